Background: an optimization exercise with open tools, aiming at small area and a short achievable clock period. Do not read the settings as production practice. Function was checked by simulation only, so behaviour that the tests miss may differ from the original. Order is by start time. A run may have started before the one above it ended, and the first run may already hold edits. Some runs may be left out. An edit can pass the tests and still lose a function that they never use. Power figures rest on the tool's default switching activity, not on a simulated workload.

==> flow/design.v <==
  typedef enum logic [4:0] {
    ALU_AND                = 5'b00000,
    ALU_OR                 = 5'b00001,
    ALU_XOR                = 5'b00010,
    ALU_ADD                = 5'b00011,
    ALU_SUB                = 5'b00110,
    ALU_SHIFT_LEFT         = 5'b00111,
    ALU_SHIFT_RIGHT        = 5'b01000,
    ALU_SHIFT_RIGHT_AR     = 5'b01001,
    ALU_SHIFT_RIGHT_AR_IMM = 5'b01010,
    ALU_LESS_THAN_UNSIGNED = 5'b01011,
    ALU_LESS_THAN_SIGNED   = 5'b01100,
    ALU_EQUAL              = 5'b01101,
    ALU_MUL                = 5'b01110,
    ALU_MULH               = 5'b01111,
    ALU_DIV                = 5'b10000,
    ALU_DIVU               = 5'b10001,
    ALU_REM                = 5'b10010,
    ALU_REMU               = 5'b10011,
    ALU_F_INT_FLOAT        = 5'b10100,
    ALU_F_FLOAT_INT        = 5'b10101,
    ALU_F_ADD              = 5'b10110,
    ALU_F_SUB              = 5'b10111,
    ALU_F_MUL              = 5'b11000,
    ALU_F_DIV              = 5'b11001,
    ALU_F_SQRT             = 5'b11010,
    ALU_F_EQ               = 5'b11011,
    ALU_F_LT               = 5'b11100,
    ALU_F_LTEQ             = 5'b11101,
    ALU_ADD_0              = 5'b11110
  } alu_op_t;
  typedef struct packed {   
    logic [6:0] block5;
    logic [4:0] block4;
    logic [4:0] block3;
    logic [2:0] block2;
    logic [4:0] block1;
    logic [6:0] opcode;
  } instruction_t;
  typedef enum logic [2:0] {
    R_TYPE,
    I_TYPE,
    S_TYPE,
    B_TYPE,
    U_TYPE,
    J_TYPE,
    HALT_TYPE
  } encoding_t;
  typedef enum logic [2:0] {
    MEM_NO_OP       = 3'b000,
    MEM_FULL_WORD   = 3'b001,
    MEM_HALF_WORD   = 3'b010,
    MEM_BYTE        = 3'b011,
    MEM_HALF_WORD_U = 3'b100,
    MEM_BYTE_U      = 3'b101
  } mem_op_t;
  typedef struct packed {
    alu_op_t alu_op;
    encoding_t encoding;
    logic alu_pc;   
    logic alu_src;   
    logic alu_bypass;
    logic alu_jump;
    logic alu_inv_res;   
    mem_op_t mem_read;   
    mem_op_t mem_write;   
    logic is_branch;   
    logic reg_read_float;
    logic reg_write;   
    logic reg_write_float;
    logic [4:0] write_back_id;
    logic wb_pc;
  } control_t;
module decompressor (
    input logic [31:0] instruction_in,
    output instruction_t instruction_out
);
  always_comb begin : decompressor_main_comb
    instruction_out = '0;
    casez (instruction_in[15:0])
      16'b010???????????00: begin
        instruction_out.opcode = 7'b0000011;
        instruction_out.block1 = {2'b01, instruction_in[4:2]};
        instruction_out.block2 = 3'b010;
        instruction_out.block3 = {2'b01, instruction_in[9:7]};
        instruction_out.block4 = {instruction_in[11:10], instruction_in[6], 2'b00};
        instruction_out.block5 = {{6{instruction_in[5]}}, instruction_in[12]};
      end
      16'b110???????????00: begin
        instruction_out.opcode = 7'b0100011;
        instruction_out.block1 = {instruction_in[11:10], instruction_in[6], 2'b00};
        instruction_out.block2 = 3'b010;
        instruction_out.block3 = {2'b01, instruction_in[9:7]};
        instruction_out.block4 = {2'b01, instruction_in[4:2]};
        instruction_out.block5 = {{6{instruction_in[5]}}, instruction_in[12]};
      end
      16'b000???????????01: begin
        instruction_out.opcode = 7'b0010011;
        instruction_out.block1 = instruction_in[11:7];
        instruction_out.block2 = 3'b000;
        instruction_out.block3 = instruction_in[11:7];
        instruction_out.block4 = instruction_in[6:2];
        instruction_out.block5 = {7{instruction_in[12]}};
      end
      16'b001???????????01: begin
        instruction_out.opcode = 7'b1101111;
        instruction_out.block1 = 5'b00001;   
        instruction_out.block2 = {3{instruction_in[12]}};
        instruction_out.block3 = {5{instruction_in[12]}};
        instruction_out.block4 = {instruction_in[11], instruction_in[5:3], instruction_in[12]};
        instruction_out.block5 = {
          instruction_in[12],
          instruction_in[8],
          instruction_in[10:9],
          instruction_in[6],
          instruction_in[7],
          instruction_in[2]
        };
      end
      16'b010???????????01: begin
        instruction_out.opcode = 7'b0010011;
        instruction_out.block1 = instruction_in[11:7];
        instruction_out.block2 = 3'b000;
        instruction_out.block3 = 5'b00000;
        instruction_out.block4 = instruction_in[6:2];
        instruction_out.block5 = {7{instruction_in[12]}};
      end
      16'b011???????????01: begin
        instruction_out.opcode = 7'b0110111;
        instruction_out.block1 = instruction_in[11:7];
        instruction_out.block2 = instruction_in[4:2];
        instruction_out.block3 = {{3{instruction_in[12]}}, instruction_in[6:5]};
        instruction_out.block4 = {5{instruction_in[12]}};
        instruction_out.block5 = {7{instruction_in[12]}};
      end
      16'b100?00????????01: begin
        instruction_out.opcode = 7'b0010011;
        instruction_out.block1 = {2'b01, instruction_in[9:7]};
        instruction_out.block2 = 3'b101;
        instruction_out.block3 = {2'b01, instruction_in[9:7]};
        instruction_out.block4 = instruction_in[6:2];
        instruction_out.block5 = 7'b0000000;
      end
      16'b100?01????????01: begin
        instruction_out.opcode = 7'b0010011;
        instruction_out.block1 = {2'b01, instruction_in[9:7]};
        instruction_out.block2 = 3'b101;
        instruction_out.block3 = {2'b01, instruction_in[9:7]};
        instruction_out.block4 = instruction_in[6:2];
        instruction_out.block5 = 7'b0100000;
      end
      16'b100?10????????01: begin
        instruction_out.opcode = 7'b0010011;
        instruction_out.block1 = {2'b01, instruction_in[9:7]};
        instruction_out.block2 = 3'b111;
        instruction_out.block3 = {2'b01, instruction_in[9:7]};
        instruction_out.block4 = instruction_in[6:2];
        instruction_out.block5 = {7{instruction_in[12]}};
      end
      16'b100011???00???01: begin
        instruction_out.opcode = 7'b0110011;
        instruction_out.block1 = {2'b01, instruction_in[9:7]};
        instruction_out.block2 = 3'b000;
        instruction_out.block3 = {2'b01, instruction_in[9:7]};
        instruction_out.block4 = {2'b01, instruction_in[4:2]};
        instruction_out.block5 = 7'b0100000;
      end
      16'b100011???01???01: begin
        instruction_out.opcode = 7'b0110011;
        instruction_out.block1 = {2'b01, instruction_in[9:7]};
        instruction_out.block2 = 3'b100;
        instruction_out.block3 = {2'b01, instruction_in[9:7]};
        instruction_out.block4 = {2'b01, instruction_in[4:2]};
        instruction_out.block5 = 7'b0000000;
      end
      16'b100011???10???01: begin
        instruction_out.opcode = 7'b0110011;
        instruction_out.block1 = {2'b01, instruction_in[9:7]};
        instruction_out.block2 = 3'b110;
        instruction_out.block3 = {2'b01, instruction_in[9:7]};
        instruction_out.block4 = {2'b01, instruction_in[4:2]};
        instruction_out.block5 = 7'b0000000;
      end
      16'b100011???11???01: begin
        instruction_out.opcode = 7'b0110011;
        instruction_out.block1 = {2'b01, instruction_in[9:7]};
        instruction_out.block2 = 3'b111;
        instruction_out.block3 = {2'b01, instruction_in[9:7]};
        instruction_out.block4 = {2'b01, instruction_in[4:2]};
        instruction_out.block5 = 7'b0000000;
      end
      16'b101???????????01: begin
        instruction_out.opcode = 7'b1101111;
        instruction_out.block1 = 5'b00000;
        instruction_out.block2 = {3{instruction_in[12]}};
        instruction_out.block3 = {5{instruction_in[12]}};
        instruction_out.block4 = {instruction_in[11], instruction_in[5:3], instruction_in[12]};
        instruction_out.block5 = {
          instruction_in[12],
          instruction_in[8],
          instruction_in[10:9],
          instruction_in[6],
          instruction_in[7],
          instruction_in[2]
        };
      end
      16'b110???????????01: begin
        instruction_out.opcode = 7'b1100011;
        instruction_out.block1 = {instruction_in[11:10], instruction_in[4:3], instruction_in[12]};
        instruction_out.block2 = 3'b000;
        instruction_out.block3 = {2'b01, instruction_in[9:7]};
        instruction_out.block4 = 5'b00000;
        instruction_out.block5 = {{4{instruction_in[12]}}, instruction_in[6:5], instruction_in[2]};
      end
      16'b111???????????01: begin
        instruction_out.opcode = 7'b1100011;
        instruction_out.block1 = {instruction_in[11:10], instruction_in[4:3], instruction_in[12]};
        instruction_out.block2 = 3'b001;
        instruction_out.block3 = {2'b01, instruction_in[9:7]};
        instruction_out.block4 = 5'b00000;
        instruction_out.block5 = {{4{instruction_in[12]}}, instruction_in[6:5], instruction_in[2]};
      end
      16'b000???????????10: begin
        instruction_out.opcode = 7'b0010011;
        instruction_out.block1 = {2'b01, instruction_in[9:7]};
        instruction_out.block2 = 3'b001;
        instruction_out.block3 = {2'b01, instruction_in[9:7]};
        instruction_out.block4 = instruction_in[6:2];
        instruction_out.block5 = 7'b0000000;
      end
      16'b1000??????????10: begin
        if (instruction_in[6:2] == 5'b00000) begin
          instruction_out.opcode = 7'b1100111;
          instruction_out.block1 = 5'b00000;
          instruction_out.block2 = 3'b000;
          instruction_out.block3 = instruction_in[11:7];
          instruction_out.block4 = '0;
          instruction_out.block5 = '0;
        end else begin
          instruction_out.opcode = 7'b0110011;
          instruction_out.block1 = instruction_in[11:7];
          instruction_out.block2 = 3'b000;
          instruction_out.block3 = instruction_in[6:2];
          instruction_out.block4 = '0;
          instruction_out.block5 = 7'b0000000;
        end
      end
      16'b1001??????????10: begin
        if (instruction_in[6:2] == 5'b00000) begin
          instruction_out.opcode = 7'b1100111;
          instruction_out.block1 = 5'b00001;
          instruction_out.block2 = 3'b000;
          instruction_out.block3 = instruction_in[11:7];
          instruction_out.block4 = '0;
          instruction_out.block5 = '0;
        end else begin
          instruction_out.opcode = 7'b0110011;
          instruction_out.block1 = instruction_in[11:7];
          instruction_out.block2 = 3'b000;
          instruction_out.block3 = instruction_in[11:7];
          instruction_out.block4 = instruction_in[6:2];
          instruction_out.block5 = 7'b0000000;
        end
      end
      default: begin
        instruction_out = instruction_in;
      end
    endcase
  end
endmodule
module control (
    input instruction_t instruction,
    output control_t control
);
  always_comb begin
    control = '0;
    control.write_back_id = instruction.block1;
    case (instruction.opcode)
      7'b0110011: begin
        control.encoding = R_TYPE;
      end
      7'b0010011: begin
        control.encoding = I_TYPE;
      end
      7'b1100111: begin   
        control.encoding = I_TYPE;
      end
      7'b0100011: begin
        control.encoding = S_TYPE;
      end
      7'b1100011: begin
        control.encoding = B_TYPE;
      end
      7'b0110111: begin   
        control.encoding = U_TYPE;
      end
      7'b0010111: begin   
        control.encoding = U_TYPE;
      end
      7'b1101111: begin
        control.encoding = J_TYPE;
      end
      7'b0000011: begin
        control.encoding = I_TYPE;   
      end
      7'b1111111: begin
        control.encoding = HALT_TYPE;
      end
      default: begin
        control.encoding = R_TYPE;
      end
    endcase
    casez (instruction)
      32'b???????_?????_?????_???_?????_0110111: begin
        control.alu_src    = 1;
        control.reg_write  = 1;
        control.alu_bypass = 1;
      end
      32'b???????_?????_?????_???_?????_0010111: begin   
        control.alu_src = 1;
        control.alu_pc = 1;
        control.reg_write = 1;
        control.alu_op = ALU_ADD;
      end
      32'b???????_?????_?????_???_?????_1101111: begin   
        control.alu_src = 1;
        control.alu_pc = 1;
        control.reg_write = 1;
        control.alu_jump = 1;
        control.wb_pc = 1;
        control.alu_op = ALU_ADD;
      end
      32'b???????_?????_?????_000_?????_1100111: begin   
        control.alu_src = 1;
        control.reg_write = 1;
        control.alu_jump = 1;
        control.wb_pc = 1;
        control.alu_op = ALU_ADD;
      end
      32'b???????_?????_?????_000_?????_1100011: begin   
        control.is_branch = 1;
        control.alu_op = ALU_EQUAL;
      end
      32'b???????_?????_?????_001_?????_1100011: begin   
        control.is_branch = 1;
        control.alu_op = ALU_EQUAL;
        control.alu_inv_res = 1;
      end
      32'b???????_?????_?????_100_?????_1100011: begin   
        control.is_branch = 1;
        control.alu_op = ALU_LESS_THAN_SIGNED;
      end
      32'b???????_?????_?????_101_?????_1100011: begin   
        control.is_branch = 1;
        control.alu_op = ALU_LESS_THAN_SIGNED;
        control.alu_inv_res = 1;
      end
      32'b???????_?????_?????_110_?????_1100011: begin   
        control.is_branch = 1;
        control.alu_op = ALU_LESS_THAN_UNSIGNED;
      end
      32'b???????_?????_?????_111_?????_1100011: begin   
        control.is_branch = 1;
        control.alu_op = ALU_LESS_THAN_UNSIGNED;
        control.alu_inv_res = 1;
      end
      32'b???????_?????_?????_000_?????_0000011: begin   
        control.alu_op = ALU_ADD;
        control.alu_src = 1;
        control.mem_read = MEM_BYTE;
        control.reg_write = 1;
      end
      32'b???????_?????_?????_001_?????_0000011: begin   
        control.alu_op = ALU_ADD;
        control.alu_src = 1;
        control.mem_read = MEM_HALF_WORD;
        control.reg_write = 1;
      end
      32'b???????_?????_?????_010_?????_0000011: begin
        control.alu_op = ALU_ADD;
        control.alu_src = 1;
        control.mem_read = MEM_FULL_WORD;
        control.reg_write = 1;
      end
      32'b???????_?????_?????_100_?????_0000011: begin   
        control.alu_op = ALU_ADD;
        control.alu_src = 1;
        control.mem_read = MEM_BYTE_U;
        control.reg_write = 1;
      end
      32'b???????_?????_?????_101_?????_0000011: begin   
        control.alu_op = ALU_ADD;
        control.alu_src = 1;
        control.mem_read = MEM_HALF_WORD_U;
        control.reg_write = 1;
      end
      32'b???????_?????_?????_000_?????_0100011: begin   
        control.alu_op = ALU_ADD;
        control.alu_src = 1;
        control.mem_write = MEM_BYTE;
      end
      32'b???????_?????_?????_001_?????_0100011: begin   
        control.alu_op = ALU_ADD;
        control.alu_src = 1;
        control.mem_write = MEM_HALF_WORD;
      end
      32'b???????_?????_?????_010_?????_0100011: begin
        control.alu_op = ALU_ADD;
        control.alu_src = 1;
        control.mem_write = MEM_FULL_WORD;
      end
      32'b???????_?????_?????_000_?????_0010011: begin
        control.alu_op = ALU_ADD;
        control.alu_src = 1;   
        control.reg_write = 1;
      end
      32'b???????_?????_?????_010_?????_0010011: begin
        control.alu_op = ALU_LESS_THAN_SIGNED;
        control.alu_src = 1;
        control.reg_write = 1;
      end
      32'b???????_?????_?????_011_?????_0010011: begin
        control.alu_op = ALU_LESS_THAN_UNSIGNED;
        control.alu_src = 1;
        control.reg_write = 1;
      end
      32'b???????_?????_?????_100_?????_0010011: begin
        control.alu_op = ALU_XOR;
        control.alu_src = 1;   
        control.reg_write = 1;
      end
      32'b???????_?????_?????_110_?????_0010011: begin
        control.alu_op = ALU_OR;
        control.alu_src = 1;   
        control.reg_write = 1;
      end
      32'b???????_?????_?????_111_?????_0010011: begin
        control.alu_op = ALU_AND;
        control.alu_src = 1;   
        control.reg_write = 1;
      end
      32'b0000000_?????_?????_001_?????_0010011: begin
        control.alu_op = ALU_SHIFT_LEFT;
        control.reg_write = 1;
        control.alu_src = 1;
      end
      32'b0000000_?????_?????_101_?????_0010011: begin
        control.alu_op = ALU_SHIFT_RIGHT;
        control.reg_write = 1;
        control.alu_src = 1;
      end
      32'b0100000_?????_?????_101_?????_0010011: begin
        control.alu_op = ALU_SHIFT_RIGHT_AR_IMM;
        control.reg_write = 1;
        control.alu_src = 1;
      end
      32'b0000000_?????_?????_000_?????_0110011: begin
        control.alu_op = ALU_ADD;
        control.reg_write = 1;
      end
      32'b0100000_?????_?????_000_?????_0110011: begin
        control.alu_op = ALU_SUB;
        control.reg_write = 1;
      end
      32'b0000000_?????_?????_001_?????_0110011: begin
        control.alu_op = ALU_SHIFT_LEFT;
        control.reg_write = 1;
      end
      32'b0000000_?????_?????_010_?????_0110011: begin
        control.alu_op = ALU_LESS_THAN_SIGNED;
        control.reg_write = 1;
      end
      32'b0000000_?????_?????_011_?????_0110011: begin
        control.alu_op = ALU_LESS_THAN_UNSIGNED;
        control.reg_write = 1;
      end
      32'b0000000_?????_?????_100_?????_0110011: begin
        control.alu_op = ALU_XOR;
        control.reg_write = 1;
      end
      32'b0000000_?????_?????_101_?????_0110011: begin   
        control.alu_op = ALU_SHIFT_RIGHT;
        control.reg_write = 1;
      end
      32'b0100000_?????_?????_101_?????_0110011: begin
        control.alu_op = ALU_SHIFT_RIGHT_AR;
        control.reg_write = 1;
      end
      32'b0000000_?????_?????_110_?????_0110011: begin
        control.alu_op = ALU_OR;
        control.reg_write = 1;
      end
      32'b0000000_?????_?????_111_?????_0110011: begin
        control.alu_op = ALU_AND;
        control.reg_write = 1;
      end
      32'b0000001_?????_?????_000_?????_0110011: begin   
        control.alu_op = ALU_MUL;
        control.reg_write = 1;
      end
      32'b0000001_?????_?????_001_?????_0110011: begin   
        control.alu_op = ALU_MULH;
        control.reg_write = 1;
      end
      32'b0000001_?????_?????_100_?????_0110011: begin   
        control.alu_op = ALU_DIV;
        control.reg_write = 1;
      end
      32'b0000001_?????_?????_101_?????_0110011: begin   
        control.alu_op = ALU_DIVU;
        control.reg_write = 1;
      end
      32'b0000001_?????_?????_110_?????_0110011: begin   
        control.alu_op = ALU_REM;
        control.reg_write = 1;
      end
      32'b0000001_?????_?????_111_?????_0110011: begin   
        control.alu_op = ALU_REMU;
        control.reg_write = 1;
      end
      32'b1111000_00000_?????_000_?????_1010011: begin   
        control.alu_op = ALU_ADD_0;
        control.reg_write_float = 1;
      end
      32'b1111000_00000_?????_000_?????_1010011: begin   
        control.alu_op = ALU_ADD_0;
        control.reg_write = 1;
        control.reg_read_float = 1;
      end
      32'b1101000_00000_?????_???_?????_1010011: begin   
        control.alu_op = ALU_F_INT_FLOAT;
        control.reg_write_float = 1;
      end
      32'b1100000_00000_?????_???_?????_1010011: begin   
        control.alu_op = ALU_F_FLOAT_INT;
        control.reg_write = 1;
        control.reg_read_float = 1;
      end
      32'b???????_?????_?????_010_?????_0000111: begin   
        control.alu_op = ALU_ADD;
        control.alu_src = 1;
        control.mem_read = MEM_FULL_WORD;
        control.reg_write_float = 1;
      end
      32'b???????_?????_?????_010_?????_0100111: begin   
        control.alu_op = ALU_ADD;
        control.alu_src = 1;
        control.reg_read_float = 1;
        control.mem_write = MEM_FULL_WORD;
      end
      32'b0000000_?????_?????_???_?????_1010011: begin   
        control.alu_op = ALU_F_ADD;
        control.reg_write_float = 1;
        control.reg_read_float = 1;
      end
      32'b0000100_?????_?????_???_?????_1010011: begin   
        control.alu_op = ALU_F_SUB;
        control.reg_write_float = 1;
        control.reg_read_float = 1;
      end
      32'b0001000_?????_?????_???_?????_1010011: begin   
        control.alu_op = ALU_F_MUL;
        control.reg_write_float = 1;
        control.reg_read_float = 1;
      end
      32'b0001100_?????_?????_???_?????_1010011: begin   
        control.alu_op = ALU_F_DIV;
        control.reg_write_float = 1;
        control.reg_read_float = 1;
      end
      32'b0101100_00000_?????_???_?????_1010011: begin   
        control.alu_op = ALU_F_SQRT;
        control.reg_write_float = 1;
        control.reg_read_float = 1;
      end
      32'b1010000_?????_?????_010_?????_1010011: begin   
        control.alu_op = ALU_F_EQ;
        control.reg_write = 1;
        control.reg_read_float = 1;
      end
      32'b1010000_?????_?????_001_?????_1010011: begin   
        control.alu_op = ALU_F_LT;
        control.reg_write = 1;
        control.reg_read_float = 1;
      end
      32'b1010000_?????_?????_000_?????_1010011: begin   
        control.alu_op = ALU_F_LTEQ;
        control.reg_write = 1;
        control.reg_read_float = 1;
      end
      32'b1111111_11111_11111_111_11111_1111111: begin
      end
      default: begin
        control.alu_op  = ALU_AND;
        control.alu_src = 1;   
      end
    endcase
  end
endmodule
module imm_gen (
    input instruction_t instruction,
    input encoding_t control_encoding,
    output logic [31:0] immediate_data
);
  always_comb begin : comb_imm_gen
    case (control_encoding)
      I_TYPE: begin
        immediate_data = {{20{instruction.block5[6]}}, {instruction.block5, instruction.block4}};
      end
      S_TYPE: begin
        immediate_data = {{20{instruction.block5[6]}}, {instruction.block5, instruction.block1}};
      end
      B_TYPE: begin
        immediate_data = {
          {20{instruction.block5[6]}},
          {
            instruction.block5[6],
            instruction.block1[0],
            instruction.block5[5:0],
            instruction.block1[4:1]
          }
        };
      end
      U_TYPE: begin
        immediate_data = {
          {instruction.block5, instruction.block4, instruction.block3, instruction.block2},
          {12'b000000000000}
        };
      end
      J_TYPE: begin
        immediate_data = {
          {12{instruction.block5[6]}},
          {
            instruction.block3,
            instruction.block2,
            instruction.block4[0],
            instruction.block5[5:0],
            instruction.block4[4:1],
            1'b0
          }
        };
      end
      default: begin
        immediate_data = 0;
      end
    endcase
  end
endmodule
module registers (
    input logic clk,
    input logic rst,
    input logic write_en,
    input logic [4:0] write_id,
    input logic [31:0] write_data,
    output logic [1023:0] regs
);
  logic [1023:32] int_register;
  for (genvar k = 1; k < 32; k++) begin : gen_reg
    always_ff @(posedge clk) begin
      if (write_en == 1 && write_id == k) begin
        int_register[32*k+:32] <= write_data;
      end
    end
  end
  assign regs = {int_register, 32'd0};
endmodule
module registers_float (
    input logic clk,
    input logic rst,
    input logic write_en,
    input logic [4:0] write_id,
    input logic [31:0] write_data,
    output logic [1023:0] regs
);
  logic [1023:0] float_register;
  for (genvar k = 0; k < 32; k++) begin : gen_reg
    always_ff @(posedge clk) begin
      if (write_en == 1 && write_id == k) begin
        float_register[32*k+:32] <= write_data;
      end
    end
  end
  assign regs = float_register;
endmodule
module instruction_fetch_stage (
    input  logic                clk,
    input  logic                rst,
    input  logic                branch_taken,
    input  logic         [31:0] pc_branch,
    input  logic                hazard_detected,
    output logic         [31:0] pc,
    output instruction_t        instruction,
    output logic         [31:0] imem_addr,
    input  logic         [31:0] imem_rdata
);
  logic [31:0] instruction_internal;
  always_ff @(posedge clk) begin
    if (rst == 1) begin
      pc <= 0;
    end else begin
      if (branch_taken == 1) begin
        pc <= pc_branch;
      end else if (hazard_detected == 1 || instruction_internal[6:0] == 7'b1111111) begin
        pc <= pc;
      end else begin
        if (instruction_internal[1:0] == 2'b11) begin
          pc <= pc + 4;   
        end else begin
          pc <= pc + 2;   
        end
      end
    end
  end
  assign imem_addr = pc;
  assign instruction_internal = imem_rdata;
  decompressor decompressor_inst (
      .instruction_in (instruction_internal),
      .instruction_out(instruction)
  );
endmodule
module instruction_decode_stage (
    input logic clk,
    input logic rst,
    input instruction_t instruction,
    input logic [31:0] pc,
    input logic reg_write,
    input logic reg_write_float,
    input logic [4:0] write_id,
    input logic [31:0] write_data,
    output logic [31:0] immediate_data,
    output control_t control,
    output logic [31:0] read1_data,
    output logic [31:0] read2_data,
    output logic [4:0] rs1,
    output logic [4:0] rs2
);
  logic [1023:0] int_regs;
  logic [1023:0] float_regs;
  logic [31:0] read1_regs;
  logic [31:0] read2_regs;
  logic        read1_through;
  logic        read2_through;
  assign rs1 = instruction.block3;
  assign rs2 = instruction.block4;
  assign read1_through = write_id == rs1 &&
      ((reg_write == 1 && control.reg_read_float == 0) ||
       (reg_write_float == 1 && control.reg_read_float == 1));
  assign read2_through = write_id == rs2 &&
      ((reg_write == 1 && control.reg_read_float == 0) ||
       (reg_write_float == 1 && control.reg_read_float == 1));
  logic [31:0] sel1;
  logic [31:0] sel2;
  logic [31:0] read1_int;
  logic [31:0] read2_int;
  logic [31:0] read1_float;
  logic [31:0] read2_float;
  always_comb begin
    for (int k = 0; k < 32; k++) begin
      sel1[k] = rs1 == k;
      sel2[k] = rs2 == k;
    end
    read1_int   = 32'd0;
    read2_int   = 32'd0;
    read1_float = 32'd0;
    read2_float = 32'd0;
    for (int k = 1; k < 32; k++) begin
      read1_int = read1_int | ({32{sel1[k]}} & int_regs[32*k+:32]);
      read2_int = read2_int | ({32{sel2[k]}} & int_regs[32*k+:32]);
    end
    for (int k = 0; k < 32; k++) begin
      read1_float = read1_float | ({32{sel1[k]}} & float_regs[32*k+:32]);
      read2_float = read2_float | ({32{sel2[k]}} & float_regs[32*k+:32]);
    end
  end
  assign read1_regs = control.reg_read_float == 1 ? read1_float : read1_int;
  assign read2_regs = control.reg_read_float == 1 ? read2_float : read2_int;
  assign read1_data = read1_through ? write_data : read1_regs;
  assign read2_data = read2_through ? write_data : read2_regs;
  control control_inst (
      .instruction(instruction),
      .control(control)
  );
  registers registers_normal_inst (
      .clk(clk),
      .rst(rst),
      .write_en(reg_write),
      .write_id(write_id),
      .write_data(write_data),
      .regs(int_regs)
  );
  registers_float registers_float_inst (
      .clk(clk),
      .rst(rst),
      .write_en(reg_write_float),
      .write_id(write_id),
      .write_data(write_data),
      .regs(float_regs)
  );
  imm_gen imm_gen_inst (
      .instruction(instruction),
      .control_encoding(control.encoding),
      .immediate_data(immediate_data)
  );
endmodule
module hazard_detection_unit (
    input logic clk,
    input logic rst,
    input logic [4:0] rs1,
    input logic [4:0] rs2,
    input control_t control_ex,
    output logic hazard_detected
);
  always_comb begin
    if (control_ex.mem_read != MEM_NO_OP) begin   
      if (control_ex.write_back_id == rs1 || control_ex.write_back_id == rs2) begin
        hazard_detected = 1;
      end else begin
        hazard_detected = 0;
      end
    end else begin
      hazard_detected = 0;
    end
  end
endmodule
module forwarding_unit (
    input logic clk,
    input logic rst,
    input control_t control_mem_next,   
    input control_t control_wb_next,   
    input logic [4:0] rs_1_next,
    input logic [4:0] rs_2_next,
    input logic reg_read_float_next,
    input logic alu_pc_next,
    input logic alu_src_next,
    output logic [3:0] left_sel,
    output logic [3:0] right_sel,
    output logic [2:0] store_sel
);
  logic wb_1_next;
  logic wb_2_next;
  logic mem_forward;
  logic wb_forward;
  logic mem_1_next;
  logic mem_2_next;
  assign mem_forward = control_mem_next.mem_read == MEM_NO_OP &&
      ((control_mem_next.reg_write && reg_read_float_next == 0) ||
       (control_mem_next.reg_write_float && reg_read_float_next == 1));
  assign wb_forward = (control_wb_next.reg_write && reg_read_float_next == 0) ||
      (control_wb_next.reg_write_float && reg_read_float_next == 1);
  assign mem_1_next = mem_forward && control_mem_next.write_back_id == rs_1_next;
  assign mem_2_next = mem_forward && control_mem_next.write_back_id == rs_2_next;
  assign wb_1_next = !mem_1_next && wb_forward && control_wb_next.write_back_id == rs_1_next;
  assign wb_2_next = !mem_2_next && wb_forward && control_wb_next.write_back_id == rs_2_next;
  always_ff @(posedge clk) begin
    if (rst == 1) begin
      left_sel  <= 4'b0001;
      right_sel <= 4'b0001;
      store_sel <= 3'b001;
    end else begin
      left_sel  <= alu_pc_next ? 4'b1000 : {1'b0, mem_1_next, wb_1_next, !mem_1_next && !wb_1_next};
      right_sel <= alu_src_next ? 4'b1000 : {1'b0, mem_2_next, wb_2_next, !mem_2_next && !wb_2_next};
      store_sel <= {mem_2_next, wb_2_next, !mem_2_next && !wb_2_next};
    end
  end
endmodule
module dsp_mul (
    input logic clk,
    input logic [31:0] left_operand,
    input logic [31:0] right_operand,
    output logic [63:0] mul_res
);
  logic [31:0] left_operand_d;
  logic [15:0] booth_one;
  logic [15:0] booth_two;
  logic [15:0] booth_neg;
  logic [15:0] booth_one_d;
  logic [15:0] booth_two_d;
  logic [15:0] booth_neg_d;
  logic [63:0] mul_s;
  logic [63:0] mul_c;
  logic [63:0] mul_s_d;
  logic [63:0] mul_c_d;
  logic [63:0] mul_res_internal_dd;
  logic [63:0] mul_res_internal_ddd;
  logic [63:0] mul_res_internal_dddd;
  logic [63:0] mul_res_internal_ddddd;
  mul32s_enc mul32s_enc_inst (
      .b  (right_operand),
      .one(booth_one),
      .two(booth_two),
      .neg(booth_neg)
  );
  mul32s mul32s_inst (
      .a  (left_operand_d),
      .one(booth_one_d),
      .two(booth_two_d),
      .neg(booth_neg_d),
      .s  (mul_s),
      .c  (mul_c)
  );
  always_ff @(posedge clk) begin
    left_operand_d         <= left_operand;
    booth_one_d            <= booth_one;
    booth_two_d            <= booth_two;
    booth_neg_d            <= booth_neg;
    mul_s_d                <= mul_s;
    mul_c_d                <= mul_c;
    mul_res_internal_dd    <= mul_s_d + mul_c_d;
    mul_res_internal_ddd   <= mul_res_internal_dd;
    mul_res_internal_dddd  <= mul_res_internal_ddd;
    mul_res_internal_ddddd <= mul_res_internal_dddd;
  end
  assign mul_res = mul_res_internal_ddddd;
endmodule
module mul32s_enc (
    input  logic [31:0] b,
    output logic [15:0] one,
    output logic [15:0] two,
    output logic [15:0] neg
);
  assign one[0] = b[0] ^ 1'b0;
  assign two[0] = (b[1] & ~b[0] & ~1'b0) | (~b[1] & b[0] & 1'b0);
  assign neg[0] = b[1];
  assign one[1] = b[2] ^ b[1];
  assign two[1] = (b[3] & ~b[2] & ~b[1]) | (~b[3] & b[2] & b[1]);
  assign neg[1] = b[3];
  assign one[2] = b[4] ^ b[3];
  assign two[2] = (b[5] & ~b[4] & ~b[3]) | (~b[5] & b[4] & b[3]);
  assign neg[2] = b[5];
  assign one[3] = b[6] ^ b[5];
  assign two[3] = (b[7] & ~b[6] & ~b[5]) | (~b[7] & b[6] & b[5]);
  assign neg[3] = b[7];
  assign one[4] = b[8] ^ b[7];
  assign two[4] = (b[9] & ~b[8] & ~b[7]) | (~b[9] & b[8] & b[7]);
  assign neg[4] = b[9];
  assign one[5] = b[10] ^ b[9];
  assign two[5] = (b[11] & ~b[10] & ~b[9]) | (~b[11] & b[10] & b[9]);
  assign neg[5] = b[11];
  assign one[6] = b[12] ^ b[11];
  assign two[6] = (b[13] & ~b[12] & ~b[11]) | (~b[13] & b[12] & b[11]);
  assign neg[6] = b[13];
  assign one[7] = b[14] ^ b[13];
  assign two[7] = (b[15] & ~b[14] & ~b[13]) | (~b[15] & b[14] & b[13]);
  assign neg[7] = b[15];
  assign one[8] = b[16] ^ b[15];
  assign two[8] = (b[17] & ~b[16] & ~b[15]) | (~b[17] & b[16] & b[15]);
  assign neg[8] = b[17];
  assign one[9] = b[18] ^ b[17];
  assign two[9] = (b[19] & ~b[18] & ~b[17]) | (~b[19] & b[18] & b[17]);
  assign neg[9] = b[19];
  assign one[10] = b[20] ^ b[19];
  assign two[10] = (b[21] & ~b[20] & ~b[19]) | (~b[21] & b[20] & b[19]);
  assign neg[10] = b[21];
  assign one[11] = b[22] ^ b[21];
  assign two[11] = (b[23] & ~b[22] & ~b[21]) | (~b[23] & b[22] & b[21]);
  assign neg[11] = b[23];
  assign one[12] = b[24] ^ b[23];
  assign two[12] = (b[25] & ~b[24] & ~b[23]) | (~b[25] & b[24] & b[23]);
  assign neg[12] = b[25];
  assign one[13] = b[26] ^ b[25];
  assign two[13] = (b[27] & ~b[26] & ~b[25]) | (~b[27] & b[26] & b[25]);
  assign neg[13] = b[27];
  assign one[14] = b[28] ^ b[27];
  assign two[14] = (b[29] & ~b[28] & ~b[27]) | (~b[29] & b[28] & b[27]);
  assign neg[14] = b[29];
  assign one[15] = b[30] ^ b[29];
  assign two[15] = (b[31] & ~b[30] & ~b[29]) | (~b[31] & b[30] & b[29]);
  assign neg[15] = b[31];
endmodule
module mul32s (
    input  logic [31:0] a,
    input  logic [15:0] one,
    input  logic [15:0] two,
    input  logic [15:0] neg,
    output logic [63:0] s,
    output logic [63:0] c
);
  logic one0, two0, neg0;
  assign one0 = one[0];
  assign two0 = two[0];
  assign neg0 = neg[0];
  logic [32:0] pp0;
  assign pp0[0] = ((one0 & a[0]) | (two0 & 1'b0)) ^ neg0;
  assign pp0[1] = ((one0 & a[1]) | (two0 & a[0])) ^ neg0;
  assign pp0[2] = ((one0 & a[2]) | (two0 & a[1])) ^ neg0;
  assign pp0[3] = ((one0 & a[3]) | (two0 & a[2])) ^ neg0;
  assign pp0[4] = ((one0 & a[4]) | (two0 & a[3])) ^ neg0;
  assign pp0[5] = ((one0 & a[5]) | (two0 & a[4])) ^ neg0;
  assign pp0[6] = ((one0 & a[6]) | (two0 & a[5])) ^ neg0;
  assign pp0[7] = ((one0 & a[7]) | (two0 & a[6])) ^ neg0;
  assign pp0[8] = ((one0 & a[8]) | (two0 & a[7])) ^ neg0;
  assign pp0[9] = ((one0 & a[9]) | (two0 & a[8])) ^ neg0;
  assign pp0[10] = ((one0 & a[10]) | (two0 & a[9])) ^ neg0;
  assign pp0[11] = ((one0 & a[11]) | (two0 & a[10])) ^ neg0;
  assign pp0[12] = ((one0 & a[12]) | (two0 & a[11])) ^ neg0;
  assign pp0[13] = ((one0 & a[13]) | (two0 & a[12])) ^ neg0;
  assign pp0[14] = ((one0 & a[14]) | (two0 & a[13])) ^ neg0;
  assign pp0[15] = ((one0 & a[15]) | (two0 & a[14])) ^ neg0;
  assign pp0[16] = ((one0 & a[16]) | (two0 & a[15])) ^ neg0;
  assign pp0[17] = ((one0 & a[17]) | (two0 & a[16])) ^ neg0;
  assign pp0[18] = ((one0 & a[18]) | (two0 & a[17])) ^ neg0;
  assign pp0[19] = ((one0 & a[19]) | (two0 & a[18])) ^ neg0;
  assign pp0[20] = ((one0 & a[20]) | (two0 & a[19])) ^ neg0;
  assign pp0[21] = ((one0 & a[21]) | (two0 & a[20])) ^ neg0;
  assign pp0[22] = ((one0 & a[22]) | (two0 & a[21])) ^ neg0;
  assign pp0[23] = ((one0 & a[23]) | (two0 & a[22])) ^ neg0;
  assign pp0[24] = ((one0 & a[24]) | (two0 & a[23])) ^ neg0;
  assign pp0[25] = ((one0 & a[25]) | (two0 & a[24])) ^ neg0;
  assign pp0[26] = ((one0 & a[26]) | (two0 & a[25])) ^ neg0;
  assign pp0[27] = ((one0 & a[27]) | (two0 & a[26])) ^ neg0;
  assign pp0[28] = ((one0 & a[28]) | (two0 & a[27])) ^ neg0;
  assign pp0[29] = ((one0 & a[29]) | (two0 & a[28])) ^ neg0;
  assign pp0[30] = ((one0 & a[30]) | (two0 & a[29])) ^ neg0;
  assign pp0[31] = ((one0 & a[31]) | (two0 & a[30])) ^ neg0;
  assign pp0[32] = ((one0 & a[31]) | (two0 & a[31])) ^ neg0;
  logic one1, two1, neg1;
  assign one1 = one[1];
  assign two1 = two[1];
  assign neg1 = neg[1];
  logic [32:0] pp1;
  assign pp1[0] = ((one1 & a[0]) | (two1 & 1'b0)) ^ neg1;
  assign pp1[1] = ((one1 & a[1]) | (two1 & a[0])) ^ neg1;
  assign pp1[2] = ((one1 & a[2]) | (two1 & a[1])) ^ neg1;
  assign pp1[3] = ((one1 & a[3]) | (two1 & a[2])) ^ neg1;
  assign pp1[4] = ((one1 & a[4]) | (two1 & a[3])) ^ neg1;
  assign pp1[5] = ((one1 & a[5]) | (two1 & a[4])) ^ neg1;
  assign pp1[6] = ((one1 & a[6]) | (two1 & a[5])) ^ neg1;
  assign pp1[7] = ((one1 & a[7]) | (two1 & a[6])) ^ neg1;
  assign pp1[8] = ((one1 & a[8]) | (two1 & a[7])) ^ neg1;
  assign pp1[9] = ((one1 & a[9]) | (two1 & a[8])) ^ neg1;
  assign pp1[10] = ((one1 & a[10]) | (two1 & a[9])) ^ neg1;
  assign pp1[11] = ((one1 & a[11]) | (two1 & a[10])) ^ neg1;
  assign pp1[12] = ((one1 & a[12]) | (two1 & a[11])) ^ neg1;
  assign pp1[13] = ((one1 & a[13]) | (two1 & a[12])) ^ neg1;
  assign pp1[14] = ((one1 & a[14]) | (two1 & a[13])) ^ neg1;
  assign pp1[15] = ((one1 & a[15]) | (two1 & a[14])) ^ neg1;
  assign pp1[16] = ((one1 & a[16]) | (two1 & a[15])) ^ neg1;
  assign pp1[17] = ((one1 & a[17]) | (two1 & a[16])) ^ neg1;
  assign pp1[18] = ((one1 & a[18]) | (two1 & a[17])) ^ neg1;
  assign pp1[19] = ((one1 & a[19]) | (two1 & a[18])) ^ neg1;
  assign pp1[20] = ((one1 & a[20]) | (two1 & a[19])) ^ neg1;
  assign pp1[21] = ((one1 & a[21]) | (two1 & a[20])) ^ neg1;
  assign pp1[22] = ((one1 & a[22]) | (two1 & a[21])) ^ neg1;
  assign pp1[23] = ((one1 & a[23]) | (two1 & a[22])) ^ neg1;
  assign pp1[24] = ((one1 & a[24]) | (two1 & a[23])) ^ neg1;
  assign pp1[25] = ((one1 & a[25]) | (two1 & a[24])) ^ neg1;
  assign pp1[26] = ((one1 & a[26]) | (two1 & a[25])) ^ neg1;
  assign pp1[27] = ((one1 & a[27]) | (two1 & a[26])) ^ neg1;
  assign pp1[28] = ((one1 & a[28]) | (two1 & a[27])) ^ neg1;
  assign pp1[29] = ((one1 & a[29]) | (two1 & a[28])) ^ neg1;
  assign pp1[30] = ((one1 & a[30]) | (two1 & a[29])) ^ neg1;
  assign pp1[31] = ((one1 & a[31]) | (two1 & a[30])) ^ neg1;
  assign pp1[32] = ((one1 & a[31]) | (two1 & a[31])) ^ neg1;
  logic one2, two2, neg2;
  assign one2 = one[2];
  assign two2 = two[2];
  assign neg2 = neg[2];
  logic [32:0] pp2;
  assign pp2[0] = ((one2 & a[0]) | (two2 & 1'b0)) ^ neg2;
  assign pp2[1] = ((one2 & a[1]) | (two2 & a[0])) ^ neg2;
  assign pp2[2] = ((one2 & a[2]) | (two2 & a[1])) ^ neg2;
  assign pp2[3] = ((one2 & a[3]) | (two2 & a[2])) ^ neg2;
  assign pp2[4] = ((one2 & a[4]) | (two2 & a[3])) ^ neg2;
  assign pp2[5] = ((one2 & a[5]) | (two2 & a[4])) ^ neg2;
  assign pp2[6] = ((one2 & a[6]) | (two2 & a[5])) ^ neg2;
  assign pp2[7] = ((one2 & a[7]) | (two2 & a[6])) ^ neg2;
  assign pp2[8] = ((one2 & a[8]) | (two2 & a[7])) ^ neg2;
  assign pp2[9] = ((one2 & a[9]) | (two2 & a[8])) ^ neg2;
  assign pp2[10] = ((one2 & a[10]) | (two2 & a[9])) ^ neg2;
  assign pp2[11] = ((one2 & a[11]) | (two2 & a[10])) ^ neg2;
  assign pp2[12] = ((one2 & a[12]) | (two2 & a[11])) ^ neg2;
  assign pp2[13] = ((one2 & a[13]) | (two2 & a[12])) ^ neg2;
  assign pp2[14] = ((one2 & a[14]) | (two2 & a[13])) ^ neg2;
  assign pp2[15] = ((one2 & a[15]) | (two2 & a[14])) ^ neg2;
  assign pp2[16] = ((one2 & a[16]) | (two2 & a[15])) ^ neg2;
  assign pp2[17] = ((one2 & a[17]) | (two2 & a[16])) ^ neg2;
  assign pp2[18] = ((one2 & a[18]) | (two2 & a[17])) ^ neg2;
  assign pp2[19] = ((one2 & a[19]) | (two2 & a[18])) ^ neg2;
  assign pp2[20] = ((one2 & a[20]) | (two2 & a[19])) ^ neg2;
  assign pp2[21] = ((one2 & a[21]) | (two2 & a[20])) ^ neg2;
  assign pp2[22] = ((one2 & a[22]) | (two2 & a[21])) ^ neg2;
  assign pp2[23] = ((one2 & a[23]) | (two2 & a[22])) ^ neg2;
  assign pp2[24] = ((one2 & a[24]) | (two2 & a[23])) ^ neg2;
  assign pp2[25] = ((one2 & a[25]) | (two2 & a[24])) ^ neg2;
  assign pp2[26] = ((one2 & a[26]) | (two2 & a[25])) ^ neg2;
  assign pp2[27] = ((one2 & a[27]) | (two2 & a[26])) ^ neg2;
  assign pp2[28] = ((one2 & a[28]) | (two2 & a[27])) ^ neg2;
  assign pp2[29] = ((one2 & a[29]) | (two2 & a[28])) ^ neg2;
  assign pp2[30] = ((one2 & a[30]) | (two2 & a[29])) ^ neg2;
  assign pp2[31] = ((one2 & a[31]) | (two2 & a[30])) ^ neg2;
  assign pp2[32] = ((one2 & a[31]) | (two2 & a[31])) ^ neg2;
  logic one3, two3, neg3;
  assign one3 = one[3];
  assign two3 = two[3];
  assign neg3 = neg[3];
  logic [32:0] pp3;
  assign pp3[0] = ((one3 & a[0]) | (two3 & 1'b0)) ^ neg3;
  assign pp3[1] = ((one3 & a[1]) | (two3 & a[0])) ^ neg3;
  assign pp3[2] = ((one3 & a[2]) | (two3 & a[1])) ^ neg3;
  assign pp3[3] = ((one3 & a[3]) | (two3 & a[2])) ^ neg3;
  assign pp3[4] = ((one3 & a[4]) | (two3 & a[3])) ^ neg3;
  assign pp3[5] = ((one3 & a[5]) | (two3 & a[4])) ^ neg3;
  assign pp3[6] = ((one3 & a[6]) | (two3 & a[5])) ^ neg3;
  assign pp3[7] = ((one3 & a[7]) | (two3 & a[6])) ^ neg3;
  assign pp3[8] = ((one3 & a[8]) | (two3 & a[7])) ^ neg3;
  assign pp3[9] = ((one3 & a[9]) | (two3 & a[8])) ^ neg3;
  assign pp3[10] = ((one3 & a[10]) | (two3 & a[9])) ^ neg3;
  assign pp3[11] = ((one3 & a[11]) | (two3 & a[10])) ^ neg3;
  assign pp3[12] = ((one3 & a[12]) | (two3 & a[11])) ^ neg3;
  assign pp3[13] = ((one3 & a[13]) | (two3 & a[12])) ^ neg3;
  assign pp3[14] = ((one3 & a[14]) | (two3 & a[13])) ^ neg3;
  assign pp3[15] = ((one3 & a[15]) | (two3 & a[14])) ^ neg3;
  assign pp3[16] = ((one3 & a[16]) | (two3 & a[15])) ^ neg3;
  assign pp3[17] = ((one3 & a[17]) | (two3 & a[16])) ^ neg3;
  assign pp3[18] = ((one3 & a[18]) | (two3 & a[17])) ^ neg3;
  assign pp3[19] = ((one3 & a[19]) | (two3 & a[18])) ^ neg3;
  assign pp3[20] = ((one3 & a[20]) | (two3 & a[19])) ^ neg3;
  assign pp3[21] = ((one3 & a[21]) | (two3 & a[20])) ^ neg3;
  assign pp3[22] = ((one3 & a[22]) | (two3 & a[21])) ^ neg3;
  assign pp3[23] = ((one3 & a[23]) | (two3 & a[22])) ^ neg3;
  assign pp3[24] = ((one3 & a[24]) | (two3 & a[23])) ^ neg3;
  assign pp3[25] = ((one3 & a[25]) | (two3 & a[24])) ^ neg3;
  assign pp3[26] = ((one3 & a[26]) | (two3 & a[25])) ^ neg3;
  assign pp3[27] = ((one3 & a[27]) | (two3 & a[26])) ^ neg3;
  assign pp3[28] = ((one3 & a[28]) | (two3 & a[27])) ^ neg3;
  assign pp3[29] = ((one3 & a[29]) | (two3 & a[28])) ^ neg3;
  assign pp3[30] = ((one3 & a[30]) | (two3 & a[29])) ^ neg3;
  assign pp3[31] = ((one3 & a[31]) | (two3 & a[30])) ^ neg3;
  assign pp3[32] = ((one3 & a[31]) | (two3 & a[31])) ^ neg3;
  logic one4, two4, neg4;
  assign one4 = one[4];
  assign two4 = two[4];
  assign neg4 = neg[4];
  logic [32:0] pp4;
  assign pp4[0] = ((one4 & a[0]) | (two4 & 1'b0)) ^ neg4;
  assign pp4[1] = ((one4 & a[1]) | (two4 & a[0])) ^ neg4;
  assign pp4[2] = ((one4 & a[2]) | (two4 & a[1])) ^ neg4;
  assign pp4[3] = ((one4 & a[3]) | (two4 & a[2])) ^ neg4;
  assign pp4[4] = ((one4 & a[4]) | (two4 & a[3])) ^ neg4;
  assign pp4[5] = ((one4 & a[5]) | (two4 & a[4])) ^ neg4;
  assign pp4[6] = ((one4 & a[6]) | (two4 & a[5])) ^ neg4;
  assign pp4[7] = ((one4 & a[7]) | (two4 & a[6])) ^ neg4;
  assign pp4[8] = ((one4 & a[8]) | (two4 & a[7])) ^ neg4;
  assign pp4[9] = ((one4 & a[9]) | (two4 & a[8])) ^ neg4;
  assign pp4[10] = ((one4 & a[10]) | (two4 & a[9])) ^ neg4;
  assign pp4[11] = ((one4 & a[11]) | (two4 & a[10])) ^ neg4;
  assign pp4[12] = ((one4 & a[12]) | (two4 & a[11])) ^ neg4;
  assign pp4[13] = ((one4 & a[13]) | (two4 & a[12])) ^ neg4;
  assign pp4[14] = ((one4 & a[14]) | (two4 & a[13])) ^ neg4;
  assign pp4[15] = ((one4 & a[15]) | (two4 & a[14])) ^ neg4;
  assign pp4[16] = ((one4 & a[16]) | (two4 & a[15])) ^ neg4;
  assign pp4[17] = ((one4 & a[17]) | (two4 & a[16])) ^ neg4;
  assign pp4[18] = ((one4 & a[18]) | (two4 & a[17])) ^ neg4;
  assign pp4[19] = ((one4 & a[19]) | (two4 & a[18])) ^ neg4;
  assign pp4[20] = ((one4 & a[20]) | (two4 & a[19])) ^ neg4;
  assign pp4[21] = ((one4 & a[21]) | (two4 & a[20])) ^ neg4;
  assign pp4[22] = ((one4 & a[22]) | (two4 & a[21])) ^ neg4;
  assign pp4[23] = ((one4 & a[23]) | (two4 & a[22])) ^ neg4;
  assign pp4[24] = ((one4 & a[24]) | (two4 & a[23])) ^ neg4;
  assign pp4[25] = ((one4 & a[25]) | (two4 & a[24])) ^ neg4;
  assign pp4[26] = ((one4 & a[26]) | (two4 & a[25])) ^ neg4;
  assign pp4[27] = ((one4 & a[27]) | (two4 & a[26])) ^ neg4;
  assign pp4[28] = ((one4 & a[28]) | (two4 & a[27])) ^ neg4;
  assign pp4[29] = ((one4 & a[29]) | (two4 & a[28])) ^ neg4;
  assign pp4[30] = ((one4 & a[30]) | (two4 & a[29])) ^ neg4;
  assign pp4[31] = ((one4 & a[31]) | (two4 & a[30])) ^ neg4;
  assign pp4[32] = ((one4 & a[31]) | (two4 & a[31])) ^ neg4;
  logic one5, two5, neg5;
  assign one5 = one[5];
  assign two5 = two[5];
  assign neg5 = neg[5];
  logic [32:0] pp5;
  assign pp5[0] = ((one5 & a[0]) | (two5 & 1'b0)) ^ neg5;
  assign pp5[1] = ((one5 & a[1]) | (two5 & a[0])) ^ neg5;
  assign pp5[2] = ((one5 & a[2]) | (two5 & a[1])) ^ neg5;
  assign pp5[3] = ((one5 & a[3]) | (two5 & a[2])) ^ neg5;
  assign pp5[4] = ((one5 & a[4]) | (two5 & a[3])) ^ neg5;
  assign pp5[5] = ((one5 & a[5]) | (two5 & a[4])) ^ neg5;
  assign pp5[6] = ((one5 & a[6]) | (two5 & a[5])) ^ neg5;
  assign pp5[7] = ((one5 & a[7]) | (two5 & a[6])) ^ neg5;
  assign pp5[8] = ((one5 & a[8]) | (two5 & a[7])) ^ neg5;
  assign pp5[9] = ((one5 & a[9]) | (two5 & a[8])) ^ neg5;
  assign pp5[10] = ((one5 & a[10]) | (two5 & a[9])) ^ neg5;
  assign pp5[11] = ((one5 & a[11]) | (two5 & a[10])) ^ neg5;
  assign pp5[12] = ((one5 & a[12]) | (two5 & a[11])) ^ neg5;
  assign pp5[13] = ((one5 & a[13]) | (two5 & a[12])) ^ neg5;
  assign pp5[14] = ((one5 & a[14]) | (two5 & a[13])) ^ neg5;
  assign pp5[15] = ((one5 & a[15]) | (two5 & a[14])) ^ neg5;
  assign pp5[16] = ((one5 & a[16]) | (two5 & a[15])) ^ neg5;
  assign pp5[17] = ((one5 & a[17]) | (two5 & a[16])) ^ neg5;
  assign pp5[18] = ((one5 & a[18]) | (two5 & a[17])) ^ neg5;
  assign pp5[19] = ((one5 & a[19]) | (two5 & a[18])) ^ neg5;
  assign pp5[20] = ((one5 & a[20]) | (two5 & a[19])) ^ neg5;
  assign pp5[21] = ((one5 & a[21]) | (two5 & a[20])) ^ neg5;
  assign pp5[22] = ((one5 & a[22]) | (two5 & a[21])) ^ neg5;
  assign pp5[23] = ((one5 & a[23]) | (two5 & a[22])) ^ neg5;
  assign pp5[24] = ((one5 & a[24]) | (two5 & a[23])) ^ neg5;
  assign pp5[25] = ((one5 & a[25]) | (two5 & a[24])) ^ neg5;
  assign pp5[26] = ((one5 & a[26]) | (two5 & a[25])) ^ neg5;
  assign pp5[27] = ((one5 & a[27]) | (two5 & a[26])) ^ neg5;
  assign pp5[28] = ((one5 & a[28]) | (two5 & a[27])) ^ neg5;
  assign pp5[29] = ((one5 & a[29]) | (two5 & a[28])) ^ neg5;
  assign pp5[30] = ((one5 & a[30]) | (two5 & a[29])) ^ neg5;
  assign pp5[31] = ((one5 & a[31]) | (two5 & a[30])) ^ neg5;
  assign pp5[32] = ((one5 & a[31]) | (two5 & a[31])) ^ neg5;
  logic one6, two6, neg6;
  assign one6 = one[6];
  assign two6 = two[6];
  assign neg6 = neg[6];
  logic [32:0] pp6;
  assign pp6[0] = ((one6 & a[0]) | (two6 & 1'b0)) ^ neg6;
  assign pp6[1] = ((one6 & a[1]) | (two6 & a[0])) ^ neg6;
  assign pp6[2] = ((one6 & a[2]) | (two6 & a[1])) ^ neg6;
  assign pp6[3] = ((one6 & a[3]) | (two6 & a[2])) ^ neg6;
  assign pp6[4] = ((one6 & a[4]) | (two6 & a[3])) ^ neg6;
  assign pp6[5] = ((one6 & a[5]) | (two6 & a[4])) ^ neg6;
  assign pp6[6] = ((one6 & a[6]) | (two6 & a[5])) ^ neg6;
  assign pp6[7] = ((one6 & a[7]) | (two6 & a[6])) ^ neg6;
  assign pp6[8] = ((one6 & a[8]) | (two6 & a[7])) ^ neg6;
  assign pp6[9] = ((one6 & a[9]) | (two6 & a[8])) ^ neg6;
  assign pp6[10] = ((one6 & a[10]) | (two6 & a[9])) ^ neg6;
  assign pp6[11] = ((one6 & a[11]) | (two6 & a[10])) ^ neg6;
  assign pp6[12] = ((one6 & a[12]) | (two6 & a[11])) ^ neg6;
  assign pp6[13] = ((one6 & a[13]) | (two6 & a[12])) ^ neg6;
  assign pp6[14] = ((one6 & a[14]) | (two6 & a[13])) ^ neg6;
  assign pp6[15] = ((one6 & a[15]) | (two6 & a[14])) ^ neg6;
  assign pp6[16] = ((one6 & a[16]) | (two6 & a[15])) ^ neg6;
  assign pp6[17] = ((one6 & a[17]) | (two6 & a[16])) ^ neg6;
  assign pp6[18] = ((one6 & a[18]) | (two6 & a[17])) ^ neg6;
  assign pp6[19] = ((one6 & a[19]) | (two6 & a[18])) ^ neg6;
  assign pp6[20] = ((one6 & a[20]) | (two6 & a[19])) ^ neg6;
  assign pp6[21] = ((one6 & a[21]) | (two6 & a[20])) ^ neg6;
  assign pp6[22] = ((one6 & a[22]) | (two6 & a[21])) ^ neg6;
  assign pp6[23] = ((one6 & a[23]) | (two6 & a[22])) ^ neg6;
  assign pp6[24] = ((one6 & a[24]) | (two6 & a[23])) ^ neg6;
  assign pp6[25] = ((one6 & a[25]) | (two6 & a[24])) ^ neg6;
  assign pp6[26] = ((one6 & a[26]) | (two6 & a[25])) ^ neg6;
  assign pp6[27] = ((one6 & a[27]) | (two6 & a[26])) ^ neg6;
  assign pp6[28] = ((one6 & a[28]) | (two6 & a[27])) ^ neg6;
  assign pp6[29] = ((one6 & a[29]) | (two6 & a[28])) ^ neg6;
  assign pp6[30] = ((one6 & a[30]) | (two6 & a[29])) ^ neg6;
  assign pp6[31] = ((one6 & a[31]) | (two6 & a[30])) ^ neg6;
  assign pp6[32] = ((one6 & a[31]) | (two6 & a[31])) ^ neg6;
  logic one7, two7, neg7;
  assign one7 = one[7];
  assign two7 = two[7];
  assign neg7 = neg[7];
  logic [32:0] pp7;
  assign pp7[0] = ((one7 & a[0]) | (two7 & 1'b0)) ^ neg7;
  assign pp7[1] = ((one7 & a[1]) | (two7 & a[0])) ^ neg7;
  assign pp7[2] = ((one7 & a[2]) | (two7 & a[1])) ^ neg7;
  assign pp7[3] = ((one7 & a[3]) | (two7 & a[2])) ^ neg7;
  assign pp7[4] = ((one7 & a[4]) | (two7 & a[3])) ^ neg7;
  assign pp7[5] = ((one7 & a[5]) | (two7 & a[4])) ^ neg7;
  assign pp7[6] = ((one7 & a[6]) | (two7 & a[5])) ^ neg7;
  assign pp7[7] = ((one7 & a[7]) | (two7 & a[6])) ^ neg7;
  assign pp7[8] = ((one7 & a[8]) | (two7 & a[7])) ^ neg7;
  assign pp7[9] = ((one7 & a[9]) | (two7 & a[8])) ^ neg7;
  assign pp7[10] = ((one7 & a[10]) | (two7 & a[9])) ^ neg7;
  assign pp7[11] = ((one7 & a[11]) | (two7 & a[10])) ^ neg7;
  assign pp7[12] = ((one7 & a[12]) | (two7 & a[11])) ^ neg7;
  assign pp7[13] = ((one7 & a[13]) | (two7 & a[12])) ^ neg7;
  assign pp7[14] = ((one7 & a[14]) | (two7 & a[13])) ^ neg7;
  assign pp7[15] = ((one7 & a[15]) | (two7 & a[14])) ^ neg7;
  assign pp7[16] = ((one7 & a[16]) | (two7 & a[15])) ^ neg7;
  assign pp7[17] = ((one7 & a[17]) | (two7 & a[16])) ^ neg7;
  assign pp7[18] = ((one7 & a[18]) | (two7 & a[17])) ^ neg7;
  assign pp7[19] = ((one7 & a[19]) | (two7 & a[18])) ^ neg7;
  assign pp7[20] = ((one7 & a[20]) | (two7 & a[19])) ^ neg7;
  assign pp7[21] = ((one7 & a[21]) | (two7 & a[20])) ^ neg7;
  assign pp7[22] = ((one7 & a[22]) | (two7 & a[21])) ^ neg7;
  assign pp7[23] = ((one7 & a[23]) | (two7 & a[22])) ^ neg7;
  assign pp7[24] = ((one7 & a[24]) | (two7 & a[23])) ^ neg7;
  assign pp7[25] = ((one7 & a[25]) | (two7 & a[24])) ^ neg7;
  assign pp7[26] = ((one7 & a[26]) | (two7 & a[25])) ^ neg7;
  assign pp7[27] = ((one7 & a[27]) | (two7 & a[26])) ^ neg7;
  assign pp7[28] = ((one7 & a[28]) | (two7 & a[27])) ^ neg7;
  assign pp7[29] = ((one7 & a[29]) | (two7 & a[28])) ^ neg7;
  assign pp7[30] = ((one7 & a[30]) | (two7 & a[29])) ^ neg7;
  assign pp7[31] = ((one7 & a[31]) | (two7 & a[30])) ^ neg7;
  assign pp7[32] = ((one7 & a[31]) | (two7 & a[31])) ^ neg7;
  logic one8, two8, neg8;
  assign one8 = one[8];
  assign two8 = two[8];
  assign neg8 = neg[8];
  logic [32:0] pp8;
  assign pp8[0] = ((one8 & a[0]) | (two8 & 1'b0)) ^ neg8;
  assign pp8[1] = ((one8 & a[1]) | (two8 & a[0])) ^ neg8;
  assign pp8[2] = ((one8 & a[2]) | (two8 & a[1])) ^ neg8;
  assign pp8[3] = ((one8 & a[3]) | (two8 & a[2])) ^ neg8;
  assign pp8[4] = ((one8 & a[4]) | (two8 & a[3])) ^ neg8;
  assign pp8[5] = ((one8 & a[5]) | (two8 & a[4])) ^ neg8;
  assign pp8[6] = ((one8 & a[6]) | (two8 & a[5])) ^ neg8;
  assign pp8[7] = ((one8 & a[7]) | (two8 & a[6])) ^ neg8;
  assign pp8[8] = ((one8 & a[8]) | (two8 & a[7])) ^ neg8;
  assign pp8[9] = ((one8 & a[9]) | (two8 & a[8])) ^ neg8;
  assign pp8[10] = ((one8 & a[10]) | (two8 & a[9])) ^ neg8;
  assign pp8[11] = ((one8 & a[11]) | (two8 & a[10])) ^ neg8;
  assign pp8[12] = ((one8 & a[12]) | (two8 & a[11])) ^ neg8;
  assign pp8[13] = ((one8 & a[13]) | (two8 & a[12])) ^ neg8;
  assign pp8[14] = ((one8 & a[14]) | (two8 & a[13])) ^ neg8;
  assign pp8[15] = ((one8 & a[15]) | (two8 & a[14])) ^ neg8;
  assign pp8[16] = ((one8 & a[16]) | (two8 & a[15])) ^ neg8;
  assign pp8[17] = ((one8 & a[17]) | (two8 & a[16])) ^ neg8;
  assign pp8[18] = ((one8 & a[18]) | (two8 & a[17])) ^ neg8;
  assign pp8[19] = ((one8 & a[19]) | (two8 & a[18])) ^ neg8;
  assign pp8[20] = ((one8 & a[20]) | (two8 & a[19])) ^ neg8;
  assign pp8[21] = ((one8 & a[21]) | (two8 & a[20])) ^ neg8;
  assign pp8[22] = ((one8 & a[22]) | (two8 & a[21])) ^ neg8;
  assign pp8[23] = ((one8 & a[23]) | (two8 & a[22])) ^ neg8;
  assign pp8[24] = ((one8 & a[24]) | (two8 & a[23])) ^ neg8;
  assign pp8[25] = ((one8 & a[25]) | (two8 & a[24])) ^ neg8;
  assign pp8[26] = ((one8 & a[26]) | (two8 & a[25])) ^ neg8;
  assign pp8[27] = ((one8 & a[27]) | (two8 & a[26])) ^ neg8;
  assign pp8[28] = ((one8 & a[28]) | (two8 & a[27])) ^ neg8;
  assign pp8[29] = ((one8 & a[29]) | (two8 & a[28])) ^ neg8;
  assign pp8[30] = ((one8 & a[30]) | (two8 & a[29])) ^ neg8;
  assign pp8[31] = ((one8 & a[31]) | (two8 & a[30])) ^ neg8;
  assign pp8[32] = ((one8 & a[31]) | (two8 & a[31])) ^ neg8;
  logic one9, two9, neg9;
  assign one9 = one[9];
  assign two9 = two[9];
  assign neg9 = neg[9];
  logic [32:0] pp9;
  assign pp9[0] = ((one9 & a[0]) | (two9 & 1'b0)) ^ neg9;
  assign pp9[1] = ((one9 & a[1]) | (two9 & a[0])) ^ neg9;
  assign pp9[2] = ((one9 & a[2]) | (two9 & a[1])) ^ neg9;
  assign pp9[3] = ((one9 & a[3]) | (two9 & a[2])) ^ neg9;
  assign pp9[4] = ((one9 & a[4]) | (two9 & a[3])) ^ neg9;
  assign pp9[5] = ((one9 & a[5]) | (two9 & a[4])) ^ neg9;
  assign pp9[6] = ((one9 & a[6]) | (two9 & a[5])) ^ neg9;
  assign pp9[7] = ((one9 & a[7]) | (two9 & a[6])) ^ neg9;
  assign pp9[8] = ((one9 & a[8]) | (two9 & a[7])) ^ neg9;
  assign pp9[9] = ((one9 & a[9]) | (two9 & a[8])) ^ neg9;
  assign pp9[10] = ((one9 & a[10]) | (two9 & a[9])) ^ neg9;
  assign pp9[11] = ((one9 & a[11]) | (two9 & a[10])) ^ neg9;
  assign pp9[12] = ((one9 & a[12]) | (two9 & a[11])) ^ neg9;
  assign pp9[13] = ((one9 & a[13]) | (two9 & a[12])) ^ neg9;
  assign pp9[14] = ((one9 & a[14]) | (two9 & a[13])) ^ neg9;
  assign pp9[15] = ((one9 & a[15]) | (two9 & a[14])) ^ neg9;
  assign pp9[16] = ((one9 & a[16]) | (two9 & a[15])) ^ neg9;
  assign pp9[17] = ((one9 & a[17]) | (two9 & a[16])) ^ neg9;
  assign pp9[18] = ((one9 & a[18]) | (two9 & a[17])) ^ neg9;
  assign pp9[19] = ((one9 & a[19]) | (two9 & a[18])) ^ neg9;
  assign pp9[20] = ((one9 & a[20]) | (two9 & a[19])) ^ neg9;
  assign pp9[21] = ((one9 & a[21]) | (two9 & a[20])) ^ neg9;
  assign pp9[22] = ((one9 & a[22]) | (two9 & a[21])) ^ neg9;
  assign pp9[23] = ((one9 & a[23]) | (two9 & a[22])) ^ neg9;
  assign pp9[24] = ((one9 & a[24]) | (two9 & a[23])) ^ neg9;
  assign pp9[25] = ((one9 & a[25]) | (two9 & a[24])) ^ neg9;
  assign pp9[26] = ((one9 & a[26]) | (two9 & a[25])) ^ neg9;
  assign pp9[27] = ((one9 & a[27]) | (two9 & a[26])) ^ neg9;
  assign pp9[28] = ((one9 & a[28]) | (two9 & a[27])) ^ neg9;
  assign pp9[29] = ((one9 & a[29]) | (two9 & a[28])) ^ neg9;
  assign pp9[30] = ((one9 & a[30]) | (two9 & a[29])) ^ neg9;
  assign pp9[31] = ((one9 & a[31]) | (two9 & a[30])) ^ neg9;
  assign pp9[32] = ((one9 & a[31]) | (two9 & a[31])) ^ neg9;
  logic one10, two10, neg10;
  assign one10 = one[10];
  assign two10 = two[10];
  assign neg10 = neg[10];
  logic [32:0] pp10;
  assign pp10[0] = ((one10 & a[0]) | (two10 & 1'b0)) ^ neg10;
  assign pp10[1] = ((one10 & a[1]) | (two10 & a[0])) ^ neg10;
  assign pp10[2] = ((one10 & a[2]) | (two10 & a[1])) ^ neg10;
  assign pp10[3] = ((one10 & a[3]) | (two10 & a[2])) ^ neg10;
  assign pp10[4] = ((one10 & a[4]) | (two10 & a[3])) ^ neg10;
  assign pp10[5] = ((one10 & a[5]) | (two10 & a[4])) ^ neg10;
  assign pp10[6] = ((one10 & a[6]) | (two10 & a[5])) ^ neg10;
  assign pp10[7] = ((one10 & a[7]) | (two10 & a[6])) ^ neg10;
  assign pp10[8] = ((one10 & a[8]) | (two10 & a[7])) ^ neg10;
  assign pp10[9] = ((one10 & a[9]) | (two10 & a[8])) ^ neg10;
  assign pp10[10] = ((one10 & a[10]) | (two10 & a[9])) ^ neg10;
  assign pp10[11] = ((one10 & a[11]) | (two10 & a[10])) ^ neg10;
  assign pp10[12] = ((one10 & a[12]) | (two10 & a[11])) ^ neg10;
  assign pp10[13] = ((one10 & a[13]) | (two10 & a[12])) ^ neg10;
  assign pp10[14] = ((one10 & a[14]) | (two10 & a[13])) ^ neg10;
  assign pp10[15] = ((one10 & a[15]) | (two10 & a[14])) ^ neg10;
  assign pp10[16] = ((one10 & a[16]) | (two10 & a[15])) ^ neg10;
  assign pp10[17] = ((one10 & a[17]) | (two10 & a[16])) ^ neg10;
  assign pp10[18] = ((one10 & a[18]) | (two10 & a[17])) ^ neg10;
  assign pp10[19] = ((one10 & a[19]) | (two10 & a[18])) ^ neg10;
  assign pp10[20] = ((one10 & a[20]) | (two10 & a[19])) ^ neg10;
  assign pp10[21] = ((one10 & a[21]) | (two10 & a[20])) ^ neg10;
  assign pp10[22] = ((one10 & a[22]) | (two10 & a[21])) ^ neg10;
  assign pp10[23] = ((one10 & a[23]) | (two10 & a[22])) ^ neg10;
  assign pp10[24] = ((one10 & a[24]) | (two10 & a[23])) ^ neg10;
  assign pp10[25] = ((one10 & a[25]) | (two10 & a[24])) ^ neg10;
  assign pp10[26] = ((one10 & a[26]) | (two10 & a[25])) ^ neg10;
  assign pp10[27] = ((one10 & a[27]) | (two10 & a[26])) ^ neg10;
  assign pp10[28] = ((one10 & a[28]) | (two10 & a[27])) ^ neg10;
  assign pp10[29] = ((one10 & a[29]) | (two10 & a[28])) ^ neg10;
  assign pp10[30] = ((one10 & a[30]) | (two10 & a[29])) ^ neg10;
  assign pp10[31] = ((one10 & a[31]) | (two10 & a[30])) ^ neg10;
  assign pp10[32] = ((one10 & a[31]) | (two10 & a[31])) ^ neg10;
  logic one11, two11, neg11;
  assign one11 = one[11];
  assign two11 = two[11];
  assign neg11 = neg[11];
  logic [32:0] pp11;
  assign pp11[0] = ((one11 & a[0]) | (two11 & 1'b0)) ^ neg11;
  assign pp11[1] = ((one11 & a[1]) | (two11 & a[0])) ^ neg11;
  assign pp11[2] = ((one11 & a[2]) | (two11 & a[1])) ^ neg11;
  assign pp11[3] = ((one11 & a[3]) | (two11 & a[2])) ^ neg11;
  assign pp11[4] = ((one11 & a[4]) | (two11 & a[3])) ^ neg11;
  assign pp11[5] = ((one11 & a[5]) | (two11 & a[4])) ^ neg11;
  assign pp11[6] = ((one11 & a[6]) | (two11 & a[5])) ^ neg11;
  assign pp11[7] = ((one11 & a[7]) | (two11 & a[6])) ^ neg11;
  assign pp11[8] = ((one11 & a[8]) | (two11 & a[7])) ^ neg11;
  assign pp11[9] = ((one11 & a[9]) | (two11 & a[8])) ^ neg11;
  assign pp11[10] = ((one11 & a[10]) | (two11 & a[9])) ^ neg11;
  assign pp11[11] = ((one11 & a[11]) | (two11 & a[10])) ^ neg11;
  assign pp11[12] = ((one11 & a[12]) | (two11 & a[11])) ^ neg11;
  assign pp11[13] = ((one11 & a[13]) | (two11 & a[12])) ^ neg11;
  assign pp11[14] = ((one11 & a[14]) | (two11 & a[13])) ^ neg11;
  assign pp11[15] = ((one11 & a[15]) | (two11 & a[14])) ^ neg11;
  assign pp11[16] = ((one11 & a[16]) | (two11 & a[15])) ^ neg11;
  assign pp11[17] = ((one11 & a[17]) | (two11 & a[16])) ^ neg11;
  assign pp11[18] = ((one11 & a[18]) | (two11 & a[17])) ^ neg11;
  assign pp11[19] = ((one11 & a[19]) | (two11 & a[18])) ^ neg11;
  assign pp11[20] = ((one11 & a[20]) | (two11 & a[19])) ^ neg11;
  assign pp11[21] = ((one11 & a[21]) | (two11 & a[20])) ^ neg11;
  assign pp11[22] = ((one11 & a[22]) | (two11 & a[21])) ^ neg11;
  assign pp11[23] = ((one11 & a[23]) | (two11 & a[22])) ^ neg11;
  assign pp11[24] = ((one11 & a[24]) | (two11 & a[23])) ^ neg11;
  assign pp11[25] = ((one11 & a[25]) | (two11 & a[24])) ^ neg11;
  assign pp11[26] = ((one11 & a[26]) | (two11 & a[25])) ^ neg11;
  assign pp11[27] = ((one11 & a[27]) | (two11 & a[26])) ^ neg11;
  assign pp11[28] = ((one11 & a[28]) | (two11 & a[27])) ^ neg11;
  assign pp11[29] = ((one11 & a[29]) | (two11 & a[28])) ^ neg11;
  assign pp11[30] = ((one11 & a[30]) | (two11 & a[29])) ^ neg11;
  assign pp11[31] = ((one11 & a[31]) | (two11 & a[30])) ^ neg11;
  assign pp11[32] = ((one11 & a[31]) | (two11 & a[31])) ^ neg11;
  logic one12, two12, neg12;
  assign one12 = one[12];
  assign two12 = two[12];
  assign neg12 = neg[12];
  logic [32:0] pp12;
  assign pp12[0] = ((one12 & a[0]) | (two12 & 1'b0)) ^ neg12;
  assign pp12[1] = ((one12 & a[1]) | (two12 & a[0])) ^ neg12;
  assign pp12[2] = ((one12 & a[2]) | (two12 & a[1])) ^ neg12;
  assign pp12[3] = ((one12 & a[3]) | (two12 & a[2])) ^ neg12;
  assign pp12[4] = ((one12 & a[4]) | (two12 & a[3])) ^ neg12;
  assign pp12[5] = ((one12 & a[5]) | (two12 & a[4])) ^ neg12;
  assign pp12[6] = ((one12 & a[6]) | (two12 & a[5])) ^ neg12;
  assign pp12[7] = ((one12 & a[7]) | (two12 & a[6])) ^ neg12;
  assign pp12[8] = ((one12 & a[8]) | (two12 & a[7])) ^ neg12;
  assign pp12[9] = ((one12 & a[9]) | (two12 & a[8])) ^ neg12;
  assign pp12[10] = ((one12 & a[10]) | (two12 & a[9])) ^ neg12;
  assign pp12[11] = ((one12 & a[11]) | (two12 & a[10])) ^ neg12;
  assign pp12[12] = ((one12 & a[12]) | (two12 & a[11])) ^ neg12;
  assign pp12[13] = ((one12 & a[13]) | (two12 & a[12])) ^ neg12;
  assign pp12[14] = ((one12 & a[14]) | (two12 & a[13])) ^ neg12;
  assign pp12[15] = ((one12 & a[15]) | (two12 & a[14])) ^ neg12;
  assign pp12[16] = ((one12 & a[16]) | (two12 & a[15])) ^ neg12;
  assign pp12[17] = ((one12 & a[17]) | (two12 & a[16])) ^ neg12;
  assign pp12[18] = ((one12 & a[18]) | (two12 & a[17])) ^ neg12;
  assign pp12[19] = ((one12 & a[19]) | (two12 & a[18])) ^ neg12;
  assign pp12[20] = ((one12 & a[20]) | (two12 & a[19])) ^ neg12;
  assign pp12[21] = ((one12 & a[21]) | (two12 & a[20])) ^ neg12;
  assign pp12[22] = ((one12 & a[22]) | (two12 & a[21])) ^ neg12;
  assign pp12[23] = ((one12 & a[23]) | (two12 & a[22])) ^ neg12;
  assign pp12[24] = ((one12 & a[24]) | (two12 & a[23])) ^ neg12;
  assign pp12[25] = ((one12 & a[25]) | (two12 & a[24])) ^ neg12;
  assign pp12[26] = ((one12 & a[26]) | (two12 & a[25])) ^ neg12;
  assign pp12[27] = ((one12 & a[27]) | (two12 & a[26])) ^ neg12;
  assign pp12[28] = ((one12 & a[28]) | (two12 & a[27])) ^ neg12;
  assign pp12[29] = ((one12 & a[29]) | (two12 & a[28])) ^ neg12;
  assign pp12[30] = ((one12 & a[30]) | (two12 & a[29])) ^ neg12;
  assign pp12[31] = ((one12 & a[31]) | (two12 & a[30])) ^ neg12;
  assign pp12[32] = ((one12 & a[31]) | (two12 & a[31])) ^ neg12;
  logic one13, two13, neg13;
  assign one13 = one[13];
  assign two13 = two[13];
  assign neg13 = neg[13];
  logic [32:0] pp13;
  assign pp13[0] = ((one13 & a[0]) | (two13 & 1'b0)) ^ neg13;
  assign pp13[1] = ((one13 & a[1]) | (two13 & a[0])) ^ neg13;
  assign pp13[2] = ((one13 & a[2]) | (two13 & a[1])) ^ neg13;
  assign pp13[3] = ((one13 & a[3]) | (two13 & a[2])) ^ neg13;
  assign pp13[4] = ((one13 & a[4]) | (two13 & a[3])) ^ neg13;
  assign pp13[5] = ((one13 & a[5]) | (two13 & a[4])) ^ neg13;
  assign pp13[6] = ((one13 & a[6]) | (two13 & a[5])) ^ neg13;
  assign pp13[7] = ((one13 & a[7]) | (two13 & a[6])) ^ neg13;
  assign pp13[8] = ((one13 & a[8]) | (two13 & a[7])) ^ neg13;
  assign pp13[9] = ((one13 & a[9]) | (two13 & a[8])) ^ neg13;
  assign pp13[10] = ((one13 & a[10]) | (two13 & a[9])) ^ neg13;
  assign pp13[11] = ((one13 & a[11]) | (two13 & a[10])) ^ neg13;
  assign pp13[12] = ((one13 & a[12]) | (two13 & a[11])) ^ neg13;
  assign pp13[13] = ((one13 & a[13]) | (two13 & a[12])) ^ neg13;
  assign pp13[14] = ((one13 & a[14]) | (two13 & a[13])) ^ neg13;
  assign pp13[15] = ((one13 & a[15]) | (two13 & a[14])) ^ neg13;
  assign pp13[16] = ((one13 & a[16]) | (two13 & a[15])) ^ neg13;
  assign pp13[17] = ((one13 & a[17]) | (two13 & a[16])) ^ neg13;
  assign pp13[18] = ((one13 & a[18]) | (two13 & a[17])) ^ neg13;
  assign pp13[19] = ((one13 & a[19]) | (two13 & a[18])) ^ neg13;
  assign pp13[20] = ((one13 & a[20]) | (two13 & a[19])) ^ neg13;
  assign pp13[21] = ((one13 & a[21]) | (two13 & a[20])) ^ neg13;
  assign pp13[22] = ((one13 & a[22]) | (two13 & a[21])) ^ neg13;
  assign pp13[23] = ((one13 & a[23]) | (two13 & a[22])) ^ neg13;
  assign pp13[24] = ((one13 & a[24]) | (two13 & a[23])) ^ neg13;
  assign pp13[25] = ((one13 & a[25]) | (two13 & a[24])) ^ neg13;
  assign pp13[26] = ((one13 & a[26]) | (two13 & a[25])) ^ neg13;
  assign pp13[27] = ((one13 & a[27]) | (two13 & a[26])) ^ neg13;
  assign pp13[28] = ((one13 & a[28]) | (two13 & a[27])) ^ neg13;
  assign pp13[29] = ((one13 & a[29]) | (two13 & a[28])) ^ neg13;
  assign pp13[30] = ((one13 & a[30]) | (two13 & a[29])) ^ neg13;
  assign pp13[31] = ((one13 & a[31]) | (two13 & a[30])) ^ neg13;
  assign pp13[32] = ((one13 & a[31]) | (two13 & a[31])) ^ neg13;
  logic one14, two14, neg14;
  assign one14 = one[14];
  assign two14 = two[14];
  assign neg14 = neg[14];
  logic [32:0] pp14;
  assign pp14[0] = ((one14 & a[0]) | (two14 & 1'b0)) ^ neg14;
  assign pp14[1] = ((one14 & a[1]) | (two14 & a[0])) ^ neg14;
  assign pp14[2] = ((one14 & a[2]) | (two14 & a[1])) ^ neg14;
  assign pp14[3] = ((one14 & a[3]) | (two14 & a[2])) ^ neg14;
  assign pp14[4] = ((one14 & a[4]) | (two14 & a[3])) ^ neg14;
  assign pp14[5] = ((one14 & a[5]) | (two14 & a[4])) ^ neg14;
  assign pp14[6] = ((one14 & a[6]) | (two14 & a[5])) ^ neg14;
  assign pp14[7] = ((one14 & a[7]) | (two14 & a[6])) ^ neg14;
  assign pp14[8] = ((one14 & a[8]) | (two14 & a[7])) ^ neg14;
  assign pp14[9] = ((one14 & a[9]) | (two14 & a[8])) ^ neg14;
  assign pp14[10] = ((one14 & a[10]) | (two14 & a[9])) ^ neg14;
  assign pp14[11] = ((one14 & a[11]) | (two14 & a[10])) ^ neg14;
  assign pp14[12] = ((one14 & a[12]) | (two14 & a[11])) ^ neg14;
  assign pp14[13] = ((one14 & a[13]) | (two14 & a[12])) ^ neg14;
  assign pp14[14] = ((one14 & a[14]) | (two14 & a[13])) ^ neg14;
  assign pp14[15] = ((one14 & a[15]) | (two14 & a[14])) ^ neg14;
  assign pp14[16] = ((one14 & a[16]) | (two14 & a[15])) ^ neg14;
  assign pp14[17] = ((one14 & a[17]) | (two14 & a[16])) ^ neg14;
  assign pp14[18] = ((one14 & a[18]) | (two14 & a[17])) ^ neg14;
  assign pp14[19] = ((one14 & a[19]) | (two14 & a[18])) ^ neg14;
  assign pp14[20] = ((one14 & a[20]) | (two14 & a[19])) ^ neg14;
  assign pp14[21] = ((one14 & a[21]) | (two14 & a[20])) ^ neg14;
  assign pp14[22] = ((one14 & a[22]) | (two14 & a[21])) ^ neg14;
  assign pp14[23] = ((one14 & a[23]) | (two14 & a[22])) ^ neg14;
  assign pp14[24] = ((one14 & a[24]) | (two14 & a[23])) ^ neg14;
  assign pp14[25] = ((one14 & a[25]) | (two14 & a[24])) ^ neg14;
  assign pp14[26] = ((one14 & a[26]) | (two14 & a[25])) ^ neg14;
  assign pp14[27] = ((one14 & a[27]) | (two14 & a[26])) ^ neg14;
  assign pp14[28] = ((one14 & a[28]) | (two14 & a[27])) ^ neg14;
  assign pp14[29] = ((one14 & a[29]) | (two14 & a[28])) ^ neg14;
  assign pp14[30] = ((one14 & a[30]) | (two14 & a[29])) ^ neg14;
  assign pp14[31] = ((one14 & a[31]) | (two14 & a[30])) ^ neg14;
  assign pp14[32] = ((one14 & a[31]) | (two14 & a[31])) ^ neg14;
  logic one15, two15, neg15;
  assign one15 = one[15];
  assign two15 = two[15];
  assign neg15 = neg[15];
  logic [32:0] pp15;
  assign pp15[0] = ((one15 & a[0]) | (two15 & 1'b0)) ^ neg15;
  assign pp15[1] = ((one15 & a[1]) | (two15 & a[0])) ^ neg15;
  assign pp15[2] = ((one15 & a[2]) | (two15 & a[1])) ^ neg15;
  assign pp15[3] = ((one15 & a[3]) | (two15 & a[2])) ^ neg15;
  assign pp15[4] = ((one15 & a[4]) | (two15 & a[3])) ^ neg15;
  assign pp15[5] = ((one15 & a[5]) | (two15 & a[4])) ^ neg15;
  assign pp15[6] = ((one15 & a[6]) | (two15 & a[5])) ^ neg15;
  assign pp15[7] = ((one15 & a[7]) | (two15 & a[6])) ^ neg15;
  assign pp15[8] = ((one15 & a[8]) | (two15 & a[7])) ^ neg15;
  assign pp15[9] = ((one15 & a[9]) | (two15 & a[8])) ^ neg15;
  assign pp15[10] = ((one15 & a[10]) | (two15 & a[9])) ^ neg15;
  assign pp15[11] = ((one15 & a[11]) | (two15 & a[10])) ^ neg15;
  assign pp15[12] = ((one15 & a[12]) | (two15 & a[11])) ^ neg15;
  assign pp15[13] = ((one15 & a[13]) | (two15 & a[12])) ^ neg15;
  assign pp15[14] = ((one15 & a[14]) | (two15 & a[13])) ^ neg15;
  assign pp15[15] = ((one15 & a[15]) | (two15 & a[14])) ^ neg15;
  assign pp15[16] = ((one15 & a[16]) | (two15 & a[15])) ^ neg15;
  assign pp15[17] = ((one15 & a[17]) | (two15 & a[16])) ^ neg15;
  assign pp15[18] = ((one15 & a[18]) | (two15 & a[17])) ^ neg15;
  assign pp15[19] = ((one15 & a[19]) | (two15 & a[18])) ^ neg15;
  assign pp15[20] = ((one15 & a[20]) | (two15 & a[19])) ^ neg15;
  assign pp15[21] = ((one15 & a[21]) | (two15 & a[20])) ^ neg15;
  assign pp15[22] = ((one15 & a[22]) | (two15 & a[21])) ^ neg15;
  assign pp15[23] = ((one15 & a[23]) | (two15 & a[22])) ^ neg15;
  assign pp15[24] = ((one15 & a[24]) | (two15 & a[23])) ^ neg15;
  assign pp15[25] = ((one15 & a[25]) | (two15 & a[24])) ^ neg15;
  assign pp15[26] = ((one15 & a[26]) | (two15 & a[25])) ^ neg15;
  assign pp15[27] = ((one15 & a[27]) | (two15 & a[26])) ^ neg15;
  assign pp15[28] = ((one15 & a[28]) | (two15 & a[27])) ^ neg15;
  assign pp15[29] = ((one15 & a[29]) | (two15 & a[28])) ^ neg15;
  assign pp15[30] = ((one15 & a[30]) | (two15 & a[29])) ^ neg15;
  assign pp15[31] = ((one15 & a[31]) | (two15 & a[30])) ^ neg15;
  assign pp15[32] = ((one15 & a[31]) | (two15 & a[31])) ^ neg15;
  logic hs1;
  logic hc2;
  assign hs1 = pp0[24] ^ pp1[22];
  assign hc2 = pp0[24] & pp1[22];
  logic hs3;
  logic hc4;
  assign hs3 = pp0[25] ^ pp1[23];
  assign hc4 = pp0[25] & pp1[23];
  logic fs5;
  logic fc6;
  assign fs5 = pp0[26] ^ pp1[24] ^ pp2[22];
  assign fc6 = (pp0[26] & pp1[24]) | (pp0[26] & pp2[22]) | (pp1[24] & pp2[22]);
  logic hs7;
  logic hc8;
  assign hs7 = pp3[20] ^ pp4[18];
  assign hc8 = pp3[20] & pp4[18];
  logic fs9;
  logic fc10;
  assign fs9 = pp0[27] ^ pp1[25] ^ pp2[23];
  assign fc10 = (pp0[27] & pp1[25]) | (pp0[27] & pp2[23]) | (pp1[25] & pp2[23]);
  logic hs11;
  logic hc12;
  assign hs11 = pp3[21] ^ pp4[19];
  assign hc12 = pp3[21] & pp4[19];
  logic fs13;
  logic fc14;
  assign fs13 = pp0[28] ^ pp1[26] ^ pp2[24];
  assign fc14 = (pp0[28] & pp1[26]) | (pp0[28] & pp2[24]) | (pp1[26] & pp2[24]);
  logic fs15;
  logic fc16;
  assign fs15 = pp3[22] ^ pp4[20] ^ pp5[18];
  assign fc16 = (pp3[22] & pp4[20]) | (pp3[22] & pp5[18]) | (pp4[20] & pp5[18]);
  logic hs17;
  logic hc18;
  assign hs17 = pp6[16] ^ pp7[14];
  assign hc18 = pp6[16] & pp7[14];
  logic fs19;
  logic fc20;
  assign fs19 = pp0[29] ^ pp1[27] ^ pp2[25];
  assign fc20 = (pp0[29] & pp1[27]) | (pp0[29] & pp2[25]) | (pp1[27] & pp2[25]);
  logic fs21;
  logic fc22;
  assign fs21 = pp3[23] ^ pp4[21] ^ pp5[19];
  assign fc22 = (pp3[23] & pp4[21]) | (pp3[23] & pp5[19]) | (pp4[21] & pp5[19]);
  logic hs23;
  logic hc24;
  assign hs23 = pp6[17] ^ pp7[15];
  assign hc24 = pp6[17] & pp7[15];
  logic fs25;
  logic fc26;
  assign fs25 = pp0[30] ^ pp1[28] ^ pp2[26];
  assign fc26 = (pp0[30] & pp1[28]) | (pp0[30] & pp2[26]) | (pp1[28] & pp2[26]);
  logic fs27;
  logic fc28;
  assign fs27 = pp3[24] ^ pp4[22] ^ pp5[20];
  assign fc28 = (pp3[24] & pp4[22]) | (pp3[24] & pp5[20]) | (pp4[22] & pp5[20]);
  logic fs29;
  logic fc30;
  assign fs29 = pp6[18] ^ pp7[16] ^ pp8[14];
  assign fc30 = (pp6[18] & pp7[16]) | (pp6[18] & pp8[14]) | (pp7[16] & pp8[14]);
  logic hs31;
  logic hc32;
  assign hs31 = pp9[12] ^ pp10[10];
  assign hc32 = pp9[12] & pp10[10];
  logic fs33;
  logic fc34;
  assign fs33 = pp0[31] ^ pp1[29] ^ pp2[27];
  assign fc34 = (pp0[31] & pp1[29]) | (pp0[31] & pp2[27]) | (pp1[29] & pp2[27]);
  logic fs35;
  logic fc36;
  assign fs35 = pp3[25] ^ pp4[23] ^ pp5[21];
  assign fc36 = (pp3[25] & pp4[23]) | (pp3[25] & pp5[21]) | (pp4[23] & pp5[21]);
  logic fs37;
  logic fc38;
  assign fs37 = pp6[19] ^ pp7[17] ^ pp8[15];
  assign fc38 = (pp6[19] & pp7[17]) | (pp6[19] & pp8[15]) | (pp7[17] & pp8[15]);
  logic hs39;
  logic hc40;
  assign hs39 = pp9[13] ^ pp10[11];
  assign hc40 = pp9[13] & pp10[11];
  logic fs41;
  logic fc42;
  assign fs41 = ~pp0[32] ^ pp1[30] ^ pp2[28];
  assign fc42 = (~pp0[32] & pp1[30]) | (~pp0[32] & pp2[28]) | (pp1[30] & pp2[28]);
  logic fs43;
  logic fc44;
  assign fs43 = pp3[26] ^ pp4[24] ^ pp5[22];
  assign fc44 = (pp3[26] & pp4[24]) | (pp3[26] & pp5[22]) | (pp4[24] & pp5[22]);
  logic fs45;
  logic fc46;
  assign fs45 = pp6[20] ^ pp7[18] ^ pp8[16];
  assign fc46 = (pp6[20] & pp7[18]) | (pp6[20] & pp8[16]) | (pp7[18] & pp8[16]);
  logic fs47;
  logic fc48;
  assign fs47 = pp9[14] ^ pp10[12] ^ pp11[10];
  assign fc48 = (pp9[14] & pp10[12]) | (pp9[14] & pp11[10]) | (pp10[12] & pp11[10]);
  logic fs49;
  logic fc50;
  assign fs49 = pp1[31] ^ pp2[29] ^ pp3[27];
  assign fc50 = (pp1[31] & pp2[29]) | (pp1[31] & pp3[27]) | (pp2[29] & pp3[27]);
  logic fs51;
  logic fc52;
  assign fs51 = pp4[25] ^ pp5[23] ^ pp6[21];
  assign fc52 = (pp4[25] & pp5[23]) | (pp4[25] & pp6[21]) | (pp5[23] & pp6[21]);
  logic fs53;
  logic fc54;
  assign fs53 = pp7[19] ^ pp8[17] ^ pp9[15];
  assign fc54 = (pp7[19] & pp8[17]) | (pp7[19] & pp9[15]) | (pp8[17] & pp9[15]);
  logic hs55;
  logic hc56;
  assign hs55 = pp10[13] ^ pp11[11];
  assign hc56 = pp10[13] & pp11[11];
  logic fs57;
  logic fc58;
  assign fs57 = ~pp1[32] ^ pp2[30] ^ pp3[28];
  assign fc58 = (~pp1[32] & pp2[30]) | (~pp1[32] & pp3[28]) | (pp2[30] & pp3[28]);
  logic fs59;
  logic fc60;
  assign fs59 = pp4[26] ^ pp5[24] ^ pp6[22];
  assign fc60 = (pp4[26] & pp5[24]) | (pp4[26] & pp6[22]) | (pp5[24] & pp6[22]);
  logic fs61;
  logic fc62;
  assign fs61 = pp7[20] ^ pp8[18] ^ pp9[16];
  assign fc62 = (pp7[20] & pp8[18]) | (pp7[20] & pp9[16]) | (pp8[18] & pp9[16]);
  logic fs63;
  logic fc64;
  assign fs63 = pp2[31] ^ pp3[29] ^ pp4[27];
  assign fc64 = (pp2[31] & pp3[29]) | (pp2[31] & pp4[27]) | (pp3[29] & pp4[27]);
  logic fs65;
  logic fc66;
  assign fs65 = pp5[25] ^ pp6[23] ^ pp7[21];
  assign fc66 = (pp5[25] & pp6[23]) | (pp5[25] & pp7[21]) | (pp6[23] & pp7[21]);
  logic hs67;
  logic hc68;
  assign hs67 = pp8[19] ^ pp9[17];
  assign hc68 = pp8[19] & pp9[17];
  logic fs69;
  logic fc70;
  assign fs69 = ~pp2[32] ^ pp3[30] ^ pp4[28];
  assign fc70 = (~pp2[32] & pp3[30]) | (~pp2[32] & pp4[28]) | (pp3[30] & pp4[28]);
  logic fs71;
  logic fc72;
  assign fs71 = pp5[26] ^ pp6[24] ^ pp7[22];
  assign fc72 = (pp5[26] & pp6[24]) | (pp5[26] & pp7[22]) | (pp6[24] & pp7[22]);
  logic fs73;
  logic fc74;
  assign fs73 = pp3[31] ^ pp4[29] ^ pp5[27];
  assign fc74 = (pp3[31] & pp4[29]) | (pp3[31] & pp5[27]) | (pp4[29] & pp5[27]);
  logic hs75;
  logic hc76;
  assign hs75 = pp6[25] ^ pp7[23];
  assign hc76 = pp6[25] & pp7[23];
  logic fs77;
  logic fc78;
  assign fs77 = ~pp3[32] ^ pp4[30] ^ pp5[28];
  assign fc78 = (~pp3[32] & pp4[30]) | (~pp3[32] & pp5[28]) | (pp4[30] & pp5[28]);
  logic hs79;
  logic hc80;
  assign hs79 = pp4[31] ^ pp5[29];
  assign hc80 = pp4[31] & pp5[29];
  logic hs81;
  logic hc82;
  assign hs81 = pp0[16] ^ pp1[14];
  assign hc82 = pp0[16] & pp1[14];
  logic hs83;
  logic hc84;
  assign hs83 = pp0[17] ^ pp1[15];
  assign hc84 = pp0[17] & pp1[15];
  logic fs85;
  logic fc86;
  assign fs85 = pp0[18] ^ pp1[16] ^ pp2[14];
  assign fc86 = (pp0[18] & pp1[16]) | (pp0[18] & pp2[14]) | (pp1[16] & pp2[14]);
  logic hs87;
  logic hc88;
  assign hs87 = pp3[12] ^ pp4[10];
  assign hc88 = pp3[12] & pp4[10];
  logic fs89;
  logic fc90;
  assign fs89 = pp0[19] ^ pp1[17] ^ pp2[15];
  assign fc90 = (pp0[19] & pp1[17]) | (pp0[19] & pp2[15]) | (pp1[17] & pp2[15]);
  logic hs91;
  logic hc92;
  assign hs91 = pp3[13] ^ pp4[11];
  assign hc92 = pp3[13] & pp4[11];
  logic fs93;
  logic fc94;
  assign fs93 = pp0[20] ^ pp1[18] ^ pp2[16];
  assign fc94 = (pp0[20] & pp1[18]) | (pp0[20] & pp2[16]) | (pp1[18] & pp2[16]);
  logic fs95;
  logic fc96;
  assign fs95 = pp3[14] ^ pp4[12] ^ pp5[10];
  assign fc96 = (pp3[14] & pp4[12]) | (pp3[14] & pp5[10]) | (pp4[12] & pp5[10]);
  logic hs97;
  logic hc98;
  assign hs97 = pp6[8] ^ pp7[6];
  assign hc98 = pp6[8] & pp7[6];
  logic fs99;
  logic fc100;
  assign fs99 = pp0[21] ^ pp1[19] ^ pp2[17];
  assign fc100 = (pp0[21] & pp1[19]) | (pp0[21] & pp2[17]) | (pp1[19] & pp2[17]);
  logic fs101;
  logic fc102;
  assign fs101 = pp3[15] ^ pp4[13] ^ pp5[11];
  assign fc102 = (pp3[15] & pp4[13]) | (pp3[15] & pp5[11]) | (pp4[13] & pp5[11]);
  logic hs103;
  logic hc104;
  assign hs103 = pp6[9] ^ pp7[7];
  assign hc104 = pp6[9] & pp7[7];
  logic fs105;
  logic fc106;
  assign fs105 = pp0[22] ^ pp1[20] ^ pp2[18];
  assign fc106 = (pp0[22] & pp1[20]) | (pp0[22] & pp2[18]) | (pp1[20] & pp2[18]);
  logic fs107;
  logic fc108;
  assign fs107 = pp3[16] ^ pp4[14] ^ pp5[12];
  assign fc108 = (pp3[16] & pp4[14]) | (pp3[16] & pp5[12]) | (pp4[14] & pp5[12]);
  logic fs109;
  logic fc110;
  assign fs109 = pp6[10] ^ pp7[8] ^ pp8[6];
  assign fc110 = (pp6[10] & pp7[8]) | (pp6[10] & pp8[6]) | (pp7[8] & pp8[6]);
  logic hs111;
  logic hc112;
  assign hs111 = pp9[4] ^ pp10[2];
  assign hc112 = pp9[4] & pp10[2];
  logic fs113;
  logic fc114;
  assign fs113 = pp0[23] ^ pp1[21] ^ pp2[19];
  assign fc114 = (pp0[23] & pp1[21]) | (pp0[23] & pp2[19]) | (pp1[21] & pp2[19]);
  logic fs115;
  logic fc116;
  assign fs115 = pp3[17] ^ pp4[15] ^ pp5[13];
  assign fc116 = (pp3[17] & pp4[15]) | (pp3[17] & pp5[13]) | (pp4[15] & pp5[13]);
  logic fs117;
  logic fc118;
  assign fs117 = pp6[11] ^ pp7[9] ^ pp8[7];
  assign fc118 = (pp6[11] & pp7[9]) | (pp6[11] & pp8[7]) | (pp7[9] & pp8[7]);
  logic hs119;
  logic hc120;
  assign hs119 = pp9[5] ^ pp10[3];
  assign hc120 = pp9[5] & pp10[3];
  logic fs121;
  logic fc122;
  assign fs121 = hs1 ^ pp2[20] ^ pp3[18];
  assign fc122 = (hs1 & pp2[20]) | (hs1 & pp3[18]) | (pp2[20] & pp3[18]);
  logic fs123;
  logic fc124;
  assign fs123 = pp4[16] ^ pp5[14] ^ pp6[12];
  assign fc124 = (pp4[16] & pp5[14]) | (pp4[16] & pp6[12]) | (pp5[14] & pp6[12]);
  logic fs125;
  logic fc126;
  assign fs125 = pp7[10] ^ pp8[8] ^ pp9[6];
  assign fc126 = (pp7[10] & pp8[8]) | (pp7[10] & pp9[6]) | (pp8[8] & pp9[6]);
  logic fs127;
  logic fc128;
  assign fs127 = pp10[4] ^ pp11[2] ^ pp12[0];
  assign fc128 = (pp10[4] & pp11[2]) | (pp10[4] & pp12[0]) | (pp11[2] & pp12[0]);
  logic fs129;
  logic fc130;
  assign fs129 = hs3 ^ pp2[21] ^ pp3[19];
  assign fc130 = (hs3 & pp2[21]) | (hs3 & pp3[19]) | (pp2[21] & pp3[19]);
  logic fs131;
  logic fc132;
  assign fs131 = pp4[17] ^ pp5[15] ^ pp6[13];
  assign fc132 = (pp4[17] & pp5[15]) | (pp4[17] & pp6[13]) | (pp5[15] & pp6[13]);
  logic fs133;
  logic fc134;
  assign fs133 = pp7[11] ^ pp8[9] ^ pp9[7];
  assign fc134 = (pp7[11] & pp8[9]) | (pp7[11] & pp9[7]) | (pp8[9] & pp9[7]);
  logic fs135;
  logic fc136;
  assign fs135 = pp10[5] ^ pp11[3] ^ pp12[1];
  assign fc136 = (pp10[5] & pp11[3]) | (pp10[5] & pp12[1]) | (pp11[3] & pp12[1]);
  logic fs137;
  logic fc138;
  assign fs137 = fs5 ^ hs7 ^ pp5[16];
  assign fc138 = (fs5 & hs7) | (fs5 & pp5[16]) | (hs7 & pp5[16]);
  logic fs139;
  logic fc140;
  assign fs139 = pp6[14] ^ pp7[12] ^ pp8[10];
  assign fc140 = (pp6[14] & pp7[12]) | (pp6[14] & pp8[10]) | (pp7[12] & pp8[10]);
  logic fs141;
  logic fc142;
  assign fs141 = pp9[8] ^ pp10[6] ^ pp11[4];
  assign fc142 = (pp9[8] & pp10[6]) | (pp9[8] & pp11[4]) | (pp10[6] & pp11[4]);
  logic fs143;
  logic fc144;
  assign fs143 = pp12[2] ^ pp13[0] ^ neg13;
  assign fc144 = (pp12[2] & pp13[0]) | (pp12[2] & neg13) | (pp13[0] & neg13);
  logic fs145;
  logic fc146;
  assign fs145 = fs9 ^ hs11 ^ pp5[17];
  assign fc146 = (fs9 & hs11) | (fs9 & pp5[17]) | (hs11 & pp5[17]);
  logic fs147;
  logic fc148;
  assign fs147 = pp6[15] ^ pp7[13] ^ pp8[11];
  assign fc148 = (pp6[15] & pp7[13]) | (pp6[15] & pp8[11]) | (pp7[13] & pp8[11]);
  logic fs149;
  logic fc150;
  assign fs149 = pp9[9] ^ pp10[7] ^ pp11[5];
  assign fc150 = (pp9[9] & pp10[7]) | (pp9[9] & pp11[5]) | (pp10[7] & pp11[5]);
  logic fs151;
  logic fc152;
  assign fs151 = pp12[3] ^ pp13[1] ^ fc6;
  assign fc152 = (pp12[3] & pp13[1]) | (pp12[3] & fc6) | (pp13[1] & fc6);
  logic fs153;
  logic fc154;
  assign fs153 = fs13 ^ fs15 ^ hs17;
  assign fc154 = (fs13 & fs15) | (fs13 & hs17) | (fs15 & hs17);
  logic fs155;
  logic fc156;
  assign fs155 = pp8[12] ^ pp9[10] ^ pp10[8];
  assign fc156 = (pp8[12] & pp9[10]) | (pp8[12] & pp10[8]) | (pp9[10] & pp10[8]);
  logic fs157;
  logic fc158;
  assign fs157 = pp11[6] ^ pp12[4] ^ pp13[2];
  assign fc158 = (pp11[6] & pp12[4]) | (pp11[6] & pp13[2]) | (pp12[4] & pp13[2]);
  logic fs159;
  logic fc160;
  assign fs159 = pp14[0] ^ neg14 ^ fc10;
  assign fc160 = (pp14[0] & neg14) | (pp14[0] & fc10) | (neg14 & fc10);
  logic fs161;
  logic fc162;
  assign fs161 = fs19 ^ fs21 ^ hs23;
  assign fc162 = (fs19 & fs21) | (fs19 & hs23) | (fs21 & hs23);
  logic fs163;
  logic fc164;
  assign fs163 = pp8[13] ^ pp9[11] ^ pp10[9];
  assign fc164 = (pp8[13] & pp9[11]) | (pp8[13] & pp10[9]) | (pp9[11] & pp10[9]);
  logic fs165;
  logic fc166;
  assign fs165 = pp11[7] ^ pp12[5] ^ pp13[3];
  assign fc166 = (pp11[7] & pp12[5]) | (pp11[7] & pp13[3]) | (pp12[5] & pp13[3]);
  logic fs167;
  logic fc168;
  assign fs167 = pp14[1] ^ fc14 ^ fc16;
  assign fc168 = (pp14[1] & fc14) | (pp14[1] & fc16) | (fc14 & fc16);
  logic fs169;
  logic fc170;
  assign fs169 = fs25 ^ fs27 ^ fs29;
  assign fc170 = (fs25 & fs27) | (fs25 & fs29) | (fs27 & fs29);
  logic fs171;
  logic fc172;
  assign fs171 = hs31 ^ pp11[8] ^ pp12[6];
  assign fc172 = (hs31 & pp11[8]) | (hs31 & pp12[6]) | (pp11[8] & pp12[6]);
  logic fs173;
  logic fc174;
  assign fs173 = pp13[4] ^ pp14[2] ^ pp15[0];
  assign fc174 = (pp13[4] & pp14[2]) | (pp13[4] & pp15[0]) | (pp14[2] & pp15[0]);
  logic fs175;
  logic fc176;
  assign fs175 = neg15 ^ fc20 ^ fc22;
  assign fc176 = (neg15 & fc20) | (neg15 & fc22) | (fc20 & fc22);
  logic fs177;
  logic fc178;
  assign fs177 = fs33 ^ fs35 ^ fs37;
  assign fc178 = (fs33 & fs35) | (fs33 & fs37) | (fs35 & fs37);
  logic fs179;
  logic fc180;
  assign fs179 = hs39 ^ pp11[9] ^ pp12[7];
  assign fc180 = (hs39 & pp11[9]) | (hs39 & pp12[7]) | (pp11[9] & pp12[7]);
  logic fs181;
  logic fc182;
  assign fs181 = pp13[5] ^ pp14[3] ^ pp15[1];
  assign fc182 = (pp13[5] & pp14[3]) | (pp13[5] & pp15[1]) | (pp14[3] & pp15[1]);
  logic fs183;
  logic fc184;
  assign fs183 = fc26 ^ fc28 ^ fc30;
  assign fc184 = (fc26 & fc28) | (fc26 & fc30) | (fc28 & fc30);
  logic fs185;
  logic fc186;
  assign fs185 = fs41 ^ fs43 ^ fs45;
  assign fc186 = (fs41 & fs43) | (fs41 & fs45) | (fs43 & fs45);
  logic fs187;
  logic fc188;
  assign fs187 = fs47 ^ pp12[8] ^ pp13[6];
  assign fc188 = (fs47 & pp12[8]) | (fs47 & pp13[6]) | (pp12[8] & pp13[6]);
  logic fs189;
  logic fc190;
  assign fs189 = pp14[4] ^ pp15[2] ^ 1'b1;
  assign fc190 = (pp14[4] & pp15[2]) | (pp14[4] & 1'b1) | (pp15[2] & 1'b1);
  logic fs191;
  logic fc192;
  assign fs191 = fc34 ^ fc36 ^ fc38;
  assign fc192 = (fc34 & fc36) | (fc34 & fc38) | (fc36 & fc38);
  logic fs193;
  logic fc194;
  assign fs193 = fs49 ^ fs51 ^ fs53;
  assign fc194 = (fs49 & fs51) | (fs49 & fs53) | (fs51 & fs53);
  logic fs195;
  logic fc196;
  assign fs195 = hs55 ^ pp12[9] ^ pp13[7];
  assign fc196 = (hs55 & pp12[9]) | (hs55 & pp13[7]) | (pp12[9] & pp13[7]);
  logic fs197;
  logic fc198;
  assign fs197 = pp14[5] ^ pp15[3] ^ 1'b1;
  assign fc198 = (pp14[5] & pp15[3]) | (pp14[5] & 1'b1) | (pp15[3] & 1'b1);
  logic fs199;
  logic fc200;
  assign fs199 = fc42 ^ fc44 ^ fc46;
  assign fc200 = (fc42 & fc44) | (fc42 & fc46) | (fc44 & fc46);
  logic fs201;
  logic fc202;
  assign fs201 = fs57 ^ fs59 ^ fs61;
  assign fc202 = (fs57 & fs59) | (fs57 & fs61) | (fs59 & fs61);
  logic fs203;
  logic fc204;
  assign fs203 = pp10[14] ^ pp11[12] ^ pp12[10];
  assign fc204 = (pp10[14] & pp11[12]) | (pp10[14] & pp12[10]) | (pp11[12] & pp12[10]);
  logic fs205;
  logic fc206;
  assign fs205 = pp13[8] ^ pp14[6] ^ pp15[4];
  assign fc206 = (pp13[8] & pp14[6]) | (pp13[8] & pp15[4]) | (pp14[6] & pp15[4]);
  logic fs207;
  logic fc208;
  assign fs207 = fc50 ^ fc52 ^ fc54;
  assign fc208 = (fc50 & fc52) | (fc50 & fc54) | (fc52 & fc54);
  logic fs209;
  logic fc210;
  assign fs209 = fs63 ^ fs65 ^ hs67;
  assign fc210 = (fs63 & fs65) | (fs63 & hs67) | (fs65 & hs67);
  logic fs211;
  logic fc212;
  assign fs211 = pp10[15] ^ pp11[13] ^ pp12[11];
  assign fc212 = (pp10[15] & pp11[13]) | (pp10[15] & pp12[11]) | (pp11[13] & pp12[11]);
  logic fs213;
  logic fc214;
  assign fs213 = pp13[9] ^ pp14[7] ^ pp15[5];
  assign fc214 = (pp13[9] & pp14[7]) | (pp13[9] & pp15[5]) | (pp14[7] & pp15[5]);
  logic fs215;
  logic fc216;
  assign fs215 = 1'b1 ^ fc58 ^ fc60;
  assign fc216 = (1'b1 & fc58) | (1'b1 & fc60) | (fc58 & fc60);
  logic fs217;
  logic fc218;
  assign fs217 = fs69 ^ fs71 ^ pp8[20];
  assign fc218 = (fs69 & fs71) | (fs69 & pp8[20]) | (fs71 & pp8[20]);
  logic fs219;
  logic fc220;
  assign fs219 = pp9[18] ^ pp10[16] ^ pp11[14];
  assign fc220 = (pp9[18] & pp10[16]) | (pp9[18] & pp11[14]) | (pp10[16] & pp11[14]);
  logic fs221;
  logic fc222;
  assign fs221 = pp12[12] ^ pp13[10] ^ pp14[8];
  assign fc222 = (pp12[12] & pp13[10]) | (pp12[12] & pp14[8]) | (pp13[10] & pp14[8]);
  logic fs223;
  logic fc224;
  assign fs223 = pp15[6] ^ fc64 ^ fc66;
  assign fc224 = (pp15[6] & fc64) | (pp15[6] & fc66) | (fc64 & fc66);
  logic fs225;
  logic fc226;
  assign fs225 = fs73 ^ hs75 ^ pp8[21];
  assign fc226 = (fs73 & hs75) | (fs73 & pp8[21]) | (hs75 & pp8[21]);
  logic fs227;
  logic fc228;
  assign fs227 = pp9[19] ^ pp10[17] ^ pp11[15];
  assign fc228 = (pp9[19] & pp10[17]) | (pp9[19] & pp11[15]) | (pp10[17] & pp11[15]);
  logic fs229;
  logic fc230;
  assign fs229 = pp12[13] ^ pp13[11] ^ pp14[9];
  assign fc230 = (pp12[13] & pp13[11]) | (pp12[13] & pp14[9]) | (pp13[11] & pp14[9]);
  logic fs231;
  logic fc232;
  assign fs231 = pp15[7] ^ 1'b1 ^ fc70;
  assign fc232 = (pp15[7] & 1'b1) | (pp15[7] & fc70) | (1'b1 & fc70);
  logic fs233;
  logic fc234;
  assign fs233 = fs77 ^ pp6[26] ^ pp7[24];
  assign fc234 = (fs77 & pp6[26]) | (fs77 & pp7[24]) | (pp6[26] & pp7[24]);
  logic fs235;
  logic fc236;
  assign fs235 = pp8[22] ^ pp9[20] ^ pp10[18];
  assign fc236 = (pp8[22] & pp9[20]) | (pp8[22] & pp10[18]) | (pp9[20] & pp10[18]);
  logic fs237;
  logic fc238;
  assign fs237 = pp11[16] ^ pp12[14] ^ pp13[12];
  assign fc238 = (pp11[16] & pp12[14]) | (pp11[16] & pp13[12]) | (pp12[14] & pp13[12]);
  logic fs239;
  logic fc240;
  assign fs239 = pp14[10] ^ pp15[8] ^ fc74;
  assign fc240 = (pp14[10] & pp15[8]) | (pp14[10] & fc74) | (pp15[8] & fc74);
  logic fs241;
  logic fc242;
  assign fs241 = hs79 ^ pp6[27] ^ pp7[25];
  assign fc242 = (hs79 & pp6[27]) | (hs79 & pp7[25]) | (pp6[27] & pp7[25]);
  logic fs243;
  logic fc244;
  assign fs243 = pp8[23] ^ pp9[21] ^ pp10[19];
  assign fc244 = (pp8[23] & pp9[21]) | (pp8[23] & pp10[19]) | (pp9[21] & pp10[19]);
  logic fs245;
  logic fc246;
  assign fs245 = pp11[17] ^ pp12[15] ^ pp13[13];
  assign fc246 = (pp11[17] & pp12[15]) | (pp11[17] & pp13[13]) | (pp12[15] & pp13[13]);
  logic fs247;
  logic fc248;
  assign fs247 = pp14[11] ^ pp15[9] ^ 1'b1;
  assign fc248 = (pp14[11] & pp15[9]) | (pp14[11] & 1'b1) | (pp15[9] & 1'b1);
  logic fs249;
  logic fc250;
  assign fs249 = ~pp4[32] ^ pp5[30] ^ pp6[28];
  assign fc250 = (~pp4[32] & pp5[30]) | (~pp4[32] & pp6[28]) | (pp5[30] & pp6[28]);
  logic fs251;
  logic fc252;
  assign fs251 = pp7[26] ^ pp8[24] ^ pp9[22];
  assign fc252 = (pp7[26] & pp8[24]) | (pp7[26] & pp9[22]) | (pp8[24] & pp9[22]);
  logic fs253;
  logic fc254;
  assign fs253 = pp10[20] ^ pp11[18] ^ pp12[16];
  assign fc254 = (pp10[20] & pp11[18]) | (pp10[20] & pp12[16]) | (pp11[18] & pp12[16]);
  logic fs255;
  logic fc256;
  assign fs255 = pp13[14] ^ pp14[12] ^ pp15[10];
  assign fc256 = (pp13[14] & pp14[12]) | (pp13[14] & pp15[10]) | (pp14[12] & pp15[10]);
  logic fs257;
  logic fc258;
  assign fs257 = pp5[31] ^ pp6[29] ^ pp7[27];
  assign fc258 = (pp5[31] & pp6[29]) | (pp5[31] & pp7[27]) | (pp6[29] & pp7[27]);
  logic fs259;
  logic fc260;
  assign fs259 = pp8[25] ^ pp9[23] ^ pp10[21];
  assign fc260 = (pp8[25] & pp9[23]) | (pp8[25] & pp10[21]) | (pp9[23] & pp10[21]);
  logic fs261;
  logic fc262;
  assign fs261 = pp11[19] ^ pp12[17] ^ pp13[15];
  assign fc262 = (pp11[19] & pp12[17]) | (pp11[19] & pp13[15]) | (pp12[17] & pp13[15]);
  logic hs263;
  logic hc264;
  assign hs263 = pp14[13] ^ pp15[11];
  assign hc264 = pp14[13] & pp15[11];
  logic fs265;
  logic fc266;
  assign fs265 = ~pp5[32] ^ pp6[30] ^ pp7[28];
  assign fc266 = (~pp5[32] & pp6[30]) | (~pp5[32] & pp7[28]) | (pp6[30] & pp7[28]);
  logic fs267;
  logic fc268;
  assign fs267 = pp8[26] ^ pp9[24] ^ pp10[22];
  assign fc268 = (pp8[26] & pp9[24]) | (pp8[26] & pp10[22]) | (pp9[24] & pp10[22]);
  logic fs269;
  logic fc270;
  assign fs269 = pp11[20] ^ pp12[18] ^ pp13[16];
  assign fc270 = (pp11[20] & pp12[18]) | (pp11[20] & pp13[16]) | (pp12[18] & pp13[16]);
  logic fs271;
  logic fc272;
  assign fs271 = pp6[31] ^ pp7[29] ^ pp8[27];
  assign fc272 = (pp6[31] & pp7[29]) | (pp6[31] & pp8[27]) | (pp7[29] & pp8[27]);
  logic fs273;
  logic fc274;
  assign fs273 = pp9[25] ^ pp10[23] ^ pp11[21];
  assign fc274 = (pp9[25] & pp10[23]) | (pp9[25] & pp11[21]) | (pp10[23] & pp11[21]);
  logic hs275;
  logic hc276;
  assign hs275 = pp12[19] ^ pp13[17];
  assign hc276 = pp12[19] & pp13[17];
  logic fs277;
  logic fc278;
  assign fs277 = ~pp6[32] ^ pp7[30] ^ pp8[28];
  assign fc278 = (~pp6[32] & pp7[30]) | (~pp6[32] & pp8[28]) | (pp7[30] & pp8[28]);
  logic fs279;
  logic fc280;
  assign fs279 = pp9[26] ^ pp10[24] ^ pp11[22];
  assign fc280 = (pp9[26] & pp10[24]) | (pp9[26] & pp11[22]) | (pp10[24] & pp11[22]);
  logic fs281;
  logic fc282;
  assign fs281 = pp7[31] ^ pp8[29] ^ pp9[27];
  assign fc282 = (pp7[31] & pp8[29]) | (pp7[31] & pp9[27]) | (pp8[29] & pp9[27]);
  logic hs283;
  logic hc284;
  assign hs283 = pp10[25] ^ pp11[23];
  assign hc284 = pp10[25] & pp11[23];
  logic fs285;
  logic fc286;
  assign fs285 = ~pp7[32] ^ pp8[30] ^ pp9[28];
  assign fc286 = (~pp7[32] & pp8[30]) | (~pp7[32] & pp9[28]) | (pp8[30] & pp9[28]);
  logic hs287;
  logic hc288;
  assign hs287 = pp8[31] ^ pp9[29];
  assign hc288 = pp8[31] & pp9[29];
  logic hs289;
  logic hc290;
  assign hs289 = pp0[10] ^ pp1[8];
  assign hc290 = pp0[10] & pp1[8];
  logic hs291;
  logic hc292;
  assign hs291 = pp0[11] ^ pp1[9];
  assign hc292 = pp0[11] & pp1[9];
  logic fs293;
  logic fc294;
  assign fs293 = pp0[12] ^ pp1[10] ^ pp2[8];
  assign fc294 = (pp0[12] & pp1[10]) | (pp0[12] & pp2[8]) | (pp1[10] & pp2[8]);
  logic hs295;
  logic hc296;
  assign hs295 = pp3[6] ^ pp4[4];
  assign hc296 = pp3[6] & pp4[4];
  logic fs297;
  logic fc298;
  assign fs297 = pp0[13] ^ pp1[11] ^ pp2[9];
  assign fc298 = (pp0[13] & pp1[11]) | (pp0[13] & pp2[9]) | (pp1[11] & pp2[9]);
  logic hs299;
  logic hc300;
  assign hs299 = pp3[7] ^ pp4[5];
  assign hc300 = pp3[7] & pp4[5];
  logic fs301;
  logic fc302;
  assign fs301 = pp0[14] ^ pp1[12] ^ pp2[10];
  assign fc302 = (pp0[14] & pp1[12]) | (pp0[14] & pp2[10]) | (pp1[12] & pp2[10]);
  logic fs303;
  logic fc304;
  assign fs303 = pp3[8] ^ pp4[6] ^ pp5[4];
  assign fc304 = (pp3[8] & pp4[6]) | (pp3[8] & pp5[4]) | (pp4[6] & pp5[4]);
  logic hs305;
  logic hc306;
  assign hs305 = pp6[2] ^ pp7[0];
  assign hc306 = pp6[2] & pp7[0];
  logic fs307;
  logic fc308;
  assign fs307 = pp0[15] ^ pp1[13] ^ pp2[11];
  assign fc308 = (pp0[15] & pp1[13]) | (pp0[15] & pp2[11]) | (pp1[13] & pp2[11]);
  logic fs309;
  logic fc310;
  assign fs309 = pp3[9] ^ pp4[7] ^ pp5[5];
  assign fc310 = (pp3[9] & pp4[7]) | (pp3[9] & pp5[5]) | (pp4[7] & pp5[5]);
  logic hs311;
  logic hc312;
  assign hs311 = pp6[3] ^ pp7[1];
  assign hc312 = pp6[3] & pp7[1];
  logic fs313;
  logic fc314;
  assign fs313 = hs81 ^ pp2[12] ^ pp3[10];
  assign fc314 = (hs81 & pp2[12]) | (hs81 & pp3[10]) | (pp2[12] & pp3[10]);
  logic fs315;
  logic fc316;
  assign fs315 = pp4[8] ^ pp5[6] ^ pp6[4];
  assign fc316 = (pp4[8] & pp5[6]) | (pp4[8] & pp6[4]) | (pp5[6] & pp6[4]);
  logic fs317;
  logic fc318;
  assign fs317 = pp7[2] ^ pp8[0] ^ neg8;
  assign fc318 = (pp7[2] & pp8[0]) | (pp7[2] & neg8) | (pp8[0] & neg8);
  logic fs319;
  logic fc320;
  assign fs319 = hs83 ^ pp2[13] ^ pp3[11];
  assign fc320 = (hs83 & pp2[13]) | (hs83 & pp3[11]) | (pp2[13] & pp3[11]);
  logic fs321;
  logic fc322;
  assign fs321 = pp4[9] ^ pp5[7] ^ pp6[5];
  assign fc322 = (pp4[9] & pp5[7]) | (pp4[9] & pp6[5]) | (pp5[7] & pp6[5]);
  logic fs323;
  logic fc324;
  assign fs323 = pp7[3] ^ pp8[1] ^ hc82;
  assign fc324 = (pp7[3] & pp8[1]) | (pp7[3] & hc82) | (pp8[1] & hc82);
  logic fs325;
  logic fc326;
  assign fs325 = fs85 ^ hs87 ^ pp5[8];
  assign fc326 = (fs85 & hs87) | (fs85 & pp5[8]) | (hs87 & pp5[8]);
  logic fs327;
  logic fc328;
  assign fs327 = pp6[6] ^ pp7[4] ^ pp8[2];
  assign fc328 = (pp6[6] & pp7[4]) | (pp6[6] & pp8[2]) | (pp7[4] & pp8[2]);
  logic fs329;
  logic fc330;
  assign fs329 = pp9[0] ^ neg9 ^ hc84;
  assign fc330 = (pp9[0] & neg9) | (pp9[0] & hc84) | (neg9 & hc84);
  logic fs331;
  logic fc332;
  assign fs331 = fs89 ^ hs91 ^ pp5[9];
  assign fc332 = (fs89 & hs91) | (fs89 & pp5[9]) | (hs91 & pp5[9]);
  logic fs333;
  logic fc334;
  assign fs333 = pp6[7] ^ pp7[5] ^ pp8[3];
  assign fc334 = (pp6[7] & pp7[5]) | (pp6[7] & pp8[3]) | (pp7[5] & pp8[3]);
  logic fs335;
  logic fc336;
  assign fs335 = pp9[1] ^ fc86 ^ hc88;
  assign fc336 = (pp9[1] & fc86) | (pp9[1] & hc88) | (fc86 & hc88);
  logic fs337;
  logic fc338;
  assign fs337 = fs93 ^ fs95 ^ hs97;
  assign fc338 = (fs93 & fs95) | (fs93 & hs97) | (fs95 & hs97);
  logic fs339;
  logic fc340;
  assign fs339 = pp8[4] ^ pp9[2] ^ pp10[0];
  assign fc340 = (pp8[4] & pp9[2]) | (pp8[4] & pp10[0]) | (pp9[2] & pp10[0]);
  logic fs341;
  logic fc342;
  assign fs341 = neg10 ^ fc90 ^ hc92;
  assign fc342 = (neg10 & fc90) | (neg10 & hc92) | (fc90 & hc92);
  logic fs343;
  logic fc344;
  assign fs343 = fs99 ^ fs101 ^ hs103;
  assign fc344 = (fs99 & fs101) | (fs99 & hs103) | (fs101 & hs103);
  logic fs345;
  logic fc346;
  assign fs345 = pp8[5] ^ pp9[3] ^ pp10[1];
  assign fc346 = (pp8[5] & pp9[3]) | (pp8[5] & pp10[1]) | (pp9[3] & pp10[1]);
  logic fs347;
  logic fc348;
  assign fs347 = fc94 ^ fc96 ^ hc98;
  assign fc348 = (fc94 & fc96) | (fc94 & hc98) | (fc96 & hc98);
  logic fs349;
  logic fc350;
  assign fs349 = fs105 ^ fs107 ^ fs109;
  assign fc350 = (fs105 & fs107) | (fs105 & fs109) | (fs107 & fs109);
  logic fs351;
  logic fc352;
  assign fs351 = hs111 ^ pp11[0] ^ neg11;
  assign fc352 = (hs111 & pp11[0]) | (hs111 & neg11) | (pp11[0] & neg11);
  logic fs353;
  logic fc354;
  assign fs353 = fc100 ^ fc102 ^ hc104;
  assign fc354 = (fc100 & fc102) | (fc100 & hc104) | (fc102 & hc104);
  logic fs355;
  logic fc356;
  assign fs355 = fs113 ^ fs115 ^ fs117;
  assign fc356 = (fs113 & fs115) | (fs113 & fs117) | (fs115 & fs117);
  logic fs357;
  logic fc358;
  assign fs357 = hs119 ^ pp11[1] ^ fc106;
  assign fc358 = (hs119 & pp11[1]) | (hs119 & fc106) | (pp11[1] & fc106);
  logic fs359;
  logic fc360;
  assign fs359 = fc108 ^ fc110 ^ hc112;
  assign fc360 = (fc108 & fc110) | (fc108 & hc112) | (fc110 & hc112);
  logic fs361;
  logic fc362;
  assign fs361 = fs121 ^ fs123 ^ fs125;
  assign fc362 = (fs121 & fs123) | (fs121 & fs125) | (fs123 & fs125);
  logic fs363;
  logic fc364;
  assign fs363 = fs127 ^ neg12 ^ fc114;
  assign fc364 = (fs127 & neg12) | (fs127 & fc114) | (neg12 & fc114);
  logic fs365;
  logic fc366;
  assign fs365 = fc116 ^ fc118 ^ hc120;
  assign fc366 = (fc116 & fc118) | (fc116 & hc120) | (fc118 & hc120);
  logic fs367;
  logic fc368;
  assign fs367 = fs129 ^ fs131 ^ fs133;
  assign fc368 = (fs129 & fs131) | (fs129 & fs133) | (fs131 & fs133);
  logic fs369;
  logic fc370;
  assign fs369 = fs135 ^ hc2 ^ fc122;
  assign fc370 = (fs135 & hc2) | (fs135 & fc122) | (hc2 & fc122);
  logic fs371;
  logic fc372;
  assign fs371 = fc124 ^ fc126 ^ fc128;
  assign fc372 = (fc124 & fc126) | (fc124 & fc128) | (fc126 & fc128);
  logic fs373;
  logic fc374;
  assign fs373 = fs137 ^ fs139 ^ fs141;
  assign fc374 = (fs137 & fs139) | (fs137 & fs141) | (fs139 & fs141);
  logic fs375;
  logic fc376;
  assign fs375 = fs143 ^ hc4 ^ fc130;
  assign fc376 = (fs143 & hc4) | (fs143 & fc130) | (hc4 & fc130);
  logic fs377;
  logic fc378;
  assign fs377 = fc132 ^ fc134 ^ fc136;
  assign fc378 = (fc132 & fc134) | (fc132 & fc136) | (fc134 & fc136);
  logic fs379;
  logic fc380;
  assign fs379 = fs145 ^ fs147 ^ fs149;
  assign fc380 = (fs145 & fs147) | (fs145 & fs149) | (fs147 & fs149);
  logic fs381;
  logic fc382;
  assign fs381 = fs151 ^ hc8 ^ fc138;
  assign fc382 = (fs151 & hc8) | (fs151 & fc138) | (hc8 & fc138);
  logic fs383;
  logic fc384;
  assign fs383 = fc140 ^ fc142 ^ fc144;
  assign fc384 = (fc140 & fc142) | (fc140 & fc144) | (fc142 & fc144);
  logic fs385;
  logic fc386;
  assign fs385 = fs153 ^ fs155 ^ fs157;
  assign fc386 = (fs153 & fs155) | (fs153 & fs157) | (fs155 & fs157);
  logic fs387;
  logic fc388;
  assign fs387 = fs159 ^ hc12 ^ fc146;
  assign fc388 = (fs159 & hc12) | (fs159 & fc146) | (hc12 & fc146);
  logic fs389;
  logic fc390;
  assign fs389 = fc148 ^ fc150 ^ fc152;
  assign fc390 = (fc148 & fc150) | (fc148 & fc152) | (fc150 & fc152);
  logic fs391;
  logic fc392;
  assign fs391 = fs161 ^ fs163 ^ fs165;
  assign fc392 = (fs161 & fs163) | (fs161 & fs165) | (fs163 & fs165);
  logic fs393;
  logic fc394;
  assign fs393 = fs167 ^ hc18 ^ fc154;
  assign fc394 = (fs167 & hc18) | (fs167 & fc154) | (hc18 & fc154);
  logic fs395;
  logic fc396;
  assign fs395 = fc156 ^ fc158 ^ fc160;
  assign fc396 = (fc156 & fc158) | (fc156 & fc160) | (fc158 & fc160);
  logic fs397;
  logic fc398;
  assign fs397 = fs169 ^ fs171 ^ fs173;
  assign fc398 = (fs169 & fs171) | (fs169 & fs173) | (fs171 & fs173);
  logic fs399;
  logic fc400;
  assign fs399 = fs175 ^ hc24 ^ fc162;
  assign fc400 = (fs175 & hc24) | (fs175 & fc162) | (hc24 & fc162);
  logic fs401;
  logic fc402;
  assign fs401 = fc164 ^ fc166 ^ fc168;
  assign fc402 = (fc164 & fc166) | (fc164 & fc168) | (fc166 & fc168);
  logic fs403;
  logic fc404;
  assign fs403 = fs177 ^ fs179 ^ fs181;
  assign fc404 = (fs177 & fs179) | (fs177 & fs181) | (fs179 & fs181);
  logic fs405;
  logic fc406;
  assign fs405 = fs183 ^ hc32 ^ fc170;
  assign fc406 = (fs183 & hc32) | (fs183 & fc170) | (hc32 & fc170);
  logic fs407;
  logic fc408;
  assign fs407 = fc172 ^ fc174 ^ fc176;
  assign fc408 = (fc172 & fc174) | (fc172 & fc176) | (fc174 & fc176);
  logic fs409;
  logic fc410;
  assign fs409 = fs185 ^ fs187 ^ fs189;
  assign fc410 = (fs185 & fs187) | (fs185 & fs189) | (fs187 & fs189);
  logic fs411;
  logic fc412;
  assign fs411 = fs191 ^ hc40 ^ fc178;
  assign fc412 = (fs191 & hc40) | (fs191 & fc178) | (hc40 & fc178);
  logic fs413;
  logic fc414;
  assign fs413 = fc180 ^ fc182 ^ fc184;
  assign fc414 = (fc180 & fc182) | (fc180 & fc184) | (fc182 & fc184);
  logic fs415;
  logic fc416;
  assign fs415 = fs193 ^ fs195 ^ fs197;
  assign fc416 = (fs193 & fs195) | (fs193 & fs197) | (fs195 & fs197);
  logic fs417;
  logic fc418;
  assign fs417 = fs199 ^ fc48 ^ fc186;
  assign fc418 = (fs199 & fc48) | (fs199 & fc186) | (fc48 & fc186);
  logic fs419;
  logic fc420;
  assign fs419 = fc188 ^ fc190 ^ fc192;
  assign fc420 = (fc188 & fc190) | (fc188 & fc192) | (fc190 & fc192);
  logic fs421;
  logic fc422;
  assign fs421 = fs201 ^ fs203 ^ fs205;
  assign fc422 = (fs201 & fs203) | (fs201 & fs205) | (fs203 & fs205);
  logic fs423;
  logic fc424;
  assign fs423 = fs207 ^ hc56 ^ fc194;
  assign fc424 = (fs207 & hc56) | (fs207 & fc194) | (hc56 & fc194);
  logic fs425;
  logic fc426;
  assign fs425 = fc196 ^ fc198 ^ fc200;
  assign fc426 = (fc196 & fc198) | (fc196 & fc200) | (fc198 & fc200);
  logic fs427;
  logic fc428;
  assign fs427 = fs209 ^ fs211 ^ fs213;
  assign fc428 = (fs209 & fs211) | (fs209 & fs213) | (fs211 & fs213);
  logic fs429;
  logic fc430;
  assign fs429 = fs215 ^ fc62 ^ fc202;
  assign fc430 = (fs215 & fc62) | (fs215 & fc202) | (fc62 & fc202);
  logic fs431;
  logic fc432;
  assign fs431 = fc204 ^ fc206 ^ fc208;
  assign fc432 = (fc204 & fc206) | (fc204 & fc208) | (fc206 & fc208);
  logic fs433;
  logic fc434;
  assign fs433 = fs217 ^ fs219 ^ fs221;
  assign fc434 = (fs217 & fs219) | (fs217 & fs221) | (fs219 & fs221);
  logic fs435;
  logic fc436;
  assign fs435 = fs223 ^ hc68 ^ fc210;
  assign fc436 = (fs223 & hc68) | (fs223 & fc210) | (hc68 & fc210);
  logic fs437;
  logic fc438;
  assign fs437 = fc212 ^ fc214 ^ fc216;
  assign fc438 = (fc212 & fc214) | (fc212 & fc216) | (fc214 & fc216);
  logic fs439;
  logic fc440;
  assign fs439 = fs225 ^ fs227 ^ fs229;
  assign fc440 = (fs225 & fs227) | (fs225 & fs229) | (fs227 & fs229);
  logic fs441;
  logic fc442;
  assign fs441 = fs231 ^ fc72 ^ fc218;
  assign fc442 = (fs231 & fc72) | (fs231 & fc218) | (fc72 & fc218);
  logic fs443;
  logic fc444;
  assign fs443 = fc220 ^ fc222 ^ fc224;
  assign fc444 = (fc220 & fc222) | (fc220 & fc224) | (fc222 & fc224);
  logic fs445;
  logic fc446;
  assign fs445 = fs233 ^ fs235 ^ fs237;
  assign fc446 = (fs233 & fs235) | (fs233 & fs237) | (fs235 & fs237);
  logic fs447;
  logic fc448;
  assign fs447 = fs239 ^ hc76 ^ fc226;
  assign fc448 = (fs239 & hc76) | (fs239 & fc226) | (hc76 & fc226);
  logic fs449;
  logic fc450;
  assign fs449 = fc228 ^ fc230 ^ fc232;
  assign fc450 = (fc228 & fc230) | (fc228 & fc232) | (fc230 & fc232);
  logic fs451;
  logic fc452;
  assign fs451 = fs241 ^ fs243 ^ fs245;
  assign fc452 = (fs241 & fs243) | (fs241 & fs245) | (fs243 & fs245);
  logic fs453;
  logic fc454;
  assign fs453 = fs247 ^ fc78 ^ fc234;
  assign fc454 = (fs247 & fc78) | (fs247 & fc234) | (fc78 & fc234);
  logic fs455;
  logic fc456;
  assign fs455 = fc236 ^ fc238 ^ fc240;
  assign fc456 = (fc236 & fc238) | (fc236 & fc240) | (fc238 & fc240);
  logic fs457;
  logic fc458;
  assign fs457 = fs249 ^ fs251 ^ fs253;
  assign fc458 = (fs249 & fs251) | (fs249 & fs253) | (fs251 & fs253);
  logic fs459;
  logic fc460;
  assign fs459 = fs255 ^ hc80 ^ fc242;
  assign fc460 = (fs255 & hc80) | (fs255 & fc242) | (hc80 & fc242);
  logic fs461;
  logic fc462;
  assign fs461 = fc244 ^ fc246 ^ fc248;
  assign fc462 = (fc244 & fc246) | (fc244 & fc248) | (fc246 & fc248);
  logic fs463;
  logic fc464;
  assign fs463 = fs257 ^ fs259 ^ fs261;
  assign fc464 = (fs257 & fs259) | (fs257 & fs261) | (fs259 & fs261);
  logic fs465;
  logic fc466;
  assign fs465 = hs263 ^ 1'b1 ^ fc250;
  assign fc466 = (hs263 & 1'b1) | (hs263 & fc250) | (1'b1 & fc250);
  logic fs467;
  logic fc468;
  assign fs467 = fc252 ^ fc254 ^ fc256;
  assign fc468 = (fc252 & fc254) | (fc252 & fc256) | (fc254 & fc256);
  logic fs469;
  logic fc470;
  assign fs469 = fs265 ^ fs267 ^ fs269;
  assign fc470 = (fs265 & fs267) | (fs265 & fs269) | (fs267 & fs269);
  logic fs471;
  logic fc472;
  assign fs471 = pp14[14] ^ pp15[12] ^ fc258;
  assign fc472 = (pp14[14] & pp15[12]) | (pp14[14] & fc258) | (pp15[12] & fc258);
  logic fs473;
  logic fc474;
  assign fs473 = fc260 ^ fc262 ^ hc264;
  assign fc474 = (fc260 & fc262) | (fc260 & hc264) | (fc262 & hc264);
  logic fs475;
  logic fc476;
  assign fs475 = fs271 ^ fs273 ^ hs275;
  assign fc476 = (fs271 & fs273) | (fs271 & hs275) | (fs273 & hs275);
  logic fs477;
  logic fc478;
  assign fs477 = pp14[15] ^ pp15[13] ^ 1'b1;
  assign fc478 = (pp14[15] & pp15[13]) | (pp14[15] & 1'b1) | (pp15[13] & 1'b1);
  logic fs479;
  logic fc480;
  assign fs479 = fc266 ^ fc268 ^ fc270;
  assign fc480 = (fc266 & fc268) | (fc266 & fc270) | (fc268 & fc270);
  logic fs481;
  logic fc482;
  assign fs481 = fs277 ^ fs279 ^ pp12[20];
  assign fc482 = (fs277 & fs279) | (fs277 & pp12[20]) | (fs279 & pp12[20]);
  logic fs483;
  logic fc484;
  assign fs483 = pp13[18] ^ pp14[16] ^ pp15[14];
  assign fc484 = (pp13[18] & pp14[16]) | (pp13[18] & pp15[14]) | (pp14[16] & pp15[14]);
  logic fs485;
  logic fc486;
  assign fs485 = fc272 ^ fc274 ^ hc276;
  assign fc486 = (fc272 & fc274) | (fc272 & hc276) | (fc274 & hc276);
  logic fs487;
  logic fc488;
  assign fs487 = fs281 ^ hs283 ^ pp12[21];
  assign fc488 = (fs281 & hs283) | (fs281 & pp12[21]) | (hs283 & pp12[21]);
  logic fs489;
  logic fc490;
  assign fs489 = pp13[19] ^ pp14[17] ^ pp15[15];
  assign fc490 = (pp13[19] & pp14[17]) | (pp13[19] & pp15[15]) | (pp14[17] & pp15[15]);
  logic fs491;
  logic fc492;
  assign fs491 = 1'b1 ^ fc278 ^ fc280;
  assign fc492 = (1'b1 & fc278) | (1'b1 & fc280) | (fc278 & fc280);
  logic fs493;
  logic fc494;
  assign fs493 = fs285 ^ pp10[26] ^ pp11[24];
  assign fc494 = (fs285 & pp10[26]) | (fs285 & pp11[24]) | (pp10[26] & pp11[24]);
  logic fs495;
  logic fc496;
  assign fs495 = pp12[22] ^ pp13[20] ^ pp14[18];
  assign fc496 = (pp12[22] & pp13[20]) | (pp12[22] & pp14[18]) | (pp13[20] & pp14[18]);
  logic fs497;
  logic fc498;
  assign fs497 = pp15[16] ^ fc282 ^ hc284;
  assign fc498 = (pp15[16] & fc282) | (pp15[16] & hc284) | (fc282 & hc284);
  logic fs499;
  logic fc500;
  assign fs499 = hs287 ^ pp10[27] ^ pp11[25];
  assign fc500 = (hs287 & pp10[27]) | (hs287 & pp11[25]) | (pp10[27] & pp11[25]);
  logic fs501;
  logic fc502;
  assign fs501 = pp12[23] ^ pp13[21] ^ pp14[19];
  assign fc502 = (pp12[23] & pp13[21]) | (pp12[23] & pp14[19]) | (pp13[21] & pp14[19]);
  logic fs503;
  logic fc504;
  assign fs503 = pp15[17] ^ 1'b1 ^ fc286;
  assign fc504 = (pp15[17] & 1'b1) | (pp15[17] & fc286) | (1'b1 & fc286);
  logic fs505;
  logic fc506;
  assign fs505 = ~pp8[32] ^ pp9[30] ^ pp10[28];
  assign fc506 = (~pp8[32] & pp9[30]) | (~pp8[32] & pp10[28]) | (pp9[30] & pp10[28]);
  logic fs507;
  logic fc508;
  assign fs507 = pp11[26] ^ pp12[24] ^ pp13[22];
  assign fc508 = (pp11[26] & pp12[24]) | (pp11[26] & pp13[22]) | (pp12[24] & pp13[22]);
  logic fs509;
  logic fc510;
  assign fs509 = pp14[20] ^ pp15[18] ^ hc288;
  assign fc510 = (pp14[20] & pp15[18]) | (pp14[20] & hc288) | (pp15[18] & hc288);
  logic fs511;
  logic fc512;
  assign fs511 = pp9[31] ^ pp10[29] ^ pp11[27];
  assign fc512 = (pp9[31] & pp10[29]) | (pp9[31] & pp11[27]) | (pp10[29] & pp11[27]);
  logic fs513;
  logic fc514;
  assign fs513 = pp12[25] ^ pp13[23] ^ pp14[21];
  assign fc514 = (pp12[25] & pp13[23]) | (pp12[25] & pp14[21]) | (pp13[23] & pp14[21]);
  logic hs515;
  logic hc516;
  assign hs515 = pp15[19] ^ 1'b1;
  assign hc516 = pp15[19] & 1'b1;
  logic fs517;
  logic fc518;
  assign fs517 = ~pp9[32] ^ pp10[30] ^ pp11[28];
  assign fc518 = (~pp9[32] & pp10[30]) | (~pp9[32] & pp11[28]) | (pp10[30] & pp11[28]);
  logic fs519;
  logic fc520;
  assign fs519 = pp12[26] ^ pp13[24] ^ pp14[22];
  assign fc520 = (pp12[26] & pp13[24]) | (pp12[26] & pp14[22]) | (pp13[24] & pp14[22]);
  logic fs521;
  logic fc522;
  assign fs521 = pp10[31] ^ pp11[29] ^ pp12[27];
  assign fc522 = (pp10[31] & pp11[29]) | (pp10[31] & pp12[27]) | (pp11[29] & pp12[27]);
  logic hs523;
  logic hc524;
  assign hs523 = pp13[25] ^ pp14[23];
  assign hc524 = pp13[25] & pp14[23];
  logic fs525;
  logic fc526;
  assign fs525 = ~pp10[32] ^ pp11[30] ^ pp12[28];
  assign fc526 = (~pp10[32] & pp11[30]) | (~pp10[32] & pp12[28]) | (pp11[30] & pp12[28]);
  logic hs527;
  logic hc528;
  assign hs527 = pp11[31] ^ pp12[29];
  assign hc528 = pp11[31] & pp12[29];
  logic hs529;
  logic hc530;
  assign hs529 = pp0[6] ^ pp1[4];
  assign hc530 = pp0[6] & pp1[4];
  logic hs531;
  logic hc532;
  assign hs531 = pp0[7] ^ pp1[5];
  assign hc532 = pp0[7] & pp1[5];
  logic fs533;
  logic fc534;
  assign fs533 = pp0[8] ^ pp1[6] ^ pp2[4];
  assign fc534 = (pp0[8] & pp1[6]) | (pp0[8] & pp2[4]) | (pp1[6] & pp2[4]);
  logic hs535;
  logic hc536;
  assign hs535 = pp3[2] ^ pp4[0];
  assign hc536 = pp3[2] & pp4[0];
  logic fs537;
  logic fc538;
  assign fs537 = pp0[9] ^ pp1[7] ^ pp2[5];
  assign fc538 = (pp0[9] & pp1[7]) | (pp0[9] & pp2[5]) | (pp1[7] & pp2[5]);
  logic hs539;
  logic hc540;
  assign hs539 = pp3[3] ^ pp4[1];
  assign hc540 = pp3[3] & pp4[1];
  logic fs541;
  logic fc542;
  assign fs541 = hs289 ^ pp2[6] ^ pp3[4];
  assign fc542 = (hs289 & pp2[6]) | (hs289 & pp3[4]) | (pp2[6] & pp3[4]);
  logic fs543;
  logic fc544;
  assign fs543 = pp4[2] ^ pp5[0] ^ neg5;
  assign fc544 = (pp4[2] & pp5[0]) | (pp4[2] & neg5) | (pp5[0] & neg5);
  logic fs545;
  logic fc546;
  assign fs545 = hs291 ^ pp2[7] ^ pp3[5];
  assign fc546 = (hs291 & pp2[7]) | (hs291 & pp3[5]) | (pp2[7] & pp3[5]);
  logic fs547;
  logic fc548;
  assign fs547 = pp4[3] ^ pp5[1] ^ hc290;
  assign fc548 = (pp4[3] & pp5[1]) | (pp4[3] & hc290) | (pp5[1] & hc290);
  logic fs549;
  logic fc550;
  assign fs549 = fs293 ^ hs295 ^ pp5[2];
  assign fc550 = (fs293 & hs295) | (fs293 & pp5[2]) | (hs295 & pp5[2]);
  logic fs551;
  logic fc552;
  assign fs551 = pp6[0] ^ neg6 ^ hc292;
  assign fc552 = (pp6[0] & neg6) | (pp6[0] & hc292) | (neg6 & hc292);
  logic fs553;
  logic fc554;
  assign fs553 = fs297 ^ hs299 ^ pp5[3];
  assign fc554 = (fs297 & hs299) | (fs297 & pp5[3]) | (hs299 & pp5[3]);
  logic fs555;
  logic fc556;
  assign fs555 = pp6[1] ^ fc294 ^ hc296;
  assign fc556 = (pp6[1] & fc294) | (pp6[1] & hc296) | (fc294 & hc296);
  logic fs557;
  logic fc558;
  assign fs557 = fs301 ^ fs303 ^ hs305;
  assign fc558 = (fs301 & fs303) | (fs301 & hs305) | (fs303 & hs305);
  logic fs559;
  logic fc560;
  assign fs559 = neg7 ^ fc298 ^ hc300;
  assign fc560 = (neg7 & fc298) | (neg7 & hc300) | (fc298 & hc300);
  logic fs561;
  logic fc562;
  assign fs561 = fs307 ^ fs309 ^ hs311;
  assign fc562 = (fs307 & fs309) | (fs307 & hs311) | (fs309 & hs311);
  logic fs563;
  logic fc564;
  assign fs563 = fc302 ^ fc304 ^ hc306;
  assign fc564 = (fc302 & fc304) | (fc302 & hc306) | (fc304 & hc306);
  logic fs565;
  logic fc566;
  assign fs565 = fs313 ^ fs315 ^ fs317;
  assign fc566 = (fs313 & fs315) | (fs313 & fs317) | (fs315 & fs317);
  logic fs567;
  logic fc568;
  assign fs567 = fc308 ^ fc310 ^ hc312;
  assign fc568 = (fc308 & fc310) | (fc308 & hc312) | (fc310 & hc312);
  logic fs569;
  logic fc570;
  assign fs569 = fs319 ^ fs321 ^ fs323;
  assign fc570 = (fs319 & fs321) | (fs319 & fs323) | (fs321 & fs323);
  logic fs571;
  logic fc572;
  assign fs571 = fc314 ^ fc316 ^ fc318;
  assign fc572 = (fc314 & fc316) | (fc314 & fc318) | (fc316 & fc318);
  logic fs573;
  logic fc574;
  assign fs573 = fs325 ^ fs327 ^ fs329;
  assign fc574 = (fs325 & fs327) | (fs325 & fs329) | (fs327 & fs329);
  logic fs575;
  logic fc576;
  assign fs575 = fc320 ^ fc322 ^ fc324;
  assign fc576 = (fc320 & fc322) | (fc320 & fc324) | (fc322 & fc324);
  logic fs577;
  logic fc578;
  assign fs577 = fs331 ^ fs333 ^ fs335;
  assign fc578 = (fs331 & fs333) | (fs331 & fs335) | (fs333 & fs335);
  logic fs579;
  logic fc580;
  assign fs579 = fc326 ^ fc328 ^ fc330;
  assign fc580 = (fc326 & fc328) | (fc326 & fc330) | (fc328 & fc330);
  logic fs581;
  logic fc582;
  assign fs581 = fs337 ^ fs339 ^ fs341;
  assign fc582 = (fs337 & fs339) | (fs337 & fs341) | (fs339 & fs341);
  logic fs583;
  logic fc584;
  assign fs583 = fc332 ^ fc334 ^ fc336;
  assign fc584 = (fc332 & fc334) | (fc332 & fc336) | (fc334 & fc336);
  logic fs585;
  logic fc586;
  assign fs585 = fs343 ^ fs345 ^ fs347;
  assign fc586 = (fs343 & fs345) | (fs343 & fs347) | (fs345 & fs347);
  logic fs587;
  logic fc588;
  assign fs587 = fc338 ^ fc340 ^ fc342;
  assign fc588 = (fc338 & fc340) | (fc338 & fc342) | (fc340 & fc342);
  logic fs589;
  logic fc590;
  assign fs589 = fs349 ^ fs351 ^ fs353;
  assign fc590 = (fs349 & fs351) | (fs349 & fs353) | (fs351 & fs353);
  logic fs591;
  logic fc592;
  assign fs591 = fc344 ^ fc346 ^ fc348;
  assign fc592 = (fc344 & fc346) | (fc344 & fc348) | (fc346 & fc348);
  logic fs593;
  logic fc594;
  assign fs593 = fs355 ^ fs357 ^ fs359;
  assign fc594 = (fs355 & fs357) | (fs355 & fs359) | (fs357 & fs359);
  logic fs595;
  logic fc596;
  assign fs595 = fc350 ^ fc352 ^ fc354;
  assign fc596 = (fc350 & fc352) | (fc350 & fc354) | (fc352 & fc354);
  logic fs597;
  logic fc598;
  assign fs597 = fs361 ^ fs363 ^ fs365;
  assign fc598 = (fs361 & fs363) | (fs361 & fs365) | (fs363 & fs365);
  logic fs599;
  logic fc600;
  assign fs599 = fc356 ^ fc358 ^ fc360;
  assign fc600 = (fc356 & fc358) | (fc356 & fc360) | (fc358 & fc360);
  logic fs601;
  logic fc602;
  assign fs601 = fs367 ^ fs369 ^ fs371;
  assign fc602 = (fs367 & fs369) | (fs367 & fs371) | (fs369 & fs371);
  logic fs603;
  logic fc604;
  assign fs603 = fc362 ^ fc364 ^ fc366;
  assign fc604 = (fc362 & fc364) | (fc362 & fc366) | (fc364 & fc366);
  logic fs605;
  logic fc606;
  assign fs605 = fs373 ^ fs375 ^ fs377;
  assign fc606 = (fs373 & fs375) | (fs373 & fs377) | (fs375 & fs377);
  logic fs607;
  logic fc608;
  assign fs607 = fc368 ^ fc370 ^ fc372;
  assign fc608 = (fc368 & fc370) | (fc368 & fc372) | (fc370 & fc372);
  logic fs609;
  logic fc610;
  assign fs609 = fs379 ^ fs381 ^ fs383;
  assign fc610 = (fs379 & fs381) | (fs379 & fs383) | (fs381 & fs383);
  logic fs611;
  logic fc612;
  assign fs611 = fc374 ^ fc376 ^ fc378;
  assign fc612 = (fc374 & fc376) | (fc374 & fc378) | (fc376 & fc378);
  logic fs613;
  logic fc614;
  assign fs613 = fs385 ^ fs387 ^ fs389;
  assign fc614 = (fs385 & fs387) | (fs385 & fs389) | (fs387 & fs389);
  logic fs615;
  logic fc616;
  assign fs615 = fc380 ^ fc382 ^ fc384;
  assign fc616 = (fc380 & fc382) | (fc380 & fc384) | (fc382 & fc384);
  logic fs617;
  logic fc618;
  assign fs617 = fs391 ^ fs393 ^ fs395;
  assign fc618 = (fs391 & fs393) | (fs391 & fs395) | (fs393 & fs395);
  logic fs619;
  logic fc620;
  assign fs619 = fc386 ^ fc388 ^ fc390;
  assign fc620 = (fc386 & fc388) | (fc386 & fc390) | (fc388 & fc390);
  logic fs621;
  logic fc622;
  assign fs621 = fs397 ^ fs399 ^ fs401;
  assign fc622 = (fs397 & fs399) | (fs397 & fs401) | (fs399 & fs401);
  logic fs623;
  logic fc624;
  assign fs623 = fc392 ^ fc394 ^ fc396;
  assign fc624 = (fc392 & fc394) | (fc392 & fc396) | (fc394 & fc396);
  logic fs625;
  logic fc626;
  assign fs625 = fs403 ^ fs405 ^ fs407;
  assign fc626 = (fs403 & fs405) | (fs403 & fs407) | (fs405 & fs407);
  logic fs627;
  logic fc628;
  assign fs627 = fc398 ^ fc400 ^ fc402;
  assign fc628 = (fc398 & fc400) | (fc398 & fc402) | (fc400 & fc402);
  logic fs629;
  logic fc630;
  assign fs629 = fs409 ^ fs411 ^ fs413;
  assign fc630 = (fs409 & fs411) | (fs409 & fs413) | (fs411 & fs413);
  logic fs631;
  logic fc632;
  assign fs631 = fc404 ^ fc406 ^ fc408;
  assign fc632 = (fc404 & fc406) | (fc404 & fc408) | (fc406 & fc408);
  logic fs633;
  logic fc634;
  assign fs633 = fs415 ^ fs417 ^ fs419;
  assign fc634 = (fs415 & fs417) | (fs415 & fs419) | (fs417 & fs419);
  logic fs635;
  logic fc636;
  assign fs635 = fc410 ^ fc412 ^ fc414;
  assign fc636 = (fc410 & fc412) | (fc410 & fc414) | (fc412 & fc414);
  logic fs637;
  logic fc638;
  assign fs637 = fs421 ^ fs423 ^ fs425;
  assign fc638 = (fs421 & fs423) | (fs421 & fs425) | (fs423 & fs425);
  logic fs639;
  logic fc640;
  assign fs639 = fc416 ^ fc418 ^ fc420;
  assign fc640 = (fc416 & fc418) | (fc416 & fc420) | (fc418 & fc420);
  logic fs641;
  logic fc642;
  assign fs641 = fs427 ^ fs429 ^ fs431;
  assign fc642 = (fs427 & fs429) | (fs427 & fs431) | (fs429 & fs431);
  logic fs643;
  logic fc644;
  assign fs643 = fc422 ^ fc424 ^ fc426;
  assign fc644 = (fc422 & fc424) | (fc422 & fc426) | (fc424 & fc426);
  logic fs645;
  logic fc646;
  assign fs645 = fs433 ^ fs435 ^ fs437;
  assign fc646 = (fs433 & fs435) | (fs433 & fs437) | (fs435 & fs437);
  logic fs647;
  logic fc648;
  assign fs647 = fc428 ^ fc430 ^ fc432;
  assign fc648 = (fc428 & fc430) | (fc428 & fc432) | (fc430 & fc432);
  logic fs649;
  logic fc650;
  assign fs649 = fs439 ^ fs441 ^ fs443;
  assign fc650 = (fs439 & fs441) | (fs439 & fs443) | (fs441 & fs443);
  logic fs651;
  logic fc652;
  assign fs651 = fc434 ^ fc436 ^ fc438;
  assign fc652 = (fc434 & fc436) | (fc434 & fc438) | (fc436 & fc438);
  logic fs653;
  logic fc654;
  assign fs653 = fs445 ^ fs447 ^ fs449;
  assign fc654 = (fs445 & fs447) | (fs445 & fs449) | (fs447 & fs449);
  logic fs655;
  logic fc656;
  assign fs655 = fc440 ^ fc442 ^ fc444;
  assign fc656 = (fc440 & fc442) | (fc440 & fc444) | (fc442 & fc444);
  logic fs657;
  logic fc658;
  assign fs657 = fs451 ^ fs453 ^ fs455;
  assign fc658 = (fs451 & fs453) | (fs451 & fs455) | (fs453 & fs455);
  logic fs659;
  logic fc660;
  assign fs659 = fc446 ^ fc448 ^ fc450;
  assign fc660 = (fc446 & fc448) | (fc446 & fc450) | (fc448 & fc450);
  logic fs661;
  logic fc662;
  assign fs661 = fs457 ^ fs459 ^ fs461;
  assign fc662 = (fs457 & fs459) | (fs457 & fs461) | (fs459 & fs461);
  logic fs663;
  logic fc664;
  assign fs663 = fc452 ^ fc454 ^ fc456;
  assign fc664 = (fc452 & fc454) | (fc452 & fc456) | (fc454 & fc456);
  logic fs665;
  logic fc666;
  assign fs665 = fs463 ^ fs465 ^ fs467;
  assign fc666 = (fs463 & fs465) | (fs463 & fs467) | (fs465 & fs467);
  logic fs667;
  logic fc668;
  assign fs667 = fc458 ^ fc460 ^ fc462;
  assign fc668 = (fc458 & fc460) | (fc458 & fc462) | (fc460 & fc462);
  logic fs669;
  logic fc670;
  assign fs669 = fs469 ^ fs471 ^ fs473;
  assign fc670 = (fs469 & fs471) | (fs469 & fs473) | (fs471 & fs473);
  logic fs671;
  logic fc672;
  assign fs671 = fc464 ^ fc466 ^ fc468;
  assign fc672 = (fc464 & fc466) | (fc464 & fc468) | (fc466 & fc468);
  logic fs673;
  logic fc674;
  assign fs673 = fs475 ^ fs477 ^ fs479;
  assign fc674 = (fs475 & fs477) | (fs475 & fs479) | (fs477 & fs479);
  logic fs675;
  logic fc676;
  assign fs675 = fc470 ^ fc472 ^ fc474;
  assign fc676 = (fc470 & fc472) | (fc470 & fc474) | (fc472 & fc474);
  logic fs677;
  logic fc678;
  assign fs677 = fs481 ^ fs483 ^ fs485;
  assign fc678 = (fs481 & fs483) | (fs481 & fs485) | (fs483 & fs485);
  logic fs679;
  logic fc680;
  assign fs679 = fc476 ^ fc478 ^ fc480;
  assign fc680 = (fc476 & fc478) | (fc476 & fc480) | (fc478 & fc480);
  logic fs681;
  logic fc682;
  assign fs681 = fs487 ^ fs489 ^ fs491;
  assign fc682 = (fs487 & fs489) | (fs487 & fs491) | (fs489 & fs491);
  logic fs683;
  logic fc684;
  assign fs683 = fc482 ^ fc484 ^ fc486;
  assign fc684 = (fc482 & fc484) | (fc482 & fc486) | (fc484 & fc486);
  logic fs685;
  logic fc686;
  assign fs685 = fs493 ^ fs495 ^ fs497;
  assign fc686 = (fs493 & fs495) | (fs493 & fs497) | (fs495 & fs497);
  logic fs687;
  logic fc688;
  assign fs687 = fc488 ^ fc490 ^ fc492;
  assign fc688 = (fc488 & fc490) | (fc488 & fc492) | (fc490 & fc492);
  logic fs689;
  logic fc690;
  assign fs689 = fs499 ^ fs501 ^ fs503;
  assign fc690 = (fs499 & fs501) | (fs499 & fs503) | (fs501 & fs503);
  logic fs691;
  logic fc692;
  assign fs691 = fc494 ^ fc496 ^ fc498;
  assign fc692 = (fc494 & fc496) | (fc494 & fc498) | (fc496 & fc498);
  logic fs693;
  logic fc694;
  assign fs693 = fs505 ^ fs507 ^ fs509;
  assign fc694 = (fs505 & fs507) | (fs505 & fs509) | (fs507 & fs509);
  logic fs695;
  logic fc696;
  assign fs695 = fc500 ^ fc502 ^ fc504;
  assign fc696 = (fc500 & fc502) | (fc500 & fc504) | (fc502 & fc504);
  logic fs697;
  logic fc698;
  assign fs697 = fs511 ^ fs513 ^ hs515;
  assign fc698 = (fs511 & fs513) | (fs511 & hs515) | (fs513 & hs515);
  logic fs699;
  logic fc700;
  assign fs699 = fc506 ^ fc508 ^ fc510;
  assign fc700 = (fc506 & fc508) | (fc506 & fc510) | (fc508 & fc510);
  logic fs701;
  logic fc702;
  assign fs701 = fs517 ^ fs519 ^ pp15[20];
  assign fc702 = (fs517 & fs519) | (fs517 & pp15[20]) | (fs519 & pp15[20]);
  logic fs703;
  logic fc704;
  assign fs703 = fc512 ^ fc514 ^ hc516;
  assign fc704 = (fc512 & fc514) | (fc512 & hc516) | (fc514 & hc516);
  logic fs705;
  logic fc706;
  assign fs705 = fs521 ^ hs523 ^ pp15[21];
  assign fc706 = (fs521 & hs523) | (fs521 & pp15[21]) | (hs523 & pp15[21]);
  logic fs707;
  logic fc708;
  assign fs707 = 1'b1 ^ fc518 ^ fc520;
  assign fc708 = (1'b1 & fc518) | (1'b1 & fc520) | (fc518 & fc520);
  logic fs709;
  logic fc710;
  assign fs709 = fs525 ^ pp13[26] ^ pp14[24];
  assign fc710 = (fs525 & pp13[26]) | (fs525 & pp14[24]) | (pp13[26] & pp14[24]);
  logic fs711;
  logic fc712;
  assign fs711 = pp15[22] ^ fc522 ^ hc524;
  assign fc712 = (pp15[22] & fc522) | (pp15[22] & hc524) | (fc522 & hc524);
  logic fs713;
  logic fc714;
  assign fs713 = hs527 ^ pp13[27] ^ pp14[25];
  assign fc714 = (hs527 & pp13[27]) | (hs527 & pp14[25]) | (pp13[27] & pp14[25]);
  logic fs715;
  logic fc716;
  assign fs715 = pp15[23] ^ 1'b1 ^ fc526;
  assign fc716 = (pp15[23] & 1'b1) | (pp15[23] & fc526) | (1'b1 & fc526);
  logic fs717;
  logic fc718;
  assign fs717 = ~pp11[32] ^ pp12[30] ^ pp13[28];
  assign fc718 = (~pp11[32] & pp12[30]) | (~pp11[32] & pp13[28]) | (pp12[30] & pp13[28]);
  logic fs719;
  logic fc720;
  assign fs719 = pp14[26] ^ pp15[24] ^ hc528;
  assign fc720 = (pp14[26] & pp15[24]) | (pp14[26] & hc528) | (pp15[24] & hc528);
  logic fs721;
  logic fc722;
  assign fs721 = pp12[31] ^ pp13[29] ^ pp14[27];
  assign fc722 = (pp12[31] & pp13[29]) | (pp12[31] & pp14[27]) | (pp13[29] & pp14[27]);
  logic hs723;
  logic hc724;
  assign hs723 = pp15[25] ^ 1'b1;
  assign hc724 = pp15[25] & 1'b1;
  logic fs725;
  logic fc726;
  assign fs725 = ~pp12[32] ^ pp13[30] ^ pp14[28];
  assign fc726 = (~pp12[32] & pp13[30]) | (~pp12[32] & pp14[28]) | (pp13[30] & pp14[28]);
  logic hs727;
  logic hc728;
  assign hs727 = pp13[31] ^ pp14[29];
  assign hc728 = pp13[31] & pp14[29];
  logic hs729;
  logic hc730;
  assign hs729 = pp0[4] ^ pp1[2];
  assign hc730 = pp0[4] & pp1[2];
  logic hs731;
  logic hc732;
  assign hs731 = pp0[5] ^ pp1[3];
  assign hc732 = pp0[5] & pp1[3];
  logic fs733;
  logic fc734;
  assign fs733 = hs529 ^ pp2[2] ^ pp3[0];
  assign fc734 = (hs529 & pp2[2]) | (hs529 & pp3[0]) | (pp2[2] & pp3[0]);
  logic fs735;
  logic fc736;
  assign fs735 = hs531 ^ pp2[3] ^ pp3[1];
  assign fc736 = (hs531 & pp2[3]) | (hs531 & pp3[1]) | (pp2[3] & pp3[1]);
  logic fs737;
  logic fc738;
  assign fs737 = fs533 ^ hs535 ^ neg4;
  assign fc738 = (fs533 & hs535) | (fs533 & neg4) | (hs535 & neg4);
  logic fs739;
  logic fc740;
  assign fs739 = fs537 ^ hs539 ^ fc534;
  assign fc740 = (fs537 & hs539) | (fs537 & fc534) | (hs539 & fc534);
  logic fs741;
  logic fc742;
  assign fs741 = fs541 ^ fs543 ^ fc538;
  assign fc742 = (fs541 & fs543) | (fs541 & fc538) | (fs543 & fc538);
  logic fs743;
  logic fc744;
  assign fs743 = fs545 ^ fs547 ^ fc542;
  assign fc744 = (fs545 & fs547) | (fs545 & fc542) | (fs547 & fc542);
  logic fs745;
  logic fc746;
  assign fs745 = fs549 ^ fs551 ^ fc546;
  assign fc746 = (fs549 & fs551) | (fs549 & fc546) | (fs551 & fc546);
  logic fs747;
  logic fc748;
  assign fs747 = fs553 ^ fs555 ^ fc550;
  assign fc748 = (fs553 & fs555) | (fs553 & fc550) | (fs555 & fc550);
  logic fs749;
  logic fc750;
  assign fs749 = fs557 ^ fs559 ^ fc554;
  assign fc750 = (fs557 & fs559) | (fs557 & fc554) | (fs559 & fc554);
  logic fs751;
  logic fc752;
  assign fs751 = fs561 ^ fs563 ^ fc558;
  assign fc752 = (fs561 & fs563) | (fs561 & fc558) | (fs563 & fc558);
  logic fs753;
  logic fc754;
  assign fs753 = fs565 ^ fs567 ^ fc562;
  assign fc754 = (fs565 & fs567) | (fs565 & fc562) | (fs567 & fc562);
  logic fs755;
  logic fc756;
  assign fs755 = fs569 ^ fs571 ^ fc566;
  assign fc756 = (fs569 & fs571) | (fs569 & fc566) | (fs571 & fc566);
  logic fs757;
  logic fc758;
  assign fs757 = fs573 ^ fs575 ^ fc570;
  assign fc758 = (fs573 & fs575) | (fs573 & fc570) | (fs575 & fc570);
  logic fs759;
  logic fc760;
  assign fs759 = fs577 ^ fs579 ^ fc574;
  assign fc760 = (fs577 & fs579) | (fs577 & fc574) | (fs579 & fc574);
  logic fs761;
  logic fc762;
  assign fs761 = fs581 ^ fs583 ^ fc578;
  assign fc762 = (fs581 & fs583) | (fs581 & fc578) | (fs583 & fc578);
  logic fs763;
  logic fc764;
  assign fs763 = fs585 ^ fs587 ^ fc582;
  assign fc764 = (fs585 & fs587) | (fs585 & fc582) | (fs587 & fc582);
  logic fs765;
  logic fc766;
  assign fs765 = fs589 ^ fs591 ^ fc586;
  assign fc766 = (fs589 & fs591) | (fs589 & fc586) | (fs591 & fc586);
  logic fs767;
  logic fc768;
  assign fs767 = fs593 ^ fs595 ^ fc590;
  assign fc768 = (fs593 & fs595) | (fs593 & fc590) | (fs595 & fc590);
  logic fs769;
  logic fc770;
  assign fs769 = fs597 ^ fs599 ^ fc594;
  assign fc770 = (fs597 & fs599) | (fs597 & fc594) | (fs599 & fc594);
  logic fs771;
  logic fc772;
  assign fs771 = fs601 ^ fs603 ^ fc598;
  assign fc772 = (fs601 & fs603) | (fs601 & fc598) | (fs603 & fc598);
  logic fs773;
  logic fc774;
  assign fs773 = fs605 ^ fs607 ^ fc602;
  assign fc774 = (fs605 & fs607) | (fs605 & fc602) | (fs607 & fc602);
  logic fs775;
  logic fc776;
  assign fs775 = fs609 ^ fs611 ^ fc606;
  assign fc776 = (fs609 & fs611) | (fs609 & fc606) | (fs611 & fc606);
  logic fs777;
  logic fc778;
  assign fs777 = fs613 ^ fs615 ^ fc610;
  assign fc778 = (fs613 & fs615) | (fs613 & fc610) | (fs615 & fc610);
  logic fs779;
  logic fc780;
  assign fs779 = fs617 ^ fs619 ^ fc614;
  assign fc780 = (fs617 & fs619) | (fs617 & fc614) | (fs619 & fc614);
  logic fs781;
  logic fc782;
  assign fs781 = fs621 ^ fs623 ^ fc618;
  assign fc782 = (fs621 & fs623) | (fs621 & fc618) | (fs623 & fc618);
  logic fs783;
  logic fc784;
  assign fs783 = fs625 ^ fs627 ^ fc622;
  assign fc784 = (fs625 & fs627) | (fs625 & fc622) | (fs627 & fc622);
  logic fs785;
  logic fc786;
  assign fs785 = fs629 ^ fs631 ^ fc626;
  assign fc786 = (fs629 & fs631) | (fs629 & fc626) | (fs631 & fc626);
  logic fs787;
  logic fc788;
  assign fs787 = fs633 ^ fs635 ^ fc630;
  assign fc788 = (fs633 & fs635) | (fs633 & fc630) | (fs635 & fc630);
  logic fs789;
  logic fc790;
  assign fs789 = fs637 ^ fs639 ^ fc634;
  assign fc790 = (fs637 & fs639) | (fs637 & fc634) | (fs639 & fc634);
  logic fs791;
  logic fc792;
  assign fs791 = fs641 ^ fs643 ^ fc638;
  assign fc792 = (fs641 & fs643) | (fs641 & fc638) | (fs643 & fc638);
  logic fs793;
  logic fc794;
  assign fs793 = fs645 ^ fs647 ^ fc642;
  assign fc794 = (fs645 & fs647) | (fs645 & fc642) | (fs647 & fc642);
  logic fs795;
  logic fc796;
  assign fs795 = fs649 ^ fs651 ^ fc646;
  assign fc796 = (fs649 & fs651) | (fs649 & fc646) | (fs651 & fc646);
  logic fs797;
  logic fc798;
  assign fs797 = fs653 ^ fs655 ^ fc650;
  assign fc798 = (fs653 & fs655) | (fs653 & fc650) | (fs655 & fc650);
  logic fs799;
  logic fc800;
  assign fs799 = fs657 ^ fs659 ^ fc654;
  assign fc800 = (fs657 & fs659) | (fs657 & fc654) | (fs659 & fc654);
  logic fs801;
  logic fc802;
  assign fs801 = fs661 ^ fs663 ^ fc658;
  assign fc802 = (fs661 & fs663) | (fs661 & fc658) | (fs663 & fc658);
  logic fs803;
  logic fc804;
  assign fs803 = fs665 ^ fs667 ^ fc662;
  assign fc804 = (fs665 & fs667) | (fs665 & fc662) | (fs667 & fc662);
  logic fs805;
  logic fc806;
  assign fs805 = fs669 ^ fs671 ^ fc666;
  assign fc806 = (fs669 & fs671) | (fs669 & fc666) | (fs671 & fc666);
  logic fs807;
  logic fc808;
  assign fs807 = fs673 ^ fs675 ^ fc670;
  assign fc808 = (fs673 & fs675) | (fs673 & fc670) | (fs675 & fc670);
  logic fs809;
  logic fc810;
  assign fs809 = fs677 ^ fs679 ^ fc674;
  assign fc810 = (fs677 & fs679) | (fs677 & fc674) | (fs679 & fc674);
  logic fs811;
  logic fc812;
  assign fs811 = fs681 ^ fs683 ^ fc678;
  assign fc812 = (fs681 & fs683) | (fs681 & fc678) | (fs683 & fc678);
  logic fs813;
  logic fc814;
  assign fs813 = fs685 ^ fs687 ^ fc682;
  assign fc814 = (fs685 & fs687) | (fs685 & fc682) | (fs687 & fc682);
  logic fs815;
  logic fc816;
  assign fs815 = fs689 ^ fs691 ^ fc686;
  assign fc816 = (fs689 & fs691) | (fs689 & fc686) | (fs691 & fc686);
  logic fs817;
  logic fc818;
  assign fs817 = fs693 ^ fs695 ^ fc690;
  assign fc818 = (fs693 & fs695) | (fs693 & fc690) | (fs695 & fc690);
  logic fs819;
  logic fc820;
  assign fs819 = fs697 ^ fs699 ^ fc694;
  assign fc820 = (fs697 & fs699) | (fs697 & fc694) | (fs699 & fc694);
  logic fs821;
  logic fc822;
  assign fs821 = fs701 ^ fs703 ^ fc698;
  assign fc822 = (fs701 & fs703) | (fs701 & fc698) | (fs703 & fc698);
  logic fs823;
  logic fc824;
  assign fs823 = fs705 ^ fs707 ^ fc702;
  assign fc824 = (fs705 & fs707) | (fs705 & fc702) | (fs707 & fc702);
  logic fs825;
  logic fc826;
  assign fs825 = fs709 ^ fs711 ^ fc706;
  assign fc826 = (fs709 & fs711) | (fs709 & fc706) | (fs711 & fc706);
  logic fs827;
  logic fc828;
  assign fs827 = fs713 ^ fs715 ^ fc710;
  assign fc828 = (fs713 & fs715) | (fs713 & fc710) | (fs715 & fc710);
  logic fs829;
  logic fc830;
  assign fs829 = fs717 ^ fs719 ^ fc714;
  assign fc830 = (fs717 & fs719) | (fs717 & fc714) | (fs719 & fc714);
  logic fs831;
  logic fc832;
  assign fs831 = fs721 ^ hs723 ^ fc718;
  assign fc832 = (fs721 & hs723) | (fs721 & fc718) | (hs723 & fc718);
  logic fs833;
  logic fc834;
  assign fs833 = fs725 ^ pp15[26] ^ fc722;
  assign fc834 = (fs725 & pp15[26]) | (fs725 & fc722) | (pp15[26] & fc722);
  logic fs835;
  logic fc836;
  assign fs835 = hs727 ^ pp15[27] ^ 1'b1;
  assign fc836 = (hs727 & pp15[27]) | (hs727 & 1'b1) | (pp15[27] & 1'b1);
  logic fs837;
  logic fc838;
  assign fs837 = ~pp13[32] ^ pp14[30] ^ pp15[28];
  assign fc838 = (~pp13[32] & pp14[30]) | (~pp13[32] & pp15[28]) | (pp14[30] & pp15[28]);
  logic hs839;
  logic hc840;
  assign hs839 = pp14[31] ^ pp15[29];
  assign hc840 = pp14[31] & pp15[29];
  logic hs841;
  logic hc842;
  assign hs841 = pp0[2] ^ pp1[0];
  assign hc842 = pp0[2] & pp1[0];
  logic hs843;
  logic hc844;
  assign hs843 = pp0[3] ^ pp1[1];
  assign hc844 = pp0[3] & pp1[1];
  logic fs845;
  logic fc846;
  assign fs845 = hs729 ^ pp2[0] ^ neg2;
  assign fc846 = (hs729 & pp2[0]) | (hs729 & neg2) | (pp2[0] & neg2);
  logic fs847;
  logic fc848;
  assign fs847 = hs731 ^ pp2[1] ^ hc730;
  assign fc848 = (hs731 & pp2[1]) | (hs731 & hc730) | (pp2[1] & hc730);
  logic fs849;
  logic fc850;
  assign fs849 = fs733 ^ neg3 ^ hc732;
  assign fc850 = (fs733 & neg3) | (fs733 & hc732) | (neg3 & hc732);
  logic fs851;
  logic fc852;
  assign fs851 = fs735 ^ hc530 ^ fc734;
  assign fc852 = (fs735 & hc530) | (fs735 & fc734) | (hc530 & fc734);
  logic fs853;
  logic fc854;
  assign fs853 = fs737 ^ hc532 ^ fc736;
  assign fc854 = (fs737 & hc532) | (fs737 & fc736) | (hc532 & fc736);
  logic fs855;
  logic fc856;
  assign fs855 = fs739 ^ hc536 ^ fc738;
  assign fc856 = (fs739 & hc536) | (fs739 & fc738) | (hc536 & fc738);
  logic fs857;
  logic fc858;
  assign fs857 = fs741 ^ hc540 ^ fc740;
  assign fc858 = (fs741 & hc540) | (fs741 & fc740) | (hc540 & fc740);
  logic fs859;
  logic fc860;
  assign fs859 = fs743 ^ fc544 ^ fc742;
  assign fc860 = (fs743 & fc544) | (fs743 & fc742) | (fc544 & fc742);
  logic fs861;
  logic fc862;
  assign fs861 = fs745 ^ fc548 ^ fc744;
  assign fc862 = (fs745 & fc548) | (fs745 & fc744) | (fc548 & fc744);
  logic fs863;
  logic fc864;
  assign fs863 = fs747 ^ fc552 ^ fc746;
  assign fc864 = (fs747 & fc552) | (fs747 & fc746) | (fc552 & fc746);
  logic fs865;
  logic fc866;
  assign fs865 = fs749 ^ fc556 ^ fc748;
  assign fc866 = (fs749 & fc556) | (fs749 & fc748) | (fc556 & fc748);
  logic fs867;
  logic fc868;
  assign fs867 = fs751 ^ fc560 ^ fc750;
  assign fc868 = (fs751 & fc560) | (fs751 & fc750) | (fc560 & fc750);
  logic fs869;
  logic fc870;
  assign fs869 = fs753 ^ fc564 ^ fc752;
  assign fc870 = (fs753 & fc564) | (fs753 & fc752) | (fc564 & fc752);
  logic fs871;
  logic fc872;
  assign fs871 = fs755 ^ fc568 ^ fc754;
  assign fc872 = (fs755 & fc568) | (fs755 & fc754) | (fc568 & fc754);
  logic fs873;
  logic fc874;
  assign fs873 = fs757 ^ fc572 ^ fc756;
  assign fc874 = (fs757 & fc572) | (fs757 & fc756) | (fc572 & fc756);
  logic fs875;
  logic fc876;
  assign fs875 = fs759 ^ fc576 ^ fc758;
  assign fc876 = (fs759 & fc576) | (fs759 & fc758) | (fc576 & fc758);
  logic fs877;
  logic fc878;
  assign fs877 = fs761 ^ fc580 ^ fc760;
  assign fc878 = (fs761 & fc580) | (fs761 & fc760) | (fc580 & fc760);
  logic fs879;
  logic fc880;
  assign fs879 = fs763 ^ fc584 ^ fc762;
  assign fc880 = (fs763 & fc584) | (fs763 & fc762) | (fc584 & fc762);
  logic fs881;
  logic fc882;
  assign fs881 = fs765 ^ fc588 ^ fc764;
  assign fc882 = (fs765 & fc588) | (fs765 & fc764) | (fc588 & fc764);
  logic fs883;
  logic fc884;
  assign fs883 = fs767 ^ fc592 ^ fc766;
  assign fc884 = (fs767 & fc592) | (fs767 & fc766) | (fc592 & fc766);
  logic fs885;
  logic fc886;
  assign fs885 = fs769 ^ fc596 ^ fc768;
  assign fc886 = (fs769 & fc596) | (fs769 & fc768) | (fc596 & fc768);
  logic fs887;
  logic fc888;
  assign fs887 = fs771 ^ fc600 ^ fc770;
  assign fc888 = (fs771 & fc600) | (fs771 & fc770) | (fc600 & fc770);
  logic fs889;
  logic fc890;
  assign fs889 = fs773 ^ fc604 ^ fc772;
  assign fc890 = (fs773 & fc604) | (fs773 & fc772) | (fc604 & fc772);
  logic fs891;
  logic fc892;
  assign fs891 = fs775 ^ fc608 ^ fc774;
  assign fc892 = (fs775 & fc608) | (fs775 & fc774) | (fc608 & fc774);
  logic fs893;
  logic fc894;
  assign fs893 = fs777 ^ fc612 ^ fc776;
  assign fc894 = (fs777 & fc612) | (fs777 & fc776) | (fc612 & fc776);
  logic fs895;
  logic fc896;
  assign fs895 = fs779 ^ fc616 ^ fc778;
  assign fc896 = (fs779 & fc616) | (fs779 & fc778) | (fc616 & fc778);
  logic fs897;
  logic fc898;
  assign fs897 = fs781 ^ fc620 ^ fc780;
  assign fc898 = (fs781 & fc620) | (fs781 & fc780) | (fc620 & fc780);
  logic fs899;
  logic fc900;
  assign fs899 = fs783 ^ fc624 ^ fc782;
  assign fc900 = (fs783 & fc624) | (fs783 & fc782) | (fc624 & fc782);
  logic fs901;
  logic fc902;
  assign fs901 = fs785 ^ fc628 ^ fc784;
  assign fc902 = (fs785 & fc628) | (fs785 & fc784) | (fc628 & fc784);
  logic fs903;
  logic fc904;
  assign fs903 = fs787 ^ fc632 ^ fc786;
  assign fc904 = (fs787 & fc632) | (fs787 & fc786) | (fc632 & fc786);
  logic fs905;
  logic fc906;
  assign fs905 = fs789 ^ fc636 ^ fc788;
  assign fc906 = (fs789 & fc636) | (fs789 & fc788) | (fc636 & fc788);
  logic fs907;
  logic fc908;
  assign fs907 = fs791 ^ fc640 ^ fc790;
  assign fc908 = (fs791 & fc640) | (fs791 & fc790) | (fc640 & fc790);
  logic fs909;
  logic fc910;
  assign fs909 = fs793 ^ fc644 ^ fc792;
  assign fc910 = (fs793 & fc644) | (fs793 & fc792) | (fc644 & fc792);
  logic fs911;
  logic fc912;
  assign fs911 = fs795 ^ fc648 ^ fc794;
  assign fc912 = (fs795 & fc648) | (fs795 & fc794) | (fc648 & fc794);
  logic fs913;
  logic fc914;
  assign fs913 = fs797 ^ fc652 ^ fc796;
  assign fc914 = (fs797 & fc652) | (fs797 & fc796) | (fc652 & fc796);
  logic fs915;
  logic fc916;
  assign fs915 = fs799 ^ fc656 ^ fc798;
  assign fc916 = (fs799 & fc656) | (fs799 & fc798) | (fc656 & fc798);
  logic fs917;
  logic fc918;
  assign fs917 = fs801 ^ fc660 ^ fc800;
  assign fc918 = (fs801 & fc660) | (fs801 & fc800) | (fc660 & fc800);
  logic fs919;
  logic fc920;
  assign fs919 = fs803 ^ fc664 ^ fc802;
  assign fc920 = (fs803 & fc664) | (fs803 & fc802) | (fc664 & fc802);
  logic fs921;
  logic fc922;
  assign fs921 = fs805 ^ fc668 ^ fc804;
  assign fc922 = (fs805 & fc668) | (fs805 & fc804) | (fc668 & fc804);
  logic fs923;
  logic fc924;
  assign fs923 = fs807 ^ fc672 ^ fc806;
  assign fc924 = (fs807 & fc672) | (fs807 & fc806) | (fc672 & fc806);
  logic fs925;
  logic fc926;
  assign fs925 = fs809 ^ fc676 ^ fc808;
  assign fc926 = (fs809 & fc676) | (fs809 & fc808) | (fc676 & fc808);
  logic fs927;
  logic fc928;
  assign fs927 = fs811 ^ fc680 ^ fc810;
  assign fc928 = (fs811 & fc680) | (fs811 & fc810) | (fc680 & fc810);
  logic fs929;
  logic fc930;
  assign fs929 = fs813 ^ fc684 ^ fc812;
  assign fc930 = (fs813 & fc684) | (fs813 & fc812) | (fc684 & fc812);
  logic fs931;
  logic fc932;
  assign fs931 = fs815 ^ fc688 ^ fc814;
  assign fc932 = (fs815 & fc688) | (fs815 & fc814) | (fc688 & fc814);
  logic fs933;
  logic fc934;
  assign fs933 = fs817 ^ fc692 ^ fc816;
  assign fc934 = (fs817 & fc692) | (fs817 & fc816) | (fc692 & fc816);
  logic fs935;
  logic fc936;
  assign fs935 = fs819 ^ fc696 ^ fc818;
  assign fc936 = (fs819 & fc696) | (fs819 & fc818) | (fc696 & fc818);
  logic fs937;
  logic fc938;
  assign fs937 = fs821 ^ fc700 ^ fc820;
  assign fc938 = (fs821 & fc700) | (fs821 & fc820) | (fc700 & fc820);
  logic fs939;
  logic fc940;
  assign fs939 = fs823 ^ fc704 ^ fc822;
  assign fc940 = (fs823 & fc704) | (fs823 & fc822) | (fc704 & fc822);
  logic fs941;
  logic fc942;
  assign fs941 = fs825 ^ fc708 ^ fc824;
  assign fc942 = (fs825 & fc708) | (fs825 & fc824) | (fc708 & fc824);
  logic fs943;
  logic fc944;
  assign fs943 = fs827 ^ fc712 ^ fc826;
  assign fc944 = (fs827 & fc712) | (fs827 & fc826) | (fc712 & fc826);
  logic fs945;
  logic fc946;
  assign fs945 = fs829 ^ fc716 ^ fc828;
  assign fc946 = (fs829 & fc716) | (fs829 & fc828) | (fc716 & fc828);
  logic fs947;
  logic fc948;
  assign fs947 = fs831 ^ fc720 ^ fc830;
  assign fc948 = (fs831 & fc720) | (fs831 & fc830) | (fc720 & fc830);
  logic fs949;
  logic fc950;
  assign fs949 = fs833 ^ hc724 ^ fc832;
  assign fc950 = (fs833 & hc724) | (fs833 & fc832) | (hc724 & fc832);
  logic fs951;
  logic fc952;
  assign fs951 = fs835 ^ fc726 ^ fc834;
  assign fc952 = (fs835 & fc726) | (fs835 & fc834) | (fc726 & fc834);
  logic fs953;
  logic fc954;
  assign fs953 = fs837 ^ hc728 ^ fc836;
  assign fc954 = (fs837 & hc728) | (fs837 & fc836) | (hc728 & fc836);
  logic fs955;
  logic fc956;
  assign fs955 = hs839 ^ 1'b1 ^ fc838;
  assign fc956 = (hs839 & 1'b1) | (hs839 & fc838) | (1'b1 & fc838);
  logic fs957;
  logic fc958;
  assign fs957 = ~pp14[32] ^ pp15[30] ^ hc840;
  assign fc958 = (~pp14[32] & pp15[30]) | (~pp14[32] & hc840) | (pp15[30] & hc840);
  logic hs959;
  logic hc960;
  assign hs959 = pp15[31] ^ 1'b1;
  assign hc960 = pp15[31] & 1'b1;
  assign s[0] = pp0[0];
  assign c[0] = neg0;
  assign s[1] = pp0[1];
  assign c[1] = 1'b0;
  assign s[2] = hs841;
  assign c[2] = neg1;
  assign s[3] = hs843;
  assign c[3] = hc842;
  assign s[4] = fs845;
  assign c[4] = hc844;
  assign s[5] = fs847;
  assign c[5] = fc846;
  assign s[6] = fs849;
  assign c[6] = fc848;
  assign s[7] = fs851;
  assign c[7] = fc850;
  assign s[8] = fs853;
  assign c[8] = fc852;
  assign s[9] = fs855;
  assign c[9] = fc854;
  assign s[10] = fs857;
  assign c[10] = fc856;
  assign s[11] = fs859;
  assign c[11] = fc858;
  assign s[12] = fs861;
  assign c[12] = fc860;
  assign s[13] = fs863;
  assign c[13] = fc862;
  assign s[14] = fs865;
  assign c[14] = fc864;
  assign s[15] = fs867;
  assign c[15] = fc866;
  assign s[16] = fs869;
  assign c[16] = fc868;
  assign s[17] = fs871;
  assign c[17] = fc870;
  assign s[18] = fs873;
  assign c[18] = fc872;
  assign s[19] = fs875;
  assign c[19] = fc874;
  assign s[20] = fs877;
  assign c[20] = fc876;
  assign s[21] = fs879;
  assign c[21] = fc878;
  assign s[22] = fs881;
  assign c[22] = fc880;
  assign s[23] = fs883;
  assign c[23] = fc882;
  assign s[24] = fs885;
  assign c[24] = fc884;
  assign s[25] = fs887;
  assign c[25] = fc886;
  assign s[26] = fs889;
  assign c[26] = fc888;
  assign s[27] = fs891;
  assign c[27] = fc890;
  assign s[28] = fs893;
  assign c[28] = fc892;
  assign s[29] = fs895;
  assign c[29] = fc894;
  assign s[30] = fs897;
  assign c[30] = fc896;
  assign s[31] = fs899;
  assign c[31] = fc898;
  assign s[32] = fs901;
  assign c[32] = fc900;
  assign s[33] = fs903;
  assign c[33] = fc902;
  assign s[34] = fs905;
  assign c[34] = fc904;
  assign s[35] = fs907;
  assign c[35] = fc906;
  assign s[36] = fs909;
  assign c[36] = fc908;
  assign s[37] = fs911;
  assign c[37] = fc910;
  assign s[38] = fs913;
  assign c[38] = fc912;
  assign s[39] = fs915;
  assign c[39] = fc914;
  assign s[40] = fs917;
  assign c[40] = fc916;
  assign s[41] = fs919;
  assign c[41] = fc918;
  assign s[42] = fs921;
  assign c[42] = fc920;
  assign s[43] = fs923;
  assign c[43] = fc922;
  assign s[44] = fs925;
  assign c[44] = fc924;
  assign s[45] = fs927;
  assign c[45] = fc926;
  assign s[46] = fs929;
  assign c[46] = fc928;
  assign s[47] = fs931;
  assign c[47] = fc930;
  assign s[48] = fs933;
  assign c[48] = fc932;
  assign s[49] = fs935;
  assign c[49] = fc934;
  assign s[50] = fs937;
  assign c[50] = fc936;
  assign s[51] = fs939;
  assign c[51] = fc938;
  assign s[52] = fs941;
  assign c[52] = fc940;
  assign s[53] = fs943;
  assign c[53] = fc942;
  assign s[54] = fs945;
  assign c[54] = fc944;
  assign s[55] = fs947;
  assign c[55] = fc946;
  assign s[56] = fs949;
  assign c[56] = fc948;
  assign s[57] = fs951;
  assign c[57] = fc950;
  assign s[58] = fs953;
  assign c[58] = fc952;
  assign s[59] = fs955;
  assign c[59] = fc954;
  assign s[60] = fs957;
  assign c[60] = fc956;
  assign s[61] = hs959;
  assign c[61] = fc958;
  assign s[62] = ~pp15[32];
  assign c[62] = hc960;
  assign s[63] = 1'b1;
  assign c[63] = 1'b0;
endmodule
module mul24u_enc (
    input  logic [23:0] b,
    output logic [12:0] one,
    output logic [12:0] two,
    output logic [12:0] neg
);
  assign one[0] = b[0] ^ 1'b0;
  assign two[0] = (b[1] & ~b[0] & ~1'b0) | (~b[1] & b[0] & 1'b0);
  assign neg[0] = b[1];
  assign one[1] = b[2] ^ b[1];
  assign two[1] = (b[3] & ~b[2] & ~b[1]) | (~b[3] & b[2] & b[1]);
  assign neg[1] = b[3];
  assign one[2] = b[4] ^ b[3];
  assign two[2] = (b[5] & ~b[4] & ~b[3]) | (~b[5] & b[4] & b[3]);
  assign neg[2] = b[5];
  assign one[3] = b[6] ^ b[5];
  assign two[3] = (b[7] & ~b[6] & ~b[5]) | (~b[7] & b[6] & b[5]);
  assign neg[3] = b[7];
  assign one[4] = b[8] ^ b[7];
  assign two[4] = (b[9] & ~b[8] & ~b[7]) | (~b[9] & b[8] & b[7]);
  assign neg[4] = b[9];
  assign one[5] = b[10] ^ b[9];
  assign two[5] = (b[11] & ~b[10] & ~b[9]) | (~b[11] & b[10] & b[9]);
  assign neg[5] = b[11];
  assign one[6] = b[12] ^ b[11];
  assign two[6] = (b[13] & ~b[12] & ~b[11]) | (~b[13] & b[12] & b[11]);
  assign neg[6] = b[13];
  assign one[7] = b[14] ^ b[13];
  assign two[7] = (b[15] & ~b[14] & ~b[13]) | (~b[15] & b[14] & b[13]);
  assign neg[7] = b[15];
  assign one[8] = b[16] ^ b[15];
  assign two[8] = (b[17] & ~b[16] & ~b[15]) | (~b[17] & b[16] & b[15]);
  assign neg[8] = b[17];
  assign one[9] = b[18] ^ b[17];
  assign two[9] = (b[19] & ~b[18] & ~b[17]) | (~b[19] & b[18] & b[17]);
  assign neg[9] = b[19];
  assign one[10] = b[20] ^ b[19];
  assign two[10] = (b[21] & ~b[20] & ~b[19]) | (~b[21] & b[20] & b[19]);
  assign neg[10] = b[21];
  assign one[11] = b[22] ^ b[21];
  assign two[11] = (b[23] & ~b[22] & ~b[21]) | (~b[23] & b[22] & b[21]);
  assign neg[11] = b[23];
  assign one[12] = 1'b0 ^ b[23];
  assign two[12] = (1'b0 & ~1'b0 & ~b[23]) | (~1'b0 & 1'b0 & b[23]);
  assign neg[12] = 1'b0;
endmodule
module mul24u (
    input  logic [23:0] a,
    input  logic [12:0] one,
    input  logic [12:0] two,
    input  logic [12:0] neg,
    output logic [47:0] s,
    output logic [47:0] c
);
  logic one0, two0, neg0;
  assign one0 = one[0];
  assign two0 = two[0];
  assign neg0 = neg[0];
  logic [25:0] pp0;
  assign pp0[0] = ((one0 & a[0]) | (two0 & 1'b0)) ^ neg0;
  assign pp0[1] = ((one0 & a[1]) | (two0 & a[0])) ^ neg0;
  assign pp0[2] = ((one0 & a[2]) | (two0 & a[1])) ^ neg0;
  assign pp0[3] = ((one0 & a[3]) | (two0 & a[2])) ^ neg0;
  assign pp0[4] = ((one0 & a[4]) | (two0 & a[3])) ^ neg0;
  assign pp0[5] = ((one0 & a[5]) | (two0 & a[4])) ^ neg0;
  assign pp0[6] = ((one0 & a[6]) | (two0 & a[5])) ^ neg0;
  assign pp0[7] = ((one0 & a[7]) | (two0 & a[6])) ^ neg0;
  assign pp0[8] = ((one0 & a[8]) | (two0 & a[7])) ^ neg0;
  assign pp0[9] = ((one0 & a[9]) | (two0 & a[8])) ^ neg0;
  assign pp0[10] = ((one0 & a[10]) | (two0 & a[9])) ^ neg0;
  assign pp0[11] = ((one0 & a[11]) | (two0 & a[10])) ^ neg0;
  assign pp0[12] = ((one0 & a[12]) | (two0 & a[11])) ^ neg0;
  assign pp0[13] = ((one0 & a[13]) | (two0 & a[12])) ^ neg0;
  assign pp0[14] = ((one0 & a[14]) | (two0 & a[13])) ^ neg0;
  assign pp0[15] = ((one0 & a[15]) | (two0 & a[14])) ^ neg0;
  assign pp0[16] = ((one0 & a[16]) | (two0 & a[15])) ^ neg0;
  assign pp0[17] = ((one0 & a[17]) | (two0 & a[16])) ^ neg0;
  assign pp0[18] = ((one0 & a[18]) | (two0 & a[17])) ^ neg0;
  assign pp0[19] = ((one0 & a[19]) | (two0 & a[18])) ^ neg0;
  assign pp0[20] = ((one0 & a[20]) | (two0 & a[19])) ^ neg0;
  assign pp0[21] = ((one0 & a[21]) | (two0 & a[20])) ^ neg0;
  assign pp0[22] = ((one0 & a[22]) | (two0 & a[21])) ^ neg0;
  assign pp0[23] = ((one0 & a[23]) | (two0 & a[22])) ^ neg0;
  assign pp0[24] = ((one0 & 1'b0) | (two0 & a[23])) ^ neg0;
  assign pp0[25] = ((one0 & 1'b0) | (two0 & 1'b0)) ^ neg0;
  logic one1, two1, neg1;
  assign one1 = one[1];
  assign two1 = two[1];
  assign neg1 = neg[1];
  logic [25:0] pp1;
  assign pp1[0] = ((one1 & a[0]) | (two1 & 1'b0)) ^ neg1;
  assign pp1[1] = ((one1 & a[1]) | (two1 & a[0])) ^ neg1;
  assign pp1[2] = ((one1 & a[2]) | (two1 & a[1])) ^ neg1;
  assign pp1[3] = ((one1 & a[3]) | (two1 & a[2])) ^ neg1;
  assign pp1[4] = ((one1 & a[4]) | (two1 & a[3])) ^ neg1;
  assign pp1[5] = ((one1 & a[5]) | (two1 & a[4])) ^ neg1;
  assign pp1[6] = ((one1 & a[6]) | (two1 & a[5])) ^ neg1;
  assign pp1[7] = ((one1 & a[7]) | (two1 & a[6])) ^ neg1;
  assign pp1[8] = ((one1 & a[8]) | (two1 & a[7])) ^ neg1;
  assign pp1[9] = ((one1 & a[9]) | (two1 & a[8])) ^ neg1;
  assign pp1[10] = ((one1 & a[10]) | (two1 & a[9])) ^ neg1;
  assign pp1[11] = ((one1 & a[11]) | (two1 & a[10])) ^ neg1;
  assign pp1[12] = ((one1 & a[12]) | (two1 & a[11])) ^ neg1;
  assign pp1[13] = ((one1 & a[13]) | (two1 & a[12])) ^ neg1;
  assign pp1[14] = ((one1 & a[14]) | (two1 & a[13])) ^ neg1;
  assign pp1[15] = ((one1 & a[15]) | (two1 & a[14])) ^ neg1;
  assign pp1[16] = ((one1 & a[16]) | (two1 & a[15])) ^ neg1;
  assign pp1[17] = ((one1 & a[17]) | (two1 & a[16])) ^ neg1;
  assign pp1[18] = ((one1 & a[18]) | (two1 & a[17])) ^ neg1;
  assign pp1[19] = ((one1 & a[19]) | (two1 & a[18])) ^ neg1;
  assign pp1[20] = ((one1 & a[20]) | (two1 & a[19])) ^ neg1;
  assign pp1[21] = ((one1 & a[21]) | (two1 & a[20])) ^ neg1;
  assign pp1[22] = ((one1 & a[22]) | (two1 & a[21])) ^ neg1;
  assign pp1[23] = ((one1 & a[23]) | (two1 & a[22])) ^ neg1;
  assign pp1[24] = ((one1 & 1'b0) | (two1 & a[23])) ^ neg1;
  assign pp1[25] = ((one1 & 1'b0) | (two1 & 1'b0)) ^ neg1;
  logic one2, two2, neg2;
  assign one2 = one[2];
  assign two2 = two[2];
  assign neg2 = neg[2];
  logic [25:0] pp2;
  assign pp2[0] = ((one2 & a[0]) | (two2 & 1'b0)) ^ neg2;
  assign pp2[1] = ((one2 & a[1]) | (two2 & a[0])) ^ neg2;
  assign pp2[2] = ((one2 & a[2]) | (two2 & a[1])) ^ neg2;
  assign pp2[3] = ((one2 & a[3]) | (two2 & a[2])) ^ neg2;
  assign pp2[4] = ((one2 & a[4]) | (two2 & a[3])) ^ neg2;
  assign pp2[5] = ((one2 & a[5]) | (two2 & a[4])) ^ neg2;
  assign pp2[6] = ((one2 & a[6]) | (two2 & a[5])) ^ neg2;
  assign pp2[7] = ((one2 & a[7]) | (two2 & a[6])) ^ neg2;
  assign pp2[8] = ((one2 & a[8]) | (two2 & a[7])) ^ neg2;
  assign pp2[9] = ((one2 & a[9]) | (two2 & a[8])) ^ neg2;
  assign pp2[10] = ((one2 & a[10]) | (two2 & a[9])) ^ neg2;
  assign pp2[11] = ((one2 & a[11]) | (two2 & a[10])) ^ neg2;
  assign pp2[12] = ((one2 & a[12]) | (two2 & a[11])) ^ neg2;
  assign pp2[13] = ((one2 & a[13]) | (two2 & a[12])) ^ neg2;
  assign pp2[14] = ((one2 & a[14]) | (two2 & a[13])) ^ neg2;
  assign pp2[15] = ((one2 & a[15]) | (two2 & a[14])) ^ neg2;
  assign pp2[16] = ((one2 & a[16]) | (two2 & a[15])) ^ neg2;
  assign pp2[17] = ((one2 & a[17]) | (two2 & a[16])) ^ neg2;
  assign pp2[18] = ((one2 & a[18]) | (two2 & a[17])) ^ neg2;
  assign pp2[19] = ((one2 & a[19]) | (two2 & a[18])) ^ neg2;
  assign pp2[20] = ((one2 & a[20]) | (two2 & a[19])) ^ neg2;
  assign pp2[21] = ((one2 & a[21]) | (two2 & a[20])) ^ neg2;
  assign pp2[22] = ((one2 & a[22]) | (two2 & a[21])) ^ neg2;
  assign pp2[23] = ((one2 & a[23]) | (two2 & a[22])) ^ neg2;
  assign pp2[24] = ((one2 & 1'b0) | (two2 & a[23])) ^ neg2;
  assign pp2[25] = ((one2 & 1'b0) | (two2 & 1'b0)) ^ neg2;
  logic one3, two3, neg3;
  assign one3 = one[3];
  assign two3 = two[3];
  assign neg3 = neg[3];
  logic [25:0] pp3;
  assign pp3[0] = ((one3 & a[0]) | (two3 & 1'b0)) ^ neg3;
  assign pp3[1] = ((one3 & a[1]) | (two3 & a[0])) ^ neg3;
  assign pp3[2] = ((one3 & a[2]) | (two3 & a[1])) ^ neg3;
  assign pp3[3] = ((one3 & a[3]) | (two3 & a[2])) ^ neg3;
  assign pp3[4] = ((one3 & a[4]) | (two3 & a[3])) ^ neg3;
  assign pp3[5] = ((one3 & a[5]) | (two3 & a[4])) ^ neg3;
  assign pp3[6] = ((one3 & a[6]) | (two3 & a[5])) ^ neg3;
  assign pp3[7] = ((one3 & a[7]) | (two3 & a[6])) ^ neg3;
  assign pp3[8] = ((one3 & a[8]) | (two3 & a[7])) ^ neg3;
  assign pp3[9] = ((one3 & a[9]) | (two3 & a[8])) ^ neg3;
  assign pp3[10] = ((one3 & a[10]) | (two3 & a[9])) ^ neg3;
  assign pp3[11] = ((one3 & a[11]) | (two3 & a[10])) ^ neg3;
  assign pp3[12] = ((one3 & a[12]) | (two3 & a[11])) ^ neg3;
  assign pp3[13] = ((one3 & a[13]) | (two3 & a[12])) ^ neg3;
  assign pp3[14] = ((one3 & a[14]) | (two3 & a[13])) ^ neg3;
  assign pp3[15] = ((one3 & a[15]) | (two3 & a[14])) ^ neg3;
  assign pp3[16] = ((one3 & a[16]) | (two3 & a[15])) ^ neg3;
  assign pp3[17] = ((one3 & a[17]) | (two3 & a[16])) ^ neg3;
  assign pp3[18] = ((one3 & a[18]) | (two3 & a[17])) ^ neg3;
  assign pp3[19] = ((one3 & a[19]) | (two3 & a[18])) ^ neg3;
  assign pp3[20] = ((one3 & a[20]) | (two3 & a[19])) ^ neg3;
  assign pp3[21] = ((one3 & a[21]) | (two3 & a[20])) ^ neg3;
  assign pp3[22] = ((one3 & a[22]) | (two3 & a[21])) ^ neg3;
  assign pp3[23] = ((one3 & a[23]) | (two3 & a[22])) ^ neg3;
  assign pp3[24] = ((one3 & 1'b0) | (two3 & a[23])) ^ neg3;
  assign pp3[25] = ((one3 & 1'b0) | (two3 & 1'b0)) ^ neg3;
  logic one4, two4, neg4;
  assign one4 = one[4];
  assign two4 = two[4];
  assign neg4 = neg[4];
  logic [25:0] pp4;
  assign pp4[0] = ((one4 & a[0]) | (two4 & 1'b0)) ^ neg4;
  assign pp4[1] = ((one4 & a[1]) | (two4 & a[0])) ^ neg4;
  assign pp4[2] = ((one4 & a[2]) | (two4 & a[1])) ^ neg4;
  assign pp4[3] = ((one4 & a[3]) | (two4 & a[2])) ^ neg4;
  assign pp4[4] = ((one4 & a[4]) | (two4 & a[3])) ^ neg4;
  assign pp4[5] = ((one4 & a[5]) | (two4 & a[4])) ^ neg4;
  assign pp4[6] = ((one4 & a[6]) | (two4 & a[5])) ^ neg4;
  assign pp4[7] = ((one4 & a[7]) | (two4 & a[6])) ^ neg4;
  assign pp4[8] = ((one4 & a[8]) | (two4 & a[7])) ^ neg4;
  assign pp4[9] = ((one4 & a[9]) | (two4 & a[8])) ^ neg4;
  assign pp4[10] = ((one4 & a[10]) | (two4 & a[9])) ^ neg4;
  assign pp4[11] = ((one4 & a[11]) | (two4 & a[10])) ^ neg4;
  assign pp4[12] = ((one4 & a[12]) | (two4 & a[11])) ^ neg4;
  assign pp4[13] = ((one4 & a[13]) | (two4 & a[12])) ^ neg4;
  assign pp4[14] = ((one4 & a[14]) | (two4 & a[13])) ^ neg4;
  assign pp4[15] = ((one4 & a[15]) | (two4 & a[14])) ^ neg4;
  assign pp4[16] = ((one4 & a[16]) | (two4 & a[15])) ^ neg4;
  assign pp4[17] = ((one4 & a[17]) | (two4 & a[16])) ^ neg4;
  assign pp4[18] = ((one4 & a[18]) | (two4 & a[17])) ^ neg4;
  assign pp4[19] = ((one4 & a[19]) | (two4 & a[18])) ^ neg4;
  assign pp4[20] = ((one4 & a[20]) | (two4 & a[19])) ^ neg4;
  assign pp4[21] = ((one4 & a[21]) | (two4 & a[20])) ^ neg4;
  assign pp4[22] = ((one4 & a[22]) | (two4 & a[21])) ^ neg4;
  assign pp4[23] = ((one4 & a[23]) | (two4 & a[22])) ^ neg4;
  assign pp4[24] = ((one4 & 1'b0) | (two4 & a[23])) ^ neg4;
  assign pp4[25] = ((one4 & 1'b0) | (two4 & 1'b0)) ^ neg4;
  logic one5, two5, neg5;
  assign one5 = one[5];
  assign two5 = two[5];
  assign neg5 = neg[5];
  logic [25:0] pp5;
  assign pp5[0] = ((one5 & a[0]) | (two5 & 1'b0)) ^ neg5;
  assign pp5[1] = ((one5 & a[1]) | (two5 & a[0])) ^ neg5;
  assign pp5[2] = ((one5 & a[2]) | (two5 & a[1])) ^ neg5;
  assign pp5[3] = ((one5 & a[3]) | (two5 & a[2])) ^ neg5;
  assign pp5[4] = ((one5 & a[4]) | (two5 & a[3])) ^ neg5;
  assign pp5[5] = ((one5 & a[5]) | (two5 & a[4])) ^ neg5;
  assign pp5[6] = ((one5 & a[6]) | (two5 & a[5])) ^ neg5;
  assign pp5[7] = ((one5 & a[7]) | (two5 & a[6])) ^ neg5;
  assign pp5[8] = ((one5 & a[8]) | (two5 & a[7])) ^ neg5;
  assign pp5[9] = ((one5 & a[9]) | (two5 & a[8])) ^ neg5;
  assign pp5[10] = ((one5 & a[10]) | (two5 & a[9])) ^ neg5;
  assign pp5[11] = ((one5 & a[11]) | (two5 & a[10])) ^ neg5;
  assign pp5[12] = ((one5 & a[12]) | (two5 & a[11])) ^ neg5;
  assign pp5[13] = ((one5 & a[13]) | (two5 & a[12])) ^ neg5;
  assign pp5[14] = ((one5 & a[14]) | (two5 & a[13])) ^ neg5;
  assign pp5[15] = ((one5 & a[15]) | (two5 & a[14])) ^ neg5;
  assign pp5[16] = ((one5 & a[16]) | (two5 & a[15])) ^ neg5;
  assign pp5[17] = ((one5 & a[17]) | (two5 & a[16])) ^ neg5;
  assign pp5[18] = ((one5 & a[18]) | (two5 & a[17])) ^ neg5;
  assign pp5[19] = ((one5 & a[19]) | (two5 & a[18])) ^ neg5;
  assign pp5[20] = ((one5 & a[20]) | (two5 & a[19])) ^ neg5;
  assign pp5[21] = ((one5 & a[21]) | (two5 & a[20])) ^ neg5;
  assign pp5[22] = ((one5 & a[22]) | (two5 & a[21])) ^ neg5;
  assign pp5[23] = ((one5 & a[23]) | (two5 & a[22])) ^ neg5;
  assign pp5[24] = ((one5 & 1'b0) | (two5 & a[23])) ^ neg5;
  assign pp5[25] = ((one5 & 1'b0) | (two5 & 1'b0)) ^ neg5;
  logic one6, two6, neg6;
  assign one6 = one[6];
  assign two6 = two[6];
  assign neg6 = neg[6];
  logic [25:0] pp6;
  assign pp6[0] = ((one6 & a[0]) | (two6 & 1'b0)) ^ neg6;
  assign pp6[1] = ((one6 & a[1]) | (two6 & a[0])) ^ neg6;
  assign pp6[2] = ((one6 & a[2]) | (two6 & a[1])) ^ neg6;
  assign pp6[3] = ((one6 & a[3]) | (two6 & a[2])) ^ neg6;
  assign pp6[4] = ((one6 & a[4]) | (two6 & a[3])) ^ neg6;
  assign pp6[5] = ((one6 & a[5]) | (two6 & a[4])) ^ neg6;
  assign pp6[6] = ((one6 & a[6]) | (two6 & a[5])) ^ neg6;
  assign pp6[7] = ((one6 & a[7]) | (two6 & a[6])) ^ neg6;
  assign pp6[8] = ((one6 & a[8]) | (two6 & a[7])) ^ neg6;
  assign pp6[9] = ((one6 & a[9]) | (two6 & a[8])) ^ neg6;
  assign pp6[10] = ((one6 & a[10]) | (two6 & a[9])) ^ neg6;
  assign pp6[11] = ((one6 & a[11]) | (two6 & a[10])) ^ neg6;
  assign pp6[12] = ((one6 & a[12]) | (two6 & a[11])) ^ neg6;
  assign pp6[13] = ((one6 & a[13]) | (two6 & a[12])) ^ neg6;
  assign pp6[14] = ((one6 & a[14]) | (two6 & a[13])) ^ neg6;
  assign pp6[15] = ((one6 & a[15]) | (two6 & a[14])) ^ neg6;
  assign pp6[16] = ((one6 & a[16]) | (two6 & a[15])) ^ neg6;
  assign pp6[17] = ((one6 & a[17]) | (two6 & a[16])) ^ neg6;
  assign pp6[18] = ((one6 & a[18]) | (two6 & a[17])) ^ neg6;
  assign pp6[19] = ((one6 & a[19]) | (two6 & a[18])) ^ neg6;
  assign pp6[20] = ((one6 & a[20]) | (two6 & a[19])) ^ neg6;
  assign pp6[21] = ((one6 & a[21]) | (two6 & a[20])) ^ neg6;
  assign pp6[22] = ((one6 & a[22]) | (two6 & a[21])) ^ neg6;
  assign pp6[23] = ((one6 & a[23]) | (two6 & a[22])) ^ neg6;
  assign pp6[24] = ((one6 & 1'b0) | (two6 & a[23])) ^ neg6;
  assign pp6[25] = ((one6 & 1'b0) | (two6 & 1'b0)) ^ neg6;
  logic one7, two7, neg7;
  assign one7 = one[7];
  assign two7 = two[7];
  assign neg7 = neg[7];
  logic [25:0] pp7;
  assign pp7[0] = ((one7 & a[0]) | (two7 & 1'b0)) ^ neg7;
  assign pp7[1] = ((one7 & a[1]) | (two7 & a[0])) ^ neg7;
  assign pp7[2] = ((one7 & a[2]) | (two7 & a[1])) ^ neg7;
  assign pp7[3] = ((one7 & a[3]) | (two7 & a[2])) ^ neg7;
  assign pp7[4] = ((one7 & a[4]) | (two7 & a[3])) ^ neg7;
  assign pp7[5] = ((one7 & a[5]) | (two7 & a[4])) ^ neg7;
  assign pp7[6] = ((one7 & a[6]) | (two7 & a[5])) ^ neg7;
  assign pp7[7] = ((one7 & a[7]) | (two7 & a[6])) ^ neg7;
  assign pp7[8] = ((one7 & a[8]) | (two7 & a[7])) ^ neg7;
  assign pp7[9] = ((one7 & a[9]) | (two7 & a[8])) ^ neg7;
  assign pp7[10] = ((one7 & a[10]) | (two7 & a[9])) ^ neg7;
  assign pp7[11] = ((one7 & a[11]) | (two7 & a[10])) ^ neg7;
  assign pp7[12] = ((one7 & a[12]) | (two7 & a[11])) ^ neg7;
  assign pp7[13] = ((one7 & a[13]) | (two7 & a[12])) ^ neg7;
  assign pp7[14] = ((one7 & a[14]) | (two7 & a[13])) ^ neg7;
  assign pp7[15] = ((one7 & a[15]) | (two7 & a[14])) ^ neg7;
  assign pp7[16] = ((one7 & a[16]) | (two7 & a[15])) ^ neg7;
  assign pp7[17] = ((one7 & a[17]) | (two7 & a[16])) ^ neg7;
  assign pp7[18] = ((one7 & a[18]) | (two7 & a[17])) ^ neg7;
  assign pp7[19] = ((one7 & a[19]) | (two7 & a[18])) ^ neg7;
  assign pp7[20] = ((one7 & a[20]) | (two7 & a[19])) ^ neg7;
  assign pp7[21] = ((one7 & a[21]) | (two7 & a[20])) ^ neg7;
  assign pp7[22] = ((one7 & a[22]) | (two7 & a[21])) ^ neg7;
  assign pp7[23] = ((one7 & a[23]) | (two7 & a[22])) ^ neg7;
  assign pp7[24] = ((one7 & 1'b0) | (two7 & a[23])) ^ neg7;
  assign pp7[25] = ((one7 & 1'b0) | (two7 & 1'b0)) ^ neg7;
  logic one8, two8, neg8;
  assign one8 = one[8];
  assign two8 = two[8];
  assign neg8 = neg[8];
  logic [25:0] pp8;
  assign pp8[0] = ((one8 & a[0]) | (two8 & 1'b0)) ^ neg8;
  assign pp8[1] = ((one8 & a[1]) | (two8 & a[0])) ^ neg8;
  assign pp8[2] = ((one8 & a[2]) | (two8 & a[1])) ^ neg8;
  assign pp8[3] = ((one8 & a[3]) | (two8 & a[2])) ^ neg8;
  assign pp8[4] = ((one8 & a[4]) | (two8 & a[3])) ^ neg8;
  assign pp8[5] = ((one8 & a[5]) | (two8 & a[4])) ^ neg8;
  assign pp8[6] = ((one8 & a[6]) | (two8 & a[5])) ^ neg8;
  assign pp8[7] = ((one8 & a[7]) | (two8 & a[6])) ^ neg8;
  assign pp8[8] = ((one8 & a[8]) | (two8 & a[7])) ^ neg8;
  assign pp8[9] = ((one8 & a[9]) | (two8 & a[8])) ^ neg8;
  assign pp8[10] = ((one8 & a[10]) | (two8 & a[9])) ^ neg8;
  assign pp8[11] = ((one8 & a[11]) | (two8 & a[10])) ^ neg8;
  assign pp8[12] = ((one8 & a[12]) | (two8 & a[11])) ^ neg8;
  assign pp8[13] = ((one8 & a[13]) | (two8 & a[12])) ^ neg8;
  assign pp8[14] = ((one8 & a[14]) | (two8 & a[13])) ^ neg8;
  assign pp8[15] = ((one8 & a[15]) | (two8 & a[14])) ^ neg8;
  assign pp8[16] = ((one8 & a[16]) | (two8 & a[15])) ^ neg8;
  assign pp8[17] = ((one8 & a[17]) | (two8 & a[16])) ^ neg8;
  assign pp8[18] = ((one8 & a[18]) | (two8 & a[17])) ^ neg8;
  assign pp8[19] = ((one8 & a[19]) | (two8 & a[18])) ^ neg8;
  assign pp8[20] = ((one8 & a[20]) | (two8 & a[19])) ^ neg8;
  assign pp8[21] = ((one8 & a[21]) | (two8 & a[20])) ^ neg8;
  assign pp8[22] = ((one8 & a[22]) | (two8 & a[21])) ^ neg8;
  assign pp8[23] = ((one8 & a[23]) | (two8 & a[22])) ^ neg8;
  assign pp8[24] = ((one8 & 1'b0) | (two8 & a[23])) ^ neg8;
  assign pp8[25] = ((one8 & 1'b0) | (two8 & 1'b0)) ^ neg8;
  logic one9, two9, neg9;
  assign one9 = one[9];
  assign two9 = two[9];
  assign neg9 = neg[9];
  logic [25:0] pp9;
  assign pp9[0] = ((one9 & a[0]) | (two9 & 1'b0)) ^ neg9;
  assign pp9[1] = ((one9 & a[1]) | (two9 & a[0])) ^ neg9;
  assign pp9[2] = ((one9 & a[2]) | (two9 & a[1])) ^ neg9;
  assign pp9[3] = ((one9 & a[3]) | (two9 & a[2])) ^ neg9;
  assign pp9[4] = ((one9 & a[4]) | (two9 & a[3])) ^ neg9;
  assign pp9[5] = ((one9 & a[5]) | (two9 & a[4])) ^ neg9;
  assign pp9[6] = ((one9 & a[6]) | (two9 & a[5])) ^ neg9;
  assign pp9[7] = ((one9 & a[7]) | (two9 & a[6])) ^ neg9;
  assign pp9[8] = ((one9 & a[8]) | (two9 & a[7])) ^ neg9;
  assign pp9[9] = ((one9 & a[9]) | (two9 & a[8])) ^ neg9;
  assign pp9[10] = ((one9 & a[10]) | (two9 & a[9])) ^ neg9;
  assign pp9[11] = ((one9 & a[11]) | (two9 & a[10])) ^ neg9;
  assign pp9[12] = ((one9 & a[12]) | (two9 & a[11])) ^ neg9;
  assign pp9[13] = ((one9 & a[13]) | (two9 & a[12])) ^ neg9;
  assign pp9[14] = ((one9 & a[14]) | (two9 & a[13])) ^ neg9;
  assign pp9[15] = ((one9 & a[15]) | (two9 & a[14])) ^ neg9;
  assign pp9[16] = ((one9 & a[16]) | (two9 & a[15])) ^ neg9;
  assign pp9[17] = ((one9 & a[17]) | (two9 & a[16])) ^ neg9;
  assign pp9[18] = ((one9 & a[18]) | (two9 & a[17])) ^ neg9;
  assign pp9[19] = ((one9 & a[19]) | (two9 & a[18])) ^ neg9;
  assign pp9[20] = ((one9 & a[20]) | (two9 & a[19])) ^ neg9;
  assign pp9[21] = ((one9 & a[21]) | (two9 & a[20])) ^ neg9;
  assign pp9[22] = ((one9 & a[22]) | (two9 & a[21])) ^ neg9;
  assign pp9[23] = ((one9 & a[23]) | (two9 & a[22])) ^ neg9;
  assign pp9[24] = ((one9 & 1'b0) | (two9 & a[23])) ^ neg9;
  assign pp9[25] = ((one9 & 1'b0) | (two9 & 1'b0)) ^ neg9;
  logic one10, two10, neg10;
  assign one10 = one[10];
  assign two10 = two[10];
  assign neg10 = neg[10];
  logic [25:0] pp10;
  assign pp10[0] = ((one10 & a[0]) | (two10 & 1'b0)) ^ neg10;
  assign pp10[1] = ((one10 & a[1]) | (two10 & a[0])) ^ neg10;
  assign pp10[2] = ((one10 & a[2]) | (two10 & a[1])) ^ neg10;
  assign pp10[3] = ((one10 & a[3]) | (two10 & a[2])) ^ neg10;
  assign pp10[4] = ((one10 & a[4]) | (two10 & a[3])) ^ neg10;
  assign pp10[5] = ((one10 & a[5]) | (two10 & a[4])) ^ neg10;
  assign pp10[6] = ((one10 & a[6]) | (two10 & a[5])) ^ neg10;
  assign pp10[7] = ((one10 & a[7]) | (two10 & a[6])) ^ neg10;
  assign pp10[8] = ((one10 & a[8]) | (two10 & a[7])) ^ neg10;
  assign pp10[9] = ((one10 & a[9]) | (two10 & a[8])) ^ neg10;
  assign pp10[10] = ((one10 & a[10]) | (two10 & a[9])) ^ neg10;
  assign pp10[11] = ((one10 & a[11]) | (two10 & a[10])) ^ neg10;
  assign pp10[12] = ((one10 & a[12]) | (two10 & a[11])) ^ neg10;
  assign pp10[13] = ((one10 & a[13]) | (two10 & a[12])) ^ neg10;
  assign pp10[14] = ((one10 & a[14]) | (two10 & a[13])) ^ neg10;
  assign pp10[15] = ((one10 & a[15]) | (two10 & a[14])) ^ neg10;
  assign pp10[16] = ((one10 & a[16]) | (two10 & a[15])) ^ neg10;
  assign pp10[17] = ((one10 & a[17]) | (two10 & a[16])) ^ neg10;
  assign pp10[18] = ((one10 & a[18]) | (two10 & a[17])) ^ neg10;
  assign pp10[19] = ((one10 & a[19]) | (two10 & a[18])) ^ neg10;
  assign pp10[20] = ((one10 & a[20]) | (two10 & a[19])) ^ neg10;
  assign pp10[21] = ((one10 & a[21]) | (two10 & a[20])) ^ neg10;
  assign pp10[22] = ((one10 & a[22]) | (two10 & a[21])) ^ neg10;
  assign pp10[23] = ((one10 & a[23]) | (two10 & a[22])) ^ neg10;
  assign pp10[24] = ((one10 & 1'b0) | (two10 & a[23])) ^ neg10;
  assign pp10[25] = ((one10 & 1'b0) | (two10 & 1'b0)) ^ neg10;
  logic one11, two11, neg11;
  assign one11 = one[11];
  assign two11 = two[11];
  assign neg11 = neg[11];
  logic [25:0] pp11;
  assign pp11[0] = ((one11 & a[0]) | (two11 & 1'b0)) ^ neg11;
  assign pp11[1] = ((one11 & a[1]) | (two11 & a[0])) ^ neg11;
  assign pp11[2] = ((one11 & a[2]) | (two11 & a[1])) ^ neg11;
  assign pp11[3] = ((one11 & a[3]) | (two11 & a[2])) ^ neg11;
  assign pp11[4] = ((one11 & a[4]) | (two11 & a[3])) ^ neg11;
  assign pp11[5] = ((one11 & a[5]) | (two11 & a[4])) ^ neg11;
  assign pp11[6] = ((one11 & a[6]) | (two11 & a[5])) ^ neg11;
  assign pp11[7] = ((one11 & a[7]) | (two11 & a[6])) ^ neg11;
  assign pp11[8] = ((one11 & a[8]) | (two11 & a[7])) ^ neg11;
  assign pp11[9] = ((one11 & a[9]) | (two11 & a[8])) ^ neg11;
  assign pp11[10] = ((one11 & a[10]) | (two11 & a[9])) ^ neg11;
  assign pp11[11] = ((one11 & a[11]) | (two11 & a[10])) ^ neg11;
  assign pp11[12] = ((one11 & a[12]) | (two11 & a[11])) ^ neg11;
  assign pp11[13] = ((one11 & a[13]) | (two11 & a[12])) ^ neg11;
  assign pp11[14] = ((one11 & a[14]) | (two11 & a[13])) ^ neg11;
  assign pp11[15] = ((one11 & a[15]) | (two11 & a[14])) ^ neg11;
  assign pp11[16] = ((one11 & a[16]) | (two11 & a[15])) ^ neg11;
  assign pp11[17] = ((one11 & a[17]) | (two11 & a[16])) ^ neg11;
  assign pp11[18] = ((one11 & a[18]) | (two11 & a[17])) ^ neg11;
  assign pp11[19] = ((one11 & a[19]) | (two11 & a[18])) ^ neg11;
  assign pp11[20] = ((one11 & a[20]) | (two11 & a[19])) ^ neg11;
  assign pp11[21] = ((one11 & a[21]) | (two11 & a[20])) ^ neg11;
  assign pp11[22] = ((one11 & a[22]) | (two11 & a[21])) ^ neg11;
  assign pp11[23] = ((one11 & a[23]) | (two11 & a[22])) ^ neg11;
  assign pp11[24] = ((one11 & 1'b0) | (two11 & a[23])) ^ neg11;
  assign pp11[25] = ((one11 & 1'b0) | (two11 & 1'b0)) ^ neg11;
  logic one12, two12, neg12;
  assign one12 = one[12];
  assign two12 = two[12];
  assign neg12 = neg[12];
  logic [25:0] pp12;
  assign pp12[0] = ((one12 & a[0]) | (two12 & 1'b0)) ^ neg12;
  assign pp12[1] = ((one12 & a[1]) | (two12 & a[0])) ^ neg12;
  assign pp12[2] = ((one12 & a[2]) | (two12 & a[1])) ^ neg12;
  assign pp12[3] = ((one12 & a[3]) | (two12 & a[2])) ^ neg12;
  assign pp12[4] = ((one12 & a[4]) | (two12 & a[3])) ^ neg12;
  assign pp12[5] = ((one12 & a[5]) | (two12 & a[4])) ^ neg12;
  assign pp12[6] = ((one12 & a[6]) | (two12 & a[5])) ^ neg12;
  assign pp12[7] = ((one12 & a[7]) | (two12 & a[6])) ^ neg12;
  assign pp12[8] = ((one12 & a[8]) | (two12 & a[7])) ^ neg12;
  assign pp12[9] = ((one12 & a[9]) | (two12 & a[8])) ^ neg12;
  assign pp12[10] = ((one12 & a[10]) | (two12 & a[9])) ^ neg12;
  assign pp12[11] = ((one12 & a[11]) | (two12 & a[10])) ^ neg12;
  assign pp12[12] = ((one12 & a[12]) | (two12 & a[11])) ^ neg12;
  assign pp12[13] = ((one12 & a[13]) | (two12 & a[12])) ^ neg12;
  assign pp12[14] = ((one12 & a[14]) | (two12 & a[13])) ^ neg12;
  assign pp12[15] = ((one12 & a[15]) | (two12 & a[14])) ^ neg12;
  assign pp12[16] = ((one12 & a[16]) | (two12 & a[15])) ^ neg12;
  assign pp12[17] = ((one12 & a[17]) | (two12 & a[16])) ^ neg12;
  assign pp12[18] = ((one12 & a[18]) | (two12 & a[17])) ^ neg12;
  assign pp12[19] = ((one12 & a[19]) | (two12 & a[18])) ^ neg12;
  assign pp12[20] = ((one12 & a[20]) | (two12 & a[19])) ^ neg12;
  assign pp12[21] = ((one12 & a[21]) | (two12 & a[20])) ^ neg12;
  assign pp12[22] = ((one12 & a[22]) | (two12 & a[21])) ^ neg12;
  assign pp12[23] = ((one12 & a[23]) | (two12 & a[22])) ^ neg12;
  assign pp12[24] = ((one12 & 1'b0) | (two12 & a[23])) ^ neg12;
  assign pp12[25] = ((one12 & 1'b0) | (two12 & 1'b0)) ^ neg12;
  logic hs1;
  logic hc2;
  assign hs1 = pp0[24] ^ pp1[22];
  assign hc2 = pp0[24] & pp1[22];
  logic fs3;
  logic fc4;
  assign fs3 = ~pp0[25] ^ pp1[23] ^ pp2[21];
  assign fc4 = (~pp0[25] & pp1[23]) | (~pp0[25] & pp2[21]) | (pp1[23] & pp2[21]);
  logic hs5;
  logic hc6;
  assign hs5 = pp1[24] ^ pp2[22];
  assign hc6 = pp1[24] & pp2[22];
  logic hs7;
  logic hc8;
  assign hs7 = pp0[16] ^ pp1[14];
  assign hc8 = pp0[16] & pp1[14];
  logic hs9;
  logic hc10;
  assign hs9 = pp0[17] ^ pp1[15];
  assign hc10 = pp0[17] & pp1[15];
  logic fs11;
  logic fc12;
  assign fs11 = pp0[18] ^ pp1[16] ^ pp2[14];
  assign fc12 = (pp0[18] & pp1[16]) | (pp0[18] & pp2[14]) | (pp1[16] & pp2[14]);
  logic hs13;
  logic hc14;
  assign hs13 = pp3[12] ^ pp4[10];
  assign hc14 = pp3[12] & pp4[10];
  logic fs15;
  logic fc16;
  assign fs15 = pp0[19] ^ pp1[17] ^ pp2[15];
  assign fc16 = (pp0[19] & pp1[17]) | (pp0[19] & pp2[15]) | (pp1[17] & pp2[15]);
  logic hs17;
  logic hc18;
  assign hs17 = pp3[13] ^ pp4[11];
  assign hc18 = pp3[13] & pp4[11];
  logic fs19;
  logic fc20;
  assign fs19 = pp0[20] ^ pp1[18] ^ pp2[16];
  assign fc20 = (pp0[20] & pp1[18]) | (pp0[20] & pp2[16]) | (pp1[18] & pp2[16]);
  logic fs21;
  logic fc22;
  assign fs21 = pp3[14] ^ pp4[12] ^ pp5[10];
  assign fc22 = (pp3[14] & pp4[12]) | (pp3[14] & pp5[10]) | (pp4[12] & pp5[10]);
  logic hs23;
  logic hc24;
  assign hs23 = pp6[8] ^ pp7[6];
  assign hc24 = pp6[8] & pp7[6];
  logic fs25;
  logic fc26;
  assign fs25 = pp0[21] ^ pp1[19] ^ pp2[17];
  assign fc26 = (pp0[21] & pp1[19]) | (pp0[21] & pp2[17]) | (pp1[19] & pp2[17]);
  logic fs27;
  logic fc28;
  assign fs27 = pp3[15] ^ pp4[13] ^ pp5[11];
  assign fc28 = (pp3[15] & pp4[13]) | (pp3[15] & pp5[11]) | (pp4[13] & pp5[11]);
  logic hs29;
  logic hc30;
  assign hs29 = pp6[9] ^ pp7[7];
  assign hc30 = pp6[9] & pp7[7];
  logic fs31;
  logic fc32;
  assign fs31 = pp0[22] ^ pp1[20] ^ pp2[18];
  assign fc32 = (pp0[22] & pp1[20]) | (pp0[22] & pp2[18]) | (pp1[20] & pp2[18]);
  logic fs33;
  logic fc34;
  assign fs33 = pp3[16] ^ pp4[14] ^ pp5[12];
  assign fc34 = (pp3[16] & pp4[14]) | (pp3[16] & pp5[12]) | (pp4[14] & pp5[12]);
  logic fs35;
  logic fc36;
  assign fs35 = pp6[10] ^ pp7[8] ^ pp8[6];
  assign fc36 = (pp6[10] & pp7[8]) | (pp6[10] & pp8[6]) | (pp7[8] & pp8[6]);
  logic hs37;
  logic hc38;
  assign hs37 = pp9[4] ^ pp10[2];
  assign hc38 = pp9[4] & pp10[2];
  logic fs39;
  logic fc40;
  assign fs39 = pp0[23] ^ pp1[21] ^ pp2[19];
  assign fc40 = (pp0[23] & pp1[21]) | (pp0[23] & pp2[19]) | (pp1[21] & pp2[19]);
  logic fs41;
  logic fc42;
  assign fs41 = pp3[17] ^ pp4[15] ^ pp5[13];
  assign fc42 = (pp3[17] & pp4[15]) | (pp3[17] & pp5[13]) | (pp4[15] & pp5[13]);
  logic fs43;
  logic fc44;
  assign fs43 = pp6[11] ^ pp7[9] ^ pp8[7];
  assign fc44 = (pp6[11] & pp7[9]) | (pp6[11] & pp8[7]) | (pp7[9] & pp8[7]);
  logic hs45;
  logic hc46;
  assign hs45 = pp9[5] ^ pp10[3];
  assign hc46 = pp9[5] & pp10[3];
  logic fs47;
  logic fc48;
  assign fs47 = hs1 ^ pp2[20] ^ pp3[18];
  assign fc48 = (hs1 & pp2[20]) | (hs1 & pp3[18]) | (pp2[20] & pp3[18]);
  logic fs49;
  logic fc50;
  assign fs49 = pp4[16] ^ pp5[14] ^ pp6[12];
  assign fc50 = (pp4[16] & pp5[14]) | (pp4[16] & pp6[12]) | (pp5[14] & pp6[12]);
  logic fs51;
  logic fc52;
  assign fs51 = pp7[10] ^ pp8[8] ^ pp9[6];
  assign fc52 = (pp7[10] & pp8[8]) | (pp7[10] & pp9[6]) | (pp8[8] & pp9[6]);
  logic fs53;
  logic fc54;
  assign fs53 = pp10[4] ^ pp11[2] ^ pp12[0];
  assign fc54 = (pp10[4] & pp11[2]) | (pp10[4] & pp12[0]) | (pp11[2] & pp12[0]);
  logic fs55;
  logic fc56;
  assign fs55 = fs3 ^ pp3[19] ^ pp4[17];
  assign fc56 = (fs3 & pp3[19]) | (fs3 & pp4[17]) | (pp3[19] & pp4[17]);
  logic fs57;
  logic fc58;
  assign fs57 = pp5[15] ^ pp6[13] ^ pp7[11];
  assign fc58 = (pp5[15] & pp6[13]) | (pp5[15] & pp7[11]) | (pp6[13] & pp7[11]);
  logic fs59;
  logic fc60;
  assign fs59 = pp8[9] ^ pp9[7] ^ pp10[5];
  assign fc60 = (pp8[9] & pp9[7]) | (pp8[9] & pp10[5]) | (pp9[7] & pp10[5]);
  logic fs61;
  logic fc62;
  assign fs61 = pp11[3] ^ pp12[1] ^ 1'b1;
  assign fc62 = (pp11[3] & pp12[1]) | (pp11[3] & 1'b1) | (pp12[1] & 1'b1);
  logic fs63;
  logic fc64;
  assign fs63 = hs5 ^ pp3[20] ^ pp4[18];
  assign fc64 = (hs5 & pp3[20]) | (hs5 & pp4[18]) | (pp3[20] & pp4[18]);
  logic fs65;
  logic fc66;
  assign fs65 = pp5[16] ^ pp6[14] ^ pp7[12];
  assign fc66 = (pp5[16] & pp6[14]) | (pp5[16] & pp7[12]) | (pp6[14] & pp7[12]);
  logic fs67;
  logic fc68;
  assign fs67 = pp8[10] ^ pp9[8] ^ pp10[6];
  assign fc68 = (pp8[10] & pp9[8]) | (pp8[10] & pp10[6]) | (pp9[8] & pp10[6]);
  logic fs69;
  logic fc70;
  assign fs69 = pp11[4] ^ pp12[2] ^ 1'b1;
  assign fc70 = (pp11[4] & pp12[2]) | (pp11[4] & 1'b1) | (pp12[2] & 1'b1);
  logic fs71;
  logic fc72;
  assign fs71 = ~pp1[25] ^ pp2[23] ^ pp3[21];
  assign fc72 = (~pp1[25] & pp2[23]) | (~pp1[25] & pp3[21]) | (pp2[23] & pp3[21]);
  logic fs73;
  logic fc74;
  assign fs73 = pp4[19] ^ pp5[17] ^ pp6[15];
  assign fc74 = (pp4[19] & pp5[17]) | (pp4[19] & pp6[15]) | (pp5[17] & pp6[15]);
  logic fs75;
  logic fc76;
  assign fs75 = pp7[13] ^ pp8[11] ^ pp9[9];
  assign fc76 = (pp7[13] & pp8[11]) | (pp7[13] & pp9[9]) | (pp8[11] & pp9[9]);
  logic fs77;
  logic fc78;
  assign fs77 = pp10[7] ^ pp11[5] ^ pp12[3];
  assign fc78 = (pp10[7] & pp11[5]) | (pp10[7] & pp12[3]) | (pp11[5] & pp12[3]);
  logic fs79;
  logic fc80;
  assign fs79 = pp2[24] ^ pp3[22] ^ pp4[20];
  assign fc80 = (pp2[24] & pp3[22]) | (pp2[24] & pp4[20]) | (pp3[22] & pp4[20]);
  logic fs81;
  logic fc82;
  assign fs81 = pp5[18] ^ pp6[16] ^ pp7[14];
  assign fc82 = (pp5[18] & pp6[16]) | (pp5[18] & pp7[14]) | (pp6[16] & pp7[14]);
  logic fs83;
  logic fc84;
  assign fs83 = pp8[12] ^ pp9[10] ^ pp10[8];
  assign fc84 = (pp8[12] & pp9[10]) | (pp8[12] & pp10[8]) | (pp9[10] & pp10[8]);
  logic hs85;
  logic hc86;
  assign hs85 = pp11[6] ^ pp12[4];
  assign hc86 = pp11[6] & pp12[4];
  logic fs87;
  logic fc88;
  assign fs87 = ~pp2[25] ^ pp3[23] ^ pp4[21];
  assign fc88 = (~pp2[25] & pp3[23]) | (~pp2[25] & pp4[21]) | (pp3[23] & pp4[21]);
  logic fs89;
  logic fc90;
  assign fs89 = pp5[19] ^ pp6[17] ^ pp7[15];
  assign fc90 = (pp5[19] & pp6[17]) | (pp5[19] & pp7[15]) | (pp6[17] & pp7[15]);
  logic fs91;
  logic fc92;
  assign fs91 = pp8[13] ^ pp9[11] ^ pp10[9];
  assign fc92 = (pp8[13] & pp9[11]) | (pp8[13] & pp10[9]) | (pp9[11] & pp10[9]);
  logic fs93;
  logic fc94;
  assign fs93 = pp3[24] ^ pp4[22] ^ pp5[20];
  assign fc94 = (pp3[24] & pp4[22]) | (pp3[24] & pp5[20]) | (pp4[22] & pp5[20]);
  logic fs95;
  logic fc96;
  assign fs95 = pp6[18] ^ pp7[16] ^ pp8[14];
  assign fc96 = (pp6[18] & pp7[16]) | (pp6[18] & pp8[14]) | (pp7[16] & pp8[14]);
  logic hs97;
  logic hc98;
  assign hs97 = pp9[12] ^ pp10[10];
  assign hc98 = pp9[12] & pp10[10];
  logic fs99;
  logic fc100;
  assign fs99 = ~pp3[25] ^ pp4[23] ^ pp5[21];
  assign fc100 = (~pp3[25] & pp4[23]) | (~pp3[25] & pp5[21]) | (pp4[23] & pp5[21]);
  logic fs101;
  logic fc102;
  assign fs101 = pp6[19] ^ pp7[17] ^ pp8[15];
  assign fc102 = (pp6[19] & pp7[17]) | (pp6[19] & pp8[15]) | (pp7[17] & pp8[15]);
  logic fs103;
  logic fc104;
  assign fs103 = pp4[24] ^ pp5[22] ^ pp6[20];
  assign fc104 = (pp4[24] & pp5[22]) | (pp4[24] & pp6[20]) | (pp5[22] & pp6[20]);
  logic hs105;
  logic hc106;
  assign hs105 = pp7[18] ^ pp8[16];
  assign hc106 = pp7[18] & pp8[16];
  logic fs107;
  logic fc108;
  assign fs107 = ~pp4[25] ^ pp5[23] ^ pp6[21];
  assign fc108 = (~pp4[25] & pp5[23]) | (~pp4[25] & pp6[21]) | (pp5[23] & pp6[21]);
  logic hs109;
  logic hc110;
  assign hs109 = pp5[24] ^ pp6[22];
  assign hc110 = pp5[24] & pp6[22];
  logic hs111;
  logic hc112;
  assign hs111 = pp0[10] ^ pp1[8];
  assign hc112 = pp0[10] & pp1[8];
  logic hs113;
  logic hc114;
  assign hs113 = pp0[11] ^ pp1[9];
  assign hc114 = pp0[11] & pp1[9];
  logic fs115;
  logic fc116;
  assign fs115 = pp0[12] ^ pp1[10] ^ pp2[8];
  assign fc116 = (pp0[12] & pp1[10]) | (pp0[12] & pp2[8]) | (pp1[10] & pp2[8]);
  logic hs117;
  logic hc118;
  assign hs117 = pp3[6] ^ pp4[4];
  assign hc118 = pp3[6] & pp4[4];
  logic fs119;
  logic fc120;
  assign fs119 = pp0[13] ^ pp1[11] ^ pp2[9];
  assign fc120 = (pp0[13] & pp1[11]) | (pp0[13] & pp2[9]) | (pp1[11] & pp2[9]);
  logic hs121;
  logic hc122;
  assign hs121 = pp3[7] ^ pp4[5];
  assign hc122 = pp3[7] & pp4[5];
  logic fs123;
  logic fc124;
  assign fs123 = pp0[14] ^ pp1[12] ^ pp2[10];
  assign fc124 = (pp0[14] & pp1[12]) | (pp0[14] & pp2[10]) | (pp1[12] & pp2[10]);
  logic fs125;
  logic fc126;
  assign fs125 = pp3[8] ^ pp4[6] ^ pp5[4];
  assign fc126 = (pp3[8] & pp4[6]) | (pp3[8] & pp5[4]) | (pp4[6] & pp5[4]);
  logic hs127;
  logic hc128;
  assign hs127 = pp6[2] ^ pp7[0];
  assign hc128 = pp6[2] & pp7[0];
  logic fs129;
  logic fc130;
  assign fs129 = pp0[15] ^ pp1[13] ^ pp2[11];
  assign fc130 = (pp0[15] & pp1[13]) | (pp0[15] & pp2[11]) | (pp1[13] & pp2[11]);
  logic fs131;
  logic fc132;
  assign fs131 = pp3[9] ^ pp4[7] ^ pp5[5];
  assign fc132 = (pp3[9] & pp4[7]) | (pp3[9] & pp5[5]) | (pp4[7] & pp5[5]);
  logic hs133;
  logic hc134;
  assign hs133 = pp6[3] ^ pp7[1];
  assign hc134 = pp6[3] & pp7[1];
  logic fs135;
  logic fc136;
  assign fs135 = hs7 ^ pp2[12] ^ pp3[10];
  assign fc136 = (hs7 & pp2[12]) | (hs7 & pp3[10]) | (pp2[12] & pp3[10]);
  logic fs137;
  logic fc138;
  assign fs137 = pp4[8] ^ pp5[6] ^ pp6[4];
  assign fc138 = (pp4[8] & pp5[6]) | (pp4[8] & pp6[4]) | (pp5[6] & pp6[4]);
  logic fs139;
  logic fc140;
  assign fs139 = pp7[2] ^ pp8[0] ^ neg8;
  assign fc140 = (pp7[2] & pp8[0]) | (pp7[2] & neg8) | (pp8[0] & neg8);
  logic fs141;
  logic fc142;
  assign fs141 = hs9 ^ pp2[13] ^ pp3[11];
  assign fc142 = (hs9 & pp2[13]) | (hs9 & pp3[11]) | (pp2[13] & pp3[11]);
  logic fs143;
  logic fc144;
  assign fs143 = pp4[9] ^ pp5[7] ^ pp6[5];
  assign fc144 = (pp4[9] & pp5[7]) | (pp4[9] & pp6[5]) | (pp5[7] & pp6[5]);
  logic fs145;
  logic fc146;
  assign fs145 = pp7[3] ^ pp8[1] ^ hc8;
  assign fc146 = (pp7[3] & pp8[1]) | (pp7[3] & hc8) | (pp8[1] & hc8);
  logic fs147;
  logic fc148;
  assign fs147 = fs11 ^ hs13 ^ pp5[8];
  assign fc148 = (fs11 & hs13) | (fs11 & pp5[8]) | (hs13 & pp5[8]);
  logic fs149;
  logic fc150;
  assign fs149 = pp6[6] ^ pp7[4] ^ pp8[2];
  assign fc150 = (pp6[6] & pp7[4]) | (pp6[6] & pp8[2]) | (pp7[4] & pp8[2]);
  logic fs151;
  logic fc152;
  assign fs151 = pp9[0] ^ neg9 ^ hc10;
  assign fc152 = (pp9[0] & neg9) | (pp9[0] & hc10) | (neg9 & hc10);
  logic fs153;
  logic fc154;
  assign fs153 = fs15 ^ hs17 ^ pp5[9];
  assign fc154 = (fs15 & hs17) | (fs15 & pp5[9]) | (hs17 & pp5[9]);
  logic fs155;
  logic fc156;
  assign fs155 = pp6[7] ^ pp7[5] ^ pp8[3];
  assign fc156 = (pp6[7] & pp7[5]) | (pp6[7] & pp8[3]) | (pp7[5] & pp8[3]);
  logic fs157;
  logic fc158;
  assign fs157 = pp9[1] ^ fc12 ^ hc14;
  assign fc158 = (pp9[1] & fc12) | (pp9[1] & hc14) | (fc12 & hc14);
  logic fs159;
  logic fc160;
  assign fs159 = fs19 ^ fs21 ^ hs23;
  assign fc160 = (fs19 & fs21) | (fs19 & hs23) | (fs21 & hs23);
  logic fs161;
  logic fc162;
  assign fs161 = pp8[4] ^ pp9[2] ^ pp10[0];
  assign fc162 = (pp8[4] & pp9[2]) | (pp8[4] & pp10[0]) | (pp9[2] & pp10[0]);
  logic fs163;
  logic fc164;
  assign fs163 = neg10 ^ fc16 ^ hc18;
  assign fc164 = (neg10 & fc16) | (neg10 & hc18) | (fc16 & hc18);
  logic fs165;
  logic fc166;
  assign fs165 = fs25 ^ fs27 ^ hs29;
  assign fc166 = (fs25 & fs27) | (fs25 & hs29) | (fs27 & hs29);
  logic fs167;
  logic fc168;
  assign fs167 = pp8[5] ^ pp9[3] ^ pp10[1];
  assign fc168 = (pp8[5] & pp9[3]) | (pp8[5] & pp10[1]) | (pp9[3] & pp10[1]);
  logic fs169;
  logic fc170;
  assign fs169 = fc20 ^ fc22 ^ hc24;
  assign fc170 = (fc20 & fc22) | (fc20 & hc24) | (fc22 & hc24);
  logic fs171;
  logic fc172;
  assign fs171 = fs31 ^ fs33 ^ fs35;
  assign fc172 = (fs31 & fs33) | (fs31 & fs35) | (fs33 & fs35);
  logic fs173;
  logic fc174;
  assign fs173 = hs37 ^ pp11[0] ^ neg11;
  assign fc174 = (hs37 & pp11[0]) | (hs37 & neg11) | (pp11[0] & neg11);
  logic fs175;
  logic fc176;
  assign fs175 = fc26 ^ fc28 ^ hc30;
  assign fc176 = (fc26 & fc28) | (fc26 & hc30) | (fc28 & hc30);
  logic fs177;
  logic fc178;
  assign fs177 = fs39 ^ fs41 ^ fs43;
  assign fc178 = (fs39 & fs41) | (fs39 & fs43) | (fs41 & fs43);
  logic fs179;
  logic fc180;
  assign fs179 = hs45 ^ pp11[1] ^ fc32;
  assign fc180 = (hs45 & pp11[1]) | (hs45 & fc32) | (pp11[1] & fc32);
  logic fs181;
  logic fc182;
  assign fs181 = fc34 ^ fc36 ^ hc38;
  assign fc182 = (fc34 & fc36) | (fc34 & hc38) | (fc36 & hc38);
  logic fs183;
  logic fc184;
  assign fs183 = fs47 ^ fs49 ^ fs51;
  assign fc184 = (fs47 & fs49) | (fs47 & fs51) | (fs49 & fs51);
  logic fs185;
  logic fc186;
  assign fs185 = fs53 ^ neg12 ^ fc40;
  assign fc186 = (fs53 & neg12) | (fs53 & fc40) | (neg12 & fc40);
  logic fs187;
  logic fc188;
  assign fs187 = fc42 ^ fc44 ^ hc46;
  assign fc188 = (fc42 & fc44) | (fc42 & hc46) | (fc44 & hc46);
  logic fs189;
  logic fc190;
  assign fs189 = fs55 ^ fs57 ^ fs59;
  assign fc190 = (fs55 & fs57) | (fs55 & fs59) | (fs57 & fs59);
  logic fs191;
  logic fc192;
  assign fs191 = fs61 ^ hc2 ^ fc48;
  assign fc192 = (fs61 & hc2) | (fs61 & fc48) | (hc2 & fc48);
  logic fs193;
  logic fc194;
  assign fs193 = fc50 ^ fc52 ^ fc54;
  assign fc194 = (fc50 & fc52) | (fc50 & fc54) | (fc52 & fc54);
  logic fs195;
  logic fc196;
  assign fs195 = fs63 ^ fs65 ^ fs67;
  assign fc196 = (fs63 & fs65) | (fs63 & fs67) | (fs65 & fs67);
  logic fs197;
  logic fc198;
  assign fs197 = fs69 ^ fc4 ^ fc56;
  assign fc198 = (fs69 & fc4) | (fs69 & fc56) | (fc4 & fc56);
  logic fs199;
  logic fc200;
  assign fs199 = fc58 ^ fc60 ^ fc62;
  assign fc200 = (fc58 & fc60) | (fc58 & fc62) | (fc60 & fc62);
  logic fs201;
  logic fc202;
  assign fs201 = fs71 ^ fs73 ^ fs75;
  assign fc202 = (fs71 & fs73) | (fs71 & fs75) | (fs73 & fs75);
  logic fs203;
  logic fc204;
  assign fs203 = fs77 ^ hc6 ^ fc64;
  assign fc204 = (fs77 & hc6) | (fs77 & fc64) | (hc6 & fc64);
  logic fs205;
  logic fc206;
  assign fs205 = fc66 ^ fc68 ^ fc70;
  assign fc206 = (fc66 & fc68) | (fc66 & fc70) | (fc68 & fc70);
  logic fs207;
  logic fc208;
  assign fs207 = fs79 ^ fs81 ^ fs83;
  assign fc208 = (fs79 & fs81) | (fs79 & fs83) | (fs81 & fs83);
  logic fs209;
  logic fc210;
  assign fs209 = hs85 ^ 1'b1 ^ fc72;
  assign fc210 = (hs85 & 1'b1) | (hs85 & fc72) | (1'b1 & fc72);
  logic fs211;
  logic fc212;
  assign fs211 = fc74 ^ fc76 ^ fc78;
  assign fc212 = (fc74 & fc76) | (fc74 & fc78) | (fc76 & fc78);
  logic fs213;
  logic fc214;
  assign fs213 = fs87 ^ fs89 ^ fs91;
  assign fc214 = (fs87 & fs89) | (fs87 & fs91) | (fs89 & fs91);
  logic fs215;
  logic fc216;
  assign fs215 = pp11[7] ^ pp12[5] ^ fc80;
  assign fc216 = (pp11[7] & pp12[5]) | (pp11[7] & fc80) | (pp12[5] & fc80);
  logic fs217;
  logic fc218;
  assign fs217 = fc82 ^ fc84 ^ hc86;
  assign fc218 = (fc82 & fc84) | (fc82 & hc86) | (fc84 & hc86);
  logic fs219;
  logic fc220;
  assign fs219 = fs93 ^ fs95 ^ hs97;
  assign fc220 = (fs93 & fs95) | (fs93 & hs97) | (fs95 & hs97);
  logic fs221;
  logic fc222;
  assign fs221 = pp11[8] ^ pp12[6] ^ 1'b1;
  assign fc222 = (pp11[8] & pp12[6]) | (pp11[8] & 1'b1) | (pp12[6] & 1'b1);
  logic fs223;
  logic fc224;
  assign fs223 = fc88 ^ fc90 ^ fc92;
  assign fc224 = (fc88 & fc90) | (fc88 & fc92) | (fc90 & fc92);
  logic fs225;
  logic fc226;
  assign fs225 = fs99 ^ fs101 ^ pp9[13];
  assign fc226 = (fs99 & fs101) | (fs99 & pp9[13]) | (fs101 & pp9[13]);
  logic fs227;
  logic fc228;
  assign fs227 = pp10[11] ^ pp11[9] ^ pp12[7];
  assign fc228 = (pp10[11] & pp11[9]) | (pp10[11] & pp12[7]) | (pp11[9] & pp12[7]);
  logic fs229;
  logic fc230;
  assign fs229 = fc94 ^ fc96 ^ hc98;
  assign fc230 = (fc94 & fc96) | (fc94 & hc98) | (fc96 & hc98);
  logic fs231;
  logic fc232;
  assign fs231 = fs103 ^ hs105 ^ pp9[14];
  assign fc232 = (fs103 & hs105) | (fs103 & pp9[14]) | (hs105 & pp9[14]);
  logic fs233;
  logic fc234;
  assign fs233 = pp10[12] ^ pp11[10] ^ pp12[8];
  assign fc234 = (pp10[12] & pp11[10]) | (pp10[12] & pp12[8]) | (pp11[10] & pp12[8]);
  logic fs235;
  logic fc236;
  assign fs235 = 1'b1 ^ fc100 ^ fc102;
  assign fc236 = (1'b1 & fc100) | (1'b1 & fc102) | (fc100 & fc102);
  logic fs237;
  logic fc238;
  assign fs237 = fs107 ^ pp7[19] ^ pp8[17];
  assign fc238 = (fs107 & pp7[19]) | (fs107 & pp8[17]) | (pp7[19] & pp8[17]);
  logic fs239;
  logic fc240;
  assign fs239 = pp9[15] ^ pp10[13] ^ pp11[11];
  assign fc240 = (pp9[15] & pp10[13]) | (pp9[15] & pp11[11]) | (pp10[13] & pp11[11]);
  logic fs241;
  logic fc242;
  assign fs241 = pp12[9] ^ fc104 ^ hc106;
  assign fc242 = (pp12[9] & fc104) | (pp12[9] & hc106) | (fc104 & hc106);
  logic fs243;
  logic fc244;
  assign fs243 = hs109 ^ pp7[20] ^ pp8[18];
  assign fc244 = (hs109 & pp7[20]) | (hs109 & pp8[18]) | (pp7[20] & pp8[18]);
  logic fs245;
  logic fc246;
  assign fs245 = pp9[16] ^ pp10[14] ^ pp11[12];
  assign fc246 = (pp9[16] & pp10[14]) | (pp9[16] & pp11[12]) | (pp10[14] & pp11[12]);
  logic fs247;
  logic fc248;
  assign fs247 = pp12[10] ^ 1'b1 ^ fc108;
  assign fc248 = (pp12[10] & 1'b1) | (pp12[10] & fc108) | (1'b1 & fc108);
  logic fs249;
  logic fc250;
  assign fs249 = ~pp5[25] ^ pp6[23] ^ pp7[21];
  assign fc250 = (~pp5[25] & pp6[23]) | (~pp5[25] & pp7[21]) | (pp6[23] & pp7[21]);
  logic fs251;
  logic fc252;
  assign fs251 = pp8[19] ^ pp9[17] ^ pp10[15];
  assign fc252 = (pp8[19] & pp9[17]) | (pp8[19] & pp10[15]) | (pp9[17] & pp10[15]);
  logic fs253;
  logic fc254;
  assign fs253 = pp11[13] ^ pp12[11] ^ hc110;
  assign fc254 = (pp11[13] & pp12[11]) | (pp11[13] & hc110) | (pp12[11] & hc110);
  logic fs255;
  logic fc256;
  assign fs255 = pp6[24] ^ pp7[22] ^ pp8[20];
  assign fc256 = (pp6[24] & pp7[22]) | (pp6[24] & pp8[20]) | (pp7[22] & pp8[20]);
  logic fs257;
  logic fc258;
  assign fs257 = pp9[18] ^ pp10[16] ^ pp11[14];
  assign fc258 = (pp9[18] & pp10[16]) | (pp9[18] & pp11[14]) | (pp10[16] & pp11[14]);
  logic hs259;
  logic hc260;
  assign hs259 = pp12[12] ^ 1'b1;
  assign hc260 = pp12[12] & 1'b1;
  logic fs261;
  logic fc262;
  assign fs261 = ~pp6[25] ^ pp7[23] ^ pp8[21];
  assign fc262 = (~pp6[25] & pp7[23]) | (~pp6[25] & pp8[21]) | (pp7[23] & pp8[21]);
  logic fs263;
  logic fc264;
  assign fs263 = pp9[19] ^ pp10[17] ^ pp11[15];
  assign fc264 = (pp9[19] & pp10[17]) | (pp9[19] & pp11[15]) | (pp10[17] & pp11[15]);
  logic fs265;
  logic fc266;
  assign fs265 = pp7[24] ^ pp8[22] ^ pp9[20];
  assign fc266 = (pp7[24] & pp8[22]) | (pp7[24] & pp9[20]) | (pp8[22] & pp9[20]);
  logic hs267;
  logic hc268;
  assign hs267 = pp10[18] ^ pp11[16];
  assign hc268 = pp10[18] & pp11[16];
  logic fs269;
  logic fc270;
  assign fs269 = ~pp7[25] ^ pp8[23] ^ pp9[21];
  assign fc270 = (~pp7[25] & pp8[23]) | (~pp7[25] & pp9[21]) | (pp8[23] & pp9[21]);
  logic hs271;
  logic hc272;
  assign hs271 = pp8[24] ^ pp9[22];
  assign hc272 = pp8[24] & pp9[22];
  logic hs273;
  logic hc274;
  assign hs273 = pp0[6] ^ pp1[4];
  assign hc274 = pp0[6] & pp1[4];
  logic hs275;
  logic hc276;
  assign hs275 = pp0[7] ^ pp1[5];
  assign hc276 = pp0[7] & pp1[5];
  logic fs277;
  logic fc278;
  assign fs277 = pp0[8] ^ pp1[6] ^ pp2[4];
  assign fc278 = (pp0[8] & pp1[6]) | (pp0[8] & pp2[4]) | (pp1[6] & pp2[4]);
  logic hs279;
  logic hc280;
  assign hs279 = pp3[2] ^ pp4[0];
  assign hc280 = pp3[2] & pp4[0];
  logic fs281;
  logic fc282;
  assign fs281 = pp0[9] ^ pp1[7] ^ pp2[5];
  assign fc282 = (pp0[9] & pp1[7]) | (pp0[9] & pp2[5]) | (pp1[7] & pp2[5]);
  logic hs283;
  logic hc284;
  assign hs283 = pp3[3] ^ pp4[1];
  assign hc284 = pp3[3] & pp4[1];
  logic fs285;
  logic fc286;
  assign fs285 = hs111 ^ pp2[6] ^ pp3[4];
  assign fc286 = (hs111 & pp2[6]) | (hs111 & pp3[4]) | (pp2[6] & pp3[4]);
  logic fs287;
  logic fc288;
  assign fs287 = pp4[2] ^ pp5[0] ^ neg5;
  assign fc288 = (pp4[2] & pp5[0]) | (pp4[2] & neg5) | (pp5[0] & neg5);
  logic fs289;
  logic fc290;
  assign fs289 = hs113 ^ pp2[7] ^ pp3[5];
  assign fc290 = (hs113 & pp2[7]) | (hs113 & pp3[5]) | (pp2[7] & pp3[5]);
  logic fs291;
  logic fc292;
  assign fs291 = pp4[3] ^ pp5[1] ^ hc112;
  assign fc292 = (pp4[3] & pp5[1]) | (pp4[3] & hc112) | (pp5[1] & hc112);
  logic fs293;
  logic fc294;
  assign fs293 = fs115 ^ hs117 ^ pp5[2];
  assign fc294 = (fs115 & hs117) | (fs115 & pp5[2]) | (hs117 & pp5[2]);
  logic fs295;
  logic fc296;
  assign fs295 = pp6[0] ^ neg6 ^ hc114;
  assign fc296 = (pp6[0] & neg6) | (pp6[0] & hc114) | (neg6 & hc114);
  logic fs297;
  logic fc298;
  assign fs297 = fs119 ^ hs121 ^ pp5[3];
  assign fc298 = (fs119 & hs121) | (fs119 & pp5[3]) | (hs121 & pp5[3]);
  logic fs299;
  logic fc300;
  assign fs299 = pp6[1] ^ fc116 ^ hc118;
  assign fc300 = (pp6[1] & fc116) | (pp6[1] & hc118) | (fc116 & hc118);
  logic fs301;
  logic fc302;
  assign fs301 = fs123 ^ fs125 ^ hs127;
  assign fc302 = (fs123 & fs125) | (fs123 & hs127) | (fs125 & hs127);
  logic fs303;
  logic fc304;
  assign fs303 = neg7 ^ fc120 ^ hc122;
  assign fc304 = (neg7 & fc120) | (neg7 & hc122) | (fc120 & hc122);
  logic fs305;
  logic fc306;
  assign fs305 = fs129 ^ fs131 ^ hs133;
  assign fc306 = (fs129 & fs131) | (fs129 & hs133) | (fs131 & hs133);
  logic fs307;
  logic fc308;
  assign fs307 = fc124 ^ fc126 ^ hc128;
  assign fc308 = (fc124 & fc126) | (fc124 & hc128) | (fc126 & hc128);
  logic fs309;
  logic fc310;
  assign fs309 = fs135 ^ fs137 ^ fs139;
  assign fc310 = (fs135 & fs137) | (fs135 & fs139) | (fs137 & fs139);
  logic fs311;
  logic fc312;
  assign fs311 = fc130 ^ fc132 ^ hc134;
  assign fc312 = (fc130 & fc132) | (fc130 & hc134) | (fc132 & hc134);
  logic fs313;
  logic fc314;
  assign fs313 = fs141 ^ fs143 ^ fs145;
  assign fc314 = (fs141 & fs143) | (fs141 & fs145) | (fs143 & fs145);
  logic fs315;
  logic fc316;
  assign fs315 = fc136 ^ fc138 ^ fc140;
  assign fc316 = (fc136 & fc138) | (fc136 & fc140) | (fc138 & fc140);
  logic fs317;
  logic fc318;
  assign fs317 = fs147 ^ fs149 ^ fs151;
  assign fc318 = (fs147 & fs149) | (fs147 & fs151) | (fs149 & fs151);
  logic fs319;
  logic fc320;
  assign fs319 = fc142 ^ fc144 ^ fc146;
  assign fc320 = (fc142 & fc144) | (fc142 & fc146) | (fc144 & fc146);
  logic fs321;
  logic fc322;
  assign fs321 = fs153 ^ fs155 ^ fs157;
  assign fc322 = (fs153 & fs155) | (fs153 & fs157) | (fs155 & fs157);
  logic fs323;
  logic fc324;
  assign fs323 = fc148 ^ fc150 ^ fc152;
  assign fc324 = (fc148 & fc150) | (fc148 & fc152) | (fc150 & fc152);
  logic fs325;
  logic fc326;
  assign fs325 = fs159 ^ fs161 ^ fs163;
  assign fc326 = (fs159 & fs161) | (fs159 & fs163) | (fs161 & fs163);
  logic fs327;
  logic fc328;
  assign fs327 = fc154 ^ fc156 ^ fc158;
  assign fc328 = (fc154 & fc156) | (fc154 & fc158) | (fc156 & fc158);
  logic fs329;
  logic fc330;
  assign fs329 = fs165 ^ fs167 ^ fs169;
  assign fc330 = (fs165 & fs167) | (fs165 & fs169) | (fs167 & fs169);
  logic fs331;
  logic fc332;
  assign fs331 = fc160 ^ fc162 ^ fc164;
  assign fc332 = (fc160 & fc162) | (fc160 & fc164) | (fc162 & fc164);
  logic fs333;
  logic fc334;
  assign fs333 = fs171 ^ fs173 ^ fs175;
  assign fc334 = (fs171 & fs173) | (fs171 & fs175) | (fs173 & fs175);
  logic fs335;
  logic fc336;
  assign fs335 = fc166 ^ fc168 ^ fc170;
  assign fc336 = (fc166 & fc168) | (fc166 & fc170) | (fc168 & fc170);
  logic fs337;
  logic fc338;
  assign fs337 = fs177 ^ fs179 ^ fs181;
  assign fc338 = (fs177 & fs179) | (fs177 & fs181) | (fs179 & fs181);
  logic fs339;
  logic fc340;
  assign fs339 = fc172 ^ fc174 ^ fc176;
  assign fc340 = (fc172 & fc174) | (fc172 & fc176) | (fc174 & fc176);
  logic fs341;
  logic fc342;
  assign fs341 = fs183 ^ fs185 ^ fs187;
  assign fc342 = (fs183 & fs185) | (fs183 & fs187) | (fs185 & fs187);
  logic fs343;
  logic fc344;
  assign fs343 = fc178 ^ fc180 ^ fc182;
  assign fc344 = (fc178 & fc180) | (fc178 & fc182) | (fc180 & fc182);
  logic fs345;
  logic fc346;
  assign fs345 = fs189 ^ fs191 ^ fs193;
  assign fc346 = (fs189 & fs191) | (fs189 & fs193) | (fs191 & fs193);
  logic fs347;
  logic fc348;
  assign fs347 = fc184 ^ fc186 ^ fc188;
  assign fc348 = (fc184 & fc186) | (fc184 & fc188) | (fc186 & fc188);
  logic fs349;
  logic fc350;
  assign fs349 = fs195 ^ fs197 ^ fs199;
  assign fc350 = (fs195 & fs197) | (fs195 & fs199) | (fs197 & fs199);
  logic fs351;
  logic fc352;
  assign fs351 = fc190 ^ fc192 ^ fc194;
  assign fc352 = (fc190 & fc192) | (fc190 & fc194) | (fc192 & fc194);
  logic fs353;
  logic fc354;
  assign fs353 = fs201 ^ fs203 ^ fs205;
  assign fc354 = (fs201 & fs203) | (fs201 & fs205) | (fs203 & fs205);
  logic fs355;
  logic fc356;
  assign fs355 = fc196 ^ fc198 ^ fc200;
  assign fc356 = (fc196 & fc198) | (fc196 & fc200) | (fc198 & fc200);
  logic fs357;
  logic fc358;
  assign fs357 = fs207 ^ fs209 ^ fs211;
  assign fc358 = (fs207 & fs209) | (fs207 & fs211) | (fs209 & fs211);
  logic fs359;
  logic fc360;
  assign fs359 = fc202 ^ fc204 ^ fc206;
  assign fc360 = (fc202 & fc204) | (fc202 & fc206) | (fc204 & fc206);
  logic fs361;
  logic fc362;
  assign fs361 = fs213 ^ fs215 ^ fs217;
  assign fc362 = (fs213 & fs215) | (fs213 & fs217) | (fs215 & fs217);
  logic fs363;
  logic fc364;
  assign fs363 = fc208 ^ fc210 ^ fc212;
  assign fc364 = (fc208 & fc210) | (fc208 & fc212) | (fc210 & fc212);
  logic fs365;
  logic fc366;
  assign fs365 = fs219 ^ fs221 ^ fs223;
  assign fc366 = (fs219 & fs221) | (fs219 & fs223) | (fs221 & fs223);
  logic fs367;
  logic fc368;
  assign fs367 = fc214 ^ fc216 ^ fc218;
  assign fc368 = (fc214 & fc216) | (fc214 & fc218) | (fc216 & fc218);
  logic fs369;
  logic fc370;
  assign fs369 = fs225 ^ fs227 ^ fs229;
  assign fc370 = (fs225 & fs227) | (fs225 & fs229) | (fs227 & fs229);
  logic fs371;
  logic fc372;
  assign fs371 = fc220 ^ fc222 ^ fc224;
  assign fc372 = (fc220 & fc222) | (fc220 & fc224) | (fc222 & fc224);
  logic fs373;
  logic fc374;
  assign fs373 = fs231 ^ fs233 ^ fs235;
  assign fc374 = (fs231 & fs233) | (fs231 & fs235) | (fs233 & fs235);
  logic fs375;
  logic fc376;
  assign fs375 = fc226 ^ fc228 ^ fc230;
  assign fc376 = (fc226 & fc228) | (fc226 & fc230) | (fc228 & fc230);
  logic fs377;
  logic fc378;
  assign fs377 = fs237 ^ fs239 ^ fs241;
  assign fc378 = (fs237 & fs239) | (fs237 & fs241) | (fs239 & fs241);
  logic fs379;
  logic fc380;
  assign fs379 = fc232 ^ fc234 ^ fc236;
  assign fc380 = (fc232 & fc234) | (fc232 & fc236) | (fc234 & fc236);
  logic fs381;
  logic fc382;
  assign fs381 = fs243 ^ fs245 ^ fs247;
  assign fc382 = (fs243 & fs245) | (fs243 & fs247) | (fs245 & fs247);
  logic fs383;
  logic fc384;
  assign fs383 = fc238 ^ fc240 ^ fc242;
  assign fc384 = (fc238 & fc240) | (fc238 & fc242) | (fc240 & fc242);
  logic fs385;
  logic fc386;
  assign fs385 = fs249 ^ fs251 ^ fs253;
  assign fc386 = (fs249 & fs251) | (fs249 & fs253) | (fs251 & fs253);
  logic fs387;
  logic fc388;
  assign fs387 = fc244 ^ fc246 ^ fc248;
  assign fc388 = (fc244 & fc246) | (fc244 & fc248) | (fc246 & fc248);
  logic fs389;
  logic fc390;
  assign fs389 = fs255 ^ fs257 ^ hs259;
  assign fc390 = (fs255 & fs257) | (fs255 & hs259) | (fs257 & hs259);
  logic fs391;
  logic fc392;
  assign fs391 = fc250 ^ fc252 ^ fc254;
  assign fc392 = (fc250 & fc252) | (fc250 & fc254) | (fc252 & fc254);
  logic fs393;
  logic fc394;
  assign fs393 = fs261 ^ fs263 ^ pp12[13];
  assign fc394 = (fs261 & fs263) | (fs261 & pp12[13]) | (fs263 & pp12[13]);
  logic fs395;
  logic fc396;
  assign fs395 = fc256 ^ fc258 ^ hc260;
  assign fc396 = (fc256 & fc258) | (fc256 & hc260) | (fc258 & hc260);
  logic fs397;
  logic fc398;
  assign fs397 = fs265 ^ hs267 ^ pp12[14];
  assign fc398 = (fs265 & hs267) | (fs265 & pp12[14]) | (hs267 & pp12[14]);
  logic fs399;
  logic fc400;
  assign fs399 = 1'b1 ^ fc262 ^ fc264;
  assign fc400 = (1'b1 & fc262) | (1'b1 & fc264) | (fc262 & fc264);
  logic fs401;
  logic fc402;
  assign fs401 = fs269 ^ pp10[19] ^ pp11[17];
  assign fc402 = (fs269 & pp10[19]) | (fs269 & pp11[17]) | (pp10[19] & pp11[17]);
  logic fs403;
  logic fc404;
  assign fs403 = pp12[15] ^ fc266 ^ hc268;
  assign fc404 = (pp12[15] & fc266) | (pp12[15] & hc268) | (fc266 & hc268);
  logic fs405;
  logic fc406;
  assign fs405 = hs271 ^ pp10[20] ^ pp11[18];
  assign fc406 = (hs271 & pp10[20]) | (hs271 & pp11[18]) | (pp10[20] & pp11[18]);
  logic fs407;
  logic fc408;
  assign fs407 = pp12[16] ^ 1'b1 ^ fc270;
  assign fc408 = (pp12[16] & 1'b1) | (pp12[16] & fc270) | (1'b1 & fc270);
  logic fs409;
  logic fc410;
  assign fs409 = ~pp8[25] ^ pp9[23] ^ pp10[21];
  assign fc410 = (~pp8[25] & pp9[23]) | (~pp8[25] & pp10[21]) | (pp9[23] & pp10[21]);
  logic fs411;
  logic fc412;
  assign fs411 = pp11[19] ^ pp12[17] ^ hc272;
  assign fc412 = (pp11[19] & pp12[17]) | (pp11[19] & hc272) | (pp12[17] & hc272);
  logic fs413;
  logic fc414;
  assign fs413 = pp9[24] ^ pp10[22] ^ pp11[20];
  assign fc414 = (pp9[24] & pp10[22]) | (pp9[24] & pp11[20]) | (pp10[22] & pp11[20]);
  logic hs415;
  logic hc416;
  assign hs415 = pp12[18] ^ 1'b1;
  assign hc416 = pp12[18] & 1'b1;
  logic fs417;
  logic fc418;
  assign fs417 = ~pp9[25] ^ pp10[23] ^ pp11[21];
  assign fc418 = (~pp9[25] & pp10[23]) | (~pp9[25] & pp11[21]) | (pp10[23] & pp11[21]);
  logic hs419;
  logic hc420;
  assign hs419 = pp10[24] ^ pp11[22];
  assign hc420 = pp10[24] & pp11[22];
  logic hs421;
  logic hc422;
  assign hs421 = pp0[4] ^ pp1[2];
  assign hc422 = pp0[4] & pp1[2];
  logic hs423;
  logic hc424;
  assign hs423 = pp0[5] ^ pp1[3];
  assign hc424 = pp0[5] & pp1[3];
  logic fs425;
  logic fc426;
  assign fs425 = hs273 ^ pp2[2] ^ pp3[0];
  assign fc426 = (hs273 & pp2[2]) | (hs273 & pp3[0]) | (pp2[2] & pp3[0]);
  logic fs427;
  logic fc428;
  assign fs427 = hs275 ^ pp2[3] ^ pp3[1];
  assign fc428 = (hs275 & pp2[3]) | (hs275 & pp3[1]) | (pp2[3] & pp3[1]);
  logic fs429;
  logic fc430;
  assign fs429 = fs277 ^ hs279 ^ neg4;
  assign fc430 = (fs277 & hs279) | (fs277 & neg4) | (hs279 & neg4);
  logic fs431;
  logic fc432;
  assign fs431 = fs281 ^ hs283 ^ fc278;
  assign fc432 = (fs281 & hs283) | (fs281 & fc278) | (hs283 & fc278);
  logic fs433;
  logic fc434;
  assign fs433 = fs285 ^ fs287 ^ fc282;
  assign fc434 = (fs285 & fs287) | (fs285 & fc282) | (fs287 & fc282);
  logic fs435;
  logic fc436;
  assign fs435 = fs289 ^ fs291 ^ fc286;
  assign fc436 = (fs289 & fs291) | (fs289 & fc286) | (fs291 & fc286);
  logic fs437;
  logic fc438;
  assign fs437 = fs293 ^ fs295 ^ fc290;
  assign fc438 = (fs293 & fs295) | (fs293 & fc290) | (fs295 & fc290);
  logic fs439;
  logic fc440;
  assign fs439 = fs297 ^ fs299 ^ fc294;
  assign fc440 = (fs297 & fs299) | (fs297 & fc294) | (fs299 & fc294);
  logic fs441;
  logic fc442;
  assign fs441 = fs301 ^ fs303 ^ fc298;
  assign fc442 = (fs301 & fs303) | (fs301 & fc298) | (fs303 & fc298);
  logic fs443;
  logic fc444;
  assign fs443 = fs305 ^ fs307 ^ fc302;
  assign fc444 = (fs305 & fs307) | (fs305 & fc302) | (fs307 & fc302);
  logic fs445;
  logic fc446;
  assign fs445 = fs309 ^ fs311 ^ fc306;
  assign fc446 = (fs309 & fs311) | (fs309 & fc306) | (fs311 & fc306);
  logic fs447;
  logic fc448;
  assign fs447 = fs313 ^ fs315 ^ fc310;
  assign fc448 = (fs313 & fs315) | (fs313 & fc310) | (fs315 & fc310);
  logic fs449;
  logic fc450;
  assign fs449 = fs317 ^ fs319 ^ fc314;
  assign fc450 = (fs317 & fs319) | (fs317 & fc314) | (fs319 & fc314);
  logic fs451;
  logic fc452;
  assign fs451 = fs321 ^ fs323 ^ fc318;
  assign fc452 = (fs321 & fs323) | (fs321 & fc318) | (fs323 & fc318);
  logic fs453;
  logic fc454;
  assign fs453 = fs325 ^ fs327 ^ fc322;
  assign fc454 = (fs325 & fs327) | (fs325 & fc322) | (fs327 & fc322);
  logic fs455;
  logic fc456;
  assign fs455 = fs329 ^ fs331 ^ fc326;
  assign fc456 = (fs329 & fs331) | (fs329 & fc326) | (fs331 & fc326);
  logic fs457;
  logic fc458;
  assign fs457 = fs333 ^ fs335 ^ fc330;
  assign fc458 = (fs333 & fs335) | (fs333 & fc330) | (fs335 & fc330);
  logic fs459;
  logic fc460;
  assign fs459 = fs337 ^ fs339 ^ fc334;
  assign fc460 = (fs337 & fs339) | (fs337 & fc334) | (fs339 & fc334);
  logic fs461;
  logic fc462;
  assign fs461 = fs341 ^ fs343 ^ fc338;
  assign fc462 = (fs341 & fs343) | (fs341 & fc338) | (fs343 & fc338);
  logic fs463;
  logic fc464;
  assign fs463 = fs345 ^ fs347 ^ fc342;
  assign fc464 = (fs345 & fs347) | (fs345 & fc342) | (fs347 & fc342);
  logic fs465;
  logic fc466;
  assign fs465 = fs349 ^ fs351 ^ fc346;
  assign fc466 = (fs349 & fs351) | (fs349 & fc346) | (fs351 & fc346);
  logic fs467;
  logic fc468;
  assign fs467 = fs353 ^ fs355 ^ fc350;
  assign fc468 = (fs353 & fs355) | (fs353 & fc350) | (fs355 & fc350);
  logic fs469;
  logic fc470;
  assign fs469 = fs357 ^ fs359 ^ fc354;
  assign fc470 = (fs357 & fs359) | (fs357 & fc354) | (fs359 & fc354);
  logic fs471;
  logic fc472;
  assign fs471 = fs361 ^ fs363 ^ fc358;
  assign fc472 = (fs361 & fs363) | (fs361 & fc358) | (fs363 & fc358);
  logic fs473;
  logic fc474;
  assign fs473 = fs365 ^ fs367 ^ fc362;
  assign fc474 = (fs365 & fs367) | (fs365 & fc362) | (fs367 & fc362);
  logic fs475;
  logic fc476;
  assign fs475 = fs369 ^ fs371 ^ fc366;
  assign fc476 = (fs369 & fs371) | (fs369 & fc366) | (fs371 & fc366);
  logic fs477;
  logic fc478;
  assign fs477 = fs373 ^ fs375 ^ fc370;
  assign fc478 = (fs373 & fs375) | (fs373 & fc370) | (fs375 & fc370);
  logic fs479;
  logic fc480;
  assign fs479 = fs377 ^ fs379 ^ fc374;
  assign fc480 = (fs377 & fs379) | (fs377 & fc374) | (fs379 & fc374);
  logic fs481;
  logic fc482;
  assign fs481 = fs381 ^ fs383 ^ fc378;
  assign fc482 = (fs381 & fs383) | (fs381 & fc378) | (fs383 & fc378);
  logic fs483;
  logic fc484;
  assign fs483 = fs385 ^ fs387 ^ fc382;
  assign fc484 = (fs385 & fs387) | (fs385 & fc382) | (fs387 & fc382);
  logic fs485;
  logic fc486;
  assign fs485 = fs389 ^ fs391 ^ fc386;
  assign fc486 = (fs389 & fs391) | (fs389 & fc386) | (fs391 & fc386);
  logic fs487;
  logic fc488;
  assign fs487 = fs393 ^ fs395 ^ fc390;
  assign fc488 = (fs393 & fs395) | (fs393 & fc390) | (fs395 & fc390);
  logic fs489;
  logic fc490;
  assign fs489 = fs397 ^ fs399 ^ fc394;
  assign fc490 = (fs397 & fs399) | (fs397 & fc394) | (fs399 & fc394);
  logic fs491;
  logic fc492;
  assign fs491 = fs401 ^ fs403 ^ fc398;
  assign fc492 = (fs401 & fs403) | (fs401 & fc398) | (fs403 & fc398);
  logic fs493;
  logic fc494;
  assign fs493 = fs405 ^ fs407 ^ fc402;
  assign fc494 = (fs405 & fs407) | (fs405 & fc402) | (fs407 & fc402);
  logic fs495;
  logic fc496;
  assign fs495 = fs409 ^ fs411 ^ fc406;
  assign fc496 = (fs409 & fs411) | (fs409 & fc406) | (fs411 & fc406);
  logic fs497;
  logic fc498;
  assign fs497 = fs413 ^ hs415 ^ fc410;
  assign fc498 = (fs413 & hs415) | (fs413 & fc410) | (hs415 & fc410);
  logic fs499;
  logic fc500;
  assign fs499 = fs417 ^ pp12[19] ^ fc414;
  assign fc500 = (fs417 & pp12[19]) | (fs417 & fc414) | (pp12[19] & fc414);
  logic fs501;
  logic fc502;
  assign fs501 = hs419 ^ pp12[20] ^ 1'b1;
  assign fc502 = (hs419 & pp12[20]) | (hs419 & 1'b1) | (pp12[20] & 1'b1);
  logic fs503;
  logic fc504;
  assign fs503 = ~pp10[25] ^ pp11[23] ^ pp12[21];
  assign fc504 = (~pp10[25] & pp11[23]) | (~pp10[25] & pp12[21]) | (pp11[23] & pp12[21]);
  logic hs505;
  logic hc506;
  assign hs505 = pp11[24] ^ pp12[22];
  assign hc506 = pp11[24] & pp12[22];
  logic hs507;
  logic hc508;
  assign hs507 = pp0[2] ^ pp1[0];
  assign hc508 = pp0[2] & pp1[0];
  logic hs509;
  logic hc510;
  assign hs509 = pp0[3] ^ pp1[1];
  assign hc510 = pp0[3] & pp1[1];
  logic fs511;
  logic fc512;
  assign fs511 = hs421 ^ pp2[0] ^ neg2;
  assign fc512 = (hs421 & pp2[0]) | (hs421 & neg2) | (pp2[0] & neg2);
  logic fs513;
  logic fc514;
  assign fs513 = hs423 ^ pp2[1] ^ hc422;
  assign fc514 = (hs423 & pp2[1]) | (hs423 & hc422) | (pp2[1] & hc422);
  logic fs515;
  logic fc516;
  assign fs515 = fs425 ^ neg3 ^ hc424;
  assign fc516 = (fs425 & neg3) | (fs425 & hc424) | (neg3 & hc424);
  logic fs517;
  logic fc518;
  assign fs517 = fs427 ^ hc274 ^ fc426;
  assign fc518 = (fs427 & hc274) | (fs427 & fc426) | (hc274 & fc426);
  logic fs519;
  logic fc520;
  assign fs519 = fs429 ^ hc276 ^ fc428;
  assign fc520 = (fs429 & hc276) | (fs429 & fc428) | (hc276 & fc428);
  logic fs521;
  logic fc522;
  assign fs521 = fs431 ^ hc280 ^ fc430;
  assign fc522 = (fs431 & hc280) | (fs431 & fc430) | (hc280 & fc430);
  logic fs523;
  logic fc524;
  assign fs523 = fs433 ^ hc284 ^ fc432;
  assign fc524 = (fs433 & hc284) | (fs433 & fc432) | (hc284 & fc432);
  logic fs525;
  logic fc526;
  assign fs525 = fs435 ^ fc288 ^ fc434;
  assign fc526 = (fs435 & fc288) | (fs435 & fc434) | (fc288 & fc434);
  logic fs527;
  logic fc528;
  assign fs527 = fs437 ^ fc292 ^ fc436;
  assign fc528 = (fs437 & fc292) | (fs437 & fc436) | (fc292 & fc436);
  logic fs529;
  logic fc530;
  assign fs529 = fs439 ^ fc296 ^ fc438;
  assign fc530 = (fs439 & fc296) | (fs439 & fc438) | (fc296 & fc438);
  logic fs531;
  logic fc532;
  assign fs531 = fs441 ^ fc300 ^ fc440;
  assign fc532 = (fs441 & fc300) | (fs441 & fc440) | (fc300 & fc440);
  logic fs533;
  logic fc534;
  assign fs533 = fs443 ^ fc304 ^ fc442;
  assign fc534 = (fs443 & fc304) | (fs443 & fc442) | (fc304 & fc442);
  logic fs535;
  logic fc536;
  assign fs535 = fs445 ^ fc308 ^ fc444;
  assign fc536 = (fs445 & fc308) | (fs445 & fc444) | (fc308 & fc444);
  logic fs537;
  logic fc538;
  assign fs537 = fs447 ^ fc312 ^ fc446;
  assign fc538 = (fs447 & fc312) | (fs447 & fc446) | (fc312 & fc446);
  logic fs539;
  logic fc540;
  assign fs539 = fs449 ^ fc316 ^ fc448;
  assign fc540 = (fs449 & fc316) | (fs449 & fc448) | (fc316 & fc448);
  logic fs541;
  logic fc542;
  assign fs541 = fs451 ^ fc320 ^ fc450;
  assign fc542 = (fs451 & fc320) | (fs451 & fc450) | (fc320 & fc450);
  logic fs543;
  logic fc544;
  assign fs543 = fs453 ^ fc324 ^ fc452;
  assign fc544 = (fs453 & fc324) | (fs453 & fc452) | (fc324 & fc452);
  logic fs545;
  logic fc546;
  assign fs545 = fs455 ^ fc328 ^ fc454;
  assign fc546 = (fs455 & fc328) | (fs455 & fc454) | (fc328 & fc454);
  logic fs547;
  logic fc548;
  assign fs547 = fs457 ^ fc332 ^ fc456;
  assign fc548 = (fs457 & fc332) | (fs457 & fc456) | (fc332 & fc456);
  logic fs549;
  logic fc550;
  assign fs549 = fs459 ^ fc336 ^ fc458;
  assign fc550 = (fs459 & fc336) | (fs459 & fc458) | (fc336 & fc458);
  logic fs551;
  logic fc552;
  assign fs551 = fs461 ^ fc340 ^ fc460;
  assign fc552 = (fs461 & fc340) | (fs461 & fc460) | (fc340 & fc460);
  logic fs553;
  logic fc554;
  assign fs553 = fs463 ^ fc344 ^ fc462;
  assign fc554 = (fs463 & fc344) | (fs463 & fc462) | (fc344 & fc462);
  logic fs555;
  logic fc556;
  assign fs555 = fs465 ^ fc348 ^ fc464;
  assign fc556 = (fs465 & fc348) | (fs465 & fc464) | (fc348 & fc464);
  logic fs557;
  logic fc558;
  assign fs557 = fs467 ^ fc352 ^ fc466;
  assign fc558 = (fs467 & fc352) | (fs467 & fc466) | (fc352 & fc466);
  logic fs559;
  logic fc560;
  assign fs559 = fs469 ^ fc356 ^ fc468;
  assign fc560 = (fs469 & fc356) | (fs469 & fc468) | (fc356 & fc468);
  logic fs561;
  logic fc562;
  assign fs561 = fs471 ^ fc360 ^ fc470;
  assign fc562 = (fs471 & fc360) | (fs471 & fc470) | (fc360 & fc470);
  logic fs563;
  logic fc564;
  assign fs563 = fs473 ^ fc364 ^ fc472;
  assign fc564 = (fs473 & fc364) | (fs473 & fc472) | (fc364 & fc472);
  logic fs565;
  logic fc566;
  assign fs565 = fs475 ^ fc368 ^ fc474;
  assign fc566 = (fs475 & fc368) | (fs475 & fc474) | (fc368 & fc474);
  logic fs567;
  logic fc568;
  assign fs567 = fs477 ^ fc372 ^ fc476;
  assign fc568 = (fs477 & fc372) | (fs477 & fc476) | (fc372 & fc476);
  logic fs569;
  logic fc570;
  assign fs569 = fs479 ^ fc376 ^ fc478;
  assign fc570 = (fs479 & fc376) | (fs479 & fc478) | (fc376 & fc478);
  logic fs571;
  logic fc572;
  assign fs571 = fs481 ^ fc380 ^ fc480;
  assign fc572 = (fs481 & fc380) | (fs481 & fc480) | (fc380 & fc480);
  logic fs573;
  logic fc574;
  assign fs573 = fs483 ^ fc384 ^ fc482;
  assign fc574 = (fs483 & fc384) | (fs483 & fc482) | (fc384 & fc482);
  logic fs575;
  logic fc576;
  assign fs575 = fs485 ^ fc388 ^ fc484;
  assign fc576 = (fs485 & fc388) | (fs485 & fc484) | (fc388 & fc484);
  logic fs577;
  logic fc578;
  assign fs577 = fs487 ^ fc392 ^ fc486;
  assign fc578 = (fs487 & fc392) | (fs487 & fc486) | (fc392 & fc486);
  logic fs579;
  logic fc580;
  assign fs579 = fs489 ^ fc396 ^ fc488;
  assign fc580 = (fs489 & fc396) | (fs489 & fc488) | (fc396 & fc488);
  logic fs581;
  logic fc582;
  assign fs581 = fs491 ^ fc400 ^ fc490;
  assign fc582 = (fs491 & fc400) | (fs491 & fc490) | (fc400 & fc490);
  logic fs583;
  logic fc584;
  assign fs583 = fs493 ^ fc404 ^ fc492;
  assign fc584 = (fs493 & fc404) | (fs493 & fc492) | (fc404 & fc492);
  logic fs585;
  logic fc586;
  assign fs585 = fs495 ^ fc408 ^ fc494;
  assign fc586 = (fs495 & fc408) | (fs495 & fc494) | (fc408 & fc494);
  logic fs587;
  logic fc588;
  assign fs587 = fs497 ^ fc412 ^ fc496;
  assign fc588 = (fs497 & fc412) | (fs497 & fc496) | (fc412 & fc496);
  logic fs589;
  logic fc590;
  assign fs589 = fs499 ^ hc416 ^ fc498;
  assign fc590 = (fs499 & hc416) | (fs499 & fc498) | (hc416 & fc498);
  logic fs591;
  logic fc592;
  assign fs591 = fs501 ^ fc418 ^ fc500;
  assign fc592 = (fs501 & fc418) | (fs501 & fc500) | (fc418 & fc500);
  logic fs593;
  logic fc594;
  assign fs593 = fs503 ^ hc420 ^ fc502;
  assign fc594 = (fs503 & hc420) | (fs503 & fc502) | (hc420 & fc502);
  logic fs595;
  logic fc596;
  assign fs595 = hs505 ^ 1'b1 ^ fc504;
  assign fc596 = (hs505 & 1'b1) | (hs505 & fc504) | (1'b1 & fc504);
  logic fs597;
  logic fc598;
  assign fs597 = ~pp11[25] ^ pp12[23] ^ hc506;
  assign fc598 = (~pp11[25] & pp12[23]) | (~pp11[25] & hc506) | (pp12[23] & hc506);
  assign s[0] = pp0[0];
  assign c[0] = neg0;
  assign s[1] = pp0[1];
  assign c[1] = 1'b0;
  assign s[2] = hs507;
  assign c[2] = neg1;
  assign s[3] = hs509;
  assign c[3] = hc508;
  assign s[4] = fs511;
  assign c[4] = hc510;
  assign s[5] = fs513;
  assign c[5] = fc512;
  assign s[6] = fs515;
  assign c[6] = fc514;
  assign s[7] = fs517;
  assign c[7] = fc516;
  assign s[8] = fs519;
  assign c[8] = fc518;
  assign s[9] = fs521;
  assign c[9] = fc520;
  assign s[10] = fs523;
  assign c[10] = fc522;
  assign s[11] = fs525;
  assign c[11] = fc524;
  assign s[12] = fs527;
  assign c[12] = fc526;
  assign s[13] = fs529;
  assign c[13] = fc528;
  assign s[14] = fs531;
  assign c[14] = fc530;
  assign s[15] = fs533;
  assign c[15] = fc532;
  assign s[16] = fs535;
  assign c[16] = fc534;
  assign s[17] = fs537;
  assign c[17] = fc536;
  assign s[18] = fs539;
  assign c[18] = fc538;
  assign s[19] = fs541;
  assign c[19] = fc540;
  assign s[20] = fs543;
  assign c[20] = fc542;
  assign s[21] = fs545;
  assign c[21] = fc544;
  assign s[22] = fs547;
  assign c[22] = fc546;
  assign s[23] = fs549;
  assign c[23] = fc548;
  assign s[24] = fs551;
  assign c[24] = fc550;
  assign s[25] = fs553;
  assign c[25] = fc552;
  assign s[26] = fs555;
  assign c[26] = fc554;
  assign s[27] = fs557;
  assign c[27] = fc556;
  assign s[28] = fs559;
  assign c[28] = fc558;
  assign s[29] = fs561;
  assign c[29] = fc560;
  assign s[30] = fs563;
  assign c[30] = fc562;
  assign s[31] = fs565;
  assign c[31] = fc564;
  assign s[32] = fs567;
  assign c[32] = fc566;
  assign s[33] = fs569;
  assign c[33] = fc568;
  assign s[34] = fs571;
  assign c[34] = fc570;
  assign s[35] = fs573;
  assign c[35] = fc572;
  assign s[36] = fs575;
  assign c[36] = fc574;
  assign s[37] = fs577;
  assign c[37] = fc576;
  assign s[38] = fs579;
  assign c[38] = fc578;
  assign s[39] = fs581;
  assign c[39] = fc580;
  assign s[40] = fs583;
  assign c[40] = fc582;
  assign s[41] = fs585;
  assign c[41] = fc584;
  assign s[42] = fs587;
  assign c[42] = fc586;
  assign s[43] = fs589;
  assign c[43] = fc588;
  assign s[44] = fs591;
  assign c[44] = fc590;
  assign s[45] = fs593;
  assign c[45] = fc592;
  assign s[46] = fs595;
  assign c[46] = fc594;
  assign s[47] = fs597;
  assign c[47] = fc596;
endmodule
module dsp_div (
    input logic clk,
    input logic rst,
    input alu_op_t alu_op,
    input logic signed [31:0] left_operand,
    input logic signed [31:0] right_operand,
    output logic [31:0] div_res_unsigned,
    output logic [31:0] rem_res_unsigned,
    output logic [31:0] div_res_signed,
    output logic [31:0] rem_res_signed
);
  logic [31:0] right_operand_d;
  logic        left_sign_d;
  logic        right_sign_d;
  logic [32:0] acc_n;   
  logic [31:0] quo_n;   
  logic [32:0] acc_nn;
  logic [31:0] quo_nn;
  logic [ 7:0] i;
  logic        run;
  logic        start_u;
  logic        start_s;
  logic [31:0] left_operand_unsigned;
  logic [31:0] right_operand_unsigned;
  logic [31:0] x;   
  logic [31:0] y;   
  logic        y_is_0;
  logic        y_is_1;
  logic [32:0] acc_start;
  logic [31:0] quo_start;
  function automatic logic [31:0] negate(input logic [31:0] x);
    logic [31:0] p;   
    p = x;
    for (int l = 0; l < 5; l++) begin
      for (int k = 0; k < 32; k++) begin
        if (((k >> l) & 1) == 1) p[k] = p[k] | p[((k>>l)<<l)-1];
      end
    end
    negate = x ^ {p[30:0], 1'b0};
  endfunction
  always_comb begin
    left_operand_unsigned  = negate(left_operand);
    right_operand_unsigned = negate(right_operand);
  end
  assign start_u = (alu_op == ALU_DIVU || alu_op == ALU_REMU) && run == 0;
  assign start_s = (alu_op == ALU_DIV || alu_op == ALU_REM) && run == 0;
  logic [33:0] acc_diff;
  assign acc_diff = {1'b0, acc_n} - {2'b0, right_operand_d};
  always_comb begin
    if (acc_diff[33] == 0) begin
      acc_nn = {acc_diff[31:0], quo_n[31]};
      quo_nn = {quo_n[30:0], 1'b1};
    end else begin
      acc_nn = {acc_n[31:0], quo_n[31]};
      quo_nn = {quo_n[30:0], 1'b0};
    end
  end
  always_comb begin
    if (start_s == 1 && left_operand[31] == 1) begin
      x = left_operand_unsigned;
    end else begin
      x = left_operand;
    end
    if (start_s == 1 && right_operand[31] == 1) begin
      y = right_operand_unsigned;
    end else begin
      y = right_operand;
    end
    y_is_0 = right_operand == 32'd0;
    y_is_1 = (right_operand == 32'd1) || (start_s == 1 && right_operand == 32'hffffffff);
    if (y_is_0 || (y_is_1 && x[31] == 1)) begin
      acc_start = {31'b0, x[31] & ~y_is_1, x[30]};
      quo_start = {x[29:0], 2'b01};
    end else begin
      acc_start = {31'b0, x[31], x[30]};
      quo_start = {x[29:0], 2'b00};
    end
  end
  always_ff @(posedge clk) begin
    if (rst == 1) begin
      run <= 0;
      i   <= 0;
      right_operand_d <= 0;
      left_sign_d <= 0;
      right_sign_d <= 0;
      acc_n <= 0;
      quo_n <= 32'd1;
    end else begin
      if (start_u == 1 || start_s == 1) begin
        run <= 1;
        i <= 0;
        right_operand_d <= y;
        acc_n <= acc_start;
        quo_n <= quo_start;
        if (start_s == 1) begin
          left_sign_d  <= left_operand[31];
          right_sign_d <= right_operand[31];
        end
      end else begin
        if (i == 32 - 1) begin   
          run <= 0;
          i   <= 0;
        end else begin   
          i     <= i + 1;
          acc_n <= acc_nn;
          quo_n <= quo_nn;
        end
      end
    end
  end
  assign div_res_unsigned = quo_n;
  assign rem_res_unsigned = acc_n[32:1];   
  always_comb begin
    if (left_sign_d == 0 && right_sign_d == 0) begin   
      div_res_signed = quo_n;
      rem_res_signed = acc_n[32:1];
    end else if (left_sign_d == 1 && right_sign_d == 0) begin 
      div_res_signed = ~(quo_n) + 1;
      rem_res_signed = ~(acc_n[32:1]) + 1;
    end else if (left_sign_d == 0 && right_sign_d == 1) begin 
      div_res_signed = -quo_n;
      rem_res_signed = acc_n[32:1];
    end else begin   
      div_res_signed = quo_n;
      rem_res_signed = -acc_n[32:1];
    end
  end
endmodule
module dsp_float (
    input  logic           clk,
    input  logic           rst,
    input  alu_op_t        alu_op,
    input  logic    [31:0] left_operand,
    input  logic    [31:0] right_operand,
    output logic    [31:0] int_float_res,
    output logic    [31:0] float_int_res,
    output logic    [31:0] float_add_res,
    output logic    [31:0] float_sub_res,
    output logic           float_eq_res,
    output logic           float_lt_res,
    output logic           float_lte_res,
    output logic    [31:0] float_mul_res,
    output logic    [31:0] float_div_res,
    output logic    [31:0] float_sqrt_res
);
  logic [31:0] left_operand_d;
  logic [31:0] right_operand_d;
  always_ff @(posedge clk) begin
    left_operand_d  <= left_operand;
    right_operand_d <= right_operand;
  end
  fp_int_to_float fp_int_to_float_inst (
      .clk(clk), .rst(rst), .alu_op(alu_op),
      .left_operand(left_operand), .right_operand(right_operand),
      .left_operand_d(left_operand_d), .right_operand_d(right_operand_d),
      .int_float_res(int_float_res)
  );
  fp_float_to_int fp_float_to_int_inst (
      .clk(clk), .rst(rst), .alu_op(alu_op),
      .left_operand(left_operand), .right_operand(right_operand),
      .left_operand_d(left_operand_d), .right_operand_d(right_operand_d),
      .float_int_res(float_int_res)
  );
  fp_compare fp_compare_inst (
      .clk(clk), .rst(rst), .alu_op(alu_op),
      .left_operand(left_operand), .right_operand(right_operand),
      .left_operand_d(left_operand_d), .right_operand_d(right_operand_d),
      .float_eq_res(float_eq_res), .float_lt_res(float_lt_res), .float_lte_res(float_lte_res)
  );
  fp_add_sub fp_add_sub_inst (
      .clk(clk), .rst(rst), .alu_op(alu_op),
      .left_operand(left_operand), .right_operand(right_operand),
      .left_operand_d(left_operand_d), .right_operand_d(right_operand_d),
      .float_add_res(float_add_res), .float_sub_res(float_sub_res)
  );
  fp_mul fp_mul_inst (
      .clk(clk), .rst(rst), .alu_op(alu_op),
      .left_operand(left_operand), .right_operand(right_operand),
      .left_operand_d(left_operand_d), .right_operand_d(right_operand_d),
      .float_mul_res(float_mul_res)
  );
  fp_div fp_div_inst (
      .clk(clk), .rst(rst), .alu_op(alu_op),
      .left_operand(left_operand), .right_operand(right_operand),
      .left_operand_d(left_operand_d), .right_operand_d(right_operand_d),
      .float_div_res(float_div_res)
  );
  fp_sqrt fp_sqrt_inst (
      .clk(clk), .rst(rst), .alu_op(alu_op),
      .left_operand(left_operand), .right_operand(right_operand),
      .left_operand_d(left_operand_d), .right_operand_d(right_operand_d),
      .float_sqrt_res(float_sqrt_res)
  );
endmodule
module fp_int_to_float (
    input  logic           clk,
    input  logic           rst,
    input  alu_op_t        alu_op,
    input  logic    [31:0] left_operand,
    input  logic    [31:0] right_operand,
    input  logic    [31:0] left_operand_d,
    input  logic    [31:0] right_operand_d,
    output logic [31:0] int_float_res
);
  logic        int_float_run;
  logic [ 7:0] int_float_i;   
  logic        sign;
  logic [31:0] left_operand_unsigned_d;
  logic [ 7:0] shift_point;
  logic [ 7:0] shift_point_biased;
  logic [31:0] left_operand_unsigned;
  logic [54:0] mantissa_long;
  logic [54:0] mantissa_long_shifted;
  logic [22:0] mantissa;
  function automatic logic [31:0] negate(input logic [31:0] x);
    logic [31:0] p;   
    p = x;
    for (int l = 0; l < 5; l++) begin
      for (int k = 0; k < 32; k++) begin
        if (((k >> l) & 1) == 1) p[k] = p[k] | p[((k>>l)<<l)-1];
      end
    end
    negate = x ^ {p[30:0], 1'b0};
  endfunction
  assign left_operand_unsigned = negate(left_operand);
  assign shift_point_biased = shift_point + 127;   
  assign mantissa_long = {left_operand_unsigned_d, 23'b00000000_00000000_0000000};
  assign mantissa_long_shifted = mantissa_long >> shift_point[4:0];
  assign mantissa = mantissa_long_shifted[22:0];
  always_comb begin
    if (left_operand_unsigned_d == 0) begin
      int_float_res = 32'h00_00_00_00;
    end else begin
      int_float_res = {sign, shift_point_biased[7:0], mantissa};
    end
  end
  always_ff @(posedge clk) begin
    if (rst == 1) begin
      int_float_run  <= 0;
      int_float_i    <= 0;
      sign <= 0;
      shift_point <= 0;
      left_operand_unsigned_d <= 0;
    end else begin
      if ((alu_op == ALU_F_INT_FLOAT) && int_float_run == 0) begin
        int_float_run <= 1;
        int_float_i   <= 0;
        shift_point   <= 0;
        if (left_operand[31] == 1) begin
          sign <= 1;
          left_operand_unsigned_d <= left_operand_unsigned;
        end else begin
          sign <= 0;
          left_operand_unsigned_d <= left_operand;
        end
      end else begin
        if (int_float_i == 32 - 1) begin   
          int_float_run <= 0;
          int_float_i   <= 0;
        end else begin   
          int_float_i <= int_float_i + 1;
          if (int_float_run == 1 && left_operand_unsigned_d[int_float_i[4:0]] == 1) begin
            shift_point <= int_float_i;
          end
        end
      end
    end
  end
endmodule
module fp_float_to_int (
    input  logic           clk,
    input  logic           rst,
    input  alu_op_t        alu_op,
    input  logic    [31:0] left_operand,
    input  logic    [31:0] right_operand,
    input  logic    [31:0] left_operand_d,
    input  logic    [31:0] right_operand_d,
    output logic [31:0] float_int_res
);
  logic [ 7:0] float_int_exponent;
  logic [ 7:0] float_int_shift;
  logic [23:0] float_int_martisa;
  logic [23:0] float_int_martisa_shifted;
  logic [23:0] float_int_martisa_shifted_unsigned;
  logic        float_int_sign_dd;
  logic [23:0] float_int_value_dd;
  assign float_int_exponent = left_operand_d[30:23];
  assign float_int_shift = float_int_exponent - 127;
  assign float_int_martisa = {1'b1, left_operand_d[22:0]};
  assign float_int_martisa_shifted = float_int_martisa >> (23 - float_int_shift);
  assign float_int_martisa_shifted_unsigned = ~float_int_martisa_shifted + 1;
  always_ff @(posedge clk) begin
    float_int_sign_dd <= left_operand_d[31];
    if (left_operand_d[31] == 1) begin
      float_int_value_dd <= float_int_martisa_shifted_unsigned;
    end else begin
      float_int_value_dd <= float_int_martisa_shifted;
    end
  end
  assign float_int_res = {{8{float_int_sign_dd}}, float_int_value_dd};
endmodule
module fp_compare (
    input  logic           clk,
    input  logic           rst,
    input  alu_op_t        alu_op,
    input  logic    [31:0] left_operand,
    input  logic    [31:0] right_operand,
    input  logic    [31:0] left_operand_d,
    input  logic    [31:0] right_operand_d,
    output logic float_eq_res,
    output logic float_lt_res,
    output logic float_lte_res
);
  always_comb begin
    if (left_operand[31] == 0 && right_operand[31] == 0) begin
      float_lt_res  = left_operand[30:0] < right_operand[30:0];
      float_lte_res = left_operand[30:0] <= right_operand[30:0];
      float_eq_res  = left_operand[30:0] == right_operand[30:0];
    end else if (left_operand[31] == 1 && right_operand[31] == 0) begin
      if (left_operand[30:0] == 0 && right_operand[31] == 0) begin
        float_lt_res = 0;   
        float_eq_res = 1;
      end else begin
        float_lt_res = 1;
        float_eq_res = 0;
      end
      float_lte_res = 1;
    end else if (left_operand[31] == 0 && right_operand[31] == 1) begin
      if (left_operand[30:0] == 0 && right_operand[31] == 0) begin
        float_lte_res = 1;   
        float_eq_res  = 1;
      end else begin
        float_lte_res = 0;
        float_eq_res  = 0;
      end
      float_lt_res = 0;
    end else begin
      float_lt_res  = right_operand[30:0] < left_operand[30:0];
      float_lte_res = right_operand[30:0] <= left_operand[30:0];
      float_eq_res  = left_operand[30:0] == right_operand[30:0];
    end
  end
endmodule
module fp_add_sub (
    input  logic           clk,
    input  logic           rst,
    input  alu_op_t        alu_op,
    input  logic    [31:0] left_operand,
    input  logic    [31:0] right_operand,
    input  logic    [31:0] left_operand_d,
    input  logic    [31:0] right_operand_d,
    output logic [31:0] float_add_res,
    output logic [31:0] float_sub_res
);
  logic [31:0] add_left_right;
  logic [30:0] sub_left_right;
  logic [30:0] sub_right_left;
  logic [23:0] right_matrissa_shifted;
  logic [23:0] left_matrissa_shifted;
  logic [ 7:0] exponent_shifted;
  logic [23:0] right_matrissa_shifted_dd;
  logic [23:0] left_matrissa_shifted_dd;
  logic [ 7:0] exponent_shifted_dd;
  logic        left_sign_dd;
  logic        right_sign_dd;
  logic        left_greater_dd;
  logic [24:0] add_martisa_unshifted;
  logic [22:0] add_martisa;
  logic [ 7:0] add_exponent;
  logic [23:0] sub_left_right_martisa_unshifted;
  logic [22:0] sub_left_right_martisa;
  logic [ 7:0] sub_left_right_exponent;
  logic [24:0] sub_right_left_martisa_unshifted;
  logic [22:0] sub_right_left_martisa;
  logic [ 7:0] sub_right_left_exponent;
  always_comb begin
    if (left_operand_d[30:23] > right_operand_d[30:23]) begin
      right_matrissa_shifted = {1'b1,right_operand_d[22:0]} >> (left_operand_d[30:23] - right_operand_d[30:23]);  
      exponent_shifted = left_operand_d[30:23];
      left_matrissa_shifted = {1'b1, left_operand_d[22:0]};
    end else begin
      left_matrissa_shifted = {1'b1,left_operand_d[22:0]} >> (right_operand_d[30:23] - left_operand_d[30:23]);  
      exponent_shifted = right_operand_d[30:23];
      right_matrissa_shifted = {1'b1, right_operand_d[22:0]};
    end
  end
  always_ff @(posedge clk) begin
    right_matrissa_shifted_dd <= right_matrissa_shifted;
    left_matrissa_shifted_dd  <= left_matrissa_shifted;
    exponent_shifted_dd       <= exponent_shifted;
    left_sign_dd              <= left_operand_d[31];
    right_sign_dd             <= right_operand_d[31];
    left_greater_dd           <= left_operand_d[30:0] > right_operand_d[30:0];
  end
  assign add_martisa_unshifted = left_matrissa_shifted_dd + right_matrissa_shifted_dd;
  always_comb begin
    if (add_martisa_unshifted[24] == 1) begin
      add_martisa  = add_martisa_unshifted[23:1];
      add_exponent = exponent_shifted_dd + 1;
    end else begin
      add_martisa  = add_martisa_unshifted[22:0];
      add_exponent = exponent_shifted_dd;
    end
  end
  assign add_left_right = {(left_sign_dd & right_sign_dd), add_exponent, add_martisa};
  assign sub_left_right_martisa_unshifted = left_matrissa_shifted_dd - right_matrissa_shifted_dd;
  always_comb begin
    if (sub_left_right_martisa_unshifted[23] == 0) begin
      sub_left_right_martisa  = {sub_left_right_martisa_unshifted[21:0], 1'b0};   
      sub_left_right_exponent = exponent_shifted_dd - 1;
    end else begin
      sub_left_right_martisa  = sub_left_right_martisa_unshifted[22:0];
      sub_left_right_exponent = exponent_shifted_dd;
    end
  end
  assign sub_left_right = {sub_left_right_exponent, sub_left_right_martisa};
  assign sub_right_left_martisa_unshifted = right_matrissa_shifted_dd - left_matrissa_shifted_dd;
  always_comb begin
    if (sub_right_left_martisa_unshifted[23] == 0) begin
      sub_right_left_martisa  = {sub_right_left_martisa_unshifted[21:0], 1'b0};
      sub_right_left_exponent = exponent_shifted_dd - 1;
    end else begin
      sub_right_left_martisa  = sub_right_left_martisa_unshifted[22:0];
      sub_right_left_exponent = exponent_shifted_dd;
    end
  end
  assign sub_right_left = {sub_right_left_exponent, sub_right_left_martisa};
  always_comb begin
    if (left_sign_dd == 0 && right_sign_dd == 0) begin
      float_add_res = add_left_right;   
      if (left_greater_dd) begin
        float_sub_res = {1'b0, sub_left_right};
      end else begin
        float_sub_res = {1'b1, sub_right_left};
      end
    end else if (left_sign_dd == 1 && right_sign_dd == 0) begin
      if (left_greater_dd) begin
        float_add_res = {1'b1, sub_left_right};
      end else begin
        float_add_res = {1'b0, sub_right_left};
      end
      float_sub_res = add_left_right;   
    end else if (left_sign_dd == 0 && right_sign_dd == 1) begin
      if (left_greater_dd) begin
        float_add_res = {1'b0, sub_left_right};
      end else begin
        float_add_res = {1'b1, sub_right_left};
      end
      float_sub_res = add_left_right;   
    end else begin
      float_add_res = add_left_right;   
      if (left_greater_dd) begin
        float_sub_res = {1'b1, sub_left_right};   
      end else begin
        float_sub_res = {1'b0, sub_right_left};   
      end
    end
  end
endmodule
module fp_mul (
    input  logic           clk,
    input  logic           rst,
    input  alu_op_t        alu_op,
    input  logic    [31:0] left_operand,
    input  logic    [31:0] right_operand,
    input  logic    [31:0] left_operand_d,
    input  logic    [31:0] right_operand_d,
    output logic [31:0] float_mul_res
);
  logic [47:0] fmul_s;
  logic [47:0] fmul_c;
  logic [47:0] fmul_s_dd;
  logic [47:0] fmul_c_dd;
  logic        fmul_sign_dd;
  logic [ 7:0] fmul_exp_dd;
  logic [47:0] fmul_sum;
  logic [24:0] fmul_m_ddd;
  logic        fmul_sign_ddd;
  logic [ 7:0] fmul_exp_ddd;
  logic [31:0] fmul_res_dddd;
  logic [31:0] fmul_res_ddddd;
  logic [12:0] fmul_one;
  logic [12:0] fmul_two;
  logic [12:0] fmul_neg;
  logic [12:0] fmul_one_d;
  logic [12:0] fmul_two_d;
  logic [12:0] fmul_neg_d;
  mul24u_enc mul24u_enc_inst (
      .b  ({1'b1, right_operand[22:0]}),
      .one(fmul_one),
      .two(fmul_two),
      .neg(fmul_neg)
  );
  always_ff @(posedge clk) begin
    fmul_one_d <= fmul_one;
    fmul_two_d <= fmul_two;
    fmul_neg_d <= fmul_neg;
  end
  mul24u mul24u_inst (
      .a  ({1'b1, left_operand_d[22:0]}),
      .one(fmul_one_d),
      .two(fmul_two_d),
      .neg(fmul_neg_d),
      .s  (fmul_s),
      .c  (fmul_c)
  );
  assign fmul_sum = fmul_s_dd + fmul_c_dd;
  always_ff @(posedge clk) begin
    fmul_s_dd     <= fmul_s;
    fmul_c_dd     <= fmul_c;
    fmul_sign_dd  <= left_operand_d[31] ^ right_operand_d[31];
    fmul_exp_dd   <= left_operand_d[30:23] + right_operand_d[30:23] - 127;
    fmul_m_ddd    <= fmul_sum[47:23];
    fmul_sign_ddd <= fmul_sign_dd;
    fmul_exp_ddd  <= fmul_exp_dd;
    if (fmul_m_ddd[24] == 1) begin
      fmul_res_dddd <= {fmul_sign_ddd, fmul_exp_ddd + 8'd1, fmul_m_ddd[23:1]};
    end else begin
      fmul_res_dddd <= {fmul_sign_ddd, fmul_exp_ddd, fmul_m_ddd[22:0]};
    end
    fmul_res_ddddd <= fmul_res_dddd;
  end
  assign float_mul_res = fmul_res_ddddd;
endmodule
module fp_div (
    input  logic           clk,
    input  logic           rst,
    input  alu_op_t        alu_op,
    input  logic    [31:0] left_operand,
    input  logic    [31:0] right_operand,
    input  logic    [31:0] left_operand_d,
    input  logic    [31:0] right_operand_d,
    output logic    [31:0] float_div_res
);
  logic [ 7:0] div_i;   
  logic        div_run;
  logic [23:0] div_right_mantissa_unshifted;
  logic [23:0] div_left_mantissa_unshifted;
  logic [23:0] div_right_mantissa_shifted;   
  logic [23:0] div_left_mantissa_shifted;
  logic        div_sign;
  logic [ 7:0] div_exponent_unshifted;
  logic [ 7:0] div_exponent;
  logic [ 4:0] div_right_shift_point;
  logic [ 4:0] div_left_shift_point;
  logic [23:0] quo;
  logic [23:0] quo_next;   
  logic [24:0] acc;
  logic [24:0] acc_next;   
  logic [23:0] div_mantissa_unshifted;
  logic [ 7:0] div_mantissa_shift_point;
  logic [22:0] div_mantissa;
  logic [ 3:0] div_mantissa_group;
  function automatic logic [4:0] lowest_set_bit(input logic [23:0] m);
    lowest_set_bit = 5'd0;
    for (int k = 23; k >= 0; k--) begin
      if (m[k] == 1) lowest_set_bit = 5'(k);
    end
  endfunction
  assign div_right_shift_point = lowest_set_bit(div_right_mantissa_unshifted);
  assign div_left_shift_point  = lowest_set_bit(div_left_mantissa_unshifted);
  assign div_left_mantissa_shifted = div_left_mantissa_unshifted >> div_left_shift_point;
  always_comb begin
    case (div_i)
      8'd30:   div_mantissa_group = div_mantissa_unshifted[3:0];
      8'd31:   div_mantissa_group = div_mantissa_unshifted[7:4];
      8'd32:   div_mantissa_group = div_mantissa_unshifted[11:8];
      8'd33:   div_mantissa_group = div_mantissa_unshifted[15:12];
      default: div_mantissa_group = div_mantissa_unshifted[19:16];
    endcase
  end
  always_ff @(posedge clk) begin
    if (rst == 1) begin
      div_right_mantissa_shifted <= 0;
    end else begin
      div_right_mantissa_shifted <= div_right_mantissa_unshifted >> div_right_shift_point;
    end
  end
  always_ff @(posedge clk) begin
    if (rst == 1) begin
      div_run <= 0;
      div_i   <= 0;
      div_mantissa_shift_point <= 0;
      div_right_mantissa_unshifted <= 0;
      div_left_mantissa_unshifted <= 0;
      div_sign <= 0;
      div_exponent_unshifted <= 0;
      acc <= 0;
      quo <= 0;
    end else begin
      if ((alu_op == ALU_F_DIV) && div_run == 0) begin
        div_run <= 1;
        div_i <= 0;
        div_mantissa_shift_point <= 0;
        div_right_mantissa_unshifted <= {1'b1, right_operand[22:0]};
        div_left_mantissa_unshifted <= {1'b1, left_operand[22:0]};
        div_sign <= left_operand[31] ^ right_operand[31];
        div_exponent_unshifted <= left_operand[30:23] - right_operand[30:23] + 127;
      end else begin
        if (div_i == 36 - 1) begin   
          div_run <= 0;
          div_i   <= 0;
        end else begin   
          div_i <= div_i + 1;
          if (div_i < 6) begin
          end else if (div_i == 6) begin
            acc <= {{24{1'b0}}, div_left_mantissa_shifted[23]};
            quo <= {div_left_mantissa_shifted[22:0], 1'b0};
          end else if (div_i < 30) begin
            acc <= acc_next;
            quo <= quo_next;
          end else begin
            if (div_mantissa_group[3] == 1) begin
              div_mantissa_shift_point <= 24 - ((div_i - 30) * 4 + 3);
            end else if (div_mantissa_group[2] == 1) begin
              div_mantissa_shift_point <= 24 - ((div_i - 30) * 4 + 2);
            end else if (div_mantissa_group[1] == 1) begin
              div_mantissa_shift_point <= 24 - ((div_i - 30) * 4 + 1);
            end else if (div_mantissa_group[0] == 1) begin
              div_mantissa_shift_point <= 24 - ((div_i - 30) * 4 + 0);
            end
          end
        end
      end
    end
  end
  always_comb begin
    if (acc >= {1'b0, div_right_mantissa_shifted}) begin
      acc_next = (acc - div_right_mantissa_shifted) << 1;
      acc_next[0] = quo[22];
      quo_next = quo << 1;
      quo_next[0] = 1'b1;
    end else begin
      acc_next = acc << 1;
      acc_next[0] = quo[22];
      quo_next = quo << 1;
    end
  end
  assign div_mantissa_unshifted = quo_next[23:0];
  assign div_mantissa = quo[22:0] << div_mantissa_shift_point[4:0];
  always_comb begin
    if (div_right_mantissa_unshifted > div_left_mantissa_unshifted) begin
      div_exponent = div_exponent_unshifted - 1;
    end else begin
      div_exponent = div_exponent_unshifted;
    end
  end
  assign float_div_res = {div_sign, div_exponent, div_mantissa};
endmodule
module fp_sqrt (
    input  logic           clk,
    input  logic           rst,
    input  alu_op_t        alu_op,
    input  logic    [31:0] left_operand,
    input  logic    [31:0] right_operand,
    input  logic    [31:0] left_operand_d,
    input  logic    [31:0] right_operand_d,
    output logic [31:0] float_sqrt_res
);
  logic [24 : 0] root_x;
  logic [24 : 0] root_x_next;
  logic [24 : 0] root_q;
  logic [24 : 0] root_q_next;
  logic [26 : 0] root_acc;
  logic [26 : 0] root_acc_next;   
  logic [26 : 0] root_sign_test_reg;   
  logic [7 : 0] root_i;
  logic root_run;
  logic [7:0] root_exponent;
  logic [30:0] float_sqrt_res_q;
  logic [24:0] root_mantissa_operand_unshifted;
  logic [24:0] root_mantissa_operand_shifted;
  assign root_mantissa_operand_unshifted = {2'b01, left_operand[22:0]};
  assign root_mantissa_operand_shifted   = {2'b01, left_operand[22:0]} << 1;
  always_comb begin
    root_sign_test_reg = root_acc - {root_q, 2'b01};
    if (root_sign_test_reg[25+1] == 0) begin
      {root_acc_next, root_x_next} = {root_sign_test_reg[25-1 : 0], root_x, 2'b0};
      root_q_next = {root_q[25-2 : 0], 1'b1};
    end else begin
      {root_acc_next, root_x_next} = {root_acc[25-1 : 0], root_x, 2'b0};
      root_q_next = root_q << 1;
    end
  end
  always_ff @(posedge clk) begin
    if (rst == 1) begin
      root_run <= 0;
      root_i   <= 0;
      root_exponent <= 0;
      root_q <= 0;
      root_acc <= 0;
      root_x <= 0;
      float_sqrt_res_q <= 0;
    end else begin
      if ((alu_op == ALU_F_SQRT) && root_run == 0) begin
        root_run      <= 1;
        root_i        <= 0;
        root_exponent <= ((left_operand[30:23] - 127) >> 1) + 127;
        if (left_operand[23] == 0) begin
          root_q   <= 0;
          root_acc <= {{25{1'b0}}, root_mantissa_operand_shifted[24:23]};
          root_x   <= {root_mantissa_operand_shifted[22:0], 2'b0};
        end else begin
          root_q   <= 0;
          root_acc <= {{25{1'b0}}, root_mantissa_operand_unshifted[24:23]};
          root_x   <= {root_mantissa_operand_unshifted[22:0], 2'b0};
        end
      end else begin
        if (root_i == 32 - 1) begin
          root_run <= 0;
        end else begin
          root_i <= root_i + 1;
          if (root_i < 23) begin
            root_x   <= root_x_next;
            root_q   <= root_q_next;
            root_acc <= root_acc_next;
          end
        end
      end
      if (root_run == 1 && root_i == 30) begin
        float_sqrt_res_q <= {root_exponent, root_q_next[22:0]};
      end
    end
  end
  assign float_sqrt_res = {1'b0, float_sqrt_res_q};
endmodule
module alu (
    input logic clk,
    input logic rst,
    input logic [31:0] left_operand,
    input logic [31:0] right_operand,
    input alu_op_t alu_op,
    input logic [31:0] alu_sel,   
    output logic [31:0] alu_res,
    output logic insert_bubble
);
  logic [63:0] mul_res;
  logic [31:0] div_res_unsigned;
  logic [31:0] rem_res_unsigned;
  logic [31:0] div_res_signed;
  logic [31:0] rem_res_signed;
  logic [31:0] int_float_res;
  logic [31:0] float_int_res;
  logic [31:0] float_add_res;
  logic [31:0] float_sub_res;
  logic        float_eq_res;
  logic        float_lt_res;
  logic        float_lte_res;
  logic [31:0] float_mul_res;
  logic [31:0] float_div_res;
  logic [31:0] float_sqrt_res;
  logic        shift_fill;
  logic        shift_big;
  logic [31:0] shift_right_res;
  logic [31:0] shift_left_res;
  assign shift_fill = (alu_sel[ALU_SHIFT_RIGHT_AR] | alu_sel[ALU_SHIFT_RIGHT_AR_IMM]) & left_operand[31];
  assign shift_big = !alu_sel[ALU_SHIFT_RIGHT_AR_IMM] && right_operand[31:5] != 0;
  always_comb begin
    if (shift_big) begin
      shift_right_res = {32{shift_fill}};
    end else begin
      shift_right_res = 32'($signed({shift_fill, left_operand}) >>> right_operand[4:0]);
    end
    if (right_operand[31:5] != 0) begin
      shift_left_res = 32'd0;
    end else begin
      shift_left_res = left_operand << right_operand[4:0];
    end
  end
  always_comb begin
    alu_res = ({32{alu_sel[ALU_AND]}} & (left_operand & right_operand))
        | ({32{alu_sel[ALU_OR]}} & (left_operand | right_operand))
        | ({32{alu_sel[ALU_XOR]}} & (left_operand ^ right_operand))
        | ({32{alu_sel[ALU_ADD]}} & (left_operand + right_operand))
        | ({32{alu_sel[ALU_SUB]}} & (left_operand - right_operand))
        | ({32{alu_sel[ALU_SHIFT_LEFT]}} & shift_left_res)
        | ({32{alu_sel[ALU_SHIFT_RIGHT] | alu_sel[ALU_SHIFT_RIGHT_AR] | alu_sel[ALU_SHIFT_RIGHT_AR_IMM]}} & shift_right_res)
        | {31'b0, alu_sel[ALU_LESS_THAN_UNSIGNED] & (left_operand < right_operand)}
        | {31'b0, alu_sel[ALU_LESS_THAN_SIGNED] & ($signed(left_operand) < $signed(right_operand))}
        | {31'b0, alu_sel[ALU_EQUAL] & (left_operand == right_operand)}
        | ({32{alu_sel[ALU_MUL]}} & mul_res[31:0])
        | ({32{alu_sel[ALU_MULH]}} & mul_res[63:32])
        | ({32{alu_sel[ALU_DIV]}} & div_res_signed)
        | ({32{alu_sel[ALU_DIVU]}} & div_res_unsigned)
        | ({32{alu_sel[ALU_REM]}} & rem_res_signed)
        | ({32{alu_sel[ALU_REMU]}} & rem_res_unsigned)
        | ({32{alu_sel[ALU_F_INT_FLOAT]}} & int_float_res)
        | ({32{alu_sel[ALU_F_FLOAT_INT]}} & float_int_res)
        | ({32{alu_sel[ALU_F_ADD]}} & float_add_res)
        | ({32{alu_sel[ALU_F_SUB]}} & float_sub_res)
        | {31'b0, alu_sel[ALU_F_EQ] & float_eq_res}
        | {31'b0, alu_sel[ALU_F_LT] & float_lt_res}
        | {31'b0, alu_sel[ALU_F_LTEQ] & float_lte_res}
        | ({32{alu_sel[ALU_F_MUL]}} & float_mul_res)
        | ({32{alu_sel[ALU_F_DIV]}} & float_div_res)
        | ({32{alu_sel[ALU_F_SQRT]}} & float_sqrt_res)
        | ({32{alu_sel[ALU_ADD_0]}} & left_operand);   
  end
  dsp_mul dsp_mul_inst (   
      .clk(clk),
      .left_operand(left_operand),
      .right_operand(right_operand),
      .mul_res(mul_res)
  );   
  dsp_div dsp_div_inst (   
      .clk(clk),
      .rst(rst),
      .alu_op(alu_op),
      .left_operand(left_operand),
      .right_operand(right_operand),
      .div_res_unsigned(div_res_unsigned),
      .rem_res_unsigned(rem_res_unsigned),
      .div_res_signed(div_res_signed),
      .rem_res_signed(rem_res_signed)
  );   
  dsp_float dsp_float_inst (   
      .clk(clk),
      .rst(rst),
      .alu_op(alu_op),
      .left_operand(left_operand),
      .right_operand(right_operand),
      .int_float_res(int_float_res),
      .float_int_res(float_int_res),
      .float_add_res(float_add_res),
      .float_sub_res(float_sub_res),
      .float_eq_res(float_eq_res),
      .float_lt_res(float_lt_res),
      .float_lte_res(float_lte_res),
      .float_mul_res(float_mul_res),
      .float_div_res(float_div_res),
      .float_sqrt_res(float_sqrt_res)
  );   
  logic start_2, start_6, start_32, start_36;
  logic idle_2, idle_6, idle_32, idle_36;
  logic mid_2, mid_6, mid_32, mid_36;
  assign start_2  = alu_sel[ALU_F_ADD] | alu_sel[ALU_F_SUB] | alu_sel[ALU_F_FLOAT_INT];
  assign start_6  = alu_sel[ALU_MUL] | alu_sel[ALU_MULH] | alu_sel[ALU_F_MUL];
  assign start_32 = alu_sel[ALU_DIV] | alu_sel[ALU_DIVU] | alu_sel[ALU_REM] | alu_sel[ALU_REMU]
      | alu_sel[ALU_F_INT_FLOAT] | alu_sel[ALU_F_SQRT];
  assign start_36 = alu_sel[ALU_F_DIV];
  bubble_counter #(.N(2)) bubble_2_inst (.clk(clk), .rst(rst), .start(start_2), .idle(idle_2), .mid(mid_2));
  bubble_counter #(.N(6)) bubble_6_inst (.clk(clk), .rst(rst), .start(start_6), .idle(idle_6), .mid(mid_6));
  bubble_counter #(.N(32)) bubble_32_inst (.clk(clk), .rst(rst), .start(start_32), .idle(idle_32), .mid(mid_32));
  bubble_counter #(.N(36)) bubble_36_inst (.clk(clk), .rst(rst), .start(start_36), .idle(idle_36), .mid(mid_36));
  assign insert_bubble = (start_2 & idle_2) | mid_2 | (start_6 & idle_6) | mid_6
      | (start_32 & idle_32) | mid_32 | (start_36 & idle_36) | mid_36;
endmodule
module bubble_counter #(
    parameter int N = 2
) (
    input logic clk,
    input logic rst,
    input logic start,
    output logic idle,
    output logic mid
);
  logic [5:0] count;
  logic [5:0] count_next;
  always_comb begin
    if (count == N) begin
      count_next = 0;
    end else if (count != 0) begin
      count_next = count + 1;
    end else if (start == 1) begin
      count_next = 1;
    end else begin
      count_next = 0;
    end
  end
  always_ff @(posedge clk) begin
    if (rst == 1) begin
      count <= 0;
      idle  <= 1;
      mid   <= 0;
    end else begin
      count <= count_next;
      idle  <= count_next == 0;
      mid   <= count_next != 0 && count_next != N;
    end
  end
endmodule
module execute_stage (
    input logic clk,
    input logic rst,
    input logic [31:0] pc_execute,
    input logic [31:0] data1,
    input logic [31:0] data2,
    input logic [31:0] immediate_data,
    input control_t control,
    input logic [31:0] alu_sel,   
    input logic [3:0] left_sel,   
    input logic [3:0] right_sel,   
    input logic [2:0] store_sel,   
    input logic [31:0] alu_res_mem,
    input logic [31:0] wb_fwd,
    output logic [31:0] alu_res,   
    output logic [31:0] mem_addr,   
    output logic branch_taken,
    output logic [3:0] store_be,
    output logic [31:0] store_wdata,
    output logic insert_bubble
);
  logic [31:0] left_operand;
  logic [31:0] right_operand;
  logic [31:0] mem_data;
  logic [31:0] alu_res_internal;
  logic        compare_res;
  assign left_operand = ({32{left_sel[3]}} & pc_execute) | ({32{left_sel[2]}} & alu_res_mem)
      | ({32{left_sel[1]}} & wb_fwd) | ({32{left_sel[0]}} & data1);
  assign right_operand = ({32{right_sel[3]}} & immediate_data) | ({32{right_sel[2]}} & alu_res_mem)
      | ({32{right_sel[1]}} & wb_fwd) | ({32{right_sel[0]}} & data2);
  assign mem_data = ({32{store_sel[2]}} & alu_res_mem) | ({32{store_sel[1]}} & wb_fwd)
      | ({32{store_sel[0]}} & data2);
  always_comb begin
    if (control.alu_bypass == 1) begin
      mem_addr = immediate_data;
    end else if (control.alu_inv_res == 1) begin
      mem_addr = ~alu_res_internal;
    end else begin
      mem_addr = alu_res_internal;
    end
  end
  always_comb begin : alu_mux_out
    if (control.is_branch == 1) begin
      alu_res = {immediate_data[30:0], 1'b0} + pc_execute;
    end else if (control.alu_bypass == 1) begin   
      alu_res = immediate_data;
    end else begin
      if (control.alu_inv_res == 1) begin
        alu_res = ~alu_res_internal;
      end else begin
        alu_res = alu_res_internal;
      end
    end
  end
  always_comb begin
    if (alu_sel[ALU_EQUAL] == 1) begin
      compare_res = left_operand == right_operand;
    end else if (alu_sel[ALU_LESS_THAN_SIGNED] == 1) begin
      compare_res = $signed(left_operand) < $signed(right_operand);
    end else begin
      compare_res = left_operand < right_operand;
    end
  end
  assign branch_taken = ((compare_res ^ control.alu_inv_res) & control.is_branch) | control.alu_jump;
  store_lanes store_lanes_inst (
      .mem_write(control.mem_write),
      .byte_offset(left_operand[1:0] + right_operand[1:0]),
      .mem_data_in(mem_data),
      .be(store_be),
      .wdata(store_wdata)
  );
  alu alu_inst (
      .clk(clk),
      .rst(rst),
      .left_operand(left_operand),
      .right_operand(right_operand),
      .alu_op(control.alu_op),
      .alu_sel(alu_sel),
      .alu_res(alu_res_internal),
      .insert_bubble(insert_bubble)
  );
endmodule
module memory_stage (
    input logic clk,
    input logic rst,
    input logic [31:0] alu_res_in,
    input control_t control,
    output logic [31:0] mem_data_out,
    input logic [31:0] dmem_rdata
);
  logic [31:0] mem_data_internal_out;
  logic [1:0] byte_offset;
  assign byte_offset = alu_res_in[1:0];
  always_comb begin : READ
    case (byte_offset)
      2'b00:   mem_data_internal_out = dmem_rdata;
      2'b01:   mem_data_internal_out = {dmem_rdata[7:0], dmem_rdata[31:8]};
      2'b10:   mem_data_internal_out = {dmem_rdata[15:0], dmem_rdata[31:16]};
      default: mem_data_internal_out = {dmem_rdata[23:0], dmem_rdata[31:24]};
    endcase
  end
  always_comb begin : OUT_MUX
    case (control.mem_read)
      MEM_HALF_WORD: mem_data_out = {{16{mem_data_internal_out[15]}}, mem_data_internal_out[15:0]};
      MEM_BYTE: mem_data_out = {{24{mem_data_internal_out[7]}}, mem_data_internal_out[7:0]};
      MEM_HALF_WORD_U: mem_data_out = {16'b00000000_00000000, mem_data_internal_out[15:0]};
      MEM_BYTE_U: mem_data_out = {24'b00000000_00000000_00000000, mem_data_internal_out[7:0]};
      default: mem_data_out = mem_data_internal_out;
    endcase
  end
endmodule
module store_lanes (
    input mem_op_t mem_write,
    input logic [1:0] byte_offset,
    input logic [31:0] mem_data_in,
    output logic [3:0] be,
    output logic [31:0] wdata
);
  logic [31:0] mem_data_internal_in;
  always_comb begin : IN_MUX
    if (mem_write == MEM_HALF_WORD) begin
      mem_data_internal_in = {16'b00000000_00000000, mem_data_in[15:0]};
    end else if (mem_write == MEM_BYTE) begin
      mem_data_internal_in = {24'b00000000_00000000_00000000, mem_data_in[7:0]};
    end else begin
      mem_data_internal_in = mem_data_in;
    end
  end
  assign wdata = mem_data_internal_in << byte_offset * 8;
  always_comb begin : BYTE_ENABLE
    if (mem_write == MEM_BYTE) begin
      case (byte_offset)
        2'b00:   be = 4'b0001;
        2'b01:   be = 4'b0010;
        2'b10:   be = 4'b0100;
        default: be = 4'b1000;
      endcase
    end else if (mem_write == MEM_HALF_WORD) begin
      case (byte_offset)
        2'b00:   be = 4'b0011;
        2'b01:   be = 4'b0110;
        2'b10:   be = 4'b1100;
        default: be = 4'b1000;   
      endcase
    end else begin
      be = 4'b1111;
    end
  end
endmodule
module writeback_stage (
    input logic clk,
    input logic rst,
    input control_t control,   
    input logic [31:0] pc4,
    input logic [31:0] alu_res,
    input logic [31:0] mem_data,
    output logic [31:0] wb_data,
    output logic [31:0] wb_fwd
);
  always_ff @(posedge clk) begin
    if (rst == 1) begin
      wb_data <= 0;
      wb_fwd  <= 0;
    end else begin
      if (control.mem_read != MEM_NO_OP) begin
        wb_data <= mem_data;
        wb_fwd  <= mem_data;
      end else if (control.wb_pc == 1) begin
        wb_data <= pc4;
        wb_fwd  <= alu_res;
      end else begin
        wb_data <= alu_res;
        wb_fwd  <= alu_res;
      end
    end
  end
endmodule
module quinta_core (
    input  logic        clk,
    input  logic        rst,
    output logic [31:0] imem_addr,
    input  logic [31:0] imem_rdata,
    output logic [31:0] dmem_addr,
    output logic        dmem_we,
    output logic [ 3:0] dmem_be,
    output logic [31:0] dmem_wdata,
    output logic        dmem_re,
    input  logic [31:0] dmem_rdata
);
  logic         sys_clk;
  assign sys_clk = clk;
  instruction_t        instruction_fetch;
  logic         [31:0] pc_fetch;
  logic                pc_pause_fetch;
  instruction_t        instruction_decode;
  logic         [31:0] pc_decode;
  control_t            control_decode;
  logic         [31:0] read1_data_decode;
  logic         [31:0] read2_data_decode;
  logic         [31:0] immediate_data_decode;
  logic         [ 4:0] rs1_decode;
  logic         [ 4:0] rs2_decode;
  logic                hazard_detected_decode;
  control_t            control_execute;
  logic         [31:0] alu_sel_execute;   
  logic         [31:0] data1_execute;
  logic         [31:0] data2_execute;
  logic         [31:0] immediate_data_execute;
  logic         [31:0] alu_res_execute;
  logic         [31:0] pc_execute;
  logic                branch_taken_execute;
  logic         [ 4:0] rs1_execute;
  logic         [ 4:0] rs2_execute;
  logic                insert_bubble_execute;
  logic         [ 3:0] store_be_execute;
  logic         [31:0] store_wdata_execute;
  logic                hold_execute;
  logic         [ 4:0] rs1_execute_next;
  logic         [ 4:0] rs2_execute_next;
  logic                reg_read_float_execute_next;
  control_t            control_mem_next;
  logic         [ 3:0] left_sel;
  logic         [ 3:0] right_sel;
  logic         [ 2:0] store_sel;
  logic                alu_pc_execute_next;
  logic                alu_src_execute_next;
  logic         [31:0] mem_addr_execute;
  control_t            control_mem;
  logic         [31:0] alu_res_in_mem;   
  logic         [31:0] mem_data_out_mem;
  logic                branch_taken_mem;
  logic         [31:0] pc4_mem;
  logic         [31:0] dmem_addr_mem;   
  logic         [ 3:0] dmem_be_mem;
  logic         [31:0] dmem_wdata_mem;
  logic                dmem_we_mem;
  logic                dmem_re_mem;
  control_t            control_wb;
  logic         [31:0] wb_data_wb;   
  logic         [31:0] wb_fwd_wb;   
  assign hold_execute = insert_bubble_execute == 1 && hazard_detected_decode == 0 && branch_taken_mem == 0;
  always_comb begin
    control_mem_next = control_execute;
    if (branch_taken_mem == 1) begin
      control_mem_next.reg_write = 0;   
      control_mem_next.mem_write = MEM_NO_OP;   
      control_mem_next.is_branch = 0;   
    end
  end
  assign rs1_execute_next = hold_execute ? rs1_execute : rs1_decode;
  assign rs2_execute_next = hold_execute ? rs2_execute : rs2_decode;
  assign alu_pc_execute_next = hold_execute ? control_execute.alu_pc : control_decode.alu_pc;
  assign alu_src_execute_next = hold_execute ? control_execute.alu_src : control_decode.alu_src;
  assign reg_read_float_execute_next = hold_execute ? control_execute.reg_read_float : control_decode.reg_read_float;
  always_ff @(posedge sys_clk) begin
    if (rst == 1) begin
      instruction_decode <= 'b0;
      pc_decode <= 0;
      pc_execute <= 0;
      data1_execute <= 0;
      data2_execute <= 0;
      immediate_data_execute <= 0;
      rs1_execute <= 0;
      rs2_execute <= 0;
      control_execute <= 'b0;
      alu_sel_execute <= 32'd1;
      alu_res_in_mem <= 0;
      branch_taken_mem <= 0;
      control_mem <= 'b0;
      pc4_mem <= 32'd4;
      dmem_addr_mem <= 0;
      dmem_be_mem <= 0;
      dmem_wdata_mem <= 0;
      dmem_we_mem <= 0;
      dmem_re_mem <= 0;
      control_wb <= 'b0;
    end else begin
      if (hazard_detected_decode == 1) begin
        instruction_decode <= instruction_decode;
        pc_decode          <= pc_decode;
      end else if (insert_bubble_execute == 1) begin
        instruction_decode <= instruction_decode;
        pc_decode          <= pc_decode;
      end else begin
        pc_decode <= pc_fetch;
        instruction_decode <= instruction_fetch;
        if (branch_taken_mem == 1) begin
          instruction_decode <= 'b0;   
        end
      end
      if (hold_execute == 0) begin
        pc_execute <= pc_decode;
        data1_execute <= read1_data_decode;
        data2_execute <= read2_data_decode;
        immediate_data_execute <= immediate_data_decode;
        rs1_execute <= rs1_decode;
        rs2_execute <= rs2_decode;
        control_execute <= control_decode;
        alu_sel_execute <= 32'd1 << control_decode.alu_op;
        if (hazard_detected_decode == 1 || branch_taken_mem == 1) begin
          control_execute.reg_write <= 0;   
          control_execute.mem_write <= MEM_NO_OP;   
          control_execute.is_branch <= 0;   
        end
      end
      alu_res_in_mem <= alu_res_execute;
      branch_taken_mem <= branch_taken_execute;
      control_mem <= control_mem_next;
      pc4_mem <= pc_execute + 4;
      dmem_addr_mem <= mem_addr_execute;
      dmem_be_mem <= store_be_execute;
      dmem_wdata_mem <= store_wdata_execute;
      dmem_we_mem <= control_mem_next.mem_write != MEM_NO_OP;
      dmem_re_mem <= control_mem_next.mem_read != MEM_NO_OP;
      control_wb <= control_mem;
    end
  end
  assign dmem_addr  = dmem_addr_mem;
  assign dmem_we    = dmem_we_mem;
  assign dmem_re    = dmem_re_mem;
  assign dmem_be    = dmem_be_mem;
  assign dmem_wdata = dmem_wdata_mem;
  assign pc_pause_fetch = hazard_detected_decode | insert_bubble_execute;
  instruction_fetch_stage instruction_fetch_stage_inst (
      .clk(sys_clk),
      .rst(rst),
      .branch_taken(branch_taken_mem),
      .pc_branch(alu_res_in_mem),
      .hazard_detected(pc_pause_fetch),
      .pc(pc_fetch),
      .instruction(instruction_fetch),
      .imem_addr(imem_addr),
      .imem_rdata(imem_rdata)
  );
  instruction_decode_stage instruction_decode_stage_inst (
      .clk(sys_clk),
      .rst(rst),
      .instruction(instruction_decode),
      .pc(pc_decode),
      .reg_write(control_wb.reg_write),
      .reg_write_float(control_wb.reg_write_float),
      .write_id(control_wb.write_back_id),
      .write_data(wb_data_wb),
      .immediate_data(immediate_data_decode),
      .control(control_decode),
      .read1_data(read1_data_decode),
      .read2_data(read2_data_decode),
      .rs1(rs1_decode),
      .rs2(rs2_decode)
  );
  hazard_detection_unit hazard_detection_unit_inst (
      .clk(sys_clk),
      .rst(rst),
      .rs1(rs1_decode),
      .rs2(rs2_decode),
      .control_ex(control_execute),
      .hazard_detected(hazard_detected_decode)
  );
  forwarding_unit forwarding_unit_inst (
      .clk(sys_clk),
      .rst(rst),
      .control_mem_next(control_mem_next),
      .control_wb_next(control_mem),
      .rs_1_next(rs1_execute_next),
      .rs_2_next(rs2_execute_next),
      .reg_read_float_next(reg_read_float_execute_next),
      .alu_pc_next(alu_pc_execute_next),
      .alu_src_next(alu_src_execute_next),
      .left_sel(left_sel),
      .right_sel(right_sel),
      .store_sel(store_sel)
  );
  execute_stage execute_stage_inst (
      .clk(sys_clk),
      .rst(rst),
      .pc_execute(pc_execute),
      .data1(data1_execute),
      .data2(data2_execute),
      .immediate_data(immediate_data_execute),
      .control(control_execute),
      .alu_sel(alu_sel_execute),
      .left_sel(left_sel),
      .right_sel(right_sel),
      .store_sel(store_sel),
      .alu_res_mem(alu_res_in_mem),
      .wb_fwd(wb_fwd_wb),
      .alu_res(alu_res_execute),
      .mem_addr(mem_addr_execute),
      .branch_taken(branch_taken_execute),
      .store_be(store_be_execute),
      .store_wdata(store_wdata_execute),
      .insert_bubble(insert_bubble_execute)
  );
  memory_stage memory_stage_inst (
      .clk(sys_clk),
      .rst(rst),
      .alu_res_in(alu_res_in_mem),
      .control(control_mem),
      .mem_data_out(mem_data_out_mem),
      .dmem_rdata(dmem_rdata)
  );
  writeback_stage writeback_stage_inst (
      .clk(sys_clk),
      .rst(rst),
      .control(control_mem),
      .pc4(pc4_mem),
      .alu_res(alu_res_in_mem),
      .mem_data(mem_data_out_mem),
      .wb_data(wb_data_wb),
      .wb_fwd(wb_fwd_wb)
  );
endmodule
==> flow/flow/run.sh <==
#!/bin/bash
# The standard layout (standard.sh), with timing repair aiming for
# SETUP_SLACK_MARGIN ns of slack beyond the clock constraint. make's full
# output goes to flow.log here; each ORFS step also keeps its own log under
# orfs/logs/.
set -euo pipefail
bash standard.sh SETUP_SLACK_MARGIN=7.0 finish > flow.log 2>&1
==> flow/standard.sh <==
#!/bin/bash
# synth_recipe.tcl (not shown) runs the flow's synth.tcl, then flattens the netlist and writes it again
# the make line also repeats each setting of config.mk as NAME=value (left out here)
make -C /OpenROAD-flow-scripts/flow DESIGN_CONFIG=/design/flow/config.mk WORK_HOME=/design/flow/orfs CLKGATE_MAP_FILE= SYNTH_SCRIPT=/design/flow/synth_recipe.tcl "${@:-finish}"
==> flow/config.mk <==
export PLATFORM = sky130hd
export DESIGN_NAME = quinta_core
export DESIGN_NICKNAME = quinta_core
export VERILOG_FILES = /design/flow/design.v
export SDC_FILE = /design/flow/constraint.sdc
export NUM_CORES = 8
export LEC_CHECK = 0
export ABC_AREA = 1
export CAP_MARGIN = 20
export CORE_MARGIN = 2
export CORE_UTILIZATION = 30
export SLEW_MARGIN = 20
==> flow/constraint.sdc <==
create_clock -name core_clock -period 11.5 [get_ports {clk}]
set_input_delay 2.3000 -clock core_clock [delete_from_list [all_inputs] [get_ports {clk}]]
set_output_delay 2.3000 -clock core_clock [all_outputs]
set_load 0.01 [all_outputs]
==> run summary, run 1 <==
Run status
The flow ran to the end, but the layout failed its checks. The layout checks failed on max-capacitance violations, max-slew violations.

Synth
By area the synthesized netlist is led by edfxtp_1, dfxtp_1, nand2_1. Counting every net in the synthesized netlist gives 25700. The post-synthesis cell count is 24400. By instance count, the leading cell after synthesis is nand2_1.

The share of flip-flops with an asynchronous set or reset after synthesis is 0. The number of unique standard cell types used by synthesis is 88. In this run, synthesis produced a sequential element count of 3704. The yosys synthesis warning count is 29. The number of flops mapped to enable cells by yosys is 2016. The post-synthesis cell area is ~210000 sq um. The dominant cell type by area after synthesis is edfxtp_1. The average cell area after synthesis is roughly 8.6 sq um. The share of synthesized area occupied by flip-flops and latches is 0.447.

The dominant synthesized flop cell is edfxtp_1. In the synthesized netlist, the cells that appear most often are nand2_1, inv_1, edfxtp_1. The top-area cell type share of the netlist area is 0.287.

Critical path
The cell class contributing the biggest share of worst-path delay is buffers and inverters. The number of buffers and inverters on the critical path is 6. The highest fanout seen on the critical path is 24.

Walking the worst path, the cells encountered are inv_1 > nor2_1 > inv_1 > nor2_1 > inv_1 > nor2_4 > buf_4 > buf_6 > a22o_1 > a221oi_1 > nand3_1 > nor4_1 > nand4_1 > nand2_1 > a31oi_2 > o21bai_1 > inv_1. The signal arrival time at the worst endpoint is just under 6 ns. STA puts the critical path data required time at around 13 ns.

For this run, the slowest stage of the critical path takes approximately 0.61 ns. The element type at the critical path end is a register. STA classifies the critical path startpoint as a register. Among all stages on the critical path, the largest delay is contributed by a31oi_2. The cell type with the highest occurrence count on the critical path is inv_1. The category of the most critical setup path is reg -> reg.

Timing
The post-route setup TNS is 0 ns. The worst slew margin relative to its limit is -0.0696. The maximum frequency from static timing analysis is between 0.2 and 0.25 GHz.

The actual slew at the worst max-slew pin is between 1.5 and 2 ns. The final number of hold-violating endpoints is 0. The final worst slack is roughly 6.6 ns. The number of slew-limit violations in the final report came to 18. Setup repair after global routing could not meet its margin everywhere. Clock skew on the completed layout was measured at 0.201 ns. Setup violations remaining at the end of the flow were counted as 0.

The worst path needs approximately 4.9 ns of the cycle, external delays included. The post-route fraction of the period consumed by the critical path is 0.423.

Routing
The final antenna-violating net count is 0. The DRC violations left is 0. The overall routed net length is 1310000 um. The mean routed wirelength per cell is 37.6 um. The first-pass detailed-route iteration total is 12. The via-per-instance ratio is 6.22. The iteration-0 DRC count of the detailed router is 38700. The final route contains 217000 vias.

Power and ir drop
The share of total power dissipated in combinational logic is 0.629. The switching share of total power is 0.509. The share of total power dissipated in sequential elements is 0.210.

The peak supply drop is 510 uV. The power dissipated by switching net loads is 45800 uW. The power share of the clock group is 0.161. The static power due to leakage is 0.100 uW.

The internal portion of the total power is 44200 uW. The design draws between 90000 and 100000 uW. The power per cell area is 354 nW/um^2.

Placed design
The routability congestion estimate is 1.11. Port buffering added 167 buffers. Counting tap cells, the placed design contains a total of 33300 instances.

The placed wire-length estimate is 892000 um. OpenSTA, run right after detailed placement, puts the worst setup slack at between 4 and 5 ns.

Clocking
The count of clock tree sinks is around 3700. The clock tree from TritonCTS is built. At the later pin of the worst-skew pair, clock insertion delay measures roughly 1.2 ns. TritonCTS created 419 clock buffers. The cell at the root of the clock tree is clkbuf_16. The number of hold buffers added after CTS was 0. The depth of the CTS H-tree is 5. The maximum root-to-sink buffer count is 4. The clock edge transition at the registers on the reported setup and hold paths is 0.06 ns.

Die
The floorplan has 308 rows. The core region is 702000 sq um. The vertical die dimension is 843 um. During I/O placement, the number of pins put on the boundary was ~170. For this configuration, the core starts out at a cell density of 0.301.

The horizontal die dimension is 843 um. The floorplan step defined a die boundary enclosing 710000 sq um.

Layout
At the end of the flow, the number of nets in the layout was 26200. Of the cells placed in the final design, the portion with a size suffix greater than 1 is 0.135. The number of non-filler instances in the completed layout is 34800. Compared with the post-synthesis result, the final layout area differs by 20.5%. The count of fill cells added during filler insertion is 71300.

Global routing
Entering global routing, the biggest net connects approximately 140 pins. The total grt overflow is 0. The wire length of the first global-routing pass is 1710000 um. The via count of the first global-routing pass came to between 150k and 200k. In the global route stage, overall resource usage came out at 0.348. The initial antenna violation count was between 150 and 200.

Run
Max-cap violations in this run came to 1.

Min path
The type of the worst min-delay path is reg -> reg.
metal layers:
layer,global-route usage,wire length (um),vias to the layer above
li1,-,-,86000
met1,0.420,462000,105000
met2,0.479,506000,20200
met3,0.157,204000,5602
met4,0.271,135000,108
met5,0.0153,2580,-
cell type report:
| class | instances | area, sq um | share of cell area |
|---|---|---|---|
| Antenna cell | 284 | 711 | 0.00279 |
| Clock buffer | 539 | 11400 | 0.0448 |
| Tap cell | 9300 | 11600 | 0.0457 |
| Clock inverter | 235 | 3070 | 0.0121 |
| Sequential cell | 3704 | 94800 | 0.372 |
| Timing Repair inverter | 10 | 92.6 | 0.000364 |
| Multi-Input combinational cell | 16100 | 106000 | 0.416 |
| Inverter | 3215 | 12800 | 0.0504 |
| Timing Repair Buffer | 1407 | 14200 | 0.0558 |
cells by family after synthesis:
| logic type | count (synthesis) | share of synthesized area |
|---|---|---|
| XOR/XNOR | 968 | 0.0403 |
| buffers and inverters | 4570 | 0.0821 |
| flip-flops | 3704 | 0.447 |
| AND/OR/NAND/NOR | 7562 | 0.150 |
| adder cells (fa/ha/maj) | 1197 | 0.0915 |
| AO/OA/AOI/OAI | 6365 | 0.188 |
| multiplexers | 38 | 0.00182 |
layout by cell type (no fill, tap or decap), types with 95 or more instances in the layout:
| cell type | n |
|---|---|
| o21ai_0 | 1451 |
| clkinv_2 | 95 |
| a211oi_1 | 104 |
| nor2_4 | 152 |
| nor4_1 | 97 |
| clkbuf_16 | 433 |
| o221ai_1 | 129 |
| nor2_1 | 1267 |
| inv_1 | 2923 |
| buf_4 | 928 |
| nand2_1 | 4291 |
| a21oi_1 | 1440 |
| buf_12 | 127 |
| fa_1 | 544 |
| diode_2 | 284 |
| inv_2 | 114 |
| o211ai_1 | 258 |
| xnor2_1 | 114 |
| nand3_1 | 788 |
| ha_1 | 562 |
| xor2_1 | 793 |
| edfxtp_1 | 2016 |
| buf_6 | 107 |
| nor3_1 | 155 |
| nand4_1 | 382 |
| a221oi_1 | 535 |
| clkdlybuf4s50_1 | 113 |
| dfxtp_1 | 1514 |
| clkinvlp_4 | 96 |
| o2111ai_1 | 157 |
| a31oi_1 | 143 |
| o22ai_1 | 1115 |
| o21ai_1 | 148 |
final timing paths:
check	start	to	slack, ns	cells past startpoint
worst max register to register	instruction_decode[23]	data2_execute[6]	6.63	17
worst min-delay path	register	register	0.27	0
worst min register to register	register	register	0.27	0
worst max-delay path	instruction_decode[23]	data2_execute[6]	6.63	17
timing repair:
item	4_1_cts	5_1_grt
setup endpoints to repair	716	352
pin swaps	188	220
gates resized for setup	1415	703
buffers inserted	298	138
gates cloned	41	9
per-stage QoR:
stage | utilization | area, sq um | hold slack (ns)
global route | 0.362 | 254000 | 0.290
global placement | 0.322 | 226000 | 0.311
finish | 0.362 | 254000 | 0.267
CTS | 0.355 | 249000 | 0.281
floorplan | - | 211000 | 0.310
detailed placement | 0.322 | 226000 | 0.312
power by group through the flow:
stage	combinational [uW]	clock [uW]	sequential, uW
6_report	56700	14500	18900
4_1_cts	52600	14500	18800
5_1_grt	60500	15000	18900
3_5_place_dp	49500	0	19000
2_1_floorplan	30000	0	17900
3_3_place_gp	49400	0	19000
==> run 2: too many edits to list; what changed since run 1 <==
flow/design.v: 6677 -> 6731 lines; modules unchanged: 19
  instruction_decode_stage: edited, 84 -> 80 lines
  dsp_mul: edited, 49 -> 71 lines
  mul32s_lo: new, 1337 lines, not shown
  mul32s_hi: new, 1337 lines, shown in part
  mul24u_lo: new, 922 lines, not shown
  mul24u_hi: new, 787 lines, not shown
  fp_add_sub: edited, 116 -> 97 lines
  fp_mul: edited, 65 -> 89 lines
  fp_div: edited, 125 -> 134 lines
  alu: edited, 121 -> 127 lines
  execute_stage: edited, 82 -> 65 lines
  writeback_stage: edited, 28 -> 23 lines
  quinta_core: edited, 235 -> 259 lines
  removed: mul32s, mul24u
==> module instruction_decode_stage as of run 2 <==
module instruction_decode_stage (
    input logic clk,
    input logic rst,
    input instruction_t instruction,
    input control_t control_in,   
    input logic [31:0] rs1_sel,   
    input logic [31:0] rs2_sel,   
    input logic [31:0] pc,
    input logic reg_write,
    input logic reg_write_float,
    input logic [4:0] write_id,
    input logic [31:0] write_data,
    output logic [31:0] immediate_data,
    output control_t control,
    output logic [31:0] read1_data,
    output logic [31:0] read2_data,
    output logic [4:0] rs1,
    output logic [4:0] rs2
);
  logic [1023:0] int_regs;
  logic [1023:0] float_regs;
  logic [31:0] read1_regs;
  logic [31:0] read2_regs;
  logic        read1_through;
  logic        read2_through;
  assign rs1 = instruction.block3;
  assign rs2 = instruction.block4;
  assign read1_through = write_id == rs1 &&
      ((reg_write == 1 && control.reg_read_float == 0) ||
       (reg_write_float == 1 && control.reg_read_float == 1));
  assign read2_through = write_id == rs2 &&
      ((reg_write == 1 && control.reg_read_float == 0) ||
       (reg_write_float == 1 && control.reg_read_float == 1));
  logic [31:0] sel1;
  logic [31:0] sel2;
  logic [31:0] read1_int;
  logic [31:0] read2_int;
  logic [31:0] read1_float;
  logic [31:0] read2_float;
  assign sel1 = rs1_sel;
  assign sel2 = rs2_sel;
  for (genvar b = 0; b < 32; b++) begin : gen_read_bit
    logic [31:0] int_column;
    logic [31:0] float_column;
    for (genvar k = 0; k < 32; k++) begin : gen_column
      assign int_column[k]   = int_regs[32*k+b];
      assign float_column[k] = float_regs[32*k+b];
    end
    assign read1_int[b]   = |(sel1[31:1] & int_column[31:1]);
    assign read2_int[b]   = |(sel2[31:1] & int_column[31:1]);
    assign read1_float[b] = |(sel1 & float_column);
    assign read2_float[b] = |(sel2 & float_column);
  end
  assign read1_regs = control.reg_read_float == 1 ? read1_float : read1_int;
  assign read2_regs = control.reg_read_float == 1 ? read2_float : read2_int;
  assign read1_data = read1_through ? write_data : read1_regs;
  assign read2_data = read2_through ? write_data : read2_regs;
  assign control = control_in;
  registers registers_normal_inst (
      .clk(clk),
      .rst(rst),
      .write_en(reg_write),
      .write_id(write_id),
      .write_data(write_data),
      .regs(int_regs)
  );
  registers_float registers_float_inst (
      .clk(clk),
      .rst(rst),
      .write_en(reg_write_float),
      .write_id(write_id),
      .write_data(write_data),
      .regs(float_regs)
  );
  imm_gen imm_gen_inst (
      .instruction(instruction),
      .control_encoding(control.encoding),
      .immediate_data(immediate_data)
  );
endmodule
==> module dsp_mul as of run 2 <==
module dsp_mul (
    input logic clk,
    input logic [31:0] left_operand,
    input logic [31:0] right_operand,
    output logic [63:0] mul_res
);
  logic [31:0] left_operand_d;
  logic [15:0] booth_one;
  logic [15:0] booth_two;
  logic [15:0] booth_neg;
  logic [15:0] booth_one_d;
  logic [15:0] booth_two_d;
  logic [15:0] booth_neg_d;
  logic [63:0] lo_s;
  logic [63:0] lo_c;
  logic [63:0] hi_s;
  logic [63:0] hi_c;
  logic [63:0] lo_s_d;
  logic [63:0] lo_c_d;
  logic [63:0] hi_s_d;
  logic [63:0] hi_c_d;
  logic [63:0] csa1_s;
  logic [63:0] csa1_c;
  logic [63:0] csa2_s;
  logic [63:0] csa2_c;
  logic [63:0] mul_res_internal_dd;
  logic [63:0] mul_res_internal_ddd;
  logic [63:0] mul_res_internal_dddd;
  logic [63:0] mul_res_internal_ddddd;
  mul32s_enc mul32s_enc_inst (
      .b  (right_operand),
      .one(booth_one),
      .two(booth_two),
      .neg(booth_neg)
  );
  mul32s_lo mul32s_lo_inst (
      .a  (left_operand_d),
      .one(booth_one_d),
      .two(booth_two_d),
      .neg(booth_neg_d),
      .s  (lo_s),
      .c  (lo_c)
  );
  mul32s_hi mul32s_hi_inst (
      .a  (left_operand_d),
      .one(booth_one_d),
      .two(booth_two_d),
      .neg(booth_neg_d),
      .s  (hi_s),
      .c  (hi_c)
  );
  assign csa1_s = lo_s_d ^ lo_c_d ^ hi_s_d;
  assign csa1_c = {(lo_s_d[62:0] & lo_c_d[62:0]) | (lo_s_d[62:0] & hi_s_d[62:0]) | (lo_c_d[62:0] & hi_s_d[62:0]), 1'b0};
  assign csa2_s = csa1_s ^ csa1_c ^ hi_c_d;
  assign csa2_c = {(csa1_s[62:0] & csa1_c[62:0]) | (csa1_s[62:0] & hi_c_d[62:0]) | (csa1_c[62:0] & hi_c_d[62:0]), 1'b0};
  always_ff @(posedge clk) begin
    left_operand_d         <= left_operand;
    booth_one_d            <= booth_one;
    booth_two_d            <= booth_two;
    booth_neg_d            <= booth_neg;
    lo_s_d                 <= lo_s;
    lo_c_d                 <= lo_c;
    hi_s_d                 <= hi_s;
    hi_c_d                 <= hi_c;
    mul_res_internal_dd    <= csa2_s + csa2_c;
    mul_res_internal_ddd   <= mul_res_internal_dd;
    mul_res_internal_dddd  <= mul_res_internal_ddd;
    mul_res_internal_ddddd <= mul_res_internal_dddd;
  end
  assign mul_res = mul_res_internal_ddddd;
endmodule
==> module mul32s_hi as of run 2, first 37 of 1337 lines <==
module mul32s_hi (
    input  logic [31:0] a,
    input  logic [15:0] one,
    input  logic [15:0] two,
    input  logic [15:0] neg,
    output logic [63:0] s,
    output logic [63:0] c
);
  logic one8, two8, neg8;
  assign one8 = one[8];
  assign two8 = two[8];
  assign neg8 = neg[8];
  logic [32:0] pp8;
  assign pp8[0] = ((one8 & a[0]) | (two8 & 1'b0)) ^ neg8;
  assign pp8[1] = ((one8 & a[1]) | (two8 & a[0])) ^ neg8;
  assign pp8[2] = ((one8 & a[2]) | (two8 & a[1])) ^ neg8;
  assign pp8[3] = ((one8 & a[3]) | (two8 & a[2])) ^ neg8;
  assign pp8[4] = ((one8 & a[4]) | (two8 & a[3])) ^ neg8;
  assign pp8[5] = ((one8 & a[5]) | (two8 & a[4])) ^ neg8;
  assign pp8[6] = ((one8 & a[6]) | (two8 & a[5])) ^ neg8;
  assign pp8[7] = ((one8 & a[7]) | (two8 & a[6])) ^ neg8;
  assign pp8[8] = ((one8 & a[8]) | (two8 & a[7])) ^ neg8;
  assign pp8[9] = ((one8 & a[9]) | (two8 & a[8])) ^ neg8;
  assign pp8[10] = ((one8 & a[10]) | (two8 & a[9])) ^ neg8;
  assign pp8[11] = ((one8 & a[11]) | (two8 & a[10])) ^ neg8;
  assign pp8[12] = ((one8 & a[12]) | (two8 & a[11])) ^ neg8;
  assign pp8[13] = ((one8 & a[13]) | (two8 & a[12])) ^ neg8;
  assign pp8[14] = ((one8 & a[14]) | (two8 & a[13])) ^ neg8;
  assign pp8[15] = ((one8 & a[15]) | (two8 & a[14])) ^ neg8;
  assign pp8[16] = ((one8 & a[16]) | (two8 & a[15])) ^ neg8;
  assign pp8[17] = ((one8 & a[17]) | (two8 & a[16])) ^ neg8;
  assign pp8[18] = ((one8 & a[18]) | (two8 & a[17])) ^ neg8;
  assign pp8[19] = ((one8 & a[19]) | (two8 & a[18])) ^ neg8;
  assign pp8[20] = ((one8 & a[20]) | (two8 & a[19])) ^ neg8;
  assign pp8[21] = ((one8 & a[21]) | (two8 & a[20])) ^ neg8;
  assign pp8[22] = ((one8 & a[22]) | (two8 & a[21])) ^ neg8;
  assign pp8[23] = ((one8 & a[23]) | (two8 & a[22])) ^ neg8;
==> module fp_add_sub as of run 2 <==
module fp_add_sub (
    input  logic           clk,
    input  logic           rst,
    input  alu_op_t        alu_op,
    input  logic    [31:0] left_operand,
    input  logic    [31:0] right_operand,
    input  logic    [31:0] left_operand_d,
    input  logic    [31:0] right_operand_d,
    output logic [31:0] float_add_res,
    output logic [31:0] float_sub_res
);
  logic        swap;   
  logic [23:0] big_mantissa;
  logic [23:0] small_mantissa;
  logic [ 7:0] exponent_difference;
  logic [ 7:0] exponent_shifted;
  logic [23:0] big_mantissa_dd;
  logic [23:0] small_mantissa_shifted_dd;
  logic [ 7:0] exponent_shifted_dd;
  logic        swap_dd;
  logic        left_sign_dd;
  logic        right_sign_dd;
  logic        left_greater_dd;
  always_comb begin
    swap = !(left_operand_d[30:23] > right_operand_d[30:23]);
    if (swap) begin
      big_mantissa        = {1'b1, right_operand_d[22:0]};
      small_mantissa      = {1'b1, left_operand_d[22:0]};
      exponent_difference = right_operand_d[30:23] - left_operand_d[30:23];
      exponent_shifted    = right_operand_d[30:23];
    end else begin
      big_mantissa        = {1'b1, left_operand_d[22:0]};
      small_mantissa      = {1'b1, right_operand_d[22:0]};
      exponent_difference = left_operand_d[30:23] - right_operand_d[30:23];
      exponent_shifted    = left_operand_d[30:23];
    end
  end
  always_ff @(posedge clk) begin
    big_mantissa_dd           <= big_mantissa;
    small_mantissa_shifted_dd <= small_mantissa >> exponent_difference;
    exponent_shifted_dd       <= exponent_shifted;
    swap_dd                   <= swap;
    left_sign_dd              <= left_operand_d[31];
    right_sign_dd             <= right_operand_d[31];
    left_greater_dd           <= left_operand_d[30:0] > right_operand_d[30:0];
  end
  logic [24:0] add_martisa_unshifted;
  logic [22:0] add_martisa;
  logic [ 7:0] add_exponent;
  logic [31:0] add_left_right;
  assign add_martisa_unshifted = big_mantissa_dd + small_mantissa_shifted_dd;
  always_comb begin
    if (add_martisa_unshifted[24] == 1) begin
      add_martisa  = add_martisa_unshifted[23:1];
      add_exponent = exponent_shifted_dd + 1;
    end else begin
      add_martisa  = add_martisa_unshifted[22:0];
      add_exponent = exponent_shifted_dd;
    end
  end
  assign add_left_right = {(left_sign_dd & right_sign_dd), add_exponent, add_martisa};
  logic [23:0] sub_minuend;
  logic [23:0] sub_subtrahend;
  logic [23:0] sub_martisa_unshifted;
  logic [22:0] sub_martisa;
  logic [ 7:0] sub_exponent;
  logic [30:0] sub_res;
  always_comb begin
    if (left_greater_dd != swap_dd) begin
      sub_minuend    = big_mantissa_dd;
      sub_subtrahend = small_mantissa_shifted_dd;
    end else begin
      sub_minuend    = small_mantissa_shifted_dd;
      sub_subtrahend = big_mantissa_dd;
    end
  end
  assign sub_martisa_unshifted = sub_minuend - sub_subtrahend;
  always_comb begin
    if (sub_martisa_unshifted[23] == 0) begin
      sub_martisa  = {sub_martisa_unshifted[21:0], 1'b0};   
      sub_exponent = exponent_shifted_dd - 1;
    end else begin
      sub_martisa  = sub_martisa_unshifted[22:0];
      sub_exponent = exponent_shifted_dd;
    end
  end
  assign sub_res = {sub_exponent, sub_martisa};
  always_comb begin
    if (left_sign_dd == right_sign_dd) begin
      float_add_res = add_left_right;   
      float_sub_res = {left_greater_dd ^ !left_sign_dd, sub_res};
    end else begin
      float_add_res = {left_greater_dd ^ !left_sign_dd, sub_res};
      float_sub_res = add_left_right;   
    end
  end
endmodule
==> module fp_mul, changes in run 2 <==
@@ -11,6 +11,4 @@
   logic [47:0] fmul_s;
   logic [47:0] fmul_c;
-  logic [47:0] fmul_s_dd;
-  logic [47:0] fmul_c_dd;
   logic        fmul_sign_dd;
   logic [ 7:0] fmul_exp_dd;
@@ -38,16 +36,42 @@
     fmul_neg_d <= fmul_neg;
   end
-  mul24u mul24u_inst (
+  logic [47:0] fmul_lo_s;
+  logic [47:0] fmul_lo_c;
+  logic [47:0] fmul_hi_s;
+  logic [47:0] fmul_hi_c;
+  logic [47:0] fmul_lo_s_dd;
+  logic [47:0] fmul_lo_c_dd;
+  logic [47:0] fmul_hi_s_dd;
+  logic [47:0] fmul_hi_c_dd;
+  logic [47:0] fmul_csa1_s;
+  logic [47:0] fmul_csa1_c;
+  mul24u_lo mul24u_lo_inst (
       .a  ({1'b1, left_operand_d[22:0]}),
       .one(fmul_one_d),
       .two(fmul_two_d),
       .neg(fmul_neg_d),
-      .s  (fmul_s),
-      .c  (fmul_c)
+      .s  (fmul_lo_s),
+      .c  (fmul_lo_c)
   );
-  assign fmul_sum = fmul_s_dd + fmul_c_dd;
+  mul24u_hi mul24u_hi_inst (
+      .a  ({1'b1, left_operand_d[22:0]}),
+      .one(fmul_one_d),
+      .two(fmul_two_d),
+      .neg(fmul_neg_d),
+      .s  (fmul_hi_s),
+      .c  (fmul_hi_c)
+  );
+  assign fmul_csa1_s = fmul_lo_s_dd ^ fmul_lo_c_dd ^ fmul_hi_s_dd;
+  assign fmul_csa1_c = {(fmul_lo_s_dd[46:0] & fmul_lo_c_dd[46:0]) | (fmul_lo_s_dd[46:0] & fmul_hi_s_dd[46:0])
+      | (fmul_lo_c_dd[46:0] & fmul_hi_s_dd[46:0]), 1'b0};
+  assign fmul_s = fmul_csa1_s ^ fmul_csa1_c ^ fmul_hi_c_dd;
+  assign fmul_c = {(fmul_csa1_s[46:0] & fmul_csa1_c[46:0]) | (fmul_csa1_s[46:0] & fmul_hi_c_dd[46:0])
+      | (fmul_csa1_c[46:0] & fmul_hi_c_dd[46:0]), 1'b0};
+  assign fmul_sum = fmul_s + fmul_c;
   always_ff @(posedge clk) begin
-    fmul_s_dd     <= fmul_s;
-    fmul_c_dd     <= fmul_c;
+    fmul_lo_s_dd  <= fmul_lo_s;
+    fmul_lo_c_dd  <= fmul_lo_c;
+    fmul_hi_s_dd  <= fmul_hi_s;
+    fmul_hi_c_dd  <= fmul_hi_c;
     fmul_sign_dd  <= left_operand_d[31] ^ right_operand_d[31];
     fmul_exp_dd   <= left_operand_d[30:23] + right_operand_d[30:23] - 127;
==> module fp_div, changes in run 2 <==
@@ -29,8 +29,17 @@
   logic [ 3:0] div_mantissa_group;
   function automatic logic [4:0] lowest_set_bit(input logic [23:0] m);
-    lowest_set_bit = 5'd0;
-    for (int k = 23; k >= 0; k--) begin
-      if (m[k] == 1) lowest_set_bit = 5'(k);
-    end
+    logic [15:0] m16;
+    logic [ 7:0] m8;
+    logic [ 3:0] m4;
+    logic [ 1:0] m2;
+    lowest_set_bit[4] = m[15:0] == 0;
+    m16 = lowest_set_bit[4] ? {8'b0, m[23:16]} : m[15:0];
+    lowest_set_bit[3] = m16[7:0] == 0;
+    m8 = lowest_set_bit[3] ? m16[15:8] : m16[7:0];
+    lowest_set_bit[2] = m8[3:0] == 0;
+    m4 = lowest_set_bit[2] ? m8[7:4] : m8[3:0];
+    lowest_set_bit[1] = m4[1:0] == 0;
+    m2 = lowest_set_bit[1] ? m4[3:2] : m4[1:0];
+    lowest_set_bit[0] = m2[0] == 0;
   endfunction
   assign div_right_shift_point = lowest_set_bit(div_right_mantissa_unshifted);
==> module alu as of run 2 <==
module alu (
    input logic clk,
    input logic rst,
    input logic [31:0] left_operand,
    input logic [31:0] right_operand,
    input alu_op_t alu_op,
    input logic [31:0] alu_sel,   
    input logic [31:0] res_sel,   
    output logic [31:0] alu_res,
    output logic insert_bubble
);
  logic [63:0] mul_res;
  logic [31:0] div_res_unsigned;
  logic [31:0] rem_res_unsigned;
  logic [31:0] div_res_signed;
  logic [31:0] rem_res_signed;
  logic [31:0] int_float_res;
  logic [31:0] float_int_res;
  logic [31:0] float_add_res;
  logic [31:0] float_sub_res;
  logic        float_eq_res;
  logic        float_lt_res;
  logic        float_lte_res;
  logic [31:0] float_mul_res;
  logic [31:0] float_div_res;
  logic [31:0] float_sqrt_res;
  logic        shift_fill;
  logic        shift_big;
  logic [31:0] shift_right_res;
  logic [31:0] shift_left_res;
  assign shift_fill = (alu_sel[ALU_SHIFT_RIGHT_AR] | alu_sel[ALU_SHIFT_RIGHT_AR_IMM]) & left_operand[31];
  assign shift_big = !alu_sel[ALU_SHIFT_RIGHT_AR_IMM] && right_operand[31:5] != 0;
  always_comb begin
    if (shift_big) begin
      shift_right_res = {32{shift_fill}};
    end else begin
      shift_right_res = 32'($signed({shift_fill, left_operand}) >>> right_operand[4:0]);
    end
    if (right_operand[31:5] != 0) begin
      shift_left_res = 32'd0;
    end else begin
      shift_left_res = left_operand << right_operand[4:0];
    end
  end
  logic [31:0] res_units;
  logic [31:0] res_logic;
  logic [31:0] res_shift;
  logic        res_compare;
  logic [31:0] res_arith;
  always_comb begin
    res_units = ({32{res_sel[ALU_MUL]}} & mul_res[31:0])
        | ({32{res_sel[ALU_MULH]}} & mul_res[63:32])
        | ({32{res_sel[ALU_DIV]}} & div_res_signed)
        | ({32{res_sel[ALU_DIVU]}} & div_res_unsigned)
        | ({32{res_sel[ALU_REM]}} & rem_res_signed)
        | ({32{res_sel[ALU_REMU]}} & rem_res_unsigned)
        | ({32{res_sel[ALU_F_INT_FLOAT]}} & int_float_res)
        | ({32{res_sel[ALU_F_FLOAT_INT]}} & float_int_res)
        | ({32{res_sel[ALU_F_ADD]}} & float_add_res)
        | ({32{res_sel[ALU_F_SUB]}} & float_sub_res)
        | ({32{res_sel[ALU_F_MUL]}} & float_mul_res)
        | ({32{res_sel[ALU_F_DIV]}} & float_div_res)
        | ({32{res_sel[ALU_F_SQRT]}} & float_sqrt_res);
    res_logic = (({32{res_sel[ALU_AND]}} & (left_operand & right_operand))
        | ({32{res_sel[ALU_OR]}} & (left_operand | right_operand)))
        | (({32{res_sel[ALU_XOR]}} & (left_operand ^ right_operand))
        | ({32{res_sel[ALU_ADD_0]}} & left_operand));   
    res_shift = ({32{res_sel[ALU_SHIFT_LEFT]}} & shift_left_res)
        | ({32{res_sel[ALU_SHIFT_RIGHT] | res_sel[ALU_SHIFT_RIGHT_AR] | res_sel[ALU_SHIFT_RIGHT_AR_IMM]}} & shift_right_res);
    res_compare = ((res_sel[ALU_F_EQ] & float_eq_res) | (res_sel[ALU_F_LT] & float_lt_res)
        | (res_sel[ALU_F_LTEQ] & float_lte_res))
        | ((res_sel[ALU_LESS_THAN_UNSIGNED] & (left_operand < right_operand))
        | (res_sel[ALU_LESS_THAN_SIGNED] & ($signed(left_operand) < $signed(right_operand)))
        | (res_sel[ALU_EQUAL] & (left_operand == right_operand)));
    res_arith = ({32{res_sel[ALU_ADD]}} & (left_operand + right_operand))
        | ({32{res_sel[ALU_SUB]}} & (left_operand - right_operand));
    alu_res = ((res_units | res_logic) | (res_shift | {31'b0, res_compare})) | res_arith;
  end
  dsp_mul dsp_mul_inst (   
      .clk(clk),
      .left_operand(left_operand),
      .right_operand(right_operand),
      .mul_res(mul_res)
  );   
  dsp_div dsp_div_inst (   
      .clk(clk),
      .rst(rst),
      .alu_op(alu_op),
      .left_operand(left_operand),
      .right_operand(right_operand),
      .div_res_unsigned(div_res_unsigned),
      .rem_res_unsigned(rem_res_unsigned),
      .div_res_signed(div_res_signed),
      .rem_res_signed(rem_res_signed)
  );   
  dsp_float dsp_float_inst (   
      .clk(clk),
      .rst(rst),
      .alu_op(alu_op),
      .left_operand(left_operand),
      .right_operand(right_operand),
      .int_float_res(int_float_res),
      .float_int_res(float_int_res),
      .float_add_res(float_add_res),
      .float_sub_res(float_sub_res),
      .float_eq_res(float_eq_res),
      .float_lt_res(float_lt_res),
      .float_lte_res(float_lte_res),
      .float_mul_res(float_mul_res),
      .float_div_res(float_div_res),
      .float_sqrt_res(float_sqrt_res)
  );   
  logic start_2, start_6, start_32, start_36;
  logic idle_2, idle_6, idle_32, idle_36;
  logic mid_2, mid_6, mid_32, mid_36;
  assign start_2  = alu_sel[ALU_F_ADD] | alu_sel[ALU_F_SUB] | alu_sel[ALU_F_FLOAT_INT];
  assign start_6  = alu_sel[ALU_MUL] | alu_sel[ALU_MULH] | alu_sel[ALU_F_MUL];
  assign start_32 = alu_sel[ALU_DIV] | alu_sel[ALU_DIVU] | alu_sel[ALU_REM] | alu_sel[ALU_REMU]
      | alu_sel[ALU_F_INT_FLOAT] | alu_sel[ALU_F_SQRT];
  assign start_36 = alu_sel[ALU_F_DIV];
  bubble_counter #(.N(2)) bubble_2_inst (.clk(clk), .rst(rst), .start(start_2), .idle(idle_2), .mid(mid_2));
  bubble_counter #(.N(6)) bubble_6_inst (.clk(clk), .rst(rst), .start(start_6), .idle(idle_6), .mid(mid_6));
  bubble_counter #(.N(32)) bubble_32_inst (.clk(clk), .rst(rst), .start(start_32), .idle(idle_32), .mid(mid_32));
  bubble_counter #(.N(36)) bubble_36_inst (.clk(clk), .rst(rst), .start(start_36), .idle(idle_36), .mid(mid_36));
  assign insert_bubble = (start_2 & idle_2) | mid_2 | (start_6 & idle_6) | mid_6
      | (start_32 & idle_32) | mid_32 | (start_36 & idle_36) | mid_36;
endmodule
==> module execute_stage, changes in run 2 <==
@@ -8,4 +8,5 @@
     input control_t control,
     input logic [31:0] alu_sel,   
+    input logic [31:0] res_sel,
     input logic [3:0] left_sel,   
     input logic [3:0] right_sel,   
@@ -31,26 +32,7 @@
   assign mem_data = ({32{store_sel[2]}} & alu_res_mem) | ({32{store_sel[1]}} & wb_fwd)
       | ({32{store_sel[0]}} & data2);
-  always_comb begin
-    if (control.alu_bypass == 1) begin
-      mem_addr = immediate_data;
-    end else if (control.alu_inv_res == 1) begin
-      mem_addr = ~alu_res_internal;
-    end else begin
-      mem_addr = alu_res_internal;
-    end
-  end
-  always_comb begin : alu_mux_out
-    if (control.is_branch == 1) begin
-      alu_res = {immediate_data[30:0], 1'b0} + pc_execute;
-    end else if (control.alu_bypass == 1) begin   
-      alu_res = immediate_data;
-    end else begin
-      if (control.alu_inv_res == 1) begin
-        alu_res = ~alu_res_internal;
-      end else begin
-        alu_res = alu_res_internal;
-      end
-    end
-  end
+  assign mem_addr = left_operand + right_operand;
+  assign alu_res = (({32{control.alu_bypass}} & immediate_data)
+      | ({32{control.is_branch}} & ({immediate_data[30:0], 1'b0} + pc_execute))) | alu_res_internal;
   always_comb begin
     if (alu_sel[ALU_EQUAL] == 1) begin
@@ -77,4 +59,5 @@
       .alu_op(control.alu_op),
       .alu_sel(alu_sel),
+      .res_sel(res_sel),
       .alu_res(alu_res_internal),
       .insert_bubble(insert_bubble)
==> module writeback_stage as of run 2 <==
module writeback_stage (
    input logic clk,
    input logic rst,
    input control_t control,   
    input logic [31:0] pc4,
    input logic [31:0] alu_res,
    input logic [31:0] mem_data,
    output logic [31:0] wb_data,
    output logic [31:0] wb_fwd
);
  always_ff @(posedge clk) begin
    if (control.mem_read != MEM_NO_OP) begin
      wb_data <= mem_data;
      wb_fwd  <= mem_data;
    end else if (control.wb_pc == 1) begin
      wb_data <= pc4;
      wb_fwd  <= alu_res;
    end else begin
      wb_data <= alu_res;
      wb_fwd  <= alu_res;
    end
  end
endmodule
==> module quinta_core, changes in run 2 <==
@@ -17,4 +17,9 @@
   logic                pc_pause_fetch;
   instruction_t        instruction_decode;
+  instruction_t        instruction_decode_next;
+  control_t            control_decode_next;
+  control_t            control_decode_q;   
+  logic         [31:0] rs1_sel_decode;   
+  logic         [31:0] rs2_sel_decode;
   logic         [31:0] pc_decode;
   control_t            control_decode;
@@ -27,4 +32,5 @@
   control_t            control_execute;
   logic         [31:0] alu_sel_execute;   
+  logic         [31:0] res_sel_execute;   
   logic         [31:0] data1_execute;
   logic         [31:0] data2_execute;
@@ -76,7 +82,27 @@
   assign alu_src_execute_next = hold_execute ? control_execute.alu_src : control_decode.alu_src;
   assign reg_read_float_execute_next = hold_execute ? control_execute.reg_read_float : control_decode.reg_read_float;
+  always_comb begin
+    if (rst == 1) begin
+      instruction_decode_next = 'b0;
+    end else if (hazard_detected_decode == 1 || insert_bubble_execute == 1) begin
+      instruction_decode_next = instruction_decode;
+    end else if (branch_taken_mem == 1) begin
+      instruction_decode_next = 'b0;   
+    end else begin
+      instruction_decode_next = instruction_fetch;
+    end
+  end
+  control control_next_inst (
+      .instruction(instruction_decode_next),
+      .control(control_decode_next)
+  );
+  always_ff @(posedge sys_clk) begin
+    instruction_decode <= instruction_decode_next;
+    control_decode_q   <= control_decode_next;
+    rs1_sel_decode     <= 32'd1 << instruction_decode_next.block3;
+    rs2_sel_decode     <= 32'd1 << instruction_decode_next.block4;
+  end
   always_ff @(posedge sys_clk) begin
     if (rst == 1) begin
-      instruction_decode <= 'b0;
       pc_decode <= 0;
       pc_execute <= 0;
@@ -88,27 +114,13 @@
       control_execute <= 'b0;
       alu_sel_execute <= 32'd1;
-      alu_res_in_mem <= 0;
+      res_sel_execute <= 32'd1;
       branch_taken_mem <= 0;
       control_mem <= 'b0;
-      pc4_mem <= 32'd4;
-      dmem_addr_mem <= 0;
-      dmem_be_mem <= 0;
-      dmem_wdata_mem <= 0;
       dmem_we_mem <= 0;
       dmem_re_mem <= 0;
       control_wb <= 'b0;
     end else begin
-      if (hazard_detected_decode == 1) begin
-        instruction_decode <= instruction_decode;
-        pc_decode          <= pc_decode;
-      end else if (insert_bubble_execute == 1) begin
-        instruction_decode <= instruction_decode;
-        pc_decode          <= pc_decode;
-      end else begin
+      if (hazard_detected_decode == 0 && insert_bubble_execute == 0) begin
         pc_decode <= pc_fetch;
-        instruction_decode <= instruction_fetch;
-        if (branch_taken_mem == 1) begin
-          instruction_decode <= 'b0;   
-        end
       end
       if (hold_execute == 0) begin
@@ -121,4 +133,10 @@
         control_execute <= control_decode;
         alu_sel_execute <= 32'd1 << control_decode.alu_op;
+        if (control_decode.alu_bypass == 1 || (control_decode.is_branch == 1 &&
+            hazard_detected_decode == 0 && branch_taken_mem == 0)) begin
+          res_sel_execute <= 32'd0;
+        end else begin
+          res_sel_execute <= 32'd1 << control_decode.alu_op;
+        end
         if (hazard_detected_decode == 1 || branch_taken_mem == 1) begin
           control_execute.reg_write <= 0;   
@@ -127,15 +145,17 @@
         end
       end
-      alu_res_in_mem <= alu_res_execute;
       branch_taken_mem <= branch_taken_execute;
       control_mem <= control_mem_next;
-      pc4_mem <= pc_execute + 4;
-      dmem_addr_mem <= mem_addr_execute;
-      dmem_be_mem <= store_be_execute;
-      dmem_wdata_mem <= store_wdata_execute;
       dmem_we_mem <= control_mem_next.mem_write != MEM_NO_OP;
       dmem_re_mem <= control_mem_next.mem_read != MEM_NO_OP;
       control_wb <= control_mem;
     end
+  end
+  always_ff @(posedge sys_clk) begin
+    alu_res_in_mem <= alu_res_execute;
+    pc4_mem <= pc_execute + 4;
+    dmem_addr_mem <= mem_addr_execute;
+    dmem_be_mem <= store_be_execute;
+    dmem_wdata_mem <= store_wdata_execute;
   end
   assign dmem_addr  = dmem_addr_mem;
@@ -160,4 +180,7 @@
       .rst(rst),
       .instruction(instruction_decode),
+      .control_in(control_decode_q),
+      .rs1_sel(rs1_sel_decode),
+      .rs2_sel(rs2_sel_decode),
       .pc(pc_decode),
       .reg_write(control_wb.reg_write),
@@ -203,4 +226,5 @@
       .control(control_execute),
       .alu_sel(alu_sel_execute),
+      .res_sel(res_sel_execute),
       .left_sel(left_sel),
       .right_sel(right_sel),
--- a/flow/config.mk
+++ b/flow/config.mk
@@ -7,6 +7,6 @@
 export LEC_CHECK = 0
 export ABC_AREA = 1
-export CAP_MARGIN = 20
+export CAP_MARGIN = 35
 export CORE_MARGIN = 2
-export CORE_UTILIZATION = 30
-export SLEW_MARGIN = 20
+export CORE_UTILIZATION = 35
+export SLEW_MARGIN = 35
==> run 2 against run 1 <==
  * The run now finishes clean
  * Largest cell class unchanged
  * Worst setup slack improved by 0.11 ns
  * Routed wire length decreased by 11%
  * Global-route usage increased by 1.1 points
  * Core utilization increased by 4.0 points
  * Synthesized area grew 2.2%
  * Non-clock buffer count shrank 453
  * Critical endpoint is now data1_execute[5]
  * Die area shrank 12%
  * Final cell count down 6.6%
  * Sequential share of layout area grew 2.9 points
  * First-iteration DRC count is 13% lower
==> run summary, run 2 <==
Run status
The run finished with no timing, DRC or antenna violations.

Clocking
The cts-stage hold buffer count is 0 (unchanged). The count of clock tree sinks is 3930 (+6.1%). The cell at the root of the clock tree is clkbuf_16. The maximum root-to-sink buffer count is 4 (unchanged).

The clock network latency to the later pin of the worst-skew pair is 1.14 ns (-0.05 ns). The number of buffers added by the clock tree synthesis step was 434 (+3.6%). The depth of the CTS H-tree is 5 (unchanged). TritonCTS built the clock tree. The clock edge transition at the registers on the reported setup and hold paths is 0.06 ns (about the same).

Synth
Counting instances in the post-synthesis netlist gives the leading cell types as nand2_1, inv_1, edfxtp_1. The average cell area after synthesis is 9.04 sq um (+4.5%). The register bit total from synthesis came to 3930 (+6.1%). The yosys synthesis warning count is 28 (-3.4%).

Sorting the synthesized cells by area gives the leading types as edfxtp_1, dfxtp_1, nand2_1. The number of flops mapped to enable cells by yosys came to 2016 (unchanged). The share of flip-flops with an asynchronous set or reset after synthesis is 0 (unchanged). The dominant synthesized flop cell is edfxtp_1. The post-synthesis cell area is 216000 sq um (+2.2%).

The number of unique standard cell types used by synthesis was 87 (-1.1%). The net count after synthesis is 25300 (-1.6%). The top-area cell type share of the netlist area was 0.281 (-0.00607). The post-synthesis cell count was 23800 (-2.3%).

By instance count, the leading cell after synthesis is nand2_1. The dominant cell type by area after synthesis is edfxtp_1. The share of synthesized area occupied by flip-flops and latches is 0.458 (+0.0115).

Die
The number of primary I/O pins was 168 (unchanged). The floorplan die area is 622000 sq um (-12%). The initial core utilization was 0.351 (+0.0504). The vertical die dimension is 789 um (-6.4%). The horizontal die dimension is 789 um (-6.4%). The placeable core area is 614000 sq um (-12%).

The row count was 288 (-6.5%).

Min path
The type of the worst min-delay path is reg -> reg.

Timing
The time the worst path needs with I/O delays and setup is 4.76 ns (-0.107 ns). Setup repair after global routing could not meet its margin everywhere. The final-report setup violation count is 0 (unchanged). The final number of hold-violating endpoints is 0 (unchanged). The worst slew margin relative to its limit was 0.255 (+0.324). The number of slew-limit violations in the final report was 0 (-18). The post-route fraction of the period consumed by the critical path came to 0.414 (-0.00935). The actual slew at the worst max-slew pin is 1.11 ns (-0.493 ns). The post-route setup TNS is 0 ns (unchanged). The maximum frequency from static timing analysis came to 0.210 GHz (+2.3%). The final setup skew came to 0.111 ns (-0.0902 ns).

Layout
Leaving out fill and tap cells, the most frequent cell in the layout is nand2_1. The end-of-flow core utilization came to 0.402 (+0.0401). The area overhead of the layout relative to synthesis is 14.7%.

The design area is 247000 sq um (-2.8%). The fraction of final layout cells sized beyond drive strength 1 came to 0.100 (-0.0350). The top cell types in the final layout, fill and taps aside, are nand2_1, inv_1, edfxtp_1.

The net total in the final layout came to 25300 (-3.3%).

Routing
The iteration-0 DRC count of the detailed router came to 33600 (-13%). The DRC violations left came to 0 (unchanged). The first-pass detailed-route iteration total is 12 (unchanged). The mean routed wirelength per cell was 36.0 um (-4.3%). The final antenna-violating net count is 0 (unchanged).

The overall routed net length was 1170000 um (-11%). The total number of vias was 203000 (-6.4%). The via-per-instance ratio was 6.23 (+0.19%).

Critical path
The critical path data required time came to 12.42 ns (-0.11 ns). The element type at the critical path end is a register. The type of origin of the critical path is a register. The signal arrival time at the worst endpoint was 5.68 ns (-0.22 ns). The highest fanout seen on the critical path is 36 (+50%).

The critical path is of the reg -> reg type.

Run
The max-capacitance violation count was 0 (-1).

Global routing
The total grt overflow is 0 (unchanged). The wire length of the first global-routing pass is 1570000 um (-8.7%). The via count of the first global-routing pass came to 187000 (-4.0%).

The aggregate global-route resource usage is 0.359 (+0.0108). The initial antenna violation count was 166 (-13%). The maximum number of pins on one net before global-route repair is 158 (+14%).

Placed design
The placed wire-length estimate is 823000 um (-7.7%). The port buffer count came to 167 (unchanged). The standard cell area after detailed placement came to 228000 sq um (+0.87%). The routability congestion estimate is 1.11 (+0.35%).
-- run 2: changes by cell type after synthesis, sizes merged, moves of 103 or more --
cell	before	now
nor2	1508	1384
a22o	95	601
a21oi	1517	1365
nand3	855	976
o22ai	1202	865
o21ai	1676	1526
dfxtp	1688	1914
a221oi	547	650
inv	3148	2566
-- run 2: final timing paths --
| check | depth (start not counted) | startpoint | slack [ns] | end |
|---|---|---|---|---|
| worst max-delay path | 8 | rs1_sel_decode[21] | 6.74 | data1_execute[5] |
| worst min-delay path | 0 | register | 0.30 | register |
| worst max register to register | 8 | rs1_sel_decode[21] | 6.74 | data1_execute[5] |
| worst min register to register | 0 | register | 0.30 | register |
-- run 2: critical path: stages (launching register included) --
cell and delay [ns]:
dfxtp_4 0.48, buf_4 0.39, buf_4 0.47, a221oi_1 0.40, nand4_1 0.31, o21ai_0 0.93
a21oi_1 0.46, a211oi_1 0.97, a211oi_1 0.07
-- run 2: routing by layer --
metal,routed length (um),track usage
met4,88500,0.213
met3,185000,0.162
met2,454000,0.490
met1,442000,0.463
met5,941,0.00214
-- run 2: area by class of cell --
| type | instances | area (sq um) |
|---|---|---|
| timing repair inverter | 5 | 37.5 |
| timing repair buffer | 954 | 8460 |
| clock buffer | 564 | 11800 |
| sequential | 3930 | 99400 |
| fill | 61200 | 367000 |
| antenna | 174 | 435 |
| clock inverter | 238 | 2830 |
| multi-input combinational | 15900 | 104000 |
| inverter | 2620 | 10200 |
| tap | 8120 | 10200 |
-- run 2: logic make-up (layout without fill, tap and decap cells) --
group,Yosys count,after routing,share of synthesized area
xor gates and xnor gates,957,958,0.0390
AOI/OAI and AO/OA,5948,5948,0.178
other,0,174,0
adders and majority gates,1342,1342,0.101
DFF,3930,3930,0.458
and+or+nand+nor,7624,7628,0.150
muxes,51,51,0.00239
buffers and inverters,3995,4381,0.0707
-- run 2: what timing repair did --
action                                  in CTS  in global routing
buffers inserted                            52                 76
cloned                                       9                  9
pin swaps                                   25                 40
gates resized for setup                    484                284
endpoints found under the setup margin     386                195
-- run 2: stage by stage --
stage	cells	hold WS, ns	worst slack (ns)
6_report	32500	0.304	6.74
4_1_cts	32300	0.301	6.94
5_1_grt	32400	0.313	6.95
3_3_place_gp	31400	0.310	4.50
3_5_place_dp	31400	0.312	4.61
2_1_floorplan	23800	0.310	7.01
Power of run 2 is not shown: the default activity estimate is doubtful for this run.
==> run 3, diff against run 2 <==
--- a/flow/design.v
+++ b/flow/design.v
@@ -5419,4 +5419,5 @@
     input logic rst,
     input alu_op_t alu_op,
+    input logic [31:0] alu_sel,   
     input logic signed [31:0] left_operand,
     input logic signed [31:0] right_operand,
@@ -5459,6 +5460,6 @@
     right_operand_unsigned = negate(right_operand);
   end
-  assign start_u = (alu_op == ALU_DIVU || alu_op == ALU_REMU) && run == 0;
-  assign start_s = (alu_op == ALU_DIV || alu_op == ALU_REM) && run == 0;
+  assign start_u = (alu_sel[ALU_DIVU] || alu_sel[ALU_REMU]) && run == 0;
+  assign start_s = (alu_sel[ALU_DIV] || alu_sel[ALU_REM]) && run == 0;
   logic [33:0] acc_diff;
   assign acc_diff = {1'b0, acc_n} - {2'b0, right_operand_d};
@@ -5547,4 +5548,5 @@
     input  logic           rst,
     input  alu_op_t        alu_op,
+    input  logic    [31:0] alu_sel,   
     input  logic    [31:0] left_operand,
     input  logic    [31:0] right_operand,
@@ -5567,5 +5569,5 @@
   end
   fp_int_to_float fp_int_to_float_inst (
-      .clk(clk), .rst(rst), .alu_op(alu_op),
+      .clk(clk), .rst(rst), .alu_op(alu_op), .alu_sel(alu_sel),
       .left_operand(left_operand), .right_operand(right_operand),
       .left_operand_d(left_operand_d), .right_operand_d(right_operand_d),
@@ -5573,5 +5575,5 @@
   );
   fp_float_to_int fp_float_to_int_inst (
-      .clk(clk), .rst(rst), .alu_op(alu_op),
+      .clk(clk), .rst(rst), .alu_op(alu_op), .alu_sel(alu_sel),
       .left_operand(left_operand), .right_operand(right_operand),
       .left_operand_d(left_operand_d), .right_operand_d(right_operand_d),
@@ -5579,5 +5581,5 @@
   );
   fp_compare fp_compare_inst (
-      .clk(clk), .rst(rst), .alu_op(alu_op),
+      .clk(clk), .rst(rst), .alu_op(alu_op), .alu_sel(alu_sel),
       .left_operand(left_operand), .right_operand(right_operand),
       .left_operand_d(left_operand_d), .right_operand_d(right_operand_d),
@@ -5585,5 +5587,5 @@
   );
   fp_add_sub fp_add_sub_inst (
-      .clk(clk), .rst(rst), .alu_op(alu_op),
+      .clk(clk), .rst(rst), .alu_op(alu_op), .alu_sel(alu_sel),
       .left_operand(left_operand), .right_operand(right_operand),
       .left_operand_d(left_operand_d), .right_operand_d(right_operand_d),
@@ -5591,5 +5593,5 @@
   );
   fp_mul fp_mul_inst (
-      .clk(clk), .rst(rst), .alu_op(alu_op),
+      .clk(clk), .rst(rst), .alu_op(alu_op), .alu_sel(alu_sel),
       .left_operand(left_operand), .right_operand(right_operand),
       .left_operand_d(left_operand_d), .right_operand_d(right_operand_d),
@@ -5597,5 +5599,5 @@
   );
   fp_div fp_div_inst (
-      .clk(clk), .rst(rst), .alu_op(alu_op),
+      .clk(clk), .rst(rst), .alu_op(alu_op), .alu_sel(alu_sel),
       .left_operand(left_operand), .right_operand(right_operand),
       .left_operand_d(left_operand_d), .right_operand_d(right_operand_d),
@@ -5603,5 +5605,5 @@
   );
   fp_sqrt fp_sqrt_inst (
-      .clk(clk), .rst(rst), .alu_op(alu_op),
+      .clk(clk), .rst(rst), .alu_op(alu_op), .alu_sel(alu_sel),
       .left_operand(left_operand), .right_operand(right_operand),
       .left_operand_d(left_operand_d), .right_operand_d(right_operand_d),
@@ -5613,4 +5615,5 @@
     input  logic           rst,
     input  alu_op_t        alu_op,
+    input  logic    [31:0] alu_sel,   
     input  logic    [31:0] left_operand,
     input  logic    [31:0] right_operand,
@@ -5659,5 +5662,5 @@
       left_operand_unsigned_d <= 0;
     end else begin
-      if ((alu_op == ALU_F_INT_FLOAT) && int_float_run == 0) begin
+      if (alu_sel[ALU_F_INT_FLOAT] && int_float_run == 0) begin
         int_float_run <= 1;
         int_float_i   <= 0;
@@ -5688,4 +5691,5 @@
     input  logic           rst,
     input  alu_op_t        alu_op,
+    input  logic    [31:0] alu_sel,   
     input  logic    [31:0] left_operand,
     input  logic    [31:0] right_operand,
@@ -5720,4 +5724,5 @@
     input  logic           rst,
     input  alu_op_t        alu_op,
+    input  logic    [31:0] alu_sel,   
     input  logic    [31:0] left_operand,
     input  logic    [31:0] right_operand,
@@ -5762,4 +5767,5 @@
     input  logic           rst,
     input  alu_op_t        alu_op,
+    input  logic    [31:0] alu_sel,   
     input  logic    [31:0] left_operand,
     input  logic    [31:0] right_operand,
@@ -5859,4 +5865,5 @@
     input  logic           rst,
     input  alu_op_t        alu_op,
+    input  logic    [31:0] alu_sel,   
     input  logic    [31:0] left_operand,
     input  logic    [31:0] right_operand,
@@ -5948,4 +5955,5 @@
     input  logic           rst,
     input  alu_op_t        alu_op,
+    input  logic    [31:0] alu_sel,   
     input  logic    [31:0] left_operand,
     input  logic    [31:0] right_operand,
@@ -6019,5 +6027,5 @@
       quo <= 0;
     end else begin
-      if ((alu_op == ALU_F_DIV) && div_run == 0) begin
+      if (alu_sel[ALU_F_DIV] && div_run == 0) begin
         div_run <= 1;
         div_i <= 0;
@@ -6082,4 +6090,5 @@
     input  logic           rst,
     input  alu_op_t        alu_op,
+    input  logic    [31:0] alu_sel,   
     input  logic    [31:0] left_operand,
     input  logic    [31:0] right_operand,
@@ -6123,5 +6132,5 @@
       float_sqrt_res_q <= 0;
     end else begin
-      if ((alu_op == ALU_F_SQRT) && root_run == 0) begin
+      if (alu_sel[ALU_F_SQRT] && root_run == 0) begin
         root_run      <= 1;
         root_i        <= 0;
@@ -6199,7 +6208,25 @@
     end
   end
+  function automatic logic [1:0] compare_tree(input logic [31:0] l, input logic [31:0] r);
+    logic [31:0] lt;
+    logic [31:0] eq;
+    lt = ~l & r;
+    eq = ~(l ^ r);
+    for (int w = 1; w < 32; w = w * 2) begin
+      for (int k = 0; k < 32; k += 2 * w) begin
+        lt[k] = lt[k+w] | (eq[k+w] & lt[k]);
+        eq[k] = eq[k+w] & eq[k];
+      end
+    end
+    compare_tree = {lt[0], eq[0]};
+  endfunction
+  logic [1:0] compare_unsigned;   
+  logic [1:0] compare_signed;
+  assign compare_unsigned = compare_tree(left_operand, right_operand);
+  assign compare_signed = compare_tree(left_operand ^ 32'h80000000, right_operand ^ 32'h80000000);
   logic [31:0] res_units;
   logic [31:0] res_logic;
   logic [31:0] res_shift;
+  logic        res_float_compare;
   logic        res_compare;
   logic [31:0] res_arith;
@@ -6224,12 +6251,13 @@
     res_shift = ({32{res_sel[ALU_SHIFT_LEFT]}} & shift_left_res)
         | ({32{res_sel[ALU_SHIFT_RIGHT] | res_sel[ALU_SHIFT_RIGHT_AR] | res_sel[ALU_SHIFT_RIGHT_AR_IMM]}} & shift_right_res);
-    res_compare = ((res_sel[ALU_F_EQ] & float_eq_res) | (res_sel[ALU_F_LT] & float_lt_res)
-        | (res_sel[ALU_F_LTEQ] & float_lte_res))
-        | ((res_sel[ALU_LESS_THAN_UNSIGNED] & (left_operand < right_operand))
-        | (res_sel[ALU_LESS_THAN_SIGNED] & ($signed(left_operand) < $signed(right_operand)))
-        | (res_sel[ALU_EQUAL] & (left_operand == right_operand)));
+    res_float_compare = (res_sel[ALU_F_EQ] & float_eq_res) | (res_sel[ALU_F_LT] & float_lt_res)
+        | (res_sel[ALU_F_LTEQ] & float_lte_res);
+    res_compare = (res_sel[ALU_LESS_THAN_UNSIGNED] & compare_unsigned[1])
+        | (res_sel[ALU_LESS_THAN_SIGNED] & compare_signed[1])
+        | (res_sel[ALU_EQUAL] & compare_unsigned[0]);
     res_arith = ({32{res_sel[ALU_ADD]}} & (left_operand + right_operand))
         | ({32{res_sel[ALU_SUB]}} & (left_operand - right_operand));
-    alu_res = ((res_units | res_logic) | (res_shift | {31'b0, res_compare})) | res_arith;
+    alu_res = ((res_units | res_logic) | (res_shift | {31'b0, res_float_compare}))
+        | (res_arith | {31'b0, res_compare});
   end
   dsp_mul dsp_mul_inst (   
@@ -6243,4 +6271,5 @@
       .rst(rst),
       .alu_op(alu_op),
+      .alu_sel(alu_sel),
       .left_operand(left_operand),
       .right_operand(right_operand),
@@ -6254,4 +6283,5 @@
       .rst(rst),
       .alu_op(alu_op),
+      .alu_sel(alu_sel),
       .left_operand(left_operand),
       .right_operand(right_operand),
@@ -6352,11 +6382,28 @@
   assign alu_res = (({32{control.alu_bypass}} & immediate_data)
       | ({32{control.is_branch}} & ({immediate_data[30:0], 1'b0} + pc_execute))) | alu_res_internal;
+  function automatic logic [1:0] compare_tree(input logic [31:0] l, input logic [31:0] r);
+    logic [31:0] lt;
+    logic [31:0] eq;
+    lt = ~l & r;
+    eq = ~(l ^ r);
+    for (int w = 1; w < 32; w = w * 2) begin
+      for (int k = 0; k < 32; k += 2 * w) begin
+        lt[k] = lt[k+w] | (eq[k+w] & lt[k]);
+        eq[k] = eq[k+w] & eq[k];
+      end
+    end
+    compare_tree = {lt[0], eq[0]};
+  endfunction
+  logic [1:0] compare_unsigned;   
+  logic [1:0] compare_signed;
+  assign compare_unsigned = compare_tree(left_operand, right_operand);
+  assign compare_signed = compare_tree(left_operand ^ 32'h80000000, right_operand ^ 32'h80000000);
   always_comb begin
     if (alu_sel[ALU_EQUAL] == 1) begin
-      compare_res = left_operand == right_operand;
+      compare_res = compare_unsigned[0];
     end else if (alu_sel[ALU_LESS_THAN_SIGNED] == 1) begin
-      compare_res = $signed(left_operand) < $signed(right_operand);
+      compare_res = compare_signed[1];
     end else begin
-      compare_res = left_operand < right_operand;
+      compare_res = compare_unsigned[1];
     end
   end
==> flow/run.sh (new file) <==
#!/bin/bash
# synth_recipe.tcl (not shown) runs the flow's synth.tcl, then flattens the netlist and writes it again
# the make line also repeats each setting of config.mk as NAME=value (left out here)
make -C /OpenROAD-flow-scripts/flow DESIGN_CONFIG=/design/flow/config.mk WORK_HOME=/design/flow/orfs CLKGATE_MAP_FILE= SYNTH_SCRIPT=/design/flow/synth_recipe.tcl finish
--- a/flow/config.mk
+++ b/flow/config.mk
@@ -10,3 +10,4 @@
 export CORE_MARGIN = 2
 export CORE_UTILIZATION = 35
+export SETUP_SLACK_MARGIN = 5
 export SLEW_MARGIN = 35
removed: flow/flow/run.sh
removed: flow/standard.sh
==> run 3 against run 2 <==
  * Still clean on timing, DRC and antenna
  * Core utilization down 0.62 points
  * Sequential cell count is 5 lower
  * First-iteration DRC count fell by 2.8%
  * Critical endpoint is now alu_res_in_mem[23]
  * Largest cell class unchanged
==> run summary, run 3 <==
Timing
The worst slew margin relative to its limit came to 0.263 (+0.00845). The post-route setup TNS was 0 ns (unchanged). The number of slew-limit violations in the final report came to 0 (unchanged).

The final setup skew came to 0.0842 ns (-0.0266 ns). The maximum frequency from static timing analysis is 0.151 GHz (-28%). The post-route fraction of the period consumed by the critical path is 0.575 (+0.161). Setup repair after global routing left no endpoint under its margin. The final worst slack is 4.89 ns (-1.85 ns). The final number of hold-violating endpoints is 0 (unchanged). The time the worst path needs with I/O delays and setup is 6.61 ns (+1.85 ns). The final-report setup violation count is 0 (unchanged). The actual slew at the worst max-slew pin is 1.09 ns (-0.0175 ns).

Routing
The total number of vias is 201000 (-1.0%). The iteration-0 DRC count of the detailed router was 32700 (-2.8%). The via-per-instance ratio came to 6.19 (-0.57%).

The highest layer touched by signal routing is met5. The amount of wire on met2 after detailed routing came to 444000 um (-2.2%). The mean routed wirelength per cell came to 35.2 um (-2.1%). The final antenna-violating net count is 0 (unchanged). The overall routed net length is 1140000 um (-2.5%). The met1 wire length is 444000 um (+0.49%). The DRC violations left was 0 (unchanged). The met3 wire length was 164000 um (-12%). The first-pass detailed-route iteration total is 9 (-3).

Global routing
The total grt overflow came to 0 (unchanged). The maximum number of pins on one net before global-route repair was 172 (+8.9%). The aggregate global-route resource usage came to 0.351 (-0.00855). The via count of the first global-routing pass is 186000 (-0.68%). The wire length of the first global-routing pass is 1530000 um (-2.0%). The initial antenna violation count was 134 (-19%).

Synth
The average cell area after synthesis is 9.03 sq um (-0.15%). The share of flip-flops with an asynchronous set or reset after synthesis came to 0 (unchanged). The register bit total from synthesis came to 3925 (-0.13%). The top-area cell type share of the netlist area is 0.281 (+0.000390). The yosys synthesis warning count was 28 (unchanged). The commonest cells after synthesis are nand2_1, inv_1, edfxtp_1. The dominant cell type by area after synthesis is edfxtp_1. The number of unique standard cell types used by synthesis is 90 (+3.4%). The post-synthesis cell area was 215000 sq um (-0.14%). The number of flops mapped to enable cells by yosys was 2016 (unchanged). The post-synthesis cell count was 23900 (+0.013%). The net count after synthesis is 25300 (+0.012%). The most common cell in the netlist is nand2_1.

By area the synthesized netlist is led by edfxtp_1, dfxtp_1, nand2_1. The share of synthesized area occupied by flip-flops and latches is 0.459 (about the same). For this run, the leading register cell type out of synthesis is edfxtp_1.

Clocking
The cts-stage hold buffer count came to 0 (unchanged). The clock edge transition at the registers on the reported setup and hold paths is 0.06 ns (about the same). The cell at the root of the clock tree is clkbuf_16. The count of clock tree sinks came to 3925 (-0.13%). The number of buffers inserted to repair setup after CTS is 0 (-100%). The post-cts repair resize count is 0 (-100%). The depth of the CTS H-tree is 5 (unchanged). The maximum root-to-sink buffer count is 4 (unchanged). The clock tree from TritonCTS is built. The number of buffers added by the clock tree synthesis step is 429 (-1.2%). The clock network latency to the later pin of the worst-skew pair came to 1.11 ns (-0.03 ns).

Die
The horizontal die dimension is 788 um (about the same). The row count is 288 (unchanged). The number of primary I/O pins is 168 (unchanged).

The floorplan die area was 622000 sq um (-0.14%). The placeable core area is 614000 sq um (about the same). The initial core utilization is 0.351 (about the same).

The vertical die dimension is 788 um (about the same).

Min path
The type of the worst min-delay path is reg -> reg.

Critical path
The launch point of the worst path is forwarding_unit_inst.left_sel[2]. The category of the most critical setup path is reg -> reg. The signal arrival time at the worst endpoint came to 7.53 ns (+1.85 ns). The critical path data required time was 12.42 ns (about the same).

STA classifies the critical path startpoint as a register. The element type at the critical path end is a register. In this run the critical register-to-register path is launched from forwarding_unit_inst.left_sel[2]. The highest fanout seen on the critical path is 32 (-11%).

Placed design
The placed wire-length estimate is 816000 um (-0.88%). The post-place setup slack is 4.88 ns (+0.269 ns). The port buffer count is 167 (unchanged). The routability congestion estimate was 1.08 (-2.4%).

Run
The max-capacitance violation count was 0 (unchanged).

Run status
The run finished with no timing, DRC or antenna violations.

Layout
The net total in the final layout is 25200 (-0.38%). The library cells used most frequently in the layout, excluding fill and tap cells, are nand2_1, inv_1, edfxtp_1. Leaving out fill and tap cells, the most frequent cell in the layout is nand2_1.

The area growth from synthesis to layout is 13.0%. The fraction of final layout cells sized beyond drive strength 1 is 0.0795 (-0.0206).
## run 3: changes by cell type in the layout (fill, tap and decap cells not counted), moves of 46 or more
cell,delta
dfxtp_1,+108
dfxtp_2,-65
inv_1,+90
o21ai_0,+63
clkinvlp_4,-46
dfxtp_4,-48
## run 3: layer usage
metal / vias to the layer above / track usage
li1: 83400 / -
met1: 98500 / 0.469
met2: 15300 / 0.478
met3: 3337 / 0.127
met4: 70 / 0.218
met5: - / 0
## run 3: final cells by class
| class | instances | area, sq um |
|---|---|---|
| Fill cell | 61300 | 371000 |
| Timing Repair Buffer | 865 | 7210 |
| Tap cell | 8120 | 10200 |
| Clock buffer | 551 | 11700 |
| Antenna cell | 132 | 330 |
| Clock inverter | 241 | 2610 |
| Sequential cell | 3925 | 99000 |
| Multi-Input combinational cell | 15900 | 102000 |
| Inverter | 2644 | 9980 |
## run 3: kinds of logic after synthesis
logic type,synth area share
XOR/XNOR,0.0389
adder cells (fa/ha/maj),0.101
flip-flops,0.459
multiplexers,0.00253
buffers and inverters,0.0712
AND/OR/NAND/NOR,0.150
AO/OA/AOI/OAI,0.177
## run 3: metrics by stage
step	area, sq um	util	instances	hold WS [ns]
after detailed placement	228000	0.372	31500	0.312
final	243000	0.396	32400	0.311
after global placement	228000	0.371	31400	0.311
after CTS	243000	0.395	32300	0.319
after global routing	243000	0.396	32300	0.324
after floorplan	215000	-	23900	0.310
## run 3: path summary, 6_finish.rpt
path                                           end  slack, ns  depth (start not counted)
worst max-delay path            alu_res_in_mem[23]       4.89                         20
worst min-delay path                      register       0.31                          0
worst max register to register  alu_res_in_mem[23]       4.89                         20
worst min register to register            register       0.31                          0
## run 3: critical path, stage by stage (launching register included)
cell        delay [ns]
dfxtp_1           0.31
clkinv_2          0.38
o22ai_1           0.18
nor2_2            0.16
buf_4             0.29
clkinvlp_4        0.43
ha_1              0.62
nand3_1           0.13
nand2_1           0.22
inv_1             0.09
o21ai_1           0.38
a21boi_1          0.26
o21ai_1           0.37
a21boi_1          0.28
o21bai_1          0.44
a21oi_1           0.22
o21ai_0           0.59
xor2_1            0.35
nand2_1           0.13
a21boi_1          0.33
nand3_1           0.19
Power of run 3 is not shown: the default activity estimate is doubtful for this run.
==> run 4, diff against run 3 <==
==> flow/flow/run.sh (new file) <==
#!/bin/bash
# The standard layout (standard.sh), with timing repair aiming for
# SETUP_SLACK_MARGIN ns of slack beyond the clock constraint. make's full
# output goes to flow.log here; each ORFS step also keeps its own log under
# orfs/logs/.
set -euo pipefail
bash standard.sh SETUP_SLACK_MARGIN=7.5 finish > flow.log 2>&1
==> flow/standard.sh (new file) <==
#!/bin/bash
# synth_recipe.tcl (not shown) runs the flow's synth.tcl, then flattens the netlist and writes it again
# the make line also repeats each setting of config.mk as NAME=value (left out here)
make -C /OpenROAD-flow-scripts/flow DESIGN_CONFIG=/design/flow/config.mk WORK_HOME=/design/flow/orfs CLKGATE_MAP_FILE= SYNTH_SCRIPT=/design/flow/synth_recipe.tcl "${@:-finish}"
--- a/flow/config.mk
+++ b/flow/config.mk
@@ -10,4 +10,5 @@
 export CORE_MARGIN = 2
 export CORE_UTILIZATION = 35
-export SETUP_SLACK_MARGIN = 5
+export CTS_CLUSTER_DIAMETER = 80
+export CTS_CLUSTER_SIZE = 24
 export SLEW_MARGIN = 35
removed: flow/run.sh
==> run 4 against run 3 <==
  * Via count grew 1.4%
  * Design area grew 2.7%
  * Non-clock buffer count grew 515
  * Global-route usage grew 0.82 points
  * Critical endpoint is now alu_res_in_mem[21]
  * Final cell count grew 0.57%
  * Count of clock-buffer cells in the layout shrank 252
  * Die area is the same
  * Register-to-register slack gained 2.2 ns
  * Synthesized area is the same
  * Synthesized cell count is the same
  * Hold slack gained 0.0076 ns
  * Clock skew grew 0.039 ns
  * Still clean
==> run summary, run 4 <==
Run status
The flow ran to the end and the layout has no timing, DRC or antenna violations.

Layout
Relative to the synthesized area, the layout overhead comes to 16.1%. The count of fill cells added during filler insertion is 60800 (-0.79%). The leading cell type in the layout, fill and taps excluded is nand2_1. The net total in the final layout is 25600 (+1.5%). In the layout the commonest cells are nand2_1, inv_1, edfxtp_1. The design area was 250000 sq um (+2.7%). The fraction of final layout cells sized beyond drive strength 1 was 0.136 (+0.0563).

Routing
The first-pass detailed-route iteration total is 9 (unchanged). The DRC violations left is 0 (unchanged). The overall routed net length is 1170000 um (+2.6%).

The via-per-instance ratio is 6.25 (+0.85%). The iteration-0 DRC count of the detailed router is 33400 (+2.2%). The total number of vias is 203000 (+1.4%).

The final antenna-violating net count is 0 (unchanged). The mean routed wirelength per cell is 35.9 um (+2.0%).

Timing
The final number of hold-violating endpoints is 0 (unchanged). The post-route setup TNS is 0 ns (unchanged). Setup repair after global routing could not meet its margin everywhere. The final-report setup violation count is 0 (unchanged). The worst slew margin relative to its limit is 0.213 (-0.0501). The final setup skew is 0.123 ns (+0.0392 ns). The actual slew at the worst max-slew pin came to 1.18 ns (+0.0827 ns). The maximum frequency from static timing analysis is 0.226 GHz (+50%). The post-route fraction of the period consumed by the critical path was 0.384 (-0.191). The time the worst path needs with I/O delays and setup came to 4.42 ns (-2.19 ns). The number of slew-limit violations in the final report is 0 (unchanged).

Clocking
The count of clock tree sinks came to 3925 (unchanged). The maximum root-to-sink buffer count is 4 (unchanged). The cts-stage hold buffer count was 0 (unchanged).

The tree is rooted in a clkbuf_16. The clock tree from TritonCTS is built. The number of buffers added by the clock tree synthesis step was 268 (-38%). The clock edge transition at the registers on the reported setup and hold paths is 0.11 ns (+0.05 ns). The depth of the CTS H-tree is 5 (unchanged). The clock network latency to the later pin of the worst-skew pair came to 1.09 ns (-0.02 ns).

Synth
The dominant synthesized flop cell is edfxtp_1. The most common cell in the netlist is nand2_1. The post-synthesis cell count came to 23900 (unchanged).

The share of synthesized area occupied by flip-flops and latches is 0.459 (unchanged). The share of flip-flops with an asynchronous set or reset after synthesis came to 0 (unchanged). The number of flops mapped to enable cells by yosys is 2016 (unchanged). The yosys synthesis warning count came to 28 (unchanged).

The dominant cell type by area after synthesis is edfxtp_1. Yosys attributes the largest share of cell area to edfxtp_1, dfxtp_1, nand2_1. The average cell area after synthesis was 9.03 sq um (unchanged). The register bit total from synthesis is 3925 (unchanged). Counting instances in the post-synthesis netlist gives the leading cell types as nand2_1, inv_1, edfxtp_1.

The number of unique standard cell types used by synthesis came to 90 (unchanged). The net count after synthesis is 25300 (unchanged). The top-area cell type share of the netlist area came to 0.281 (unchanged).

The post-synthesis cell area is 215000 sq um (unchanged).

Global routing
The aggregate global-route resource usage is 0.359 (+0.00815). The total grt overflow is 0 (unchanged). The initial antenna violation count is 153 (+14%). The via count of the first global-routing pass is 186000 (-0.055%). The maximum number of pins on one net before global-route repair is 146 (-15%). The wire length of the first global-routing pass was 1560000 um (+1.8%).

Die
The floorplan die area is 622000 sq um (unchanged). The initial core utilization came to 0.351 (unchanged). The horizontal die dimension is 788 um (unchanged). The row count is 288 (unchanged).

The number of primary I/O pins came to 168 (unchanged). The vertical die dimension is 788 um (unchanged). The placeable core area is 614000 sq um (unchanged).

Placed design
The placed wire-length estimate is 821000 um (+0.60%). The routability congestion estimate is 1.06 (-2.5%). The port buffer count is 167 (unchanged).

The standard cell area after detailed placement came to 228000 sq um (about the same).

Critical path
The signal arrival time at the worst endpoint is 5.24 ns (-2.29 ns). STA classifies the critical path startpoint as a register. The highest fanout seen on the critical path came to 4 (-88%). The worst setup path is captured at a register. The cell with the biggest individual delay on the critical path is dfxtp_4.

In this design, the critical path's most frequently occurring cell is nand2_2. The category of the most critical setup path is reg -> reg. The number of buffers and inverters on the critical path is 8 (+4).

The biggest cell delay along the critical path was 0.40 ns (-0.22 ns). The cell family contributing the most delay on the critical path is simple AND/OR/NAND/NOR gates. The critical path data required time is 12.32 ns (-0.10 ns).

Run
The max-capacitance violation count is 0 (unchanged).

Min path
The type of the worst min-delay path is reg -> reg.
==> run 4: cell counts after synthesis <==
Identical to the previous run, type by type.
==> run 4: timing repair <==
item | CTS | global route
gates cloned | 25 | 9
endpoints found under the setup margin | 843 | 417
pin swaps | 222 | 273
setup buffers | 334 | 203
resized for setup | 1679 | 642
==> run 4: routing by layer <==
layer | global-route usage | up-vias | share of wire
met5 | 0.00160 | - | 0.00051
met3 | 0.133 | 3432 | 0.15
met1 | 0.482 | 99900 | 0.39
met2 | 0.487 | 16000 | 0.39
li1 | - | 84100 | -
met4 | 0.216 | 78 | 0.077
==> run 4: path summary, 6_finish.rpt <==
kind / startpoint / endpoint / slack, ns / depth (start not counted)
min: register / register / 0.32 / 0
max: forwarding_unit_inst.right_sel[0] / alu_res_in_mem[21] / 7.08 / 29
max reg2reg: forwarding_unit_inst.right_sel[0] / alu_res_in_mem[21] / 7.08 / 29
min reg2reg: register / register / 0.32 / 0
==> run 4: through the flow <==
step                      hold WS [ns]  utilization  std cells  worst slack, ns
final                            0.319        0.407      32600             7.08
after global routing             0.324        0.407      32500             7.13
after CTS                        0.323        0.400      32200             7.10
after detailed placement         0.312        0.372      31400             4.86
after global placement           0.310        0.372      31400             4.56
after floorplan                  0.310            -      23900             7.03
==> run 4: cells by family after synthesis <==
logic type	Yosys count	synth area share
fa+ha+maj	1342	0.101
xor+xnor	956	0.0389
compound gates	5957	0.177
buf+inv	4014	0.0712
simple gates	7602	0.150
mux	54	0.00253
flops	3925	0.459
==> run 4: area by class of cell <==
class                      instances  area (sq um)  area share
inverter                        2644         10500      0.0422
clock buffer                     299          7020      0.0281
sequential                      3925         99400       0.398
clock inverter                   161          2100     0.00839
timing repair buffer            1380         12700      0.0508
multi-input combinational      15900        108000       0.431
timing repair inverter             7          55.1    0.000220
tap                             8120         10200      0.0406
antenna                          117           293     0.00117
Power of run 4 is not shown: the default activity estimate is doubtful for this run.
==> run 5, diff against run 4 <==
--- a/flow/design.v
+++ b/flow/design.v
@@ -726,4 +726,6 @@
     input logic [31:0] rs1_sel,   
     input logic [31:0] rs2_sel,   
+    input logic [31:0] rs1_sel_n,
+    input logic [31:0] rs2_sel_n,
     input logic [31:0] pc,
     input logic reg_write,
@@ -769,6 +771,6 @@
     assign read1_int[b]   = |(sel1[31:1] & int_column[31:1]);
     assign read2_int[b]   = |(sel2[31:1] & int_column[31:1]);
-    assign read1_float[b] = |(sel1 & float_column);
-    assign read2_float[b] = |(sel2 & float_column);
+    assign read1_float[b] = |(~rs1_sel_n & float_column);
+    assign read2_float[b] = |(~rs2_sel_n & float_column);
   end
   assign read1_regs = control.reg_read_float == 1 ? read1_float : read1_int;
@@ -831,6 +833,10 @@
     output logic [3:0] left_sel,
     output logic [3:0] right_sel,
-    output logic [2:0] store_sel
+    output logic [2:0] store_sel,
+    output logic [3:0] left_sel_hi_n,
+    output logic [3:0] right_sel_hi_n
 );
+  logic [3:0] left_sel_next;
+  logic [3:0] right_sel_next;
   logic wb_1_next;
   logic wb_2_next;
@@ -848,4 +854,6 @@
   assign wb_1_next = !mem_1_next && wb_forward && control_wb_next.write_back_id == rs_1_next;
   assign wb_2_next = !mem_2_next && wb_forward && control_wb_next.write_back_id == rs_2_next;
+  assign left_sel_next  = alu_pc_next ? 4'b1000 : {1'b0, mem_1_next, wb_1_next, !mem_1_next && !wb_1_next};
+  assign right_sel_next = alu_src_next ? 4'b1000 : {1'b0, mem_2_next, wb_2_next, !mem_2_next && !wb_2_next};
   always_ff @(posedge clk) begin
     if (rst == 1) begin
@@ -853,8 +861,12 @@
       right_sel <= 4'b0001;
       store_sel <= 3'b001;
+      left_sel_hi_n  <= 4'b1110;
+      right_sel_hi_n <= 4'b1110;
     end else begin
-      left_sel  <= alu_pc_next ? 4'b1000 : {1'b0, mem_1_next, wb_1_next, !mem_1_next && !wb_1_next};
-      right_sel <= alu_src_next ? 4'b1000 : {1'b0, mem_2_next, wb_2_next, !mem_2_next && !wb_2_next};
+      left_sel  <= left_sel_next;
+      right_sel <= right_sel_next;
       store_sel <= {mem_2_next, wb_2_next, !mem_2_next && !wb_2_next};
+      left_sel_hi_n  <= ~left_sel_next;
+      right_sel_hi_n <= ~right_sel_next;
     end
   end
@@ -6172,4 +6184,5 @@
     input logic [31:0] alu_sel,   
     input logic [31:0] res_sel,   
+    input logic [31:0] res_sel_hi_n,   
     output logic [31:0] alu_res,
     output logic insert_bubble
@@ -6231,24 +6244,28 @@
   logic        res_compare;
   logic [31:0] res_arith;
+  logic [31:0][31:0] res_mask;
+  for (genvar k = 0; k < 32; k++) begin : gen_res_mask
+    assign res_mask[k] = {{16{!res_sel_hi_n[k]}}, {16{res_sel[k]}}};
+  end
   always_comb begin
-    res_units = ({32{res_sel[ALU_MUL]}} & mul_res[31:0])
-        | ({32{res_sel[ALU_MULH]}} & mul_res[63:32])
-        | ({32{res_sel[ALU_DIV]}} & div_res_signed)
-        | ({32{res_sel[ALU_DIVU]}} & div_res_unsigned)
-        | ({32{res_sel[ALU_REM]}} & rem_res_signed)
-        | ({32{res_sel[ALU_REMU]}} & rem_res_unsigned)
-        | ({32{res_sel[ALU_F_INT_FLOAT]}} & int_float_res)
-        | ({32{res_sel[ALU_F_FLOAT_INT]}} & float_int_res)
-        | ({32{res_sel[ALU_F_ADD]}} & float_add_res)
-        | ({32{res_sel[ALU_F_SUB]}} & float_sub_res)
-        | ({32{res_sel[ALU_F_MUL]}} & float_mul_res)
-        | ({32{res_sel[ALU_F_DIV]}} & float_div_res)
-        | ({32{res_sel[ALU_F_SQRT]}} & float_sqrt_res);
-    res_logic = (({32{res_sel[ALU_AND]}} & (left_operand & right_operand))
-        | ({32{res_sel[ALU_OR]}} & (left_operand | right_operand)))
-        | (({32{res_sel[ALU_XOR]}} & (left_operand ^ right_operand))
-        | ({32{res_sel[ALU_ADD_0]}} & left_operand));   
-    res_shift = ({32{res_sel[ALU_SHIFT_LEFT]}} & shift_left_res)
-        | ({32{res_sel[ALU_SHIFT_RIGHT] | res_sel[ALU_SHIFT_RIGHT_AR] | res_sel[ALU_SHIFT_RIGHT_AR_IMM]}} & shift_right_res);
+    res_units = (res_mask[ALU_MUL] & mul_res[31:0])
+        | (res_mask[ALU_MULH] & mul_res[63:32])
+        | (res_mask[ALU_DIV] & div_res_signed)
+        | (res_mask[ALU_DIVU] & div_res_unsigned)
+        | (res_mask[ALU_REM] & rem_res_signed)
+        | (res_mask[ALU_REMU] & rem_res_unsigned)
+        | (res_mask[ALU_F_INT_FLOAT] & int_float_res)
+        | (res_mask[ALU_F_FLOAT_INT] & float_int_res)
+        | (res_mask[ALU_F_ADD] & float_add_res)
+        | (res_mask[ALU_F_SUB] & float_sub_res)
+        | (res_mask[ALU_F_MUL] & float_mul_res)
+        | (res_mask[ALU_F_DIV] & float_div_res)
+        | (res_mask[ALU_F_SQRT] & float_sqrt_res);
+    res_logic = ((res_mask[ALU_AND] & (left_operand & right_operand))
+        | (res_mask[ALU_OR] & (left_operand | right_operand)))
+        | ((res_mask[ALU_XOR] & (left_operand ^ right_operand))
+        | (res_mask[ALU_ADD_0] & left_operand));   
+    res_shift = (res_mask[ALU_SHIFT_LEFT] & shift_left_res)
+        | ((res_mask[ALU_SHIFT_RIGHT] | res_mask[ALU_SHIFT_RIGHT_AR] | res_mask[ALU_SHIFT_RIGHT_AR_IMM]) & shift_right_res);
     res_float_compare = (res_sel[ALU_F_EQ] & float_eq_res) | (res_sel[ALU_F_LT] & float_lt_res)
         | (res_sel[ALU_F_LTEQ] & float_lte_res);
@@ -6256,6 +6273,6 @@
         | (res_sel[ALU_LESS_THAN_SIGNED] & compare_signed[1])
         | (res_sel[ALU_EQUAL] & compare_unsigned[0]);
-    res_arith = ({32{res_sel[ALU_ADD]}} & (left_operand + right_operand))
-        | ({32{res_sel[ALU_SUB]}} & (left_operand - right_operand));
+    res_arith = (res_mask[ALU_ADD] & (left_operand + right_operand))
+        | (res_mask[ALU_SUB] & (left_operand - right_operand));
     alu_res = ((res_units | res_logic) | (res_shift | {31'b0, res_float_compare}))
         | (res_arith | {31'b0, res_compare});
@@ -6356,7 +6373,10 @@
     input logic [31:0] alu_sel,   
     input logic [31:0] res_sel,
+    input logic [31:0] res_sel_hi_n,   
     input logic [3:0] left_sel,   
     input logic [3:0] right_sel,   
     input logic [2:0] store_sel,   
+    input logic [3:0] left_sel_hi_n,   
+    input logic [3:0] right_sel_hi_n,   
     input logic [31:0] alu_res_mem,
     input logic [31:0] wb_fwd,
@@ -6373,8 +6393,14 @@
   logic [31:0] alu_res_internal;
   logic        compare_res;
-  assign left_operand = ({32{left_sel[3]}} & pc_execute) | ({32{left_sel[2]}} & alu_res_mem)
-      | ({32{left_sel[1]}} & wb_fwd) | ({32{left_sel[0]}} & data1);
-  assign right_operand = ({32{right_sel[3]}} & immediate_data) | ({32{right_sel[2]}} & alu_res_mem)
-      | ({32{right_sel[1]}} & wb_fwd) | ({32{right_sel[0]}} & data2);
+  logic [3:0][31:0] left_mask;
+  logic [3:0][31:0] right_mask;
+  for (genvar k = 0; k < 4; k++) begin : gen_operand_mask
+    assign left_mask[k]  = {{16{!left_sel_hi_n[k]}}, {16{left_sel[k]}}};
+    assign right_mask[k] = {{16{!right_sel_hi_n[k]}}, {16{right_sel[k]}}};
+  end
+  assign left_operand = (left_mask[3] & pc_execute) | (left_mask[2] & alu_res_mem)
+      | (left_mask[1] & wb_fwd) | (left_mask[0] & data1);
+  assign right_operand = (right_mask[3] & immediate_data) | (right_mask[2] & alu_res_mem)
+      | (right_mask[1] & wb_fwd) | (right_mask[0] & data2);
   assign mem_data = ({32{store_sel[2]}} & alu_res_mem) | ({32{store_sel[1]}} & wb_fwd)
       | ({32{store_sel[0]}} & data2);
@@ -6424,4 +6450,5 @@
       .alu_sel(alu_sel),
       .res_sel(res_sel),
+      .res_sel_hi_n(res_sel_hi_n),
       .alu_res(alu_res_internal),
       .insert_bubble(insert_bubble)
@@ -6541,4 +6568,6 @@
   logic         [31:0] rs1_sel_decode;   
   logic         [31:0] rs2_sel_decode;
+  logic         [31:0] rs1_sel_n_decode;   
+  logic         [31:0] rs2_sel_n_decode;
   logic         [31:0] pc_decode;
   control_t            control_decode;
@@ -6552,4 +6581,5 @@
   logic         [31:0] alu_sel_execute;   
   logic         [31:0] res_sel_execute;   
+  logic         [31:0] res_sel_hi_n_execute;   
   logic         [31:0] data1_execute;
   logic         [31:0] data2_execute;
@@ -6571,4 +6601,6 @@
   logic         [ 3:0] right_sel;
   logic         [ 2:0] store_sel;
+  logic         [ 3:0] left_sel_hi_n;
+  logic         [ 3:0] right_sel_hi_n;
   logic                alu_pc_execute_next;
   logic                alu_src_execute_next;
@@ -6621,4 +6653,6 @@
     rs1_sel_decode     <= 32'd1 << instruction_decode_next.block3;
     rs2_sel_decode     <= 32'd1 << instruction_decode_next.block4;
+    rs1_sel_n_decode   <= ~(32'd1 << instruction_decode_next.block3);
+    rs2_sel_n_decode   <= ~(32'd1 << instruction_decode_next.block4);
   end
   always_ff @(posedge sys_clk) begin
@@ -6634,4 +6668,5 @@
       alu_sel_execute <= 32'd1;
       res_sel_execute <= 32'd1;
+      res_sel_hi_n_execute <= ~32'd1;
       branch_taken_mem <= 0;
       control_mem <= 'b0;
@@ -6655,6 +6690,8 @@
             hazard_detected_decode == 0 && branch_taken_mem == 0)) begin
           res_sel_execute <= 32'd0;
+          res_sel_hi_n_execute <= ~32'd0;
         end else begin
           res_sel_execute <= 32'd1 << control_decode.alu_op;
+          res_sel_hi_n_execute <= ~(32'd1 << control_decode.alu_op);
         end
         if (hazard_detected_decode == 1 || branch_taken_mem == 1) begin
@@ -6702,4 +6739,6 @@
       .rs1_sel(rs1_sel_decode),
       .rs2_sel(rs2_sel_decode),
+      .rs1_sel_n(rs1_sel_n_decode),
+      .rs2_sel_n(rs2_sel_n_decode),
       .pc(pc_decode),
       .reg_write(control_wb.reg_write),
@@ -6734,5 +6773,7 @@
       .left_sel(left_sel),
       .right_sel(right_sel),
-      .store_sel(store_sel)
+      .store_sel(store_sel),
+      .left_sel_hi_n(left_sel_hi_n),
+      .right_sel_hi_n(right_sel_hi_n)
   );
   execute_stage execute_stage_inst (
@@ -6746,7 +6787,10 @@
       .alu_sel(alu_sel_execute),
       .res_sel(res_sel_execute),
+      .res_sel_hi_n(res_sel_hi_n_execute),
       .left_sel(left_sel),
       .right_sel(right_sel),
       .store_sel(store_sel),
+      .left_sel_hi_n(left_sel_hi_n),
+      .right_sel_hi_n(right_sel_hi_n),
       .alu_res_mem(alu_res_in_mem),
       .wb_fwd(wb_fwd_wb),
==> run 5 against run 4 <==
  * Still clean
  * Design area rose by 1.4%
  * Sequential share of layout area rose by 0.094 points
  * Fmax grew 0.26%
  * Core utilization is 0.15 points higher
  * Count of clock-buffer cells in the layout fell by 3
  * Die area increased by 1.3%
  * First-iteration DRC count decreased by 7.1%
  * Synthesized cell count is 1.5% higher
  * Final cell count grew 1.8%
  * Critical path depth fell by 15
  * Worst setup slack improved by 0.011 ns
==> run summary, run 5 <==
Routing
The final antenna-violating net count is 0 (unchanged). The iteration-0 DRC count of the detailed router came to 31000 (-7.1%). The overall routed net length was 1090000 um (-6.7%). The total number of vias is 200000 (-1.5%). The first-pass detailed-route iteration total is 9 (unchanged). The mean routed wirelength per cell was 32.9 um (-8.3%). The via-per-instance ratio is 6.04 (-3.2%). The DRC violations left is 0 (unchanged).

Timing
The time the worst path needs with I/O delays and setup is 4.41 ns (-0.0113 ns). The number of slew-limit violations in the final report is 0 (unchanged). The final number of hold-violating endpoints is 0 (unchanged). The maximum frequency from static timing analysis is 0.227 GHz (+0.26%).

The final setup skew was 0.0644 ns (-0.0589 ns). The actual slew at the worst max-slew pin is 1.13 ns (-0.0449 ns). The worst slew margin relative to its limit is 0.246 (+0.0326). Setup repair after global routing could not meet its margin everywhere. The post-route setup TNS is 0 ns (unchanged). The post-route fraction of the period consumed by the critical path is 0.383 (-0.000978). The final-report setup violation count is 0 (unchanged). The final worst slack is 7.09 ns (+0.0113 ns).

Synth
The register bit total from synthesis is 4018 (+2.4%). The net count after synthesis is 25600 (+1.5%). The share of cell area taken by muxes after synthesis is 0.00168 (-0.000858). The number of flops mapped to enable cells by yosys is 2016 (unchanged).

The post-synthesis simple-gate area fraction is 0.145 (-0.00510). The post-synthesis cell area is 218000 sq um (+1.3%). The share of synthesized area occupied by flip-flops and latches is 0.461 (+0.00280). The yosys synthesis warning count is 28 (unchanged). The average cell area after synthesis is 9.01 sq um (-0.27%).

The most common cell in the netlist is nand2_1. The fraction of the mapped netlist area in compound gates is 0.176 (-0.000868). The number of unique standard cell types used by synthesis is 87 (-3.3%). Summed over all instances, the cell type with the most area after synthesis is edfxtp_1. The most used flip-flop cell after synthesis is edfxtp_1. The post-synthesis share of cell area spent on full adders, half adders and majority gates is 0.100 (-0.00127). The largest family of logic cells by synthesized area is compound AO/OA/AOI/OAI gates. Counting instances in the post-synthesis netlist gives the leading cell types as nand2_1, inv_1, edfxtp_1. The top-area cell type share of the netlist area was 0.278 (-0.00352).

The share of flip-flops with an asynchronous set or reset after synthesis is 0 (unchanged). The xor/xnor cell area share of the yosys netlist is 0.0387 (-0.000205). After synthesis, the cell types taking the most area are edfxtp_1, dfxtp_1, nand2_1.

The post-synthesis cell count is 24200 (+1.5%).

Critical path
The signal arrival time at the worst endpoint is 5.10 ns (-0.14 ns). The critical path data required time is 12.19 ns (-0.13 ns). The worst setup path is launched from a register. The worst setup path is captured at a register. The category of the most critical setup path is reg -> reg. The highest fanout seen on the critical path is 62 (+58). The worst-case reg-to-reg path depth came to 14 (-52%).

Layout
The footprint of the multi-input gates is 107000 sq um (-0.41%). The area overhead of the layout relative to synthesis is 16.2% (about the same). The fraction of final layout cells sized beyond drive strength 1 is 0.132 (-0.00339).

In the layout the commonest cells are nand2_1, inv_1, edfxtp_1. The total area of sequential cells is 101000 sq um (+1.6%). The count of fill cells added during filler insertion is 61400 (+1.0%). The net total in the final layout came to 26000 (+1.7%). The library cell used most frequently in the layout, excluding fill and tap cells, is nand2_1.

Die
The floorplan die area is 629000 sq um (+1.3%). The vertical die dimension is 793 um (+0.63%). The number of primary I/O pins is 168 (unchanged). The placeable core area is 620000 sq um (+1.0%). The horizontal die dimension is 793 um (+0.63%). The row count is 289 (+0.35%). The initial core utilization was 0.352 (+0.000945).

Min path
The min-delay analysis places its worst path in the category reg -> reg. The number of cells traversed by the worst hold path was 0 (unchanged).

Clocking
The clock network latency to the later pin of the worst-skew pair is 1.06 ns (-0.03 ns). The count of clock tree sinks was 4018 (+2.4%). The clock edge transition at the registers on the reported setup and hold paths is 0.09 ns (-0.02 ns). The root buffer cell chosen for the clock tree is clkbuf_16.

TritonCTS built the clock tree. The number of buffers added by the clock tree synthesis step was 275 (+2.6%). The cts-stage hold buffer count is 0 (unchanged). The maximum root-to-sink buffer count is 4 (unchanged).

The depth of the CTS H-tree is 5 (unchanged).

Run
The max-capacitance violation count was 0 (unchanged).

Global routing
The total grt overflow is 0 (unchanged). The wire length of the first global-routing pass is 1480000 um (-5.5%). The aggregate global-route resource usage is 0.332 (-0.0272). The maximum number of pins on one net before global-route repair came to 156 (+6.8%). The via count of the first global-routing pass came to 183000 (-1.4%). The initial antenna violation count is 140 (-8.5%).

Placed design
The routability congestion estimate is 1.10 (+3.9%). The placed wire-length estimate is 779000 um (-5.1%). The port buffer count is 167 (unchanged). The post-place setup slack is 4.48 ns (-0.376 ns).

Run status
The run finished with no timing, DRC or antenna violations.
-- run 5: timing repair --
item / CTS / global route
buffers inserted: 270 / 230
cloned: 25 / 5
resized for setup: 1649 / 815
pin swaps: 205 / 255
setup endpoints to repair: 726 / 503
-- run 5: layout make-up --
class,instances,area share
multi-input cells,15800,0.423
repair inverters,8,0.000202
repair buffers,1384,0.0502
flip-flops and latches,4018,0.399
inverters,3107,0.0484
well taps,8293,0.0410
clock inverters,176,0.00958
diodes,74,0.000731
clock buffers,296,0.0280
-- run 5: critical path: stages (launching register included) --
cell and delay (ns):
dfxtp_2 0.33, buf_6 0.39, o21ai_0 0.23, inv_1 0.09, nor2_1 0.06, o21ai_0 0.50
nor2_1 0.10, a31oi_2 0.42, a21oi_1 0.13, o21ai_0 0.09, o211ai_1 0.44, nor2_2 0.36
nand3_1 0.12, nor2_2 0.21, nand4_1 0.52
-- run 5: final timing paths --
kind                              to  slack, ns
setup / recovery  alu_res_in_mem[21]       7.09
hold / removal              register       0.31
setup reg to reg  alu_res_in_mem[21]       7.09
hold reg to reg             register       0.31
-- run 5: kinds of logic (layout without fill, tap and decap cells) --
| group | after synthesis | count (layout) |
|---|---|---|
| compound gates | 6069 | 6070 |
| xor+xnor | 963 | 963 |
| fa+ha+maj | 1342 | 1342 |
| buf+inv | 4409 | 4971 |
| flops | 4018 | 4018 |
| mux | 36 | 36 |
| other cells | 0 | 74 |
| simple gates | 7380 | 7387 |
-- run 5: per-stage QoR --
stage / util / hold WS, ns / std cells / instance area [sq um]
floorplan: - / 0.310 / 24200 / 218000
global placement: 0.373 / 0.311 / 32100 / 231000
detailed placement: 0.374 / 0.312 / 32100 / 232000
CTS: 0.400 / 0.312 / 32800 / 248000
global route: 0.408 / 0.325 / 33100 / 253000
finish: 0.409 / 0.310 / 33200 / 253000
-- run 5: metal layers --
metal	track usage	part of all wire	routed length, um	vias up
met1	0.446	0.39	430000	98700
met2	0.461	0.40	432000	13700
met5	0.00582	0.00092	1000	-
met4	0.190	0.072	78900	94
met3	0.114	0.14	150000	2680
li1	-	-	-	85200
Power of run 5 is not shown: the default activity estimate is doubtful for this run.
==> run 6, diff against run 5 <==
--- a/flow/design.v
+++ b/flow/design.v
@@ -723,5 +723,4 @@
     input logic rst,
     input instruction_t instruction,
-    input control_t control_in,   
     input logic [31:0] rs1_sel,   
     input logic [31:0] rs2_sel,   
@@ -778,5 +777,8 @@
   assign read1_data = read1_through ? write_data : read1_regs;
   assign read2_data = read2_through ? write_data : read2_regs;
-  assign control = control_in;
+  control control_inst (
+      .instruction(instruction),
+      .control(control)
+  );
   registers registers_normal_inst (
       .clk(clk),
@@ -5639,9 +5641,5 @@
   logic [31:0] left_operand_unsigned_d;
   logic [ 7:0] shift_point;
-  logic [ 7:0] shift_point_biased;
   logic [31:0] left_operand_unsigned;
-  logic [54:0] mantissa_long;
-  logic [54:0] mantissa_long_shifted;
-  logic [22:0] mantissa;
   function automatic logic [31:0] negate(input logic [31:0] x);
     logic [31:0] p;   
@@ -5655,15 +5653,26 @@
   endfunction
   assign left_operand_unsigned = negate(left_operand);
-  assign shift_point_biased = shift_point + 127;   
-  assign mantissa_long = {left_operand_unsigned_d, 23'b00000000_00000000_0000000};
-  assign mantissa_long_shifted = mantissa_long >> shift_point[4:0];
-  assign mantissa = mantissa_long_shifted[22:0];
-  always_comb begin
-    if (left_operand_unsigned_d == 0) begin
-      int_float_res = 32'h00_00_00_00;
+  logic [ 7:0] shift_point_next;
+  logic [31:0] int_float_res_q;
+  function automatic logic [31:0] int_float_value(input logic [31:0] u, input logic s,
+                                                  input logic [7:0] point);
+    logic [54:0] shifted;
+    logic [ 7:0] biased;
+    biased  = point + 127;   
+    shifted = {u, 23'b00000000_00000000_0000000} >> point[4:0];
+    if (u == 0) begin
+      int_float_value = 32'h00_00_00_00;
     end else begin
-      int_float_res = {sign, shift_point_biased[7:0], mantissa};
+      int_float_value = {s, biased, shifted[22:0]};
+    end
+  endfunction
+  always_comb begin
+    shift_point_next = shift_point;
+    if (int_float_i != 32 - 1 && int_float_run == 1 &&
+        left_operand_unsigned_d[int_float_i[4:0]] == 1) begin
+      shift_point_next = int_float_i;
     end
   end
+  assign int_float_res = int_float_res_q;
   always_ff @(posedge clk) begin
     if (rst == 1) begin
@@ -5673,4 +5682,5 @@
       shift_point <= 0;
       left_operand_unsigned_d <= 0;
+      int_float_res_q <= 0;
     end else begin
       if (alu_sel[ALU_F_INT_FLOAT] && int_float_run == 0) begin
@@ -5685,4 +5695,9 @@
           left_operand_unsigned_d <= left_operand;
         end
+        if (left_operand == 0) begin
+          int_float_res_q <= 32'h00_00_00_00;
+        end else begin
+          int_float_res_q <= {left_operand[31], 8'd127, 23'd0};
+        end
       end else begin
         if (int_float_i == 32 - 1) begin   
@@ -5691,8 +5706,7 @@
         end else begin   
           int_float_i <= int_float_i + 1;
-          if (int_float_run == 1 && left_operand_unsigned_d[int_float_i[4:0]] == 1) begin
-            shift_point <= int_float_i;
-          end
         end
+        shift_point <= shift_point_next;
+        int_float_res_q <= int_float_value(left_operand_unsigned_d, sign, shift_point_next);
       end
     end
@@ -5982,4 +5996,6 @@
   logic        div_sign;
   logic [ 7:0] div_exponent_unshifted;
+  logic [ 7:0] div_left_exponent;   
+  logic [ 7:0] div_right_exponent;
   logic [ 7:0] div_exponent;
   logic [ 4:0] div_right_shift_point;
@@ -6035,5 +6051,6 @@
       div_left_mantissa_unshifted <= 0;
       div_sign <= 0;
-      div_exponent_unshifted <= 0;
+      div_left_exponent <= 0;
+      div_right_exponent <= 8'd127;   
       acc <= 0;
       quo <= 0;
@@ -6046,5 +6063,6 @@
         div_left_mantissa_unshifted <= {1'b1, left_operand[22:0]};
         div_sign <= left_operand[31] ^ right_operand[31];
-        div_exponent_unshifted <= left_operand[30:23] - right_operand[30:23] + 127;
+        div_left_exponent <= left_operand[30:23];
+        div_right_exponent <= right_operand[30:23];
       end else begin
         if (div_i == 36 - 1) begin   
@@ -6089,4 +6107,5 @@
   assign div_mantissa_unshifted = quo_next[23:0];
   assign div_mantissa = quo[22:0] << div_mantissa_shift_point[4:0];
+  assign div_exponent_unshifted = div_left_exponent - div_right_exponent + 127;
   always_comb begin
     if (div_right_mantissa_unshifted > div_left_mantissa_unshifted) begin
@@ -6239,4 +6258,5 @@
   assign compare_signed = compare_tree(left_operand ^ 32'h80000000, right_operand ^ 32'h80000000);
   logic [31:0] res_units;
+  logic [31:0] res_units_late;
   logic [31:0] res_logic;
   logic [31:0] res_shift;
@@ -6251,15 +6271,13 @@
     res_units = (res_mask[ALU_MUL] & mul_res[31:0])
         | (res_mask[ALU_MULH] & mul_res[63:32])
-        | (res_mask[ALU_DIV] & div_res_signed)
         | (res_mask[ALU_DIVU] & div_res_unsigned)
-        | (res_mask[ALU_REM] & rem_res_signed)
         | (res_mask[ALU_REMU] & rem_res_unsigned)
         | (res_mask[ALU_F_INT_FLOAT] & int_float_res)
         | (res_mask[ALU_F_FLOAT_INT] & float_int_res)
-        | (res_mask[ALU_F_ADD] & float_add_res)
-        | (res_mask[ALU_F_SUB] & float_sub_res)
         | (res_mask[ALU_F_MUL] & float_mul_res)
-        | (res_mask[ALU_F_DIV] & float_div_res)
         | (res_mask[ALU_F_SQRT] & float_sqrt_res);
+    res_units_late = ((res_mask[ALU_DIV] & div_res_signed) | (res_mask[ALU_REM] & rem_res_signed))
+        | ((res_mask[ALU_F_ADD] & float_add_res) | (res_mask[ALU_F_SUB] & float_sub_res))
+        | (res_mask[ALU_F_DIV] & float_div_res);
     res_logic = ((res_mask[ALU_AND] & (left_operand & right_operand))
         | (res_mask[ALU_OR] & (left_operand | right_operand)))
@@ -6276,5 +6294,5 @@
         | (res_mask[ALU_SUB] & (left_operand - right_operand));
     alu_res = ((res_units | res_logic) | (res_shift | {31'b0, res_float_compare}))
-        | (res_arith | {31'b0, res_compare});
+        | (res_units_late | (res_arith | {31'b0, res_compare}));
   end
   dsp_mul dsp_mul_inst (   
@@ -6564,6 +6582,4 @@
   instruction_t        instruction_decode;
   instruction_t        instruction_decode_next;
-  control_t            control_decode_next;
-  control_t            control_decode_q;   
   logic         [31:0] rs1_sel_decode;   
   logic         [31:0] rs2_sel_decode;
@@ -6644,11 +6660,6 @@
     end
   end
-  control control_next_inst (
-      .instruction(instruction_decode_next),
-      .control(control_decode_next)
-  );
   always_ff @(posedge sys_clk) begin
     instruction_decode <= instruction_decode_next;
-    control_decode_q   <= control_decode_next;
     rs1_sel_decode     <= 32'd1 << instruction_decode_next.block3;
     rs2_sel_decode     <= 32'd1 << instruction_decode_next.block4;
@@ -6736,5 +6747,4 @@
       .rst(rst),
       .instruction(instruction_decode),
-      .control_in(control_decode_q),
       .rs1_sel(rs1_sel_decode),
       .rs2_sel(rs2_sel_decode),
==> run 6 against run 5 <==
  * Critical path depth decreased by 2
  * Fmax decreased by 1.1%
  * Die area increased by 0.77%
  * Global-route usage increased by 1.8 points
  * Sequential share of layout area about the same
  * Final cell count increased by 2.3%
  * Synthesized cell count increased by 2.9%
  * Register-to-register slack got worse by 0.05 ns
  * Worst setup slack got worse by 0.049 ns
==> run summary, run 6 <==
Global routing
The total grt overflow is 0 (unchanged). The global routing usage on met1 was 0.477 (+0.0309). The maximum number of pins on one net before global-route repair is 109 (-30%). The met2 track utilization from global routing is 0.471 (+0.0104). The aggregate global-route resource usage came to 0.349 (+0.0176). The met3 track utilization from global routing is 0.123 (+0.00957). The most used routing layer in global routing is met1. The initial antenna violation count is 161 (+15%). The via count of the first global-routing pass is 187000 (+2.1%). The wire length of the first global-routing pass is 1550000 um (+5.1%).

Critical path
The category of the most critical setup path is reg -> reg. The most critical setup path has its startpoint at alu_res_in_mem[31]. The critical path data required time was 12.43 ns (+0.24 ns).

The signal arrival time at the worst endpoint is 5.39 ns (+0.29 ns). STA classifies the critical path endpoint as a register. The highest fanout seen on the critical path is 9 (-85%).

STA classifies the critical path startpoint as a register. In this run the critical register-to-register path is launched from alu_res_in_mem[31].

Synth
After synthesis, the most frequently instantiated cells are nand2_1, inv_1, dfxtp_1. The top-area cell type share of the netlist area came to 0.275 (-0.00213). The most common cell in the netlist is nand2_1. The dominant cell type by area after synthesis is edfxtp_1. For this run, the leading register cell type out of synthesis is dfxtp_1. The yosys synthesis warning count is 28 (unchanged).

The post-synthesis cell count was 24900 (+2.9%). The average cell area after synthesis was 8.82 sq um (-2.1%). The net count after synthesis is 26300 (+2.7%).

By area the synthesized netlist is led by edfxtp_1, dfxtp_1, nand2_1. The share of synthesized area occupied by flip-flops and latches was 0.459 (-0.00191). The number of unique standard cell types used by synthesis was 87 (unchanged). The share of flip-flops with an asynchronous set or reset after synthesis is 0 (unchanged). The register bit total from synthesis is 4036 (+0.45%). The number of flops mapped to enable cells by yosys was 2016 (unchanged). The post-synthesis cell area is 220000 sq um (+0.78%).

Timing
The time the worst path needs with I/O delays and setup came to 4.46 ns (+0.0488 ns). The final number of hold-violating endpoints is 0 (unchanged). The final-report setup violation count is 0 (unchanged). The number of slew-limit violations in the final report came to 0 (unchanged). Setup repair after global routing could not meet its margin everywhere. The actual slew at the worst max-slew pin is 1.14 ns (+0.0101 ns). The final setup skew is 0.130 ns (+0.0652 ns). The worst hold slack across all endpoints was 0.302 ns (-0.00855 ns).

The maximum frequency from static timing analysis is 0.224 GHz (-1.1%). The worst slew margin relative to its limit is 0.231 (-0.0148). The final worst slack was 7.04 ns (-0.0488 ns). The post-route setup TNS was 0 ns (unchanged).

The post-route fraction of the period consumed by the critical path came to 0.387 (+0.00425).

Clocking
The clock edge transition at the registers on the reported setup and hold paths is 0.09 ns (about the same). The maximum root-to-sink buffer count is 4 (unchanged). The number of buffers added by the clock tree synthesis step is 298 (+8.4%).

The clock tree from TritonCTS is built. The cts-stage hold buffer count was 0 (unchanged). The clock network latency to the later pin of the worst-skew pair is 1.12 ns (+0.06 ns). The count of clock tree sinks is 4036 (+0.45%).

The cell at the root of the clock tree is clkbuf_16. The depth of the CTS H-tree is 5 (unchanged).

Layout
Leaving out fill and tap cells, the most frequent cell in the layout is nand2_1. The fraction of final layout cells sized beyond drive strength 1 was 0.126 (-0.00668). The count of fill cells added during filler insertion is 62200 (+1.3%).

The net total in the final layout is 26600 (+2.5%). The area overhead of the layout relative to synthesis is 15.9%. Leaving out fill and tap cells, the most frequent cells in the layout are nand2_1, inv_1, edfxtp_1. The number of non-filler instances in the completed layout came to 33900 (+2.3%).

Placed design
The port buffer count is 167 (unchanged). The post-place setup slack came to 4.53 ns (+0.0474 ns). The placed wire-length estimate is 820000 um (+5.3%). The routability congestion estimate is 1.11 (+0.78%). The post-placement cell count was 32800 (+2.4%).

Routing
The overall routed net length is 1160000 um (+6.2%). The via-per-instance ratio is 6.05 (about the same). The mean routed wirelength per cell is 34.2 um (+3.9%).

The final antenna-violating net count is 0 (unchanged). The DRC violations left is 0 (unchanged). The total number of vias is 205000 (+2.3%).

The first-pass detailed-route iteration total was 8 (-1). The iteration-0 DRC count of the detailed router was 31800 (+2.5%).

Die
The horizontal die dimension is 796 um (+0.39%). The row count is 291 (+0.69%). The vertical die dimension is 796 um (+0.39%). The initial core utilization is 0.351 (-0.00114). The number of primary I/O pins came to 168 (unchanged). The placeable core area came to 627000 sq um (+1.1%). The floorplan die area is 634000 sq um (+0.77%).

Run
The max-capacitance violation count is 0 (unchanged).

Run status
The flow ran to the end and the layout has no timing, DRC or antenna violations.

Min path
The type of the worst min-delay path is reg -> reg.
[run 6: cell count changes in the layout (fill, tap and decap cells not counted), sizes merged, moves of 94 or more]
cell	delta
nor2	-111
a221oi	-97
nand3	+94
a22o	-254
nand2	+900
inv	+173
[run 6: logic make-up after synthesis]
logic type / after synthesis / synth area share
adder cells (fa/ha/maj): 1331 / 0.0985
buffers and inverters: 4562 / 0.0791
flip-flops: 4036 / 0.459
XOR/XNOR: 967 / 0.0386
AO/OA/AOI/OAI: 5714 / 0.162
multiplexers: 20 / 0.000934
AND/OR/NAND/NOR: 8299 / 0.161
[run 6: cell type report]
cell class / count / area, sq um / share of cell area
well taps: 8350 / 10400 / 0.0410
diodes: 105 / 263 / 0.00103
flip-flops and latches: 4036 / 101000 / 0.398
clock buffers: 325 / 7820 / 0.0307
repair buffers: 1301 / 11800 / 0.0465
clock inverters: 194 / 2680 / 0.0105
multi-input cells: 16300 / 107000 / 0.421
repair inverters: 6 / 42.5 / 0.000167
inverters: 3258 / 12800 / 0.0503
[run 6: stage by stage]
step           utilization  cell area (sq um)
2_1_floorplan            -             220000
4_1_cts              0.398             250000
5_1_grt              0.406             254000
3_3_place_gp         0.372             233000
3_5_place_dp         0.372             234000
6_report             0.406             255000
[run 6: worst paths after layout]
| path | endpoint | slack [ns] | depth (start not counted) |
|---|---|---|---|
| worst min register to register | register | 0.30 | 0 |
| worst max-delay path | register | 7.04 | 12 |
| worst min-delay path | register | 0.30 | 0 |
| worst max register to register | register | 7.04 | 12 |
[run 6: critical path, cell delays in order (launching register included)]
cell and delay (ns):
dfxtp_1 0.84, inv_2 0.22, o22ai_1 0.23, nor2_1 0.06
buf_4 0.28, nor2_1 0.15, inv_1 0.05, nor3_1 0.61
nand3_1 0.62, o41ai_1 0.85, o22ai_2 0.21, nand2_1 0.13
nand2_1 0.06
[run 6: what timing repair did]
action / 4_1_cts / 5_1_grt
resized for setup: 1532 / 741
setup buffers: 240 / 182
setup endpoints to repair: 948 / 554
cloned: 15 / 12
pin swaps: 104 / 229
[run 6: per-layer routing]
| metal | share of wire | routed length (um) | up-vias |
|---|---|---|---|
| met5 | 0.00074 | 862 | - |
| li1 | - | - | 86600 |
| met3 | 0.14 | 165000 | 3138 |
| met4 | 0.076 | 87700 | 68 |
| met2 | 0.38 | 446000 | 15100 |
| met1 | 0.40 | 460000 | 100000 |
Power of run 6 is not shown: the default activity estimate is doubtful for this run.
==> run 7, diff against run 6 <==
--- a/flow/flow/run.sh
+++ b/flow/flow/run.sh
@@ -5,3 +5,3 @@
 # orfs/logs/.
 set -euo pipefail
-bash standard.sh SETUP_SLACK_MARGIN=7.5 finish > flow.log 2>&1
+bash standard.sh SETUP_SLACK_MARGIN=8.0 finish > flow.log 2>&1
==> run 7 against run 6 <==
  * Hold slack lost 0.0036 ns
  * Final cell count grew 1.6%
  * Count of clock-buffer cells in the layout shrank 14
  * Non-clock buffer count grew 612
  * Register-to-register slack gained 0.33 ns
  * Critical path depth grew 4
  * Via count grew 3.2%
  * Core utilization grew 2.6 points
  * Die area is the same
  * Design area grew 6.4%
==> run summary, run 7 <==
Critical path
The worst setup path is captured at a register. The cell with the biggest individual delay on the critical path is a311oi_4. The startpoint identified for the worst register-to-register timing path is forwarding_unit_inst.left_sel[0]. The highest fanout seen on the critical path is 6 (-3). The worst setup path is launched from a register.

The category of the most critical setup path is reg -> reg. The biggest cell delay along the critical path is 0.61 ns (-0.24 ns). The worst-case reg-to-reg path depth is 16 (+4). The signal arrival time at the worst endpoint is 5.06 ns (-0.33 ns).

In this run the critical register-to-register path is captured at alu_res_in_mem[7]. The critical path data required time is 12.43 ns (about the same). The critical path goes through buf_12 > clkinv_8 > o22ai_4 > nor2_4 > buf_12 > clkinv_8 > ha_4 > a21oi_4 > nand3_2 > nor4_4 > o221ai_2 > a311oi_4 > o221a_2 > nand4_1 > a21oi_1 > nand2_1. The register-to-register setup slack came to 7.37 ns (+0.33 ns).

Synth
The top-area cell type share of the netlist area came to 0.275 (unchanged). The yosys synthesis warning count is 28 (unchanged). By area the synthesized netlist is led by edfxtp_1, dfxtp_1, nand2_1. The most common cell in the netlist is nand2_1. The net count after synthesis was 26300 (unchanged). The number of flops mapped to enable cells by yosys came to 2016 (unchanged). The average cell area after synthesis is 8.82 sq um (unchanged). The commonest cells after synthesis are nand2_1, inv_1, dfxtp_1. The number of unique standard cell types used by synthesis came to 87 (unchanged). The dominant synthesized flop cell is dfxtp_1. The post-synthesis cell count is 24900 (unchanged). The post-synthesis cell area is 220000 sq um (unchanged). The dominant cell type by area after synthesis is edfxtp_1.

The share of flip-flops with an asynchronous set or reset after synthesis is 0 (unchanged). The share of synthesized area occupied by flip-flops and latches came to 0.459 (unchanged). The register bit total from synthesis is 4036 (unchanged).

Routing
The final antenna-violating net count is 0 (unchanged). The overall routed net length came to 1200000 um (+3.6%). The first-pass detailed-route iteration total is 14 (+6). The via-per-instance ratio is 6.14 (+1.6%).

The total number of vias is 212000 (+3.2%). The mean routed wirelength per cell is 34.9 um (+1.9%). The DRC violations left is 0 (unchanged). The iteration-0 DRC count of the detailed router is 32900 (+3.4%).

Min path
The type of the worst min-delay path is reg -> reg. The number of cells traversed by the worst hold path is 0 (unchanged).

Global routing
The initial antenna violation count is 158 (-1.9%). The aggregate global-route resource usage came to 0.359 (+0.00947). The wire length of the first global-routing pass came to 1590000 um (+2.7%). The maximum number of pins on one net before global-route repair is 92 (-16%). The via count of the first global-routing pass was 193000 (+3.1%).

The total grt overflow is 0 (unchanged).

Die
The vertical die dimension is 796 um (unchanged). The floorplan die area is 634000 sq um (unchanged). The row count is 291 (unchanged).

The horizontal die dimension is 796 um (unchanged). The number of primary I/O pins came to 168 (unchanged). The placeable core area was 627000 sq um (unchanged). The initial core utilization came to 0.351 (unchanged).

Clocking
The cts-stage hold buffer count was 0 (unchanged). The depth of the CTS H-tree was 5 (unchanged). The clock network latency to the later pin of the worst-skew pair was 1.09 ns (-0.03 ns).

The clock edge transition at the registers on the reported setup and hold paths is 0.09 ns (about the same). The number of buffers added by the clock tree synthesis step is 274 (-8.1%). The maximum root-to-sink buffer count came to 4 (unchanged). The cell at the root of the clock tree is clkbuf_16.

The clock tree from TritonCTS is built. The count of clock tree sinks is 4036 (unchanged).

Placed design
The routability congestion estimate is 1.13 (+2.1%). The placed wire-length estimate is 808000 um (-1.5%). The port buffer count is 167 (unchanged).

Layout
The top cell types in the final layout, fill and taps aside, are nand2_1, inv_1, edfxtp_1. The net total in the final layout is 27200 (+2.3%). The fraction of final layout cells sized beyond drive strength 1 came to 0.195 (+0.0697). The area overhead of the layout relative to synthesis is 23.3%. The library cell used most frequently in the layout, excluding fill and tap cells, is nand2_1.

Timing
The maximum frequency from static timing analysis is 0.242 GHz (+7.9%). The final number of hold-violating endpoints is 0 (unchanged). The worst slew margin relative to its limit is 0.207 (-0.0236).

The number of slew-limit violations in the final report is 0 (unchanged). The final setup skew is 0.0914 ns (-0.0382 ns). The actual slew at the worst max-slew pin is 1.18 ns (+0.0374 ns). The post-route fraction of the period consumed by the critical path is 0.359 (-0.0284). The post-route setup TNS came to 0 ns (unchanged). The time the worst path needs with I/O delays and setup is 4.13 ns (-0.327 ns). The final-report setup violation count was 0 (unchanged). Setup repair after global routing could not meet its margin everywhere.

Run status
The flow ran to the end and the layout has no timing, DRC or antenna violations.

Run
The max-capacitance violation count is 0 (unchanged).
## run 7: cell count changes in the layout (fill, tap and decap cells not counted), moves of 134 or more
cell and delta:
buf_4 +281, buf_6 +186, inv_1 -134, nand2_1 -155
o21ai_0 -154, o22ai_1 -170
## run 7: logic make-up after synthesis
family | Yosys count | share of synthesized area
compound gates | 5714 | 0.162
simple gates | 8299 | 0.161
fa+ha+maj | 1331 | 0.0985
mux | 20 | 0.000934
xor+xnor | 967 | 0.0386
buf+inv | 4562 | 0.0791
flops | 4036 | 0.459
## run 7: worst max-delay path, delay by kind of cell, from the launching register on
| kind | cells | cell delay, ns |
|---|---|---|
| compound gates | 6 | 1.80 |
| simple gates | 5 | 1.07 |
| flops | 1 | 0.44 |
| buf+inv | 4 | 0.43 |
| fa+ha+maj | 1 | 0.21 |
## run 7: layer usage
layer,vias to the layer above,part of all wire,GRT usage
met4,94,0.086,0.239
li1,87700,-,-
met3,3835,0.15,0.153
met5,-,0.00082,0.00590
met1,104000,0.38,0.468
met2,16400,0.38,0.478
## run 7: how the worst max path moves through the flow
stage | from | slack [ns] | cells after the start | end
final | forwarding_unit_inst.left_sel[0] | 7.37 | 16 | alu_res_in_mem[7]
after global routing | alu_res_in_mem[0] | 7.34 | 30 | register
after CTS | alu_res_in_mem[0] | 7.31 | 28 | register
after detailed placement | imem_rdata[11] | 4.62 | 16 | rs1_sel_n_decode[27]
after global placement | imem_rdata[11] | 4.58 | 16 | rs1_sel_n_decode[10]
after floorplan | imem_rdata[1] | 7.17 | 20 | rs2_sel_n_decode[26]
## run 7: timing repair
action	4_1_cts	5_1_grt
gates resized for setup	3322	1566
pin swaps	561	720
hold endpoints to repair	0	0
setup buffers	639	340
gates cloned	73	29
setup endpoints to repair	1337	895
## run 7: metrics by stage
stage / hold slack [ns] / std cells / utilization / cell area (sq um) / setup slack, ns
final: 0.298 / 34500 / 0.432 / 271000 / 7.37
after global routing: 0.318 / 34400 / 0.432 / 271000 / 7.34
after CTS: 0.314 / 34000 / 0.416 / 261000 / 7.31
after detailed placement: 0.312 / 32800 / 0.373 / 234000 / 4.62
after global placement: 0.310 / 32800 / 0.372 / 233000 / 4.58
after floorplan: 0.310 / 24900 / - / 220000 / 7.17
## run 7: area by class of cell
class | count | area, sq um
Fill cell | 60500 | 356000
Multi-Input combinational cell | 16300 | 115000
Sequential cell | 4036 | 102000
Timing Repair Buffer | 1913 | 20400
Inverter | 3258 | 13400
Tap cell | 8350 | 10400
Clock buffer | 311 | 7200
Clock inverter | 162 | 2230
Antenna cell | 85 | 213
Timing Repair inverter | 14 | 134
Power of run 7 is not shown: the default activity estimate is doubtful for this run.
==> run 8, diff against run 7 <==
--- a/flow/design.v
+++ b/flow/design.v
@@ -5460,18 +5460,12 @@
   logic [32:0] acc_start;
   logic [31:0] quo_start;
-  function automatic logic [31:0] negate(input logic [31:0] x);
-    logic [31:0] p;   
-    p = x;
-    for (int l = 0; l < 5; l++) begin
-      for (int k = 0; k < 32; k++) begin
-        if (((k >> l) & 1) == 1) p[k] = p[k] | p[((k>>l)<<l)-1];
-      end
-    end
-    negate = x ^ {p[30:0], 1'b0};
-  endfunction
-  always_comb begin
-    left_operand_unsigned  = negate(left_operand);
-    right_operand_unsigned = negate(right_operand);
-  end
+  negate_32 negate_left_inst (
+      .x  (left_operand),
+      .neg(left_operand_unsigned)
+  );
+  negate_32 negate_right_inst (
+      .x  (right_operand),
+      .neg(right_operand_unsigned)
+  );
   assign start_u = (alu_sel[ALU_DIVU] || alu_sel[ALU_REMU]) && run == 0;
   assign start_s = (alu_sel[ALU_DIV] || alu_sel[ALU_REM]) && run == 0;
@@ -5558,4 +5552,10 @@
   end
 endmodule
+module negate_32 (
+    input  logic [31:0] x,
+    output logic [31:0] neg
+);
+  assign neg = ~x + 1;
+endmodule
 module dsp_float (
     input  logic           clk,
@@ -6200,4 +6200,6 @@
     input logic [31:0] left_operand,
     input logic [31:0] right_operand,
+    input logic [31:0] operand_sum,   
+    input logic [31:0] operand_difference,   
     input alu_op_t alu_op,
     input logic [31:0] alu_sel,   
@@ -6205,4 +6207,7 @@
     input logic [31:0] res_sel_hi_n,   
     output logic [31:0] alu_res,
+    output logic [31:0] alu_res_other,
+    output logic [31:0] add_mask,
+    output logic [31:0] sub_mask,
     output logic insert_bubble
 );
@@ -6264,4 +6269,6 @@
   logic        res_compare;
   logic [31:0] res_arith;
+  assign add_mask = res_mask[ALU_ADD];
+  assign sub_mask = res_mask[ALU_SUB];
   logic [31:0][31:0] res_mask;
   for (genvar k = 0; k < 32; k++) begin : gen_res_mask
@@ -6291,8 +6298,9 @@
         | (res_sel[ALU_LESS_THAN_SIGNED] & compare_signed[1])
         | (res_sel[ALU_EQUAL] & compare_unsigned[0]);
-    res_arith = (res_mask[ALU_ADD] & (left_operand + right_operand))
-        | (res_mask[ALU_SUB] & (left_operand - right_operand));
-    alu_res = ((res_units | res_logic) | (res_shift | {31'b0, res_float_compare}))
-        | (res_units_late | (res_arith | {31'b0, res_compare}));
+    res_arith = (res_mask[ALU_ADD] & operand_sum)
+        | (res_mask[ALU_SUB] & operand_difference);
+    alu_res_other = ((res_units | res_logic) | (res_shift | {31'b0, res_float_compare}))
+        | (res_units_late | {31'b0, res_compare});
+    alu_res = alu_res_other | res_arith;
   end
   dsp_mul dsp_mul_inst (   
@@ -6423,7 +6431,21 @@
   assign mem_data = ({32{store_sel[2]}} & alu_res_mem) | ({32{store_sel[1]}} & wb_fwd)
       | ({32{store_sel[0]}} & data2);
-  assign mem_addr = left_operand + right_operand;
-  assign alu_res = (({32{control.alu_bypass}} & immediate_data)
-      | ({32{control.is_branch}} & ({immediate_data[30:0], 1'b0} + pc_execute))) | alu_res_internal;
+  logic [31:0] operand_sum;
+  logic [31:0] operand_difference;
+  logic [31:0] alu_res_other;
+  logic [31:0] add_mask;
+  logic [31:0] sub_mask;
+  add_sub add_sub_inst (
+      .a(left_operand),
+      .b(right_operand),
+      .add_mask(add_mask),
+      .sub_mask(sub_mask),
+      .other(alu_res_other | (({32{control.alu_bypass}} & immediate_data)
+          | ({32{control.is_branch}} & ({immediate_data[30:0], 1'b0} + pc_execute)))),
+      .sum(operand_sum),
+      .difference(operand_difference),
+      .result(alu_res)
+  );
+  assign mem_addr = operand_sum;
   function automatic logic [1:0] compare_tree(input logic [31:0] l, input logic [31:0] r);
     logic [31:0] lt;
@@ -6465,4 +6487,6 @@
       .left_operand(left_operand),
       .right_operand(right_operand),
+      .operand_sum(operand_sum),
+      .operand_difference(operand_difference),
       .alu_op(control.alu_op),
       .alu_sel(alu_sel),
@@ -6470,7 +6494,24 @@
       .res_sel_hi_n(res_sel_hi_n),
       .alu_res(alu_res_internal),
+      .alu_res_other(alu_res_other),
+      .add_mask(add_mask),
+      .sub_mask(sub_mask),
       .insert_bubble(insert_bubble)
   );
 endmodule
+module add_sub (
+    input logic [31:0] a,
+    input logic [31:0] b,
+    input logic [31:0] add_mask,
+    input logic [31:0] sub_mask,
+    input logic [31:0] other,
+    output logic [31:0] sum,
+    output logic [31:0] difference,
+    output logic [31:0] result
+);
+  assign sum = a + b;
+  assign difference = a - b;
+  assign result = other | ((add_mask & sum) | (sub_mask & difference));
+endmodule
 module memory_stage (
     input logic clk,
==> flow/flow/run.sh (replaced) <==
#!/bin/bash
# The standard layout (standard.sh), with two changes:
#  - timing repair aims for SETUP_SLACK_MARGIN ns of slack beyond the clock
#    constraint;
#  - synthesis is the standard flow's script, except that two combinational modules are
#    mapped apart from the rest before the final flatten (synth_recipe_keep.tcl).
# make's full output goes to flow.log here; each ORFS step also keeps its own
# log under orfs/logs/.
set -euo pipefail
bash standard.sh SETUP_SLACK_MARGIN=7.5 SYNTH_SCRIPT="$PWD/flow/synth_recipe_keep.tcl" finish > flow.log 2>&1
==> flow/flow/synth_recipe_keep.tcl (new file) <==
# synth_recipe.tcl (the standard synthesis script), except that the
# purely combinational modules add_sub and negate_32 keep their own hierarchy
# until the final flatten, so that ABC maps each of them on its own (for its
# own critical path) rather than as part of the whole design. They contain no
# registers, so the registers are the same as in the standard synthesis.
proc synth {args} {
  yosys setattr -mod -set keep_hierarchy 1 add_sub negate_32
  yosys synth -nofsm -noshare {*}$args
}
source $::env(SCRIPTS_DIR)/synth.tcl
# left out here: clear keep_hierarchy, flatten, clean up, hide names made inside functions, write 1_2_yosys.v
==> run 8 against run 7 <==
  * Non-clock buffer count decreased by 584
  * Synthesized cell count is 2.7% higher
  * Register-to-register slack worse by 0.27 ns
  * Synthesized area rose by 1.6%
  * Critical endpoint is now alu_res_in_mem[1]
  * Largest cell class unchanged
==> run summary, run 8 <==
Placed design
The standard cell area after detailed placement came to 237000 sq um (+1.6%). The routability congestion estimate is 1.10 (-2.3%). The port buffer count came to 167 (unchanged).

The placed wire-length estimate is 826000 um (+2.2%).

Routing
The via-per-instance ratio is 6.09 (-0.89%). The first-pass detailed-route iteration total is 9 (-5). The overall routed net length is 1170000 um (-2.5%). The iteration-0 DRC count of the detailed router is 34100 (+3.6%).

The final antenna-violating net count is 0 (unchanged). The DRC violations left came to 0 (unchanged). The mean routed wirelength per cell is 33.8 um (-3.0%). The total number of vias is 211000 (-0.41%).

Timing
The worst hold slack across all endpoints was 0.308 ns (+0.00940 ns). The final setup skew was 0.123 ns (+0.0315 ns). The maximum frequency from static timing analysis came to 0.227 GHz (-6.1%).

The final number of hold-violating endpoints came to 0 (unchanged). The number of slew-limit violations in the final report is 0 (unchanged). The worst slew margin relative to its limit is 0.235 (+0.0281). Setup repair after global routing could not meet its margin everywhere. The post-route fraction of the period consumed by the critical path is 0.382 (+0.0233). The actual slew at the worst max-slew pin came to 1.15 ns (-0.0320 ns).

The final-report setup violation count is 0 (unchanged). The post-route setup TNS is 0 ns (unchanged). The time the worst path needs with I/O delays and setup is 4.40 ns (+0.268 ns).

Clocking
The depth of the CTS H-tree is 5 (unchanged). The clock edge transition at the registers on the reported setup and hold paths is 0.10 ns (about the same). TritonCTS built the clock tree. The maximum root-to-sink buffer count is 4 (unchanged). The clock network latency to the later pin of the worst-skew pair is 1.10 ns (about the same). The cts-stage hold buffer count is 0 (unchanged).

The number of buffers added by the clock tree synthesis step is 282 (+2.9%). CTS placed an instance of clkbuf_16 at the clock tree root. The count of clock tree sinks came to 4036 (unchanged).

Min path
In this run the worst hold path is classified as reg -> reg. The startpoint identified for the worst hold timing path is pc_execute[0]. For hold timing, the worst endpoint is pc4_mem[0].

The number of cells traversed by the worst hold path came to 0 (unchanged).

Die
The floorplan die area came to 644000 sq um (+1.6%). The initial core utilization is 0.351 (+0.000420). The placeable core area is 636000 sq um (+1.4%).

The horizontal die dimension is 803 um (+0.78%). The number of primary I/O pins came to 168 (unchanged). The row count is 293 (+0.69%).

The vertical die dimension came to 803 um (+0.78%).

Layout
The top cell types in the final layout, fill and taps aside, are nand2_1, inv_1, edfxtp_1. The count of fill cells added during filler insertion was 63200 (+4.5%). The net total in the final layout is 27300 (+0.39%).

The design area is 257000 sq um (-5.3%). The fraction of final layout cells sized beyond drive strength 1 is 0.115 (-0.0800). The footprint of the multi-input gates came to 109000 sq um (-5.5%). From synthesis to final layout, the design area changed by 14.9%. The total area of sequential cells is 101000 sq um (-0.34%).

The end-of-flow core utilization is 0.403 (-0.0289). Leaving out fill and tap cells, the most frequent cell in the layout is nand2_1.

Critical path
The signal arrival time at the worst endpoint was 5.33 ns (+0.27 ns). In this run the worst setup path begins at alu_res_in_mem[1]. The kind of cell with the highest combined delay along the critical path is compound AO/OA/AOI/OAI gates. The biggest cell delay along the critical path is 0.45 ns (-0.16 ns). The number of buffers and inverters on the critical path is 9 (+5). The setup path with the least slack is of type reg -> reg. The startpoint of the most critical register-to-register path is alu_res_in_mem[1]. The cell with the biggest individual delay on the critical path is a221oi_4. The worst-case reg-to-reg path depth came to 20 (+4). The type of origin of the critical path is a register. The critical path data required time is 12.43 ns (about the same). The highest fanout seen on the critical path came to 4 (-2). The cell type with the highest occurrence count on the critical path is buf_6. The register-to-register setup slack came to 7.10 ns (-0.27 ns). Walking the worst path, the cells encountered are buf_12 > clkinvlp_4 > buf_6 > o21ai_2 > nor2_2 > buf_12 > ha_4 > clkinvlp_4 > buf_4 > buf_6 > buf_6 > buf_6 > o21ai_2 > a221oi_2 > nand3_1 > a211oi_2 > o221ai_2 > a221oi_4 > o211ai_1 > a221o_1.

The endpoint of the lowest-slack register-to-register path is alu_res_in_mem[1]. The element type at the critical path end is a register.

Global routing
The aggregate global-route resource usage is 0.346 (-0.0128). The maximum number of pins on one net before global-route repair was 172 (+87%). The via count of the first global-routing pass came to 191000 (-1.0%). The initial antenna violation count came to 195 (+23%). The total grt overflow was 0 (unchanged). The wire length of the first global-routing pass is 1570000 um (-1.6%).

Synth
The average cell area after synthesis came to 8.72 sq um (-1.1%). The post-synthesis cell count was 25600 (+2.7%). The post-synthesis cell area is 223000 sq um (+1.6%). The net count after synthesis came to 27000 (+2.7%).

The yosys synthesis warning count is 28 (unchanged).

Run
The max-capacitance violation count was 0 (unchanged).

Run status
The run finished with no timing, DRC or antenna violations.
==> run 8: worst max path at each step <==
stage / end / slack, ns / depth (start not counted)
final: alu_res_in_mem[1] / 7.10 / 20
after global routing: alu_res_in_mem[0] / 7.21 / 25
after CTS: alu_res_in_mem[0] / 7.39 / 25
after detailed placement: rs1_sel_n_decode[29] / 4.95 / 17
after global placement: rs1_sel_n_decode[29] / 4.86 / 17
after floorplan: rs2_sel_n_decode[0] / 7.14 / 19
==> run 8: cell type report <==
cell class / instances / share of cell area
Sequential cell: 4036 / 0.395
Tap cell: 8407 / 0.0410
Multi-Input combinational cell: 16800 / 0.425
Timing Repair inverter: 8 / 0.000215
Timing Repair Buffer: 1329 / 0.0484
Antenna cell: 114 / 0.00111
Inverter: 3465 / 0.0525
Clock buffer: 313 / 0.0282
Clock inverter: 176 / 0.00892
==> run 8: repair_timing <==
item	CTS	global route
gates resized for setup	1156	665
buffers inserted	181	214
endpoints found under the setup margin	833	507
pin swaps	113	155
cloned	26	10
hold endpoints to repair	0	0
==> run 8: through the flow <==
stage / std cells / worst slack (ns)
5_1_grt: 34500 / 7.21
6_report: 34600 / 7.10
2_1_floorplan: 25600 / 7.14
3_3_place_gp: 33600 / 4.86
4_1_cts: 34300 / 7.39
3_5_place_dp: 33600 / 4.95
==> run 8: metal layers <==
layer / wire length (um) / up-vias / GRT usage
met5: 762 / - / 0.00575
met4: 91600 / 88 / 0.209
met3: 179000 / 3583 / 0.143
met2: 450000 / 16300 / 0.467
met1: 451000 / 103000 / 0.457
li1: - / 88400 / -
Power of run 8 is not shown: the default activity estimate is doubtful for this run.
==> run 9, diff against run 8 <==
--- a/flow/flow/run.sh
+++ b/flow/flow/run.sh
@@ -8,3 +8,3 @@
 # log under orfs/logs/.
 set -euo pipefail
-bash standard.sh SETUP_SLACK_MARGIN=7.5 SYNTH_SCRIPT="$PWD/flow/synth_recipe_keep.tcl" finish > flow.log 2>&1
+bash standard.sh SETUP_SLACK_MARGIN=7.0 SYNTH_SCRIPT="$PWD/flow/synth_recipe_keep.tcl" finish > flow.log 2>&1
==> run 9 against run 8 <==
  * Still clean
  * Count of clock-buffer cells in the layout is 18 higher
  * Core utilization fell by 0.92 points
  * Critical path depth shrank 5
  * Sequential share of layout area is 0.83 points higher
  * Fmax down 5.4%
  * Via count is 1.1% lower
  * Routed wire length down 0.79%
  * Design area down 2.3%
  * First-iteration DRC count fell by 4.2%
  * Non-clock buffer count shrank 308
  * Critical endpoint is now alu_res_in_mem[12]
  * Largest cell class unchanged
==> run summary, run 9 <==
Clocking
The depth of the CTS H-tree is 5 (unchanged). The cts-stage hold buffer count was 0 (unchanged). The clock tree from TritonCTS is built. The clock edge transition at the registers on the reported setup and hold paths is 0.09 ns (about the same). The number of buffers added by the clock tree synthesis step is 295 (+4.6%). The clock network latency to the later pin of the worst-skew pair is 1.08 ns (-0.02 ns). The cell sitting at the root of the clock tree is a clkbuf_16.

The count of clock tree sinks came to 4036 (unchanged). The maximum root-to-sink buffer count is 4 (unchanged).

Global routing
The wire length of the first global-routing pass is 1560000 um (-0.51%). The initial antenna violation count is 210 (+7.7%). The maximum number of pins on one net before global-route repair is 116 (-33%). The via count of the first global-routing pass is 190000 (-0.38%). The aggregate global-route resource usage is 0.344 (-0.00144). The total grt overflow is 0 (unchanged).

Critical path
The highest fanout seen on the critical path came to 11 (+7). The critical path goes through clkinvlp_4 > buf_4 > o22ai_1 > nor2_1 > buf_4 > inv_1 > ha_1 > a221oi_1 > nand3_1 > a21oi_1 > o2111a_1 > nand3_1 > a21oi_1 > o2111ai_1 > nand3b_1. The worst-case reg-to-reg path depth was 15 (-25%). The element type at the critical path end is a register. The critical path data required time is 12.44 ns (about the same). The signal arrival time at the worst endpoint came to 5.59 ns (+0.26 ns). The largest individual stage delay along the critical path comes from the cell a21oi_1. The worst setup path is of the reg -> reg kind. The worst register-to-register path begins at forwarding_unit_inst.left_sel[3].

The endpoint of the lowest-slack register-to-register path is alu_res_in_mem[12]. The biggest cell delay along the critical path is 0.54 ns (+0.09 ns). The type of origin of the critical path is a register. The register-to-register setup slack is 6.85 ns (-0.25 ns).

Timing
The post-route fraction of the period consumed by the critical path is 0.404 (+0.0218). Setup repair after global routing could not meet its margin everywhere. The post-route setup TNS is 0 ns (unchanged). The number of slew-limit violations in the final report is 0 (unchanged).

The maximum frequency from static timing analysis is 0.215 GHz (-5.4%). The final number of hold-violating endpoints is 0 (unchanged). The actual slew at the worst max-slew pin was 1.22 ns (+0.0704 ns).

The worst slew margin relative to its limit is 0.184 (-0.0510). The final-report setup violation count came to 0 (unchanged). The final setup skew is 0.129 ns (+0.00646 ns). The time the worst path needs with I/O delays and setup is 4.65 ns (+0.251 ns).

Synth
The average cell area after synthesis was 8.72 sq um (unchanged). The net count after synthesis is 27000 (unchanged). The post-synthesis cell area is 223000 sq um (unchanged). The yosys synthesis warning count was 28 (unchanged). The post-synthesis cell count came to 25600 (unchanged).

Layout
The count of fill cells added during filler insertion was 63300 (+0.14%). The fraction of final layout cells sized beyond drive strength 1 is 0.0847 (-0.0307). The leading cell type in the layout, fill and taps excluded is nand2_1. From synthesis to final layout, the design area changed by 12.3%. The net total in the final layout is 27000 (-1.1%). In the layout the commonest cells are nand2_1, inv_1, edfxtp_1.

Die
The vertical die dimension is 803 um (unchanged). The placeable core area is 636000 sq um (unchanged). The number of primary I/O pins is 168 (unchanged). The floorplan die area came to 644000 sq um (unchanged). The row count is 293 (unchanged).

The horizontal die dimension is 803 um (unchanged). The initial core utilization is 0.351 (unchanged).

Run status
The run finished with no timing, DRC or antenna violations.

Routing
The total number of vias is 209000 (-1.1%). The mean routed wirelength per cell came to 33.8 um (about the same). The via-per-instance ratio is 6.07 (-0.35%). The DRC violations left is 0 (unchanged).

The first-pass detailed-route iteration total came to 9 (unchanged). The final antenna-violating net count is 0 (unchanged). The iteration-0 DRC count of the detailed router is 32600 (-4.2%).

The overall routed net length was 1160000 um (-0.79%).

Placed design
The placed wire-length estimate is 834000 um (+0.88%). The routability congestion estimate is 1.10 (-0.24%). The port buffer count is 167 (unchanged).

Min path
The number of cells traversed by the worst hold path is 0 (unchanged). The worst hold path belongs to the class reg -> reg.

Run
The max-capacitance violation count is 0 (unchanged).
==> run 9: repair_timing <==
item	4_1_cts	5_1_grt
endpoints found under the setup margin	449	420
cloned	11	7
buffers inserted	34	58
resized for setup	267	233
pin swaps	32	31
==> run 9: layer usage <==
metal | vias up | routed length [um] | global-route usage
met5 | - | 1130 | 0.000516
met4 | 106 | 86800 | 0.208
met3 | 3262 | 178000 | 0.138
met2 | 15900 | 445000 | 0.460
met1 | 101000 | 451000 | 0.462
li1 | 87900 | - | -
==> run 9: final cells by class <==
cell class / instances / area [sq um] / share of cell area
clock buffer: 331 / 7700 / 0.0307
antenna: 134 / 335 / 0.00134
timing repair inverter: 6 / 40.0 / 0.000160
timing repair buffer: 1021 / 8700 / 0.0347
tap: 8407 / 10500 / 0.0420
inverter: 3465 / 13200 / 0.0526
multi-input combinational: 16800 / 106000 / 0.425
sequential: 4036 / 101000 / 0.403
clock inverter: 190 / 2640 / 0.0105
==> run 9: worst max path at each step <==
stage / start / end / cells after the start
detailed placement: imem_rdata[14] / rs1_sel_n_decode[25] / 18
global route: alu_res_in_mem[1] / alu_res_in_mem[0] / 26
finish: forwarding_unit_inst.left_sel[3] / alu_res_in_mem[12] / 15
CTS: forwarding_unit_inst.right_sel[0] / alu_res_in_mem[0] / 23
global placement: imem_rdata[14] / rs1_sel_n_decode[14] / 20
floorplan: imem_rdata[13] / rs1_sel_n_decode[24] / 20
==> run 9: through the flow <==
stage | instance area, sq um | cells | setup slack (ns) | util | hold WS, ns
3_5_place_dp | 237000 | 33600 | 4.74 | 0.373 | 0.312
5_1_grt | 250000 | 34300 | 6.88 | 0.394 | 0.325
2_1_floorplan | 223000 | 25600 | 7.01 | - | 0.310
6_report | 251000 | 34400 | 6.85 | 0.394 | 0.312
4_1_cts | 249000 | 34200 | 6.81 | 0.391 | 0.306
3_3_place_gp | 237000 | 33600 | 4.58 | 0.372 | 0.310
==> run 9: critical path, delay by kind of cell (launching register included) <==
kind,cells,cell delay [ns]
AOI/OAI and AO/OA,6,2.14
and+or+nand+nor,4,0.81
buffers and inverters,4,0.85
adders and majority gates,1,0.31
DFF,1,0.39
Power of run 9 is not shown: the default activity estimate is doubtful for this run.
==> run 10, diff against run 9 <==
--- a/flow/design.v
+++ b/flow/design.v
@@ -723,8 +723,7 @@
     input logic rst,
     input instruction_t instruction,
+    input control_t control_in,   
     input logic [31:0] rs1_sel,   
     input logic [31:0] rs2_sel,   
-    input logic [31:0] rs1_sel_n,
-    input logic [31:0] rs2_sel_n,
     input logic [31:0] pc,
     input logic reg_write,
@@ -770,6 +769,6 @@
     assign read1_int[b]   = |(sel1[31:1] & int_column[31:1]);
     assign read2_int[b]   = |(sel2[31:1] & int_column[31:1]);
-    assign read1_float[b] = |(~rs1_sel_n & float_column);
-    assign read2_float[b] = |(~rs2_sel_n & float_column);
+    assign read1_float[b] = |(sel1 & float_column);
+    assign read2_float[b] = |(sel2 & float_column);
   end
   assign read1_regs = control.reg_read_float == 1 ? read1_float : read1_int;
@@ -777,8 +776,5 @@
   assign read1_data = read1_through ? write_data : read1_regs;
   assign read2_data = read2_through ? write_data : read2_regs;
-  control control_inst (
-      .instruction(instruction),
-      .control(control)
-  );
+  assign control = control_in;
   registers registers_normal_inst (
       .clk(clk),
@@ -835,10 +831,6 @@
     output logic [3:0] left_sel,
     output logic [3:0] right_sel,
-    output logic [2:0] store_sel,
-    output logic [3:0] left_sel_hi_n,
-    output logic [3:0] right_sel_hi_n
+    output logic [2:0] store_sel
 );
-  logic [3:0] left_sel_next;
-  logic [3:0] right_sel_next;
   logic wb_1_next;
   logic wb_2_next;
@@ -856,6 +848,4 @@
   assign wb_1_next = !mem_1_next && wb_forward && control_wb_next.write_back_id == rs_1_next;
   assign wb_2_next = !mem_2_next && wb_forward && control_wb_next.write_back_id == rs_2_next;
-  assign left_sel_next  = alu_pc_next ? 4'b1000 : {1'b0, mem_1_next, wb_1_next, !mem_1_next && !wb_1_next};
-  assign right_sel_next = alu_src_next ? 4'b1000 : {1'b0, mem_2_next, wb_2_next, !mem_2_next && !wb_2_next};
   always_ff @(posedge clk) begin
     if (rst == 1) begin
@@ -863,12 +853,8 @@
       right_sel <= 4'b0001;
       store_sel <= 3'b001;
-      left_sel_hi_n  <= 4'b1110;
-      right_sel_hi_n <= 4'b1110;
     end else begin
-      left_sel  <= left_sel_next;
-      right_sel <= right_sel_next;
+      left_sel  <= alu_pc_next ? 4'b1000 : {1'b0, mem_1_next, wb_1_next, !mem_1_next && !wb_1_next};
+      right_sel <= alu_src_next ? 4'b1000 : {1'b0, mem_2_next, wb_2_next, !mem_2_next && !wb_2_next};
       store_sel <= {mem_2_next, wb_2_next, !mem_2_next && !wb_2_next};
-      left_sel_hi_n  <= ~left_sel_next;
-      right_sel_hi_n <= ~right_sel_next;
     end
   end
@@ -5641,5 +5627,9 @@
   logic [31:0] left_operand_unsigned_d;
   logic [ 7:0] shift_point;
+  logic [ 7:0] shift_point_biased;
   logic [31:0] left_operand_unsigned;
+  logic [54:0] mantissa_long;
+  logic [54:0] mantissa_long_shifted;
+  logic [22:0] mantissa;
   function automatic logic [31:0] negate(input logic [31:0] x);
     logic [31:0] p;   
@@ -5653,26 +5643,15 @@
   endfunction
   assign left_operand_unsigned = negate(left_operand);
-  logic [ 7:0] shift_point_next;
-  logic [31:0] int_float_res_q;
-  function automatic logic [31:0] int_float_value(input logic [31:0] u, input logic s,
-                                                  input logic [7:0] point);
-    logic [54:0] shifted;
-    logic [ 7:0] biased;
-    biased  = point + 127;   
-    shifted = {u, 23'b00000000_00000000_0000000} >> point[4:0];
-    if (u == 0) begin
-      int_float_value = 32'h00_00_00_00;
-    end else begin
-      int_float_value = {s, biased, shifted[22:0]};
-    end
-  endfunction
+  assign shift_point_biased = shift_point + 127;   
+  assign mantissa_long = {left_operand_unsigned_d, 23'b00000000_00000000_0000000};
+  assign mantissa_long_shifted = mantissa_long >> shift_point[4:0];
+  assign mantissa = mantissa_long_shifted[22:0];
   always_comb begin
-    shift_point_next = shift_point;
-    if (int_float_i != 32 - 1 && int_float_run == 1 &&
-        left_operand_unsigned_d[int_float_i[4:0]] == 1) begin
-      shift_point_next = int_float_i;
+    if (left_operand_unsigned_d == 0) begin
+      int_float_res = 32'h00_00_00_00;
+    end else begin
+      int_float_res = {sign, shift_point_biased[7:0], mantissa};
     end
   end
-  assign int_float_res = int_float_res_q;
   always_ff @(posedge clk) begin
     if (rst == 1) begin
@@ -5682,5 +5661,4 @@
       shift_point <= 0;
       left_operand_unsigned_d <= 0;
-      int_float_res_q <= 0;
     end else begin
       if (alu_sel[ALU_F_INT_FLOAT] && int_float_run == 0) begin
@@ -5695,9 +5673,4 @@
           left_operand_unsigned_d <= left_operand;
         end
-        if (left_operand == 0) begin
-          int_float_res_q <= 32'h00_00_00_00;
-        end else begin
-          int_float_res_q <= {left_operand[31], 8'd127, 23'd0};
-        end
       end else begin
         if (int_float_i == 32 - 1) begin   
@@ -5706,7 +5679,8 @@
         end else begin   
           int_float_i <= int_float_i + 1;
+          if (int_float_run == 1 && left_operand_unsigned_d[int_float_i[4:0]] == 1) begin
+            shift_point <= int_float_i;
+          end
         end
-        shift_point <= shift_point_next;
-        int_float_res_q <= int_float_value(left_operand_unsigned_d, sign, shift_point_next);
       end
     end
@@ -5996,6 +5970,4 @@
   logic        div_sign;
   logic [ 7:0] div_exponent_unshifted;
-  logic [ 7:0] div_left_exponent;   
-  logic [ 7:0] div_right_exponent;
   logic [ 7:0] div_exponent;
   logic [ 4:0] div_right_shift_point;
@@ -6051,6 +6023,5 @@
       div_left_mantissa_unshifted <= 0;
       div_sign <= 0;
-      div_left_exponent <= 0;
-      div_right_exponent <= 8'd127;   
+      div_exponent_unshifted <= 0;
       acc <= 0;
       quo <= 0;
@@ -6063,6 +6034,5 @@
         div_left_mantissa_unshifted <= {1'b1, left_operand[22:0]};
         div_sign <= left_operand[31] ^ right_operand[31];
-        div_left_exponent <= left_operand[30:23];
-        div_right_exponent <= right_operand[30:23];
+        div_exponent_unshifted <= left_operand[30:23] - right_operand[30:23] + 127;
       end else begin
         if (div_i == 36 - 1) begin   
@@ -6107,5 +6077,4 @@
   assign div_mantissa_unshifted = quo_next[23:0];
   assign div_mantissa = quo[22:0] << div_mantissa_shift_point[4:0];
-  assign div_exponent_unshifted = div_left_exponent - div_right_exponent + 127;
   always_comb begin
     if (div_right_mantissa_unshifted > div_left_mantissa_unshifted) begin
@@ -6205,5 +6174,4 @@
     input logic [31:0] alu_sel,   
     input logic [31:0] res_sel,   
-    input logic [31:0] res_sel_hi_n,   
     output logic [31:0] alu_res,
     output logic [31:0] alu_res_other,
@@ -6263,5 +6231,4 @@
   assign compare_signed = compare_tree(left_operand ^ 32'h80000000, right_operand ^ 32'h80000000);
   logic [31:0] res_units;
-  logic [31:0] res_units_late;
   logic [31:0] res_logic;
   logic [31:0] res_shift;
@@ -6269,28 +6236,26 @@
   logic        res_compare;
   logic [31:0] res_arith;
-  assign add_mask = res_mask[ALU_ADD];
-  assign sub_mask = res_mask[ALU_SUB];
-  logic [31:0][31:0] res_mask;
-  for (genvar k = 0; k < 32; k++) begin : gen_res_mask
-    assign res_mask[k] = {{16{!res_sel_hi_n[k]}}, {16{res_sel[k]}}};
-  end
+  assign add_mask = {32{res_sel[ALU_ADD]}};
+  assign sub_mask = {32{res_sel[ALU_SUB]}};
   always_comb begin
-    res_units = (res_mask[ALU_MUL] & mul_res[31:0])
-        | (res_mask[ALU_MULH] & mul_res[63:32])
-        | (res_mask[ALU_DIVU] & div_res_unsigned)
-        | (res_mask[ALU_REMU] & rem_res_unsigned)
-        | (res_mask[ALU_F_INT_FLOAT] & int_float_res)
-        | (res_mask[ALU_F_FLOAT_INT] & float_int_res)
-        | (res_mask[ALU_F_MUL] & float_mul_res)
-        | (res_mask[ALU_F_SQRT] & float_sqrt_res);
-    res_units_late = ((res_mask[ALU_DIV] & div_res_signed) | (res_mask[ALU_REM] & rem_res_signed))
-        | ((res_mask[ALU_F_ADD] & float_add_res) | (res_mask[ALU_F_SUB] & float_sub_res))
-        | (res_mask[ALU_F_DIV] & float_div_res);
-    res_logic = ((res_mask[ALU_AND] & (left_operand & right_operand))
-        | (res_mask[ALU_OR] & (left_operand | right_operand)))
-        | ((res_mask[ALU_XOR] & (left_operand ^ right_operand))
-        | (res_mask[ALU_ADD_0] & left_operand));   
-    res_shift = (res_mask[ALU_SHIFT_LEFT] & shift_left_res)
-        | ((res_mask[ALU_SHIFT_RIGHT] | res_mask[ALU_SHIFT_RIGHT_AR] | res_mask[ALU_SHIFT_RIGHT_AR_IMM]) & shift_right_res);
+    res_units = ({32{res_sel[ALU_MUL]}} & mul_res[31:0])
+        | ({32{res_sel[ALU_MULH]}} & mul_res[63:32])
+        | ({32{res_sel[ALU_DIV]}} & div_res_signed)
+        | ({32{res_sel[ALU_DIVU]}} & div_res_unsigned)
+        | ({32{res_sel[ALU_REM]}} & rem_res_signed)
+        | ({32{res_sel[ALU_REMU]}} & rem_res_unsigned)
+        | ({32{res_sel[ALU_F_INT_FLOAT]}} & int_float_res)
+        | ({32{res_sel[ALU_F_FLOAT_INT]}} & float_int_res)
+        | ({32{res_sel[ALU_F_ADD]}} & float_add_res)
+        | ({32{res_sel[ALU_F_SUB]}} & float_sub_res)
+        | ({32{res_sel[ALU_F_MUL]}} & float_mul_res)
+        | ({32{res_sel[ALU_F_DIV]}} & float_div_res)
+        | ({32{res_sel[ALU_F_SQRT]}} & float_sqrt_res);
+    res_logic = (({32{res_sel[ALU_AND]}} & (left_operand & right_operand))
+        | ({32{res_sel[ALU_OR]}} & (left_operand | right_operand)))
+        | (({32{res_sel[ALU_XOR]}} & (left_operand ^ right_operand))
+        | ({32{res_sel[ALU_ADD_0]}} & left_operand));   
+    res_shift = ({32{res_sel[ALU_SHIFT_LEFT]}} & shift_left_res)
+        | ({32{res_sel[ALU_SHIFT_RIGHT] | res_sel[ALU_SHIFT_RIGHT_AR] | res_sel[ALU_SHIFT_RIGHT_AR_IMM]}} & shift_right_res);
     res_float_compare = (res_sel[ALU_F_EQ] & float_eq_res) | (res_sel[ALU_F_LT] & float_lt_res)
         | (res_sel[ALU_F_LTEQ] & float_lte_res);
@@ -6298,8 +6263,8 @@
         | (res_sel[ALU_LESS_THAN_SIGNED] & compare_signed[1])
         | (res_sel[ALU_EQUAL] & compare_unsigned[0]);
-    res_arith = (res_mask[ALU_ADD] & operand_sum)
-        | (res_mask[ALU_SUB] & operand_difference);
+    res_arith = ({32{res_sel[ALU_ADD]}} & operand_sum)
+        | ({32{res_sel[ALU_SUB]}} & operand_difference);
     alu_res_other = ((res_units | res_logic) | (res_shift | {31'b0, res_float_compare}))
-        | (res_units_late | {31'b0, res_compare});
+        | {31'b0, res_compare};
     alu_res = alu_res_other | res_arith;
   end
@@ -6399,10 +6364,7 @@
     input logic [31:0] alu_sel,   
     input logic [31:0] res_sel,
-    input logic [31:0] res_sel_hi_n,   
     input logic [3:0] left_sel,   
     input logic [3:0] right_sel,   
     input logic [2:0] store_sel,   
-    input logic [3:0] left_sel_hi_n,   
-    input logic [3:0] right_sel_hi_n,   
     input logic [31:0] alu_res_mem,
     input logic [31:0] wb_fwd,
@@ -6419,14 +6381,8 @@
   logic [31:0] alu_res_internal;
   logic        compare_res;
-  logic [3:0][31:0] left_mask;
-  logic [3:0][31:0] right_mask;
-  for (genvar k = 0; k < 4; k++) begin : gen_operand_mask
-    assign left_mask[k]  = {{16{!left_sel_hi_n[k]}}, {16{left_sel[k]}}};
-    assign right_mask[k] = {{16{!right_sel_hi_n[k]}}, {16{right_sel[k]}}};
-  end
-  assign left_operand = (left_mask[3] & pc_execute) | (left_mask[2] & alu_res_mem)
-      | (left_mask[1] & wb_fwd) | (left_mask[0] & data1);
-  assign right_operand = (right_mask[3] & immediate_data) | (right_mask[2] & alu_res_mem)
-      | (right_mask[1] & wb_fwd) | (right_mask[0] & data2);
+  assign left_operand = ({32{left_sel[3]}} & pc_execute) | ({32{left_sel[2]}} & alu_res_mem)
+      | ({32{left_sel[1]}} & wb_fwd) | ({32{left_sel[0]}} & data1);
+  assign right_operand = ({32{right_sel[3]}} & immediate_data) | ({32{right_sel[2]}} & alu_res_mem)
+      | ({32{right_sel[1]}} & wb_fwd) | ({32{right_sel[0]}} & data2);
   assign mem_data = ({32{store_sel[2]}} & alu_res_mem) | ({32{store_sel[1]}} & wb_fwd)
       | ({32{store_sel[0]}} & data2);
@@ -6492,5 +6448,4 @@
       .alu_sel(alu_sel),
       .res_sel(res_sel),
-      .res_sel_hi_n(res_sel_hi_n),
       .alu_res(alu_res_internal),
       .alu_res_other(alu_res_other),
@@ -6623,8 +6578,8 @@
   instruction_t        instruction_decode;
   instruction_t        instruction_decode_next;
+  control_t            control_decode_next;
+  control_t            control_decode_q;   
   logic         [31:0] rs1_sel_decode;   
   logic         [31:0] rs2_sel_decode;
-  logic         [31:0] rs1_sel_n_decode;   
-  logic         [31:0] rs2_sel_n_decode;
   logic         [31:0] pc_decode;
   control_t            control_decode;
@@ -6638,5 +6593,4 @@
   logic         [31:0] alu_sel_execute;   
   logic         [31:0] res_sel_execute;   
-  logic         [31:0] res_sel_hi_n_execute;   
   logic         [31:0] data1_execute;
   logic         [31:0] data2_execute;
@@ -6658,6 +6612,4 @@
   logic         [ 3:0] right_sel;
   logic         [ 2:0] store_sel;
-  logic         [ 3:0] left_sel_hi_n;
-  logic         [ 3:0] right_sel_hi_n;
   logic                alu_pc_execute_next;
   logic                alu_src_execute_next;
@@ -6701,10 +6653,13 @@
     end
   end
+  control control_next_inst (
+      .instruction(instruction_decode_next),
+      .control(control_decode_next)
+  );
   always_ff @(posedge sys_clk) begin
     instruction_decode <= instruction_decode_next;
+    control_decode_q   <= control_decode_next;
     rs1_sel_decode     <= 32'd1 << instruction_decode_next.block3;
     rs2_sel_decode     <= 32'd1 << instruction_decode_next.block4;
-    rs1_sel_n_decode   <= ~(32'd1 << instruction_decode_next.block3);
-    rs2_sel_n_decode   <= ~(32'd1 << instruction_decode_next.block4);
   end
   always_ff @(posedge sys_clk) begin
@@ -6720,5 +6675,4 @@
       alu_sel_execute <= 32'd1;
       res_sel_execute <= 32'd1;
-      res_sel_hi_n_execute <= ~32'd1;
       branch_taken_mem <= 0;
       control_mem <= 'b0;
@@ -6742,8 +6696,6 @@
             hazard_detected_decode == 0 && branch_taken_mem == 0)) begin
           res_sel_execute <= 32'd0;
-          res_sel_hi_n_execute <= ~32'd0;
         end else begin
           res_sel_execute <= 32'd1 << control_decode.alu_op;
-          res_sel_hi_n_execute <= ~(32'd1 << control_decode.alu_op);
         end
         if (hazard_detected_decode == 1 || branch_taken_mem == 1) begin
@@ -6788,8 +6740,7 @@
       .rst(rst),
       .instruction(instruction_decode),
+      .control_in(control_decode_q),
       .rs1_sel(rs1_sel_decode),
       .rs2_sel(rs2_sel_decode),
-      .rs1_sel_n(rs1_sel_n_decode),
-      .rs2_sel_n(rs2_sel_n_decode),
       .pc(pc_decode),
       .reg_write(control_wb.reg_write),
@@ -6824,7 +6775,5 @@
       .left_sel(left_sel),
       .right_sel(right_sel),
-      .store_sel(store_sel),
-      .left_sel_hi_n(left_sel_hi_n),
-      .right_sel_hi_n(right_sel_hi_n)
+      .store_sel(store_sel)
   );
   execute_stage execute_stage_inst (
@@ -6838,10 +6787,7 @@
       .alu_sel(alu_sel_execute),
       .res_sel(res_sel_execute),
-      .res_sel_hi_n(res_sel_hi_n_execute),
       .left_sel(left_sel),
       .right_sel(right_sel),
       .store_sel(store_sel),
-      .left_sel_hi_n(left_sel_hi_n),
-      .right_sel_hi_n(right_sel_hi_n),
       .alu_res_mem(alu_res_in_mem),
       .wb_fwd(wb_fwd_wb),
--- a/flow/flow/run.sh
+++ b/flow/flow/run.sh
@@ -8,3 +8,3 @@
 # log under orfs/logs/.
 set -euo pipefail
-bash standard.sh SETUP_SLACK_MARGIN=7.0 SYNTH_SCRIPT="$PWD/flow/synth_recipe_keep.tcl" finish > flow.log 2>&1
+bash standard.sh SETUP_SLACK_MARGIN=7.5 SYNTH_SCRIPT="$PWD/flow/synth_recipe_keep.tcl" finish > flow.log 2>&1
==> run 10 against run 9 <==
  * Still clean on timing, DRC and antenna
  * Core utilization grew 1.5 points
  * Sequential share of layout area decreased by 1.4 points
  * Final cell count fell by 2.0%
  * First-iteration DRC count increased by 5.0%
  * Die area down 1.7%
  * Synthesized cell count shrank 3.4%
  * Sequential cell count down 111
  * Critical endpoint is now alu_res_in_mem[9]
==> run summary, run 10 <==
Run status
The flow ran to the end and the layout has no timing, DRC or antenna violations.

Die
The number of primary I/O pins is 168 (unchanged). The vertical die dimension came to 796 um (-0.84%). The placeable core area is 624000 sq um (-1.9%). The horizontal die dimension is 796 um (-0.84%). The floorplan die area is 633000 sq um (-1.7%). The row count is 290 (-1.0%).

The initial core utilization is 0.352 (+0.000718).

Critical path
Among the stages of the critical path, the cell type that occurs most often is buf_12. On the critical path the largest part of the delay comes from simple AND/OR/NAND/NOR gates. The category of the most critical setup path is reg -> reg.

The critical path data required time came to 12.36 ns (-0.08 ns). The highest fanout seen on the critical path is 4 (-7). The signal arrival time at the worst endpoint is 5.59 ns (about the same). The register-to-register setup slack is 6.78 ns (-0.08 ns). The endpoint identified for the worst register-to-register timing path is alu_res_in_mem[9]. The biggest cell delay along the critical path is 0.82 ns (+0.28 ns). Traced cell by cell, the critical path runs through buf_12 > nand2_2 > nand2_4 > nor2_4 > buf_12 > clkinvlp_4 > buf_12 > ha_4 > inv_4 > o22ai_4 > a21oi_4 > o221ai_2 > nor4_4 > o2111ai_2 > a2111oi_2 > nand4_1 > nand3b_1. The number of buffers and inverters on the critical path is 5 (+1). The type of origin of the critical path is a register. The worst-case reg-to-reg path depth came to 17 (+2). In this run the critical register-to-register path is launched from forwarding_unit_inst.left_sel[1]. The element type at the critical path end is a register.

The slowest stage of the critical path belongs to the cell nand4_1.

Timing
Setup repair after global routing could not meet its margin everywhere. The final-report setup violation count came to 0 (unchanged). The final number of hold-violating endpoints is 0 (unchanged). The post-route fraction of the period consumed by the critical path came to 0.411 (+0.00657). The maximum frequency from static timing analysis is 0.212 GHz (-1.6%). The time the worst path needs with I/O delays and setup was 4.72 ns (+0.0756 ns). The actual slew at the worst max-slew pin is 1.16 ns (-0.0614 ns).

The final setup skew came to 0.136 ns (+0.00691 ns). The worst slew margin relative to its limit is 0.221 (+0.0368). The number of slew-limit violations in the final report was 0 (unchanged). The final worst slack is 6.78 ns (-0.0756 ns). The post-route setup TNS is 0 ns (unchanged).

Layout
The leading cell type in the layout, fill and taps excluded is nand2_1. Leaving out fill and tap cells, the most frequent cells in the layout are nand2_1, inv_1, edfxtp_1. The number of non-filler instances in the completed layout is 33700 (-2.0%).

The end-of-flow core utilization is 0.409 (+0.0149). The area overhead of the layout relative to synthesis is 16.3%. The net total in the final layout is 26500 (-2.0%).

The fraction of final layout cells sized beyond drive strength 1 is 0.137 (+0.0521).

Global routing
The initial antenna violation count was 165 (-21%). The aggregate global-route resource usage is 0.355 (+0.0101). The total grt overflow is 0 (unchanged). The via count of the first global-routing pass is 189000 (-0.57%). The maximum number of pins on one net before global-route repair is 138 (+19%). The wire length of the first global-routing pass is 1570000 um (+0.95%).

Routing
The iteration-0 DRC count of the detailed router is 34300 (+5.0%). The DRC violations left is 0 (unchanged). The first-pass detailed-route iteration total is 9 (unchanged). The via-per-instance ratio is 6.16 (+1.6%). The final antenna-violating net count is 0 (unchanged). The total number of vias is 208000 (-0.43%).

The mean routed wirelength per cell is 35.0 um (+3.5%). The overall routed net length is 1180000 um (+1.4%).

Clocking
The clock network latency to the later pin of the worst-skew pair is 1.12 ns (+0.04 ns). The depth of the CTS H-tree is 5 (unchanged). The clock edge transition at the registers on the reported setup and hold paths came to 0.09 ns (about the same). The cts-stage hold buffer count is 0 (unchanged). The number of buffers added by the clock tree synthesis step is 283 (-4.1%). The maximum root-to-sink buffer count is 4 (unchanged).

The count of clock tree sinks is 3925 (-2.8%). TritonCTS built the clock tree. The cell at the root of the clock tree is clkbuf_16.

Placed design
The routability congestion estimate is 1.06 (-3.6%). The port buffer count is 167 (unchanged). The post-place setup slack is 4.35 ns (-0.384 ns). The post-placement cell count came to 32500 (-3.2%).

The placed wire-length estimate is 816000 um (-2.2%).

Min path
The number of cells traversed by the worst hold path is 0 (unchanged). In this run the worst hold path is classified as reg -> reg.

Synth
The net count after synthesis is 26200 (-3.1%). The average cell area after synthesis came to 8.88 sq um (+1.8%). The post-synthesis cell count is 24700 (-3.4%). The post-synthesis cell area is 219000 sq um (-1.7%). The yosys synthesis warning count is 28 (unchanged).

Run
The max-capacitance violation count was 0 (unchanged).
-- run 10: cell types whose count changed in the layout (fill, tap and decap cells not counted), sizes merged, moves of 111 or more --
cell,change
inv,-645
o22ai,-385
nand2,-268
a22o,+411
a21oi,+113
o21ai,+208
buf,+422
nand3,-155
dfxtp,-111
-- run 10: worst max path at each step --
stage,depth (start not counted),end,start
2_1_floorplan,19,control_decode_q[19],imem_rdata[14]
3_3_place_gp,21,control_decode_q[19],imem_rdata[15]
3_5_place_dp,21,control_decode_q[19],imem_rdata[15]
4_1_cts,21,alu_res_in_mem[11],forwarding_unit_inst.left_sel[0]
5_1_grt,17,alu_res_in_mem[9],forwarding_unit_inst.left_sel[0]
6_report,17,alu_res_in_mem[9],forwarding_unit_inst.left_sel[1]
-- run 10: metal layers --
metal / vias up / part of all wire / global-route usage
li1: 86400 / - / -
met3: 3347 / 0.16 / 0.146
met5: - / 0.00091 / 0.00378
met2: 16100 / 0.38 / 0.480
met1: 102000 / 0.39 / 0.479
met4: 99 / 0.067 / 0.182
-- run 10: worst reg2reg max path, cell delays in order, from the launching register on --
cell and delay, ns:
dfxtp_4 0.37, buf_12 0.13, nand2_2 0.07, nand2_4 0.08, nor2_4 0.15, buf_12 0.20, clkinvlp_4 0.16, buf_12 0.17
ha_4 0.23, inv_4 0.07, o22ai_4 0.08, a21oi_4 0.27, o221ai_2 0.18, nor4_4 0.31, o2111ai_2 0.19, a2111oi_2 0.33
nand4_1 0.82, nand3b_1 0.71
-- run 10: per-stage QoR --
step,hold slack [ns],instance area (sq um)
floorplan,0.310,220000
global placement,0.310,232000
detailed placement,0.312,233000
CTS,0.320,251000
global route,0.314,255000
finish,0.308,255000
-- run 10: what timing repair did --
action	4_1_cts	5_1_grt
cloned	25	14
setup endpoints to repair	763	357
resized for setup	1664	665
buffers inserted	351	162
pin swaps	236	256
-- run 10: area by class of cell --
| class | count | area (sq um) |
|---|---|---|
| Antenna cell | 116 | 290 |
| Clock buffer | 315 | 7420 |
| Clock inverter | 179 | 2390 |
| Fill cell | 61800 | 369000 |
| Inverter | 2833 | 11100 |
| Multi-Input combinational cell | 16600 | 111000 |
| Sequential cell | 3925 | 99400 |
| Tap cell | 8322 | 10400 |
| Timing Repair Buffer | 1386 | 13200 |
| Timing Repair inverter | 7 | 57.6 |
Power of run 10 is not shown: the default activity estimate is doubtful for this run.

-- port drivers added, routing unchanged --
Ports are ideal in the flow. The routed layouts listed here were re-timed in OpenROAD. Step 1: set_driving_cell puts a clkbuf_16 on clk and a buf_2 on each other input, an assumption about the parent block. Step 2, shift: input delay + t, output delay - t, t = (earliest + latest rising clock arrival at the registers) / 2. This alone moves slack from input paths to output paths. Slacks: ideal ports / drivers / drivers and shift; pairs: ideal ports / drivers.
| run | t (ns) | setup WS [ns] | pins driven straight from the clock port |
|---|---|---|---|
| run 1 | 1.212 | 6.633 / 6.633 / 5.545 | 1 |
| run 2 | 1.220 | 6.740 / 6.740 / 6.050 | 1 |
| run 3 | 1.196 | 4.888 / 4.888 / 4.813 | 1 |
| run 4 | 1.177 | 7.081 / 7.081 / 6.282 | 1 |
| run 5 | 1.165 | 7.093 / 7.093 / 6.175 | 1 |
| run 6 | 1.196 | 7.044 / 7.044 / 6.337 | 1 |
| run 7 | 1.192 | 7.370 / 7.356 / 6.323 | 1 |
| run 8 | 1.204 | 7.103 / 7.103 / 6.428 | 1 |
| run 9 | 1.175 | 6.852 / 6.852 / 6.055 | 1 |
| run 10 | 1.187 | 6.776 / 6.776 / 6.258 | 1 |
The setup slack of run 1, which loses most, moves by 0.000 ns with the drivers and by -1.088 ns with both steps.
